Source: an optimization exercise on an open RTL-to-GDS flow (aim: small area and a short achievable clock period). Production flows keep margins and buffers that such runs may drop.
Where RTL was checked, it was by simulation tests only, not by an equivalence proof against the original.
Order is by start time. A run may have started before the one above it ended, and the first run may already hold edits.
The series may have gaps, and a smaller design here may also do less where the tests do not look.
Only the layout flow was run in runs 11 to 22; the RTL was not checked for function there.
No activity file was given, so power comes from the tool's default toggle rates.

## flow/run.sh

```bash
#!/bin/bash
# synth_recipe.tcl (not shown) runs the flow's synth.tcl, then flattens the netlist and writes it again
# the make line also repeats each setting of config.mk as NAME=value (left out here)
make -C /OpenROAD-flow-scripts/flow DESIGN_CONFIG=/design/flow/config.mk WORK_HOME=/design/flow/orfs CLKGATE_MAP_FILE= SYNTH_SCRIPT=/design/flow/synth_recipe.tcl finish
```

## flow/config.mk

```make
export PLATFORM = sky130hd
export DESIGN_NAME = floatingPointAdder
export DESIGN_NICKNAME = floatingPointAdder
export VERILOG_FILES = /design/flow/design.v
export SDC_FILE = /design/flow/constraint.sdc
export NUM_CORES = 4
export LEC_CHECK = 0
export CAP_MARGIN = 20
export CORE_MARGIN = 2
export CORE_UTILIZATION = 40
export SLEW_MARGIN = 20
```

## flow/constraint.sdc

```tcl
create_clock -name core_clock -period 11.0 [get_ports {clk}]
set_input_delay 2.2000 -clock core_clock [delete_from_list [all_inputs] [get_ports {clk}]]
set_output_delay 2.2000 -clock core_clock [all_outputs]
set_load 0.01 [all_outputs]
```

## flow/design.v

```verilog
module D_ff(input clk, input reset, input d, output reg q);
	always @ (posedge clk)
	begin
		if(reset==1)
			q<=0;
		else
			q<=d;
	end
endmodule
module register32bits(input clk, input reset, input [31:0] numberIn, output [31:0] numberOut);
	D_ff d0(clk, reset, numberIn[0], numberOut[0]);
	D_ff d1(clk, reset, numberIn[1], numberOut[1]);
	D_ff d2(clk, reset, numberIn[2], numberOut[2]);
	D_ff d3(clk, reset, numberIn[3], numberOut[3]);
	D_ff d4(clk, reset, numberIn[4], numberOut[4]);
	D_ff d5(clk, reset, numberIn[5], numberOut[5]);
	D_ff d6(clk, reset, numberIn[6], numberOut[6]);
	D_ff d7(clk, reset, numberIn[7], numberOut[7]);
	D_ff d8(clk, reset, numberIn[8], numberOut[8]);
	D_ff d9(clk, reset, numberIn[9], numberOut[9]);
	D_ff d10(clk, reset, numberIn[10], numberOut[10]);
	D_ff d11(clk, reset, numberIn[11], numberOut[11]);
	D_ff d12(clk, reset, numberIn[12], numberOut[12]);
	D_ff d13(clk, reset, numberIn[13], numberOut[13]);
	D_ff d14(clk, reset, numberIn[14], numberOut[14]);
	D_ff d15(clk, reset, numberIn[15], numberOut[15]);
	D_ff d16(clk, reset, numberIn[16], numberOut[16]);
	D_ff d17(clk, reset, numberIn[17], numberOut[17]);
	D_ff d18(clk, reset, numberIn[18], numberOut[18]);
	D_ff d19(clk, reset, numberIn[19], numberOut[19]);
	D_ff d20(clk, reset, numberIn[20], numberOut[20]);
	D_ff d21(clk, reset, numberIn[21], numberOut[21]);
	D_ff d22(clk, reset, numberIn[22], numberOut[22]);
	D_ff d23(clk, reset, numberIn[23], numberOut[23]);
	D_ff d24(clk, reset, numberIn[24], numberOut[24]);
	D_ff d25(clk, reset, numberIn[25], numberOut[25]);
	D_ff d26(clk, reset, numberIn[26], numberOut[26]);
	D_ff d27(clk, reset, numberIn[27], numberOut[27]);
	D_ff d28(clk, reset, numberIn[28], numberOut[28]);
	D_ff d29(clk, reset, numberIn[29], numberOut[29]);
	D_ff d30(clk, reset, numberIn[30], numberOut[30]);
	D_ff d31(clk, reset, numberIn[31], numberOut[31]);
endmodule
module signDiffExpo(input [7:0] number1OutExpo, input [7:0] number2OutExpo, output reg [8:0] diffExpo);
	always @ (number1OutExpo or number2OutExpo)
	begin
		diffExpo=number1OutExpo-number2OutExpo;
	end
endmodule
module signToUnsign9(input [8:0] diffExpo, output reg sign, output reg [7:0] absDiff);
	always @ (diffExpo)
	begin
		sign=diffExpo[8];
		absDiff=diffExpo[7:0];
		if (sign==1)
		begin
			absDiff=~absDiff+1;
		end
	end
endmodule
module muxGreaterExpo(input [7:0] number1OutExpo, input [7:0] number2OutExpo, input sign, output reg [7:0] ResultExponent8bits);
	always @ (number1OutExpo or number2OutExpo or sign)
	begin
		case (sign)
			0:
			begin
				ResultExponent8bits=number1OutExpo;
			end
			1:
			begin
				ResultExponent8bits=number2OutExpo;
			end
		endcase
	end
endmodule
module muxInputFrac(input [24:0] in1, input [24:0] in2, input selOp, output reg [24:0] Op);
	always @ (in1 or in2 or selOp)
	begin
		case (selOp)
			0:
			begin
				Op=in1;
			end
			1:
			begin
				Op=in2;
			end
		endcase
	end
endmodule
module shiftRightOp1(input [24:0] tempOp, input [7:0] absDiff, output reg [24:0] shiftOp);
	always @ (tempOp or absDiff)
	begin
		shiftOp=tempOp>>absDiff;
	end
endmodule
module muxSign(input s1, input s2, input selSign, output reg ResultSign);
	always @ (s1 or s2 or selSign)
	begin
		case (selSign)
			0:
			begin
				ResultSign=s1;
			end
			1:
			begin
				ResultSign=s2;
			end
		endcase
	end
endmodule
module unsignToSign26b(input [24:0] in25bUnsigned, input sign, output reg [25:0] out26bSigned);
	always @ (in25bUnsigned or sign)
	begin
		out26bSigned={1'b0, in25bUnsigned};
		if (sign==1)
		begin
			out26bSigned=~out26bSigned+1;
		end
	end
endmodule
module bigALU(input [25:0] ALUin1, input [25:0] ALUin2, output reg [25:0] ALUout);
	always @ (ALUin1 or ALUin2)
	begin
		ALUout=ALUin1+ALUin2;
	end
endmodule
module signToUnsign26(input [25:0] ALUout, output reg sign, output reg [24:0] frac);
	always @ (ALUout)
	begin
		sign=ALUout[25];
		frac=ALUout[24:0];
		if (sign==1)
		begin
			frac=~frac+1;
		end
	end
endmodule
module floatingPointAdder(input [31:0] in1, input [31:0] in2, input clk, input reset, output ResultSign1bit, output [7:0] ResultExponent8bits, output [24:0] ResultFraction25bits);
	wire [31:0] num1, num2;
	wire [24:0] tempOp, I1, I2;
	wire [25:0] ALUin1, ALUin2, ALUOut;
	wire [8:0] diffExpo;
	wire [7:0] absDiff;
	wire sign, signBit0, signBit1;
	register32bits R1(clk, reset, in1, num1);
	register32bits R2(clk, reset, in2, num2);
	signDiffExpo SDE(num1[30:23], num2[30:23], diffExpo);
	signToUnsign9 STU9(diffExpo, sign, absDiff);
	muxGreaterExpo MGE(num1[30:23], num2[30:23], sign, ResultExponent8bits);
	muxInputFrac MIF1({2'b01, num2[22:0]}, {2'b01, num1[22:0]}, sign, tempOp);
	shiftRightOp1 SRO(tempOp, absDiff, I1);
	muxInputFrac MIF2({2'b01, num1[22:0]}, {2'b01, num2[22:0]}, sign, I2);
	muxSign MS1(num2[31], num1[31], sign, signBit0);
	muxSign MS2(num1[31], num2[31], sign, signBit1);
	unsignToSign26b UTS1(I1, signBit0, ALUin1);
	unsignToSign26b UTS2(I2, signBit1, ALUin2);
	bigALU BA(ALUin1, ALUin2, ALUOut);
	signToUnsign26 STU26(ALUOut, ResultSign1bit, ResultFraction25bits);
endmodule
```

==> flow_metrics.tcl, run 1 <==
set metrics [dict create \
    power_mw 2.52 \
    ys_top_cells_by_count "135 x nor2_1, 115 x nand2_1, 94 x nor3_1, 94 x o21ai_0, 76 x nor2b_1" \
    preCtsSetupSlack_ps 271 \
    pin_count 100 \
    fin_crit_ps 10570 \
    wl_per_cell_microns 18.7 \
    syn_inst 1352 \
    first_global_vias 9560 \
    p_comb_frac 0.798 \
    post-dp-hpwl_mm 24.9 \
    fmax_ghz 0.0946 \
    hold_viol 0 \
    holdWs_ps 2430 \
    power.density_mw_per_mm2 221 \
    setup_ws_ps 426 \
    final_layout_size_suffix_gt1_frac 0.119 \
    run_status "complete, no violations" \
    cts_buffer_depth 2 \
    syn_to_final_growth_pct 20.4 \
    cp_max_fo 18 \
    synth_warnings 10 \
    final_util 0.489 \
    die_area_sq_mm 0.0250 \
    die_h_microns 158 \
    drv_cap 0 \
    initial_core_util 0.406 \
    io_buffers 99 \
    intPower_mw 1.23 \
    synth-seq-cells 64 \
    setup_tns_ps 0 \
    fill_cells 2445 \
    cp_slowest_stage_delay_ps 580 \
    yosysUniqueCellTypes 98 \
    core_region_area_sq_mm 0.0234 \
    min_from "in2[28]" \
    cts.clk_slew.worst_paths_ps 50 \
    synth_edf_count 0 \
    final_cells 1748 \
    vias 10400 \
    cp-start-kind "flop" \
    via_per_inst 5.97 \
    cts.sinks 64 \
    p_sw_frac 0.511 \
    gr-total-overflow 0 \
    finalCritPeriodShare 0.961 \
    ir_worst_vdd_mv 0.0919 \
    firstDrtPassIters 7 \
    dp_cells 1724 \
    ant_nets 0 \
    synth_area_sq_mm 0.00950 \
    die_x_microns 158 \
    yosysTopAreaCell "dfxtp_1" \
    diodes 0 \
    cts_buffers 9 \
    regArea_sq_mm 0.00128 \
    final_nets 1530 \
    worst_pin_slew_ps 1000 \
    cp-end-kind "output pin" \
    grt_first_pass_wirelength_mm 51.6 \
    gp_congestion 0.950 \
    cts_tree "built" \
    rsz0062_at_grt "no" \
    critical_path_required_ps 8800 \
    synth-async-reset-ratio 0 \
    max-slew-margin-rel 0.332 \
    finalInstanceArea_sq_mm 0.0114 \
    placed_cell_area_sq_mm 0.0109 \
    worstSetupStartpoint "R2.d27.q$_SDFF_PP0_" \
    drc 0 \
    crit_type "reg2out" \
    synth.most_common_cell "nor2_1" \
    clock-root-buffer "clkbuf_16" \
    synth-seq-area-share 0.135 \
    synth.area.top_cells "dfxtp_1 13%, mux2i_1 7.5%, nor2_1 5.3%, nor2b_1 5.0%, nor3_1 5.0%" \
    rows 56 \
    seqPwrFrac 0.103 \
    leakage_nw 4.35 \
    grt_max_degree 65 \
    multi_input_area_sq_mm 0.00794 \
    drt_iter0_markers 832 \
    avgSynthCellArea_sq_um 7.02 \
    synth_flop_cell "dfxtp_1" \
    htreeDepth 3 \
    synth_top_area_share 0.135 \
    cp_slowest_cell "clkdlybuf4s50_1" \
    hold_path_class "in2reg" \
    p_sw_mw 1.29 \
    setup_viol 0 \
    arrival_ps 8370 \
    wirelength_mm 32.7 \
    maxSlewViolCount 0 \
    p_clk_frac 0.099 \
    synth_nets 1457 \
    grtUsageTotal 0.257 \
    grt_antenna_before_repair 0 \
]
==> cells by family after synthesis <==
group / after synthesis / synth area share
adders and majority gates: 39 / 0.0530
xor gates and xnor gates: 71 / 0.0682
AOI/OAI and AO/OA: 355 / 0.255
buffers and inverters: 125 / 0.0544
DFF: 64 / 0.135
and+or+nand+nor: 597 / 0.322
muxes: 101 / 0.113
==> per-layer routing <==
metal	wire, microns	track usage	part of all wire	vias to the layer above
met5	0	0	0	-
met4	604	0.0708	0.018	0
met3	1860	0.0170	0.057	35
met2	15000	0.419	0.46	359
met1	15300	0.365	0.47	4900
li1	-	-	-	5133
==> worst max-delay path, delay by kind of cell (launching register included) <==
| family | cells | cell delay (ps) |
|---|---|---|
| compound gates | 12 | 3090 |
| xor+xnor | 2 | 300 |
| simple gates | 10 | 2040 |
| buf+inv | 4 | 1160 |
| fa+ha+maj | 2 | 750 |
| flops | 1 | 300 |
| mux | 1 | 420 |
==> placed cells by master (no fill, tap or decap), drive strengths merged, types with 32 or more instances in the layout <==
cell type / count
dfxtp: 64
o211ai: 39
nor3: 96
clkdlybuf4s50: 98
nor2b: 76
buf: 56
ha: 37
nand2: 116
mux2i: 71
nand3: 49
inv: 32
a21oi: 59
o21ai: 106
nor2: 136
xnor2: 45
==> power by group through the flow <==
stage / logic, mW / registers [mW] / clock network, mW
finish: 2.01 / 0.260 / 0.250
global route: 2.18 / 0.261 / 0.269
CTS: 1.92 / 0.259 / 0.258
detailed placement: 1.90 / 0.264 / 0
global placement: 1.90 / 0.263 / 0
floorplan: 1.28 / 0.258 / 0
==> worst paths after layout <==
check | end | slack (ps) | cells past startpoint
max | ResultFraction25bits[23] | 430 | 31
min | R2.d28.q$_SDFF_PP0_ | 2430 | 2
==> layout make-up <==
| cell class | instances | area share |
|---|---|---|
| clock buffers | 12 | 0.0224 |
| repair buffers | 154 | 0.125 |
| inverters | 32 | 0.0105 |
| well taps | 319 | 0.0349 |
| flip-flops and latches | 64 | 0.112 |
| multi-input cells | 1164 | 0.694 |
| clock inverters | 3 | 0.00153 |
==> timing repair <==
action,4_1_cts,5_1_grt
pin swaps,2,4
buffers inserted,0,8
hold buffers,0,0
gates cloned,1,0
setup endpoints to repair,9,25
gates resized for setup,1,40
==> run 2, diff against run 1 <==
--- a/flow/design.v
+++ b/flow/design.v
@@ -137,24 +137,44 @@
 	end
 endmodule
 module floatingPointAdder(input [31:0] in1, input [31:0] in2, input clk, input reset, output ResultSign1bit, output [7:0] ResultExponent8bits, output [24:0] ResultFraction25bits);
-	wire [31:0] num1, num2;
-	wire [24:0] tempOp, I1, I2;
-	wire [25:0] ALUin1, ALUin2, ALUOut;
-	wire [8:0] diffExpo;
-	wire [7:0] absDiff;
-	wire sign, signBit0, signBit1;
-	register32bits R1(clk, reset, in1, num1);
-	register32bits R2(clk, reset, in2, num2);
-	signDiffExpo SDE(num1[30:23], num2[30:23], diffExpo);
-	signToUnsign9 STU9(diffExpo, sign, absDiff);
-	muxGreaterExpo MGE(num1[30:23], num2[30:23], sign, ResultExponent8bits);
-	muxInputFrac MIF1({2'b01, num2[22:0]}, {2'b01, num1[22:0]}, sign, tempOp);
-	shiftRightOp1 SRO(tempOp, absDiff, I1);
-	muxInputFrac MIF2({2'b01, num1[22:0]}, {2'b01, num2[22:0]}, sign, I2);
-	muxSign MS1(num2[31], num1[31], sign, signBit0);
-	muxSign MS2(num1[31], num2[31], sign, signBit1);
-	unsignToSign26b UTS1(I1, signBit0, ALUin1);
-	unsignToSign26b UTS2(I2, signBit1, ALUin2);
-	bigALU BA(ALUin1, ALUin2, ALUOut);
-	signToUnsign26 STU26(ALUOut, ResultSign1bit, ResultFraction25bits);
+	wire        swap   = in2[30:0] > in1[30:0];           
+	wire        same   = in2[30:0] == in1[30:0];
+	wire        sub    = in1[31] ^ in2[31];
+	wire [7:0]  d12    = in1[30:23] - in2[30:23];
+	wire [7:0]  d21    = in2[30:23] - in1[30:23];
+	wire [7:0]  absd   = swap ? d21 : d12;
+	wire [7:0]  expBig = swap ? in2[30:23] : in1[30:23];
+	wire [22:0] fBig   = swap ? in2[22:0] : in1[22:0];
+	wire        sBig   = swap ? in2[31] : in1[31];
+	wire [23:0] s1     = {1'b1, in1[22:0]} ^ {24{sub}};
+	wire [23:0] s2     = {1'b1, in2[22:0]} ^ {24{sub}};
+	wire [23:0] sSm    = swap ? s1 : s2;
+	wire [23:0] l0     = absd[0] ? {sub, sSm[23:1]}        : sSm;
+	wire [23:0] l1     = absd[1] ? {{2{sub}}, l0[23:2]}    : l0;
+	wire [23:0] l2     = absd[2] ? {{4{sub}}, l1[23:4]}    : l1;
+	wire [23:0] l3     = absd[3] ? {{8{sub}}, l2[23:8]}    : l2;
+	wire [23:0] l4     = absd[4] ? {{16{sub}}, l3[23:16]}  : l3;
+	wire [23:0] sAl    = (absd[7:5] != 0) ? {24{sub}} : l4;
+	reg  [7:0]  rExp;
+	reg  [22:0] rBig;
+	reg  [23:0] rSm;
+	reg         rSub, rSign;
+	always @(posedge clk) begin
+		if (reset) begin
+			rExp  <= 8'd0;
+			rBig  <= 23'd0;
+			rSm   <= 24'h800000;
+			rSub  <= 1'b0;
+			rSign <= 1'b0;
+		end else begin
+			rExp  <= expBig;
+			rBig  <= fBig;
+			rSm   <= sAl;
+			rSub  <= sub;
+			rSign <= sBig & ~(sub & same);
+		end
+	end
+	assign ResultFraction25bits = {2'b01, rBig} + {rSub, rSm} + {24'd0, rSub};
+	assign ResultSign1bit       = rSign;
+	assign ResultExponent8bits  = rExp;
 endmodule
==> flow_metrics.tcl, run 2 <==
set metrics [dict create \
    run_status "complete, no violations" \
    maxSlewViolCount 0 \
    p_clk_frac 0.260 \
    cp-end-kind "flop" \
    worstSetupStartpoint "in1[23]" \
    die_x_microns 131 \
    arrival_ps 7140 \
    htreeDepth 3 \
    fmax_ghz 0.144 \
    final_cells 1115 \
    hold_buffers 0 \
    diodes 0 \
    whs_endpoint "rExp[7]$_SDFF_PP0_" \
    fin_crit_ps 6950 \
    dp_cells 1099 \
    first_global_vias 5969 \
    wirelength_mm 19.3 \
    gp_congestion 0.963 \
    max-slew-margin-rel 0.441 \
    synth-seq-cells 57 \
    cp_slowest_stage_delay_ps 610 \
    die_area_sq_mm 0.0173 \
    routedLengthMet1_mm 8.85 \
    synth_flop_cell "dfxtp_1" \
    synth-seq-area-share 0.176 \
    final_util 0.500 \
    crit_chain "clkdlybuf4s50_1 > inv_1 > ha_1 > buf_4 > nand3_1 > o21bai_1 > o31ai_2 > nand3_1 > o21ai_4 > buf_4 > mux4_2 > xnor2_1 > mux2i_1 > mux2i_4 > a222oi_1 > o22ai_1" \
    synth.most_common_cell "nand2_1" \
    initial_core_util 0.409 \
    synth_area_sq_mm 0.00649 \
    cts_buffer_depth 2 \
    vias 6330 \
    crit_type "in2reg" \
    synth.area.top_cells "dfxtp_1 18%, ha_1 12%, mux4_2 7.3%, xnor2_1 6.9%, nand2_1 6.5%" \
    hold_path_class "in2reg" \
    cts_tree "built" \
    syn_inst 817 \
    largest_reg_flops 24 \
    drv_cap 0 \
    cts.sinks 57 \
    clock-root-buffer "clkbuf_16" \
    avgSynthCellArea_sq_um 7.95 \
    synth_top_area_share 0.176 \
    cp-start-kind "input port" \
    final_common_cell "nand2_1" \
    hold_viol 0 \
    p_sw_uw 439 \
    ir_worst_vdd_mv 0.0653 \
    firstDrtPassIters 5 \
    highest_layer "met4" \
    min_path_cells 3 \
    post_cts_buffers 0 \
    wl_per_cell_microns 17.3 \
    drt_iter0_markers 496 \
    syn_to_final_growth_pct 22.4 \
    grtUsageTotal 0.224 \
    critical_path_required_ps 11190 \
    cts_buffers 9 \
    reg.largest.list "rSm x24, rBig x23, rExp x8" \
    io_buffers 99 \
    die_h_microns 131 \
    grt_antenna_before_repair 0 \
    grt_first_pass_wirelength_mm 31.5 \
    final_nets 1025 \
    layout_common_cells "113 x nand2_1, 98 x clkdlybuf4s50_1, 67 x a21oi_1" \
    cp_max_fo 46 \
    final_layout_size_suffix_gt1_frac 0.0901 \
    synth-async-reset-ratio 0 \
    holdWs_ps 2440 \
    power.density_mw_per_mm2 143 \
    via_per_inst 5.68 \
    intPower_uw 698 \
    pin_count 100 \
    yosysTopAreaCell "dfxtp_1" \
    core_region_area_sq_mm 0.0159 \
    p_sw_frac 0.386 \
    ant_nets 0 \
    cts.clk_slew.worst_paths_ps 60 \
    grt_max_degree 51 \
    rows 46 \
    route.met3.wl_mm 1.24 \
    synth_edf_count 0 \
    setup_viol 0 \
    routed-wl-met2_mm 8.91 \
    synth_nets 948 \
    cts_resized 0 \
    min_from "in1[30]" \
    regMostFlops "rSm" \
    cp_slowest_cell "buf_4" \
    finalCritPeriodShare 0.632 \
    leakage_nw 3.40 \
    worst_pin_slew_ps 834 \
    ys_top_cells_by_count "113 x nand2_1, 67 x a21oi_1, 65 x inv_1, 61 x ha_1, 57 x dfxtp_1" \
    seqPwrFrac 0.210 \
    yosysUniqueCellTypes 78 \
    synth_warnings 1 \
    post-dp-hpwl_mm 15.1 \
    drc 0 \
    rsz0062_at_grt "no" \
    gr-total-overflow 0 \
    setup_tns_ps 0 \
    p_comb_frac 0.530 \
]
run 2: cell types whose count changed in the layout (fill, tap and decap cells not counted), moves of 22 or more:
| cell | previous run | this run |
|---|---|---|
| or3_1 | 29 | 3 |
| xor2_1 | 25 | 3 |
| nor2_1 | 131 | 46 |
| nand3_1 | 48 | 26 |
| mux2i_1 | 68 | 40 |
| mux2_2 | 27 | 4 |
| inv_1 | 31 | 65 |
| buf_4 | 53 | 9 |
| ha_1 | 35 | 61 |
| o211ai_1 | 38 | 11 |
| nor3_1 | 93 | 15 |
| nor2b_1 | 75 | 4 |
| o21ai_0 | 92 | 26 |
run 2: cell type report:
cell class | instances | area (sq um)
fill | 1588 | 7940
multi-input combinational | 653 | 4920
sequential | 57 | 1140
timing repair buffer | 108 | 1050
tap | 216 | 270
inverter | 65 | 244
clock buffer | 11 | 233
clock inverter | 5 | 80.1
run 2: power groups by stage:
stage	Sequential [mW]	Clock (mW)	Combinational, mW
after floorplan	0.241	0	0.403
after global placement	0.243	0	0.593
after detailed placement	0.243	0	0.593
after CTS	0.239	0.301	0.596
after global routing	0.241	0.309	0.654
final	0.239	0.296	0.602
run 2: cell families (layout without fill, tap and decap cells):
group / Yosys count / in the layout / synth area share
compound gates: 208 / 208 / 0.218
xor+xnor: 56 / 56 / 0.0767
fa+ha+maj: 65 / 65 / 0.130
buf+inv: 107 / 189 / 0.0699
flops: 57 / 57 / 0.176
mux: 67 / 67 / 0.147
simple gates: 257 / 257 / 0.184
run 2: worst max path at each step:
stage | depth (start not counted) | endpoint | slack [ps]
floorplan | 16 | rSm[7]$_SDFF_PP0_ | 5660
global placement | 16 | rSm[3]$_SDFF_PP0_ | 3750
detailed placement | 16 | rSm[5]$_SDFF_PP0_ | 3650
CTS | 16 | rSm[5]$_SDFF_PP0_ | 4020
global route | 16 | rSm[1]$_SDFF_PP0_ | 3580
finish | 16 | rSm[5]$_SDFF_PP0_ | 4050
run 2: worst max-delay path, delay by kind of cell:
kind / cells / cell delay (ps)
compound gates: 5 / 1540
buf+inv: 4 / 1470
mux: 3 / 1030
simple gates: 2 / 410
fa+ha+maj: 1 / 280
xor+xnor: 1 / 170
run 2: through the flow:
stage               setup WS [ps]  power [mW]  instance area, sq um
floorplan                    5660       0.645                  6490
global placement             3750       0.837                  7630
detailed placement           3650       0.836                  7630
CTS                          4020        1.14                  7950
global route                 3580        1.20                  7950
finish                       4050        1.14                  7950
run 2: layer usage:
layer,vias to the layer above,GRT usage
met1,2959,0.309
met5,-,0
met2,239,0.359
li1,3105,-
met4,0,0.0622
met3,27,0.0421
==> run 3, diff against run 2 <==
--- a/flow/config.mk
+++ b/flow/config.mk
@@ -8,4 +8,5 @@
 export CAP_MARGIN = 20
 export CORE_MARGIN = 2
 export CORE_UTILIZATION = 40
+export SETUP_SLACK_MARGIN = 5
 export SLEW_MARGIN = 20
==> flow_metrics.tcl, run 3 <==
set metrics [dict create \
    run_status "complete, no violations" \
    cts.clk_slew.worst_paths_ps 60 \
    reg.largest.list "rSm x24, rBig x23, rExp x8" \
    pin_count 100 \
    yosysUniqueCellTypes 78 \
    final_common_cell "nand2_1" \
    dp_cells 1099 \
    worst_pin_slew_ps 674 \
    synth-seq-cells 57 \
    die_area_sq_mm 0.0173 \
    htreeDepth 3 \
    finalCritPeriodShare 0.541 \
    final_nets 1065 \
    cp_max_fo 10 \
    drc 0 \
    cp-start-kind "input port" \
    gp_congestion 0.963 \
    synth-seq-area-share 0.176 \
    gr-total-overflow 0 \
    syn_to_final_growth_pct 33.5 \
    power_mw 1.21 \
    crit_type "in2reg" \
    ys_top_cells_by_count "113 x nand2_1, 67 x a21oi_1, 65 x inv_1, 61 x ha_1, 57 x dfxtp_1" \
    regMostFlops "rSm" \
    fin_crit_ps 5950 \
    hold_buffers 0 \
    layout_common_cells "113 x nand2_1, 76 x clkdlybuf4s50_1, 64 x inv_1, 64 x a21oi_1, 57 x dfxtp_1" \
    syn_inst 817 \
    diodes 0 \
    first_global_vias 6190 \
    wirelength_mm 20.6 \
    largest_reg_flops 24 \
    synth_flop_cell "dfxtp_1" \
    cts_tree "built" \
    avgSynthCellArea_sq_um 7.95 \
    final_cells 1155 \
    core_region_area_sq_mm 0.0159 \
    cts.sinks 57 \
    hold_viol 0 \
    synth_warnings 1 \
    post-dp-hpwl_mm 15.1 \
    rows 46 \
    synth_edf_count 0 \
    rsz0062_at_grt "yes" \
    synth_area_sq_mm 0.00649 \
    power.density_mw_per_mm2 139 \
    ir_worst_vdd_mv 0.0654 \
    synth.most_common_cell "nand2_1" \
    critical_path_required_ps 11180 \
    synth_top_area_share 0.176 \
    max-slew-margin-rel 0.549 \
    grt_first_pass_wirelength_mm 32.6 \
    setup_viol 0 \
    via_per_inst 5.71 \
    clock-root-buffer "clkbuf_16" \
    drv_cap 0 \
    cp-end-kind "flop" \
    cts_buffers 9 \
    hold_path_class "in2reg" \
    fmax_ghz 0.168 \
    firstDrtPassIters 5 \
    drt_iter0_markers 529 \
    arrival_ps 6130 \
    wl_per_cell_microns 17.8 \
    setup_tns_ps 0 \
    synth.area.top_cells "dfxtp_1 18%, ha_1 12%, mux4_2 7.3%, xnor2_1 6.9%, nand2_1 6.5%" \
    synth-async-reset-ratio 0 \
    synth_nets 948 \
    io_buffers 99 \
    yosysTopAreaCell "dfxtp_1" \
    die_h_microns 131 \
    ant_nets 0 \
    grt_max_degree 51 \
    leakage_nw 3.87 \
    grtUsageTotal 0.233 \
    final_layout_size_suffix_gt1_frac 0.175 \
    initial_core_util 0.409 \
    grt_antenna_before_repair 0 \
    cts_buffer_depth 2 \
    maxSlewViolCount 0 \
    vias 6595 \
    die_x_microns 131 \
]
## run 3: worst paths after layout
path	cells after the start	end	slack, ps	startpoint
worst max-delay path	14	rSm[6]$_SDFF_PP0_	5050	in1[13]
worst min-delay path	3	rExp[0]$_SDFF_PP0_	2180	in1[23]
## run 3: what timing repair did
action,in CTS,in global routing
setup endpoints to repair,31,30
buffers inserted,17,19
pin swaps,10,26
gates resized for setup,37,64
gates cloned,2,2
## run 3: critical path, stage by stage
cell             delay (ps)
clkdlybuf4s50_1         570
inv_1                    70
ha_1                    340
and4_1                  230
a221oi_4                380
a21oi_4                 130
o21ai_4                 230
buf_12                  180
mux4_2                  510
xnor2_1                 220
a222oi_1                540
nor2_1                  140
o311ai_1                240
o21ai_1                 140
## run 3: area by class of cell
class / instances / area (sq um)
well taps: 216 / 270
inverters: 65 / 244
multi-input cells: 654 / 5210
fillers: 1542 / 7210
clock buffers: 11 / 233
repair buffers: 147 / 1500
flip-flops and latches: 57 / 1140
clock inverters: 5 / 80.1
## run 3: power by group
group / leakage, nW / switching [mW] / internal [mW]
Clock: 0.146 / 0.0983 / 0.198
Sequential: 0.474 / 0.00875 / 0.230
Combinational: 3.25 / 0.357 / 0.315
## run 3: kinds of logic (layout without fill, tap and decap cells)
group / count (synthesis) / count (layout) / share of synthesized area
AND/OR/NAND/NOR: 257 / 257 / 0.184
XOR/XNOR: 56 / 56 / 0.0767
adder cells (fa/ha/maj): 65 / 65 / 0.130
flip-flops: 57 / 57 / 0.176
AO/OA/AOI/OAI: 208 / 209 / 0.218
multiplexers: 67 / 67 / 0.147
buffers and inverters: 107 / 228 / 0.0699
## run 3: stage by stage
step | util | setup slack, ps | cell area, sq um | hold slack (ps)
2_1_floorplan | - | 5660 | 6490 | 2310
3_3_place_gp | 0.481 | 3750 | 7630 | 2800
3_5_place_dp | 0.481 | 3650 | 7630 | 2800
4_1_cts | 0.520 | 5010 | 8260 | 2440
5_1_grt | 0.546 | 4840 | 8670 | 2190
6_report | 0.546 | 5050 | 8670 | 2180
## run 3: layer usage
| layer | global-route usage | vias up | routed length, microns |
|---|---|---|---|
| met4 | 0.0707 | 0 | 389 |
| met3 | 0.0417 | 37 | 1380 |
| met2 | 0.371 | 298 | 9620 |
| met5 | 0 | - | 0 |
| li1 | - | 3199 | - |
| met1 | 0.320 | 3061 | 9200 |
==> run 4, diff against run 3 <==
--- a/flow/config.mk
+++ b/flow/config.mk
@@ -5,8 +5,8 @@
 export SDC_FILE = /design/flow/constraint.sdc
 export NUM_CORES = 4
 export LEC_CHECK = 0
+export ABC_AREA = 1
 export CAP_MARGIN = 20
 export CORE_MARGIN = 2
 export CORE_UTILIZATION = 40
-export SETUP_SLACK_MARGIN = 5
 export SLEW_MARGIN = 20
==> flow_metrics.tcl, run 4 <==
set metrics [dict create \
    rows 46 \
    final_layout_size_suffix_gt1_frac 0.0403 \
    crit_top_cell "nand2_1" \
    vias 7017 \
    p_sw_uw 491 \
    finalCritPeriodShare 0.682 \
    htreeDepth 3 \
    hold_viol 0 \
    yosysUniqueCellTypes 48 \
    synth_top_area_share 0.193 \
    post_cts_buffers 0 \
    critical_path_required_ps 11230 \
    rsz0062_at_grt "no" \
    grt_antenna_before_repair 0 \
    die_area_sq_mm 0.0171 \
    gp_congestion 0.934 \
    largest_reg_flops 24 \
    synth-seq-cells 57 \
    clock-root-buffer "clkbuf_16" \
    cts_tree "built" \
    synth-async-reset-ratio 0 \
    setup_viol 0 \
    setup_ws_ps 3500 \
    reg.largest.list "rSm x24, rBig x23, rExp x8" \
    arrival_ps 7740 \
    synth.area.top_cells "nand3_1 19%, dfxtp_1 18%, nand2_1 16%, ha_1 12%, a21oi_1 6.8%" \
    syn_inst 1050 \
    hold_buffers 0 \
    synth_flop_cell "dfxtp_1" \
    final_nets 1242 \
    diodes 0 \
    cts_resized 0 \
    wl_per_cell_microns 15.6 \
    p_sw_frac 0.426 \
    first_global_vias 6317 \
    regMostFlops "rSm" \
    synth.most_common_cell "nand2_1" \
    cts_buffers 9 \
    grt_max_degree 108 \
    leakage_nw 3.87 \
    run_status "complete, no violations" \
    avgSynthCellArea_sq_um 6.11 \
    yosysTopAreaCell "nand3_1" \
    synth_edf_count 0 \
    drv_cap 0 \
    placed_cell_area_sq_mm 0.00745 \
    cts.sinks 57 \
    synth_nets 1181 \
    ir_worst_vdd_mv 0.0674 \
    core_region_area_sq_mm 0.0158 \
    synth_warnings 1 \
    crit_chain "clkdlybuf4s50_1 > inv_1 > ha_1 > nand2_1 > nor4_2 > nand3_4 > nand2_4 > inv_4 > o31ai_4 > inv_2 > nand3_1 > nand2_1 > nand2_1 > nand2_1 > nand2_1 > nand3_1 > nand2_1 > inv_1" \
    die_x_microns 131 \
    fmax_ghz 0.133 \
    io_buffers 99 \
    intPower_uw 662 \
    seqPwrFrac 0.217 \
    preCtsSetupSlack_ps 3230 \
    power.density_mw_per_mm2 149 \
    grtUsageTotal 0.250 \
    pin_count 100 \
    final_util 0.492 \
    layout_common_cells "276 x nand2_1, 248 x nand3_1, 109 x inv_1" \
    drc 0 \
    drt_iter0_markers 486 \
    crit_type "in2reg" \
    via_per_inst 5.27 \
    initial_core_util 0.407 \
    fill_cells 1695 \
    p_clk_frac 0.249 \
    ys_top_cells_by_count "276 x nand2_1, 248 x nand3_1, 110 x inv_1, 87 x a21oi_1, 61 x ha_1" \
    fin_crit_ps 7500 \
    cp_slowest_cell "ha_1" \
    ant_nets 0 \
    gr-total-overflow 0 \
    hold_path_class "in2reg" \
    finalInstanceArea_sq_mm 0.00776 \
    setup_tns_ps 0 \
    synth-seq-area-share 0.178 \
    firstDrtPassIters 5 \
    syn_to_final_growth_pct 20.9 \
    synth_area_sq_mm 0.00642 \
    p_comb_frac 0.534 \
    post-dp-hpwl_mm 16.4 \
    cp-start-kind "input port" \
    maxSlewViolCount 0 \
    final_common_cell "nand2_1" \
    cts.clk_slew.worst_paths_ps 50 \
    wirelength_mm 20.8 \
    grt_first_pass_wirelength_mm 32.9 \
    worst_pin_slew_ps 1050 \
    cp_slowest_stage_delay_ps 970 \
    cts_buffer_depth 2 \
    cp_max_fo 107 \
    cp-end-kind "flop" \
    max-slew-margin-rel 0.299 \
    die_h_microns 131 \
]
## run 4: changes by cell type in the layout (fill, tap and decap cells not counted), sizes merged, moves of 17 or more
cell and change:
nor2 -22, inv +51, xor2 +21, nand3 +223, nand2 +165, xnor2 -48, clkdlybuf4s50 +23, mux2i -41
dlymetal6s2s -18, o21ai +17, a21oi +17, buf -44, mux4 -21
## run 4: final timing paths
kind,start,end,slack [ps],cells past startpoint
worst max-delay path,in1[23],rSm[5]$_SDFF_PP0_,3500,18
worst min-delay path,in1[30],rExp[7]$_SDFF_PP0_,2460,3
## run 4: per-layer routing
metal,share of wire,global-route usage,vias up
li1,-,-,3640
met1,0.46,0.337,3125
met2,0.45,0.393,216
met3,0.058,0.0525,36
met4,0.029,0.0951,0
met5,0,0,-
## run 4: final cells by class
class,instances,area (sq um),area share
Timing Repair Buffer,101,1010,0.130
Inverter,118,445,0.0574
Clock buffer,12,256,0.0331
Clock inverter,4,51.3,0.00661
Multi-Input combinational cell,824,4590,0.591
Sequential cell,57,1140,0.147
Tap cell,216,270,0.0348
## run 4: power by group through the flow
stage / Combinational (mW) / Sequential, mW / Clock (mW)
final: 0.616 / 0.250 / 0.288
after global routing: 0.690 / 0.252 / 0.303
after CTS: 0.613 / 0.251 / 0.294
after detailed placement: 0.611 / 0.255 / 0
after global placement: 0.612 / 0.256 / 0
after floorplan: 0.420 / 0.245 / 0
## run 4: cell families (layout without fill, tap and decap cells)
family | count (synthesis) | after routing | share of synthesized area
AND/OR/NAND/NOR | 566 | 566 | 0.397
buffers and inverters | 169 | 235 | 0.110
AO/OA/AOI/OAI | 164 | 164 | 0.145
adder cells (fa/ha/maj) | 65 | 65 | 0.131
flip-flops | 57 | 57 | 0.178
XOR/XNOR | 29 | 29 | 0.0396
## run 4: through the flow
step	hold WS, ps	total power, mW	instances
floorplan	2350	0.666	1050
global placement	2790	0.867	1316
detailed placement	2800	0.866	1316
CTS	2450	1.16	1332
global route	2460	1.24	1332
finish	2460	1.15	1332
## run 4: worst max-delay path: cells and delay by family
kind	cells	cell delay (ps)
fa+ha+maj	1	970
simple gates	11	2650
compound gates	1	780
buf+inv	5	1100
==> run 5, diff against run 4 <==
--- a/flow/design.v
+++ b/flow/design.v
@@ -137,18 +137,41 @@
 	end
 endmodule
 module floatingPointAdder(input [31:0] in1, input [31:0] in2, input clk, input reset, output ResultSign1bit, output [7:0] ResultExponent8bits, output [24:0] ResultFraction25bits);
-	wire        swap   = in2[30:0] > in1[30:0];           
-	wire        same   = in2[30:0] == in1[30:0];
+	wire [31:0] g0 = {1'b0, in2[30:0] & ~in1[30:0]};
+	wire [31:0] e0 = {1'b1, ~(in2[30:0] ^ in1[30:0])};
+	wire [15:0] g1, e1;
+	wire [7:0]  g2, e2;
+	wire [3:0]  g3, e3;
+	wire [1:0]  g4, e4;
+	genvar i;
+	generate
+		for (i = 0; i < 16; i = i + 1) begin : lv1
+			assign g1[i] = g0[2*i+1] | (e0[2*i+1] & g0[2*i]);
+			assign e1[i] = e0[2*i+1] & e0[2*i];
+		end
+		for (i = 0; i < 8; i = i + 1) begin : lv2
+			assign g2[i] = g1[2*i+1] | (e1[2*i+1] & g1[2*i]);
+			assign e2[i] = e1[2*i+1] & e1[2*i];
+		end
+		for (i = 0; i < 4; i = i + 1) begin : lv3
+			assign g3[i] = g2[2*i+1] | (e2[2*i+1] & g2[2*i]);
+			assign e3[i] = e2[2*i+1] & e2[2*i];
+		end
+		for (i = 0; i < 2; i = i + 1) begin : lv4
+			assign g4[i] = g3[2*i+1] | (e3[2*i+1] & g3[2*i]);
+			assign e4[i] = e3[2*i+1] & e3[2*i];
+		end
+	endgenerate
+	wire        swap   = g4[1] | (e4[1] & g4[0]);       
+	wire        same   = e4[1] & e4[0];                 
 	wire        sub    = in1[31] ^ in2[31];
-	wire [7:0]  d12    = in1[30:23] - in2[30:23];
+	wire [8:0]  d12    = {1'b0, in1[30:23]} - {1'b0, in2[30:23]};
 	wire [7:0]  d21    = in2[30:23] - in1[30:23];
-	wire [7:0]  absd   = swap ? d21 : d12;
+	wire [7:0]  absd   = d12[8] ? d21 : d12[7:0];       
 	wire [7:0]  expBig = swap ? in2[30:23] : in1[30:23];
 	wire [22:0] fBig   = swap ? in2[22:0] : in1[22:0];
 	wire        sBig   = swap ? in2[31] : in1[31];
-	wire [23:0] s1     = {1'b1, in1[22:0]} ^ {24{sub}};
-	wire [23:0] s2     = {1'b1, in2[22:0]} ^ {24{sub}};
-	wire [23:0] sSm    = swap ? s1 : s2;
+	wire [23:0] sSm    = {1'b1, swap ? in1[22:0] : in2[22:0]} ^ {24{sub}};
 	wire [23:0] l0     = absd[0] ? {sub, sSm[23:1]}        : sSm;
 	wire [23:0] l1     = absd[1] ? {{2{sub}}, l0[23:2]}    : l0;
 	wire [23:0] l2     = absd[2] ? {{4{sub}}, l1[23:4]}    : l1;
==> flow/flow/run.sh (new file) <==
#!/bin/bash
# Standard layout with two changes: synthesis maps the logic with the ABC script
# in flow/abc_area.script (area-oriented mapping, then gate sizing), and the
# ports get a plain buf_2 as their buffer.
set -e
rm -rf scripts_mod
cp -r "$FLOW_HOME/scripts" scripts_mod
cp flow/abc_area.script scripts_mod/abc_area.script
export BUFFER_PORTS_ARGS="-buffer_cell sky130_fd_sc_hd__buf_2"
SCRIPTS_DIR=$PWD/scripts_mod bash standard.sh synth > synth.log 2>&1
bash standard.sh > standard.log 2>&1
==> flow/flow/abc_area.script (new file) <==
strash
dch
amap
topo
stime -c
buffer -c
upsize -c
dnsize -c
==> flow/standard.sh (new file) <==
#!/bin/bash
# synth_recipe.tcl (not shown) runs the flow's synth.tcl, then flattens the netlist and writes it again
# the make line also repeats each setting of config.mk as NAME=value (left out here)
make -C /OpenROAD-flow-scripts/flow DESIGN_CONFIG=/design/flow/config.mk WORK_HOME=/design/flow/orfs CLKGATE_MAP_FILE= SYNTH_SCRIPT=/design/flow/synth_recipe.tcl "${@:-finish}"
--- a/flow/config.mk
+++ b/flow/config.mk
@@ -9,4 +9,6 @@
 export CAP_MARGIN = 20
 export CORE_MARGIN = 2
 export CORE_UTILIZATION = 40
+export CTS_BUF_LIST = sky130_fd_sc_hd__clkbuf_4 sky130_fd_sc_hd__clkbuf_8
+export SETUP_SLACK_MARGIN = 5
 export SLEW_MARGIN = 20
removed: flow/run.sh
==> flow_metrics.tcl, run 5 <==
set metrics [dict create \
    run_status "complete, no violations" \
    grt_max_degree 79 \
    synth-seq-area-share 0.214 \
    intPower_uw 543 \
    io_buffers 99 \
    hold_buffers 0 \
    leakage_nw 3.11 \
    cp_max_fo 3 \
    finalCritPeriodShare 0.583 \
    fill_cells 1304 \
    cts_buffer_depth 2 \
    cts_buffers 9 \
    power.density_mw_per_mm2 140 \
    p_sw_frac 0.440 \
    p_comb_frac 0.570 \
    reg.largest.list "rSm x24, rBig x23, rExp x8" \
    final_cells 1031 \
    ir_worst_vdd_mv 0.0481 \
    initial_core_util 0.406 \
    arrival_ps 4210 \
    final_layout_size_suffix_gt1_frac 0.305 \
    via_per_inst 5.75 \
    cts_tree "built" \
    dp_cells 959 \
    cp-start-kind "flop" \
    ant_nets 0 \
    fin_crit_ps 6410 \
    hold_path_class "in2reg" \
    grt_first_pass_wirelength_mm 26.6 \
    setup_tns_ps 0 \
    syn_to_final_growth_pct 29.9 \
    ys_top_cells_by_count "80 x a21oi_1, 73 x inv_1, 71 x nor2_1, 63 x o21ai_0, 62 x ha_1" \
    synth_nets 853 \
    synth.most_common_cell "a21oi_1" \
    placed_cell_area_sq_mm 0.00589 \
    diodes 0 \
    yosysTopAreaCell "dfxtp_1" \
    setup_ws_ps 4590 \
    synth_top_area_share 0.214 \
    pin_count 100 \
    final_common_cell "buf_2" \
    cts.sinks 57 \
    post-dp-hpwl_mm 12.5 \
    layout_common_cells "100 x buf_2, 74 x a21oi_1, 68 x inv_1" \
    regMostFlops "rSm" \
    largest_reg_flops 24 \
    rows 42 \
    die_h_microns 119 \
    preCtsSetupSlack_ps 4060 \
    maxSlewViolCount 0 \
    synth.area.top_cells "dfxtp_1 21%, ha_1 15%, a21oi_1 7.5%, o21ai_0 5.9%, o22ai_1 5.2%" \
    p_sw_uw 427 \
    cp_slowest_stage_delay_ps 380 \
    avgSynthCellArea_sq_um 7.40 \
    vias 5928 \
    seqPwrFrac 0.248 \
    wirelength_mm 18.3 \
    drv_cap 0 \
    finalInstanceArea_sq_mm 0.00693 \
    core_region_area_sq_mm 0.0131 \
    synth_warnings 1 \
    htreeDepth 3 \
    firstDrtPassIters 5 \
    worst_pin_slew_ps 756 \
    gp_congestion 0.964 \
    crit_type "reg2out" \
    synth_area_sq_mm 0.00534 \
    yosysUniqueCellTypes 50 \
    grt_antenna_before_repair 0 \
    rsz0062_at_grt "yes" \
    synth-async-reset-ratio 0 \
    final_nets 985 \
    critical_path_required_ps 8800 \
    p_clk_frac 0.182 \
    synth-seq-cells 57 \
    cp-end-kind "output pin" \
    synth_edf_count 0 \
    gr-total-overflow 0 \
    syn_inst 721 \
    grtUsageTotal 0.234 \
    cts.clk_slew.worst_paths_ps 60 \
    first_global_vias 5210 \
    clock-root-buffer "clkbuf_8" \
    wl_per_cell_microns 17.8 \
    fmax_ghz 0.156 \
    hold_viol 0 \
    min_path_cells 3 \
    die_area_sq_mm 0.0143 \
    final_util 0.527 \
    setup_viol 0 \
    max-slew-margin-rel 0.495 \
    drc 0 \
    synth_flop_cell "dfxtp_1" \
    die_x_microns 119 \
    cp_slowest_cell "fa_2" \
    drt_iter0_markers 433 \
]
-- run 5: cell count changes after synthesis, moves of 10 or more --
cell,previous run,this run
nand3_1,248,1
nand2_1,276,57
nor2_1,21,71
o22ai_1,0,44
inv_1,110,73
o22a_1,0,30
xor2_1,25,0
o21ai_0,45,63
o21ai_1,1,15
a221oi_1,0,11
a22oi_1,0,10
o21a_1,1,11
-- run 5: worst paths after layout --
kind	start	to	slack [ps]
max	rSub$_SDFF_PP0_	ResultFraction25bits[24]	4590
min	in1[8]	rBig[8]$_SDFF_PP0_	2130
-- run 5: timing repair --
item	4_1_cts	5_1_grt
buffers inserted	20	29
pin swaps	25	39
endpoints found under the setup margin	34	34
hold endpoints to repair	0	0
resized for setup	37	63
cloned	0	10
-- run 5: worst max-delay path, delay by kind of cell, from the launching register on --
family / cells / cell delay, ps
AOI/OAI and AO/OA: 11 / 1610
buffers and inverters: 6 / 680
and+or+nand+nor: 6 / 620
adders and majority gates: 2 / 600
DFF: 1 / 370
-- run 5: metal layers --
metal | vias to the layer above | track usage | share of wire
met2 | 201 | 0.390 | 0.47
li1 | 2919 | - | -
met1 | 2773 | 0.311 | 0.45
met3 | 35 | 0.0323 | 0.065
met4 | 0 | 0.0787 | 0.021
met5 | - | 0 | 0
-- run 5: area by class of cell --
type                       count  area [sq um]  area share
sequential                    57          1150       0.165
inverter                      78           313      0.0452
clock buffer                  12           153      0.0220
timing repair inverter         3          22.5     0.00325
multi-input combinational    545          4060       0.586
timing repair buffer         159          1010       0.146
tap                          176           220      0.0318
clock inverter                 1          5.00    0.000722
-- run 5: kinds of logic (layout without fill, tap and decap cells) --
family                     after synthesis  count (layout)  share of synthesized area
AOI/OAI and AO/OA                      328             329                      0.417
adders and majority gates               66              66                      0.160
buffers and inverters                  120             253                     0.0933
DFF                                     57              57                      0.214
and+or+nand+nor                        150             150                      0.116
-- run 5: stage by stage --
stage                     total power [mW]  hold WS [ps]
after floorplan                      0.562          2350
after global placement               0.682          2490
after detailed placement             0.682          2490
after CTS                            0.889          2120
after global routing                  1.03          2150
final                                0.970          2130
-- run 5: power by group through the flow --
| stage | Sequential (mW) | Clock (mW) | Combinational (mW) |
|---|---|---|---|
| floorplan | 0.241 | 0 | 0.321 |
| global placement | 0.245 | 0 | 0.438 |
| detailed placement | 0.245 | 0 | 0.437 |
| CTS | 0.241 | 0.178 | 0.470 |
| global route | 0.242 | 0.184 | 0.604 |
| finish | 0.241 | 0.176 | 0.553 |
==> run 6, diff against run 5 <==
==> flow/flow/abc_area.script (replaced) <==
strash
dch
map -a
topo
stime -c
buffer -c
upsize -c
dnsize -c
==> flow_metrics.tcl, run 6 <==
set metrics [dict create \
    run_status "complete, no violations" \
    p_sw_uw 420 \
    die_area_sq_mm 0.0148 \
    wl_per_cell_microns 13.8 \
    fmax_ghz 0.175 \
    wirelength_mm 14.8 \
    cp-end-kind "output pin" \
    ant_nets 0 \
    critical_path_required_ps 8800 \
    crit_chain "inv_2 > fa_2 > inv_2 > fa_2 > a31oi_4 > o21ai_2 > nand2_1 > nand2_1 > a21oi_2 > o21bai_1 > a21oi_2 > o31ai_4 > a21oi_2 > o31ai_2 > nand3_1 > nand2_2 > inv_2 > nor4_2 > nor4_2 > xor2_1 > buf_2" \
    synth_flop_cell "dfxtp_1" \
    leakage_nw 3.20 \
    synth-async-reset-ratio 0 \
    gr-total-overflow 0 \
    final_nets 1027 \
    yosysTopAreaCell "dfxtp_1" \
    layout_common_cells "132 x nand2_1, 114 x a21oi_1, 99 x buf_2" \
    final_common_cell "nand2_1" \
    cts_tree "built" \
    avgSynthCellArea_sq_um 6.81 \
    holdWs_ps 2110 \
    dp_cells 1054 \
    pin_count 100 \
    final_layout_size_suffix_gt1_frac 0.188 \
    grt_max_degree 43 \
    p_sw_frac 0.451 \
    grtUsageTotal 0.202 \
    arrival_ps 3520 \
    cp_slowest_stage_delay_ps 430 \
    fill_cells 1466 \
    fin_crit_ps 5720 \
    hold_buffers 0 \
    rows 42 \
    cp_slowest_cell "fa_2" \
    htreeDepth 3 \
    cts_buffer_depth 2 \
    cts.clk_slew.worst_paths_ps 70 \
    p_clk_frac 0.198 \
    regMostFlops "rSm" \
    die_h_microns 121 \
    cp_top_family "compound AO/OA/AOI/OAI gates" \
    synth-seq-area-share 0.207 \
    cp-start-kind "flop" \
    drv_cap 0 \
    cts.sinks 57 \
    reg.largest.list "rSm x24, rBig x23, rExp x8" \
    p_comb_frac 0.537 \
    cp_max_fo 2 \
    synth_area_sq_mm 0.00552 \
    syn_to_final_growth_pct 15.4 \
    power.density_mw_per_mm2 146 \
    hold_path_class "in2reg" \
    first_global_vias 4872 \
    gp_congestion 0.937 \
    finalCritPeriodShare 0.520 \
    min_path_cells 3 \
    cts_buffers 9 \
    setup_tns_ps 0 \
    synth_top_area_share 0.207 \
    cp_num_buf_inv 4 \
    synth-seq-cells 57 \
    synth.area.top_cells "dfxtp_1 21%, ha_1 14%, a21oi_1 10%, nand2_1 9.0%, xor2_1 7.5%" \
    post-dp-hpwl_mm 12.0 \
    clock-root-buffer "clkbuf_8" \
    min_from "in2[30]" \
    worst_pin_slew_ps 776 \
    die_x_microns 121 \
    hold_viol 0 \
    rsz0062_at_grt "no" \
    synth_edf_count 0 \
    intPower_uw 512 \
    yosysUniqueCellTypes 50 \
    io_buffers 99 \
    largest_reg_flops 24 \
    firstDrtPassIters 5 \
    initial_core_util 0.414 \
    crit_type "reg2out" \
    final_cells 1075 \
    drt_iter0_markers 320 \
    seqPwrFrac 0.265 \
    max-slew-margin-rel 0.481 \
    whs_endpoint "rExp[7]$_SDFF_PP0_" \
    core_region_area_sq_mm 0.0133 \
    via_per_inst 5.10 \
    maxSlewViolCount 0 \
    synth_warnings 1 \
    setup_viol 0 \
    syn_inst 811 \
    synth_nets 943 \
    ys_top_cells_by_count "133 x nand2_1, 115 x a21oi_1, 97 x inv_1, 70 x o21ai_1, 62 x ha_1" \
    drc 0 \
    synth.most_common_cell "nand2_1" \
    ir_worst_vdd_mv 0.0510 \
    grt_antenna_before_repair 0 \
    vias 5485 \
    grt_first_pass_wirelength_mm 23.6 \
    diodes 0 \
]
run 6: cell types whose count changed after synthesis, moves of 9 or more:
cell,before,now
a21oi_1,80,115
a221oi_1,11,2
a22oi_1,10,0
inv_1,73,97
nand2_1,57,133
nand3_1,1,17
nor2_1,71,37
o21ai_1,15,70
o22a_1,30,0
o22ai_1,44,2
o22ai_2,9,0
xor2_1,0,47
run 6: stage by stage:
stage	power, mW	worst slack [ps]	cell area (sq um)	utilization
floorplan	0.609	5800	5520	-
global placement	0.734	4720	6080	0.456
detailed placement	0.734	4670	6080	0.456
CTS	0.920	5010	6270	0.470
global route	1.01	4970	6370	0.477
finish	0.932	5280	6370	0.477
run 6: routing by layer:
layer	vias to the layer above	wire length [microns]	share of wire	track usage
met4	0	263	0.018	0.0690
met5	-	0	0	0
met3	16	974	0.066	0.0362
met2	167	6000	0.40	0.288
met1	2417	7600	0.51	0.304
li1	2885	-	-	-
run 6: area by class of cell:
| class | instances | area [sq um] | share of cell area |
|---|---|---|---|
| tap | 176 | 220 | 0.0346 |
| clock inverter | 3 | 15.0 | 0.00236 |
| multi-input combinational | 612 | 3850 | 0.604 |
| timing repair buffer | 111 | 589 | 0.0925 |
| inverter | 104 | 390 | 0.0613 |
| clock buffer | 12 | 165 | 0.0259 |
| sequential | 57 | 1140 | 0.179 |
run 6: kinds of logic (layout without fill, tap and decap cells):
| kind of cell | Yosys count | count (layout) | share of synthesized area |
|---|---|---|---|
| AOI/OAI and AO/OA | 284 | 284 | 0.284 |
| DFF | 57 | 57 | 0.207 |
| and+or+nand+nor | 206 | 206 | 0.157 |
| xor gates and xnor gates | 52 | 52 | 0.0838 |
| buffers and inverters | 142 | 230 | 0.107 |
| adders and majority gates | 66 | 66 | 0.155 |
| muxes | 4 | 4 | 0.00725 |
run 6: what timing repair did:
item / CTS / global route
setup buffers: 0 / 6
setup endpoints to repair: 1 / 31
resized for setup: 1 / 14
run 6: worst min-delay path, stage by stage:
cell and delay (ps):
buf_2 110, inv_1 60, a21oi_1 50
run 6: worst max-delay path by stage:
stage,startpoint,end,slack (ps),cells past startpoint
after floorplan,rBig[0]$_SDFF_PP0_,ResultFraction25bits[24],5800,20
after global placement,in1[23],rSm[1]$_SDFF_PP0_,4720,22
after detailed placement,in1[23],rSm[1]$_SDFF_PP0_,4670,23
after CTS,rBig[0]$_SDFF_PP0_,ResultFraction25bits[24],5010,21
after global routing,rBig[0]$_SDFF_PP0_,ResultFraction25bits[24],4970,21
final,rBig[0]$_SDFF_PP0_,ResultFraction25bits[24],5280,21
run 6: power groups by stage:
stage          Clock [mW]  Combinational [mW]  Sequential [mW]
3_5_place_dp            0               0.484            0.250
6_report            0.184               0.501            0.247
4_1_cts             0.187               0.486            0.246
2_1_floorplan           0               0.364            0.244
3_3_place_gp            0               0.484            0.250
5_1_grt             0.196               0.564            0.248
==> run 7, diff against run 6 <==
--- a/flow/flow/run.sh
+++ b/flow/flow/run.sh
@@ -7,5 +7,6 @@
 cp -r "$FLOW_HOME/scripts" scripts_mod
 cp flow/abc_area.script scripts_mod/abc_area.script
 export BUFFER_PORTS_ARGS="-buffer_cell sky130_fd_sc_hd__buf_2"
+export SETUP_SLACK_MARGIN=6
 SCRIPTS_DIR=$PWD/scripts_mod bash standard.sh synth > synth.log 2>&1
 bash standard.sh > standard.log 2>&1
--- a/flow/config.mk
+++ b/flow/config.mk
@@ -10,5 +10,4 @@
 export CORE_MARGIN = 2
 export CORE_UTILIZATION = 40
 export CTS_BUF_LIST = sky130_fd_sc_hd__clkbuf_4 sky130_fd_sc_hd__clkbuf_8
-export SETUP_SLACK_MARGIN = 5
 export SLEW_MARGIN = 20
==> flow_metrics.tcl, run 7 <==
set metrics [dict create \
    regMostFlops "rSm" \
    wirelength_mm 17.9 \
    leakage_nw 3.71 \
    cp-start-kind "flop" \
    final_nets 1093 \
    vias 6041 \
    pin_count 100 \
    cts_buffers 9 \
    firstDrtPassIters 5 \
    cts.sinks 57 \
    yosysUniqueCellTypes 50 \
    final_common_cell "nand2_1" \
    ir_worst_vdd_mv 0.0533 \
    synth_flop_cell "dfxtp_1" \
    initial_core_util 0.414 \
    die_x_microns 121 \
    max-slew-margin-rel 0.454 \
    met2_usage 0.384 \
    setup_ws_ps 5240 \
    synth_warnings 1 \
    grt_max_degree 46 \
    drv_cap 0 \
    power.density_mw_per_mm2 144 \
    final_cells 1142 \
    drt_iter0_markers 423 \
    die_h_microns 121 \
    die_area_sq_mm 0.0148 \
    post-dp-hpwl_mm 12.2 \
    grt_antenna_before_repair 0 \
    via_per_inst 5.29 \
    setup_tns_ps 0 \
    intPower_uw 617 \
    met3_usage 0.0399 \
    io_buffers 99 \
    cp_top_family "compound AO/OA/AOI/OAI gates" \
    ys_top_cells_by_count "133 x nand2_1, 115 x a21oi_1, 97 x inv_1, 70 x o21ai_1, 62 x ha_1" \
    synth.area.top_cells "dfxtp_1 21%, ha_1 14%, a21oi_1 10%, nand2_1 9.0%, xor2_1 7.5%" \
    power_mw 1.14 \
    seqPwrFrac 0.216 \
    cp-end-kind "output pin" \
    worst_pin_slew_ps 818 \
    syn_inst 811 \
    synth_top_area_share 0.207 \
    htreeDepth 3 \
    run_status "complete, no violations" \
    core_region_area_sq_mm 0.0133 \
    drc 0 \
    synth_nets 943 \
    cp_slowest_stage_delay_ps 380 \
    critical_path_required_ps 8800 \
    finalCritPeriodShare 0.524 \
    synth_edf_count 0 \
    diodes 0 \
    synth-seq-cells 57 \
    gp_congestion 0.945 \
    fmax_ghz 0.174 \
    crit_chain "inv_2 > fa_2 > inv_2 > fa_2 > a31oi_4 > o21ai_2 > nand2_1 > nand2_2 > a21oi_4 > o21bai_1 > a21oi_2 > o31ai_4 > a21oi_2 > o31ai_4 > nand3_2 > nand2_2 > inv_2 > nor4_4 > nor4_2 > xor2_1 > buf_2" \
    final_layout_size_suffix_gt1_frac 0.400 \
    crit_type "reg2out" \
    rsz0062_at_grt "yes" \
    hold_buffers 0 \
    first_global_vias 5481 \
    gr-total-overflow 0 \
    largest_reg_flops 24 \
    p_sw_uw 525 \
    dp_cells 1053 \
    p_sw_frac 0.460 \
    setup_viol 0 \
    rows 42 \
    p_comb_frac 0.606 \
    fin_crit_ps 5760 \
    synth-seq-area-share 0.207 \
    hold_path_class "in2reg" \
    busiest_layer "met2" \
    synth_area_sq_mm 0.00552 \
    syn_to_final_growth_pct 43.2 \
    reg.largest.list "rSm x24, rBig x23, rExp x8" \
    arrival_ps 3560 \
    grtUsageTotal 0.231 \
    avgSynthCellArea_sq_um 6.81 \
    crit_top_cell "inv_2" \
    final_util 0.593 \
    maxSlewViolCount 0 \
    cp_num_buf_inv 4 \
    cts_tree "built" \
    wl_per_cell_microns 15.6 \
    hold_viol 0 \
    cp_max_fo 2 \
    cp_slowest_cell "fa_2" \
    cts.clk_slew.worst_paths_ps 60 \
    yosysTopAreaCell "dfxtp_1" \
    synth.most_common_cell "nand2_1" \
    ant_nets 0 \
    synth-async-reset-ratio 0 \
    p_clk_frac 0.178 \
    preCtsSetupSlack_ps 4630 \
    grt_first_pass_wirelength_mm 26.7 \
    clock-root-buffer "clkbuf_8" \
    layout_common_cells "115 x nand2_1, 92 x buf_2, 91 x a21oi_1" \
    use_met1 0.299 \
    cts_buffer_depth 2 \
]
## run 7: cell counts after synthesis
No cell type changed its count.
## run 7: worst paths after layout
| path | startpoint | end | slack [ps] | cells past startpoint |
|---|---|---|---|---|
| worst max-delay path | rBig[0]$_SDFF_PP0_ | ResultFraction25bits[24] | 5240 | 21 |
| worst min-delay path | in1[2] | rBig[2]$_SDFF_PP0_ | 2100 | 3 |
## run 7: routing by layer
| layer | vias to the layer above | routed length, microns |
|---|---|---|
| met2 | 198 | 8440 |
| met4 | 0 | 536 |
| li1 | 3042 | - |
| met1 | 2763 | 7870 |
| met3 | 38 | 1020 |
| met5 | - | 0 |
## run 7: power groups by stage
stage / clock network [mW] / logic (mW) / registers [mW]
after floorplan: 0 / 0.368 / 0.245
after global placement: 0 / 0.496 / 0.250
after global routing: 0.215 / 0.755 / 0.248
final: 0.203 / 0.693 / 0.246
after detailed placement: 0 / 0.495 / 0.250
after CTS: 0.206 / 0.553 / 0.246
## run 7: logic make-up after synthesis
family                   after synthesis  share of synthesized area
AO/OA/AOI/OAI                        284                      0.284
AND/OR/NAND/NOR                      206                      0.157
buffers and inverters                142                      0.107
adder cells (fa/ha/maj)               66                      0.155
flip-flops                            57                      0.207
XOR/XNOR                              52                     0.0838
multiplexers                           4                    0.00725
## run 7: timing repair
action,in CTS,in global routing
endpoints found under the setup margin,60,38
setup buffers,25,40
pin swaps,18,67
gates cloned,5,2
gates resized for setup,54,178
## run 7: area by class of cell
type,instances,area (sq um)
Multi-Input combinational cell,616,4700
Inverter,104,408
Tap cell,176,220
Sequential cell,57,1140
Clock buffer,10,131
Timing Repair inverter,1,5.00
Fill cell,1283,5440
Timing Repair Buffer,172,1230
Clock inverter,6,67.6
## run 7: per-stage QoR
stage	instance area (sq um)	hold WS [ps]
finish	7910	2100
global route	7910	2090
CTS	6830	2100
detailed placement	6110	2480
global placement	6110	2480
floorplan	5550	2320
==> run 8, diff against run 7 <==
--- a/flow/flow/run.sh
+++ b/flow/flow/run.sh
@@ -6,7 +6,6 @@
 rm -rf scripts_mod
 cp -r "$FLOW_HOME/scripts" scripts_mod
 cp flow/abc_area.script scripts_mod/abc_area.script
-export BUFFER_PORTS_ARGS="-buffer_cell sky130_fd_sc_hd__buf_2"
-export SETUP_SLACK_MARGIN=6
+export BUFFER_PORTS_ARGS="-buffer_cell sky130_fd_sc_hd__buf_1"
 SCRIPTS_DIR=$PWD/scripts_mod bash standard.sh synth > synth.log 2>&1
 bash standard.sh > standard.log 2>&1
--- a/flow/config.mk
+++ b/flow/config.mk
@@ -10,4 +10,5 @@
 export CORE_MARGIN = 2
 export CORE_UTILIZATION = 40
 export CTS_BUF_LIST = sky130_fd_sc_hd__clkbuf_4 sky130_fd_sc_hd__clkbuf_8
+export SETUP_SLACK_MARGIN = 5
 export SLEW_MARGIN = 20
==> flow_metrics.tcl, run 8 <==
set metrics [dict create \
    rsz0062_at_grt "yes" \
    ys_top_cells_by_count "133 x nand2_1, 115 x a21oi_1, 97 x inv_1, 70 x o21ai_1, 62 x ha_1" \
    finalInstanceArea_sq_mm 0.00630 \
    maxSlewViolCount 0 \
    worst_pin_slew_ps 697 \
    cts_buffers 9 \
    placed_cell_area_sq_mm 0.00595 \
    synth-seq-area-share 0.207 \
    first_global_vias 4798 \
    final_layout_size_suffix_gt1_frac 0.0844 \
    synth_area_sq_mm 0.00552 \
    crit_type "reg2out" \
    via_per_inst 5.09 \
    cp-start-kind "flop" \
    synth_top_family_by_area "compound AO/OA/AOI/OAI gates" \
    yosysTopAreaCell "dfxtp_1" \
    ant_nets 0 \
    cp_max_fo 3 \
    die_x_microns 121 \
    regMostFlops "rSm" \
    core_region_area_sq_mm 0.0133 \
    fin_crit_ps 5960 \
    arrival_ps 3760 \
    avgSynthCellArea_sq_um 6.81 \
    post-dp-hpwl_mm 11.9 \
    initial_core_util 0.414 \
    ir_worst_vdd_mv 0.0519 \
    vias 5487 \
    syn_inst 811 \
    synth_edf_count 0 \
    regArea_sq_mm 0.00114 \
    min_from "in2[28]" \
    run_status "complete, no violations" \
    grt_first_pass_wirelength_mm 23.9 \
    cts_tree "built" \
    cts_buffer_depth 2 \
    setup_viol 0 \
    power.density_mw_per_mm2 149 \
    layout_common_cells "132 x nand2_1, 114 x a21oi_1, 98 x buf_1" \
    cp-end-kind "output pin" \
    synth_xor_area_frac 0.0838 \
    hold_path_class "in2reg" \
    fill_cells 1456 \
    synth-seq-cells 57 \
    reg.largest.list "rSm x24, rBig x23, rExp x8" \
    firstDrtPassIters 5 \
    setup_tns_ps 0 \
    critical_path_required_ps 8800 \
    cts.sinks 57 \
    synthSimpleGateAreaFrac 0.157 \
    final_common_cell "nand2_1" \
    grt_antenna_before_repair 0 \
    leakage_nw 2.94 \
    cts.clk_slew.worst_paths_ps 70 \
    route.met3.wl_microns 876 \
    synth.area.top_cells "dfxtp_1 21%, ha_1 14%, a21oi_1 10%, nand2_1 9.0%, xor2_1 7.5%" \
    clock-root-buffer "clkbuf_8" \
    wl_per_cell_microns 13.6 \
    yosysUniqueCellTypes 50 \
    preCtsSetupSlack_ps 4490 \
    grt_max_degree 67 \
    syn_to_final_growth_pct 14.1 \
    hold_viol 0 \
    pin_count 100 \
    drv_cap 0 \
    routed-wl-met2_mm 5.81 \
    grtUsageTotal 0.205 \
    gr-total-overflow 0 \
    fmax_ghz 0.168 \
    whs_endpoint "rExp[5]$_SDFF_PP0_" \
    synth_nets 943 \
    synth_flop_cell "dfxtp_1" \
    wirelength_mm 14.7 \
    synth_mux_area_frac 0.00725 \
    io_buffers 99 \
    synth-async-reset-ratio 0 \
    diodes 0 \
    die_area_sq_mm 0.0148 \
    drt_iter0_markers 367 \
    die_h_microns 121 \
    synth-compound-area-share 0.284 \
    rows 42 \
    routedLengthMet1_mm 7.80 \
    synthAdderAreaFrac 0.155 \
    hold_buffers 0 \
    setup_ws_ps 5040 \
    min_path_cells 3 \
    synth.most_common_cell "nand2_1" \
    final_nets 1029 \
    synth_top_area_share 0.207 \
    synth_warnings 1 \
    largest_reg_flops 24 \
    gp_congestion 0.951 \
    drc 0 \
    htreeDepth 3 \
    highest_layer "met4" \
    max-slew-margin-rel 0.535 \
    finalCritPeriodShare 0.542 \
    final_util 0.472 \
    multi_input_area_sq_mm 0.00387 \
]
run 8: changes by cell type in the layout (fill, tap and decap cells not counted), sizes merged:
cell and delta:
buf -58, clkinvlp -5, nand2 -3, clkbuf +2, bufbuf -1, inv +1, xor2 -1
run 8: stage by stage:
stage	cells	total power [mW]	hold WS [ps]
finish	1077	0.941	2110
global placement	1053	0.723	2470
detailed placement	1053	0.721	2470
global route	1077	1.02	2120
floorplan	811	0.609	2330
CTS	1069	0.928	2090
run 8: area by class of cell:
| type | instances | share of cell area |
|---|---|---|
| Timing Repair Buffer | 113 | 0.0758 |
| Sequential cell | 57 | 0.181 |
| Tap cell | 176 | 0.0349 |
| Multi-Input combinational cell | 612 | 0.614 |
| Clock buffer | 12 | 0.0252 |
| Inverter | 104 | 0.0619 |
| Clock inverter | 3 | 0.00635 |
run 8: repair_timing:
| action | CTS | global route |
|---|---|---|
| endpoints found under the setup margin | 8 | 27 |
| pin swaps | 1 | 16 |
| buffers inserted | 1 | 8 |
| gates cloned | 0 | 0 |
| resized for setup | 3 | 18 |
run 8: kinds of logic (layout without fill, tap and decap cells):
group	Yosys count	in the layout
compound gates	284	284
xor+xnor	52	52
fa+ha+maj	66	66
buf+inv	142	232
flops	57	57
mux	4	4
simple gates	206	206
run 8: report_power, final:
part | internal [mW] | total [mW] | switching (mW) | leakage, nW
sequential | 0.232 | 0.247 | 0.0146 | 0.477
clock | 0.117 | 0.203 | 0.0854 | 0.106
combinational | 0.171 | 0.492 | 0.321 | 2.36
total | 0.520 | 0.941 | 0.421 | 2.94
run 8: worst max-delay path by stage:
stage / startpoint / slack, ps / cells after the start / to
5_1_grt: rSm[0]$_SDFF_PP0_ / 4810 / 21 / ResultFraction25bits[24]
2_1_floorplan: rBig[0]$_SDFF_PP0_ / 5800 / 20 / ResultFraction25bits[24]
3_5_place_dp: in1[23] / 4490 / 21 / rSm[1]$_SDFF_PP0_
3_3_place_gp: in1[23] / 4580 / 21 / rSm[1]$_SDFF_PP0_
4_1_cts: rBig[0]$_SDFF_PP0_ / 5060 / 21 / ResultFraction25bits[24]
6_report: rSm[0]$_SDFF_PP0_ / 5040 / 21 / ResultFraction25bits[24]
run 8: worst max-delay path: stages, from the launching register on:
cell      delay (ps)
dfxtp_2          320
inv_2             40
fa_2             420
inv_2             80
fa_2             230
a31oi_4          100
o21ai_2          170
nand2_1           70
nand2_1           80
a21oi_2           60
o21bai_1         180
a21oi_2          110
o31ai_4          280
a21oi_2          110
o31ai_2          240
nand3_1          130
nand2_2          110
inv_2             50
nor4_4           210
nor4_2            90
xor2_1           170
buf_2            150
run 8: metal layers:
metal,GRT usage,vias up
met5,0,-
met3,0.0320,16
met2,0.283,170
met4,0.0625,0
met1,0.320,2403
li1,-,2898
==> run 9, diff against run 8 <==
--- a/flow/flow/run.sh
+++ b/flow/flow/run.sh
@@ -6,6 +6,6 @@
 rm -rf scripts_mod
 cp -r "$FLOW_HOME/scripts" scripts_mod
 cp flow/abc_area.script scripts_mod/abc_area.script
-export BUFFER_PORTS_ARGS="-buffer_cell sky130_fd_sc_hd__buf_1"
+export BUFFER_PORTS_ARGS="-buffer_cell sky130_fd_sc_hd__buf_2"
 SCRIPTS_DIR=$PWD/scripts_mod bash standard.sh synth > synth.log 2>&1
 bash standard.sh > standard.log 2>&1
--- a/flow/config.mk
+++ b/flow/config.mk
@@ -10,5 +10,5 @@
 export CORE_MARGIN = 2
 export CORE_UTILIZATION = 40
 export CTS_BUF_LIST = sky130_fd_sc_hd__clkbuf_4 sky130_fd_sc_hd__clkbuf_8
-export SETUP_SLACK_MARGIN = 5
+export SETUP_SLACK_MARGIN = 4
 export SLEW_MARGIN = 20
==> flow_metrics.tcl, run 9 <==
set metrics [dict create \
    setup_viol 0 \
    drt_iter0_markers 379 \
    setup_tns_ps 0 \
    die_h_microns 121 \
    fin_crit_ps 6020 \
    yosysTopAreaCell "dfxtp_1" \
    synth-seq-cells 57 \
    cp_slowest_stage_delay_ps 510 \
    largest_reg_flops 24 \
    min_from "in2[30]" \
    synth-compound-area-share 0.284 \
    rows 42 \
    post-dp-hpwl_mm 12.0 \
    synth.most_common_cell "nand2_1" \
    avgSynthCellArea_sq_um 6.81 \
    firstDrtPassIters 5 \
    final_common_cell "nand2_1" \
    cts_buffer_depth 2 \
    syn_to_final_growth_pct 13.5 \
    synth_area_sq_mm 0.00552 \
    p_comb_frac 0.531 \
    core_region_area_sq_mm 0.0133 \
    regMostFlops "rSm" \
    cp_top_family "compound AO/OA/AOI/OAI gates" \
    final_cells 1069 \
    placed_cell_area_sq_mm 0.00608 \
    clock-root-buffer "clkbuf_8" \
    crit_chain "inv_1 > fa_1 > inv_1 > fa_1 > a31oi_1 > o21ai_2 > nand2_1 > nand2_1 > a21oi_1 > o21bai_1 > a21oi_2 > o31ai_4 > a21oi_2 > o31ai_2 > nand3_1 > nand2_1 > inv_1 > nor4_1 > nor4_2 > xor2_1 > buf_2" \
    seqPwrFrac 0.268 \
    diodes 0 \
    wl_per_cell_microns 13.7 \
    hold_buffers 0 \
    synth-async-reset-ratio 0 \
    maxSlewViolCount 0 \
    layout_common_cells "133 x nand2_1, 115 x a21oi_1, 99 x buf_2" \
    yosysUniqueCellTypes 50 \
    cts.sinks 57 \
    arrival_ps 3820 \
    post_cts_buffers 0 \
    rsz0062_at_grt "no" \
    synth_top_area_share 0.207 \
    pin_count 100 \
    finalCritPeriodShare 0.548 \
    synth_nets 943 \
    syn_inst 811 \
    die_area_sq_mm 0.0148 \
    cp_slowest_cell "fa_1" \
    cp_max_fo 3 \
    synthSimpleGateAreaFrac 0.157 \
    drv_cap 0 \
    cts_resized 0 \
    synth_xor_area_frac 0.0838 \
    cp-end-kind "output pin" \
    critical_path_required_ps 8800 \
    cp_num_buf_inv 4 \
    finalInstanceArea_sq_mm 0.00626 \
    wirelength_mm 14.7 \
    gr-total-overflow 0 \
    die_x_microns 121 \
    synth_edf_count 0 \
    crit_type "reg2out" \
    htreeDepth 3 \
    hold_path_class "in2reg" \
    run_status "complete, no violations" \
    p_sw_frac 0.451 \
    initial_core_util 0.414 \
    cts_buffers 9 \
    worstSetupStartpoint "rBig[0]$_SDFF_PP0_" \
    final_layout_size_suffix_gt1_frac 0.170 \
    grt_max_degree 43 \
    synth.area.top_cells "dfxtp_1 21%, ha_1 14%, a21oi_1 10%, nand2_1 9.0%, xor2_1 7.5%" \
    synth_warnings 1 \
    synthAdderAreaFrac 0.155 \
    grt_antenna_before_repair 0 \
    dp_cells 1054 \
    cp-start-kind "flop" \
    ant_nets 0 \
    leakage_nw 3.16 \
    ys_top_cells_by_count "133 x nand2_1, 115 x a21oi_1, 97 x inv_1, 70 x o21ai_1, 62 x ha_1" \
    max-slew-margin-rel 0.447 \
    intPower_uw 504 \
    final_nets 1021 \
    vias 5475 \
    fmax_ghz 0.166 \
    cts.clk_slew.worst_paths_ps 60 \
    synth-seq-area-share 0.207 \
    cts_tree "built" \
    p_sw_uw 414 \
    synth_mux_area_frac 0.00725 \
    via_per_inst 5.12 \
    final_util 0.469 \
    reg.largest.list "rSm x24, rBig x23, rExp x8" \
    hold_viol 0 \
    fill_cells 1473 \
    grtUsageTotal 0.202 \
    p_clk_frac 0.201 \
    synth_top_family_by_area "compound AO/OA/AOI/OAI gates" \
    worst_pin_slew_ps 828 \
    io_buffers 99 \
    ir_worst_vdd_mv 0.0510 \
    power.density_mw_per_mm2 147 \
    gp_congestion 0.937 \
    grt_first_pass_wirelength_mm 23.6 \
    first_global_vias 4859 \
    synth_flop_cell "dfxtp_1" \
    drc 0 \
]
-- run 9: cell counts after synthesis --
Identical to the previous run, type by type.
-- run 9: through the flow --
stage	setup WS, ps	total power [mW]	hold WS (ps)
floorplan	5800	0.609	2330
global placement	4720	0.734	2480
detailed placement	4670	0.734	2480
CTS	4940	0.920	2100
global route	4460	0.995	2120
finish	4980	0.918	2110
-- run 9: power by group through the flow --
stage	registers, mW	logic [mW]	clock network (mW)
global route	0.248	0.551	0.196
global placement	0.250	0.484	0
detailed placement	0.250	0.484	0
CTS	0.246	0.486	0.187
floorplan	0.244	0.364	0
finish	0.246	0.488	0.184
-- run 9: cell families (layout without fill, tap and decap cells) --
| logic type | count (synthesis) | count (layout) |
|---|---|---|
| xor+xnor | 52 | 52 |
| fa+ha+maj | 66 | 66 |
| flops | 57 | 57 |
| compound gates | 284 | 284 |
| buf+inv | 142 | 224 |
| simple gates | 206 | 206 |
| mux | 4 | 4 |
-- run 9: layout make-up --
type | instances | area [sq um] | share of cell area
multi-input cells | 612 | 3790 | 0.605
flip-flops and latches | 57 | 1140 | 0.182
repair buffers | 105 | 541 | 0.0863
inverters | 104 | 390 | 0.0623
well taps | 176 | 220 | 0.0352
clock buffers | 12 | 165 | 0.0264
clock inverters | 3 | 15.0 | 0.00240
-- run 9: per-layer routing --
metal  GRT usage  wire length [microns]  vias to the layer above
li1            -                      -                     2876
met1       0.303                   7540                     2415
met2       0.287                   5870                      164
met3      0.0362                    971                       20
met4      0.0690                    275                        0
met5           0                      0                        -
-- run 9: path summary, 6_finish.rpt --
check	end	slack, ps	cells past startpoint
min	rExp[7]$_SDFF_PP0_	2110	3
max	ResultFraction25bits[24]	4980	21
==> run 10, diff against run 9 <==
--- a/flow/config.mk
+++ b/flow/config.mk
@@ -10,5 +10,5 @@
 export CORE_MARGIN = 2
 export CORE_UTILIZATION = 40
 export CTS_BUF_LIST = sky130_fd_sc_hd__clkbuf_4 sky130_fd_sc_hd__clkbuf_8
-export SETUP_SLACK_MARGIN = 4
+export SETUP_SLACK_MARGIN = 3
 export SLEW_MARGIN = 20
==> flow_metrics.tcl, run 10 <==
set metrics [dict create \
    initial_core_util 0.414 \
    post_cts_buffers 0 \
    regMostFlops "rSm" \
    core_region_area_sq_mm 0.0133 \
    critical_path_required_ps 8800 \
    ir_worst_vdd_mv 0.0510 \
    crit_type "reg2out" \
    fin_crit_ps 6020 \
    synth-async-reset-ratio 0 \
    htreeDepth 3 \
    first_global_vias 4859 \
    post-dp-hpwl_mm 12.0 \
    run_status "complete, no violations" \
    firstDrtPassIters 5 \
    vias 5475 \
    grt_antenna_before_repair 0 \
    cp_top_family "compound AO/OA/AOI/OAI gates" \
    grt_first_pass_wirelength_mm 23.6 \
    intPower_uw 504 \
    worst_pin_slew_ps 828 \
    maxSlewViolCount 0 \
    gr-total-overflow 0 \
    die_h_microns 121 \
    power.density_mw_per_mm2 147 \
    p_sw_frac 0.451 \
    die_area_sq_mm 0.0148 \
    wl_per_cell_microns 13.7 \
    rsz0062_at_grt "no" \
    io_buffers 99 \
    avgSynthCellArea_sq_um 6.81 \
    diodes 0 \
    syn_to_final_growth_pct 13.5 \
    final_common_cell "nand2_1" \
    drt_iter0_markers 379 \
    cp_num_buf_inv 4 \
    power_uw 918 \
    leakage_nw 3.16 \
    p_clk_frac 0.201 \
    drv_cap 0 \
    holdWs_ps 2110 \
    cts_resized 0 \
    wirelength_mm 14.7 \
    hold_viol 0 \
    fill_cells 1473 \
    hold_path_class "in2reg" \
    synth-seq-cells 57 \
    syn_inst 811 \
    synth_nets 943 \
    grt_max_degree 43 \
    yosysUniqueCellTypes 50 \
    max-slew-margin-rel 0.447 \
    synth-seq-area-share 0.207 \
    final_layout_size_suffix_gt1_frac 0.170 \
    arrival_ps 3820 \
    setup_tns_ps 0 \
    cp_max_fo 3 \
    synth_warnings 1 \
    cts.sinks 57 \
    setup_viol 0 \
    yosysTopAreaCell "dfxtp_1" \
    gp_congestion 0.937 \
    fmax_ghz 0.166 \
    layout_common_cells "133 x nand2_1, 115 x a21oi_1, 99 x buf_2" \
    min_from "in2[30]" \
    hold_buffers 0 \
    synth_top_area_share 0.207 \
    worstSetupStartpoint "rBig[0]$_SDFF_PP0_" \
    synth.area.top_cells "dfxtp_1 21%, ha_1 14%, a21oi_1 10%, nand2_1 9.0%, xor2_1 7.5%" \
    cp-end-kind "output pin" \
    finalCritPeriodShare 0.548 \
    p_comb_frac 0.531 \
    cp-start-kind "flop" \
    synth_edf_count 0 \
    grtUsageTotal 0.202 \
    die_x_microns 121 \
    drc 0 \
    p_sw_uw 414 \
    synth_flop_cell "dfxtp_1" \
    final_nets 1021 \
    reg.largest.list "rSm x24, rBig x23, rExp x8" \
    pin_count 100 \
    synth.most_common_cell "nand2_1" \
    seqPwrFrac 0.268 \
    cp_slowest_stage_delay_ps 510 \
    synth_area_sq_mm 0.00552 \
    rows 42 \
    cp_slowest_cell "fa_1" \
    clock-root-buffer "clkbuf_8" \
    cts_buffer_depth 2 \
    ant_nets 0 \
    crit_chain "inv_1 > fa_1 > inv_1 > fa_1 > a31oi_1 > o21ai_2 > nand2_1 > nand2_1 > a21oi_1 > o21bai_1 > a21oi_2 > o31ai_4 > a21oi_2 > o31ai_2 > nand3_1 > nand2_1 > inv_1 > nor4_1 > nor4_2 > xor2_1 > buf_2" \
    via_per_inst 5.12 \
    cts_tree "built" \
    ys_top_cells_by_count "133 x nand2_1, 115 x a21oi_1, 97 x inv_1, 70 x o21ai_1, 62 x ha_1" \
    cts.clk_slew.worst_paths_ps 60 \
    cts_buffers 9 \
    largest_reg_flops 24 \
]
run 10: cell counts after synthesis:
No cell type changed its count.
run 10: cell type report:
| cell class | count | area [sq um] | share of cell area |
|---|---|---|---|
| Clock buffer | 12 | 165 | 0.0264 |
| Clock inverter | 3 | 15.0 | 0.00240 |
| Inverter | 104 | 390 | 0.0623 |
| Multi-Input combinational cell | 612 | 3790 | 0.605 |
| Sequential cell | 57 | 1140 | 0.182 |
| Tap cell | 176 | 220 | 0.0352 |
| Timing Repair Buffer | 105 | 541 | 0.0863 |
run 10: logic make-up (layout without fill, tap and decap cells):
logic type | count (synthesis) | in the layout | share of synthesized area
flip-flops | 57 | 57 | 0.207
XOR/XNOR | 52 | 52 | 0.0838
AO/OA/AOI/OAI | 284 | 284 | 0.284
multiplexers | 4 | 4 | 0.00725
AND/OR/NAND/NOR | 206 | 206 | 0.157
buffers and inverters | 142 | 224 | 0.107
adder cells (fa/ha/maj) | 66 | 66 | 0.155
run 10: stage by stage:
| stage | util | setup slack (ps) | cell area [sq um] | cells |
|---|---|---|---|---|
| 2_1_floorplan | - | 5800 | 5520 | 811 |
| 3_3_place_gp | 0.456 | 4720 | 6080 | 1054 |
| 3_5_place_dp | 0.456 | 4670 | 6080 | 1054 |
| 4_1_cts | 0.469 | 4940 | 6260 | 1069 |
| 5_1_grt | 0.469 | 4460 | 6260 | 1069 |
| 6_report | 0.469 | 4980 | 6260 | 1069 |
run 10: final timing paths:
path | to | slack (ps) | cells after the start
worst max-delay path | ResultFraction25bits[24] | 4980 | 21
worst min-delay path | rExp[7]$_SDFF_PP0_ | 2110 | 3
run 10: metal layers:
| layer | wire (microns) | vias up | GRT usage |
|---|---|---|---|
| li1 | - | 2876 | - |
| met1 | 7540 | 2415 | 0.303 |
| met2 | 5870 | 164 | 0.287 |
| met3 | 971 | 20 | 0.0362 |
| met4 | 275 | 0 | 0.0690 |
| met5 | 0 | - | 0 |
run 10: power by group through the flow:
| stage | Sequential (mW) | Clock [mW] | Combinational, mW |
|---|---|---|---|
| 2_1_floorplan | 0.244 | 0 | 0.364 |
| 3_3_place_gp | 0.250 | 0 | 0.484 |
| 3_5_place_dp | 0.250 | 0 | 0.484 |
| 4_1_cts | 0.246 | 0.187 | 0.486 |
| 5_1_grt | 0.248 | 0.196 | 0.551 |
| 6_report | 0.246 | 0.184 | 0.488 |
==> run 11, diff against run 10 <==
--- a/flow/design.v
+++ b/flow/design.v
@@ -197,7 +197,8 @@
 			rSign <= sBig & ~(sub & same);
 		end
 	end
-	assign ResultFraction25bits = {2'b01, rBig} + {rSub, rSm} + {24'd0, rSub};
+	wire [25:0] sum = {2'b01, rBig, 1'b1} + {rSub, rSm, rSub};
+	assign ResultFraction25bits = sum[25:1];
 	assign ResultSign1bit       = rSign;
 	assign ResultExponent8bits  = rExp;
 endmodule
==> flow/flow/abc_area.script (replaced) <==
strash
dch
map -D 2500
topo
stime -c
buffer -c
upsize -c -D 2500
dnsize -c -D 2500
--- a/flow/config.mk
+++ b/flow/config.mk
@@ -10,5 +10,5 @@
 export CORE_MARGIN = 2
 export CORE_UTILIZATION = 40
 export CTS_BUF_LIST = sky130_fd_sc_hd__clkbuf_4 sky130_fd_sc_hd__clkbuf_8
-export SETUP_SLACK_MARGIN = 3
+export SETUP_SLACK_MARGIN = 5
 export SLEW_MARGIN = 20
==> flow_metrics.tcl, run 11 <==
set metrics [dict create \
    cp_slowest_cell "dfxtp_1" \
    vias 5657 \
    synth_nets 943 \
    hold_buffers 0 \
    ir_worst_vdd_mv 0.0649 \
    ys_top_cells_by_count "121 x a21oi_1, 107 x nand2_1, 91 x inv_1, 76 x nor2_1, 68 x o21ai_0" \
    synth_area_sq_mm 0.00551 \
    cp_max_fo 4 \
    critical_path_required_ps 8800 \
    firstDrtPassIters 5 \
    pin_count 100 \
    via_per_inst 5.20 \
    arrival_ps 3550 \
    synth_warnings 1 \
    largest_reg_flops 24 \
    io_buffers 99 \
    synth_top_family_by_area "compound AO/OA/AOI/OAI gates" \
    yosysTopAreaCell "dfxtp_1" \
    rsz0062_at_grt "yes" \
    gr-total-overflow 0 \
    drv_cap 0 \
    fmax_ghz 0.174 \
    p_sw_frac 0.436 \
    gp_congestion 0.893 \
    diodes 0 \
    grt_max_degree 74 \
    layout_common_cells "114 x a21oi_1, 106 x nand2_1, 99 x buf_2" \
    cp_num_buf_inv 4 \
    intPower_uw 555 \
    finalCritPeriodShare 0.523 \
    setup_viol 0 \
    synth-compound-area-share 0.266 \
    synth-seq-cells 57 \
    drc 0 \
    cts_tree "built" \
    synth_edf_count 0 \
    crit_top_cell "a21oi_2" \
    synth-async-reset-ratio 0 \
    fin_crit_ps 5750 \
    hold_viol 0 \
    htreeDepth 3 \
    cp_top_family "compound AO/OA/AOI/OAI gates" \
    worstSetupStartpoint "rSm[1]$_SDFF_PP0_" \
    avgSynthCellArea_sq_um 6.79 \
    die_x_microns 121 \
    synth_flop_cell "dfxtp_1" \
    final_nets 1038 \
    grt_first_pass_wirelength_mm 25.1 \
    final_common_cell "a21oi_1" \
    cts.sinks 57 \
    die_area_sq_mm 0.0147 \
    max-slew-margin-rel 0.545 \
    cp-end-kind "output pin" \
    synth.area.top_cells "dfxtp_1 21%, ha_1 14%, a21oi_1 11%, xor2_1 7.8%, nand2_1 7.3%" \
    finalInstanceArea_sq_mm 0.00658 \
    hold_path_class "in2reg" \
    cts_buffers 9 \
    synth.most_common_cell "a21oi_1" \
    crit_type "reg2out" \
    syn_to_final_growth_pct 19.3 \
    cts_buffer_depth 2 \
    crit_chain "ha_4 > nand2_1 > nor2_1 > a211oi_2 > o21ai_2 > a21oi_2 > inv_1 > a21oi_2 > inv_1 > a21oi_2 > inv_1 > a21oi_2 > o31ai_1 > nand3_1 > nand2_1 > a211oi_4 > xor2_1 > buf_2" \
    power_uw 983 \
    worst_pin_slew_ps 678 \
    min_from "in1[26]" \
    wl_per_cell_microns 14.5 \
    leakage_nw 3.24 \
    post-dp-hpwl_mm 12.0 \
    synthAdderAreaFrac 0.154 \
    cp-start-kind "flop" \
    synthSimpleGateAreaFrac 0.167 \
    grtUsageTotal 0.214 \
    reg.largest.list "rSm x24, rBig x23, rExp x8" \
    maxSlewViolCount 0 \
    die_h_microns 121 \
    p_comb_frac 0.530 \
    synth_top_area_share 0.207 \
    p_sw_uw 428 \
    yosysUniqueCellTypes 46 \
    seqPwrFrac 0.248 \
    wirelength_mm 15.8 \
    run_status "complete, no violations" \
    first_global_vias 5174 \
    grt_antenna_before_repair 0 \
    clock-root-buffer "clkbuf_8" \
    synth-seq-area-share 0.207 \
    cts.clk_slew.worst_paths_ps 70 \
    setup_tns_ps 0 \
    initial_core_util 0.413 \
    drt_iter0_markers 399 \
    core_region_area_sq_mm 0.0133 \
    synth_mux_area_frac 0.0218 \
    synth_xor_area_frac 0.0858 \
    syn_inst 811 \
    p_clk_frac 0.222 \
    final_layout_size_suffix_gt1_frac 0.188 \
    ant_nets 0 \
    power.density_mw_per_mm2 150 \
    rows 42 \
    cp_slowest_stage_delay_ps 380 \
    placed_cell_area_sq_mm 0.00608 \
    regMostFlops "rSm" \
]
run 11: per-layer routing:
metal  GRT usage  share of wire  vias up
li1            -              -     2916
met1       0.276           0.46     2560
met2       0.367           0.47      164
met3      0.0338          0.046       17
met4      0.0639          0.017        0
met5           0              0        -
run 11: area by class of cell:
cell class	instances	area [sq um]
flip-flops and latches	57	1140
fillers	1438	6770
well taps	176	220
repair buffers	118	658
inverters	96	365
multi-input cells	624	3980
clock inverters	2	35.0
clock buffers	14	180
run 11: metrics by stage:
| step | std cells | hold slack, ps | utilization | worst slack, ps |
|---|---|---|---|---|
| final | 1087 | 2110 | 0.493 | 5250 |
| after detailed placement | 1056 | 2480 | 0.456 | 4330 |
| after floorplan | 811 | 2350 | - | 5770 |
| after global placement | 1056 | 2480 | 0.456 | 4350 |
| after global routing | 1087 | 2120 | 0.493 | 4990 |
| after CTS | 1073 | 2100 | 0.476 | 5000 |
run 11: what timing repair did:
action                     4_1_cts  5_1_grt
pin swaps                        2       15
gates cloned                     0        1
setup buffers                    1       13
setup endpoints to repair       26       27
resized for setup               14       20
run 11: kinds of logic (layout without fill, tap and decap cells):
logic type,after synthesis,count (layout)
compound gates,270,270
simple gates,221,222
buf+inv,131,230
fa+ha+maj,66,66
flops,57,57
xor+xnor,54,54
mux,12,12
run 11: path summary, 6_finish.rpt:
path | end | slack [ps] | depth (start not counted)
max | ResultFraction25bits[24] | 5250 | 18
min | rExp[3]$_SDFF_PP0_ | 2110 | 3
run 11: power by group through the flow:
stage / Clock [mW] / Sequential (mW) / Combinational, mW
detailed placement: 0 / 0.247 / 0.482
global route: 0.231 / 0.246 / 0.585
global placement: 0 / 0.247 / 0.482
finish: 0.218 / 0.244 / 0.521
floorplan: 0 / 0.244 / 0.356
CTS: 0.224 / 0.243 / 0.491
==> run 12, diff against run 11 <==
==> flow/flow/abc_area.script (replaced) <==
strash
dch
map -D 3000
topo
stime -c
buffer -c
upsize -c -D 3000
dnsize -c -D 3000
==> flow_metrics.tcl, run 12 <==
set metrics [dict create \
    setup_viol 0 \
    cts.clk_slew.worst_paths_ps 70 \
    wirelength_mm 16.2 \
    synth_nets 954 \
    die_area_sq_mm 0.0145 \
    min_from "in2[0]" \
    fill_cells 1432 \
    finalCritPeriodShare 0.528 \
    initial_core_util 0.410 \
    synth_top_area_share 0.210 \
    final_util 0.485 \
    power_uw 995 \
    synth_edf_count 0 \
    post-dp-hpwl_mm 12.8 \
    p_sw_frac 0.430 \
    crit_type "reg2out" \
    seqPwrFrac 0.247 \
    drc 0 \
    preCtsSetupSlack_ps 4430 \
    rows 42 \
    synth_warnings 1 \
    grt_antenna_before_repair 0 \
    cp_slowest_cell "fa_2" \
    wl_per_cell_microns 14.9 \
    multi_input_area_sq_mm 0.00384 \
    largest_reg_flops 24 \
    grt_first_pass_wirelength_mm 25.4 \
    p_clk_frac 0.251 \
    avgSynthCellArea_sq_um 6.61 \
    hold_path_class "in2reg" \
    max-slew-margin-rel 0.590 \
    cts.sinks 57 \
    cp_num_buf_inv 4 \
    gr-total-overflow 0 \
    whs_endpoint "rBig[0]$_SDFF_PP0_" \
    htreeDepth 3 \
    synth_flop_cell "dfxtp_1" \
    synth.area.top_cells "dfxtp_1 21%, ha_1 15%, o21ai_0 12%, a21oi_1 10%, nand2_1 9.0%" \
    cp_max_fo 3 \
    cp_slowest_stage_delay_ps 410 \
    maxSlewViolCount 0 \
    die_h_microns 121 \
    yosysTopAreaCell "dfxtp_1" \
    arrival_ps 3610 \
    dp_cells 1068 \
    synth_area_sq_mm 0.00544 \
    setup_tns_ps 0 \
    power.density_mw_per_mm2 155 \
    grt_max_degree 45 \
    crit_chain "inv_1 > fa_2 > o21ai_2 > a21oi_1 > o21bai_1 > a21o_1 > a21oi_1 > nor2_1 > nor2_1 > nor2_1 > nor2_2 > o31ai_2 > nand3_1 > nand2_2 > a21oi_2 > inv_1 > nand3_1 > nand2_2 > inv_2 > o31ai_4 > xnor2_1 > buf_2" \
    clock-root-buffer "clkbuf_8" \
    cp-end-kind "output pin" \
    layout_common_cells "130 x o21ai_0, 127 x nand2_1, 111 x a21oi_1" \
    syn_to_final_growth_pct 18.3 \
    fmax_ghz 0.172 \
    firstDrtPassIters 5 \
    synth-seq-cells 57 \
    die_x_microns 121 \
    setup_ws_ps 5190 \
    gp_congestion 0.921 \
    ant_nets 0 \
    pin_count 100 \
    regMostFlops "rSm" \
    via_per_inst 5.17 \
    final_common_cell "o21ai_0" \
    critical_path_required_ps 8800 \
    cts_buffer_depth 2 \
    first_global_vias 5024 \
    core_region_area_sq_mm 0.0132 \
    vias 5625 \
    synth-seq-area-share 0.210 \
    final_layout_size_suffix_gt1_frac 0.161 \
    ir_worst_vdd_mv 0.0614 \
    run_status "complete, no violations" \
    final_cells 1088 \
    cts_tree "built" \
    io_buffers 99 \
    drv_cap 0 \
    regArea_sq_mm 0.00114 \
    grtUsageTotal 0.221 \
    cts_buffers 9 \
    p_comb_frac 0.502 \
    drt_iter0_markers 379 \
    synth.most_common_cell "o21ai_0" \
    cp_top_family "compound AO/OA/AOI/OAI gates" \
    intPower_uw 567 \
    fin_crit_ps 5810 \
    cp-start-kind "flop" \
    worst_pin_slew_ps 614 \
    syn_inst 822 \
    diodes 0 \
    reg.largest.list "rSm x24, rBig x23, rExp x8" \
    ys_top_cells_by_count "135 x o21ai_0, 130 x nand2_1, 113 x a21oi_1, 107 x inv_1, 63 x ha_1" \
    rsz0062_at_grt "yes" \
    hold_viol 0 \
    p_sw_uw 428 \
    min_path_cells 3 \
    crit_top_cell "nor2_1" \
    final_nets 1039 \
    leakage_nw 3.23 \
    synth-async-reset-ratio 0 \
    yosysUniqueCellTypes 36 \
]
==> run 12: power groups by stage <==
stage / logic, mW / registers (mW) / clock network (mW)
6_report: 0.499 / 0.246 / 0.250
5_1_grt: 0.559 / 0.247 / 0.262
4_1_cts: 0.485 / 0.246 / 0.253
3_5_place_dp: 0.481 / 0.250 / 0
3_3_place_gp: 0.482 / 0.250 / 0
2_1_floorplan: 0.340 / 0.244 / 0
==> run 12: logic make-up (layout without fill, tap and decap cells) <==
group,after synthesis,in the layout,share of synthesized area
AO/OA/AOI/OAI,285,285,0.282
multiplexers,7,7,0.0129
adder cells (fa/ha/maj),66,66,0.156
buffers and inverters,143,232,0.0988
XOR/XNOR,54,54,0.0870
flip-flops,57,57,0.210
AND/OR/NAND/NOR,210,211,0.154
==> run 12: layer usage <==
layer / share of wire / GRT usage / up-vias / routed length [microns]
met2: 0.45 / 0.366 / 163 / 7250
li1: - / - / 2933 / -
met1: 0.48 / 0.302 / 2513 / 7720
met3: 0.058 / 0.0325 / 16 / 937
met4: 0.019 / 0.0545 / 0 / 303
met5: 0 / 0 / - / 0
==> run 12: layout make-up <==
cell class,instances,share of cell area
Multi-Input combinational cell,623,0.597
Sequential cell,57,0.178
Timing Repair Buffer,109,0.0888
Inverter,107,0.0631
Tap cell,176,0.0343
Clock buffer,11,0.0226
Clock inverter,5,0.0160
==> run 12: per-stage QoR <==
step | area (sq um) | hold WS (ps)
final | 6430 | 2110
after detailed placement | 6070 | 2480
after global routing | 6430 | 2110
after CTS | 6340 | 2110
after floorplan | 5440 | 2280
after global placement | 6070 | 2480
==> run 12: worst max-delay path by stage <==
stage                             from                       end  slack (ps)  depth (start not counted)
floorplan           rBig[0]$_SDFF_PP0_  ResultFraction25bits[23]        5760                         21
global placement               in1[23]         rSm[0]$_SDFF_PP0_        4520                         19
detailed placement             in1[23]         rSm[0]$_SDFF_PP0_        4430                         19
CTS                 rBig[0]$_SDFF_PP0_  ResultFraction25bits[23]        4970                         22
global route         rSm[0]$_SDFF_PP0_  ResultFraction25bits[23]        4950                         22
finish               rSm[0]$_SDFF_PP0_  ResultFraction25bits[23]        5190                         22
==> run 12: tightest hold or removal path: stages <==
cell	delay (ps)
buf_2	120
inv_1	50
a21oi_1	50
==> run 12: timing repair <==
action,in CTS,in global routing
buffers inserted,0,3
cloned,0,1
pin swaps,0,11
gates resized for setup,6,19
hold buffers,0,0
endpoints found under the setup margin,19,24
==> run 13, diff against run 12 <==
--- a/flow/design.v
+++ b/flow/design.v
@@ -119,11 +119,244 @@
 		end
 	end
 endmodule
-module bigALU(input [25:0] ALUin1, input [25:0] ALUin2, output reg [25:0] ALUout);
-	always @ (ALUin1 or ALUin2)
-	begin
-		ALUout=ALUin1+ALUin2;
-	end
+module prefixAdder25(input [24:0] x, input [24:0] y, input cin, output [24:0] s);
+	wire g0_1 = x[0] & y[0];
+	wire p0_1 = x[0] ^ y[0];
+	wire g0_2 = x[1] & y[1];
+	wire p0_2 = x[1] ^ y[1];
+	wire g0_3 = x[2] & y[2];
+	wire p0_3 = x[2] ^ y[2];
+	wire g0_4 = x[3] & y[3];
+	wire p0_4 = x[3] ^ y[3];
+	wire g0_5 = x[4] & y[4];
+	wire p0_5 = x[4] ^ y[4];
+	wire g0_6 = x[5] & y[5];
+	wire p0_6 = x[5] ^ y[5];
+	wire g0_7 = x[6] & y[6];
+	wire p0_7 = x[6] ^ y[6];
+	wire g0_8 = x[7] & y[7];
+	wire p0_8 = x[7] ^ y[7];
+	wire g0_9 = x[8] & y[8];
+	wire p0_9 = x[8] ^ y[8];
+	wire g0_10 = x[9] & y[9];
+	wire p0_10 = x[9] ^ y[9];
+	wire g0_11 = x[10] & y[10];
+	wire p0_11 = x[10] ^ y[10];
+	wire g0_12 = x[11] & y[11];
+	wire p0_12 = x[11] ^ y[11];
+	wire g0_13 = x[12] & y[12];
+	wire p0_13 = x[12] ^ y[12];
+	wire g0_14 = x[13] & y[13];
+	wire p0_14 = x[13] ^ y[13];
+	wire g0_15 = x[14] & y[14];
+	wire p0_15 = x[14] ^ y[14];
+	wire g0_16 = x[15] & y[15];
+	wire p0_16 = x[15] ^ y[15];
+	wire g0_17 = x[16] & y[16];
+	wire p0_17 = x[16] ^ y[16];
+	wire g0_18 = x[17] & y[17];
+	wire p0_18 = x[17] ^ y[17];
+	wire g0_19 = x[18] & y[18];
+	wire p0_19 = x[18] ^ y[18];
+	wire g0_20 = x[19] & y[19];
+	wire p0_20 = x[19] ^ y[19];
+	wire g0_21 = x[20] & y[20];
+	wire p0_21 = x[20] ^ y[20];
+	wire g0_22 = x[21] & y[21];
+	wire p0_22 = x[21] ^ y[21];
+	wire g0_23 = x[22] & y[22];
+	wire p0_23 = x[22] ^ y[22];
+	wire g0_24 = x[23] & y[23];
+	wire p0_24 = x[23] ^ y[23];
+	wire gl1_24 = g0_24 | (p0_24 & g0_23);
+	wire pl1_24 = p0_24 & p0_23;
+	wire gl1_23 = g0_23 | (p0_23 & g0_22);
+	wire pl1_23 = p0_23 & p0_22;
+	wire gl1_22 = g0_22 | (p0_22 & g0_21);
+	wire pl1_22 = p0_22 & p0_21;
+	wire gl1_21 = g0_21 | (p0_21 & g0_20);
+	wire pl1_21 = p0_21 & p0_20;
+	wire gl1_20 = g0_20 | (p0_20 & g0_19);
+	wire pl1_20 = p0_20 & p0_19;
+	wire gl1_19 = g0_19 | (p0_19 & g0_18);
+	wire pl1_19 = p0_19 & p0_18;
+	wire gl1_18 = g0_18 | (p0_18 & g0_17);
+	wire pl1_18 = p0_18 & p0_17;
+	wire gl1_17 = g0_17 | (p0_17 & g0_16);
+	wire pl1_17 = p0_17 & p0_16;
+	wire gl1_16 = g0_16 | (p0_16 & g0_15);
+	wire pl1_16 = p0_16 & p0_15;
+	wire gl1_15 = g0_15 | (p0_15 & g0_14);
+	wire pl1_15 = p0_15 & p0_14;
+	wire gl1_14 = g0_14 | (p0_14 & g0_13);
+	wire pl1_14 = p0_14 & p0_13;
+	wire gl1_13 = g0_13 | (p0_13 & g0_12);
+	wire pl1_13 = p0_13 & p0_12;
+	wire gl1_12 = g0_12 | (p0_12 & g0_11);
+	wire pl1_12 = p0_12 & p0_11;
+	wire gl1_11 = g0_11 | (p0_11 & g0_10);
+	wire pl1_11 = p0_11 & p0_10;
+	wire gl1_10 = g0_10 | (p0_10 & g0_9);
+	wire pl1_10 = p0_10 & p0_9;
+	wire gl1_9 = g0_9 | (p0_9 & g0_8);
+	wire pl1_9 = p0_9 & p0_8;
+	wire gl1_8 = g0_8 | (p0_8 & g0_7);
+	wire pl1_8 = p0_8 & p0_7;
+	wire gl1_7 = g0_7 | (p0_7 & g0_6);
+	wire pl1_7 = p0_7 & p0_6;
+	wire gl1_6 = g0_6 | (p0_6 & g0_5);
+	wire pl1_6 = p0_6 & p0_5;
+	wire gl1_5 = g0_5 | (p0_5 & g0_4);
+	wire pl1_5 = p0_5 & p0_4;
+	wire gl1_4 = g0_4 | (p0_4 & g0_3);
+	wire pl1_4 = p0_4 & p0_3;
+	wire gl1_3 = g0_3 | (p0_3 & g0_2);
+	wire pl1_3 = p0_3 & p0_2;
+	wire gl1_2 = g0_2 | (p0_2 & g0_1);
+	wire pl1_2 = p0_2 & p0_1;
+	wire gl1_1 = g0_1 | (p0_1 & cin);
+	wire gl2_24 = gl1_24 | (pl1_24 & gl1_22);
+	wire pl2_24 = pl1_24 & pl1_22;
+	wire gl2_23 = gl1_23 | (pl1_23 & gl1_21);
+	wire pl2_23 = pl1_23 & pl1_21;
+	wire gl2_22 = gl1_22 | (pl1_22 & gl1_20);
+	wire pl2_22 = pl1_22 & pl1_20;
+	wire gl2_21 = gl1_21 | (pl1_21 & gl1_19);
+	wire pl2_21 = pl1_21 & pl1_19;
+	wire gl2_20 = gl1_20 | (pl1_20 & gl1_18);
+	wire pl2_20 = pl1_20 & pl1_18;
+	wire gl2_19 = gl1_19 | (pl1_19 & gl1_17);
+	wire pl2_19 = pl1_19 & pl1_17;
+	wire gl2_18 = gl1_18 | (pl1_18 & gl1_16);
+	wire pl2_18 = pl1_18 & pl1_16;
+	wire gl2_17 = gl1_17 | (pl1_17 & gl1_15);
+	wire pl2_17 = pl1_17 & pl1_15;
+	wire gl2_16 = gl1_16 | (pl1_16 & gl1_14);
+	wire pl2_16 = pl1_16 & pl1_14;
+	wire gl2_15 = gl1_15 | (pl1_15 & gl1_13);
+	wire pl2_15 = pl1_15 & pl1_13;
+	wire gl2_14 = gl1_14 | (pl1_14 & gl1_12);
+	wire pl2_14 = pl1_14 & pl1_12;
+	wire gl2_13 = gl1_13 | (pl1_13 & gl1_11);
+	wire pl2_13 = pl1_13 & pl1_11;
+	wire gl2_12 = gl1_12 | (pl1_12 & gl1_10);
+	wire pl2_12 = pl1_12 & pl1_10;
+	wire gl2_11 = gl1_11 | (pl1_11 & gl1_9);
+	wire pl2_11 = pl1_11 & pl1_9;
+	wire gl2_10 = gl1_10 | (pl1_10 & gl1_8);
+	wire pl2_10 = pl1_10 & pl1_8;
+	wire gl2_9 = gl1_9 | (pl1_9 & gl1_7);
+	wire pl2_9 = pl1_9 & pl1_7;
+	wire gl2_8 = gl1_8 | (pl1_8 & gl1_6);
+	wire pl2_8 = pl1_8 & pl1_6;
+	wire gl2_7 = gl1_7 | (pl1_7 & gl1_5);
+	wire pl2_7 = pl1_7 & pl1_5;
+	wire gl2_6 = gl1_6 | (pl1_6 & gl1_4);
+	wire pl2_6 = pl1_6 & pl1_4;
+	wire gl2_5 = gl1_5 | (pl1_5 & gl1_3);
+	wire pl2_5 = pl1_5 & pl1_3;
+	wire gl2_4 = gl1_4 | (pl1_4 & gl1_2);
+	wire pl2_4 = pl1_4 & pl1_2;
+	wire gl2_3 = gl1_3 | (pl1_3 & gl1_1);
+	wire gl2_2 = gl1_2 | (pl1_2 & cin);
+	wire gl3_24 = gl2_24 | (pl2_24 & gl2_20);
+	wire pl3_24 = pl2_24 & pl2_20;
+	wire gl3_23 = gl2_23 | (pl2_23 & gl2_19);
+	wire pl3_23 = pl2_23 & pl2_19;
+	wire gl3_22 = gl2_22 | (pl2_22 & gl2_18);
+	wire pl3_22 = pl2_22 & pl2_18;
+	wire gl3_21 = gl2_21 | (pl2_21 & gl2_17);
+	wire pl3_21 = pl2_21 & pl2_17;
+	wire gl3_20 = gl2_20 | (pl2_20 & gl2_16);
+	wire pl3_20 = pl2_20 & pl2_16;
+	wire gl3_19 = gl2_19 | (pl2_19 & gl2_15);
+	wire pl3_19 = pl2_19 & pl2_15;
+	wire gl3_18 = gl2_18 | (pl2_18 & gl2_14);
+	wire pl3_18 = pl2_18 & pl2_14;
+	wire gl3_17 = gl2_17 | (pl2_17 & gl2_13);
+	wire pl3_17 = pl2_17 & pl2_13;
+	wire gl3_16 = gl2_16 | (pl2_16 & gl2_12);
+	wire pl3_16 = pl2_16 & pl2_12;
+	wire gl3_15 = gl2_15 | (pl2_15 & gl2_11);
+	wire pl3_15 = pl2_15 & pl2_11;
+	wire gl3_14 = gl2_14 | (pl2_14 & gl2_10);
+	wire pl3_14 = pl2_14 & pl2_10;
+	wire gl3_13 = gl2_13 | (pl2_13 & gl2_9);
+	wire pl3_13 = pl2_13 & pl2_9;
+	wire gl3_12 = gl2_12 | (pl2_12 & gl2_8);
+	wire pl3_12 = pl2_12 & pl2_8;
+	wire gl3_11 = gl2_11 | (pl2_11 & gl2_7);
+	wire pl3_11 = pl2_11 & pl2_7;
+	wire gl3_10 = gl2_10 | (pl2_10 & gl2_6);
+	wire pl3_10 = pl2_10 & pl2_6;
+	wire gl3_9 = gl2_9 | (pl2_9 & gl2_5);
+	wire pl3_9 = pl2_9 & pl2_5;
+	wire gl3_8 = gl2_8 | (pl2_8 & gl2_4);
+	wire pl3_8 = pl2_8 & pl2_4;
+	wire gl3_7 = gl2_7 | (pl2_7 & gl2_3);
+	wire gl3_6 = gl2_6 | (pl2_6 & gl2_2);
+	wire gl3_5 = gl2_5 | (pl2_5 & gl1_1);
+	wire gl3_4 = gl2_4 | (pl2_4 & cin);
+	wire gl4_24 = gl3_24 | (pl3_24 & gl3_16);
+	wire pl4_24 = pl3_24 & pl3_16;
+	wire gl4_23 = gl3_23 | (pl3_23 & gl3_15);
+	wire pl4_23 = pl3_23 & pl3_15;
+	wire gl4_22 = gl3_22 | (pl3_22 & gl3_14);
+	wire pl4_22 = pl3_22 & pl3_14;
+	wire gl4_21 = gl3_21 | (pl3_21 & gl3_13);
+	wire pl4_21 = pl3_21 & pl3_13;
+	wire gl4_20 = gl3_20 | (pl3_20 & gl3_12);
+	wire pl4_20 = pl3_20 & pl3_12;
+	wire gl4_19 = gl3_19 | (pl3_19 & gl3_11);
+	wire pl4_19 = pl3_19 & pl3_11;
+	wire gl4_18 = gl3_18 | (pl3_18 & gl3_10);
+	wire pl4_18 = pl3_18 & pl3_10;
+	wire gl4_17 = gl3_17 | (pl3_17 & gl3_9);
+	wire pl4_17 = pl3_17 & pl3_9;
+	wire gl4_16 = gl3_16 | (pl3_16 & gl3_8);
+	wire pl4_16 = pl3_16 & pl3_8;
+	wire gl4_15 = gl3_15 | (pl3_15 & gl3_7);
+	wire gl4_14 = gl3_14 | (pl3_14 & gl3_6);
+	wire gl4_13 = gl3_13 | (pl3_13 & gl3_5);
+	wire gl4_12 = gl3_12 | (pl3_12 & gl3_4);
+	wire gl4_11 = gl3_11 | (pl3_11 & gl2_3);
+	wire gl4_10 = gl3_10 | (pl3_10 & gl2_2);
+	wire gl4_9 = gl3_9 | (pl3_9 & gl1_1);
+	wire gl4_8 = gl3_8 | (pl3_8 & cin);
+	wire gl5_24 = gl4_24 | (pl4_24 & gl4_8);
+	wire gl5_23 = gl4_23 | (pl4_23 & gl3_7);
+	wire gl5_22 = gl4_22 | (pl4_22 & gl3_6);
+	wire gl5_21 = gl4_21 | (pl4_21 & gl3_5);
+	wire gl5_20 = gl4_20 | (pl4_20 & gl3_4);
+	wire gl5_19 = gl4_19 | (pl4_19 & gl2_3);
+	wire gl5_18 = gl4_18 | (pl4_18 & gl2_2);
+	wire gl5_17 = gl4_17 | (pl4_17 & gl1_1);
+	wire gl5_16 = gl4_16 | (pl4_16 & cin);
+	assign s[0] = (x[0] ^ y[0]) ^ cin;
+	assign s[1] = (x[1] ^ y[1]) ^ gl1_1;
+	assign s[2] = (x[2] ^ y[2]) ^ gl2_2;
+	assign s[3] = (x[3] ^ y[3]) ^ gl2_3;
+	assign s[4] = (x[4] ^ y[4]) ^ gl3_4;
+	assign s[5] = (x[5] ^ y[5]) ^ gl3_5;
+	assign s[6] = (x[6] ^ y[6]) ^ gl3_6;
+	assign s[7] = (x[7] ^ y[7]) ^ gl3_7;
+	assign s[8] = (x[8] ^ y[8]) ^ gl4_8;
+	assign s[9] = (x[9] ^ y[9]) ^ gl4_9;
+	assign s[10] = (x[10] ^ y[10]) ^ gl4_10;
+	assign s[11] = (x[11] ^ y[11]) ^ gl4_11;
+	assign s[12] = (x[12] ^ y[12]) ^ gl4_12;
+	assign s[13] = (x[13] ^ y[13]) ^ gl4_13;
+	assign s[14] = (x[14] ^ y[14]) ^ gl4_14;
+	assign s[15] = (x[15] ^ y[15]) ^ gl4_15;
+	assign s[16] = (x[16] ^ y[16]) ^ gl5_16;
+	assign s[17] = (x[17] ^ y[17]) ^ gl5_17;
+	assign s[18] = (x[18] ^ y[18]) ^ gl5_18;
+	assign s[19] = (x[19] ^ y[19]) ^ gl5_19;
+	assign s[20] = (x[20] ^ y[20]) ^ gl5_20;
+	assign s[21] = (x[21] ^ y[21]) ^ gl5_21;
+	assign s[22] = (x[22] ^ y[22]) ^ gl5_22;
+	assign s[23] = (x[23] ^ y[23]) ^ gl5_23;
+	assign s[24] = (x[24] ^ y[24]) ^ gl5_24;
 endmodule
 module signToUnsign26(input [25:0] ALUout, output reg sign, output reg [24:0] frac);
 	always @ (ALUout)
@@ -197,8 +430,7 @@
 			rSign <= sBig & ~(sub & same);
 		end
 	end
-	wire [25:0] sum = {2'b01, rBig, 1'b1} + {rSub, rSm, rSub};
-	assign ResultFraction25bits = sum[25:1];
+	prefixAdder25 ADD({2'b01, rBig}, {rSub, rSm}, rSub, ResultFraction25bits);
 	assign ResultSign1bit       = rSign;
 	assign ResultExponent8bits  = rExp;
 endmodule
==> flow/flow/abc_area.script (replaced) <==
strash
dch
map -a
topo
stime -c
buffer -c
upsize -c
dnsize -c
==> flow_metrics.tcl, run 13 <==
set metrics [dict create \
    hold_path_class "in2reg" \
    gp_congestion 0.913 \
    syn_to_final_growth_pct 16.9 \
    die_h_microns 121 \
    wirelength_mm 15.2 \
    fill_cells 1403 \
    grt_antenna_before_repair 0 \
    initial_core_util 0.412 \
    synth-async-reset-ratio 0 \
    drc 0 \
    gr-total-overflow 0 \
    drv_cap 0 \
    ant_nets 0 \
    synth-seq-cells 57 \
    synth_top_area_share 0.208 \
    regMostFlops "rSm" \
    diodes 0 \
    synth_nets 953 \
    grtUsageTotal 0.212 \
    vias 5528 \
    synth.area.top_cells "dfxtp_1 21%, ha_1 14%, a21oi_1 10%, nand2_1 9.2%, xor2_1 8.3%" \
    fmax_ghz 0.177 \
    yosysUniqueCellTypes 43 \
    firstDrtPassIters 5 \
    multi_input_area_sq_mm 0.00383 \
    cts.clk_slew.worst_paths_ps 80 \
    worst_pin_slew_ps 628 \
    ys_top_cells_by_count "134 x nand2_1, 111 x a21oi_1, 101 x inv_1, 65 x o21ai_0, 63 x ha_1" \
    cp-start-kind "flop" \
    drt_iter0_markers 334 \
    reg.largest.list "rSm x24, rBig x23, rExp x8" \
    first_global_vias 5092 \
    finalCritPeriodShare 0.513 \
    setup_viol 0 \
    leakage_nw 3.30 \
    setup_tns_ps 0 \
    layout_common_cells "131 x nand2_1, 110 x a21oi_1, 100 x inv_1" \
    synth_edf_count 0 \
    synth_area_sq_mm 0.00548 \
    cp-end-kind "output pin" \
    hold_viol 0 \
    synth.most_common_cell "nand2_1" \
    dp_cells 1065 \
    grt_first_pass_wirelength_mm 24.5 \
    synth-seq-area-share 0.208 \
    cp_max_fo 4 \
    final_common_cell "nand2_1" \
    post-dp-hpwl_mm 12.1 \
    wl_per_cell_microns 14.0 \
    rows 42 \
    maxSlewViolCount 0 \
    avgSynthCellArea_sq_um 6.67 \
    power.density_mw_per_mm2 151 \
    htreeDepth 3 \
    largest_reg_flops 24 \
    grt_max_degree 68 \
    cts_buffers 9 \
    fin_crit_ps 5640 \
    cts_buffer_depth 2 \
    min_from "in2[3]" \
    worstSetupStartpoint "rBig[3]$_SDFF_PP0_" \
    final_nets 1034 \
    final_layout_size_suffix_gt1_frac 0.170 \
    crit_type "reg2out" \
    ir_worst_vdd_mv 0.0538 \
    die_area_sq_mm 0.0146 \
    regArea_sq_mm 0.00114 \
    rsz0062_at_grt "no" \
    arrival_ps 3440 \
    via_per_inst 5.10 \
    syn_inst 821 \
    cts.sinks 57 \
    synth_warnings 1 \
    pin_count 100 \
    cts_tree "built" \
    final_cells 1083 \
    clock-root-buffer "clkbuf_8" \
    run_status "complete, no violations" \
    yosysTopAreaCell "dfxtp_1" \
    critical_path_required_ps 8800 \
    max-slew-margin-rel 0.581 \
    io_buffers 99 \
    core_region_area_sq_mm 0.0133 \
    synth_flop_cell "dfxtp_1" \
    die_x_microns 121 \
]
==> run 13: repair_timing <==
item | in CTS | in global routing
endpoints found under the setup margin | 0 | 27
gates resized for setup | 0 | 21
endpoints found under the hold margin | 0 | 0
setup buffers | 0 | 1
hold buffers | 0 | 0
==> run 13: final cells by class <==
| class | count | share of cell area |
|---|---|---|
| clock buffers | 11 | 0.0227 |
| clock inverters | 5 | 0.0123 |
| inverters | 109 | 0.0645 |
| multi-input cells | 617 | 0.599 |
| flip-flops and latches | 57 | 0.179 |
| well taps | 176 | 0.0344 |
| repair buffers | 107 | 0.0874 |
| repair inverters | 1 | 0.00117 |
==> run 13: final timing paths <==
path / slack (ps) / cells after the start / to
worst max-delay path: 5360 / 24 / ResultFraction25bits[24]
worst min-delay path: 2090 / 3 / rBig[3]$_SDFF_PP0_
==> run 13: where the power goes <==
part	switching [mW]	internal, mW	leakage, nW	total (mW)
Sequential	0.0103	0.232	0.477	0.242
Clock	0.0944	0.136	0.117	0.230
Combinational	0.320	0.178	2.70	0.497
Total	0.424	0.546	3.30	0.970
==> run 13: layer usage <==
metal	track usage	vias to the layer above	wire length, microns
met5	0	-	0
met4	0.0749	0	284
met3	0.0315	22	765
met2	0.343	142	6970
met1	0.287	2450	7180
li1	-	2914	-
==> run 13: worst max-delay path: stages (launching register included) <==
cell     delay [ps]
dfxtp_1         400
ha_1            300
a21oi_1         190
nand2_2          90
nand3_1          70
nand2_1          90
nand3_1         100
nand2_2          70
nand3_1          70
nand2_1          80
nand3_1          70
nand2_1          80
nand3_1          70
nand2_1          80
nand3_1          70
nand2_1          80
nand3_1          70
nand2_1          80
nand3_1          70
nand2_1          90
nand3_2         110
nor2_4           40
nor4_4          340
xor2_1          210
buf_2           160
==> run 13: through the flow <==
stage           util  setup WS [ps]  hold WS (ps)  cell area, sq um  total power [mW]
3_3_place_gp   0.457           4730          2470              6080             0.732
3_5_place_dp   0.457           4700          2480              6080             0.730
2_1_floorplan      -           6040          2280              5480             0.595
4_1_cts        0.474           5050          2080              6300             0.961
5_1_grt        0.482           4990          2120              6400              1.05
6_report       0.482           5360          2090              6400             0.970
==> run 13: kinds of logic (layout without fill, tap and decap cells) <==
logic type | Yosys count | after routing | share of synthesized area
AOI/OAI and AO/OA | 266 | 266 | 0.267
and+or+nand+nor | 225 | 225 | 0.167
buffers and inverters | 147 | 233 | 0.106
adders and majority gates | 66 | 66 | 0.155
DFF | 57 | 57 | 0.208
xor gates and xnor gates | 54 | 54 | 0.0864
muxes | 6 | 6 | 0.0110
==> run 14, diff against run 13 <==
--- a/flow/flow/run.sh
+++ b/flow/flow/run.sh
@@ -7,5 +7,6 @@
 cp -r "$FLOW_HOME/scripts" scripts_mod
 cp flow/abc_area.script scripts_mod/abc_area.script
 export BUFFER_PORTS_ARGS="-buffer_cell sky130_fd_sc_hd__buf_2"
+export SETUP_SLACK_MARGIN=6
 SCRIPTS_DIR=$PWD/scripts_mod bash standard.sh synth > synth.log 2>&1
 bash standard.sh > standard.log 2>&1
--- a/flow/config.mk
+++ b/flow/config.mk
@@ -10,5 +10,4 @@
 export CORE_MARGIN = 2
 export CORE_UTILIZATION = 40
 export CTS_BUF_LIST = sky130_fd_sc_hd__clkbuf_4 sky130_fd_sc_hd__clkbuf_8
-export SETUP_SLACK_MARGIN = 5
 export SLEW_MARGIN = 20
==> flow_metrics.tcl, run 14 <==
set metrics [dict create \
    run_status "complete, no violations" \
    cp_slowest_cell "dfxtp_2" \
    grtUsageTotal 0.258 \
    cts_buffers 9 \
    yosysTopAreaCell "dfxtp_1" \
    syn_to_final_growth_pct 56.9 \
    die_h_microns 121 \
    cp-end-kind "output pin" \
    crit_top_cell "buf_4" \
    synth-seq-area-share 0.208 \
    rsz0062_at_grt "yes" \
    setup_viol 0 \
    largest_reg_flops 24 \
    syn_inst 821 \
    cp_num_buf_inv 14 \
    cp_max_fo 3 \
    routed-wl-met2_mm 10.2 \
    hold_path_class "in2reg" \
    synth_warnings 1 \
    regMostFlops "rSm" \
    drc 0 \
    firstDrtPassIters 6 \
    worst_pin_slew_ps 836 \
    cp_slowest_stage_delay_ps 340 \
    grt_max_degree 34 \
    synth_flop_cell "dfxtp_1" \
    synth-seq-cells 57 \
    hold_viol 0 \
    rows 42 \
    drv_cap 0 \
    setup_ws_ps 5490 \
    route.met3.wl_mm 1.38 \
    wl_per_cell_microns 17.1 \
    cts.clk_slew.worst_paths_ps 80 \
    cts_buffer_depth 2 \
    synth_edf_count 0 \
    synth_nets 953 \
    gr-total-overflow 0 \
    power.density_mw_per_mm2 151 \
    ir_worst_vdd_mv 0.0668 \
    setup_tns_ps 0 \
    synth_top_area_share 0.208 \
    synth.most_common_cell "nand2_1" \
    gp_congestion 0.913 \
    reg.largest.list "rSm x24, rBig x23, rExp x8" \
    arrival_ps 3310 \
    first_global_vias 6050 \
    maxSlewViolCount 0 \
    final_nets 1161 \
    leakage_nw 4.19 \
    die_area_sq_mm 0.0146 \
    synth_area_sq_mm 0.00548 \
    crit_chain "ha_4 > a21oi_4 > nand2_2 > nand3_2 > nand2_2 > nand3_2 > nand2_2 > buf_6 > buf_4 > buf_4 > buf_4 > buf_6 > buf_6 > buf_4 > buf_4 > buf_4 > buf_4 > buf_6 > buf_6 > buf_6 > xor2_2 > buf_2" \
    max-slew-margin-rel 0.442 \
    avgSynthCellArea_sq_um 6.67 \
    highest_layer "met4" \
    via_per_inst 5.43 \
    cts_tree "built" \
    grt_antenna_before_repair 0 \
    ys_top_cells_by_count "134 x nand2_1, 111 x a21oi_1, 101 x inv_1, 65 x o21ai_0, 63 x ha_1" \
    yosysUniqueCellTypes 43 \
    cp-start-kind "flop" \
    pin_count 100 \
    drt_iter0_markers 476 \
    wirelength_mm 20.7 \
    initial_core_util 0.412 \
    preCtsSetupSlack_ps 4700 \
    vias 6575 \
    cts.sinks 57 \
    clock-root-buffer "clkbuf_8" \
    final_common_cell "nand2_1" \
    crit_type "reg2out" \
    hold_buffers 0 \
    post-dp-hpwl_mm 12.1 \
    finalCritPeriodShare 0.501 \
    grt_first_pass_wirelength_mm 29.6 \
    diodes 0 \
    cp_top_family "buffers and inverters" \
    fin_crit_ps 5510 \
    htreeDepth 3 \
    final_layout_size_suffix_gt1_frac 0.439 \
    critical_path_required_ps 8800 \
    synth-async-reset-ratio 0 \
    ant_nets 0 \
    synth.area.top_cells "dfxtp_1 21%, ha_1 14%, a21oi_1 10%, nand2_1 9.2%, xor2_1 8.3%" \
    io_buffers 99 \
    fmax_ghz 0.181 \
    layout_common_cells "106 x nand2_1, 99 x buf_2, 91 x inv_1" \
    die_x_microns 121 \
    core_region_area_sq_mm 0.0133 \
    routedLengthMet1_mm 8.21 \
]
## run 14: cell counts after synthesis
No cell type changed its count.
## run 14: layout make-up
| type | count | area (sq um) |
|---|---|---|
| repair buffers | 233 | 1920 |
| fillers | 1099 | 4700 |
| repair inverters | 1 | 7.51 |
| multi-input cells | 618 | 4660 |
| flip-flops and latches | 57 | 1150 |
| clock inverters | 5 | 78.8 |
| inverters | 109 | 418 |
| well taps | 176 | 220 |
| clock buffers | 11 | 145 |
## run 14: cells by family after synthesis
group	count (synthesis)	synth area share
buffers and inverters	147	0.106
adder cells (fa/ha/maj)	66	0.155
AND/OR/NAND/NOR	225	0.167
XOR/XNOR	54	0.0864
flip-flops	57	0.208
multiplexers	6	0.0110
AO/OA/AOI/OAI	266	0.267
## run 14: what timing repair did
| item | in CTS | in global routing |
|---|---|---|
| gates cloned | 7 | 3 |
| endpoints found under the setup margin | 38 | 36 |
| pin swaps | 51 | 60 |
| hold endpoints to repair | 0 | 0 |
| setup buffers | 101 | 18 |
| resized for setup | 144 | 165 |
## run 14: tightest hold or removal path, stage by stage
cell,delay [ps]
buf_2,110
inv_1,50
a21oi_1,50
## run 14: final timing paths
check | start | end | slack [ps] | cells past startpoint
setup / recovery | rSm[1]$_SDFF_PP0_ | ResultFraction25bits[6] | 5490 | 22
hold / removal | in2[3] | rBig[3]$_SDFF_PP0_ | 2080 | 3
## run 14: per-layer routing
metal,up-vias,GRT usage
li1,3173,-
met1,3026,0.319
met2,294,0.449
met3,82,0.0334
met4,0,0.105
met5,-,0
## run 14: per-stage QoR
stage                     instances  area [sq um]  power, mW  hold WS, ps  utilization
after floorplan                 821          5480      0.595         2280            -
after global placement         1065          6080      0.732         2470        0.457
after detailed placement       1065          6080      0.730         2480        0.457
after CTS                      1189          7780       1.13         2080        0.585
after global routing           1210          8590       1.36         2100        0.646
final                          1210          8590       1.29         2080        0.646
## run 14: where the power goes
part	leakage [nW]	switching (mW)	internal, mW
combinational	3.60	0.461	0.354
clock	0.117	0.0986	0.136
sequential	0.477	0.0119	0.232
==> run 15, diff against run 14 <==
--- a/flow/flow/run.sh
+++ b/flow/flow/run.sh
@@ -7,6 +7,6 @@
 cp -r "$FLOW_HOME/scripts" scripts_mod
 cp flow/abc_area.script scripts_mod/abc_area.script
 export BUFFER_PORTS_ARGS="-buffer_cell sky130_fd_sc_hd__buf_2"
-export SETUP_SLACK_MARGIN=6
+export RECOVER_POWER=100
 SCRIPTS_DIR=$PWD/scripts_mod bash standard.sh synth > synth.log 2>&1
 bash standard.sh > standard.log 2>&1
--- a/flow/config.mk
+++ b/flow/config.mk
@@ -10,4 +10,5 @@
 export CORE_MARGIN = 2
 export CORE_UTILIZATION = 40
 export CTS_BUF_LIST = sky130_fd_sc_hd__clkbuf_4 sky130_fd_sc_hd__clkbuf_8
+export SETUP_SLACK_MARGIN = 5
 export SLEW_MARGIN = 20
==> flow_metrics.tcl, run 15 <==
set metrics [dict create \
    run_status "failed layout checks" \
    violations "max-capacitance violations, max-slew violations" \
    grt_max_degree 68 \
    setup_tns_ps 0 \
    multi_input_area_sq_mm 0.00376 \
    cp-start-kind "input port" \
    cts_buffers 9 \
    fmax_ghz 0.129 \
    cp_slowest_cell "o21ai_0" \
    hold_buffers 0 \
    synth_top_area_share 0.208 \
    use_met1 0.287 \
    vias 5542 \
    wirelength_mm 15.2 \
    layout_common_cells "134 x nand2_1, 110 x a21oi_1, 100 x inv_1" \
    ys_top_cells_by_count "134 x nand2_1, 111 x a21oi_1, 101 x inv_1, 65 x o21ai_0, 63 x ha_1" \
    first_global_vias 5092 \
    ir_worst_vdd_mv 0.0522 \
    final_common_cell "nand2_1" \
    crit_chain "clkbuf_1 > inv_1 > ha_1 > inv_1 > fa_1 > inv_1 > o31ai_1 > inv_1 > nor2_1 > nor2_1 > o21ai_0 > clkinvlp_2 > nand2_1 > o21ai_0 > o21ai_0 > o21ai_0 > a21oi_1 > a21oi_1" \
    grt_first_pass_wirelength_mm 24.5 \
    met3_usage 0.0315 \
    crit_type "in2reg" \
    arrival_ps 7980 \
    grtUsageTotal 0.212 \
    cp_top_family "compound AO/OA/AOI/OAI gates" \
    power.density_mw_per_mm2 151 \
    drt_iter0_markers 330 \
    clock-root-buffer "clkbuf_8" \
    finalCritPeriodShare 0.705 \
    synth_warnings 1 \
    final_layout_size_suffix_gt1_frac 0.123 \
    core_region_area_sq_mm 0.0133 \
    critical_path_required_ps 11230 \
    largest_reg_flops 24 \
    avgSynthCellArea_sq_um 6.67 \
    synth-seq-area-share 0.208 \
    synth_edf_count 0 \
    cp_slowest_stage_delay_ps 1790 \
    rows 42 \
    via_per_inst 5.12 \
    leakage_nw 3.18 \
    synth.area.top_cells "dfxtp_1 21%, ha_1 14%, a21oi_1 10%, nand2_1 9.2%, xor2_1 8.3%" \
    ant_nets 0 \
    diodes 0 \
    cts.sinks 57 \
    die_area_sq_mm 0.0146 \
    die_h_microns 121 \
    met2_usage 0.343 \
    cp-end-kind "flop" \
    rsz0062_at_grt "no" \
    gr-total-overflow 0 \
    yosysTopAreaCell "dfxtp_1" \
    regMostFlops "rSm" \
    initial_core_util 0.412 \
    cts.clk_slew.worst_paths_ps 80 \
    max-slew-margin-rel -0.566 \
    yosysUniqueCellTypes 43 \
    synth-seq-cells 57 \
    firstDrtPassIters 5 \
    setup_viol 0 \
    synth.most_common_cell "nand2_1" \
    busiest_layer "met2" \
    synth_area_sq_mm 0.00548 \
    holdWs_ps 2090 \
    drv_cap 2 \
    cts_buffer_depth 2 \
    wl_per_cell_microns 14.0 \
    maxSlewViolCount 53 \
    synth-async-reset-ratio 0 \
    post-dp-hpwl_mm 12.1 \
    cp_num_buf_inv 6 \
    pin_count 100 \
    htreeDepth 3 \
    gp_congestion 0.913 \
    cts_tree "built" \
    io_buffers 99 \
    hold_path_class "in2reg" \
    synth_nets 953 \
    cp_max_fo 19 \
    grt_antenna_before_repair 0 \
    drc 0 \
    fill_cells 1427 \
    regArea_sq_mm 0.00114 \
    die_x_microns 121 \
    synth_flop_cell "dfxtp_1" \
    reg.largest.list "rSm x24, rBig x23, rExp x8" \
    fin_crit_ps 7750 \
    worst_pin_slew_ps 2320 \
    syn_inst 821 \
    final_nets 1034 \
    hold_viol 0 \
    syn_to_final_growth_pct 14.7 \
]
==> run 15: worst min-delay path: stages <==
cell     delay (ps)
buf_2           110
inv_1            50
a21oi_1          50
==> run 15: kinds of logic (layout without fill, tap and decap cells) <==
logic type	after synthesis	count (layout)	share of synthesized area
flops	57	57	0.208
simple gates	225	225	0.167
fa+ha+maj	66	66	0.155
xor+xnor	54	54	0.0864
compound gates	266	266	0.267
mux	6	6	0.0110
buf+inv	147	233	0.106
==> run 15: area by class of cell <==
| class | instances | share of cell area |
|---|---|---|
| Timing Repair Buffer | 107 | 0.0816 |
| Tap cell | 176 | 0.0350 |
| Clock buffer | 11 | 0.0231 |
| Sequential cell | 57 | 0.182 |
| Inverter | 109 | 0.0653 |
| Multi-Input combinational cell | 617 | 0.599 |
| Timing Repair inverter | 1 | 0.00119 |
| Clock inverter | 5 | 0.0125 |
==> run 15: per-layer routing <==
metal / share of wire / vias up
met4: 0.023 / 0
met1: 0.47 / 2467
met5: 0 / -
li1: - / 2910
met2: 0.45 / 143
met3: 0.049 / 22
==> run 15: path summary, 6_finish.rpt <==
check / start / slack (ps) / depth (start not counted) / to
max: in1[23] / 3250 / 18 / rSm[0]$_SDFF_PP0_
min: in2[3] / 2090 / 3 / rBig[3]$_SDFF_PP0_
==> run 15: power by group <==
group	total, mW	switching [mW]	internal (mW)
combinational	0.480	0.315	0.164
sequential	0.242	0.0101	0.232
clock	0.229	0.0937	0.136
==> run 15: timing repair <==
| action | 4_1_cts | 5_1_grt |
|---|---|---|
| buffers inserted | 0 | 1 |
| resized for setup | 0 | 21 |
| endpoints found under the setup margin | 0 | 27 |
==> run 15: stage by stage <==
stage / util / instance area (sq um) / std cells / power (mW) / setup slack, ps
2_1_floorplan: - / 5480 / 821 / 0.595 / 6040
3_3_place_gp: 0.457 / 6080 / 1065 / 0.732 / 4730
3_5_place_dp: 0.457 / 6080 / 1065 / 0.730 / 4700
4_1_cts: 0.474 / 6300 / 1081 / 0.961 / 5050
5_1_grt: 0.473 / 6280 / 1083 / 1.03 / 2550
6_report: 0.473 / 6280 / 1083 / 0.951 / 3250
==> run 16, diff against run 15 <==
--- a/flow/flow/run.sh
+++ b/flow/flow/run.sh
@@ -7,6 +7,7 @@
 cp -r "$FLOW_HOME/scripts" scripts_mod
 cp flow/abc_area.script scripts_mod/abc_area.script
 export BUFFER_PORTS_ARGS="-buffer_cell sky130_fd_sc_hd__buf_2"
-export RECOVER_POWER=100
+export SETUP_SLACK_MARGIN=5.5
+export SETUP_MOVE_SEQUENCE=unbuffer,sizeup,swap
 SCRIPTS_DIR=$PWD/scripts_mod bash standard.sh synth > synth.log 2>&1
 bash standard.sh > standard.log 2>&1
--- a/flow/config.mk
+++ b/flow/config.mk
@@ -10,5 +10,4 @@
 export CORE_MARGIN = 2
 export CORE_UTILIZATION = 40
 export CTS_BUF_LIST = sky130_fd_sc_hd__clkbuf_4 sky130_fd_sc_hd__clkbuf_8
-export SETUP_SLACK_MARGIN = 5
 export SLEW_MARGIN = 20
==> flow_metrics.tcl, run 16 <==
set metrics [dict create \
    run_status "complete, no violations" \
    endpoint "ResultFraction25bits[23]" \
    post_cts_buffers 0 \
    hold_path_class "in2reg" \
    regMostFlops "rSm" \
    rows 42 \
    final_nets 1032 \
    drv_cap 0 \
    preCtsSetupSlack_ps 4700 \
    layout_common_cells "110 x nand2_1, 100 x a21oi_1, 97 x buf_2" \
    power.density_mw_per_mm2 149 \
    synth-seq-cells 57 \
    arrival_ps 3230 \
    ant_nets 0 \
    synth_nets 953 \
    maxSlewViolCount 0 \
    grtUsageTotal 0.213 \
    htreeDepth 3 \
    syn_to_final_growth_pct 25.9 \
    diodes 0 \
    cp_max_fo 2 \
    initial_core_util 0.412 \
    setup_tns_ps 0 \
    final_layout_size_suffix_gt1_frac 0.282 \
    final_common_cell "nand2_1" \
    rsz0062_at_grt "yes" \
    grt_max_degree 68 \
    synth.most_common_cell "nand2_1" \
    hold_buffers 0 \
    synth-async-reset-ratio 0 \
    synth_top_area_share 0.208 \
    grt_antenna_before_repair 0 \
    clock-root-buffer "clkbuf_8" \
    synth.area.top_cells "dfxtp_1 21%, ha_1 14%, a21oi_1 10%, nand2_1 9.2%, xor2_1 8.3%" \
    synth_area_sq_mm 0.00548 \
    die_area_sq_mm 0.0146 \
    ys_top_cells_by_count "134 x nand2_1, 111 x a21oi_1, 101 x inv_1, 65 x o21ai_0, 63 x ha_1" \
    io_buffers 99 \
    cp-end-kind "output pin" \
    synth_edf_count 0 \
    vias 5585 \
    firstDrtPassIters 5 \
    cts.clk_slew.worst_paths_ps 80 \
    setup_ws_ps 5570 \
    die_x_microns 121 \
    wl_per_cell_microns 14.4 \
    yosysTopAreaCell "dfxtp_1" \
    synth_flop_cell "dfxtp_1" \
    worstSetupStartpoint "rBig[0]$_SDFF_PP0_" \
    synth_warnings 1 \
    first_global_vias 5098 \
    core_region_area_sq_mm 0.0133 \
    cts.sinks 57 \
    min_from "in2[3]" \
    syn_inst 821 \
    grt_first_pass_wirelength_mm 24.5 \
    crit_type "reg2out" \
    max-slew-margin-rel 0.539 \
    wirelength_mm 15.6 \
    fin_crit_ps 5430 \
    avgSynthCellArea_sq_um 6.67 \
    drt_iter0_markers 320 \
    post-dp-hpwl_mm 12.1 \
    largest_reg_flops 24 \
    cts_buffers 9 \
    via_per_inst 5.17 \
    setup_viol 0 \
    yosysUniqueCellTypes 43 \
    drc 0 \
    critical_path_required_ps 8800 \
    cp-start-kind "flop" \
    gp_congestion 0.913 \
    die_h_microns 121 \
    cts_tree "built" \
    pin_count 100 \
    hold_viol 0 \
    finalCritPeriodShare 0.494 \
    worst_pin_slew_ps 691 \
    cts_buffer_depth 2 \
    fmax_ghz 0.184 \
    reg.largest.list "rSm x24, rBig x23, rExp x8" \
    ir_worst_vdd_mv 0.0626 \
    synth-seq-area-share 0.208 \
    leakage_nw 3.35 \
    gr-total-overflow 0 \
]
## run 16: how the worst min path moves through the flow
stage,endpoint,slack [ps],cells past startpoint
floorplan,rSub$_SDFF_PP0_,2280,1
global placement,rBig[3]$_SDFF_PP0_,2470,3
detailed placement,rBig[3]$_SDFF_PP0_,2480,3
CTS,rBig[3]$_SDFF_PP0_,2080,3
global route,rBig[3]$_SDFF_PP0_,2120,3
finish,rBig[3]$_SDFF_PP0_,2090,3
## run 16: timing repair
| item | CTS | global route |
|---|---|---|
| setup endpoints to repair | 28 | 28 |
| pin swaps | 2 | 47 |
| gates resized for setup | 19 | 140 |
## run 16: layout make-up
cell class	instances	area, sq um
tap	176	220
multi-input combinational	617	4290
clock buffer	11	145
fill	1350	6400
inverter	109	415
timing repair buffer	106	597
clock inverter	5	78.8
sequential	57	1150
## run 16: kinds of logic after synthesis
| kind of cell | Yosys count | synth area share |
|---|---|---|
| buf+inv | 147 | 0.106 |
| fa+ha+maj | 66 | 0.155 |
| xor+xnor | 54 | 0.0864 |
| simple gates | 225 | 0.167 |
| compound gates | 266 | 0.267 |
| flops | 57 | 0.208 |
| mux | 6 | 0.0110 |
## run 16: per-stage QoR
| step | hold slack (ps) | power, mW | util | std cells | cell area, sq um |
|---|---|---|---|---|---|
| after floorplan | 2280 | 0.595 | - | 821 | 5480 |
| after global placement | 2470 | 0.732 | 0.457 | 1065 | 6080 |
| after detailed placement | 2480 | 0.730 | 0.457 | 1065 | 6080 |
| after CTS | 2080 | 0.970 | 0.480 | 1081 | 6380 |
| after global routing | 2120 | 1.11 | 0.519 | 1081 | 6900 |
| final | 2090 | 1.03 | 0.519 | 1081 | 6900 |
## run 16: routing by layer
metal  vias to the layer above  GRT usage  wire length [microns]
li1                       2909          -                      -
met1                      2525      0.287                   7300
met2                       130      0.344                   7240
met3                        21     0.0315                    764
met4                         0     0.0749                    289
met5                         -          0                      0
## run 16: power by group
| group | internal (mW) | switching (mW) |
|---|---|---|
| clock | 0.136 | 0.0933 |
| combinational | 0.203 | 0.356 |
| sequential | 0.232 | 0.0103 |
## run 16: worst max-delay path, cell delays in order, from the launching register on
cell,delay (ps)
dfxtp_2,330
inv_1,50
fa_2,400
o21ai_2,180
nand3_1,110
nand2_2,90
nand3_1,80
nand2_2,80
nand3_1,80
nand2_2,90
nand3_2,60
nand2_2,90
nand3_1,80
nand2_2,80
nand3_1,60
nand2_1,110
nand3_1,90
nand2_2,80
nand3_1,80
nand2_2,90
inv_2,60
o31ai_4,220
xnor2_1,140
buf_2,150
==> run 17, diff against run 16 <==
--- a/flow/flow/run.sh
+++ b/flow/flow/run.sh
@@ -7,7 +7,5 @@
 cp -r "$FLOW_HOME/scripts" scripts_mod
 cp flow/abc_area.script scripts_mod/abc_area.script
 export BUFFER_PORTS_ARGS="-buffer_cell sky130_fd_sc_hd__buf_2"
-export SETUP_SLACK_MARGIN=5.5
-export SETUP_MOVE_SEQUENCE=unbuffer,sizeup,swap
 SCRIPTS_DIR=$PWD/scripts_mod bash standard.sh synth > synth.log 2>&1
 bash standard.sh > standard.log 2>&1
--- a/flow/config.mk
+++ b/flow/config.mk
@@ -8,6 +8,10 @@
 export ABC_AREA = 1
 export CAP_MARGIN = 20
 export CORE_MARGIN = 2
-export CORE_UTILIZATION = 40
-export CTS_BUF_LIST = sky130_fd_sc_hd__clkbuf_4 sky130_fd_sc_hd__clkbuf_8
+export CORE_UTILIZATION = 70
+export CTS_BUF_LIST = sky130_fd_sc_hd__clkbuf_8
+export CTS_CLUSTER_DIAMETER = 100
+export CTS_CLUSTER_SIZE = 30
+export PLACE_DENSITY = 0.8
+export SETUP_SLACK_MARGIN = 5
 export SLEW_MARGIN = 20
==> flow_metrics.tcl, run 17 <==
set metrics [dict create \
    hold_viol 0 \
    placed_cell_area_sq_mm 0.00597 \
    core_region_area_sq_mm 0.00765 \
    largest_reg_flops 24 \
    synth_area_sq_mm 0.00548 \
    met2_usage 0.592 \
    cts_buffers 9 \
    diodes 0 \
    setup_tns_ps 0 \
    cp_slowest_cell "fa_2" \
    met3_usage 0.0911 \
    die_area_sq_mm 0.00855 \
    synth-seq-cells 57 \
    worst_pin_slew_ps 905 \
    final_common_cell "nand2_1" \
    power_uw 948 \
    clock-root-buffer "clkbuf_8" \
    die_h_microns 92.5 \
    rows 32 \
    post-dp-hpwl_mm 11.9 \
    synth_flop_cell "dfxtp_1" \
    pin_count 100 \
    synth.area.top_cells "dfxtp_1 21%, ha_1 14%, a21oi_1 10%, nand2_1 9.2%, xor2_1 8.3%" \
    final_util 0.811 \
    power.density_mw_per_mm2 153 \
    fin_crit_ps 5720 \
    rsz0062_at_grt "yes" \
    fmax_ghz 0.175 \
    final_nets 1032 \
    synth-compound-area-share 0.267 \
    die_x_microns 92.5 \
    wirelength_mm 15.4 \
    synth_xor_area_frac 0.0864 \
    first_global_vias 5497 \
    finalInstanceArea_sq_mm 0.00620 \
    synth_top_family_by_area "compound AO/OA/AOI/OAI gates" \
    cts_buffer_depth 2 \
    critical_path_required_ps 8800 \
    htreeDepth 3 \
    ir_worst_vdd_mv 0.0816 \
    yosysTopAreaCell "dfxtp_1" \
    synthSimpleGateAreaFrac 0.167 \
    grt_max_degree 79 \
    maxSlewViolCount 0 \
    hold_path_class "in2reg" \
    cp_max_fo 2 \
    synth-seq-area-share 0.208 \
    gp_congestion 1.05 \
    synthAdderAreaFrac 0.155 \
    synth-async-reset-ratio 0 \
    drv_cap 0 \
    cp_slowest_stage_delay_ps 430 \
    vias 5954 \
    drt_iter0_markers 583 \
    grt_antenna_before_repair 0 \
    synth_edf_count 0 \
    ant_nets 0 \
    grt_first_pass_wirelength_mm 25.3 \
    synth_mux_area_frac 0.0110 \
    cts.clk_slew.worst_paths_ps 70 \
    avgSynthCellArea_sq_um 6.67 \
    io_buffers 99 \
    firstDrtPassIters 5 \
    use_met1 0.482 \
    cts.sinks 57 \
    busiest_layer "met2" \
    holdWs_ps 2110 \
    cp-end-kind "output pin" \
    initial_core_util 0.716 \
    regMostFlops "rSm" \
    syn_inst 821 \
    whs_endpoint "rBig[14]$_SDFF_PP0_" \
    gr-total-overflow 0 \
    run_status "complete, no violations" \
    synth.most_common_cell "nand2_1" \
    min_path_cells 3 \
    finalCritPeriodShare 0.520 \
    leakage_nw 3.26 \
    layout_common_cells "134 x nand2_1, 111 x a21oi_1, 100 x inv_1" \
    cts_tree "built" \
    wl_per_cell_microns 15.3 \
    synth_warnings 1 \
    drc 0 \
    setup_viol 0 \
    final_layout_size_suffix_gt1_frac 0.160 \
    via_per_inst 5.91 \
    reg.largest.list "rSm x24, rBig x23, rExp x8" \
    arrival_ps 3520 \
    cp_num_buf_inv 3 \
    ys_top_cells_by_count "134 x nand2_1, 111 x a21oi_1, 101 x inv_1, 65 x o21ai_0, 63 x ha_1" \
    min_from "in2[14]" \
    crit_type "reg2out" \
    crit_chain "inv_1 > fa_2 > o21ai_2 > nand3_1 > nand2_1 > nand3_1 > nand2_1 > nand3_1 > nand2_1 > nand3_1 > nand2_1 > nand3_1 > nand2_1 > nand3_1 > nand2_1 > nand3_1 > nand2_1 > nand3_1 > nand2_1 > inv_1 > o31ai_1 > xnor2_1 > buf_2" \
    max-slew-margin-rel 0.397 \
    syn_to_final_growth_pct 13.3 \
    synth_top_area_share 0.208 \
    grtUsageTotal 0.369 \
    synth_nets 953 \
    yosysUniqueCellTypes 43 \
    cp_top_family "simple AND/OR/NAND/NOR gates" \
    cp-start-kind "flop" \
]
[run 17: cell counts after synthesis]
Identical to the previous run, type by type.
[run 17: logic make-up (layout without fill, tap and decap cells)]
kind of cell | count (synthesis) | in the layout
AO/OA/AOI/OAI | 266 | 266
buffers and inverters | 147 | 231
flip-flops | 57 | 57
AND/OR/NAND/NOR | 225 | 225
adder cells (fa/ha/maj) | 66 | 66
XOR/XNOR | 54 | 54
multiplexers | 6 | 6
[run 17: metal layers]
metal | vias up | wire length [microns]
met5 | - | 0
met4 | 0 | 495
met3 | 51 | 1570
met2 | 301 | 6930
met1 | 2679 | 6450
li1 | 2923 | -
[run 17: worst max path at each step]
stage / start / to / slack [ps] / depth (start not counted)
detailed placement: in1[23] / rSm[5]$_SDFF_PP0_ / 4640 / 20
CTS: in1[23] / rSm[5]$_SDFF_PP0_ / 5000 / 20
global route: in1[23] / rSm[0]$_SDFF_PP0_ / 4950 / 19
finish: rSub$_SDFF_PP0_ / ResultFraction25bits[23] / 5280 / 23
global placement: in1[23] / rSm[5]$_SDFF_PP0_ / 4780 / 20
floorplan: rSub$_SDFF_PP0_ / ResultFraction25bits[23] / 6040 / 22
[run 17: per-stage QoR]
step                      instances  setup slack [ps]
final                          1007              5280
after CTS                      1005              5000
after floorplan                 821              6040
after global routing           1007              4950
after detailed placement        989              4640
after global placement          989              4780
[run 17: cell type report]
class	count	area, sq um
well taps	102	128
repair inverters	1	7.51
clock inverters	6	58.8
fillers	571	1440
clock buffers	10	138
inverters	109	413
flip-flops and latches	57	1140
multi-input cells	617	3770
repair buffers	105	544
[run 17: power breakdown]
group	switching, mW	internal [mW]	total [mW]
logic	0.329	0.176	0.505
registers	0.0107	0.232	0.243
clock network	0.0914	0.109	0.200
[run 17: what timing repair did]
action,in CTS,in global routing
setup buffers,0,1
hold buffers,0,0
endpoints found under the setup margin,0,22
resized for setup,0,10
==> run 18, diff against run 17 <==
--- a/flow/config.mk
+++ b/flow/config.mk
@@ -9,9 +9,7 @@
 export CAP_MARGIN = 20
 export CORE_MARGIN = 2
 export CORE_UTILIZATION = 70
-export CTS_BUF_LIST = sky130_fd_sc_hd__clkbuf_8
-export CTS_CLUSTER_DIAMETER = 100
-export CTS_CLUSTER_SIZE = 30
+export CTS_BUF_LIST = sky130_fd_sc_hd__clkbuf_4 sky130_fd_sc_hd__clkbuf_8
 export PLACE_DENSITY = 0.8
 export SETUP_SLACK_MARGIN = 5
 export SLEW_MARGIN = 20
==> flow_metrics.tcl, run 18 <==
set metrics [dict create \
    run_status "complete, no violations" \
    drc 0 \
    crit_type "reg2out" \
    critical_path_required_ps 8800 \
    max-slew-margin-rel 0.396 \
    synth_mux_area_frac 0.0110 \
    synth_top_family_by_area "compound AO/OA/AOI/OAI gates" \
    power.density_mw_per_mm2 153 \
    arrival_ps 3520 \
    drt_iter0_markers 583 \
    leakage_nw 3.26 \
    cts.sinks 57 \
    cts_buffers 9 \
    cts.clk_slew.worst_paths_ps 70 \
    setup_tns_ps 0 \
    rsz0062_at_grt "yes" \
    ir_worst_vdd_mv 0.0815 \
    drv_cap 0 \
    synthAdderAreaFrac 0.155 \
    via_per_inst 5.93 \
    synth_warnings 1 \
    fmax_ghz 0.175 \
    synth-compound-area-share 0.267 \
    synth_area_sq_mm 0.00548 \
    clock-root-buffer "clkbuf_8" \
    cp-end-kind "output pin" \
    reg.largest.list "rSm x24, rBig x23, rExp x8" \
    largest_reg_flops 24 \
    die_h_microns 92.5 \
    gp_congestion 1.05 \
    synth-seq-area-share 0.208 \
    layout_common_cells "134 x nand2_1, 111 x a21oi_1, 99 x inv_1, 99 x buf_2, 63 x o21ai_0" \
    cts_tree "built" \
    synth_flop_cell "dfxtp_1" \
    synthSimpleGateAreaFrac 0.167 \
    hold_viol 0 \
    finalCritPeriodShare 0.520 \
    gr-total-overflow 0 \
    avgSynthCellArea_sq_um 6.67 \
    io_buffers 99 \
    firstDrtPassIters 6 \
    grt_max_degree 79 \
    final_common_cell "nand2_1" \
    hold_path_class "in2reg" \
    final_layout_size_suffix_gt1_frac 0.161 \
    wl_per_cell_microns 15.4 \
    power_uw 952 \
    synth_edf_count 0 \
    synth-async-reset-ratio 0 \
    post-dp-hpwl_mm 11.9 \
    wirelength_mm 15.5 \
    fill_cells 569 \
    synth_top_area_share 0.208 \
    synth.most_common_cell "nand2_1" \
    cp-start-kind "flop" \
    synth.area.top_cells "dfxtp_1 21%, ha_1 14%, a21oi_1 10%, nand2_1 9.2%, xor2_1 8.3%" \
    initial_core_util 0.716 \
    rows 32 \
    synth_xor_area_frac 0.0864 \
    grt_antenna_before_repair 0 \
    grt_first_pass_wirelength_mm 25.3 \
    yosysTopAreaCell "dfxtp_1" \
    htreeDepth 3 \
    core_region_area_sq_mm 0.00765 \
    pin_count 100 \
    setup_viol 0 \
    fin_crit_ps 5720 \
    first_global_vias 5497 \
    die_area_sq_mm 0.00855 \
    ys_top_cells_by_count "134 x nand2_1, 111 x a21oi_1, 101 x inv_1, 65 x o21ai_0, 63 x ha_1" \
    vias 5973 \
    synth_nets 953 \
    maxSlewViolCount 0 \
    yosysUniqueCellTypes 43 \
    diodes 0 \
    syn_to_final_growth_pct 13.4 \
    cp_max_fo 2 \
    final_nets 1032 \
    worst_pin_slew_ps 906 \
    syn_inst 821 \
    regMostFlops "rSm" \
    synth-seq-cells 57 \
    grtUsageTotal 0.369 \
    ant_nets 0 \
    cts_buffer_depth 2 \
    die_x_microns 92.5 \
]
run 18: cell counts after synthesis:
Identical to the previous run, type by type.
run 18: final cells by class:
class                           count  area (sq um)  share of cell area
Inverter                          109           413              0.0665
Timing Repair inverter              1          7.51             0.00121
Tap cell                          102           128              0.0206
Sequential cell                    57          1140               0.184
Multi-Input combinational cell    617          3770               0.608
Timing Repair Buffer              105           544              0.0877
Clock inverter                      5          55.1             0.00887
Clock buffer                       11           145              0.0234
run 18: logic make-up after synthesis:
family                   Yosys count
AO/OA/AOI/OAI                    266
XOR/XNOR                          54
adder cells (fa/ha/maj)           66
buffers and inverters            147
flip-flops                        57
multiplexers                       6
AND/OR/NAND/NOR                  225
run 18: power by group:
group          total (mW)  internal (mW)  switching (mW)
combinational       0.506          0.176           0.331
clock               0.203          0.112          0.0907
sequential          0.243          0.232          0.0106
run 18: worst paths after layout:
path                                   end  slack (ps)  cells after the start       startpoint
hold / removal         rBig[14]$_SDFF_PP0_        2110                      3          in2[14]
setup / recovery  ResultFraction25bits[23]        5280                     23  rSub$_SDFF_PP0_
run 18: per-stage QoR:
step / instance area, sq um / std cells / worst slack [ps] / util / hold slack (ps)
after global routing: 6210 / 1007 / 4950 / 0.812 / 2110
after detailed placement: 5970 / 989 / 4640 / 0.780 / 2470
after global placement: 5970 / 989 / 4780 / 0.780 / 2450
after floorplan: 5480 / 821 / 6040 / - / 2280
final: 6210 / 1007 / 5280 / 0.812 / 2110
after CTS: 6170 / 1005 / 5000 / 0.807 / 2110
run 18: worst max-delay path: stages, from the launching register on:
cell	delay [ps]
dfxtp_1	330
inv_1	110
fa_2	430
o21ai_2	160
nand3_1	80
nand2_1	110
nand3_1	70
nand2_1	100
nand3_1	80
nand2_1	100
nand3_1	90
nand2_1	110
nand3_1	100
nand2_1	110
nand3_1	70
nand2_1	100
nand3_1	80
nand2_1	100
nand3_1	80
nand2_1	110
inv_1	80
o31ai_1	270
xnor2_1	150
buf_2	140
run 18: per-layer routing:
metal / vias up / track usage / wire (microns)
li1: 2920 / - / -
met1: 2694 / 0.482 / 6480
met2: 307 / 0.592 / 6970
met3: 52 / 0.0911 / 1560
met4: 0 / 0.133 / 476
met5: - / 0 / 0
run 18: repair_timing:
item,in CTS,in global routing
hold buffers,0,0
gates resized for setup,0,10
setup endpoints to repair,0,22
setup buffers,0,1
==> run 19, diff against run 18 <==
==> flow/flow/abc_area.script (replaced) <==
strash
dch
map -D 2500
topo
stime -c
buffer -c
upsize -c -D 2500
dnsize -c -D 2500
==> flow_metrics.tcl, run 19 <==
set metrics [dict create \
    run_status "complete, no violations" \
    drt_iter0_markers 532 \
    ir_worst_vdd_mv 0.0889 \
    p_sw_uw 412 \
    syn_inst 817 \
    clock-root-buffer "clkbuf_8" \
    min_path_cells 3 \
    gp_congestion 1.01 \
    final_util 0.814 \
    grtUsageTotal 0.362 \
    max-slew-margin-rel 0.515 \
    synth_flop_cell "dfxtp_1" \
    maxSlewViolCount 0 \
    grt_antenna_before_repair 0 \
    initial_core_util 0.709 \
    worst_pin_slew_ps 727 \
    cts_buffer_depth 2 \
    ant_nets 0 \
    synth_nets 949 \
    drc 0 \
    synth_warnings 1 \
    cts_tree "built" \
    post_cts_buffers 0 \
    post-dp-hpwl_mm 11.8 \
    seqPwrFrac 0.250 \
    first_global_vias 5442 \
    grt_max_degree 103 \
    cp-start-kind "flop" \
    io_buffers 99 \
    synth-async-reset-ratio 0 \
    cp_top_family "simple AND/OR/NAND/NOR gates" \
    cp_max_fo 2 \
    setup_viol 0 \
    synth_top_area_share 0.212 \
    whs_endpoint "rBig[6]$_SDFF_PP0_" \
    p_comb_frac 0.495 \
    hold_viol 0 \
    firstDrtPassIters 8 \
    wirelength_mm 15.2 \
    regMostFlops "rSm" \
    cts.clk_slew.worst_paths_ps 70 \
    largest_reg_flops 24 \
    intPower_uw 558 \
    cp_slowest_stage_delay_ps 500 \
    power.density_mw_per_mm2 157 \
    synth.most_common_cell "nand2_1" \
    placed_cell_area_sq_mm 0.00591 \
    synth.area.top_cells "dfxtp_1 21%, ha_1 15%, o21ai_0 12%, a21oi_1 10%, nand2_1 9.5%" \
    die_area_sq_mm 0.00842 \
    min_from "in2[6]" \
    finalCritPeriodShare 0.527 \
    leakage_nw 3.26 \
    synth-seq-cells 57 \
    grt_first_pass_wirelength_mm 24.6 \
    final_nets 1029 \
    p_clk_frac 0.255 \
    via_per_inst 5.86 \
    htreeDepth 3 \
    drv_cap 0 \
    synth_edf_count 0 \
    setup_tns_ps 0 \
    syn_to_final_growth_pct 14.9 \
    diodes 0 \
    cts.sinks 57 \
    cp-end-kind "output pin" \
    critical_path_required_ps 8800 \
    die_h_microns 91.8 \
    yosysUniqueCellTypes 38 \
    gr-total-overflow 0 \
    pin_count 100 \
    final_common_cell "nand2_1" \
    p_sw_frac 0.425 \
    fmax_ghz 0.172 \
    vias 5881 \
    ys_top_cells_by_count "136 x nand2_1, 125 x o21ai_0, 108 x a21oi_1, 100 x inv_1, 63 x ha_1" \
    layout_common_cells "135 x nand2_1, 123 x o21ai_0, 108 x a21oi_1" \
    cts_buffers 9 \
    synth-seq-area-share 0.212 \
    cp_slowest_cell "fa_1" \
    crit_chain "inv_1 > fa_1 > o21ai_2 > nand3_1 > nand2_1 > nand3_1 > nand2_1 > nand3_1 > nand2_1 > nand3_1 > nand2_1 > nand3_1 > nand2_1 > nand3_1 > nand2_1 > nand3_1 > nand2_1 > nand3_1 > nand2_1 > inv_1 > o31ai_2 > xnor2_1 > buf_2" \
    finalInstanceArea_sq_mm 0.00620 \
    rsz0062_at_grt "no" \
    final_layout_size_suffix_gt1_frac 0.149 \
    die_x_microns 91.8 \
    yosysTopAreaCell "dfxtp_1" \
    arrival_ps 3600 \
    crit_type "reg2out" \
    avgSynthCellArea_sq_um 6.60 \
    cp_num_buf_inv 3 \
    reg.largest.list "rSm x24, rBig x23, rExp x8" \
    rows 32 \
    fin_crit_ps 5800 \
    hold_path_class "in2reg" \
    core_region_area_sq_mm 0.00761 \
    wl_per_cell_microns 15.1 \
    synth_area_sq_mm 0.00539 \
]
[run 19: worst max path at each step]
stage	from	slack (ps)	depth (start not counted)	endpoint
after detailed placement	in1[23]	4610	21	rSm[0]$_SDFF_PP0_
final	rSub$_SDFF_PP0_	5200	23	ResultFraction25bits[23]
after global routing	rSub$_SDFF_PP0_	5020	23	ResultFraction25bits[23]
after CTS	in1[23]	5050	20	rSm[12]$_SDFF_PP0_
after floorplan	rSub$_SDFF_PP0_	6040	22	ResultFraction25bits[23]
after global placement	in1[23]	4670	21	rSm[0]$_SDFF_PP0_
[run 19: final cells by class]
type | instances | area [sq um]
repair buffers | 104 | 546
clock buffers | 11 | 145
well taps | 102 | 128
clock inverters | 5 | 103
multi-input cells | 622 | 3750
flip-flops and latches | 57 | 1140
inverters | 103 | 387
fillers | 585 | 1410
[run 19: kinds of logic (layout without fill, tap and decap cells)]
group,Yosys count,after routing,synth area share
fa+ha+maj,66,66,0.157
mux,6,6,0.0111
simple gates,233,233,0.177
xor+xnor,54,54,0.0877
buf+inv,138,223,0.0984
compound gates,263,263,0.257
flops,57,57,0.212
[run 19: layer usage]
metal  part of all wire  up-vias  global-route usage
met5                  0        -                   0
met4              0.035        0               0.131
met3              0.067       54              0.0666
met2               0.48      268               0.633
met1               0.42     2664               0.443
li1                   -     2895                   -
[run 19: power by group through the flow]
| stage | sequential [mW] | combinational, mW | clock (mW) |
|---|---|---|---|
| after global routing | 0.245 | 0.530 | 0.259 |
| after global placement | 0.247 | 0.447 | 0 |
| final | 0.242 | 0.480 | 0.248 |
| after detailed placement | 0.247 | 0.458 | 0 |
| after CTS | 0.243 | 0.463 | 0.246 |
| after floorplan | 0.244 | 0.331 | 0 |
[run 19: repair_timing]
action | CTS | global route
resized for setup | 1 | 11
endpoints found under the setup margin | 1 | 22
hold buffers | 0 | 0
[run 19: per-stage QoR]
step / std cells / setup slack, ps / power, mW / hold slack (ps)
CTS: 1004 / 5050 / 0.952 / 2110
finish: 1004 / 5200 / 0.970 / 2120
global placement: 988 / 4670 / 0.694 / 2460
detailed placement: 988 / 4610 / 0.706 / 2460
floorplan: 817 / 6040 / 0.575 / 2280
global route: 1004 / 5020 / 1.03 / 2120
==> run 20, diff against run 19 <==
==> flow/flow/abc_area.script (replaced) <==
strash
dch
map -a
topo
stime -c
buffer -c
upsize -c
dnsize -c
--- a/flow/config.mk
+++ b/flow/config.mk
@@ -13,3 +13,5 @@
 export PLACE_DENSITY = 0.8
 export SETUP_SLACK_MARGIN = 5
 export SLEW_MARGIN = 20
+export SYNTH_HIERARCHICAL = 1
+export SYNTH_MINIMUM_KEEP_SIZE = 0
==> flow_metrics.tcl, run 20 <==
set metrics [dict create \
    run_status "complete, no violations" \
    wl_per_cell_microns 15.6 \
    drt_iter0_markers 512 \
    ant_nets 0 \
    rows 33 \
    synth_mux_area_frac 0.00506 \
    core_region_area_sq_mm 0.00822 \
    setup_ws_ps 5380 \
    via_per_inst 5.95 \
    cts_buffer_depth 2 \
    synth-compound-area-share 0.295 \
    synth_top_area_share 0.192 \
    diodes 0 \
    critical_path_required_ps 11220 \
    regMostFlops "rSm" \
    cp-end-kind "flop" \
    synth_flop_cell "dfxtp_1" \
    die_h_microns 96.1 \
    first_global_vias 5555 \
    maxSlewViolCount 0 \
    leakage_nw 3.24 \
    htreeDepth 3 \
    post-dp-hpwl_mm 13.1 \
    die_area_sq_mm 0.00923 \
    holdWs_ps 2120 \
    final_layout_size_suffix_gt1_frac 0.177 \
    synth_area_sq_mm 0.00594 \
    cts_buffers 9 \
    die_x_microns 96.1 \
    largest_reg_flops 24 \
    multi_input_area_sq_mm 0.00424 \
    avgSynthCellArea_sq_um 6.70 \
    worst_pin_slew_ps 903 \
    reg.largest.list "rSm x24, rBig x23, rExp x8" \
    synthSimpleGateAreaFrac 0.188 \
    synth.area.top_cells "dfxtp_1 19%, ha_1 13%, nand2_1 10%, a21oi_1 10%, xor2_1 6.9%" \
    layout_common_cells "162 x nand2_1, 119 x a21oi_1, 99 x buf_2" \
    setup_viol 0 \
    pin_count 100 \
    fill_cells 606 \
    regArea_sq_mm 0.00114 \
    grt_antenna_before_repair 0 \
    ir_worst_vdd_mv 0.0790 \
    io_buffers 99 \
    hold_buffers 0 \
    fmax_ghz 0.178 \
    vias 6378 \
    synth_warnings 7 \
    final_common_cell "nand2_1" \
    synth-seq-cells 57 \
    yosysTopAreaCell "dfxtp_1" \
    wirelength_mm 16.7 \
    synthAdderAreaFrac 0.145 \
    grt_max_degree 79 \
    preCtsSetupSlack_ps 4910 \
    drv_cap 0 \
    max-slew-margin-rel 0.397 \
    drc 0 \
    synth_nets 1019 \
    cts.clk_slew.worst_paths_ps 70 \
    synth_edf_count 0 \
    cp_max_fo 78 \
    cp-start-kind "input port" \
    hold_path_class "in2reg" \
    cts.sinks 57 \
    syn_to_final_growth_pct 11.0 \
    synth-seq-area-share 0.192 \
    yosysUniqueCellTypes 51 \
    synth-async-reset-ratio 0 \
    initial_core_util 0.723 \
    hold_viol 0 \
    power_uw 951 \
    rsz0062_at_grt "no" \
    cts_tree "built" \
    arrival_ps 5840 \
    grt_first_pass_wirelength_mm 26.0 \
    synth_xor_area_frac 0.0797 \
    syn_inst 886 \
    gp_congestion 1.01 \
    setup_tns_ps 0 \
    ys_top_cells_by_count "162 x nand2_1, 119 x a21oi_1, 86 x inv_1, 72 x o21ai_1, 71 x o21ai_0" \
    power.density_mw_per_mm2 144 \
    grtUsageTotal 0.361 \
    clock-root-buffer "clkbuf_8" \
    firstDrtPassIters 8 \
    fin_crit_ps 5620 \
    synth.most_common_cell "nand2_1" \
    synth_top_family_by_area "compound AO/OA/AOI/OAI gates" \
    crit_type "in2reg" \
    final_nets 1095 \
    gr-total-overflow 0 \
    finalCritPeriodShare 0.511 \
]
run 20: changes by cell type after synthesis, sizes merged, moves of 8 or more:
| cell | change |
|---|---|
| nand3 | -12 |
| inv | -8 |
| o21ai | +26 |
| nand2 | +32 |
| buf | +11 |
| a21oi | +19 |
run 20: cells by family after synthesis:
group,count (synthesis)
and+or+nand+nor,262
AOI/OAI and AO/OA,308
other,2
xor gates and xnor gates,54
adders and majority gates,67
DFF,57
muxes,3
buffers and inverters,133
run 20: worst paths after layout:
kind | from | endpoint | slack (ps) | cells after the start
worst max-delay path | in1[1] | rSm[0]$_SDFF_PP0_ | 5380 | 22
worst min-delay path | in1[31] | rSign$_SDFF_PP0_ | 2120 | 3
run 20: per-module statistics from Yosys, one instance, submodules excluded:
module	cell area (sq um)	cells inside	flops+latches
floatingPointAdder	4660	696	57
prefixAdder25	1270	190	0
run 20: layer usage:
layer  GRT usage  wire length, microns  up-vias
met2       0.613                  7910      350
met4       0.132                   597        0
met1       0.453                  6750     2829
met3      0.0681                  1450       55
met5           0                     0        -
li1            -                     -     3144
run 20: timing repair:
| action | CTS | global route |
|---|---|---|
| setup buffers | 0 | 0 |
| endpoints found under the hold margin | 0 | 0 |
| endpoints found under the setup margin | 0 | 20 |
| resized for setup | 0 | 1 |
run 20: power by group:
group,leakage [nW],internal [mW],switching (mW)
registers,0.476,0.232,0.0132
clock network,0.0852,0.0824,0.0873
logic,2.68,0.186,0.351
run 20: per-stage QoR:
step / area, sq um / util / std cells
after global routing: 6590 / 0.802 / 1072
after CTS: 6560 / 0.798 / 1071
after floorplan: 5940 / - / 886
after global placement: 6390 / 0.778 / 1055
final: 6590 / 0.802 / 1072
after detailed placement: 6390 / 0.778 / 1055
run 20: cell type report:
class,instances,area share
tap,105,0.0199
multi-input combinational,696,0.644
timing repair buffer,104,0.0840
clock buffer,10,0.0199
inverter,94,0.0536
sequential,57,0.173
clock inverter,6,0.00532
run 20: critical path: stages:
cell and delay, ps:
buf_2 90, inv_1 70, ha_1 320, a21oi_1 150, o21ai_0 90, a221oi_1 510
o221ai_1 240, nand2_1 150, nand2_4 410, nand2_1 240, o21ai_2 80, xor2_1 160
inv_1 80, nand2_1 50, o21ai_1 90, inv_1 70, o21ai_1 170, nor2_1 70
a31oi_1 260, nand2_1 90, o211ai_1 120, a21oi_1 90
==> run 21, diff against run 20 <==
--- a/flow/design.v
+++ b/flow/design.v
@@ -119,6 +119,12 @@
 		end
 	end
 endmodule
+module alignAdd(input [22:0] rBig, input [23:0] rSm, input s8, input s16, input far, input sub, output [24:0] sum);
+	wire [23:0] l3  = s8  ? {{8{sub}}, rSm[23:8]}  : rSm;
+	wire [23:0] l4  = s16 ? {{16{sub}}, l3[23:16]} : l3;
+	wire [23:0] y   = far ? {24{sub}} : l4;
+	prefixAdder25 ADD({2'b01, rBig}, {sub, y}, sub, sum);
+endmodule
 module prefixAdder25(input [24:0] x, input [24:0] y, input cin, output [24:0] s);
 	wire g0_1 = x[0] & y[0];
 	wire p0_1 = x[0] ^ y[0];
@@ -168,170 +174,90 @@
 	wire p0_23 = x[22] ^ y[22];
 	wire g0_24 = x[23] & y[23];
 	wire p0_24 = x[23] ^ y[23];
-	wire gl1_24 = g0_24 | (p0_24 & g0_23);
-	wire pl1_24 = p0_24 & p0_23;
-	wire gl1_23 = g0_23 | (p0_23 & g0_22);
-	wire pl1_23 = p0_23 & p0_22;
-	wire gl1_22 = g0_22 | (p0_22 & g0_21);
-	wire pl1_22 = p0_22 & p0_21;
-	wire gl1_21 = g0_21 | (p0_21 & g0_20);
-	wire pl1_21 = p0_21 & p0_20;
-	wire gl1_20 = g0_20 | (p0_20 & g0_19);
-	wire pl1_20 = p0_20 & p0_19;
-	wire gl1_19 = g0_19 | (p0_19 & g0_18);
-	wire pl1_19 = p0_19 & p0_18;
-	wire gl1_18 = g0_18 | (p0_18 & g0_17);
-	wire pl1_18 = p0_18 & p0_17;
-	wire gl1_17 = g0_17 | (p0_17 & g0_16);
-	wire pl1_17 = p0_17 & p0_16;
-	wire gl1_16 = g0_16 | (p0_16 & g0_15);
-	wire pl1_16 = p0_16 & p0_15;
-	wire gl1_15 = g0_15 | (p0_15 & g0_14);
-	wire pl1_15 = p0_15 & p0_14;
-	wire gl1_14 = g0_14 | (p0_14 & g0_13);
-	wire pl1_14 = p0_14 & p0_13;
-	wire gl1_13 = g0_13 | (p0_13 & g0_12);
-	wire pl1_13 = p0_13 & p0_12;
-	wire gl1_12 = g0_12 | (p0_12 & g0_11);
-	wire pl1_12 = p0_12 & p0_11;
-	wire gl1_11 = g0_11 | (p0_11 & g0_10);
-	wire pl1_11 = p0_11 & p0_10;
-	wire gl1_10 = g0_10 | (p0_10 & g0_9);
-	wire pl1_10 = p0_10 & p0_9;
-	wire gl1_9 = g0_9 | (p0_9 & g0_8);
-	wire pl1_9 = p0_9 & p0_8;
-	wire gl1_8 = g0_8 | (p0_8 & g0_7);
-	wire pl1_8 = p0_8 & p0_7;
-	wire gl1_7 = g0_7 | (p0_7 & g0_6);
-	wire pl1_7 = p0_7 & p0_6;
-	wire gl1_6 = g0_6 | (p0_6 & g0_5);
-	wire pl1_6 = p0_6 & p0_5;
-	wire gl1_5 = g0_5 | (p0_5 & g0_4);
-	wire pl1_5 = p0_5 & p0_4;
-	wire gl1_4 = g0_4 | (p0_4 & g0_3);
-	wire pl1_4 = p0_4 & p0_3;
+	wire gl1_1 = g0_1 | (p0_1 & cin);
 	wire gl1_3 = g0_3 | (p0_3 & g0_2);
 	wire pl1_3 = p0_3 & p0_2;
-	wire gl1_2 = g0_2 | (p0_2 & g0_1);
-	wire pl1_2 = p0_2 & p0_1;
-	wire gl1_1 = g0_1 | (p0_1 & cin);
-	wire gl2_24 = gl1_24 | (pl1_24 & gl1_22);
-	wire pl2_24 = pl1_24 & pl1_22;
-	wire gl2_23 = gl1_23 | (pl1_23 & gl1_21);
-	wire pl2_23 = pl1_23 & pl1_21;
-	wire gl2_22 = gl1_22 | (pl1_22 & gl1_20);
-	wire pl2_22 = pl1_22 & pl1_20;
-	wire gl2_21 = gl1_21 | (pl1_21 & gl1_19);
-	wire pl2_21 = pl1_21 & pl1_19;
-	wire gl2_20 = gl1_20 | (pl1_20 & gl1_18);
-	wire pl2_20 = pl1_20 & pl1_18;
-	wire gl2_19 = gl1_19 | (pl1_19 & gl1_17);
-	wire pl2_19 = pl1_19 & pl1_17;
-	wire gl2_18 = gl1_18 | (pl1_18 & gl1_16);
-	wire pl2_18 = pl1_18 & pl1_16;
-	wire gl2_17 = gl1_17 | (pl1_17 & gl1_15);
-	wire pl2_17 = pl1_17 & pl1_15;
-	wire gl2_16 = gl1_16 | (pl1_16 & gl1_14);
-	wire pl2_16 = pl1_16 & pl1_14;
-	wire gl2_15 = gl1_15 | (pl1_15 & gl1_13);
-	wire pl2_15 = pl1_15 & pl1_13;
-	wire gl2_14 = gl1_14 | (pl1_14 & gl1_12);
-	wire pl2_14 = pl1_14 & pl1_12;
-	wire gl2_13 = gl1_13 | (pl1_13 & gl1_11);
-	wire pl2_13 = pl1_13 & pl1_11;
-	wire gl2_12 = gl1_12 | (pl1_12 & gl1_10);
-	wire pl2_12 = pl1_12 & pl1_10;
-	wire gl2_11 = gl1_11 | (pl1_11 & gl1_9);
-	wire pl2_11 = pl1_11 & pl1_9;
-	wire gl2_10 = gl1_10 | (pl1_10 & gl1_8);
-	wire pl2_10 = pl1_10 & pl1_8;
-	wire gl2_9 = gl1_9 | (pl1_9 & gl1_7);
-	wire pl2_9 = pl1_9 & pl1_7;
-	wire gl2_8 = gl1_8 | (pl1_8 & gl1_6);
-	wire pl2_8 = pl1_8 & pl1_6;
+	wire gl1_5 = g0_5 | (p0_5 & g0_4);
+	wire pl1_5 = p0_5 & p0_4;
+	wire gl1_7 = g0_7 | (p0_7 & g0_6);
+	wire pl1_7 = p0_7 & p0_6;
+	wire gl1_9 = g0_9 | (p0_9 & g0_8);
+	wire pl1_9 = p0_9 & p0_8;
+	wire gl1_11 = g0_11 | (p0_11 & g0_10);
+	wire pl1_11 = p0_11 & p0_10;
+	wire gl1_13 = g0_13 | (p0_13 & g0_12);
+	wire pl1_13 = p0_13 & p0_12;
+	wire gl1_15 = g0_15 | (p0_15 & g0_14);
+	wire pl1_15 = p0_15 & p0_14;
+	wire gl1_17 = g0_17 | (p0_17 & g0_16);
+	wire pl1_17 = p0_17 & p0_16;
+	wire gl1_19 = g0_19 | (p0_19 & g0_18);
+	wire pl1_19 = p0_19 & p0_18;
+	wire gl1_21 = g0_21 | (p0_21 & g0_20);
+	wire pl1_21 = p0_21 & p0_20;
+	wire gl1_23 = g0_23 | (p0_23 & g0_22);
+	wire pl1_23 = p0_23 & p0_22;
+	wire gl2_2 = g0_2 | (p0_2 & gl1_1);
+	wire gl2_3 = gl1_3 | (pl1_3 & gl1_1);
+	wire gl2_6 = g0_6 | (p0_6 & gl1_5);
+	wire pl2_6 = p0_6 & pl1_5;
 	wire gl2_7 = gl1_7 | (pl1_7 & gl1_5);
 	wire pl2_7 = pl1_7 & pl1_5;
-	wire gl2_6 = gl1_6 | (pl1_6 & gl1_4);
-	wire pl2_6 = pl1_6 & pl1_4;
-	wire gl2_5 = gl1_5 | (pl1_5 & gl1_3);
-	wire pl2_5 = pl1_5 & pl1_3;
-	wire gl2_4 = gl1_4 | (pl1_4 & gl1_2);
-	wire pl2_4 = pl1_4 & pl1_2;
-	wire gl2_3 = gl1_3 | (pl1_3 & gl1_1);
-	wire gl2_2 = gl1_2 | (pl1_2 & cin);
-	wire gl3_24 = gl2_24 | (pl2_24 & gl2_20);
-	wire pl3_24 = pl2_24 & pl2_20;
-	wire gl3_23 = gl2_23 | (pl2_23 & gl2_19);
-	wire pl3_23 = pl2_23 & pl2_19;
-	wire gl3_22 = gl2_22 | (pl2_22 & gl2_18);
-	wire pl3_22 = pl2_22 & pl2_18;
-	wire gl3_21 = gl2_21 | (pl2_21 & gl2_17);
-	wire pl3_21 = pl2_21 & pl2_17;
-	wire gl3_20 = gl2_20 | (pl2_20 & gl2_16);
-	wire pl3_20 = pl2_20 & pl2_16;
-	wire gl3_19 = gl2_19 | (pl2_19 & gl2_15);
-	wire pl3_19 = pl2_19 & pl2_15;
-	wire gl3_18 = gl2_18 | (pl2_18 & gl2_14);
-	wire pl3_18 = pl2_18 & pl2_14;
-	wire gl3_17 = gl2_17 | (pl2_17 & gl2_13);
-	wire pl3_17 = pl2_17 & pl2_13;
-	wire gl3_16 = gl2_16 | (pl2_16 & gl2_12);
-	wire pl3_16 = pl2_16 & pl2_12;
+	wire gl2_10 = g0_10 | (p0_10 & gl1_9);
+	wire pl2_10 = p0_10 & pl1_9;
+	wire gl2_11 = gl1_11 | (pl1_11 & gl1_9);
+	wire pl2_11 = pl1_11 & pl1_9;
+	wire gl2_14 = g0_14 | (p0_14 & gl1_13);
+	wire pl2_14 = p0_14 & pl1_13;
+	wire gl2_15 = gl1_15 | (pl1_15 & gl1_13);
+	wire pl2_15 = pl1_15 & pl1_13;
+	wire gl2_18 = g0_18 | (p0_18 & gl1_17);
+	wire pl2_18 = p0_18 & pl1_17;
+	wire gl2_19 = gl1_19 | (pl1_19 & gl1_17);
+	wire pl2_19 = pl1_19 & pl1_17;
+	wire gl2_22 = g0_22 | (p0_22 & gl1_21);
+	wire pl2_22 = p0_22 & pl1_21;
+	wire gl2_23 = gl1_23 | (pl1_23 & gl1_21);
+	wire pl2_23 = pl1_23 & pl1_21;
+	wire gl3_4 = g0_4 | (p0_4 & gl2_3);
+	wire gl3_5 = gl1_5 | (pl1_5 & gl2_3);
+	wire gl3_6 = gl2_6 | (pl2_6 & gl2_3);
+	wire gl3_7 = gl2_7 | (pl2_7 & gl2_3);
+	wire gl3_12 = g0_12 | (p0_12 & gl2_11);
+	wire pl3_12 = p0_12 & pl2_11;
+	wire gl3_13 = gl1_13 | (pl1_13 & gl2_11);
+	wire pl3_13 = pl1_13 & pl2_11;
+	wire gl3_14 = gl2_14 | (pl2_14 & gl2_11);
+	wire pl3_14 = pl2_14 & pl2_11;
 	wire gl3_15 = gl2_15 | (pl2_15 & gl2_11);
 	wire pl3_15 = pl2_15 & pl2_11;
-	wire gl3_14 = gl2_14 | (pl2_14 & gl2_10);
-	wire pl3_14 = pl2_14 & pl2_10;
-	wire gl3_13 = gl2_13 | (pl2_13 & gl2_9);
-	wire pl3_13 = pl2_13 & pl2_9;
-	wire gl3_12 = gl2_12 | (pl2_12 & gl2_8);
-	wire pl3_12 = pl2_12 & pl2_8;
-	wire gl3_11 = gl2_11 | (pl2_11 & gl2_7);
-	wire pl3_11 = pl2_11 & pl2_7;
-	wire gl3_10 = gl2_10 | (pl2_10 & gl2_6);
-	wire pl3_10 = pl2_10 & pl2_6;
-	wire gl3_9 = gl2_9 | (pl2_9 & gl2_5);
-	wire pl3_9 = pl2_9 & pl2_5;
-	wire gl3_8 = gl2_8 | (pl2_8 & gl2_4);
-	wire pl3_8 = pl2_8 & pl2_4;
-	wire gl3_7 = gl2_7 | (pl2_7 & gl2_3);
-	wire gl3_6 = gl2_6 | (pl2_6 & gl2_2);
-	wire gl3_5 = gl2_5 | (pl2_5 & gl1_1);
-	wire gl3_4 = gl2_4 | (pl2_4 & cin);
-	wire gl4_24 = gl3_24 | (pl3_24 & gl3_16);
-	wire pl4_24 = pl3_24 & pl3_16;
-	wire gl4_23 = gl3_23 | (pl3_23 & gl3_15);
-	wire pl4_23 = pl3_23 & pl3_15;
-	wire gl4_22 = gl3_22 | (pl3_22 & gl3_14);
-	wire pl4_22 = pl3_22 & pl3_14;
-	wire gl4_21 = gl3_21 | (pl3_21 & gl3_13);
-	wire pl4_21 = pl3_21 & pl3_13;
-	wire gl4_20 = gl3_20 | (pl3_20 & gl3_12);
-	wire pl4_20 = pl3_20 & pl3_12;
-	wire gl4_19 = gl3_19 | (pl3_19 & gl3_11);
-	wire pl4_19 = pl3_19 & pl3_11;
-	wire gl4_18 = gl3_18 | (pl3_18 & gl3_10);
-	wire pl4_18 = pl3_18 & pl3_10;
-	wire gl4_17 = gl3_17 | (pl3_17 & gl3_9);
-	wire pl4_17 = pl3_17 & pl3_9;
-	wire gl4_16 = gl3_16 | (pl3_16 & gl3_8);
-	wire pl4_16 = pl3_16 & pl3_8;
+	wire gl3_20 = g0_20 | (p0_20 & gl2_19);
+	wire pl3_20 = p0_20 & pl2_19;
+	wire gl3_21 = gl1_21 | (pl1_21 & gl2_19);
+	wire pl3_21 = pl1_21 & pl2_19;
+	wire gl3_22 = gl2_22 | (pl2_22 & gl2_19);
+	wire pl3_22 = pl2_22 & pl2_19;
+	wire gl3_23 = gl2_23 | (pl2_23 & gl2_19);
+	wire pl3_23 = pl2_23 & pl2_19;
+	wire gl4_8 = g0_8 | (p0_8 & gl3_7);
+	wire gl4_9 = gl1_9 | (pl1_9 & gl3_7);
+	wire gl4_10 = gl2_10 | (pl2_10 & gl3_7);
+	wire gl4_11 = gl2_11 | (pl2_11 & gl3_7);
+	wire gl4_12 = gl3_12 | (pl3_12 & gl3_7);
+	wire gl4_13 = gl3_13 | (pl3_13 & gl3_7);
+	wire gl4_14 = gl3_14 | (pl3_14 & gl3_7);
 	wire gl4_15 = gl3_15 | (pl3_15 & gl3_7);
-	wire gl4_14 = gl3_14 | (pl3_14 & gl3_6);
-	wire gl4_13 = gl3_13 | (pl3_13 & gl3_5);
-	wire gl4_12 = gl3_12 | (pl3_12 & gl3_4);
-	wire gl4_11 = gl3_11 | (pl3_11 & gl2_3);
-	wire gl4_10 = gl3_10 | (pl3_10 & gl2_2);
-	wire gl4_9 = gl3_9 | (pl3_9 & gl1_1);
-	wire gl4_8 = gl3_8 | (pl3_8 & cin);
-	wire gl5_24 = gl4_24 | (pl4_24 & gl4_8);
-	wire gl5_23 = gl4_23 | (pl4_23 & gl3_7);
-	wire gl5_22 = gl4_22 | (pl4_22 & gl3_6);
-	wire gl5_21 = gl4_21 | (pl4_21 & gl3_5);
-	wire gl5_20 = gl4_20 | (pl4_20 & gl3_4);
-	wire gl5_19 = gl4_19 | (pl4_19 & gl2_3);
-	wire gl5_18 = gl4_18 | (pl4_18 & gl2_2);
-	wire gl5_17 = gl4_17 | (pl4_17 & gl1_1);
-	wire gl5_16 = gl4_16 | (pl4_16 & cin);
+	wire gl4_24 = g0_24 | (p0_24 & gl3_23);
+	wire pl4_24 = p0_24 & pl3_23;
+	wire gl5_16 = g0_16 | (p0_16 & gl4_15);
+	wire gl5_17 = gl1_17 | (pl1_17 & gl4_15);
+	wire gl5_18 = gl2_18 | (pl2_18 & gl4_15);
+	wire gl5_19 = gl2_19 | (pl2_19 & gl4_15);
+	wire gl5_20 = gl3_20 | (pl3_20 & gl4_15);
+	wire gl5_21 = gl3_21 | (pl3_21 & gl4_15);
+	wire gl5_22 = gl3_22 | (pl3_22 & gl4_15);
+	wire gl5_23 = gl3_23 | (pl3_23 & gl4_15);
+	wire gl5_24 = gl4_24 | (pl4_24 & gl4_15);
 	assign s[0] = (x[0] ^ y[0]) ^ cin;
 	assign s[1] = (x[1] ^ y[1]) ^ gl1_1;
 	assign s[2] = (x[2] ^ y[2]) ^ gl2_2;
@@ -408,13 +334,11 @@
 	wire [23:0] l0     = absd[0] ? {sub, sSm[23:1]}        : sSm;
 	wire [23:0] l1     = absd[1] ? {{2{sub}}, l0[23:2]}    : l0;
 	wire [23:0] l2     = absd[2] ? {{4{sub}}, l1[23:4]}    : l1;
-	wire [23:0] l3     = absd[3] ? {{8{sub}}, l2[23:8]}    : l2;
-	wire [23:0] l4     = absd[4] ? {{16{sub}}, l3[23:16]}  : l3;
-	wire [23:0] sAl    = (absd[7:5] != 0) ? {24{sub}} : l4;
+	wire        far    = absd[7:5] != 0;               
 	reg  [7:0]  rExp;
 	reg  [22:0] rBig;
 	reg  [23:0] rSm;
-	reg         rSub, rSign;
+	reg         rSub, rSign, rS8, rS16, rFar;
 	always @(posedge clk) begin
 		if (reset) begin
 			rExp  <= 8'd0;
@@ -422,15 +346,21 @@
 			rSm   <= 24'h800000;
 			rSub  <= 1'b0;
 			rSign <= 1'b0;
+			rS8   <= 1'b0;
+			rS16  <= 1'b0;
+			rFar  <= 1'b0;
 		end else begin
 			rExp  <= expBig;
 			rBig  <= fBig;
-			rSm   <= sAl;
+			rSm   <= l2;
+			rS8   <= absd[3];
+			rS16  <= absd[4];
+			rFar  <= far;
 			rSub  <= sub;
 			rSign <= sBig & ~(sub & same);
 		end
 	end
-	prefixAdder25 ADD({2'b01, rBig}, {rSub, rSm}, rSub, ResultFraction25bits);
+	alignAdd AA(rBig, rSm, rS8, rS16, rFar, rSub, ResultFraction25bits);
 	assign ResultSign1bit       = rSign;
 	assign ResultExponent8bits  = rExp;
 endmodule
==> flow_metrics.tcl, run 21 <==
set metrics [dict create \
    run_status "complete, no violations" \
    grt_max_degree 65 \
    fmax_ghz 0.174 \
    cp_top_family "simple AND/OR/NAND/NOR gates" \
    cp_slowest_cell "or2_2" \
    rows 33 \
    max-slew-margin-rel 0.499 \
    initial_core_util 0.712 \
    yosysUniqueCellTypes 52 \
    hold_viol 0 \
    cp_max_fo 25 \
    gp_congestion 0.918 \
    cts.sinks 60 \
    post-dp-hpwl_mm 13.2 \
    diodes 0 \
    synth_warnings 7 \
    syn_to_final_growth_pct 11.0 \
    setup_tns_ps 0 \
    cp-end-kind "output pin" \
    via_per_inst 5.98 \
    final_nets 1040 \
    synth_top_area_share 0.208 \
    avgSynthCellArea_sq_um 6.94 \
    synth_flop_cell "dfxtp_1" \
    synth_edf_count 0 \
    syn_inst 831 \
    cts_buffers 9 \
    crit_chain "or2_2 > nand2_4 > o21ai_0 > ha_1 > nand2_1 > nor4_1 > o21ai_1 > nand2_2 > inv_2 > fa_1 > xnor2_1 > buf_2" \
    power.density_mw_per_mm2 156 \
    synth-seq-cells 60 \
    fill_cells 618 \
    firstDrtPassIters 5 \
    regMostFlops "rSm" \
    critical_path_required_ps 8800 \
    synth_area_sq_mm 0.00576 \
    drt_iter0_markers 503 \
    ys_top_cells_by_count "143 x nand2_1, 105 x o21ai_0, 99 x inv_1, 93 x a21oi_1, 63 x ha_1" \
    first_global_vias 5613 \
    reg.largest.list "rSm x24, rBig x23, rExp x8" \
    fin_crit_ps 5740 \
    synth.most_common_cell "nand2_1" \
    synth_nets 967 \
    vias 6068 \
    hold_path_class "in2reg" \
    final_common_cell "nand2_1" \
    drv_cap 0 \
    ir_worst_vdd_mv 0.0909 \
    hold_buffers 0 \
    drc 0 \
    die_area_sq_mm 0.00897 \
    core_region_area_sq_mm 0.00809 \
    gr-total-overflow 0 \
    worst-path-stages 12 \
    largest_reg_flops 24 \
    multi_input_area_sq_mm 0.00392 \
    arrival_ps 3540 \
    finalCritPeriodShare 0.522 \
    final_layout_size_suffix_gt1_frac 0.183 \
    worstSetupStartpoint "rFar$_SDFF_PP0_" \
    ant_nets 0 \
    placed_cell_area_sq_mm 0.00621 \
    grt_antenna_before_repair 0 \
    synth-async-reset-ratio 0 \
    endpoint "ResultFraction25bits[16]" \
    io_buffers 99 \
    cts_buffer_depth 2 \
    cp_slowest_stage_delay_ps 470 \
    cts.clk_slew.worst_paths_ps 80 \
    synth.area.top_cells "dfxtp_1 21%, ha_1 14%, nand2_1 9.3%, o21ai_0 9.1%, a21oi_1 8.1%" \
    maxSlewViolCount 0 \
    worst_pin_slew_ps 751 \
    die_h_microns 94.7 \
    die_x_microns 94.7 \
    cts_tree "built" \
    power_mw 1.00 \
    rsz0062_at_grt "no" \
    layout_common_cells "143 x nand2_1, 104 x o21ai_0, 99 x buf_2" \
    wirelength_mm 16.8 \
    regArea_sq_mm 0.00120 \
    crit_type "reg2out" \
    synth-seq-area-share 0.208 \
    cp-start-kind "flop" \
    yosysTopAreaCell "dfxtp_1" \
    grt_first_pass_wirelength_mm 26.3 \
    pin_count 100 \
    cp_num_buf_inv 2 \
    finalInstanceArea_sq_mm 0.00640 \
    holdWs_ps 2120 \
    wl_per_cell_microns 16.5 \
    grtUsageTotal 0.379 \
    clock-root-buffer "clkbuf_8" \
    leakage_nw 3.19 \
    htreeDepth 3 \
    setup_viol 0 \
]
-- run 21: cell types whose count changed after synthesis, moves of 5 or more --
cell and delta:
inv_1 +13, o21ai_2 -5, o21ai_1 -29, inv_2 +5, o221ai_1 +7, o21ai_0 +34, a21oi_1 -26, a31oi_1 +5
xor2_1 -11, nand2_1 -19, nor2_1 -25, nand3_1 -7
-- run 21: area by class of cell --
cell class,count,area share
clock buffer,9,0.0194
clock inverter,7,0.00821
inverter,112,0.0657
multi-input combinational,618,0.613
sequential,60,0.188
tap,105,0.0205
timing repair buffer,103,0.0853
-- run 21: logic make-up (layout without fill, tap and decap cells) --
group / after synthesis / count (layout) / synth area share
xor+xnor: 44 / 44 / 0.0669
other cells: 2 / 2 / 0.00130
compound gates: 288 / 288 / 0.288
mux: 1 / 1 / 0.00174
buf+inv: 153 / 231 / 0.112
simple gates: 213 / 213 / 0.160
flops: 60 / 60 / 0.208
fa+ha+maj: 70 / 70 / 0.161
-- run 21: timing repair --
item / 4_1_cts / 5_1_grt
gates resized for setup: 1 / 4
endpoints found under the setup margin: 1 / 8
setup buffers: 0 / 0
-- run 21: routing by layer --
metal / routed length [microns] / up-vias / global-route usage / share of wire
met2: 7930 / 322 / 0.643 / 0.47
met4: 893 / 0 / 0.211 / 0.053
met5: 0 / - / 0 / 0
met1: 6620 / 2747 / 0.462 / 0.39
met3: 1320 / 65 / 0.0527 / 0.079
li1: - / 2934 / - / -
-- run 21: per-module statistics from Yosys, one instance, submodules excluded --
module | cell area, sq um | copies in the design
floatingPointAdder | 4190 | 1
prefixAdder25 | 1090 | 1
alignAdd | 480 | 1
-- run 21: metrics by stage --
step	std cells	setup WS, ps	utilization
2_1_floorplan	831	6160	-
3_3_place_gp	997	5130	0.764
3_5_place_dp	998	5070	0.768
4_1_cts	1014	5170	0.790
5_1_grt	1014	5050	0.791
6_report	1014	5260	0.791
-- run 21: worst min path at each step --
stage,slack (ps),cells past startpoint,start,end
2_1_floorplan,2270,1,reset,rSm[11]$_SDFF_PP0_
3_3_place_gp,2470,3,in2[28],rExp[5]$_SDFF_PP0_
3_5_place_dp,2480,3,in1[6],rBig[6]$_SDFF_PP0_
4_1_cts,2120,3,in2[30],rExp[7]$_SDFF_PP0_
5_1_grt,2140,3,in2[29],rExp[6]$_SDFF_PP0_
6_report,2120,3,in2[29],rExp[6]$_SDFF_PP0_
-- run 21: power by group --
group | internal (mW) | total, mW | switching, mW
logic | 0.195 | 0.546 | 0.351
registers | 0.253 | 0.272 | 0.0198
clock network | 0.0827 | 0.182 | 0.0988
total | 0.531 | 1.00 | 0.470
-- run 21: tightest hold or removal path: stages --
cell and delay [ps]:
buf_2 100, inv_1 60, a21oi_1 60
==> run 22, diff against run 21 <==
==> flow/design.v: back to that of run 13 <==
--- a/flow/flow/run.sh
+++ b/flow/flow/run.sh
@@ -7,5 +7,6 @@
 cp -r "$FLOW_HOME/scripts" scripts_mod
 cp flow/abc_area.script scripts_mod/abc_area.script
 export BUFFER_PORTS_ARGS="-buffer_cell sky130_fd_sc_hd__buf_2"
+export CTS_ARGS="-sink_clustering_enable -repair_clock_nets -buf_list {sky130_fd_sc_hd__clkbuf_4 sky130_fd_sc_hd__clkbuf_8} -dont_use_dummy_load"
 SCRIPTS_DIR=$PWD/scripts_mod bash standard.sh synth > synth.log 2>&1
 bash standard.sh > standard.log 2>&1
--- a/flow/config.mk
+++ b/flow/config.mk
@@ -13,5 +13,3 @@
 export PLACE_DENSITY = 0.8
 export SETUP_SLACK_MARGIN = 5
 export SLEW_MARGIN = 20
-export SYNTH_HIERARCHICAL = 1
-export SYNTH_MINIMUM_KEEP_SIZE = 0
==> flow_metrics.tcl, run 22 <==
set metrics [dict create \
    synth-async-reset-ratio 0 \
    initial_core_util 0.716 \
    pin_count 100 \
    multi_input_area_sq_mm 0.00377 \
    finalInstanceArea_sq_mm 0.00613 \
    grt_max_degree 79 \
    firstDrtPassIters 7 \
    synth_nets 953 \
    gr-total-overflow 0 \
    htreeDepth 3 \
    synth-seq-area-share 0.208 \
    drc 0 \
    grt_antenna_before_repair 0 \
    die_x_microns 92.5 \
    ant_nets 0 \
    rows 32 \
    regMostFlops "rSm" \
    hold_viol 0 \
    cp_max_fo 19 \
    fin_crit_ps 5730 \
    holdWs_ps 2140 \
    synth-seq-cells 57 \
    largest_reg_flops 24 \
    diodes 0 \
    layout_common_cells "134 x nand2_1, 111 x a21oi_1, 99 x inv_1, 99 x buf_2, 63 x o21ai_0" \
    cts_buffers 9 \
    drt_iter0_markers 561 \
    synth_flop_cell "dfxtp_1" \
    core_region_area_sq_mm 0.00765 \
    arrival_ps 5980 \
    max-slew-margin-rel 0.391 \
    run_status "complete, no violations" \
    syn_to_final_growth_pct 12.0 \
    yosysUniqueCellTypes 43 \
    whs_endpoint "rBig[14]$_SDFF_PP0_" \
    fmax_ghz 0.175 \
    die_area_sq_mm 0.00855 \
    yosysTopAreaCell "dfxtp_1" \
    cp-start-kind "input port" \
    min_from "in2[14]" \
    wl_per_cell_microns 15.4 \
    synth_edf_count 0 \
    synth_top_area_share 0.208 \
    first_global_vias 5431 \
    reg.largest.list "rSm x24, rBig x23, rExp x8" \
    wirelength_mm 15.4 \
    critical_path_required_ps 11260 \
    synth.area.top_cells "dfxtp_1 21%, ha_1 14%, a21oi_1 10%, nand2_1 9.2%, xor2_1 8.3%" \
    avgSynthCellArea_sq_um 6.67 \
    cts.sinks 57 \
    post-dp-hpwl_mm 11.9 \
    crit_type "in2reg" \
    finalCritPeriodShare 0.521 \
    grtUsageTotal 0.365 \
    setup_viol 0 \
    rsz0062_at_grt "yes" \
    final_layout_size_suffix_gt1_frac 0.154 \
    final_nets 1032 \
    gp_congestion 1.05 \
    fill_cells 585 \
    dp_cells 989 \
    synth.most_common_cell "nand2_1" \
    final_cells 1000 \
    maxSlewViolCount 0 \
    io_buffers 99 \
    hold_path_class "in2reg" \
    synth_warnings 1 \
    vias 5911 \
    via_per_inst 5.91 \
    drv_cap 0 \
    final_common_cell "nand2_1" \
    leakage_nw 3.23 \
    ys_top_cells_by_count "134 x nand2_1, 111 x a21oi_1, 101 x inv_1, 65 x o21ai_0, 63 x ha_1" \
    regArea_sq_mm 0.00114 \
    placed_cell_area_sq_mm 0.00597 \
    cts.clk_slew.worst_paths_ps 60 \
    cts_tree "built" \
    power.density_mw_per_mm2 146 \
    ir_worst_vdd_mv 0.0785 \
    cp-end-kind "flop" \
    min_path_cells 3 \
    worst_pin_slew_ps 913 \
    syn_inst 821 \
    setup_tns_ps 0 \
    clock-root-buffer "clkbuf_8" \
    cts_buffer_depth 2 \
    die_h_microns 92.5 \
    synth_area_sq_mm 0.00548 \
    grt_first_pass_wirelength_mm 25.1 \
]
-- run 22: kinds of logic after synthesis --
kind of cell    after synthesis  share of synthesized area
compound gates              266                      0.267
xor+xnor                     54                     0.0864
fa+ha+maj                    66                      0.155
buf+inv                     147                      0.106
flops                        57                      0.208
mux                           6                     0.0110
simple gates                225                      0.167
-- run 22: metal layers --
metal  global-route usage  routed length (microns)  part of all wire  up-vias
li1                     -                        -                 -     2904
met1                0.490                     6520              0.42     2666
met2                0.588                     7050              0.46      309
met3               0.0797                     1440             0.094       32
met4                0.107                      339             0.022        0
met5                    0                        0                 0        -
-- run 22: critical path: stages --
cell and delay, ps:
buf_2 110, inv_1 70, ha_1 180, inv_1 60, fa_1 350, inv_1 90, o31ai_1 110, inv_1 100
nor2_1 50, nor2_1 570, nand2_1 150, o21ai_2 390, clkinvlp_4 520, nor2_1 230, a21oi_1 60, inv_1 80
a21oi_1 80, o21ai_0 300, a21oi_1 120, a21oi_1 150
-- run 22: worst max path at each step --
stage	start	to	slack [ps]	cells after the start
floorplan	rSub$_SDFF_PP0_	ResultFraction25bits[23]	6040	22
CTS	rSub$_SDFF_PP0_	ResultFraction25bits[21]	5070	23
detailed placement	in1[23]	rSm[5]$_SDFF_PP0_	4640	20
global route	rSub$_SDFF_PP0_	ResultFraction25bits[21]	4950	23
global placement	in1[23]	rSm[5]$_SDFF_PP0_	4780	20
finish	in1[23]	rSm[7]$_SDFF_PP0_	5270	20
-- run 22: cell type report --
cell class	instances	share of cell area
Timing Repair Buffer	105	0.0888
Inverter	109	0.0673
Tap cell	102	0.0208
Multi-Input combinational cell	617	0.616
Timing Repair inverter	1	0.00122
Sequential cell	57	0.186
Clock buffer	9	0.0202
-- run 22: power breakdown --
part	internal [mW]	switching (mW)	total, mW
clock	0.0726	0.0752	0.148
combinational	0.176	0.327	0.503
sequential	0.232	0.0107	0.243
-- run 22: timing repair --
action                                  4_1_cts  5_1_grt
resized for setup                             1        8
cloned                                        0        1
pin swaps                                     0        1
setup buffers                                 0        1
endpoints found under the setup margin        1       19
hold buffers                                  0        0
-- run 22: stage by stage --
step / setup WS, ps / power [mW] / util
after floorplan: 6040 / 0.595 / -
after global placement: 4780 / 0.714 / 0.780
after detailed placement: 4640 / 0.728 / 0.780
after CTS: 5070 / 0.874 / 0.797
after global routing: 4950 / 0.959 / 0.802
final: 5270 / 0.893 / 0.802
==> run 23, diff against run 22 <==
==> flow/design.v (replaced) <==
module D_ff(input clk, input reset, input d, output reg q);
	always @ (posedge clk)
	begin
		if(reset==1)
			q<=0;
		else
			q<=d;
	end
endmodule
module register32bits(input clk, input reset, input [31:0] numberIn, output [31:0] numberOut);
	D_ff d0(clk, reset, numberIn[0], numberOut[0]);
	D_ff d1(clk, reset, numberIn[1], numberOut[1]);
	D_ff d2(clk, reset, numberIn[2], numberOut[2]);
	D_ff d3(clk, reset, numberIn[3], numberOut[3]);
	D_ff d4(clk, reset, numberIn[4], numberOut[4]);
	D_ff d5(clk, reset, numberIn[5], numberOut[5]);
	D_ff d6(clk, reset, numberIn[6], numberOut[6]);
	D_ff d7(clk, reset, numberIn[7], numberOut[7]);
	D_ff d8(clk, reset, numberIn[8], numberOut[8]);
	D_ff d9(clk, reset, numberIn[9], numberOut[9]);
	D_ff d10(clk, reset, numberIn[10], numberOut[10]);
	D_ff d11(clk, reset, numberIn[11], numberOut[11]);
	D_ff d12(clk, reset, numberIn[12], numberOut[12]);
	D_ff d13(clk, reset, numberIn[13], numberOut[13]);
	D_ff d14(clk, reset, numberIn[14], numberOut[14]);
	D_ff d15(clk, reset, numberIn[15], numberOut[15]);
	D_ff d16(clk, reset, numberIn[16], numberOut[16]);
	D_ff d17(clk, reset, numberIn[17], numberOut[17]);
	D_ff d18(clk, reset, numberIn[18], numberOut[18]);
	D_ff d19(clk, reset, numberIn[19], numberOut[19]);
	D_ff d20(clk, reset, numberIn[20], numberOut[20]);
	D_ff d21(clk, reset, numberIn[21], numberOut[21]);
	D_ff d22(clk, reset, numberIn[22], numberOut[22]);
	D_ff d23(clk, reset, numberIn[23], numberOut[23]);
	D_ff d24(clk, reset, numberIn[24], numberOut[24]);
	D_ff d25(clk, reset, numberIn[25], numberOut[25]);
	D_ff d26(clk, reset, numberIn[26], numberOut[26]);
	D_ff d27(clk, reset, numberIn[27], numberOut[27]);
	D_ff d28(clk, reset, numberIn[28], numberOut[28]);
	D_ff d29(clk, reset, numberIn[29], numberOut[29]);
	D_ff d30(clk, reset, numberIn[30], numberOut[30]);
	D_ff d31(clk, reset, numberIn[31], numberOut[31]);
endmodule
module signDiffExpo(input [7:0] number1OutExpo, input [7:0] number2OutExpo, output reg [8:0] diffExpo);
	always @ (number1OutExpo or number2OutExpo)
	begin
		diffExpo=number1OutExpo-number2OutExpo;
	end
endmodule
module signToUnsign9(input [8:0] diffExpo, output reg sign, output reg [7:0] absDiff);
	always @ (diffExpo)
	begin
		sign=diffExpo[8];
		absDiff=diffExpo[7:0];
		if (sign==1)
		begin
			absDiff=~absDiff+1;
		end
	end
endmodule
module muxGreaterExpo(input [7:0] number1OutExpo, input [7:0] number2OutExpo, input sign, output reg [7:0] ResultExponent8bits);
	always @ (number1OutExpo or number2OutExpo or sign)
	begin
		case (sign)
			0:
			begin
				ResultExponent8bits=number1OutExpo;
			end
			1:
			begin
				ResultExponent8bits=number2OutExpo;
			end
		endcase
	end
endmodule
module muxInputFrac(input [24:0] in1, input [24:0] in2, input selOp, output reg [24:0] Op);
	always @ (in1 or in2 or selOp)
	begin
		case (selOp)
			0:
			begin
				Op=in1;
			end
			1:
			begin
				Op=in2;
			end
		endcase
	end
endmodule
module shiftRightOp1(input [24:0] tempOp, input [7:0] absDiff, output reg [24:0] shiftOp);
	always @ (tempOp or absDiff)
	begin
		shiftOp=tempOp>>absDiff;
	end
endmodule
module muxSign(input s1, input s2, input selSign, output reg ResultSign);
	always @ (s1 or s2 or selSign)
	begin
		case (selSign)
			0:
			begin
				ResultSign=s1;
			end
			1:
			begin
				ResultSign=s2;
			end
		endcase
	end
endmodule
module unsignToSign26b(input [24:0] in25bUnsigned, input sign, output reg [25:0] out26bSigned);
	always @ (in25bUnsigned or sign)
	begin
		out26bSigned={1'b0, in25bUnsigned};
		if (sign==1)
		begin
			out26bSigned=~out26bSigned+1;
		end
	end
endmodule
module eacAdd(input [23:0] x, input [23:0] y, input sub, output [24:0] r, output neg, output zero);
	wire gb0 = x[0] & y[0];
	wire pb0 = x[0] ^ y[0];
	wire gb1 = x[1] & y[1];
	wire pb1 = x[1] ^ y[1];
	wire gb2 = x[2] & y[2];
	wire pb2 = x[2] ^ y[2];
	wire gb3 = x[3] & y[3];
	wire pb3 = x[3] ^ y[3];
	wire gb4 = x[4] & y[4];
	wire pb4 = x[4] ^ y[4];
	wire gb5 = x[5] & y[5];
	wire pb5 = x[5] ^ y[5];
	wire gb6 = x[6] & y[6];
	wire pb6 = x[6] ^ y[6];
	wire gb7 = x[7] & y[7];
	wire pb7 = x[7] ^ y[7];
	wire gb8 = x[8] & y[8];
	wire pb8 = x[8] ^ y[8];
	wire gb9 = x[9] & y[9];
	wire pb9 = x[9] ^ y[9];
	wire gb10 = x[10] & y[10];
	wire pb10 = x[10] ^ y[10];
	wire gb11 = x[11] & y[11];
	wire pb11 = x[11] ^ y[11];
	wire gb12 = x[12] & y[12];
	wire pb12 = x[12] ^ y[12];
	wire gb13 = x[13] & y[13];
	wire pb13 = x[13] ^ y[13];
	wire gb14 = x[14] & y[14];
	wire pb14 = x[14] ^ y[14];
	wire gb15 = x[15] & y[15];
	wire pb15 = x[15] ^ y[15];
	wire gb16 = x[16] & y[16];
	wire pb16 = x[16] ^ y[16];
	wire gb17 = x[17] & y[17];
	wire pb17 = x[17] ^ y[17];
	wire gb18 = x[18] & y[18];
	wire pb18 = x[18] ^ y[18];
	wire gb19 = x[19] & y[19];
	wire pb19 = x[19] ^ y[19];
	wire gb20 = x[20] & y[20];
	wire pb20 = x[20] ^ y[20];
	wire gb21 = x[21] & y[21];
	wire pb21 = x[21] ^ y[21];
	wire gb22 = x[22] & y[22];
	wire pb22 = x[22] ^ y[22];
	wire gb23 = x[23] & y[23];
	wire pb23 = x[23] ^ y[23];
	wire g1_1 = gb1 | (pb1 & gb0);
	wire p1_1 = pb1 & pb0;
	wire g1_3 = gb3 | (pb3 & gb2);
	wire p1_3 = pb3 & pb2;
	wire g1_5 = gb5 | (pb5 & gb4);
	wire p1_5 = pb5 & pb4;
	wire g1_7 = gb7 | (pb7 & gb6);
	wire p1_7 = pb7 & pb6;
	wire g1_9 = gb9 | (pb9 & gb8);
	wire p1_9 = pb9 & pb8;
	wire g1_11 = gb11 | (pb11 & gb10);
	wire p1_11 = pb11 & pb10;
	wire g1_13 = gb13 | (pb13 & gb12);
	wire p1_13 = pb13 & pb12;
	wire g1_15 = gb15 | (pb15 & gb14);
	wire p1_15 = pb15 & pb14;
	wire g1_17 = gb17 | (pb17 & gb16);
	wire p1_17 = pb17 & pb16;
	wire g1_19 = gb19 | (pb19 & gb18);
	wire p1_19 = pb19 & pb18;
	wire g1_21 = gb21 | (pb21 & gb20);
	wire p1_21 = pb21 & pb20;
	wire g1_23 = gb23 | (pb23 & gb22);
	wire p1_23 = pb23 & pb22;
	wire g2_2 = gb2 | (pb2 & g1_1);
	wire p2_2 = pb2 & p1_1;
	wire g2_3 = g1_3 | (p1_3 & g1_1);
	wire p2_3 = p1_3 & p1_1;
	wire g2_6 = gb6 | (pb6 & g1_5);
	wire p2_6 = pb6 & p1_5;
	wire g2_7 = g1_7 | (p1_7 & g1_5);
	wire p2_7 = p1_7 & p1_5;
	wire g2_10 = gb10 | (pb10 & g1_9);
	wire p2_10 = pb10 & p1_9;
	wire g2_11 = g1_11 | (p1_11 & g1_9);
	wire p2_11 = p1_11 & p1_9;
	wire g2_14 = gb14 | (pb14 & g1_13);
	wire p2_14 = pb14 & p1_13;
	wire g2_15 = g1_15 | (p1_15 & g1_13);
	wire p2_15 = p1_15 & p1_13;
	wire g2_18 = gb18 | (pb18 & g1_17);
	wire p2_18 = pb18 & p1_17;
	wire g2_19 = g1_19 | (p1_19 & g1_17);
	wire p2_19 = p1_19 & p1_17;
	wire g2_22 = gb22 | (pb22 & g1_21);
	wire p2_22 = pb22 & p1_21;
	wire g2_23 = g1_23 | (p1_23 & g1_21);
	wire p2_23 = p1_23 & p1_21;
	wire g3_4 = gb4 | (pb4 & g2_3);
	wire p3_4 = pb4 & p2_3;
	wire g3_5 = g1_5 | (p1_5 & g2_3);
	wire p3_5 = p1_5 & p2_3;
	wire g3_6 = g2_6 | (p2_6 & g2_3);
	wire p3_6 = p2_6 & p2_3;
	wire g3_7 = g2_7 | (p2_7 & g2_3);
	wire p3_7 = p2_7 & p2_3;
	wire g3_12 = gb12 | (pb12 & g2_11);
	wire p3_12 = pb12 & p2_11;
	wire g3_13 = g1_13 | (p1_13 & g2_11);
	wire p3_13 = p1_13 & p2_11;
	wire g3_14 = g2_14 | (p2_14 & g2_11);
	wire p3_14 = p2_14 & p2_11;
	wire g3_15 = g2_15 | (p2_15 & g2_11);
	wire p3_15 = p2_15 & p2_11;
	wire g3_20 = gb20 | (pb20 & g2_19);
	wire p3_20 = pb20 & p2_19;
	wire g3_21 = g1_21 | (p1_21 & g2_19);
	wire p3_21 = p1_21 & p2_19;
	wire g3_22 = g2_22 | (p2_22 & g2_19);
	wire p3_22 = p2_22 & p2_19;
	wire g3_23 = g2_23 | (p2_23 & g2_19);
	wire p3_23 = p2_23 & p2_19;
	wire g4_8 = gb8 | (pb8 & g3_7);
	wire p4_8 = pb8 & p3_7;
	wire g4_9 = g1_9 | (p1_9 & g3_7);
	wire p4_9 = p1_9 & p3_7;
	wire g4_10 = g2_10 | (p2_10 & g3_7);
	wire p4_10 = p2_10 & p3_7;
	wire g4_11 = g2_11 | (p2_11 & g3_7);
	wire p4_11 = p2_11 & p3_7;
	wire g4_12 = g3_12 | (p3_12 & g3_7);
	wire p4_12 = p3_12 & p3_7;
	wire g4_13 = g3_13 | (p3_13 & g3_7);
	wire p4_13 = p3_13 & p3_7;
	wire g4_14 = g3_14 | (p3_14 & g3_7);
	wire p4_14 = p3_14 & p3_7;
	wire g4_15 = g3_15 | (p3_15 & g3_7);
	wire p4_15 = p3_15 & p3_7;
	wire g5_16 = gb16 | (pb16 & g4_15);
	wire p5_16 = pb16 & p4_15;
	wire g5_17 = g1_17 | (p1_17 & g4_15);
	wire p5_17 = p1_17 & p4_15;
	wire g5_18 = g2_18 | (p2_18 & g4_15);
	wire p5_18 = p2_18 & p4_15;
	wire g5_19 = g2_19 | (p2_19 & g4_15);
	wire p5_19 = p2_19 & p4_15;
	wire g5_20 = g3_20 | (p3_20 & g4_15);
	wire p5_20 = p3_20 & p4_15;
	wire g5_21 = g3_21 | (p3_21 & g4_15);
	wire p5_21 = p3_21 & p4_15;
	wire g5_22 = g3_22 | (p3_22 & g4_15);
	wire p5_22 = p3_22 & p4_15;
	wire g5_23 = g3_23 | (p3_23 & g4_15);
	wire p5_23 = p3_23 & p4_15;
	wire call = g5_23;
	wire e = sub & call;                  
	wire inv = sub & ~call;               
	assign neg = inv & ~p5_23;
	assign zero = sub & p5_23;
	assign r[0] = pb0 ^ e ^ inv;
	assign r[1] = pb1 ^ (gb0 | (pb0 & e)) ^ inv;
	assign r[2] = pb2 ^ (g1_1 | (p1_1 & e)) ^ inv;
	assign r[3] = pb3 ^ (g2_2 | (p2_2 & e)) ^ inv;
	assign r[4] = pb4 ^ (g2_3 | (p2_3 & e)) ^ inv;
	assign r[5] = pb5 ^ (g3_4 | (p3_4 & e)) ^ inv;
	assign r[6] = pb6 ^ (g3_5 | (p3_5 & e)) ^ inv;
	assign r[7] = pb7 ^ (g3_6 | (p3_6 & e)) ^ inv;
	assign r[8] = pb8 ^ (g3_7 | (p3_7 & e)) ^ inv;
	assign r[9] = pb9 ^ (g4_8 | (p4_8 & e)) ^ inv;
	assign r[10] = pb10 ^ (g4_9 | (p4_9 & e)) ^ inv;
	assign r[11] = pb11 ^ (g4_10 | (p4_10 & e)) ^ inv;
	assign r[12] = pb12 ^ (g4_11 | (p4_11 & e)) ^ inv;
	assign r[13] = pb13 ^ (g4_12 | (p4_12 & e)) ^ inv;
	assign r[14] = pb14 ^ (g4_13 | (p4_13 & e)) ^ inv;
	assign r[15] = pb15 ^ (g4_14 | (p4_14 & e)) ^ inv;
	assign r[16] = pb16 ^ (g4_15 | (p4_15 & e)) ^ inv;
	assign r[17] = pb17 ^ (g5_16 | (p5_16 & e)) ^ inv;
	assign r[18] = pb18 ^ (g5_17 | (p5_17 & e)) ^ inv;
	assign r[19] = pb19 ^ (g5_18 | (p5_18 & e)) ^ inv;
	assign r[20] = pb20 ^ (g5_19 | (p5_19 & e)) ^ inv;
	assign r[21] = pb21 ^ (g5_20 | (p5_20 & e)) ^ inv;
	assign r[22] = pb22 ^ (g5_21 | (p5_21 & e)) ^ inv;
	assign r[23] = pb23 ^ (g5_22 | (p5_22 & e)) ^ inv;
	assign r[24] = ~sub & call;
endmodule
module signToUnsign26(input [25:0] ALUout, output reg sign, output reg [24:0] frac);
	always @ (ALUout)
	begin
		sign=ALUout[25];
		frac=ALUout[24:0];
		if (sign==1)
		begin
			frac=~frac+1;
		end
	end
endmodule
module floatingPointAdder(input [31:0] in1, input [31:0] in2, input clk, input reset, output ResultSign1bit, output [7:0] ResultExponent8bits, output [24:0] ResultFraction25bits);
	wire        sub    = in1[31] ^ in2[31];
	wire [8:0]  d12    = {1'b0, in1[30:23]} - {1'b0, in2[30:23]};
	wire [7:0]  d21    = in2[30:23] - in1[30:23];
	wire        swap   = d12[8];                        
	wire [7:0]  absd   = swap ? d21 : d12[7:0];         
	wire [7:0]  expBig = swap ? in2[30:23] : in1[30:23];
	wire [22:0] fBig   = swap ? in2[22:0] : in1[22:0];
	wire        sBig   = swap ? in2[31] : in1[31];
	wire [23:0] sSm    = {1'b1, swap ? in1[22:0] : in2[22:0]} ^ {24{sub}};
	wire [23:0] l0     = absd[0] ? {sub, sSm[23:1]}        : sSm;
	wire [23:0] l1     = absd[1] ? {{2{sub}}, l0[23:2]}    : l0;
	wire [23:0] l2     = absd[2] ? {{4{sub}}, l1[23:4]}    : l1;
	wire [23:0] l3     = absd[3] ? {{8{sub}}, l2[23:8]}    : l2;
	wire [23:0] l4     = absd[4] ? {{16{sub}}, l3[23:16]}  : l3;
	wire [23:0] sAl    = (absd[7:5] != 0) ? {24{sub}} : l4;
	reg  [7:0]  rExp;
	reg  [22:0] rBig;
	reg  [23:0] rSm;
	reg         rSub, rSBig;
	always @(posedge clk) begin
		if (reset) begin
			rExp  <= 8'd0;
			rBig  <= 23'd0;
			rSm   <= 24'h800000;
			rSub  <= 1'b0;
			rSBig <= 1'b0;
		end else begin
			rExp  <= expBig;
			rBig  <= fBig;
			rSm   <= sAl;
			rSub  <= sub;
			rSBig <= sBig;
		end
	end
	wire        neg, zero;
	eacAdd ADD({1'b1, rBig}, rSm, rSub, ResultFraction25bits, neg, zero);
	assign ResultSign1bit       = (rSBig ^ neg) & ~zero;
	assign ResultExponent8bits  = rExp;
endmodule
==> flow/flow/abc_area.script (replaced) <==
strash
dch
map -D 2500
topo
stime -c
buffer -c
upsize -c -D 2500
dnsize -c -D 2500
==> flow_metrics.tcl, run 23 <==
set metrics [dict create \
    synth-seq-cells 57 \
    initial_core_util 0.713 \
    final_util 0.819 \
    layout_common_cells "108 x o21ai_0, 101 x nor2_1, 99 x buf_2" \
    rows 31 \
    power.density_mw_per_mm2 154 \
    synth_warnings 1 \
    gp_congestion 1.03 \
    die_x_microns 89.5 \
    synth-seq-area-share 0.223 \
    fin_crit_ps 5850 \
    avgSynthCellArea_sq_um 6.65 \
    run_status "complete, no violations" \
    grtUsageTotal 0.322 \
    htreeDepth 3 \
    synthSimpleGateAreaFrac 0.178 \
    cp-start-kind "input port" \
    synth_area_sq_mm 0.00512 \
    cts_buffer_depth 2 \
    setup_ws_ps 5150 \
    hold_path_class "in2reg" \
    synth_flop_cell "dfxtp_1" \
    regMostFlops "rSm" \
    p_comb_frac 0.577 \
    highest_layer "met4" \
    vias 5434 \
    setup_tns_ps 0 \
    hold_buffers 0 \
    synth-compound-area-share 0.228 \
    synthAdderAreaFrac 0.105 \
    firstDrtPassIters 7 \
    first_global_vias 4644 \
    cts.clk_slew.worst_paths_ps 60 \
    synth-async-reset-ratio 0 \
    syn_inst 770 \
    synth_xor_area_frac 0.128 \
    drv_cap 0 \
    gr-total-overflow 0 \
    synth_top_area_share 0.223 \
    setup_viol 0 \
    die_h_microns 89.5 \
    whs_endpoint "rBig[18]$_SDFF_PP0_" \
    cts_buffers 9 \
    clock-root-buffer "clkbuf_8" \
    max-slew-margin-rel 0.356 \
    diodes 0 \
    leakage_nw 2.99 \
    final_nets 961 \
    largest_reg_flops 24 \
    die_area_sq_mm 0.00801 \
    arrival_ps 6050 \
    yosysTopAreaCell "dfxtp_1" \
    yosysUniqueCellTypes 37 \
    crit_top_cell "nor2_1" \
    final_layout_size_suffix_gt1_frac 0.161 \
    reg.largest.list "rSm x24, rBig x23, rExp x8" \
    post-dp-hpwl_mm 10.4 \
    grt_max_degree 83 \
    routed-wl-met2_mm 6.77 \
    hold_viol 0 \
    cp_max_fo 82 \
    finalCritPeriodShare 0.532 \
    intPower_uw 494 \
    critical_path_required_ps 11210 \
    seqPwrFrac 0.270 \
    ys_top_cells_by_count "109 x o21ai_0, 102 x nor2_1, 96 x nand2_1, 89 x inv_1, 80 x a21oi_1" \
    synth_nets 877 \
    maxSlewViolCount 0 \
    wirelength_mm 13.5 \
    worst_pin_slew_ps 966 \
    via_per_inst 5.71 \
    crit_chain "buf_2 > inv_1 > ha_1 > inv_1 > o31ai_1 > nand4_1 > nand3_2 > buf_8 > nor2_1 > a21oi_1 > xor2_1 > buf_4 > clkinvlp_4 > o21ai_0 > o21ai_0 > nor2_1 > nor2_1" \
    synth_top_family_by_area "compound AO/OA/AOI/OAI gates" \
    drt_iter0_markers 453 \
    io_buffers 99 \
    fmax_ghz 0.171 \
    crit_type "in2reg" \
    cp-end-kind "flop" \
    pin_count 100 \
    cp_slowest_stage_delay_ps 500 \
    p_sw_uw 413 \
    drc 0 \
    min_from "in1[18]" \
    core_region_area_sq_mm 0.00718 \
    p_clk_frac 0.153 \
    grt_first_pass_wirelength_mm 20.0 \
    preCtsSetupSlack_ps 4870 \
    ant_nets 0 \
    cts_tree "built" \
    min_path_cells 3 \
    cts.sinks 57 \
    final_common_cell "o21ai_0" \
    syn_to_final_growth_pct 14.9 \
    route.met3.wl_microns 932 \
    wl_per_cell_microns 14.2 \
    rsz0062_at_grt "no" \
    synth_edf_count 0 \
    ir_worst_vdd_mv 0.121 \
    grt_antenna_before_repair 0 \
    routedLengthMet1_mm 5.53 \
    synth_mux_area_frac 0.0391 \
    p_sw_frac 0.455 \
    synth.most_common_cell "o21ai_0" \
    cp_slowest_cell "o21ai_0" \
    synth.area.top_cells "dfxtp_1 22%, xor2_1 11%, o21ai_0 11%, ha_1 9.3%, a21oi_1 7.8%" \
]
## run 23: changes by cell type in the layout (fill, tap and decap cells not counted), moves of 9 or more
cell,change
o21ai_1,-55
nand2_1,-38
xor2_1,+10
a21oi_1,-34
nor2_1,+53
mux2i_1,+14
nand3_1,-19
ha_1,-24
o21ai_0,+45
inv_1,-12
xnor2_1,+9
## run 23: power by group through the flow
stage                     logic [mW]  clock network [mW]  registers, mW
after floorplan                0.363                   0          0.246
after detailed placement       0.498                   0          0.249
after global routing           0.587               0.148          0.247
after global placement         0.483                   0          0.249
after CTS                      0.501               0.141          0.245
final                          0.524               0.139          0.245
## run 23: timing repair
item | in CTS | in global routing
resized for setup | 1 | 13
setup buffers | 0 | 6
setup endpoints to repair | 2 | 43
gates cloned | 0 | 1
pin swaps | 0 | 2
## run 23: per-layer routing
metal | up-vias | global-route usage
met1 | 2440 | 0.380
met2 | 255 | 0.596
li1 | 2700 | -
met4 | 0 | 0.0991
met3 | 39 | 0.0508
met5 | - | 0
## run 23: critical path: cells and delay by family
| family | cells | cell delay (ps) |
|---|---|---|
| buf+inv | 6 | 1270 |
| compound gates | 4 | 1210 |
| simple gates | 5 | 760 |
| fa+ha+maj | 1 | 450 |
| xor+xnor | 1 | 170 |
## run 23: cell families (layout without fill, tap and decap cells)
family,count (synthesis),in the layout
compound gates,219,219
xor+xnor,75,75
fa+ha+maj,41,41
buf+inv,131,213
flops,57,57
mux,20,20
simple gates,227,227
## run 23: worst max-delay path by stage
| stage | from | endpoint | slack, ps | cells after the start |
|---|---|---|---|---|
| after floorplan | rSm[9]$_SDFF_PP0_ | ResultFraction25bits[20] | 5910 | 17 |
| after global placement | in1[23] | rSm[17]$_SDFF_PP0_ | 4910 | 21 |
| after detailed placement | in1[23] | rSm[21]$_SDFF_PP0_ | 4870 | 21 |
| after CTS | rBig[9]$_SDFF_PP0_ | ResultFraction25bits[21] | 5020 | 19 |
| after global routing | in1[26] | rSm[5]$_SDFF_PP0_ | 5000 | 18 |
| final | in1[26] | rSm[18]$_SDFF_PP0_ | 5150 | 17 |
## run 23: through the flow
step | power [mW] | instances | area (sq um) | hold WS (ps)
final | 0.907 | 951 | 5880 | 2110
after global routing | 0.981 | 951 | 5880 | 2110
after CTS | 0.887 | 944 | 5770 | 2100
after detailed placement | 0.747 | 935 | 5640 | 2430
after global placement | 0.732 | 935 | 5640 | 2440
after floorplan | 0.610 | 770 | 5120 | 2280
## run 23: area by class of cell
class,count,area [sq um]
Tap cell,99,124
Clock buffer,9,124
Fill cell,520,1300
Timing Repair inverter,1,5.00
Inverter,93,357
Sequential cell,57,1140
Multi-Input combinational cell,582,3540
Timing Repair Buffer,110,589
==> run 24, diff against run 23 <==
==> flow/flow/abc_area.script (replaced) <==
strash
dch
map -a
topo
stime -c
buffer -c
upsize -c
dnsize -c
==> flow_metrics.tcl, run 24 <==
set metrics [dict create \
    run_status "complete, no violations" \
    synth_edf_count 0 \
    maxSlewViolCount 0 \
    synth_nets 878 \
    grtUsageTotal 0.330 \
    drc 0 \
    htreeDepth 3 \
    cts_buffers 9 \
    rows 31 \
    synth_top_area_share 0.219 \
    synth-seq-cells 57 \
    arrival_ps 3660 \
    reg.largest.list "rSm x24, rBig x23, rExp x8" \
    synth-async-reset-ratio 0 \
    final_layout_size_suffix_gt1_frac 0.169 \
    die_x_microns 90.3 \
    post-dp-hpwl_mm 10.7 \
    worst_pin_slew_ps 1010 \
    regMostFlops "rSm" \
    synth_warnings 1 \
    vias 5369 \
    cts_buffer_depth 2 \
    crit_type "reg2out" \
    firstDrtPassIters 6 \
    yosysTopAreaCell "dfxtp_1" \
    first_global_vias 4801 \
    die_h_microns 90.3 \
    hold_viol 0 \
    wl_per_cell_microns 14.7 \
    max-slew-margin-rel 0.327 \
    cp-start-kind "flop" \
    final_util 0.813 \
    grt_max_degree 84 \
    synth-seq-area-share 0.219 \
    drt_iter0_markers 421 \
    setup_viol 0 \
    pin_count 100 \
    multi_input_area_sq_mm 0.00356 \
    cts.clk_slew.worst_paths_ps 60 \
    drv_cap 0 \
    ir_worst_vdd_mv 0.0900 \
    ant_nets 0 \
    setup_tns_ps 0 \
    whs_endpoint "rBig[13]$_SDFF_PP0_" \
    cts.sinks 57 \
    clock-root-buffer "clkbuf_8" \
    synth_area_sq_mm 0.00521 \
    largest_reg_flops 24 \
    regArea_sq_mm 0.00114 \
    gp_congestion 1.02 \
    cp-end-kind "output pin" \
    synth.area.top_cells "dfxtp_1 22%, xor2_1 11%, o21ai_0 9.8%, ha_1 9.1%, a21oi_1 7.3%" \
    hold_buffers 0 \
    grt_first_pass_wirelength_mm 22.1 \
    avgSynthCellArea_sq_um 6.75 \
    min_path_cells 3 \
    core_region_area_sq_mm 0.00721 \
    wirelength_mm 13.9 \
    yosysUniqueCellTypes 44 \
    leakage_nw 3.01 \
    cp_max_fo 5 \
    via_per_inst 5.67 \
    syn_inst 771 \
    fmax_ghz 0.171 \
    syn_to_final_growth_pct 12.7 \
    synth.most_common_cell "o21ai_0" \
    min_from "in1[13]" \
    hold_path_class "in2reg" \
    rsz0062_at_grt "no" \
    fin_crit_ps 5860 \
    cts_tree "built" \
    ys_top_cells_by_count "102 x o21ai_0, 100 x nor2_1, 96 x nand2_1, 85 x inv_1, 76 x a21oi_1" \
    initial_core_util 0.722 \
    die_area_sq_mm 0.00815 \
    power.density_mw_per_mm2 157 \
    critical_path_required_ps 8800 \
    io_buffers 99 \
    grt_antenna_before_repair 0 \
    gr-total-overflow 0 \
    final_common_cell "o21ai_0" \
    layout_common_cells "102 x o21ai_0, 100 x nor2_1, 99 x buf_2" \
    synth_flop_cell "dfxtp_1" \
    finalCritPeriodShare 0.532 \
    final_nets 957 \
    fill_cells 518 \
    diodes 0 \
]
## run 24: worst max path at each step
stage	depth (start not counted)	end	slack, ps	start
global route	21	ResultFraction25bits[21]	4970	rSm[9]$_SDFF_PP0_
global placement	23	rSm[14]$_SDFF_PP0_	4810	in1[23]
floorplan	17	ResultFraction25bits[1]	6010	rSm[9]$_SDFF_PP0_
detailed placement	23	rSm[22]$_SDFF_PP0_	4580	in1[23]
finish	21	ResultFraction25bits[21]	5140	rSm[9]$_SDFF_PP0_
CTS	17	ResultFraction25bits[14]	5120	rSm[9]$_SDFF_PP0_
## run 24: metal layers
layer	GRT usage	wire length (microns)
met1	0.404	5680
met2	0.607	7140
met4	0.0897	258
met3	0.0442	859
met5	0	0
## run 24: worst max-delay path, cell delays in order (launching register included)
cell and delay, ps:
dfxtp_2 330, ha_4 240, a21oi_2 110, inv_1 70, a21oi_2 150, nor2_1 80, nor2_1 100, inv_1 80
a211o_1 290, a221oi_2 270, inv_2 90, nand3_1 100, nand2_1 120, nand2_1 100, inv_2 100, a21oi_4 190
nor2_1 90, nor3_2 260, nor2_1 80, nor2_1 160, xor2_1 170, buf_2 150
## run 24: layout make-up
cell class	count	area share
multi-input cells	582	0.606
flip-flops and latches	57	0.195
repair buffers	106	0.0962
inverters	94	0.0606
clock buffers	9	0.0211
well taps	99	0.0211
## run 24: cells by family (layout without fill, tap and decap cells)
logic type               count (synthesis)  count (layout)  share of synthesized area
AND/OR/NAND/NOR                        228             228                      0.179
AO/OA/AOI/OAI                          218             218                      0.230
buffers and inverters                  132             209                      0.104
XOR/XNOR                                75              75                      0.126
flip-flops                              57              57                      0.219
adder cells (fa/ha/maj)                 41              41                      0.103
multiplexers                            20              20                     0.0384
## run 24: power by group
group,internal [mW],switching [mW],total (mW)
clock,0.0724,0.0701,0.143
sequential,0.234,0.0124,0.246
combinational,0.189,0.341,0.530
## run 24: per-stage QoR
| stage | cell area [sq um] | total power [mW] | hold slack [ps] | worst slack (ps) | instances |
|---|---|---|---|---|---|
| floorplan | 5210 | 0.621 | 2280 | 6010 | 771 |
| global placement | 5690 | 0.744 | 2440 | 4810 | 937 |
| detailed placement | 5690 | 0.757 | 2460 | 4580 | 937 |
| CTS | 5820 | 0.901 | 2120 | 5120 | 946 |
| global route | 5870 | 0.981 | 2140 | 4970 | 947 |
| finish | 5870 | 0.919 | 2120 | 5140 | 947 |
## run 24: what timing repair did
item,4_1_cts,5_1_grt
gates resized for setup,1,12
pin swaps,0,4
buffers inserted,0,1
endpoints found under the setup margin,6,40
==> run 25, diff against run 24 <==
==> flow/flow/abc_area.script (replaced) <==
strash
dch
map -D 2000
topo
stime -c
buffer -c
upsize -c -D 2000
dnsize -c -D 2000
==> flow_metrics.tcl, run 25 <==
set metrics [dict create \
    io_buffers 99 \
    power.density_mw_per_mm2 154 \
    cp-start-kind "input port" \
    htreeDepth 3 \
    critical_path_required_ps 11250 \
    run_status "complete, no violations" \
    min_from "in2[19]" \
    wirelength_mm 14.0 \
    cts.clk_slew.worst_paths_ps 70 \
    drv_cap 0 \
    setup_ws_ps 5290 \
    setup_tns_ps 0 \
    hold_viol 0 \
    largest_reg_flops 24 \
    grt_antenna_before_repair 0 \
    avgSynthCellArea_sq_um 6.79 \
    p_sw_uw 406 \
    via_per_inst 5.74 \
    synth_area_sq_mm 0.00512 \
    arrival_ps 5970 \
    preCtsSetupSlack_ps 4400 \
    ir_worst_vdd_mv 0.0843 \
    p_clk_frac 0.161 \
    cts_tree "built" \
    cts_buffers 9 \
    cts.sinks 57 \
    synth_edf_count 0 \
    cp_max_fo 79 \
    layout_common_cells "121 x nand2_1, 104 x o21ai_0, 101 x nor2_1" \
    leakage_nw 2.95 \
    synth_warnings 1 \
    clock-root-buffer "clkbuf_8" \
    die_area_sq_mm 0.00802 \
    yosysUniqueCellTypes 43 \
    crit_type "in2reg" \
    rows 31 \
    gp_congestion 0.981 \
    synth-seq-cells 57 \
    worstSetupStartpoint "in1[23]" \
    ant_nets 0 \
    synth.most_common_cell "nand2_1" \
    final_layout_size_suffix_gt1_frac 0.168 \
    p_comb_frac 0.564 \
    seqPwrFrac 0.276 \
    die_x_microns 89.6 \
    wl_per_cell_microns 15.0 \
    ys_top_cells_by_count "121 x nand2_1, 104 x o21ai_0, 101 x nor2_1, 63 x inv_1, 63 x xor2_1" \
    grt_max_degree 80 \
    core_region_area_sq_mm 0.00718 \
    reg.largest.list "rSm x24, rBig x23, rExp x8" \
    grt_first_pass_wirelength_mm 21.2 \
    worst_pin_slew_ps 1060 \
    firstDrtPassIters 6 \
    die_h_microns 89.6 \
    gr-total-overflow 0 \
    intPower_uw 488 \
    hold_path_class "in2reg" \
    first_global_vias 4646 \
    finalCritPeriodShare 0.520 \
    syn_inst 755 \
    rsz0062_at_grt "no" \
    setup_viol 0 \
    yosysTopAreaCell "dfxtp_1" \
    drt_iter0_markers 464 \
    fin_crit_ps 5710 \
    synth_nets 862 \
    power_uw 894 \
    holdWs_ps 2090 \
    drc 0 \
    final_common_cell "nand2_1" \
    maxSlewViolCount 0 \
    synth_top_area_share 0.223 \
    regMostFlops "rSm" \
    grtUsageTotal 0.341 \
    diodes 0 \
    synth-async-reset-ratio 0 \
    synth.area.top_cells "dfxtp_1 22%, xor2_1 11%, o21ai_0 10%, ha_1 9.3%, nand2_1 8.9%" \
    pin_count 100 \
    cp-end-kind "flop" \
    p_sw_frac 0.454 \
    final_nets 942 \
    syn_to_final_growth_pct 13.1 \
    vias 5349 \
    initial_core_util 0.714 \
    post-dp-hpwl_mm 10.5 \
    max-slew-margin-rel 0.287 \
    synth-seq-area-share 0.223 \
    synth_flop_cell "dfxtp_1" \
    fill_cells 516 \
    cts_buffer_depth 2 \
    fmax_ghz 0.175 \
]
==> run 25: changes by cell type after synthesis, sizes merged, moves of 4 or more <==
cell	delta
nand2	+24
mux2i	+4
inv	-23
a21oi	-16
nor3	-7
o31ai	-4
==> run 25: layout make-up <==
cell class                 instances  area, sq um  area share
clock buffer                       9          124      0.0214
timing repair buffer             106          564      0.0973
inverter                          70          267      0.0460
tap                               99          124      0.0214
multi-input combinational        591         3580       0.617
sequential                        57         1140       0.197
==> run 25: worst paths after layout <==
check | cells past startpoint | end
setup / recovery | 22 | rSm[11]$_SDFF_PP0_
hold / removal | 3 | rBig[19]$_SDFF_PP0_
==> run 25: power by group through the flow <==
stage	combinational [mW]	clock, mW	sequential [mW]
final	0.504	0.144	0.246
after global routing	0.562	0.153	0.248
after CTS	0.489	0.145	0.246
after detailed placement	0.484	0	0.251
after global placement	0.474	0	0.250
after floorplan	0.358	0	0.245
==> run 25: timing repair <==
item | CTS | global route
endpoints found under the hold margin | 0 | 0
endpoints found under the setup margin | 21 | 33
hold buffers | 0 | 0
buffers inserted | 0 | 2
gates resized for setup | 2 | 5
==> run 25: metal layers <==
layer	track usage	share of wire	up-vias
met1	0.441	0.43	2427
met5	0	0	-
met3	0.0572	0.077	29
met2	0.585	0.48	243
met4	0.0963	0.017	0
li1	-	-	2650
==> run 25: stage by stage <==
step           cell area (sq um)  std cells   util
2_1_floorplan               5120        755      -
3_3_place_gp                5620        921  0.783
3_5_place_dp                5630        921  0.784
4_1_cts                     5760        930  0.802
5_1_grt                     5800        932  0.808
6_report                    5800        932  0.808
==> run 25: cell families after synthesis <==
kind of cell,share of synthesized area
adder cells (fa/ha/maj),0.104
buffers and inverters,0.0840
flip-flops,0.223
multiplexers,0.0469
XOR/XNOR,0.126
AND/OR/NAND/NOR,0.193
AO/OA/AOI/OAI,0.223
==> run 25: critical path: stages <==
cell and delay, ps:
buf_2 110, inv_1 50, ha_1 150, inv_1 50, fa_1 380, nand2_1 80, nand2_1 70, a21oi_2 160
nor4_2 70, nor2_4 100, buf_12 320, clkinvlp_4 220, buf_4 210, nand2_1 60, nand3_1 90, a221oi_2 290
xor2_1 140, nor2_1 150, nand2_1 360, inv_2 350, nand3_1 100, o21ai_0 240
==> run 26, diff against run 25 <==
==> flow/flow/abc_area.script (replaced) <==
strash
dch
map -a
topo
stime -c
buffer -c
upsize -c
dnsize -c
--- a/flow/config.mk
+++ b/flow/config.mk
@@ -8,8 +8,8 @@
 export ABC_AREA = 1
 export CAP_MARGIN = 20
 export CORE_MARGIN = 2
-export CORE_UTILIZATION = 70
+export CORE_UTILIZATION = 85
 export CTS_BUF_LIST = sky130_fd_sc_hd__clkbuf_4 sky130_fd_sc_hd__clkbuf_8
-export PLACE_DENSITY = 0.8
+export PLACE_DENSITY = 0.9
 export SETUP_SLACK_MARGIN = 5
 export SLEW_MARGIN = 20
==> flow_metrics.tcl, run 26 <==
set metrics [dict create \
    run_status "did not finish" \
    stop_stage "global placement (3_3_place_gp)" \
    firstError "[ERROR GPL-0301] Utilization 104.932 % exceeds 100%." \
    yosysUniqueCellTypes 44 \
    synth-seq-cells 57 \
    synth_xor_area_frac 0.126 \
    synth_flop_cell "dfxtp_1" \
    synth_warnings 1 \
    synth.most_common_cell "o21ai_0" \
    synth.area.top_cells "dfxtp_1 22%, xor2_1 11%, o21ai_0 9.8%, ha_1 9.1%, a21oi_1 7.3%" \
    synth_top_family_by_area "compound AO/OA/AOI/OAI gates" \
    synth_area_sq_mm 0.00521 \
    die_h_microns 82.3 \
    rows 28 \
    synth-seq-area-share 0.219 \
    synthAdderAreaFrac 0.103 \
    synth-compound-area-share 0.230 \
    pin_count 100 \
    synth_nets 878 \
    initial_core_util 0.880 \
    die_x_microns 82.3 \
    synth_top_area_share 0.219 \
    io_buffers 99 \
    synthSimpleGateAreaFrac 0.179 \
    synth-async-reset-ratio 0 \
    avgSynthCellArea_sq_um 6.75 \
    yosysTopAreaCell "dfxtp_1" \
    synth_edf_count 0 \
    syn_inst 771 \
    ys_top_cells_by_count "102 x o21ai_0, 100 x nor2_1, 96 x nand2_1, 85 x inv_1, 76 x a21oi_1" \
    synth_mux_area_frac 0.0384 \
]
-- run 26: changes by cell type after synthesis, moves of 4 or more --
cell,change
nand2_1,-25
inv_1,+22
a21oi_1,+19
nor3_1,+7
a211oi_1,+4
a21oi_2,-4
mux2i_1,-4
-- run 26: cells by family after synthesis --
group | count (synthesis)
xor+xnor | 75
buf+inv | 132
simple gates | 228
flops | 57
compound gates | 218
mux | 20
fa+ha+maj | 41
==> run 27, diff against run 26 <==
--- a/flow/design.v
+++ b/flow/design.v
@@ -317,13 +317,12 @@
 module floatingPointAdder(input [31:0] in1, input [31:0] in2, input clk, input reset, output ResultSign1bit, output [7:0] ResultExponent8bits, output [24:0] ResultFraction25bits);
 	wire        sub    = in1[31] ^ in2[31];
 	wire [8:0]  d12    = {1'b0, in1[30:23]} - {1'b0, in2[30:23]};
-	wire [7:0]  d21    = in2[30:23] - in1[30:23];
 	wire        swap   = d12[8];                        
-	wire [7:0]  absd   = swap ? d21 : d12[7:0];         
+	wire [7:0]  absd   = d12[7:0] ^ {8{swap}};
 	wire [7:0]  expBig = swap ? in2[30:23] : in1[30:23];
 	wire [22:0] fBig   = swap ? in2[22:0] : in1[22:0];
 	wire        sBig   = swap ? in2[31] : in1[31];
-	wire [23:0] sSm    = {1'b1, swap ? in1[22:0] : in2[22:0]} ^ {24{sub}};
+	wire [23:0] sSm    = (swap ? {2'b01, in1[22:1]} : {1'b1, in2[22:0]}) ^ {24{sub}};
 	wire [23:0] l0     = absd[0] ? {sub, sSm[23:1]}        : sSm;
 	wire [23:0] l1     = absd[1] ? {{2{sub}}, l0[23:2]}    : l0;
 	wire [23:0] l2     = absd[2] ? {{4{sub}}, l1[23:4]}    : l1;
--- a/flow/config.mk
+++ b/flow/config.mk
@@ -8,8 +8,8 @@
 export ABC_AREA = 1
 export CAP_MARGIN = 20
 export CORE_MARGIN = 2
-export CORE_UTILIZATION = 85
+export CORE_UTILIZATION = 70
 export CTS_BUF_LIST = sky130_fd_sc_hd__clkbuf_4 sky130_fd_sc_hd__clkbuf_8
-export PLACE_DENSITY = 0.9
+export PLACE_DENSITY = 0.8
 export SETUP_SLACK_MARGIN = 5
 export SLEW_MARGIN = 20
==> flow_metrics.tcl, run 27 <==
set metrics [dict create \
    avgSynthCellArea_sq_um 6.86 \
    grt_first_pass_wirelength_mm 21.6 \
    initial_core_util 0.729 \
    clock-root-buffer "clkbuf_8" \
    synth.most_common_cell "nor2_1" \
    rows 30 \
    synth-seq-cells 57 \
    synth_nets 825 \
    grtUsageTotal 0.354 \
    via_per_inst 5.90 \
    drt_iter0_markers 523 \
    yosysUniqueCellTypes 43 \
    vias 5313 \
    final_nets 906 \
    power_uw 959 \
    regMostFlops "rSm" \
    syn_to_final_growth_pct 13.6 \
    cp_num_buf_inv 5 \
    synth_flop_cell "dfxtp_1" \
    die_h_microns 88.3 \
    largest_reg_flops 24 \
    maxSlewViolCount 0 \
    crit_chain "ha_4 > a21oi_2 > inv_2 > a21oi_2 > nor2_1 > nor2_1 > inv_1 > a211o_1 > a221oi_2 > inv_2 > nand3_2 > nand2_2 > nand2_2 > inv_2 > a21oi_2 > nor3_1 > nor2_1 > nor2_1 > nor2_1 > xor2_1 > buf_2" \
    hold_buffers 0 \
    firstDrtPassIters 5 \
    htreeDepth 3 \
    wirelength_mm 14.3 \
    run_status "complete, no violations" \
    cts.sinks 57 \
    cp-start-kind "flop" \
    die_x_microns 88.3 \
    first_global_vias 4725 \
    ys_top_cells_by_count "99 x nor2_1, 97 x nand2_1, 96 x o21ai_0, 71 x inv_1, 69 x xor2_1" \
    setup_tns_ps 0 \
    yosysTopAreaCell "dfxtp_1" \
    synth_warnings 1 \
    leakage_nw 2.94 \
    synth_edf_count 0 \
    synth_area_sq_mm 0.00498 \
    hold_path_class "in2reg" \
    grt_antenna_before_repair 0 \
    wl_per_cell_microns 15.8 \
    grt_max_degree 66 \
    layout_common_cells "99 x nor2_1, 99 x buf_2, 97 x nand2_1" \
    die_area_sq_mm 0.00780 \
    cts_buffer_depth 2 \
    ant_nets 0 \
    diodes 0 \
    gp_congestion 0.958 \
    cp_max_fo 5 \
    arrival_ps 3730 \
    fin_crit_ps 5930 \
    core_region_area_sq_mm 0.00683 \
    max-slew-margin-rel 0.324 \
    io_buffers 99 \
    cts_tree "built" \
    drv_cap 0 \
    drc 0 \
    fmax_ghz 0.169 \
    post-dp-hpwl_mm 10.5 \
    cts_buffers 9 \
    crit_type "reg2out" \
    cp_top_family "compound AO/OA/AOI/OAI gates" \
    reg.largest.list "rSm x24, rBig x23, rExp x8" \
    final_layout_size_suffix_gt1_frac 0.176 \
    ir_worst_vdd_mv 0.0913 \
    cp_slowest_stage_delay_ps 360 \
    crit_top_cell "nor2_1" \
    setup_viol 0 \
    cts.clk_slew.worst_paths_ps 60 \
    synth-seq-area-share 0.229 \
    worst_pin_slew_ps 1010 \
    gr-total-overflow 0 \
    finalCritPeriodShare 0.539 \
    synth.area.top_cells "dfxtp_1 23%, xor2_1 12%, o21ai_0 9.7%, ha_1 7.8%, nor2_1 7.5%" \
    pin_count 100 \
    power.density_mw_per_mm2 170 \
    synth_top_area_share 0.229 \
    critical_path_required_ps 8800 \
    rsz0062_at_grt "no" \
    synth-async-reset-ratio 0 \
    hold_viol 0 \
    syn_inst 726 \
    cp-end-kind "output pin" \
    cp_slowest_cell "a221oi_2" \
]
-- run 27: layout make-up --
class                   instances  area (sq um)
well taps                      96           120
fillers                       496          1180
flip-flops and latches         57          1140
multi-input cells             556          3430
inverters                      77           289
clock buffers                   9           124
repair buffers                106           548
-- run 27: worst paths after layout --
check	slack, ps	startpoint	depth (start not counted)	to
worst max-delay path	5070	rSm[9]$_SDFF_PP0_	21	ResultFraction25bits[13]
worst min-delay path	2100	in2[2]	3	rBig[2]$_SDFF_PP0_
-- run 27: kinds of logic after synthesis --
family / count (synthesis) / synth area share
simple gates: 227 / 0.187
compound gates: 184 / 0.202
buf+inv: 114 / 0.0902
xor+xnor: 77 / 0.137
flops: 57 / 0.229
mux: 34 / 0.0684
fa+ha+maj: 33 / 0.0860
-- run 27: report_power, final --
part,internal (mW),leakage (nW),switching (mW)
combinational,0.199,2.40,0.370
sequential,0.233,0.476,0.0123
clock,0.0725,0.0647,0.0726
-- run 27: metrics by stage --
| step | cell area, sq um | setup slack [ps] | hold WS (ps) | cells | utilization |
|---|---|---|---|---|---|
| after floorplan | 4980 | 6020 | 2320 | 726 | - |
| after global routing | 5660 | 4940 | 2110 | 901 | 0.828 |
| final | 5660 | 5070 | 2100 | 901 | 0.828 |
| after global placement | 5490 | 5230 | 2440 | 889 | 0.804 |
| after CTS | 5620 | 5100 | 2100 | 898 | 0.822 |
| after detailed placement | 5490 | 5110 | 2430 | 889 | 0.804 |
-- run 27: what timing repair did --
item                       CTS  global route
setup endpoints to repair    0            16
setup buffers                0             2
resized for setup            0             4
-- run 27: per-layer routing --
| layer | vias to the layer above | wire length [microns] | track usage |
|---|---|---|---|
| li1 | 2544 | - | - |
| met1 | 2368 | 5660 | 0.448 |
| met2 | 342 | 6910 | 0.599 |
| met3 | 59 | 1160 | 0.0597 |
| met4 | 0 | 526 | 0.147 |
| met5 | - | 0 | 0 |
==> run 28, diff against run 27 <==
==> flow/flow/abc_area.script (replaced) <==
strash
dch
map -D 2000
topo
stime -c
buffer -c
upsize -c -D 2000
dnsize -c -D 2000
==> flow_metrics.tcl, run 28 <==
set metrics [dict create \
    cp-start-kind "flop" \
    hold_viol 0 \
    synth_top_area_share 0.228 \
    via_per_inst 5.85 \
    grt_max_degree 49 \
    layout_common_cells "151 x nand2_1, 99 x buf_2, 95 x nor2_1" \
    setup_ws_ps 5140 \
    synth.most_common_cell "nand2_1" \
    power.density_mw_per_mm2 173 \
    pin_count 100 \
    firstDrtPassIters 6 \
    grt_first_pass_wirelength_mm 22.5 \
    cts.sinks 57 \
    grt_antenna_before_repair 1 \
    multi_input_area_sq_mm 0.00347 \
    wl_per_cell_microns 16.2 \
    crit_type "reg2out" \
    synthSimpleGateAreaFrac 0.207 \
    wirelength_mm 14.8 \
    die_area_sq_mm 0.00785 \
    drt_iter0_markers 630 \
    setup_tns_ps 0 \
    synth_area_sq_mm 0.00501 \
    final_util 0.818 \
    cp_max_fo 17 \
    core_region_area_sq_mm 0.00687 \
    gp_congestion 0.988 \
    yosysTopAreaCell "dfxtp_1" \
    preCtsSetupSlack_ps 4300 \
    rsz0062_at_grt "no" \
    synth_top_family_by_area "compound AO/OA/AOI/OAI gates" \
    syn_inst 737 \
    crit_chain "ha_1 > a21o_1 > a21oi_2 > nor2_1 > or2_1 > a211oi_1 > o21ai_1 > nand2_1 > nand2_1 > nor2_2 > buf_4 > xnor2_1 > xor2_1 > buf_2" \
    final_common_cell "nand2_1" \
    min_from "in2[4]" \
    synth-compound-area-share 0.232 \
    synth_nets 836 \
    synthAdderAreaFrac 0.0854 \
    clock-root-buffer "clkbuf_8" \
    worst_pin_slew_ps 939 \
    hold_buffers 0 \
    diodes 0 \
    hold_path_class "in2reg" \
    initial_core_util 0.730 \
    grtUsageTotal 0.370 \
    ir_worst_vdd_mv 0.111 \
    fin_crit_ps 5860 \
    drv_cap 0 \
    maxSlewViolCount 0 \
    final_layout_size_suffix_gt1_frac 0.173 \
    synth_mux_area_frac 0.0200 \
    leakage_nw 2.82 \
    synth-seq-area-share 0.228 \
    first_global_vias 4859 \
    final_nets 917 \
    cts.clk_slew.worst_paths_ps 60 \
    worstSetupStartpoint "rSm[9]$_SDFF_PP0_" \
    ant_nets 0 \
    cp_num_buf_inv 2 \
    synth_edf_count 0 \
    cts_tree "built" \
    crit_top_cell "nand2_1" \
    post-dp-hpwl_mm 11.3 \
    avgSynthCellArea_sq_um 6.80 \
    setup_viol 0 \
    cp-end-kind "output pin" \
    synth.area.top_cells "dfxtp_1 23%, nand2_1 11%, xor2_1 11%, ha_1 7.7%, nor2_1 7.1%" \
    arrival_ps 3660 \
    run_status "complete, no violations" \
    synth-async-reset-ratio 0 \
    finalCritPeriodShare 0.532 \
    cp_slowest_cell "buf_4" \
    gr-total-overflow 0 \
    holdWs_ps 2100 \
    cts_buffer_depth 2 \
    die_x_microns 88.6 \
    regMostFlops "rSm" \
    synth_xor_area_frac 0.142 \
    largest_reg_flops 24 \
    cp_top_family "simple AND/OR/NAND/NOR gates" \
    rows 30 \
    max-slew-margin-rel 0.373 \
    fill_cells 482 \
    cts_buffers 9 \
    regArea_sq_mm 0.00114 \
    vias 5336 \
    die_h_microns 88.6 \
    fmax_ghz 0.171 \
    yosysUniqueCellTypes 49 \
    reg.largest.list "rSm x24, rBig x23, rExp x8" \
    synth_flop_cell "dfxtp_1" \
    htreeDepth 3 \
    io_buffers 99 \
    drc 0 \
    cp_slowest_stage_delay_ps 370 \
    syn_to_final_growth_pct 12.1 \
    synth_warnings 1 \
    ys_top_cells_by_count "151 x nand2_1, 95 x nor2_1, 69 x o21ai_0, 63 x xor2_1, 57 x dfxtp_1" \
    synth-seq-cells 57 \
    critical_path_required_ps 8800 \
]
[run 28: cell count changes in the layout (fill, tap and decap cells not counted), moves of 16 or more]
cell     delta
mux2i_1    -24
o21ai_1    +27
o21ai_0    -26
nand2_1    +54
inv_1      -16
[run 28: where the power goes]
group | total, mW | internal, mW | switching, mW
Combinational | 0.585 | 0.202 | 0.383
Sequential | 0.245 | 0.233 | 0.0126
Clock | 0.144 | 0.0725 | 0.0718
[run 28: worst paths after layout]
kind	cells past startpoint	to	slack, ps
hold / removal	3	rBig[4]$_SDFF_PP0_	2100
setup / recovery	14	ResultFraction25bits[9]	5140
[run 28: routing by layer]
layer / global-route usage / vias up / share of wire
li1: - / 2595 / -
met1: 0.467 / 2373 / 0.39
met2: 0.637 / 324 / 0.48
met3: 0.0700 / 44 / 0.098
met4: 0.120 / 0 / 0.029
met5: 0 / - / 0
[run 28: repair_timing]
action                                  CTS  global route
setup buffers                             0             1
gates cloned                              1             0
endpoints found under the setup margin   24            24
gates resized for setup                   3             1
pin swaps                                 1             1
[run 28: worst min-delay path, stage by stage]
cell and delay (ps):
buf_2 90, nor2_1 40, nor2_1 70
[run 28: cell families (layout without fill, tap and decap cells)]
kind of cell,count (synthesis),count (layout)
AO/OA/AOI/OAI,203,203
XOR/XNOR,78,78
adder cells (fa/ha/maj),33,33
buffers and inverters,94,172
flip-flops,57,57
multiplexers,10,10
AND/OR/NAND/NOR,262,263
[run 28: area by class of cell]
| type | count | share of cell area |
|---|---|---|
| multi-input cells | 587 | 0.617 |
| inverters | 58 | 0.0392 |
| well taps | 96 | 0.0214 |
| repair buffers | 105 | 0.0969 |
| flip-flops and latches | 57 | 0.203 |
| clock buffers | 9 | 0.0220 |
[run 28: metrics by stage]
stage	instance area [sq um]	power [mW]	std cells
floorplan	5010	0.663	737
global placement	5460	0.792	901
detailed placement	5460	0.807	901
CTS	5610	0.954	911
global route	5620	1.04	912
finish	5620	0.974	912
==> run 29, diff against run 28 <==
==> flow/flow/run.sh (replaced) <==
#!/bin/bash
# Standard layout with these changes: synthesis maps the logic with the ABC
# script in flow/abc_area.script (delay-bounded area mapping, then gate
# sizing); input ports get a buf_1 and output ports a buf_2 as their buffer;
# clock tree synthesis adds no dummy loads.
set -e
rm -rf scripts_mod
cp -r "$FLOW_HOME/scripts" scripts_mod
cp flow/abc_area.script scripts_mod/abc_area.script
export BUFFER_PORTS_ARGS="-buffer_cell sky130_fd_sc_hd__buf_1"
export POST_GLOBAL_PLACE_TCL=$PWD/flow/post_gpl.tcl
export CTS_ARGS="-sink_clustering_enable -repair_clock_nets -buf_list {sky130_fd_sc_hd__clkbuf_4 sky130_fd_sc_hd__clkbuf_8} -dont_use_dummy_load"
SCRIPTS_DIR=$PWD/scripts_mod bash standard.sh synth > synth.log 2>&1
bash standard.sh > standard.log 2>&1
==> flow/flow/post_gpl.tcl (new file) <==
# The ports were buffered with buf_1; the output ports drive the external
# load, so their buffers become buf_2.
foreach inst [get_cells output*] {
  replace_cell $inst sky130_fd_sc_hd__buf_2
}
==> flow_metrics.tcl, run 29 <==
set metrics [dict create \
    drc 0 \
    worst_pin_slew_ps 925 \
    final_layout_size_suffix_gt1_frac 0.0987 \
    grt_antenna_before_repair 0 \
    fmax_ghz 0.173 \
    cp_num_buf_inv 2 \
    syn_inst 737 \
    pin_count 100 \
    cts_tree "built" \
    regMostFlops "rSm" \
    synth_flop_cell "dfxtp_1" \
    drt_iter0_markers 705 \
    synth-seq-cells 57 \
    synth_top_area_share 0.228 \
    ant_nets 0 \
    clock-root-buffer "clkbuf_8" \
    cp-end-kind "output pin" \
    avgSynthCellArea_sq_um 6.80 \
    setup_tns_ps 0 \
    synth-async-reset-ratio 0 \
    io_buffers 99 \
    htreeDepth 3 \
    cp-start-kind "flop" \
    wirelength_mm 15.0 \
    yosysUniqueCellTypes 49 \
    cts.clk_slew.worst_paths_ps 60 \
    min_from "in2[29]" \
    final_util 0.810 \
    holdWs_ps 2120 \
    initial_core_util 0.730 \
    post-dp-hpwl_mm 11.4 \
    fill_cells 513 \
    final_common_cell "nand2_1" \
    crit_top_cell "nand2_1" \
    grtUsageTotal 0.376 \
    synth_nets 836 \
    core_region_area_sq_mm 0.00687 \
    diodes 0 \
    synth_warnings 1 \
    cts.sinks 57 \
    synth.area.top_cells "dfxtp_1 23%, nand2_1 11%, xor2_1 11%, ha_1 7.7%, nor2_1 7.1%" \
    synth.most_common_cell "nand2_1" \
    rows 30 \
    synth_edf_count 0 \
    crit_chain "ha_1 > a21o_1 > a21oi_2 > nor2_1 > or2_1 > a211oi_1 > o21ai_1 > nand2_1 > nand2_1 > nor2_4 > buf_4 > xnor2_1 > xor2_1 > buf_2" \
    synth-seq-area-share 0.228 \
    cp_slowest_cell "ha_1" \
    cp_slowest_stage_delay_ps 350 \
    worstSetupStartpoint "rSm[9]$_SDFF_PP0_" \
    critical_path_required_ps 8800 \
    synth_area_sq_mm 0.00501 \
    die_area_sq_mm 0.00785 \
    via_per_inst 5.88 \
    arrival_ps 3570 \
    hold_path_class "in2reg" \
    grt_first_pass_wirelength_mm 22.6 \
    leakage_nw 2.66 \
    final_nets 922 \
    maxSlewViolCount 0 \
    wl_per_cell_microns 16.3 \
    reg.largest.list "rSm x24, rBig x23, rExp x8" \
    hold_viol 0 \
    run_status "complete, no violations" \
    grt_max_degree 49 \
    cts_buffer_depth 2 \
    firstDrtPassIters 6 \
    finalCritPeriodShare 0.524 \
    ir_worst_vdd_mv 0.104 \
    first_global_vias 4721 \
    fin_crit_ps 5770 \
    rsz0062_at_grt "no" \
    cts_buffers 9 \
    syn_to_final_growth_pct 11.0 \
    setup_viol 0 \
    cp_top_family "compound AO/OA/AOI/OAI gates" \
    gr-total-overflow 0 \
    ys_top_cells_by_count "151 x nand2_1, 95 x nor2_1, 69 x o21ai_0, 63 x xor2_1, 57 x dfxtp_1" \
    vias 5394 \
    crit_type "reg2out" \
    cp_max_fo 17 \
    die_x_microns 88.6 \
    yosysTopAreaCell "dfxtp_1" \
    layout_common_cells "151 x nand2_1, 95 x nor2_1, 69 x o21ai_0" \
    largest_reg_flops 24 \
    max-slew-margin-rel 0.383 \
    power.density_mw_per_mm2 175 \
    die_h_microns 88.6 \
    drv_cap 0 \
]
## run 29: area by class of cell
| cell class | count | area (sq um) | share of cell area |
|---|---|---|---|
| multi-input combinational | 587 | 3460 | 0.622 |
| sequential | 57 | 1140 | 0.205 |
| tap | 96 | 120 | 0.0216 |
| inverter | 58 | 220 | 0.0396 |
| timing repair buffer | 110 | 497 | 0.0893 |
| clock buffer | 9 | 124 | 0.0223 |
## run 29: cell families (layout without fill, tap and decap cells)
group / Yosys count / count (layout) / share of synthesized area
flip-flops: 57 / 57 / 0.228
adder cells (fa/ha/maj): 33 / 33 / 0.0854
AND/OR/NAND/NOR: 262 / 263 / 0.207
AO/OA/AOI/OAI: 203 / 203 / 0.232
XOR/XNOR: 78 / 78 / 0.142
buffers and inverters: 94 / 177 / 0.0859
multiplexers: 10 / 10 / 0.0200
## run 29: per-layer routing
metal | global-route usage | part of all wire
met1 | 0.492 | 0.40
met2 | 0.635 | 0.47
met3 | 0.0653 | 0.093
met4 | 0.109 | 0.033
met5 | 0 | 0
## run 29: path summary, 6_finish.rpt
| kind | slack (ps) | cells after the start | to |
|---|---|---|---|
| worst max-delay path | 5230 | 14 | ResultFraction25bits[3] |
| worst min-delay path | 2120 | 3 | rExp[6]$_SDFF_PP0_ |
## run 29: what timing repair did
action,4_1_cts,5_1_grt
buffers inserted,0,5
resized for setup,0,4
hold buffers,0,0
endpoints found under the setup margin,5,14
endpoints found under the hold margin,0,0
gates cloned,1,0
pin swaps,1,1
## run 29: power breakdown
| part | leakage [nW] | total (mW) | switching [mW] | internal (mW) |
|---|---|---|---|---|
| logic | 2.12 | 0.583 | 0.381 | 0.202 |
| registers | 0.476 | 0.245 | 0.0118 | 0.233 |
| clock network | 0.0647 | 0.147 | 0.0739 | 0.0727 |
## run 29: per-stage QoR
step / setup WS, ps / area, sq um / power (mW) / std cells
floorplan: 6020 / 5010 / 0.663 / 737
global placement: 4680 / 5340 / 0.781 / 902
detailed placement: 4550 / 5380 / 0.806 / 902
CTS: 5130 / 5510 / 0.951 / 912
global route: 5070 / 5570 / 1.04 / 917
finish: 5230 / 5570 / 0.974 / 917
==> run 30, diff against run 29 <==
--- a/flow/flow/run.sh
+++ b/flow/flow/run.sh
@@ -9,6 +9,6 @@
 cp flow/abc_area.script scripts_mod/abc_area.script
 export BUFFER_PORTS_ARGS="-buffer_cell sky130_fd_sc_hd__buf_1"
 export POST_GLOBAL_PLACE_TCL=$PWD/flow/post_gpl.tcl
-export CTS_ARGS="-sink_clustering_enable -repair_clock_nets -buf_list {sky130_fd_sc_hd__clkbuf_4 sky130_fd_sc_hd__clkbuf_8} -dont_use_dummy_load"
+export CTS_ARGS="-sink_clustering_enable -repair_clock_nets -buf_list {sky130_fd_sc_hd__clkbuf_4 sky130_fd_sc_hd__clkbuf_8} -dont_use_dummy_load -sink_clustering_size 20 -sink_clustering_max_diameter 100 -sink_clustering_levels 1"
 SCRIPTS_DIR=$PWD/scripts_mod bash standard.sh synth > synth.log 2>&1
 bash standard.sh > standard.log 2>&1
==> flow_metrics.tcl, run 30 <==
set metrics [dict create \
    wirelength_mm 15.0 \
    synth_flop_cell "dfxtp_1" \
    cts_buffers 9 \
    synth-async-reset-ratio 0 \
    power.density_mw_per_mm2 175 \
    ys_top_cells_by_count "151 x nand2_1, 95 x nor2_1, 69 x o21ai_0, 63 x xor2_1, 57 x dfxtp_1" \
    min_from "in2[29]" \
    clock-root-buffer "clkbuf_8" \
    cp_num_buf_inv 2 \
    ir_worst_vdd_mv 0.104 \
    syn_to_final_growth_pct 11.0 \
    die_area_sq_mm 0.00785 \
    crit_top_cell "nand2_1" \
    synth.area.top_cells "dfxtp_1 23%, nand2_1 11%, xor2_1 11%, ha_1 7.7%, nor2_1 7.1%" \
    setup_tns_ps 0 \
    crit_type "reg2out" \
    vias 5394 \
    reg.largest.list "rSm x24, rBig x23, rExp x8" \
    synth.most_common_cell "nand2_1" \
    ant_nets 0 \
    grt_antenna_before_repair 0 \
    drv_cap 0 \
    fin_crit_ps 5770 \
    synth-seq-cells 57 \
    synth_nets 836 \
    final_layout_size_suffix_gt1_frac 0.0987 \
    first_global_vias 4721 \
    cp_slowest_stage_delay_ps 350 \
    setup_viol 0 \
    firstDrtPassIters 6 \
    hold_path_class "in2reg" \
    core_region_area_sq_mm 0.00687 \
    rows 30 \
    arrival_ps 3570 \
    drt_iter0_markers 705 \
    yosysTopAreaCell "dfxtp_1" \
    die_x_microns 88.6 \
    cp_max_fo 17 \
    maxSlewViolCount 0 \
    final_nets 922 \
    wl_per_cell_microns 16.3 \
    critical_path_required_ps 8800 \
    cp_top_family "compound AO/OA/AOI/OAI gates" \
    synth_area_sq_mm 0.00501 \
    synth-seq-area-share 0.228 \
    cp_slowest_cell "ha_1" \
    syn_inst 737 \
    hold_viol 0 \
    final_util 0.810 \
    synth_warnings 1 \
    crit_chain "ha_1 > a21o_1 > a21oi_2 > nor2_1 > or2_1 > a211oi_1 > o21ai_1 > nand2_1 > nand2_1 > nor2_4 > buf_4 > xnor2_1 > xor2_1 > buf_2" \
    cp-end-kind "output pin" \
    pin_count 100 \
    post-dp-hpwl_mm 11.4 \
    leakage_nw 2.66 \
    fmax_ghz 0.173 \
    io_buffers 99 \
    grtUsageTotal 0.376 \
    largest_reg_flops 24 \
    regMostFlops "rSm" \
    htreeDepth 3 \
    max-slew-margin-rel 0.383 \
    rsz0062_at_grt "no" \
    avgSynthCellArea_sq_um 6.80 \
    final_common_cell "nand2_1" \
    min_path_cells 3 \
    cts.clk_slew.worst_paths_ps 60 \
    cts_tree "built" \
    worstSetupStartpoint "rSm[9]$_SDFF_PP0_" \
    yosysUniqueCellTypes 49 \
    cts.sinks 57 \
    grt_first_pass_wirelength_mm 22.6 \
    initial_core_util 0.730 \
    run_status "complete, no violations" \
    grt_max_degree 49 \
    worst_pin_slew_ps 925 \
    worst-path-stages 14 \
    via_per_inst 5.88 \
    diodes 0 \
    drc 0 \
    die_h_microns 88.6 \
    synth_edf_count 0 \
    layout_common_cells "151 x nand2_1, 95 x nor2_1, 69 x o21ai_0" \
    finalCritPeriodShare 0.524 \
    synth_top_area_share 0.228 \
    power_uw 974 \
    cp-start-kind "flop" \
    cts_buffer_depth 2 \
    gr-total-overflow 0 \
]
[run 30: kinds of logic (layout without fill, tap and decap cells)]
logic type | Yosys count | count (layout) | share of synthesized area
fa+ha+maj | 33 | 33 | 0.0854
compound gates | 203 | 203 | 0.232
mux | 10 | 10 | 0.0200
xor+xnor | 78 | 78 | 0.142
buf+inv | 94 | 177 | 0.0859
flops | 57 | 57 | 0.228
simple gates | 262 | 263 | 0.207
[run 30: final cells by class]
cell class / instances / area (sq um)
sequential: 57 / 1140
clock buffer: 9 / 124
tap: 96 / 120
inverter: 58 / 220
fill: 513 / 1300
multi-input combinational: 587 / 3460
timing repair buffer: 110 / 497
[run 30: metal layers]
| layer | share of wire | GRT usage | vias to the layer above |
|---|---|---|---|
| li1 | - | - | 2586 |
| met3 | 0.093 | 0.0653 | 60 |
| met2 | 0.47 | 0.635 | 325 |
| met4 | 0.033 | 0.109 | 0 |
| met1 | 0.40 | 0.492 | 2423 |
| met5 | 0 | 0 | - |
[run 30: stage by stage]
stage | std cells | hold slack, ps | area, sq um | setup slack (ps)
floorplan | 737 | 2320 | 5010 | 6020
global placement | 902 | 2440 | 5340 | 4680
detailed placement | 902 | 2450 | 5380 | 4550
CTS | 912 | 2110 | 5510 | 5130
global route | 917 | 2120 | 5570 | 5070
finish | 917 | 2120 | 5570 | 5230
[run 30: what timing repair did]
action,4_1_cts,5_1_grt
gates resized for setup,0,4
pin swaps,1,1
buffers inserted,0,5
hold buffers,0,0
setup endpoints to repair,5,14
cloned,1,0
[run 30: worst paths after layout]
| kind | endpoint | slack [ps] |
|---|---|---|
| hold / removal | rExp[6]$_SDFF_PP0_ | 2120 |
| setup / recovery | ResultFraction25bits[3] | 5230 |
[run 30: tightest hold or removal path, stage by stage]
cell	delay, ps
buf_1	70
inv_1	60
a21oi_1	60
[run 30: report_power, final]
group	switching, mW	internal (mW)	total (mW)
clock	0.0739	0.0727	0.147
combinational	0.381	0.202	0.583
sequential	0.0118	0.233	0.245
==> run 31, diff against run 30 <==
--- a/flow/flow/run.sh
+++ b/flow/flow/run.sh
@@ -9,6 +9,6 @@
 cp flow/abc_area.script scripts_mod/abc_area.script
 export BUFFER_PORTS_ARGS="-buffer_cell sky130_fd_sc_hd__buf_1"
 export POST_GLOBAL_PLACE_TCL=$PWD/flow/post_gpl.tcl
-export CTS_ARGS="-sink_clustering_enable -repair_clock_nets -buf_list {sky130_fd_sc_hd__clkbuf_4 sky130_fd_sc_hd__clkbuf_8} -dont_use_dummy_load -sink_clustering_size 20 -sink_clustering_max_diameter 100 -sink_clustering_levels 1"
+export CTS_ARGS="-sink_clustering_enable -repair_clock_nets -buf_list {sky130_fd_sc_hd__clkbuf_4 sky130_fd_sc_hd__clkbuf_8} -dont_use_dummy_load"
 SCRIPTS_DIR=$PWD/scripts_mod bash standard.sh synth > synth.log 2>&1
 bash standard.sh > standard.log 2>&1
--- a/flow/config.mk
+++ b/flow/config.mk
@@ -8,8 +8,8 @@
 export ABC_AREA = 1
 export CAP_MARGIN = 20
 export CORE_MARGIN = 2
-export CORE_UTILIZATION = 70
+export CORE_UTILIZATION = 60
 export CTS_BUF_LIST = sky130_fd_sc_hd__clkbuf_4 sky130_fd_sc_hd__clkbuf_8
-export PLACE_DENSITY = 0.8
+export PLACE_DENSITY = 0.7
 export SETUP_SLACK_MARGIN = 5
 export SLEW_MARGIN = 20
==> flow_metrics.tcl, run 31 <==
set metrics [dict create \
    setup_ws_ps 5270 \
    fmax_ghz 0.174 \
    synthSimpleGateAreaFrac 0.207 \
    io_buffers 99 \
    syn_inst 737 \
    critical_path_required_ps 11180 \
    grt_first_pass_wirelength_mm 23.1 \
    maxSlewViolCount 0 \
    die_h_microns 95.4 \
    core_region_area_sq_mm 0.00818 \
    placed_cell_area_sq_mm 0.00540 \
    crit_chain "buf_1 > inv_1 > ha_1 > inv_1 > fa_1 > a211o_1 > o21ai_2 > nor4_2 > nor2_4 > buf_6 > inv_6 > or2_4 > nand2_8 > inv_2 > o21ai_1 > nand2_1 > o21ai_1 > nand2_1 > a31oi_1 > nor3_1 > o21ai_1 > o21ai_1" \
    synth_warnings 1 \
    fill_cells 735 \
    drt_iter0_markers 456 \
    gr-total-overflow 0 \
    grtUsageTotal 0.331 \
    drv_cap 0 \
    min_path_cells 3 \
    die_area_sq_mm 0.00910 \
    ir_worst_vdd_mv 0.0928 \
    reg.largest.list "rSm x24, rBig x23, rExp x8" \
    rows 33 \
    synth_nets 836 \
    initial_core_util 0.613 \
    final_nets 919 \
    cts.clk_slew.worst_paths_ps 60 \
    cp_slowest_cell "fa_1" \
    clock-root-buffer "clkbuf_8" \
    cts_tree "built" \
    synth_edf_count 0 \
    cp_max_fo 48 \
    die_x_microns 95.4 \
    wirelength_mm 14.9 \
    final_cells 923 \
    yosysTopAreaCell "dfxtp_1" \
    whs_endpoint "rExp[3]$_SDFF_PP0_" \
    synth.most_common_cell "nand2_1" \
    finalInstanceArea_sq_mm 0.00556 \
    hold_path_class "in2reg" \
    synth.area.top_cells "dfxtp_1 23%, nand2_1 11%, xor2_1 11%, ha_1 7.7%, nor2_1 7.1%" \
    drc 0 \
    max-slew-margin-rel 0.514 \
    power.density_mw_per_mm2 174 \
    setup_viol 0 \
    leakage_nw 2.65 \
    preCtsSetupSlack_ps 4270 \
    synth_xor_area_frac 0.142 \
    grt_antenna_before_repair 0 \
    synth-seq-area-share 0.228 \
    ys_top_cells_by_count "151 x nand2_1, 95 x nor2_1, 69 x o21ai_0, 63 x xor2_1, 57 x dfxtp_1" \
    synth_top_area_share 0.228 \
    regMostFlops "rSm" \
    synth-seq-cells 57 \
    finalCritPeriodShare 0.521 \
    htreeDepth 3 \
    hold_viol 0 \
    rsz0062_at_grt "no" \
    synth-compound-area-share 0.232 \
    arrival_ps 5920 \
    syn_to_final_growth_pct 10.9 \
    synthAdderAreaFrac 0.0854 \
    crit_top_cell "o21ai_1" \
    vias 5199 \
    crit_type "in2reg" \
    first_global_vias 4778 \
    synth_flop_cell "dfxtp_1" \
    run_status "complete, no violations" \
    cp-end-kind "flop" \
    cts.sinks 57 \
    largest_reg_flops 24 \
    power_uw 969 \
    via_per_inst 5.63 \
    synth_mux_area_frac 0.0200 \
    layout_common_cells "151 x nand2_1, 95 x nor2_1, 69 x o21ai_0" \
    wl_per_cell_microns 16.2 \
    final_layout_size_suffix_gt1_frac 0.0941 \
    post-dp-hpwl_mm 11.5 \
    synth-async-reset-ratio 0 \
    avgSynthCellArea_sq_um 6.80 \
    cp_slowest_stage_delay_ps 390 \
    cts_buffer_depth 2 \
    fin_crit_ps 5730 \
    pin_count 100 \
    firstDrtPassIters 6 \
    cts_buffers 9 \
    synth_area_sq_mm 0.00501 \
    yosysUniqueCellTypes 49 \
    cp-start-kind "input port" \
    hold_buffers 0 \
    setup_tns_ps 0 \
    grt_max_degree 49 \
    dp_cells 911 \
    diodes 0 \
    worst_pin_slew_ps 723 \
    ant_nets 0 \
    min_from "in2[26]" \
    synth_top_family_by_area "compound AO/OA/AOI/OAI gates" \
    final_common_cell "nand2_1" \
]
## run 31: cell counts after synthesis
No cell type changed its count.
## run 31: how the worst max path moves through the flow
stage | startpoint | endpoint | slack [ps] | depth (start not counted)
6_report | in1[23] | rSm[0]$_SDFF_PP0_ | 5270 | 22
5_1_grt | in1[23] | rSm[0]$_SDFF_PP0_ | 5010 | 22
4_1_cts | in1[23] | rSm[0]$_SDFF_PP0_ | 5350 | 22
3_5_place_dp | in1[23] | rSm[0]$_SDFF_PP0_ | 4270 | 22
3_3_place_gp | in1[23] | rSm[0]$_SDFF_PP0_ | 4330 | 22
2_1_floorplan | in1[23] | rSm[5]$_SDFF_PP0_ | 6020 | 18
## run 31: cells by family after synthesis
family,after synthesis
adders and majority gates,33
AOI/OAI and AO/OA,203
buffers and inverters,94
and+or+nand+nor,262
DFF,57
muxes,10
xor gates and xnor gates,78
## run 31: final cells by class
cell class,count,area (sq um),share of cell area
Sequential cell,57,1140,0.205
Clock buffer,9,124,0.0223
Tap cell,105,131,0.0236
Timing Repair Buffer,107,478,0.0860
Inverter,58,223,0.0401
Multi-Input combinational cell,587,3460,0.623
## run 31: routing by layer
| layer | routed length (microns) | GRT usage |
|---|---|---|
| met1 | 6440 | 0.440 |
| met5 | 0 | 0 |
| met4 | 347 | 0.121 |
| met3 | 1020 | 0.0443 |
| met2 | 7110 | 0.547 |
## run 31: report_power, final
part           internal [mW]  switching [mW]
Clock                 0.0725          0.0731
Combinational          0.199           0.380
Sequential             0.233          0.0120
Total                  0.504           0.465
## run 31: metrics by stage
step	hold slack, ps	utilization
after floorplan	2320	-
after global placement	2440	0.655
after detailed placement	2450	0.660
after CTS	2100	0.680
after global routing	2120	0.680
final	2100	0.680
## run 31: worst max-delay path: cells and delay by family
kind,cells,cell delay [ps]
AOI/OAI and AO/OA,7,1230
adders and majority gates,2,570
buffers and inverters,6,850
and+or+nand+nor,7,1030
## run 31: what timing repair did
item                       CTS  global route
pin swaps                    1             0
gates resized for setup      3             1
gates cloned                 1             0
setup buffers                2             0
setup endpoints to repair   24             4
==> run 32, diff against run 31 <==
--- a/flow/config.mk
+++ b/flow/config.mk
@@ -8,8 +8,10 @@
 export ABC_AREA = 1
 export CAP_MARGIN = 20
 export CORE_MARGIN = 2
-export CORE_UTILIZATION = 60
+export CORE_UTILIZATION = 70
 export CTS_BUF_LIST = sky130_fd_sc_hd__clkbuf_4 sky130_fd_sc_hd__clkbuf_8
-export PLACE_DENSITY = 0.7
+export PLACE_DENSITY = 0.8
 export SETUP_SLACK_MARGIN = 5
 export SLEW_MARGIN = 20
+export SYNTH_HIERARCHICAL = 1
+export SYNTH_MINIMUM_KEEP_SIZE = 0
==> flow_metrics.tcl, run 32 <==
set metrics [dict create \
    run_status "complete, no violations" \
    arrival_ps 3530 \
    largest_reg_flops 24 \
    synth-seq-cells 57 \
    via_per_inst 5.96 \
    final_layout_size_suffix_gt1_frac 0.0839 \
    vias 5330 \
    setup_tns_ps 0 \
    die_x_microns 88.6 \
    reg.largest.list "rSm x24, rBig x23, rExp x8" \
    hold_path_class "in2reg" \
    yosysUniqueCellTypes 44 \
    final_common_cell "nand2_1" \
    grt_antenna_before_repair 0 \
    hold_buffers 0 \
    synth_nets 821 \
    ys_top_cells_by_count "106 x nand2_1, 90 x nor2_1, 74 x o21ai_0, 66 x xor2_1, 61 x inv_1" \
    grt_first_pass_wirelength_mm 22.2 \
    yosysTopAreaCell "dfxtp_1" \
    firstDrtPassIters 5 \
    pin_count 100 \
    wl_per_cell_microns 16.1 \
    regMostFlops "rSm" \
    die_h_microns 88.6 \
    grtUsageTotal 0.363 \
    finalInstanceArea_sq_mm 0.00556 \
    io_buffers 99 \
    ant_nets 0 \
    fill_cells 486 \
    setup_ws_ps 5270 \
    final_nets 901 \
    worstSetupStartpoint "rSm[1]$_SDFF_PP0_" \
    grt_max_degree 41 \
    layout_common_cells "106 x nand2_1, 89 x nor2_1, 74 x o21ai_0" \
    cts.clk_slew.worst_paths_ps 60 \
    rsz0062_at_grt "no" \
    final_cells 895 \
    cp-start-kind "flop" \
    avgSynthCellArea_sq_um 6.95 \
    placed_cell_area_sq_mm 0.00540 \
    cp_slowest_cell "nor2_4" \
    power_uw 927 \
    cp_max_fo 24 \
    die_area_sq_mm 0.00785 \
    synth_top_area_share 0.228 \
    diodes 0 \
    cts.sinks 57 \
    routed-wl-met2_mm 6.98 \
    fin_crit_ps 5730 \
    synth_area_sq_mm 0.00501 \
    setup_viol 0 \
    synth-async-reset-ratio 0 \
    cp_slowest_stage_delay_ps 650 \
    preCtsSetupSlack_ps 4460 \
    gr-total-overflow 0 \
    cts_buffers 9 \
    initial_core_util 0.729 \
    min_path_cells 3 \
    worst_pin_slew_ps 1040 \
    power.density_mw_per_mm2 167 \
    cp-end-kind "output pin" \
    drv_cap 0 \
    dp_cells 884 \
    synth-seq-area-share 0.228 \
    synth_warnings 7 \
    leakage_nw 2.64 \
    finalCritPeriodShare 0.521 \
    ir_worst_vdd_mv 0.0897 \
    routedLengthMet1_mm 5.90 \
    clock-root-buffer "clkbuf_8" \
    htreeDepth 3 \
    syn_inst 721 \
    syn_to_final_growth_pct 10.9 \
    crit_type "reg2out" \
    cts_buffer_depth 2 \
    rows 30 \
    hold_viol 0 \
    synth_edf_count 0 \
    crit_chain "ha_1 > a21oi_1 > inv_1 > a221oi_2 > inv_1 > a21oi_2 > o221ai_2 > nand2_1 > nand2_1 > nor2_4 > xor2_1 > xnor2_1 > buf_2" \
    post-dp-hpwl_mm 11.2 \
    drc 0 \
    core_region_area_sq_mm 0.00687 \
    wirelength_mm 14.4 \
    critical_path_required_ps 8800 \
    maxSlewViolCount 0 \
    max-slew-margin-rel 0.305 \
    synth_flop_cell "dfxtp_1" \
    synth.most_common_cell "nand2_1" \
    route.met3.wl_mm 1.15 \
    cts_tree "built" \
    fmax_ghz 0.174 \
    first_global_vias 4755 \
    drt_iter0_markers 554 \
    highest_layer "met4" \
    synth.area.top_cells "dfxtp_1 23%, xor2_1 12%, ha_1 8.0%, nand2_1 7.9%, o21ai_0 7.4%" \
    endpoint "ResultFraction25bits[18]" \
]
[run 32: cell count changes in the layout (fill, tap and decap cells not counted), sizes merged, moves of 2 or more]
cell	delta
o211ai	-2
o31ai	-4
nor3	+3
o21bai	-2
nand2	-45
a21o	-2
inv	+7
o221ai	+3
buf	-3
mux2i	+20
nor2	-5
o21a	+2
nand3	+12
o21ai	-3
[run 32: worst min path at each step]
stage          slack, ps                  to     from
2_1_floorplan       2320  rBig[0]$_SDFF_PP0_   in2[0]
3_3_place_gp        2440  rExp[7]$_SDFF_PP0_  in2[30]
3_5_place_dp        2450  rExp[7]$_SDFF_PP0_  in2[30]
4_1_cts             2110  rExp[7]$_SDFF_PP0_  in2[30]
5_1_grt             2120  rExp[7]$_SDFF_PP0_  in2[30]
6_report            2120  rExp[7]$_SDFF_PP0_  in2[30]
[run 32: stage by stage]
stage	util	hold WS, ps
after detailed placement	0.786	2450
after CTS	0.805	2110
after global routing	0.809	2120
final	0.809	2120
after global placement	0.778	2440
after floorplan	-	2320
[run 32: critical path: cells and delay by family, from the launching register on]
| family | cells | cell delay (ps) |
|---|---|---|
| fa+ha+maj | 1 | 360 |
| compound gates | 4 | 850 |
| simple gates | 3 | 920 |
| flops | 1 | 310 |
| xor+xnor | 2 | 400 |
| buf+inv | 3 | 370 |
[run 32: area by class of cell]
| type | count | area [sq um] | share of cell area |
|---|---|---|---|
| clock buffer | 9 | 124 | 0.0223 |
| tap | 96 | 120 | 0.0216 |
| multi-input combinational | 564 | 3470 | 0.624 |
| sequential | 57 | 1140 | 0.205 |
| timing repair buffer | 104 | 455 | 0.0820 |
| inverter | 65 | 246 | 0.0444 |
[run 32: cell families after synthesis]
| family | synth area share |
|---|---|
| AOI/OAI and AO/OA | 0.215 |
| xor gates and xnor gates | 0.140 |
| adders and majority gates | 0.0879 |
| buffers and inverters | 0.0862 |
| DFF | 0.228 |
| muxes | 0.0599 |
| other | 0.000749 |
| and+or+nand+nor | 0.183 |
[run 32: layer usage]
layer	up-vias	GRT usage
met5	-	0
met4	0	0.0923
met3	62	0.0504
met2	337	0.640
met1	2377	0.467
li1	2554	-
[run 32: Yosys stat by module (local to each module, per instance)]
module              cells  cell area, sq um  times used
eacAdd                187              1290           1
floatingPointAdder    534              3720           1
[run 32: power breakdown]
group	leakage, nW	switching, mW	internal, mW
Combinational	2.10	0.355	0.189
Sequential	0.475	0.0109	0.231
Clock	0.0647	0.0677	0.0724
[run 32: timing repair]
item / 4_1_cts / 5_1_grt
gates cloned: 1 / 0
pin swaps: 1 / 1
endpoints found under the setup margin: 20 / 24
buffers inserted: 0 / 1
gates resized for setup: 0 / 5
==> run 33, diff against run 32 <==
--- a/flow/flow/run.sh
+++ b/flow/flow/run.sh
@@ -9,6 +9,6 @@
 cp flow/abc_area.script scripts_mod/abc_area.script
 export BUFFER_PORTS_ARGS="-buffer_cell sky130_fd_sc_hd__buf_1"
 export POST_GLOBAL_PLACE_TCL=$PWD/flow/post_gpl.tcl
-export CTS_ARGS="-sink_clustering_enable -repair_clock_nets -buf_list {sky130_fd_sc_hd__clkbuf_4 sky130_fd_sc_hd__clkbuf_8} -dont_use_dummy_load"
+export CTS_ARGS="-sink_clustering_enable -repair_clock_nets -root_buf sky130_fd_sc_hd__clkbuf_8 -buf_list {sky130_fd_sc_hd__clkbuf_4} -dont_use_dummy_load"
 SCRIPTS_DIR=$PWD/scripts_mod bash standard.sh synth > synth.log 2>&1
 bash standard.sh > standard.log 2>&1
--- a/flow/config.mk
+++ b/flow/config.mk
@@ -13,5 +13,3 @@
 export PLACE_DENSITY = 0.8
 export SETUP_SLACK_MARGIN = 5
 export SLEW_MARGIN = 20
-export SYNTH_HIERARCHICAL = 1
-export SYNTH_MINIMUM_KEEP_SIZE = 0
==> flow_metrics.tcl, run 33 <==
set metrics [dict create \
    regMostFlops "rSm" \
    initial_core_util 0.730 \
    syn_inst 737 \
    ys_top_cells_by_count "151 x nand2_1, 95 x nor2_1, 69 x o21ai_0, 63 x xor2_1, 57 x dfxtp_1" \
    vias 5394 \
    largest_reg_flops 24 \
    cp-end-kind "output pin" \
    layout_common_cells "151 x nand2_1, 95 x nor2_1, 69 x o21ai_0" \
    ant_nets 0 \
    yosysTopAreaCell "dfxtp_1" \
    fill_cells 513 \
    hold_viol 0 \
    die_x_microns 88.6 \
    synth_top_area_share 0.228 \
    grt_first_pass_wirelength_mm 22.6 \
    cp_slowest_cell "ha_1" \
    firstDrtPassIters 6 \
    crit_type "reg2out" \
    cp_num_buf_inv 2 \
    min_from "in2[29]" \
    regArea_sq_mm 0.00114 \
    htreeDepth 3 \
    final_layout_size_suffix_gt1_frac 0.0987 \
    cp_top_family "compound AO/OA/AOI/OAI gates" \
    grt_max_degree 49 \
    yosysUniqueCellTypes 49 \
    setup_viol 0 \
    wirelength_mm 15.0 \
    wl_per_cell_microns 16.3 \
    drc 0 \
    synth_area_sq_mm 0.00501 \
    drv_cap 0 \
    cp_max_fo 17 \
    diodes 0 \
    synth_warnings 1 \
    crit_chain "ha_1 > a21o_1 > a21oi_2 > nor2_1 > or2_1 > a211oi_1 > o21ai_1 > nand2_1 > nand2_1 > nor2_4 > buf_4 > xnor2_1 > xor2_1 > buf_2" \
    ir_worst_vdd_mv 0.104 \
    cts_tree "built" \
    cts.sinks 57 \
    die_area_sq_mm 0.00785 \
    grt_antenna_before_repair 0 \
    placed_cell_area_sq_mm 0.00538 \
    rows 30 \
    synth.most_common_cell "nand2_1" \
    syn_to_final_growth_pct 11.0 \
    hold_buffers 0 \
    leakage_nw 2.66 \
    setup_tns_ps 0 \
    cts_buffer_depth 2 \
    synth_edf_count 0 \
    final_common_cell "nand2_1" \
    first_global_vias 4721 \
    final_nets 922 \
    cts.clk_slew.worst_paths_ps 60 \
    synth.area.top_cells "dfxtp_1 23%, nand2_1 11%, xor2_1 11%, ha_1 7.7%, nor2_1 7.1%" \
    synth_flop_cell "dfxtp_1" \
    maxSlewViolCount 0 \
    max-slew-margin-rel 0.383 \
    critical_path_required_ps 8800 \
    grtUsageTotal 0.376 \
    fin_crit_ps 5770 \
    synth-seq-cells 57 \
    finalCritPeriodShare 0.524 \
    multi_input_area_sq_mm 0.00346 \
    die_h_microns 88.6 \
    synth_nets 836 \
    pin_count 100 \
    synth-async-reset-ratio 0 \
    holdWs_ps 2120 \
    hold_path_class "in2reg" \
    whs_endpoint "rExp[6]$_SDFF_PP0_" \
    io_buffers 99 \
    crit_top_cell "nand2_1" \
    gr-total-overflow 0 \
    via_per_inst 5.88 \
    power.density_mw_per_mm2 175 \
    core_region_area_sq_mm 0.00687 \
    post-dp-hpwl_mm 11.4 \
    clock-root-buffer "clkbuf_8" \
    synth-seq-area-share 0.228 \
    worst_pin_slew_ps 925 \
    reg.largest.list "rSm x24, rBig x23, rExp x8" \
    cp-start-kind "flop" \
    finalInstanceArea_sq_mm 0.00557 \
    fmax_ghz 0.173 \
    cp_slowest_stage_delay_ps 350 \
    cts_buffers 9 \
    avgSynthCellArea_sq_um 6.80 \
    run_status "complete, no violations" \
    arrival_ps 3570 \
    drt_iter0_markers 705 \
    rsz0062_at_grt "no" \
    min_path_cells 3 \
]
[run 33: cell count changes in the layout (fill, tap and decap cells not counted), sizes merged, moves of 3 or more]
cell / previous run / this run
o221ai: 3 / 0
nand3: 16 / 4
o21ai: 105 / 108
o31ai: 0 / 4
nor2: 94 / 99
inv: 65 / 58
nor3: 5 / 2
mux2i: 30 / 10
nand2: 107 / 152
buf: 104 / 110
[run 33: kinds of logic (layout without fill, tap and decap cells)]
kind of cell,after synthesis,in the layout,share of synthesized area
AO/OA/AOI/OAI,203,203,0.232
XOR/XNOR,78,78,0.142
adder cells (fa/ha/maj),33,33,0.0854
buffers and inverters,94,177,0.0859
flip-flops,57,57,0.228
multiplexers,10,10,0.0200
AND/OR/NAND/NOR,262,263,0.207
[run 33: what timing repair did]
| action | 4_1_cts | 5_1_grt |
|---|---|---|
| gates cloned | 1 | 0 |
| buffers inserted | 0 | 5 |
| resized for setup | 0 | 4 |
| pin swaps | 1 | 1 |
| setup endpoints to repair | 5 | 14 |
| endpoints found under the hold margin | 0 | 0 |
[run 33: stage by stage]
stage | total power, mW | setup slack (ps) | utilization | instances
after global routing | 1.04 | 5070 | 0.810 | 917
after CTS | 0.951 | 5130 | 0.803 | 912
after global placement | 0.781 | 4680 | 0.778 | 902
final | 0.974 | 5230 | 0.810 | 917
after detailed placement | 0.806 | 4550 | 0.784 | 902
after floorplan | 0.663 | 6020 | - | 737
[run 33: final cells by class]
class,count,share of cell area
Multi-Input combinational cell,587,0.622
Sequential cell,57,0.205
Timing Repair Buffer,110,0.0893
Inverter,58,0.0396
Clock buffer,9,0.0223
Tap cell,96,0.0216
[run 33: power breakdown]
group | total, mW | switching (mW) | internal (mW)
Sequential | 0.245 | 0.0118 | 0.233
Combinational | 0.583 | 0.381 | 0.202
Clock | 0.147 | 0.0739 | 0.0727
[run 33: per-layer routing]
metal / vias to the layer above / part of all wire / global-route usage
met2: 325 / 0.47 / 0.635
met4: 0 / 0.033 / 0.109
met5: - / 0 / 0
met3: 60 / 0.093 / 0.0653
li1: 2586 / - / -
met1: 2423 / 0.40 / 0.492
[run 33: how the worst max path moves through the flow]
stage / from / endpoint / slack [ps] / depth (start not counted)
6_report: rSm[9]$_SDFF_PP0_ / ResultFraction25bits[3] / 5230 / 14
2_1_floorplan: in1[23] / rSm[5]$_SDFF_PP0_ / 6020 / 18
3_3_place_gp: in1[23] / rSm[0]$_SDFF_PP0_ / 4680 / 21
4_1_cts: in1[23] / rSm[0]$_SDFF_PP0_ / 5130 / 21
5_1_grt: rSm[9]$_SDFF_PP0_ / ResultFraction25bits[12] / 5070 / 15
3_5_place_dp: in1[23] / rSm[0]$_SDFF_PP0_ / 4550 / 21
==> run 34, diff against run 33 <==
--- a/flow/flow/run.sh
+++ b/flow/flow/run.sh
@@ -8,7 +8,8 @@
 cp -r "$FLOW_HOME/scripts" scripts_mod
 cp flow/abc_area.script scripts_mod/abc_area.script
 export BUFFER_PORTS_ARGS="-buffer_cell sky130_fd_sc_hd__buf_1"
+export SETUP_SLACK_MARGIN=5.25
 export POST_GLOBAL_PLACE_TCL=$PWD/flow/post_gpl.tcl
-export CTS_ARGS="-sink_clustering_enable -repair_clock_nets -root_buf sky130_fd_sc_hd__clkbuf_8 -buf_list {sky130_fd_sc_hd__clkbuf_4} -dont_use_dummy_load"
+export CTS_ARGS="-sink_clustering_enable -repair_clock_nets -buf_list {sky130_fd_sc_hd__clkbuf_4 sky130_fd_sc_hd__clkbuf_8} -dont_use_dummy_load"
 SCRIPTS_DIR=$PWD/scripts_mod bash standard.sh synth > synth.log 2>&1
 bash standard.sh > standard.log 2>&1
--- a/flow/config.mk
+++ b/flow/config.mk
@@ -11,5 +11,6 @@
 export CORE_UTILIZATION = 70
 export CTS_BUF_LIST = sky130_fd_sc_hd__clkbuf_4 sky130_fd_sc_hd__clkbuf_8
 export PLACE_DENSITY = 0.8
-export SETUP_SLACK_MARGIN = 5
 export SLEW_MARGIN = 20
+export SYNTH_HIERARCHICAL = 1
+export SYNTH_MINIMUM_KEEP_SIZE = 0
==> flow_metrics.tcl, run 34 <==
set metrics [dict create \
    arrival_ps 3410 \
    synth_edf_count 0 \
    ir_worst_vdd_mv 0.0906 \
    final_common_cell "nand2_1" \
    cp-start-kind "flop" \
    layout_common_cells "106 x nand2_1, 89 x nor2_1, 74 x o21ai_0" \
    regMostFlops "rSm" \
    reg.largest.list "rSm x24, rBig x23, rExp x8" \
    leakage_nw 2.64 \
    cts.clk_slew.worst_paths_ps 60 \
    avgSynthCellArea_sq_um 6.95 \
    largest_reg_flops 24 \
    wirelength_mm 14.6 \
    htreeDepth 3 \
    synth-seq-cells 57 \
    die_h_microns 88.6 \
    finalCritPeriodShare 0.510 \
    synth.area.top_cells "dfxtp_1 23%, xor2_1 12%, ha_1 8.0%, nand2_1 7.9%, o21ai_0 7.4%" \
    critical_path_required_ps 8800 \
    worst_pin_slew_ps 1030 \
    yosysTopAreaCell "dfxtp_1" \
    syn_to_final_growth_pct 11.2 \
    synth_nets 821 \
    rows 30 \
    crit_chain "ha_1 > a21oi_1 > inv_1 > a221oi_2 > inv_1 > a21oi_2 > o221ai_2 > nand2_1 > nand2_1 > nor2_4 > xor2_1 > xor2_1 > buf_2" \
    run_status "complete, no violations" \
    initial_core_util 0.729 \
    grt_max_degree 41 \
    synth_warnings 7 \
    fin_crit_ps 5610 \
    wl_per_cell_microns 16.3 \
    grtUsageTotal 0.364 \
    drt_iter0_markers 485 \
    synth_top_area_share 0.228 \
    rsz0062_at_grt "yes" \
    power.density_mw_per_mm2 167 \
    yosysUniqueCellTypes 44 \
    io_buffers 99 \
    die_area_sq_mm 0.00785 \
    hold_path_class "in2reg" \
    cp_slowest_stage_delay_ps 450 \
    synth.most_common_cell "nand2_1" \
    final_layout_size_suffix_gt1_frac 0.0863 \
    grt_first_pass_wirelength_mm 22.3 \
    first_global_vias 4751 \
    synth_flop_cell "dfxtp_1" \
    vias 5310 \
    cp_max_fo 12 \
    post-dp-hpwl_mm 11.2 \
    synth_area_sq_mm 0.00501 \
    hold_viol 0 \
    die_x_microns 88.6 \
    cp-end-kind "output pin" \
    clock-root-buffer "clkbuf_8" \
    drc 0 \
    cts.sinks 57 \
    synth-seq-area-share 0.228 \
    setup_tns_ps 0 \
    power_uw 930 \
    pin_count 100 \
    ys_top_cells_by_count "106 x nand2_1, 90 x nor2_1, 74 x o21ai_0, 66 x xor2_1, 61 x inv_1" \
    cts_buffer_depth 2 \
    syn_inst 721 \
    via_per_inst 5.93 \
    crit_type "reg2out" \
    diodes 0 \
    cp_top_family "compound AO/OA/AOI/OAI gates" \
    fmax_ghz 0.178 \
    drv_cap 0 \
    firstDrtPassIters 6 \
    cp_slowest_cell "nor2_4" \
    core_region_area_sq_mm 0.00687 \
    ant_nets 0 \
    cts_tree "built" \
    cts_buffers 9 \
    worstSetupStartpoint "rSm[1]$_SDFF_PP0_" \
    max-slew-margin-rel 0.310 \
    final_nets 902 \
    cp_num_buf_inv 3 \
    hold_buffers 0 \
    min_from "in2[30]" \
    whs_endpoint "rExp[7]$_SDFF_PP0_" \
    synth-async-reset-ratio 0 \
    setup_viol 0 \
    grt_antenna_before_repair 0 \
    gr-total-overflow 0 \
    min_path_cells 3 \
    maxSlewViolCount 0 \
]
-- run 34: stage by stage --
stage	std cells	util	setup WS (ps)	area [sq um]	hold slack [ps]
after floorplan	721	-	6130	5010	2320
after global placement	884	0.778	4380	5350	2440
after detailed placement	884	0.786	4460	5400	2450
after CTS	894	0.807	5280	5550	2110
after global routing	896	0.811	5210	5570	2120
final	896	0.811	5390	5570	2120
-- run 34: modules after synthesis, one instance, submodules excluded --
module              cell area, sq um  cells
floatingPointAdder              3720    534
eacAdd                          1290    187
-- run 34: layout make-up --
cell class	instances	area, sq um
multi-input combinational	565	3480
fill	482	1300
sequential	57	1140
timing repair buffer	104	455
inverter	65	250
clock buffer	9	124
tap	96	120
-- run 34: power breakdown --
| part | switching, mW | internal [mW] |
|---|---|---|
| clock | 0.0686 | 0.0724 |
| sequential | 0.0110 | 0.231 |
| combinational | 0.358 | 0.190 |
| total | 0.437 | 0.493 |
-- run 34: layer usage --
metal	share of wire	vias up	wire length, microns	global-route usage
met5	0	-	0	0
met4	0.019	0	274	0.0937
met3	0.070	38	1030	0.0513
met2	0.49	290	7200	0.641
met1	0.42	2432	6070	0.469
li1	-	2550	-	-
-- run 34: kinds of logic after synthesis --
group           after synthesis  share of synthesized area
buf+inv                     101                     0.0862
other cells                   1                   0.000749
mux                          30                     0.0599
simple gates                225                      0.183
compound gates              194                      0.215
flops                        57                      0.228
fa+ha+maj                    34                     0.0879
xor+xnor                     79                      0.140
-- run 34: worst max path at each step --
stage | to | slack (ps) | cells past startpoint
2_1_floorplan | rSm[1]$_SDFF_PP0_ | 6130 | 19
3_3_place_gp | rSm[7]$_SDFF_PP0_ | 4380 | 16
3_5_place_dp | rSm[10]$_SDFF_PP0_ | 4460 | 19
4_1_cts | rSm[1]$_SDFF_PP0_ | 5280 | 19
5_1_grt | rSm[1]$_SDFF_PP0_ | 5210 | 19
6_report | ResultFraction25bits[22] | 5390 | 13
-- run 34: repair_timing --
action                                  CTS  global route
gates resized for setup                   3             3
buffers inserted                          0             1
pin swaps                                 1             2
endpoints found under the setup margin   24            42
hold endpoints to repair                  0             0
gates cloned                              1             1
==> run 35, diff against run 34 <==
--- a/flow/flow/run.sh
+++ b/flow/flow/run.sh
@@ -8,7 +8,7 @@
 cp -r "$FLOW_HOME/scripts" scripts_mod
 cp flow/abc_area.script scripts_mod/abc_area.script
 export BUFFER_PORTS_ARGS="-buffer_cell sky130_fd_sc_hd__buf_1"
-export SETUP_SLACK_MARGIN=5.25
+export SETUP_SLACK_MARGIN=5.4
 export POST_GLOBAL_PLACE_TCL=$PWD/flow/post_gpl.tcl
 export CTS_ARGS="-sink_clustering_enable -repair_clock_nets -buf_list {sky130_fd_sc_hd__clkbuf_4 sky130_fd_sc_hd__clkbuf_8} -dont_use_dummy_load"
 SCRIPTS_DIR=$PWD/scripts_mod bash standard.sh synth > synth.log 2>&1
==> flow_metrics.tcl, run 35 <==
set metrics [dict create \
    setup_viol 0 \
    synth-async-reset-ratio 0 \
    run_status "complete, no violations" \
    worst_pin_slew_ps 1060 \
    max-slew-margin-rel 0.292 \
    grt_first_pass_wirelength_mm 23.0 \
    endpoint "ResultFraction25bits[4]" \
    clock-root-buffer "clkbuf_8" \
    hold_buffers 0 \
    synth_area_sq_mm 0.00501 \
    setup_ws_ps 4790 \
    cp-start-kind "flop" \
    pin_count 100 \
    use_met1 0.479 \
    seqPwrFrac 0.252 \
    maxSlewViolCount 0 \
    largest_reg_flops 24 \
    critical_path_required_ps 8800 \
    drt_iter0_markers 772 \
    gr-total-overflow 0 \
    syn_to_final_growth_pct 14.0 \
    final_nets 912 \
    final_common_cell "nand2_1" \
    synth-seq-cells 57 \
    synth_top_area_share 0.228 \
    initial_core_util 0.729 \
    final_layout_size_suffix_gt1_frac 0.100 \
    rsz0062_at_grt "no" \
    diodes 0 \
    io_buffers 99 \
    p_sw_frac 0.481 \
    firstDrtPassIters 6 \
    synth.most_common_cell "nand2_1" \
    cts_buffer_depth 2 \
    rows 30 \
    finalInstanceArea_sq_mm 0.00571 \
    layout_common_cells "106 x nand2_1, 89 x nor2_1, 74 x o21ai_0" \
    holdWs_ps 2120 \
    synth_warnings 7 \
    ir_worst_vdd_mv 0.114 \
    fmax_ghz 0.161 \
    power.density_mw_per_mm2 169 \
    synth_flop_cell "dfxtp_1" \
    first_global_vias 4836 \
    cts_tree "built" \
    dp_cells 884 \
    synth_edf_count 0 \
    setup_tns_ps 0 \
    cts_buffers 9 \
    wirelength_mm 16.9 \
    drv_cap 0 \
    hold_viol 0 \
    drc 0 \
    cp_max_fo 6 \
    hold_path_class "in2reg" \
    grt_max_degree 41 \
    avgSynthCellArea_sq_um 6.95 \
    leakage_nw 2.69 \
    synth_nets 821 \
    placed_cell_area_sq_mm 0.00540 \
    ant_nets 0 \
    met3_usage 0.0513 \
    post-dp-hpwl_mm 11.2 \
    die_h_microns 88.6 \
    regMostFlops "rSm" \
    final_util 0.831 \
    power_uw 965 \
    yosysTopAreaCell "dfxtp_1" \
    fin_crit_ps 6210 \
    worstSetupStartpoint "rSm[9]$_SDFF_PP0_" \
    ys_top_cells_by_count "106 x nand2_1, 90 x nor2_1, 74 x o21ai_0, 66 x xor2_1, 61 x inv_1" \
    preCtsSetupSlack_ps 4460 \
    reg.largest.list "rSm x24, rBig x23, rExp x8" \
    grt_antenna_before_repair 0 \
    die_x_microns 88.6 \
    intPower_uw 501 \
    vias 5626 \
    cts.clk_slew.worst_paths_ps 60 \
    p_clk_frac 0.148 \
    met2_usage 0.671 \
    die_area_sq_mm 0.00785 \
    grtUsageTotal 0.378 \
    syn_inst 721 \
    via_per_inst 6.21 \
    synth.area.top_cells "dfxtp_1 23%, xor2_1 12%, ha_1 8.0%, nand2_1 7.9%, o21ai_0 7.4%" \
    busiest_layer "met2" \
    final_cells 906 \
    wl_per_cell_microns 18.6 \
    finalCritPeriodShare 0.565 \
    arrival_ps 4010 \
    crit_type "reg2out" \
    p_comb_frac 0.600 \
    synth-seq-area-share 0.228 \
    core_region_area_sq_mm 0.00687 \
    htreeDepth 3 \
    cts.sinks 57 \
    cp-end-kind "output pin" \
    yosysUniqueCellTypes 44 \
    p_sw_uw 464 \
]
==> run 35: cell counts after synthesis <==
No cell type changed its count.
==> run 35: metal layers <==
| layer | vias up | share of wire |
|---|---|---|
| met5 | - | 0 |
| li1 | 2575 | - |
| met3 | 106 | 0.085 |
| met1 | 2540 | 0.39 |
| met4 | 0 | 0.054 |
| met2 | 405 | 0.47 |
==> run 35: what timing repair did <==
item | 4_1_cts | 5_1_grt
pin swaps | 2 | 2
gates cloned | 2 | 2
buffers inserted | 2 | 7
gates resized for setup | 5 | 12
endpoints found under the setup margin | 42 | 45
==> run 35: area by class of cell <==
type | instances | area [sq um]
inverters | 65 | 253
repair inverters | 2 | 15.0
clock buffers | 9 | 124
flip-flops and latches | 57 | 1140
fillers | 444 | 1160
repair buffers | 112 | 531
multi-input cells | 565 | 3530
well taps | 96 | 120
==> run 35: Yosys stat by module, one instance, submodules excluded <==
module	flip-flops and latches	cell area, sq um	times used	cells inside
floatingPointAdder	57	3720	1	534
eacAdd	0	1290	1	187
==> run 35: worst min path at each step <==
stage                        from            endpoint  slack, ps  depth (start not counted)
final                     in2[25]  rExp[2]$_SDFF_PP0_       2120                          3
after detailed placement  in2[30]  rExp[7]$_SDFF_PP0_       2450                          3
after CTS                 in2[30]  rExp[7]$_SDFF_PP0_       2110                          3
after floorplan            in2[0]  rBig[0]$_SDFF_PP0_       2320                          2
after global routing      in2[30]  rExp[7]$_SDFF_PP0_       2110                          3
after global placement    in2[30]  rExp[7]$_SDFF_PP0_       2440                          3
==> run 35: power groups by stage <==
stage                     Sequential [mW]  Clock, mW  Combinational [mW]
final                               0.243      0.143               0.579
after global routing                0.244      0.150               0.628
after CTS                           0.242      0.143               0.531
after detailed placement            0.246          0               0.521
after global placement              0.246          0               0.497
after floorplan                     0.243          0               0.388
==> run 35: logic make-up after synthesis <==
kind of cell,count (synthesis),share of synthesized area
buffers and inverters,101,0.0862
adders and majority gates,34,0.0879
and+or+nand+nor,225,0.183
muxes,30,0.0599
xor gates and xnor gates,79,0.140
AOI/OAI and AO/OA,194,0.215
other,1,0.000749
DFF,57,0.228
==> run 35: critical path, stage by stage (launching register included) <==
cell and delay [ps]:
dfxtp_1 300, ha_1 300, inv_1 80, nor2_1 210, inv_1 120, nor2_1 270, inv_1 180, nor2_1 250
inv_1 180, o221ai_2 280, nand2_1 190, a21oi_4 320, inv_1 140, nor2_1 180, nor2_1 80, nor2_1 220
nor2_1 90, xor2_1 150, buf_2 140
==> run 36, diff against run 35 <==
--- a/flow/flow/run.sh
+++ b/flow/flow/run.sh
@@ -8,7 +8,7 @@
 cp -r "$FLOW_HOME/scripts" scripts_mod
 cp flow/abc_area.script scripts_mod/abc_area.script
 export BUFFER_PORTS_ARGS="-buffer_cell sky130_fd_sc_hd__buf_1"
-export SETUP_SLACK_MARGIN=5.4
+export SETUP_SLACK_MARGIN=5.6
 export POST_GLOBAL_PLACE_TCL=$PWD/flow/post_gpl.tcl
 export CTS_ARGS="-sink_clustering_enable -repair_clock_nets -buf_list {sky130_fd_sc_hd__clkbuf_4 sky130_fd_sc_hd__clkbuf_8} -dont_use_dummy_load"
 SCRIPTS_DIR=$PWD/scripts_mod bash standard.sh synth > synth.log 2>&1
==> flow_metrics.tcl, run 36 <==
set metrics [dict create \
    run_status "complete, no violations" \
    synth.most_common_cell "nand2_1" \
    cp-end-kind "output pin" \
    grt_first_pass_wirelength_mm 24.9 \
    io_buffers 99 \
    synth-seq-cells 57 \
    cp-start-kind "flop" \
    synth_warnings 7 \
    hold_viol 0 \
    wl_per_cell_microns 20.6 \
    final_nets 934 \
    synth.area.top_cells "dfxtp_1 23%, xor2_1 12%, ha_1 8.0%, nand2_1 7.9%, o21ai_0 7.4%" \
    final_util 0.882 \
    fmax_ghz 0.172 \
    drt_iter0_markers 966 \
    critical_path_required_ps 8800 \
    synth_flop_cell "dfxtp_1" \
    cts_tree "built" \
    final_common_cell "nand2_1" \
    synth-async-reset-ratio 0 \
    cts.sinks 57 \
    initial_core_util 0.729 \
    synth_edf_count 0 \
    cts.clk_slew.worst_paths_ps 60 \
    syn_to_final_growth_pct 20.9 \
    reg.largest.list "rSm x24, rBig x23, rExp x8" \
    gr-total-overflow 0 \
    cp_max_fo 5 \
    synth_top_area_share 0.228 \
    grt_max_degree 41 \
    clock-root-buffer "clkbuf_8" \
    synth_area_sq_mm 0.00501 \
    max-slew-margin-rel 0.275 \
    htreeDepth 3 \
    firstDrtPassIters 8 \
    crit_chain "ha_1 > inv_1 > nor2_1 > a221oi_2 > inv_2 > a21oi_4 > o221ai_4 > nand2_4 > a21oi_4 > a21oi_2 > inv_1 > a311oi_2 > xor2_1 > buf_2" \
    drc 0 \
    layout_common_cells "102 x nand2_1, 84 x nor2_1, 72 x o21ai_0" \
    grtUsageTotal 0.412 \
    grt_antenna_before_repair 1 \
    via_per_inst 6.54 \
    die_area_sq_mm 0.00785 \
    arrival_ps 3600 \
    ys_top_cells_by_count "106 x nand2_1, 90 x nor2_1, 74 x o21ai_0, 66 x xor2_1, 61 x inv_1" \
    largest_reg_flops 24 \
    maxSlewViolCount 0 \
    final_layout_size_suffix_gt1_frac 0.156 \
    yosysTopAreaCell "dfxtp_1" \
    cp_top_family "compound AO/OA/AOI/OAI gates" \
    first_global_vias 5155 \
    rsz0062_at_grt "yes" \
    rows 30 \
    regMostFlops "rSm" \
    vias 6073 \
    cts_buffer_depth 2 \
    yosysUniqueCellTypes 44 \
    post-dp-hpwl_mm 11.2 \
    synth-seq-area-share 0.228 \
    setup_tns_ps 0 \
    wirelength_mm 19.1 \
    worst_pin_slew_ps 1090 \
    cp_num_buf_inv 4 \
    ant_nets 0 \
    power.density_mw_per_mm2 169 \
    syn_inst 721 \
    fin_crit_ps 5800 \
    avgSynthCellArea_sq_um 6.95 \
    ir_worst_vdd_mv 0.0993 \
    die_h_microns 88.6 \
    finalCritPeriodShare 0.527 \
    crit_type "reg2out" \
    leakage_nw 2.83 \
    pin_count 100 \
    hold_path_class "in2reg" \
    core_region_area_sq_mm 0.00687 \
    setup_viol 0 \
    die_x_microns 88.6 \
    cp_slowest_stage_delay_ps 370 \
    drv_cap 0 \
    cts_buffers 9 \
    synth_nets 821 \
    cp_slowest_cell "a221oi_2" \
]
[run 36: layout make-up]
| class | instances | area, sq um |
|---|---|---|
| Timing Repair Buffer | 134 | 732 |
| Fill cell | 356 | 811 |
| Timing Repair inverter | 1 | 7.51 |
| Multi-Input combinational cell | 566 | 3670 |
| Tap cell | 96 | 120 |
| Clock buffer | 9 | 124 |
| Sequential cell | 57 | 1140 |
| Antenna cell | 1 | 2.50 |
| Inverter | 65 | 260 |
[run 36: final timing paths]
kind,start,end,slack [ps],cells past startpoint
min,in2[25],rExp[2]$_SDFF_PP0_,2120,3
max,rSm[3]$_SDFF_PP0_,ResultFraction25bits[11],5200,14
[run 36: cells by family (layout without fill, tap and decap cells)]
logic type                 count (synthesis)  count (layout)  share of synthesized area
adders and majority gates                 34              34                     0.0879
muxes                                     30              30                     0.0599
and+or+nand+nor                          225             228                      0.183
DFF                                       57              57                      0.228
AOI/OAI and AO/OA                        194             194                      0.215
other                                      1               2                   0.000749
xor gates and xnor gates                  79              79                      0.140
buffers and inverters                    101             209                     0.0862
[run 36: per-layer routing]
metal,up-vias,track usage,wire length [microns],part of all wire
li1,2619,-,-,-
met1,2628,0.503,6690,0.35
met2,634,0.712,8640,0.45
met3,192,0.0784,2240,0.12
met4,0,0.168,1540,0.081
met5,-,0,0,0
[run 36: timing repair]
item                       4_1_cts  5_1_grt
resized for setup                7       47
setup endpoints to repair       48       49
pin swaps                        3        9
cloned                           2        3
buffers inserted                 9       21
hold buffers                     0        0
[run 36: tightest hold or removal path, stage by stage]
cell     delay, ps
buf_1           70
inv_1           60
a21oi_1         60
[run 36: Yosys stat by module, one instance, submodules excluded]
module | area (sq um) | cells | copies in the design | flip-flops and latches
floatingPointAdder | 3720 | 534 | 1 | 57
eacAdd | 1290 | 187 | 1 | 0
[run 36: through the flow]
stage                     std cells  power (mW)  instance area [sq um]  hold slack [ps]  setup WS [ps]
after floorplan                 721       0.631                   5010             2320           6130
after global placement          884       0.743                   5350             2440           4380
after detailed placement        884       0.767                   5400             2450           4460
after CTS                       904       0.920                   5650             2110           5590
after global routing            929        1.07                   6060             2140           5050
final                           929        1.02                   6060             2120           5200
[run 36: where the power goes]
group | switching [mW] | total [mW] | internal, mW
Sequential | 0.0135 | 0.245 | 0.231
Clock | 0.0705 | 0.143 | 0.0725
Combinational | 0.414 | 0.637 | 0.223
Total | 0.498 | 1.02 | 0.527
==> run 37, diff against run 36 <==
==> flow/flow/run.sh (replaced) <==
#!/bin/bash
# Standard layout with these changes: synthesis maps the logic with the ABC
# script in flow/abc_area.script (delay-bounded area mapping, then gate
# sizing); input ports get a buf_1 and output ports a buf_2 as their buffer;
# clock tree synthesis adds no dummy loads; timing repair aims for 5.25 ns of
# setup slack (SETUP_SLACK_MARGIN).
set -e
rm -rf scripts_mod
cp -r "$FLOW_HOME/scripts" scripts_mod
cp flow/abc_area.script scripts_mod/abc_area.script
export BUFFER_PORTS_ARGS="-buffer_cell sky130_fd_sc_hd__buf_1"
export SETUP_SLACK_MARGIN=5.25
export POST_GLOBAL_PLACE_TCL=$PWD/flow/post_gpl.tcl
export CTS_ARGS="-sink_clustering_enable -repair_clock_nets -buf_list {sky130_fd_sc_hd__clkbuf_4 sky130_fd_sc_hd__clkbuf_8} -dont_use_dummy_load"
SCRIPTS_DIR=$PWD/scripts_mod bash standard.sh synth > synth.log 2>&1
bash standard.sh > standard.log 2>&1
==> flow_metrics.tcl, run 37 <==
set metrics [dict create \
    drt_iter0_markers 485 \
    grt_max_degree 41 \
    synth_area_sq_mm 0.00501 \
    synth.area.top_cells "dfxtp_1 23%, xor2_1 12%, ha_1 8.0%, nand2_1 7.9%, o21ai_0 7.4%" \
    syn_inst 721 \
    ys_top_cells_by_count "106 x nand2_1, 90 x nor2_1, 74 x o21ai_0, 66 x xor2_1, 61 x inv_1" \
    leakage_nw 2.64 \
    cts_tree "built" \
    core_region_area_sq_mm 0.00687 \
    multi_input_area_sq_mm 0.00348 \
    synth_top_area_share 0.228 \
    via_per_inst 5.93 \
    setup_viol 0 \
    rsz0062_at_grt "yes" \
    die_area_sq_mm 0.00785 \
    cp_max_fo 12 \
    hold_buffers 0 \
    hold_viol 0 \
    fmax_ghz 0.178 \
    die_h_microns 88.6 \
    setup_tns_ps 0 \
    grtUsageTotal 0.364 \
    cp-start-kind "flop" \
    power.density_mw_per_mm2 167 \
    synth_warnings 7 \
    worst_pin_slew_ps 1030 \
    rows 30 \
    synth-async-reset-ratio 0 \
    first_global_vias 4751 \
    synth-seq-cells 57 \
    synth_nets 821 \
    hold_path_class "in2reg" \
    diodes 0 \
    p_clk_frac 0.152 \
    avgSynthCellArea_sq_um 6.95 \
    seqPwrFrac 0.260 \
    wl_per_cell_microns 16.3 \
    drc 0 \
    cts_buffer_depth 2 \
    run_status "complete, no violations" \
    synth.most_common_cell "nand2_1" \
    htreeDepth 3 \
    reg.largest.list "rSm x24, rBig x23, rExp x8" \
    vias 5310 \
    io_buffers 99 \
    clock-root-buffer "clkbuf_8" \
    final_common_cell "nand2_1" \
    grt_antenna_before_repair 0 \
    final_cells 896 \
    yosysUniqueCellTypes 44 \
    power_uw 930 \
    final_nets 902 \
    cts.clk_slew.worst_paths_ps 60 \
    drv_cap 0 \
    ir_worst_vdd_mv 0.0906 \
    die_x_microns 88.6 \
    max-slew-margin-rel 0.310 \
    intPower_uw 493 \
    finalCritPeriodShare 0.510 \
    gr-total-overflow 0 \
    regArea_sq_mm 0.00114 \
    finalInstanceArea_sq_mm 0.00557 \
    dp_cells 884 \
    critical_path_required_ps 8800 \
    syn_to_final_growth_pct 11.2 \
    firstDrtPassIters 6 \
    fin_crit_ps 5610 \
    cts.sinks 57 \
    ant_nets 0 \
    regMostFlops "rSm" \
    pin_count 100 \
    wirelength_mm 14.6 \
    p_sw_uw 437 \
    synth_flop_cell "dfxtp_1" \
    crit_type "reg2out" \
    initial_core_util 0.729 \
    synth_edf_count 0 \
    grt_first_pass_wirelength_mm 22.3 \
    p_sw_frac 0.470 \
    placed_cell_area_sq_mm 0.00540 \
    layout_common_cells "106 x nand2_1, 89 x nor2_1, 74 x o21ai_0" \
    fill_cells 482 \
    p_comb_frac 0.588 \
    cp-end-kind "output pin" \
    largest_reg_flops 24 \
    yosysTopAreaCell "dfxtp_1" \
    maxSlewViolCount 0 \
    synth-seq-area-share 0.228 \
    post-dp-hpwl_mm 11.2 \
    arrival_ps 3410 \
    final_layout_size_suffix_gt1_frac 0.0863 \
    cts_buffers 9 \
]
run 37: layout make-up:
cell class              instances  share of cell area
well taps                      96              0.0216
flip-flops and latches         57               0.205
clock buffers                   9              0.0222
repair buffers                104              0.0817
multi-input cells             565               0.625
inverters                      65              0.0449
run 37: kinds of logic after synthesis:
kind of cell,share of synthesized area
AO/OA/AOI/OAI,0.215
adder cells (fa/ha/maj),0.0879
buffers and inverters,0.0862
XOR/XNOR,0.140
flip-flops,0.228
other,0.000749
AND/OR/NAND/NOR,0.183
multiplexers,0.0599
run 37: power by group through the flow:
stage	Clock [mW]	Combinational, mW	Sequential (mW)
after global placement	0	0.497	0.246
after CTS	0.143	0.527	0.242
final	0.141	0.547	0.242
after floorplan	0	0.388	0.243
after detailed placement	0	0.521	0.246
after global routing	0.151	0.599	0.244
run 37: per-layer routing:
metal | global-route usage | wire length, microns
met3 | 0.0513 | 1030
met4 | 0.0937 | 274
met2 | 0.641 | 7200
met1 | 0.469 | 6070
met5 | 0 | 0
run 37: final timing paths:
path	from	endpoint	slack, ps	cells after the start
max	rSm[1]$_SDFF_PP0_	ResultFraction25bits[22]	5390	13
min	in2[30]	rExp[7]$_SDFF_PP0_	2120	3
run 37: repair_timing:
item,in CTS,in global routing
setup buffers,0,1
pin swaps,1,2
gates cloned,1,1
setup endpoints to repair,24,42
resized for setup,3,3
run 37: critical path, cell delays in order, from the launching register on:
cell and delay, ps:
dfxtp_1 310, ha_1 360, a21oi_1 150, inv_1 80, a221oi_2 290, inv_1 140, a21oi_2 250, o221ai_2 170
nand2_1 150, nand2_1 170, nor2_4 450, xor2_1 250, xor2_1 170, buf_2 150
run 37: through the flow:
stage	setup slack (ps)	util	hold slack (ps)
floorplan	6130	-	2320
global placement	4380	0.778	2440
detailed placement	4460	0.786	2450
CTS	5280	0.807	2110
global route	5210	0.811	2120
finish	5390	0.811	2120
run 37: modules after synthesis, one instance, submodules excluded:
| module | area (sq um) | copies in the design | cells |
|---|---|---|---|
| eacAdd | 1290 | 1 | 187 |
| floatingPointAdder | 3720 | 1 | 534 |

separate check: timing with driven ports:
How much do the figures lean on ideal ports? The routed layouts below were timed once more, with nothing changed but the port constraints.
Step 1: set_driving_cell puts a clkbuf_16 on clk and a buf_2 on each other input, an assumption about the parent block.
Step 2 adds t to the input delays and takes it off the output delays; t is the mean of the earliest and latest rising clock arrival at the registers after step 1. Input paths then give back, and output paths get back, about the clock's delay inside the block.
Slacks: no drivers / after step 1 / after step 2; pairs: no drivers / after step 1.
run	shift t [ns]	slack for setup (ns)	worst hold slack (ns)
run 1	0.345	0.426 / 0.394 / 0.739	2.433 / 2.424 / 2.768
run 2	0.374	4.047 / 4.063 / 3.689	2.442 / 2.423 / 2.797
run 3	0.373	5.051 / 5.055 / 4.682	2.183 / 2.162 / 2.535
run 4	0.378	3.499 / 3.519 / 3.141	2.462 / 2.441 / 2.819
run 5	0.384	4.587 / 4.551 / 4.806	2.130 / 2.119 / 2.503
run 6	0.390	5.284 / 5.250 / 4.976	2.114 / 2.099 / 2.489
run 7	0.398	5.239 / 5.199 / 5.597	2.099 / 2.090 / 2.488
run 8	0.386	5.043 / 5.009 / 5.156	2.107 / 2.094 / 2.479
run 9	0.390	4.975 / 4.941 / 4.639	2.113 / 2.098 / 2.488
run 10	0.390	4.975 / 4.941 / 4.639	2.113 / 2.098 / 2.488
run 11	0.386	5.252 / 5.218 / 5.023	2.110 / 2.096 / 2.482
run 12	0.373	5.193 / 5.161 / 4.936	2.113 / 2.101 / 2.474
run 13	0.393	5.356 / 5.321 / 5.032	2.088 / 2.072 / 2.465
run 14	0.398	5.489 / 5.453 / 5.450	2.077 / 2.059 / 2.457
run 15	0.391	3.249 / 3.261 / 2.870	2.091 / 2.075 / 2.466
run 16	0.391	5.571 / 5.536 / 5.246	2.092 / 2.076 / 2.467
run 17	0.382	5.278 / 5.246 / 4.969	2.106 / 2.099 / 2.481
run 18	0.381	5.278 / 5.247 / 4.980	2.109 / 2.102 / 2.482
run 19	0.366	5.201 / 5.170 / 4.936	2.124 / 2.114 / 2.481
run 20	0.367	5.376 / 5.382 / 5.015	2.117 / 2.106 / 2.474
run 21	0.376	5.263 / 5.229 / 5.180	2.119 / 2.105 / 2.480
run 22	0.358	5.274 / 5.256 / 4.926	2.136 / 2.124 / 2.482
run 23	0.352	5.153 / 5.160 / 4.807	2.111 / 2.105 / 2.458
run 24	0.366	5.145 / 5.112 / 5.079	2.121 / 2.110 / 2.477
run 25	0.364	5.285 / 5.299 / 4.935	2.087 / 2.075 / 2.439
run 27	0.359	5.073 / 5.043 / 4.877	2.103 / 2.094 / 2.453
run 28	0.359	5.144 / 5.114 / 4.930	2.100 / 2.098 / 2.458
run 29	0.351	5.234 / 5.204 / 5.033	2.115 / 2.107 / 2.458
run 30	0.351	5.234 / 5.204 / 5.033	2.115 / 2.107 / 2.458
run 31	0.363	5.269 / 5.277 / 4.914	2.103 / 2.089 / 2.452
run 32	0.345	5.268 / 5.236 / 5.149	2.123 / 2.114 / 2.459
run 33	0.351	5.234 / 5.204 / 5.033	2.115 / 2.107 / 2.458
run 34	0.348	5.388 / 5.357 / 5.154	2.119 / 2.111 / 2.459
run 35	0.350	4.789 / 4.758 / 5.107	2.120 / 2.112 / 2.462
run 36	0.352	5.199 / 5.168 / 5.338	2.118 / 2.111 / 2.463
run 37	0.348	5.388 / 5.357 / 5.154	2.119 / 2.111 / 2.459
The setup slack of run 15, which loses most, moves by +0.012 ns with the drivers and by -0.379 ns with both steps.
